This is an optimization exercise on Yosys and OpenROAD, whose aim is small area, a short achievable clock period and few clock cycles per item, not a production implementation.
At most, simulation tests tie the RTL to the original design; equivalence was not proved.
Order is by start time. A run may have started before the one above it ended, and the first run may already hold edits.
The series may have gaps, and a smaller design here may also do less where the tests do not look.
Only the layout flow was run in runs 2, 4 to 6, 9, 17 and 19; the RTL was not checked for function there.

$ cat flow/run.sh
#!/bin/bash
# synth_recipe.tcl (not shown) runs the flow's synth.tcl, then flattens the netlist and writes it again
# the make line also repeats each setting of config.mk as NAME=value (left out here)
make -C /OpenROAD-flow-scripts/flow DESIGN_CONFIG=/design/flow/config.mk WORK_HOME=/design/flow/orfs CLKGATE_MAP_FILE= SYNTH_SCRIPT=/design/flow/synth_recipe.tcl finish
$ cat flow/config.mk
export PLATFORM = sky130hd
export DESIGN_NAME = MGT_01_mul_unit
export DESIGN_NICKNAME = MGT_01_mul_unit
export VERILOG_FILES = /design/flow/design.v
export SDC_FILE = /design/flow/constraint.sdc
export NUM_CORES = 4
export LEC_CHECK = 0
export CAP_MARGIN = 20
export CORE_MARGIN = 2
export CORE_UTILIZATION = 40
export PLACE_DENSITY = 0.6
export SLEW_MARGIN = 20
$ cat flow/constraint.sdc
create_clock -name core_clock -period 10.0 [get_ports {clk_i}]
set_input_delay 2.0000 -clock core_clock [delete_from_list [all_inputs] [get_ports {clk_i}]]
set_output_delay 2.0000 -clock core_clock [all_outputs]
set_load 0.01 [all_outputs]
$ cat flow/design.v
module MGT_01_booth_radix16
(  
  input  logic signed [31:0]             multiplier_i, multiplicand_i, 
  input  logic                           clk_i, clk_en_i,                
  input  logic                           rst_n_i,                        
  output logic signed [63:0]             result_o,
  output logic                           valid_o                             
); 
  localparam XLEN = 32;
  localparam TOTAL_BITS = XLEN + 4;
  typedef enum logic [1:0] {IDLE, MULTIPLY, VALID} fsm_state_e;
  fsm_state_e crt_state, nxt_state;
  logic [2:0] counter;
  logic rst_n_dly;
      always_ff @(posedge clk_i)
        begin
          rst_n_dly <= rst_n_i;
        end
      always_ff @(posedge clk_i)
        begin : STATE_REGISTER
          if (!rst_n_i)
            crt_state <= IDLE;
          else if (clk_en_i)
            crt_state <= nxt_state;
        end : STATE_REGISTER
      always_comb 
        begin
          case (crt_state)
            IDLE:     nxt_state = (~rst_n_dly) ? IDLE : MULTIPLY;
            MULTIPLY: nxt_state = (&counter) ? VALID : MULTIPLY;
            VALID:    nxt_state = IDLE;
            default:  nxt_state = IDLE;
          endcase
        end
  typedef struct packed {
    logic signed [TOTAL_BITS - 1:0] _P;       
    logic signed [XLEN - 1:0]       _A;       
      logic                         _L;       
  } reg_pair_s;
  reg_pair_s reg_pair_in, reg_pair_out;
  logic signed [TOTAL_BITS - 1:0] partial_product;
  logic signed [TOTAL_BITS - 1:0] reg_b_in, reg_b_out;    
      always_ff @(posedge clk_i)
        begin 
          if (!rst_n_i)
            reg_pair_out <= 0;
          else if (clk_en_i)   
            begin
              if (crt_state == IDLE)
                reg_pair_out <= {36'b0, multiplier_i, 1'b0};
              else if (crt_state == MULTIPLY)
                reg_pair_out <= reg_pair_in;
            end
        end
  assign reg_b_in = TOTAL_BITS'(multiplicand_i);
      always_ff @(posedge clk_i)
        begin
          if (!rst_n_i)
            reg_b_out <= 0;
          else if ((crt_state == IDLE) & clk_en_i)     
            reg_b_out <= reg_b_in;
        end
      always_comb 
        begin : BOOTH_RULES
          partial_product = reg_pair_out._P;
          if (crt_state == MULTIPLY)
            begin
              case ({reg_pair_out._A[3:0], reg_pair_out._L})     
                5'b00000,
                5'b11111:    partial_product = reg_pair_out._P;    
                5'b00001,
                5'b00010:    partial_product = reg_pair_out._P + reg_b_out;    
                5'b00011,
                5'b00100:    partial_product = reg_pair_out._P + (reg_b_out << 1);     
                5'b00101,
                5'b00110:    partial_product = reg_pair_out._P + ((reg_b_out << 1) + reg_b_out);     
                5'b00111,
                5'b01000:    partial_product = reg_pair_out._P + (reg_b_out << 2);     
                5'b01001,
                5'b01010:    partial_product = reg_pair_out._P + ((reg_b_out << 2) + reg_b_out);     
                5'b01011,
                5'b01100:    partial_product = reg_pair_out._P + ((reg_b_out << 2) + (reg_b_out << 1));    
                5'b01101,
                5'b01110:    partial_product = reg_pair_out._P + ((reg_b_out << 2) + (reg_b_out << 1) + reg_b_out);    
                5'b01111:    partial_product = reg_pair_out._P + (reg_b_out << 3);     
                5'b10000:    partial_product = reg_pair_out._P - (reg_b_out << 3);     
                5'b10001,
                5'b10010:    partial_product = reg_pair_out._P - ((reg_b_out << 2) + (reg_b_out << 1) + reg_b_out);     
                5'b10011,
                5'b10100:    partial_product = reg_pair_out._P - ((reg_b_out << 2) + (reg_b_out << 1));     
                5'b10101,
                5'b10110:    partial_product = reg_pair_out._P - ((reg_b_out << 2) + reg_b_out);    
                5'b10111,
                5'b11000:    partial_product = reg_pair_out._P - (reg_b_out << 2);     
                5'b11001,
                5'b11010:    partial_product = reg_pair_out._P - ((reg_b_out << 1) + reg_b_out);     
                5'b11011,
                5'b11100:    partial_product = reg_pair_out._P - (reg_b_out << 1);     
                5'b11101,
                5'b11110:    partial_product = reg_pair_out._P - reg_b_out;    
                default:     partial_product = reg_pair_out._P;
              endcase
              reg_pair_in = $signed({partial_product, reg_pair_out._A, reg_pair_out._L}) >>> 4;
            end
          else 
            begin 
              reg_pair_in = 0;
            end
        end : BOOTH_RULES
      always_ff @(posedge clk_i)
        begin : COUNTER
          if (!rst_n_i)
            counter <= 0;
          else if (clk_en_i & (crt_state == MULTIPLY))
            counter <= counter + 1;
        end : COUNTER
  assign result_o = {reg_pair_out._P[XLEN - 1:0], reg_pair_out._A};
  assign valid_o = (crt_state == VALID);
endmodule
module MGT_01_mul_unit
(  
  input  logic signed [31:0]       multiplier_i, multiplicand_i, 
  input  logic                     clk_i, clk_en_i,                
  input  logic                     rst_n_i,                        
  input  logic [1:0]               operation_i,
  output logic signed [31:0]       result_o,                      
  output logic                     valid_o
);
  localparam XLEN = 32;
  localparam logic [1:0] MUL_    = 2'b00;
  localparam logic [1:0] MULH_   = 2'b01;
  localparam logic [1:0] MULHSU_ = 2'b10;
  localparam logic [1:0] MULHU_  = 2'b11;
  logic signed [(XLEN * 2) - 1:0] result_mul;
  MGT_01_booth_radix16 mantissa_multiplier (
  .multiplier_i   ( multiplier_i     ),
  .multiplicand_i ( multiplicand_i   ),
  .clk_i          ( clk_i            ),
  .clk_en_i       ( clk_en_i         ),
  .rst_n_i        ( rst_n_i          ),
  .result_o       ( result_mul       ),  
  .valid_o        ( valid_o          )
  );
  logic [XLEN - 1:0] corr_a, corr_b;
  assign corr_a = multiplicand_i[XLEN - 1] ? multiplier_i : '0;
  assign corr_b = multiplier_i[XLEN - 1] ? multiplicand_i : '0;
    always_comb 
      begin : OUTPUT_LOGIC
        case (operation_i)
          MUL_:     result_o = result_mul[XLEN - 1:0];  
          MULH_:    result_o = result_mul[63:XLEN];
          MULHU_:   result_o = result_mul[63:XLEN] + corr_a + corr_b;
          MULHSU_:  result_o = result_mul[63:XLEN] + corr_a;
          default:  result_o = result_mul[XLEN - 1:0];
        endcase
      end : OUTPUT_LOGIC
endmodule
==> results.txt, run 1 <==
syn avg cell area=7.15 um^2; initial core utilization=40.6%; DP HPWL=81.7 mm; Die H=266 um; Syn Inst Count=3828; main flop type after synthesis=dfxtp_1; Sink Count=103; top-area cell type share of the netlist area=14.9%; Avg Vias per Cell=6.19; H-tree depth=3; Final nets=4254; Critical Path Most Common Cell=a21oi_2; 1st-iter DRT viols=2640; total gr overflow=0; hold_sp=mantissa_multiplier.counter[2]; Clock transition at path regs=80 ps; Vias=29292; post-route cell area=29900 um^2; Critical R2R Launch=mantissa_multiplier.reg_b_out[0]; Yosys warnings=2; worst skew pair latency=390 ps; CTS root buffer=clkbuf_16; Max Clk Rate=104 MHz; Hold Crit Class=flip-flop to flip-flop; Max stage delay on crit path=490 ps; share of cells above drive strength 1=6.12%; largest area contributor in the netlist=ha_1; Seq/Total Area, Yosys=7.53%; Yosys cell types=105; pin count of the biggest net entering global routing=76; Total Wirelength=102 mm; CP Launch Type=primary input; Slew @ Worst Pin=1240 ps; CP Capture Type=output pin; Max Cap Viol=0; row count=95; Worst Path Arrival=7630 ps; Worst Hold Endpoint=mantissa_multiplier.counter[2]; hold path depth=2; ANT nets after route=0; Pre-Repair DR Iteration Count=8; Worst Path Required=8000 ps; CTS buffer count=9; count of pins over their slew limit=0; CORE AREA=67500 um^2; GPL Wtd Cong=0.942; Worst Skew=21.4 ps; kind of critical path=primary input to output pin; R2R Setup Slk=630 ps; final setup fails=0; critical path fanouts, max=14; DP Area=29500 um^2; GRT Util Overall=27.9%; hold_buf cts=0; number of global-route vias before repair=27795; minimum clock period=9630 ps; Ports=102; Area contributors post-synth=ha_1, xnor2_1, dfxtp_1; CP max-delay cell=clkdlybuf4s50_1; I/O Buffers=101; status=no timing/DRC/antenna violations; #FFs+latches synth=103; area of the mapped netlist=27400 um^2; final critical-path share of the clock period=96.3%; Longest Clk Path Bufs=2; Post-synth EDFFs=0; asr flop ratio synth=0%; WL/cell=21.5 um; initial antenna violation count=0; Slew headroom=16.8%; Final Hold Fails=0; die area=70600 um^2; first-pass GRT wire length=157 mm; DRC Markers=0; Reg2Reg Depth=35; die width=266 um; synthesis-to-layout area growth=9.27%; CTS tree=yes; Crit Reg-Reg Endpoint=mantissa_multiplier.reg_pair_out[62]
worst max path at each step:
stage / from / endpoint / slack (ps)
2_1_floorplan: multiplicand_i[31] / result_o[29] / 1570
3_3_place_gp: multiplicand_i[31] / result_o[30] / 30
3_5_place_dp: multiplicand_i[31] / result_o[30] / -70
4_1_cts: multiplicand_i[31] / result_o[31] / 80
5_1_grt: mantissa_multiplier.reg_b_out[1] / mantissa_multiplier.reg_pair_out[62] / -9
6_report: multiplicand_i[31] / result_o[29] / 370
per-layer routing:
metal | up-vias | global-route usage, % | routed length [um]
li1 | 14250 | - | -
met1 | 13810 | 37.8 | 45800
met2 | 1076 | 47.2 | 46200
met3 | 156 | 1.99 | 6720
met4 | 0 | 8.32 | 3180
met5 | - | 0 | 0
synth_stat cells, types with 29 or more instances:
cell type	instances
dfxtp_1	103
xor2_1	111
o211a_1	33
nand2_1	402
nor2b_1	56
and2_1	93
ha_1	326
mux4_2	29
xnor2_1	292
a21oi_1	324
and3_1	38
clkbuf_1	167
o211ai_1	36
a22oi_1	30
nor3_1	94
o21a_1	58
nor2_1	266
o21bai_1	33
a21o_1	117
inv_1	137
o21ai_0	225
o22ai_1	51
o221ai_1	43
a21boi_0	62
a31oi_1	39
a221oi_1	35
nand2b_1	55
mux2i_1	45
a211oi_1	43
nand4_1	34
nand3_1	86
timing repair:
action,CTS,global route
resized for setup,5,24
setup buffers,0,0
setup endpoints to repair,2,9
pin swaps,1,7
layout by cell type (no fill, tap or decap), types with 45 or more instances in the layout:
cell type,Yosys,layout
nand2b_1,55,55
and2_1,93,93
o21ai_0,225,220
dfxtp_1,103,101
o22ai_1,51,51
nor3_1,94,90
xnor2_1,292,291
ha_1,326,326
a21boi_0,62,60
mux2i_1,45,45
a21o_1,117,117
nor2b_1,56,55
xor2_1,111,110
inv_1,137,137
clkdlybuf4s50_1,0,96
a21oi_1,324,314
nand2_1,402,402
nand3_1,86,86
o21a_1,58,57
buf_4,0,92
nor2_1,266,263
area by class of cell:
| type | count | area, um^2 |
|---|---|---|
| Sequential cell | 103 | 2060 |
| Antenna cell | 1 | 2.50 |
| Tap cell | 873 | 1090 |
| Clock inverter | 6 | 47.5 |
| Clock buffer | 10 | 229 |
| Inverter | 141 | 529 |
| Multi-Input combinational cell | 3403 | 24300 |
| Fill cell | 6979 | 37600 |
| Timing Repair Buffer | 192 | 1690 |
registers in the layout, summed over array words and instances, names as in the netlist:
name and count:
mantissa_multiplier.reg_pair_out 65, mantissa_multiplier.crt_state 2, mantissa_multiplier.reg_b_out 32, mantissa_multiplier.counter 3, mantissa_multiplier.rst_n_dly 1
through the flow:
step | util, % | worst slack [ps] | hold WS (ps) | TNS, ps | instances
2_1_floorplan | - | 1570 | 447 | 0 | 3828
3_3_place_gp | 43.7 | 33.3 | 457 | 0 | 4712
3_5_place_dp | 43.7 | -74.9 | 472 | -74.9 | 4712
4_1_cts | 44.2 | 83.7 | 483 | 0 | 4728
5_1_grt | 44.3 | -8.83 | 521 | -8.83 | 4728
6_report | 44.3 | 371 | 479 | 0 | 4729
cells by family (layout without fill, tap and decap cells):
family | after synthesis | in the layout | synth area share [%]
other | 0 | 1 | 0
AND/OR/NAND/NOR | 1265 | 1265 | 22.8
adder cells (fa/ha/maj) | 335 | 335 | 15.6
XOR/XNOR | 405 | 405 | 13.0
flip-flops | 103 | 103 | 7.53
multiplexers | 75 | 75 | 4.07
buffers and inverters | 322 | 349 | 4.42
AO/OA/AOI/OAI | 1323 | 1323 | 32.6
critical path, delay by kind of cell:
family	cells	cell delay, ps
AOI/OAI and AO/OA	12	2190
xor gates and xnor gates	2	320
adders and majority gates	3	920
buffers and inverters	4	1230
muxes	1	470
and+or+nand+nor	3	470
Testbench counts, summed over its fixed seeds: cycles 32,000, items 3,200.
Power of run 1 is not shown: the default activity estimate is doubtful for this run.
==> run 2: changes to the inputs <==
==> flow/design.v (replaced) <==
module MGT_01_booth_row
(
  input  logic [2:0]  digit_i,
  input  logic [33:0] y_i,
  output logic [33:0] pp_o,
  output logic        neg_o
);
  logic one, two;
  assign one   = digit_i[1] ^ digit_i[0];
  assign two   = (digit_i[2] & ~digit_i[1] & ~digit_i[0]) | (~digit_i[2] & digit_i[1] & digit_i[0]);
  assign neg_o = digit_i[2];
  genvar j;
  generate
    for (j = 0; j < 34; j++) begin : g_bit
      MGT_01_booth_bit u_bit (.one_i(one), .two_i(two), .neg_i(neg_o),
                              .y_i(y_i[j]), .ym1_i((j == 0) ? 1'b0 : y_i[(j == 0) ? 0 : j - 1]),
                              .pp_o(pp_o[j]));
    end
  endgenerate
endmodule
module MGT_01_booth_bit
(
  input  logic one_i, two_i, neg_i, y_i, ym1_i,
  output logic pp_o
);
  assign pp_o = ((one_i & y_i) | (two_i & ym1_i)) ^ neg_i;
endmodule
module MGT_01_fa
(
  input  logic a_i, b_i, c_i,
  output logic s_o, c_o
);
  assign s_o = a_i ^ b_i ^ c_i;
  assign c_o = (a_i & b_i) | (a_i & c_i) | (b_i & c_i);
endmodule
module MGT_01_ha
(
  input  logic a_i, b_i,
  output logic s_o, c_o
);
  assign s_o = a_i ^ b_i;
  assign c_o = a_i & b_i;
endmodule
module MGT_01_mul_unit
(  
  input  logic signed [31:0]       multiplier_i, multiplicand_i,
  input  logic                     clk_i, clk_en_i,                
  input  logic                     rst_n_i,                        
  input  logic [1:0]               operation_i,
  output logic signed [31:0]       result_o,
  output logic                     valid_o
);
  localparam int K = 2;
  logic [31:0]     b_q;       
  logic            bs_q;      
  logic            mul_q;     
  logic            corr_q;    
  logic [16:0]      d_q;       
  logic [2:0]      cnt_q;
  logic            valid_q;
  logic [32:0]     s_q, c_q;  
  logic            cl_q;      
  logic [31:0]     res_q;
  logic [2:0]      sel;
  assign sel = cnt_q;
  always_ff @(posedge clk_i) begin
    b_q    <= multiplicand_i;
    bs_q   <= (operation_i == 2'b01) & multiplicand_i[31];
    mul_q  <= (operation_i == 2'b00);
    corr_q <= operation_i[1] & operation_i[0] & multiplier_i[31];
    if (clk_en_i)
    case (sel[0:0])
      0: d_q <= {multiplier_i[15:0], 1'b0};
      1: d_q <= {multiplier_i[31:16], multiplier_i[15]};
      default: d_q <= '0;
    endcase
  end
  logic [33:0] y;
  assign y = {bs_q, bs_q, b_q};
  logic [7:0]       neg;
  logic [7:0][33:0] pp;
  genvar gi;
  generate
    for (gi = 0; gi < 8; gi++) begin : g_row
      MGT_01_booth_row u_row (.digit_i(d_q[2*gi+2:2*gi]), .y_i(y), .pp_o(pp[gi]), .neg_o(neg[gi]));
    end
  endgenerate
  logic t0_s, t0_c;
  MGT_01_ha u_ha0 (.a_i(c_q[12]), .b_i(s_q[12]), .s_o(t0_s), .c_o(t0_c));
  logic t1_s, t1_c;
  MGT_01_ha u_ha1 (.a_i(c_q[13]), .b_i(s_q[13]), .s_o(t1_s), .c_o(t1_c));
  logic t2_s, t2_c;
  MGT_01_fa u_fa2 (.a_i(c_q[14]), .b_i(s_q[14]), .c_i(neg[7]), .s_o(t2_s), .c_o(t2_c));
  logic t3_s, t3_c;
  MGT_01_ha u_ha3 (.a_i(pp[0][14]), .b_i(pp[1][12]), .s_o(t3_s), .c_o(t3_c));
  logic t4_s, t4_c;
  MGT_01_fa u_fa4 (.a_i(c_q[15]), .b_i(s_q[15]), .c_i(pp[0][15]), .s_o(t4_s), .c_o(t4_c));
  logic t5_s, t5_c;
  MGT_01_ha u_ha5 (.a_i(pp[1][13]), .b_i(pp[2][11]), .s_o(t5_s), .c_o(t5_c));
  logic t6_s, t6_c;
  MGT_01_fa u_fa6 (.a_i(c_q[16]), .b_i(s_q[16]), .c_i(pp[0][16]), .s_o(t6_s), .c_o(t6_c));
  logic t7_s, t7_c;
  MGT_01_ha u_ha7 (.a_i(pp[1][14]), .b_i(pp[2][12]), .s_o(t7_s), .c_o(t7_c));
  logic t8_s, t8_c;
  MGT_01_fa u_fa8 (.a_i(c_q[17]), .b_i(s_q[17]), .c_i(pp[0][17]), .s_o(t8_s), .c_o(t8_c));
  logic t9_s, t9_c;
  MGT_01_ha u_ha9 (.a_i(pp[1][15]), .b_i(pp[2][13]), .s_o(t9_s), .c_o(t9_c));
  logic t10_s, t10_c;
  MGT_01_fa u_fa10 (.a_i(c_q[18]), .b_i(s_q[18]), .c_i(pp[0][18]), .s_o(t10_s), .c_o(t10_c));
  logic t11_s, t11_c;
  MGT_01_ha u_ha11 (.a_i(pp[1][16]), .b_i(pp[2][14]), .s_o(t11_s), .c_o(t11_c));
  logic t12_s, t12_c;
  MGT_01_fa u_fa12 (.a_i(c_q[19]), .b_i(s_q[19]), .c_i(pp[0][19]), .s_o(t12_s), .c_o(t12_c));
  logic t13_s, t13_c;
  MGT_01_ha u_ha13 (.a_i(pp[1][17]), .b_i(pp[2][15]), .s_o(t13_s), .c_o(t13_c));
  logic t14_s, t14_c;
  MGT_01_fa u_fa14 (.a_i(c_q[20]), .b_i(s_q[20]), .c_i(pp[0][20]), .s_o(t14_s), .c_o(t14_c));
  logic t15_s, t15_c;
  MGT_01_ha u_ha15 (.a_i(pp[1][18]), .b_i(pp[2][16]), .s_o(t15_s), .c_o(t15_c));
  logic t16_s, t16_c;
  MGT_01_fa u_fa16 (.a_i(c_q[21]), .b_i(s_q[21]), .c_i(pp[0][21]), .s_o(t16_s), .c_o(t16_c));
  logic t17_s, t17_c;
  MGT_01_ha u_ha17 (.a_i(pp[1][19]), .b_i(pp[2][17]), .s_o(t17_s), .c_o(t17_c));
  logic t18_s, t18_c;
  MGT_01_fa u_fa18 (.a_i(c_q[22]), .b_i(s_q[22]), .c_i(pp[0][22]), .s_o(t18_s), .c_o(t18_c));
  logic t19_s, t19_c;
  MGT_01_ha u_ha19 (.a_i(pp[1][20]), .b_i(pp[2][18]), .s_o(t19_s), .c_o(t19_c));
  logic t20_s, t20_c;
  MGT_01_fa u_fa20 (.a_i(c_q[23]), .b_i(s_q[23]), .c_i(pp[0][23]), .s_o(t20_s), .c_o(t20_c));
  logic t21_s, t21_c;
  MGT_01_ha u_ha21 (.a_i(pp[1][21]), .b_i(pp[2][19]), .s_o(t21_s), .c_o(t21_c));
  logic t22_s, t22_c;
  MGT_01_fa u_fa22 (.a_i(c_q[24]), .b_i(s_q[24]), .c_i(pp[0][24]), .s_o(t22_s), .c_o(t22_c));
  logic t23_s, t23_c;
  MGT_01_ha u_ha23 (.a_i(pp[1][22]), .b_i(pp[2][20]), .s_o(t23_s), .c_o(t23_c));
  logic t24_s, t24_c;
  MGT_01_fa u_fa24 (.a_i(c_q[25]), .b_i(s_q[25]), .c_i(pp[0][25]), .s_o(t24_s), .c_o(t24_c));
  logic t25_s, t25_c;
  MGT_01_ha u_ha25 (.a_i(pp[1][23]), .b_i(pp[2][21]), .s_o(t25_s), .c_o(t25_c));
  logic t26_s, t26_c;
  MGT_01_fa u_fa26 (.a_i(c_q[26]), .b_i(s_q[26]), .c_i(pp[0][26]), .s_o(t26_s), .c_o(t26_c));
  logic t27_s, t27_c;
  MGT_01_ha u_ha27 (.a_i(pp[1][24]), .b_i(pp[2][22]), .s_o(t27_s), .c_o(t27_c));
  logic t28_s, t28_c;
  MGT_01_fa u_fa28 (.a_i(c_q[27]), .b_i(s_q[27]), .c_i(pp[0][27]), .s_o(t28_s), .c_o(t28_c));
  logic t29_s, t29_c;
  MGT_01_ha u_ha29 (.a_i(pp[1][25]), .b_i(pp[2][23]), .s_o(t29_s), .c_o(t29_c));
  logic t30_s, t30_c;
  MGT_01_fa u_fa30 (.a_i(c_q[28]), .b_i(s_q[28]), .c_i(pp[0][28]), .s_o(t30_s), .c_o(t30_c));
  logic t31_s, t31_c;
  MGT_01_ha u_ha31 (.a_i(pp[1][26]), .b_i(pp[2][24]), .s_o(t31_s), .c_o(t31_c));
  logic t32_s, t32_c;
  MGT_01_fa u_fa32 (.a_i(c_q[29]), .b_i(s_q[29]), .c_i(pp[0][29]), .s_o(t32_s), .c_o(t32_c));
  logic t33_s, t33_c;
  MGT_01_ha u_ha33 (.a_i(pp[1][27]), .b_i(pp[2][25]), .s_o(t33_s), .c_o(t33_c));
  logic t34_s, t34_c;
  MGT_01_fa u_fa34 (.a_i(c_q[30]), .b_i(s_q[30]), .c_i(pp[0][30]), .s_o(t34_s), .c_o(t34_c));
  logic t35_s, t35_c;
  MGT_01_ha u_ha35 (.a_i(pp[1][28]), .b_i(pp[2][26]), .s_o(t35_s), .c_o(t35_c));
  logic t36_s, t36_c;
  MGT_01_fa u_fa36 (.a_i(c_q[31]), .b_i(s_q[31]), .c_i(pp[0][31]), .s_o(t36_s), .c_o(t36_c));
  logic t37_s, t37_c;
  MGT_01_ha u_ha37 (.a_i(pp[1][29]), .b_i(pp[2][27]), .s_o(t37_s), .c_o(t37_c));
  logic t38_s, t38_c;
  MGT_01_fa u_fa38 (.a_i(c_q[32]), .b_i(s_q[32]), .c_i(pp[0][32]), .s_o(t38_s), .c_o(t38_c));
  logic t39_s, t39_c;
  MGT_01_ha u_ha39 (.a_i(pp[1][30]), .b_i(pp[2][28]), .s_o(t39_s), .c_o(t39_c));
  logic t40_s, t40_c;
  MGT_01_ha u_ha40 (.a_i(pp[1][31]), .b_i(pp[2][29]), .s_o(t40_s), .c_o(t40_c));
  logic t41_s, t41_c;
  MGT_01_ha u_ha41 (.a_i(c_q[6]), .b_i(s_q[6]), .s_o(t41_s), .c_o(t41_c));
  logic t42_s, t42_c;
  MGT_01_ha u_ha42 (.a_i(c_q[7]), .b_i(s_q[7]), .s_o(t42_s), .c_o(t42_c));
  logic t43_s, t43_c;
  MGT_01_fa u_fa43 (.a_i(c_q[8]), .b_i(s_q[8]), .c_i(neg[4]), .s_o(t43_s), .c_o(t43_c));
  logic t44_s, t44_c;
  MGT_01_ha u_ha44 (.a_i(pp[0][8]), .b_i(pp[1][6]), .s_o(t44_s), .c_o(t44_c));
  logic t45_s, t45_c;
  MGT_01_fa u_fa45 (.a_i(c_q[9]), .b_i(s_q[9]), .c_i(pp[0][9]), .s_o(t45_s), .c_o(t45_c));
  logic t46_s, t46_c;
  MGT_01_ha u_ha46 (.a_i(pp[1][7]), .b_i(pp[2][5]), .s_o(t46_s), .c_o(t46_c));
  logic t47_s, t47_c;
  MGT_01_fa u_fa47 (.a_i(c_q[10]), .b_i(s_q[10]), .c_i(neg[5]), .s_o(t47_s), .c_o(t47_c));
  logic t48_s, t48_c;
  MGT_01_fa u_fa48 (.a_i(pp[0][10]), .b_i(pp[1][8]), .c_i(pp[2][6]), .s_o(t48_s), .c_o(t48_c));
  logic t49_s, t49_c;
  MGT_01_ha u_ha49 (.a_i(pp[3][4]), .b_i(pp[4][2]), .s_o(t49_s), .c_o(t49_c));
  logic t50_s, t50_c;
  MGT_01_fa u_fa50 (.a_i(c_q[11]), .b_i(s_q[11]), .c_i(pp[0][11]), .s_o(t50_s), .c_o(t50_c));
  logic t51_s, t51_c;
  MGT_01_fa u_fa51 (.a_i(pp[1][9]), .b_i(pp[2][7]), .c_i(pp[3][5]), .s_o(t51_s), .c_o(t51_c));
  logic t52_s, t52_c;
  MGT_01_ha u_ha52 (.a_i(pp[4][3]), .b_i(pp[5][1]), .s_o(t52_s), .c_o(t52_c));
  logic t53_s, t53_c;
  MGT_01_fa u_fa53 (.a_i(t0_s), .b_i(neg[6]), .c_i(pp[0][12]), .s_o(t53_s), .c_o(t53_c));
  logic t54_s, t54_c;
  MGT_01_fa u_fa54 (.a_i(pp[1][10]), .b_i(pp[2][8]), .c_i(pp[3][6]), .s_o(t54_s), .c_o(t54_c));
  logic t55_s, t55_c;
  MGT_01_fa u_fa55 (.a_i(pp[4][4]), .b_i(pp[5][2]), .c_i(pp[6][0]), .s_o(t55_s), .c_o(t55_c));
  logic t56_s, t56_c;
  MGT_01_fa u_fa56 (.a_i(t0_c), .b_i(t1_s), .c_i(pp[0][13]), .s_o(t56_s), .c_o(t56_c));
  logic t57_s, t57_c;
  MGT_01_fa u_fa57 (.a_i(pp[1][11]), .b_i(pp[2][9]), .c_i(pp[3][7]), .s_o(t57_s), .c_o(t57_c));
  logic t58_s, t58_c;
  MGT_01_fa u_fa58 (.a_i(pp[4][5]), .b_i(pp[5][3]), .c_i(pp[6][1]), .s_o(t58_s), .c_o(t58_c));
  logic t59_s, t59_c;
  MGT_01_fa u_fa59 (.a_i(t1_c), .b_i(pp[2][10]), .c_i(pp[3][8]), .s_o(t59_s), .c_o(t59_c));
  logic t60_s, t60_c;
  MGT_01_fa u_fa60 (.a_i(pp[4][6]), .b_i(pp[5][4]), .c_i(pp[6][2]), .s_o(t60_s), .c_o(t60_c));
  logic t61_s, t61_c;
  MGT_01_fa u_fa61 (.a_i(pp[7][0]), .b_i(t2_s), .c_i(t3_s), .s_o(t61_s), .c_o(t61_c));
  logic t62_s, t62_c;
  MGT_01_fa u_fa62 (.a_i(t2_c), .b_i(pp[3][9]), .c_i(pp[4][7]), .s_o(t62_s), .c_o(t62_c));
  logic t63_s, t63_c;
  MGT_01_fa u_fa63 (.a_i(pp[5][5]), .b_i(pp[6][3]), .c_i(pp[7][1]), .s_o(t63_s), .c_o(t63_c));
  logic t64_s, t64_c;
  MGT_01_fa u_fa64 (.a_i(t3_c), .b_i(t5_s), .c_i(t4_s), .s_o(t64_s), .c_o(t64_c));
  logic t65_s, t65_c;
  MGT_01_fa u_fa65 (.a_i(pp[3][10]), .b_i(pp[4][8]), .c_i(pp[5][6]), .s_o(t65_s), .c_o(t65_c));
  logic t66_s, t66_c;
  MGT_01_fa u_fa66 (.a_i(pp[6][4]), .b_i(pp[7][2]), .c_i(t5_c), .s_o(t66_s), .c_o(t66_c));
  logic t67_s, t67_c;
  MGT_01_fa u_fa67 (.a_i(t7_s), .b_i(t4_c), .c_i(t6_s), .s_o(t67_s), .c_o(t67_c));
  logic t68_s, t68_c;
  MGT_01_fa u_fa68 (.a_i(pp[3][11]), .b_i(pp[4][9]), .c_i(pp[5][7]), .s_o(t68_s), .c_o(t68_c));
  logic t69_s, t69_c;
  MGT_01_fa u_fa69 (.a_i(pp[6][5]), .b_i(pp[7][3]), .c_i(t7_c), .s_o(t69_s), .c_o(t69_c));
  logic t70_s, t70_c;
  MGT_01_fa u_fa70 (.a_i(t9_s), .b_i(t6_c), .c_i(t8_s), .s_o(t70_s), .c_o(t70_c));
  logic t71_s, t71_c;
  MGT_01_fa u_fa71 (.a_i(pp[3][12]), .b_i(pp[4][10]), .c_i(pp[5][8]), .s_o(t71_s), .c_o(t71_c));
  logic t72_s, t72_c;
  MGT_01_fa u_fa72 (.a_i(pp[6][6]), .b_i(pp[7][4]), .c_i(t9_c), .s_o(t72_s), .c_o(t72_c));
  logic t73_s, t73_c;
  MGT_01_fa u_fa73 (.a_i(t11_s), .b_i(t8_c), .c_i(t10_s), .s_o(t73_s), .c_o(t73_c));
  logic t74_s, t74_c;
  MGT_01_fa u_fa74 (.a_i(pp[3][13]), .b_i(pp[4][11]), .c_i(pp[5][9]), .s_o(t74_s), .c_o(t74_c));
  logic t75_s, t75_c;
  MGT_01_fa u_fa75 (.a_i(pp[6][7]), .b_i(pp[7][5]), .c_i(t11_c), .s_o(t75_s), .c_o(t75_c));
  logic t76_s, t76_c;
  MGT_01_fa u_fa76 (.a_i(t13_s), .b_i(t10_c), .c_i(t12_s), .s_o(t76_s), .c_o(t76_c));
  logic t77_s, t77_c;
  MGT_01_fa u_fa77 (.a_i(pp[3][14]), .b_i(pp[4][12]), .c_i(pp[5][10]), .s_o(t77_s), .c_o(t77_c));
  logic t78_s, t78_c;
  MGT_01_fa u_fa78 (.a_i(pp[6][8]), .b_i(pp[7][6]), .c_i(t13_c), .s_o(t78_s), .c_o(t78_c));
  logic t79_s, t79_c;
  MGT_01_fa u_fa79 (.a_i(t15_s), .b_i(t12_c), .c_i(t14_s), .s_o(t79_s), .c_o(t79_c));
  logic t80_s, t80_c;
  MGT_01_fa u_fa80 (.a_i(pp[3][15]), .b_i(pp[4][13]), .c_i(pp[5][11]), .s_o(t80_s), .c_o(t80_c));
  logic t81_s, t81_c;
  MGT_01_fa u_fa81 (.a_i(pp[6][9]), .b_i(pp[7][7]), .c_i(t15_c), .s_o(t81_s), .c_o(t81_c));
  logic t82_s, t82_c;
  MGT_01_fa u_fa82 (.a_i(t17_s), .b_i(t14_c), .c_i(t16_s), .s_o(t82_s), .c_o(t82_c));
  logic t83_s, t83_c;
  MGT_01_fa u_fa83 (.a_i(pp[3][16]), .b_i(pp[4][14]), .c_i(pp[5][12]), .s_o(t83_s), .c_o(t83_c));
  logic t84_s, t84_c;
  MGT_01_fa u_fa84 (.a_i(pp[6][10]), .b_i(pp[7][8]), .c_i(t17_c), .s_o(t84_s), .c_o(t84_c));
  logic t85_s, t85_c;
  MGT_01_fa u_fa85 (.a_i(t19_s), .b_i(t16_c), .c_i(t18_s), .s_o(t85_s), .c_o(t85_c));
  logic t86_s, t86_c;
  MGT_01_fa u_fa86 (.a_i(pp[3][17]), .b_i(pp[4][15]), .c_i(pp[5][13]), .s_o(t86_s), .c_o(t86_c));
  logic t87_s, t87_c;
  MGT_01_fa u_fa87 (.a_i(pp[6][11]), .b_i(pp[7][9]), .c_i(t19_c), .s_o(t87_s), .c_o(t87_c));
  logic t88_s, t88_c;
  MGT_01_fa u_fa88 (.a_i(t21_s), .b_i(t18_c), .c_i(t20_s), .s_o(t88_s), .c_o(t88_c));
  logic t89_s, t89_c;
  MGT_01_fa u_fa89 (.a_i(pp[3][18]), .b_i(pp[4][16]), .c_i(pp[5][14]), .s_o(t89_s), .c_o(t89_c));
  logic t90_s, t90_c;
  MGT_01_fa u_fa90 (.a_i(pp[6][12]), .b_i(pp[7][10]), .c_i(t21_c), .s_o(t90_s), .c_o(t90_c));
  logic t91_s, t91_c;
  MGT_01_fa u_fa91 (.a_i(t23_s), .b_i(t20_c), .c_i(t22_s), .s_o(t91_s), .c_o(t91_c));
  logic t92_s, t92_c;
  MGT_01_fa u_fa92 (.a_i(pp[3][19]), .b_i(pp[4][17]), .c_i(pp[5][15]), .s_o(t92_s), .c_o(t92_c));
  logic t93_s, t93_c;
  MGT_01_fa u_fa93 (.a_i(pp[6][13]), .b_i(pp[7][11]), .c_i(t23_c), .s_o(t93_s), .c_o(t93_c));
  logic t94_s, t94_c;
  MGT_01_fa u_fa94 (.a_i(t25_s), .b_i(t22_c), .c_i(t24_s), .s_o(t94_s), .c_o(t94_c));
  logic t95_s, t95_c;
  MGT_01_fa u_fa95 (.a_i(pp[3][20]), .b_i(pp[4][18]), .c_i(pp[5][16]), .s_o(t95_s), .c_o(t95_c));
  logic t96_s, t96_c;
  MGT_01_fa u_fa96 (.a_i(pp[6][14]), .b_i(pp[7][12]), .c_i(t25_c), .s_o(t96_s), .c_o(t96_c));
  logic t97_s, t97_c;
  MGT_01_fa u_fa97 (.a_i(t27_s), .b_i(t24_c), .c_i(t26_s), .s_o(t97_s), .c_o(t97_c));
  logic t98_s, t98_c;
  MGT_01_fa u_fa98 (.a_i(pp[3][21]), .b_i(pp[4][19]), .c_i(pp[5][17]), .s_o(t98_s), .c_o(t98_c));
  logic t99_s, t99_c;
  MGT_01_fa u_fa99 (.a_i(pp[6][15]), .b_i(pp[7][13]), .c_i(t27_c), .s_o(t99_s), .c_o(t99_c));
  logic t100_s, t100_c;
  MGT_01_fa u_fa100 (.a_i(t29_s), .b_i(t26_c), .c_i(t28_s), .s_o(t100_s), .c_o(t100_c));
  logic t101_s, t101_c;
  MGT_01_fa u_fa101 (.a_i(pp[3][22]), .b_i(pp[4][20]), .c_i(pp[5][18]), .s_o(t101_s), .c_o(t101_c));
  logic t102_s, t102_c;
  MGT_01_fa u_fa102 (.a_i(pp[6][16]), .b_i(pp[7][14]), .c_i(t29_c), .s_o(t102_s), .c_o(t102_c));
  logic t103_s, t103_c;
  MGT_01_fa u_fa103 (.a_i(t31_s), .b_i(t28_c), .c_i(t30_s), .s_o(t103_s), .c_o(t103_c));
  logic t104_s, t104_c;
  MGT_01_fa u_fa104 (.a_i(pp[3][23]), .b_i(pp[4][21]), .c_i(pp[5][19]), .s_o(t104_s), .c_o(t104_c));
  logic t105_s, t105_c;
  MGT_01_fa u_fa105 (.a_i(pp[6][17]), .b_i(pp[7][15]), .c_i(t31_c), .s_o(t105_s), .c_o(t105_c));
  logic t106_s, t106_c;
  MGT_01_fa u_fa106 (.a_i(t33_s), .b_i(t30_c), .c_i(t32_s), .s_o(t106_s), .c_o(t106_c));
  logic t107_s, t107_c;
  MGT_01_fa u_fa107 (.a_i(pp[3][24]), .b_i(pp[4][22]), .c_i(pp[5][20]), .s_o(t107_s), .c_o(t107_c));
  logic t108_s, t108_c;
  MGT_01_fa u_fa108 (.a_i(pp[6][18]), .b_i(pp[7][16]), .c_i(t33_c), .s_o(t108_s), .c_o(t108_c));
  logic t109_s, t109_c;
  MGT_01_fa u_fa109 (.a_i(t35_s), .b_i(t32_c), .c_i(t34_s), .s_o(t109_s), .c_o(t109_c));
  logic t110_s, t110_c;
  MGT_01_fa u_fa110 (.a_i(pp[3][25]), .b_i(pp[4][23]), .c_i(pp[5][21]), .s_o(t110_s), .c_o(t110_c));
  logic t111_s, t111_c;
  MGT_01_fa u_fa111 (.a_i(pp[6][19]), .b_i(pp[7][17]), .c_i(t35_c), .s_o(t111_s), .c_o(t111_c));
  logic t112_s, t112_c;
  MGT_01_fa u_fa112 (.a_i(t37_s), .b_i(t34_c), .c_i(t36_s), .s_o(t112_s), .c_o(t112_c));
  logic t113_s, t113_c;
  MGT_01_fa u_fa113 (.a_i(pp[3][26]), .b_i(pp[4][24]), .c_i(pp[5][22]), .s_o(t113_s), .c_o(t113_c));
  logic t114_s, t114_c;
  MGT_01_fa u_fa114 (.a_i(pp[6][20]), .b_i(pp[7][18]), .c_i(t37_c), .s_o(t114_s), .c_o(t114_c));
  logic t115_s, t115_c;
  MGT_01_fa u_fa115 (.a_i(t39_s), .b_i(t36_c), .c_i(t38_s), .s_o(t115_s), .c_o(t115_c));
  logic t116_s, t116_c;
  MGT_01_fa u_fa116 (.a_i(pp[3][27]), .b_i(pp[4][25]), .c_i(pp[5][23]), .s_o(t116_s), .c_o(t116_c));
  logic t117_s, t117_c;
  MGT_01_fa u_fa117 (.a_i(pp[6][21]), .b_i(pp[7][19]), .c_i(~pp[0][33]), .s_o(t117_s), .c_o(t117_c));
  logic t118_s, t118_c;
  MGT_01_fa u_fa118 (.a_i(t39_c), .b_i(t40_s), .c_i(t38_c), .s_o(t118_s), .c_o(t118_c));
  logic t119_s, t119_c;
  MGT_01_fa u_fa119 (.a_i(pp[1][32]), .b_i(pp[2][30]), .c_i(pp[3][28]), .s_o(t119_s), .c_o(t119_c));
  logic t120_s, t120_c;
  MGT_01_fa u_fa120 (.a_i(pp[4][26]), .b_i(pp[5][24]), .c_i(pp[6][22]), .s_o(t120_s), .c_o(t120_c));
  logic t121_s, t121_c;
  MGT_01_ha u_ha121 (.a_i(pp[7][20]), .b_i(t40_c), .s_o(t121_s), .c_o(t121_c));
  logic t122_s, t122_c;
  MGT_01_fa u_fa122 (.a_i(pp[2][31]), .b_i(pp[3][29]), .c_i(pp[4][27]), .s_o(t122_s), .c_o(t122_c));
  logic t123_s, t123_c;
  MGT_01_fa u_fa123 (.a_i(pp[5][25]), .b_i(pp[6][23]), .c_i(pp[7][21]), .s_o(t123_s), .c_o(t123_c));
  logic t124_s, t124_c;
  MGT_01_fa u_fa124 (.a_i(pp[2][32]), .b_i(pp[3][30]), .c_i(pp[4][28]), .s_o(t124_s), .c_o(t124_c));
  logic t125_s, t125_c;
  MGT_01_ha u_ha125 (.a_i(pp[3][31]), .b_i(pp[4][29]), .s_o(t125_s), .c_o(t125_c));
  logic t126_s, t126_c;
  MGT_01_ha u_ha126 (.a_i(c_q[2]), .b_i(s_q[2]), .s_o(t126_s), .c_o(t126_c));
  logic t127_s, t127_c;
  MGT_01_ha u_ha127 (.a_i(c_q[3]), .b_i(s_q[3]), .s_o(t127_s), .c_o(t127_c));
  logic t128_s, t128_c;
  MGT_01_fa u_fa128 (.a_i(c_q[4]), .b_i(s_q[4]), .c_i(neg[2]), .s_o(t128_s), .c_o(t128_c));
  logic t129_s, t129_c;
  MGT_01_ha u_ha129 (.a_i(pp[0][4]), .b_i(pp[1][2]), .s_o(t129_s), .c_o(t129_c));
  logic t130_s, t130_c;
  MGT_01_fa u_fa130 (.a_i(c_q[5]), .b_i(s_q[5]), .c_i(pp[0][5]), .s_o(t130_s), .c_o(t130_c));
  logic t131_s, t131_c;
  MGT_01_ha u_ha131 (.a_i(pp[1][3]), .b_i(pp[2][1]), .s_o(t131_s), .c_o(t131_c));
  logic t132_s, t132_c;
  MGT_01_fa u_fa132 (.a_i(t41_s), .b_i(neg[3]), .c_i(pp[0][6]), .s_o(t132_s), .c_o(t132_c));
  logic t133_s, t133_c;
  MGT_01_fa u_fa133 (.a_i(pp[1][4]), .b_i(pp[2][2]), .c_i(pp[3][0]), .s_o(t133_s), .c_o(t133_c));
  logic t134_s, t134_c;
  MGT_01_fa u_fa134 (.a_i(t41_c), .b_i(t42_s), .c_i(pp[0][7]), .s_o(t134_s), .c_o(t134_c));
  logic t135_s, t135_c;
  MGT_01_fa u_fa135 (.a_i(pp[1][5]), .b_i(pp[2][3]), .c_i(pp[3][1]), .s_o(t135_s), .c_o(t135_c));
  logic t136_s, t136_c;
  MGT_01_fa u_fa136 (.a_i(t42_c), .b_i(pp[2][4]), .c_i(pp[3][2]), .s_o(t136_s), .c_o(t136_c));
  logic t137_s, t137_c;
  MGT_01_fa u_fa137 (.a_i(pp[4][0]), .b_i(t43_s), .c_i(t44_s), .s_o(t137_s), .c_o(t137_c));
  logic t138_s, t138_c;
  MGT_01_fa u_fa138 (.a_i(t43_c), .b_i(pp[3][3]), .c_i(pp[4][1]), .s_o(t138_s), .c_o(t138_c));
  logic t139_s, t139_c;
  MGT_01_fa u_fa139 (.a_i(t44_c), .b_i(t46_s), .c_i(t45_s), .s_o(t139_s), .c_o(t139_c));
  logic t140_s, t140_c;
  MGT_01_fa u_fa140 (.a_i(pp[5][0]), .b_i(t47_s), .c_i(t46_c), .s_o(t140_s), .c_o(t140_c));
  logic t141_s, t141_c;
  MGT_01_fa u_fa141 (.a_i(t49_s), .b_i(t45_c), .c_i(t48_s), .s_o(t141_s), .c_o(t141_c));
  logic t142_s, t142_c;
  MGT_01_fa u_fa142 (.a_i(t47_c), .b_i(t49_c), .c_i(t52_s), .s_o(t142_s), .c_o(t142_c));
  logic t143_s, t143_c;
  MGT_01_fa u_fa143 (.a_i(t48_c), .b_i(t50_s), .c_i(t51_s), .s_o(t143_s), .c_o(t143_c));
  logic t144_s, t144_c;
  MGT_01_fa u_fa144 (.a_i(t52_c), .b_i(t50_c), .c_i(t51_c), .s_o(t144_s), .c_o(t144_c));
  logic t145_s, t145_c;
  MGT_01_fa u_fa145 (.a_i(t53_s), .b_i(t54_s), .c_i(t55_s), .s_o(t145_s), .c_o(t145_c));
  logic t146_s, t146_c;
  MGT_01_fa u_fa146 (.a_i(t53_c), .b_i(t54_c), .c_i(t55_c), .s_o(t146_s), .c_o(t146_c));
  logic t147_s, t147_c;
  MGT_01_fa u_fa147 (.a_i(t56_s), .b_i(t57_s), .c_i(t58_s), .s_o(t147_s), .c_o(t147_c));
  logic t148_s, t148_c;
  MGT_01_fa u_fa148 (.a_i(t56_c), .b_i(t57_c), .c_i(t58_c), .s_o(t148_s), .c_o(t148_c));
  logic t149_s, t149_c;
  MGT_01_fa u_fa149 (.a_i(t59_s), .b_i(t60_s), .c_i(t61_s), .s_o(t149_s), .c_o(t149_c));
  logic t150_s, t150_c;
  MGT_01_fa u_fa150 (.a_i(t59_c), .b_i(t60_c), .c_i(t62_s), .s_o(t150_s), .c_o(t150_c));
  logic t151_s, t151_c;
  MGT_01_fa u_fa151 (.a_i(t63_s), .b_i(t61_c), .c_i(t64_s), .s_o(t151_s), .c_o(t151_c));
  logic t152_s, t152_c;
  MGT_01_fa u_fa152 (.a_i(t62_c), .b_i(t63_c), .c_i(t65_s), .s_o(t152_s), .c_o(t152_c));
  logic t153_s, t153_c;
  MGT_01_fa u_fa153 (.a_i(t66_s), .b_i(t64_c), .c_i(t67_s), .s_o(t153_s), .c_o(t153_c));
  logic t154_s, t154_c;
  MGT_01_fa u_fa154 (.a_i(t65_c), .b_i(t68_s), .c_i(t66_c), .s_o(t154_s), .c_o(t154_c));
  logic t155_s, t155_c;
  MGT_01_fa u_fa155 (.a_i(t69_s), .b_i(t67_c), .c_i(t70_s), .s_o(t155_s), .c_o(t155_c));
  logic t156_s, t156_c;
  MGT_01_fa u_fa156 (.a_i(t68_c), .b_i(t71_s), .c_i(t69_c), .s_o(t156_s), .c_o(t156_c));
  logic t157_s, t157_c;
  MGT_01_fa u_fa157 (.a_i(t72_s), .b_i(t70_c), .c_i(t73_s), .s_o(t157_s), .c_o(t157_c));
  logic t158_s, t158_c;
  MGT_01_fa u_fa158 (.a_i(t71_c), .b_i(t74_s), .c_i(t72_c), .s_o(t158_s), .c_o(t158_c));
  logic t159_s, t159_c;
  MGT_01_fa u_fa159 (.a_i(t75_s), .b_i(t73_c), .c_i(t76_s), .s_o(t159_s), .c_o(t159_c));
  logic t160_s, t160_c;
  MGT_01_fa u_fa160 (.a_i(t74_c), .b_i(t77_s), .c_i(t75_c), .s_o(t160_s), .c_o(t160_c));
  logic t161_s, t161_c;
  MGT_01_fa u_fa161 (.a_i(t78_s), .b_i(t76_c), .c_i(t79_s), .s_o(t161_s), .c_o(t161_c));
  logic t162_s, t162_c;
  MGT_01_fa u_fa162 (.a_i(t77_c), .b_i(t80_s), .c_i(t78_c), .s_o(t162_s), .c_o(t162_c));
  logic t163_s, t163_c;
  MGT_01_fa u_fa163 (.a_i(t81_s), .b_i(t79_c), .c_i(t82_s), .s_o(t163_s), .c_o(t163_c));
  logic t164_s, t164_c;
  MGT_01_fa u_fa164 (.a_i(t80_c), .b_i(t83_s), .c_i(t81_c), .s_o(t164_s), .c_o(t164_c));
  logic t165_s, t165_c;
  MGT_01_fa u_fa165 (.a_i(t84_s), .b_i(t82_c), .c_i(t85_s), .s_o(t165_s), .c_o(t165_c));
  logic t166_s, t166_c;
  MGT_01_fa u_fa166 (.a_i(t83_c), .b_i(t86_s), .c_i(t84_c), .s_o(t166_s), .c_o(t166_c));
  logic t167_s, t167_c;
  MGT_01_fa u_fa167 (.a_i(t87_s), .b_i(t85_c), .c_i(t88_s), .s_o(t167_s), .c_o(t167_c));
  logic t168_s, t168_c;
  MGT_01_fa u_fa168 (.a_i(t86_c), .b_i(t89_s), .c_i(t87_c), .s_o(t168_s), .c_o(t168_c));
  logic t169_s, t169_c;
  MGT_01_fa u_fa169 (.a_i(t90_s), .b_i(t88_c), .c_i(t91_s), .s_o(t169_s), .c_o(t169_c));
  logic t170_s, t170_c;
  MGT_01_fa u_fa170 (.a_i(t89_c), .b_i(t92_s), .c_i(t90_c), .s_o(t170_s), .c_o(t170_c));
  logic t171_s, t171_c;
  MGT_01_fa u_fa171 (.a_i(t93_s), .b_i(t91_c), .c_i(t94_s), .s_o(t171_s), .c_o(t171_c));
  logic t172_s, t172_c;
  MGT_01_fa u_fa172 (.a_i(t92_c), .b_i(t95_s), .c_i(t93_c), .s_o(t172_s), .c_o(t172_c));
  logic t173_s, t173_c;
  MGT_01_fa u_fa173 (.a_i(t96_s), .b_i(t94_c), .c_i(t97_s), .s_o(t173_s), .c_o(t173_c));
  logic t174_s, t174_c;
  MGT_01_fa u_fa174 (.a_i(t95_c), .b_i(t98_s), .c_i(t96_c), .s_o(t174_s), .c_o(t174_c));
  logic t175_s, t175_c;
  MGT_01_fa u_fa175 (.a_i(t99_s), .b_i(t97_c), .c_i(t100_s), .s_o(t175_s), .c_o(t175_c));
  logic t176_s, t176_c;
  MGT_01_fa u_fa176 (.a_i(t98_c), .b_i(t101_s), .c_i(t99_c), .s_o(t176_s), .c_o(t176_c));
  logic t177_s, t177_c;
  MGT_01_fa u_fa177 (.a_i(t102_s), .b_i(t100_c), .c_i(t103_s), .s_o(t177_s), .c_o(t177_c));
  logic t178_s, t178_c;
  MGT_01_fa u_fa178 (.a_i(t101_c), .b_i(t104_s), .c_i(t102_c), .s_o(t178_s), .c_o(t178_c));
  logic t179_s, t179_c;
  MGT_01_fa u_fa179 (.a_i(t105_s), .b_i(t103_c), .c_i(t106_s), .s_o(t179_s), .c_o(t179_c));
  logic t180_s, t180_c;
  MGT_01_fa u_fa180 (.a_i(t104_c), .b_i(t107_s), .c_i(t105_c), .s_o(t180_s), .c_o(t180_c));
  logic t181_s, t181_c;
  MGT_01_fa u_fa181 (.a_i(t108_s), .b_i(t106_c), .c_i(t109_s), .s_o(t181_s), .c_o(t181_c));
  logic t182_s, t182_c;
  MGT_01_fa u_fa182 (.a_i(t107_c), .b_i(t110_s), .c_i(t108_c), .s_o(t182_s), .c_o(t182_c));
  logic t183_s, t183_c;
  MGT_01_fa u_fa183 (.a_i(t111_s), .b_i(t109_c), .c_i(t112_s), .s_o(t183_s), .c_o(t183_c));
  logic t184_s, t184_c;
  MGT_01_fa u_fa184 (.a_i(t110_c), .b_i(t113_s), .c_i(t111_c), .s_o(t184_s), .c_o(t184_c));
  logic t185_s, t185_c;
  MGT_01_fa u_fa185 (.a_i(t114_s), .b_i(t112_c), .c_i(t115_s), .s_o(t185_s), .c_o(t185_c));
  logic t186_s, t186_c;
  MGT_01_fa u_fa186 (.a_i(t113_c), .b_i(t116_s), .c_i(t117_s), .s_o(t186_s), .c_o(t186_c));
  logic t187_s, t187_c;
  MGT_01_fa u_fa187 (.a_i(t114_c), .b_i(t115_c), .c_i(t118_s), .s_o(t187_s), .c_o(t187_c));
  logic t188_s, t188_c;
  MGT_01_fa u_fa188 (.a_i(t116_c), .b_i(t117_c), .c_i(t119_s), .s_o(t188_s), .c_o(t188_c));
  logic t189_s, t189_c;
  MGT_01_fa u_fa189 (.a_i(t120_s), .b_i(t121_s), .c_i(t118_c), .s_o(t189_s), .c_o(t189_c));
  logic t190_s, t190_c;
  MGT_01_fa u_fa190 (.a_i(~pp[1][33]), .b_i(t119_c), .c_i(t120_c), .s_o(t190_s), .c_o(t190_c));
  logic t191_s, t191_c;
  MGT_01_fa u_fa191 (.a_i(t122_s), .b_i(t123_s), .c_i(t121_c), .s_o(t191_s), .c_o(t191_c));
  logic t192_s, t192_c;
  MGT_01_fa u_fa192 (.a_i(pp[5][26]), .b_i(pp[6][24]), .c_i(pp[7][22]), .s_o(t192_s), .c_o(t192_c));
  logic t193_s, t193_c;
  MGT_01_fa u_fa193 (.a_i(t122_c), .b_i(t123_c), .c_i(t124_s), .s_o(t193_s), .c_o(t193_c));
  logic t194_s, t194_c;
  MGT_01_fa u_fa194 (.a_i(pp[5][27]), .b_i(pp[6][25]), .c_i(pp[7][23]), .s_o(t194_s), .c_o(t194_c));
  logic t195_s, t195_c;
  MGT_01_fa u_fa195 (.a_i(~pp[2][33]), .b_i(t125_s), .c_i(t124_c), .s_o(t195_s), .c_o(t195_c));
  logic t196_s, t196_c;
  MGT_01_fa u_fa196 (.a_i(pp[3][32]), .b_i(pp[4][30]), .c_i(pp[5][28]), .s_o(t196_s), .c_o(t196_c));
  logic t197_s, t197_c;
  MGT_01_fa u_fa197 (.a_i(pp[6][26]), .b_i(pp[7][24]), .c_i(t125_c), .s_o(t197_s), .c_o(t197_c));
  logic t198_s, t198_c;
  MGT_01_fa u_fa198 (.a_i(pp[4][31]), .b_i(pp[5][29]), .c_i(pp[6][27]), .s_o(t198_s), .c_o(t198_c));
  logic t199_s, t199_c;
  MGT_01_ha u_ha199 (.a_i(pp[7][25]), .b_i(~pp[3][33]), .s_o(t199_s), .c_o(t199_c));
  logic t200_s, t200_c;
  MGT_01_fa u_fa200 (.a_i(pp[4][32]), .b_i(pp[5][30]), .c_i(pp[6][28]), .s_o(t200_s), .c_o(t200_c));
  logic t201_s, t201_c;
  MGT_01_ha u_ha201 (.a_i(pp[5][31]), .b_i(pp[6][29]), .s_o(t201_s), .c_o(t201_c));
  logic t202_s, t202_c;
  MGT_01_ha u_ha202 (.a_i(c_q[0]), .b_i(s_q[0]), .s_o(t202_s), .c_o(t202_c));
  logic t203_s, t203_c;
  MGT_01_ha u_ha203 (.a_i(c_q[1]), .b_i(s_q[1]), .s_o(t203_s), .c_o(t203_c));
  logic t204_s, t204_c;
  MGT_01_fa u_fa204 (.a_i(t126_s), .b_i(neg[1]), .c_i(pp[0][2]), .s_o(t204_s), .c_o(t204_c));
  logic t205_s, t205_c;
  MGT_01_fa u_fa205 (.a_i(t126_c), .b_i(t127_s), .c_i(pp[0][3]), .s_o(t205_s), .c_o(t205_c));
  logic t206_s, t206_c;
  MGT_01_fa u_fa206 (.a_i(t127_c), .b_i(pp[2][0]), .c_i(t128_s), .s_o(t206_s), .c_o(t206_c));
  logic t207_s, t207_c;
  MGT_01_fa u_fa207 (.a_i(t128_c), .b_i(t129_c), .c_i(t131_s), .s_o(t207_s), .c_o(t207_c));
  logic t208_s, t208_c;
  MGT_01_fa u_fa208 (.a_i(t131_c), .b_i(t130_c), .c_i(t132_s), .s_o(t208_s), .c_o(t208_c));
  logic t209_s, t209_c;
  MGT_01_fa u_fa209 (.a_i(t132_c), .b_i(t133_c), .c_i(t134_s), .s_o(t209_s), .c_o(t209_c));
  logic t210_s, t210_c;
  MGT_01_fa u_fa210 (.a_i(t134_c), .b_i(t135_c), .c_i(t136_s), .s_o(t210_s), .c_o(t210_c));
  logic t211_s, t211_c;
  MGT_01_fa u_fa211 (.a_i(t136_c), .b_i(t138_s), .c_i(t137_c), .s_o(t211_s), .c_o(t211_c));
  logic t212_s, t212_c;
  MGT_01_fa u_fa212 (.a_i(t138_c), .b_i(t140_s), .c_i(t139_c), .s_o(t212_s), .c_o(t212_c));
  logic t213_s, t213_c;
  MGT_01_fa u_fa213 (.a_i(t140_c), .b_i(t142_s), .c_i(t141_c), .s_o(t213_s), .c_o(t213_c));
  logic t214_s, t214_c;
  MGT_01_fa u_fa214 (.a_i(t142_c), .b_i(t143_c), .c_i(t144_s), .s_o(t214_s), .c_o(t214_c));
  logic t215_s, t215_c;
  MGT_01_fa u_fa215 (.a_i(t144_c), .b_i(t145_c), .c_i(t146_s), .s_o(t215_s), .c_o(t215_c));
  logic t216_s, t216_c;
  MGT_01_fa u_fa216 (.a_i(t146_c), .b_i(t147_c), .c_i(t148_s), .s_o(t216_s), .c_o(t216_c));
  logic t217_s, t217_c;
  MGT_01_fa u_fa217 (.a_i(t148_c), .b_i(t150_s), .c_i(t149_c), .s_o(t217_s), .c_o(t217_c));
  logic t218_s, t218_c;
  MGT_01_fa u_fa218 (.a_i(t150_c), .b_i(t152_s), .c_i(t151_c), .s_o(t218_s), .c_o(t218_c));
  logic t219_s, t219_c;
  MGT_01_fa u_fa219 (.a_i(t152_c), .b_i(t154_s), .c_i(t153_c), .s_o(t219_s), .c_o(t219_c));
  logic t220_s, t220_c;
  MGT_01_fa u_fa220 (.a_i(t154_c), .b_i(t156_s), .c_i(t155_c), .s_o(t220_s), .c_o(t220_c));
  logic t221_s, t221_c;
  MGT_01_fa u_fa221 (.a_i(t156_c), .b_i(t158_s), .c_i(t157_c), .s_o(t221_s), .c_o(t221_c));
  logic t222_s, t222_c;
  MGT_01_fa u_fa222 (.a_i(t158_c), .b_i(t160_s), .c_i(t159_c), .s_o(t222_s), .c_o(t222_c));
  logic t223_s, t223_c;
  MGT_01_fa u_fa223 (.a_i(t160_c), .b_i(t162_s), .c_i(t161_c), .s_o(t223_s), .c_o(t223_c));
  logic t224_s, t224_c;
  MGT_01_fa u_fa224 (.a_i(t162_c), .b_i(t164_s), .c_i(t163_c), .s_o(t224_s), .c_o(t224_c));
  logic t225_s, t225_c;
  MGT_01_fa u_fa225 (.a_i(t164_c), .b_i(t166_s), .c_i(t165_c), .s_o(t225_s), .c_o(t225_c));
  logic t226_s, t226_c;
  MGT_01_fa u_fa226 (.a_i(t166_c), .b_i(t168_s), .c_i(t167_c), .s_o(t226_s), .c_o(t226_c));
  logic t227_s, t227_c;
  MGT_01_fa u_fa227 (.a_i(t168_c), .b_i(t170_s), .c_i(t169_c), .s_o(t227_s), .c_o(t227_c));
  logic t228_s, t228_c;
  MGT_01_fa u_fa228 (.a_i(t170_c), .b_i(t172_s), .c_i(t171_c), .s_o(t228_s), .c_o(t228_c));
  logic t229_s, t229_c;
  MGT_01_fa u_fa229 (.a_i(t172_c), .b_i(t174_s), .c_i(t173_c), .s_o(t229_s), .c_o(t229_c));
  logic t230_s, t230_c;
  MGT_01_fa u_fa230 (.a_i(t174_c), .b_i(t176_s), .c_i(t175_c), .s_o(t230_s), .c_o(t230_c));
  logic t231_s, t231_c;
  MGT_01_fa u_fa231 (.a_i(t176_c), .b_i(t178_s), .c_i(t177_c), .s_o(t231_s), .c_o(t231_c));
  logic t232_s, t232_c;
  MGT_01_fa u_fa232 (.a_i(t178_c), .b_i(t180_s), .c_i(t179_c), .s_o(t232_s), .c_o(t232_c));
  logic t233_s, t233_c;
  MGT_01_fa u_fa233 (.a_i(t180_c), .b_i(t182_s), .c_i(t181_c), .s_o(t233_s), .c_o(t233_c));
  logic t234_s, t234_c;
  MGT_01_fa u_fa234 (.a_i(t182_c), .b_i(t184_s), .c_i(t183_c), .s_o(t234_s), .c_o(t234_c));
  logic t235_s, t235_c;
  MGT_01_fa u_fa235 (.a_i(t186_s), .b_i(t184_c), .c_i(t185_c), .s_o(t235_s), .c_o(t235_c));
  logic t236_s, t236_c;
  MGT_01_fa u_fa236 (.a_i(t186_c), .b_i(t188_s), .c_i(t187_c), .s_o(t236_s), .c_o(t236_c));
  logic t237_s, t237_c;
  MGT_01_fa u_fa237 (.a_i(t188_c), .b_i(t190_s), .c_i(t191_s), .s_o(t237_s), .c_o(t237_c));
  logic t238_s, t238_c;
  MGT_01_fa u_fa238 (.a_i(t192_s), .b_i(t190_c), .c_i(t191_c), .s_o(t238_s), .c_o(t238_c));
  logic t239_s, t239_c;
  MGT_01_fa u_fa239 (.a_i(t192_c), .b_i(t194_s), .c_i(t193_c), .s_o(t239_s), .c_o(t239_c));
  logic t240_s, t240_c;
  MGT_01_fa u_fa240 (.a_i(t194_c), .b_i(t196_s), .c_i(t197_s), .s_o(t240_s), .c_o(t240_c));
  logic t241_s, t241_c;
  MGT_01_fa u_fa241 (.a_i(t199_s), .b_i(t196_c), .c_i(t198_s), .s_o(t241_s), .c_o(t241_c));
  logic t242_s, t242_c;
  MGT_01_fa u_fa242 (.a_i(pp[7][26]), .b_i(t199_c), .c_i(t198_c), .s_o(t242_s), .c_o(t242_c));
  logic t243_s, t243_c;
  MGT_01_fa u_fa243 (.a_i(pp[7][27]), .b_i(~pp[4][33]), .c_i(t201_s), .s_o(t243_s), .c_o(t243_c));
  logic t244_s, t244_c;
  MGT_01_fa u_fa244 (.a_i(pp[5][32]), .b_i(pp[6][30]), .c_i(pp[7][28]), .s_o(t244_s), .c_o(t244_c));
  logic t245_s, t245_c;
  MGT_01_ha u_ha245 (.a_i(pp[6][31]), .b_i(pp[7][29]), .s_o(t245_s), .c_o(t245_c));
  logic t246_s, t246_c;
  MGT_01_ha u_ha246 (.a_i(t202_s), .b_i(neg[0]), .s_o(t246_s), .c_o(t246_c));
  logic t247_s, t247_c;
  MGT_01_fa u_fa247 (.a_i(t202_c), .b_i(t203_s), .c_i(pp[0][1]), .s_o(t247_s), .c_o(t247_c));
  logic t248_s, t248_c;
  MGT_01_fa u_fa248 (.a_i(t203_c), .b_i(pp[1][0]), .c_i(t204_s), .s_o(t248_s), .c_o(t248_c));
  logic t249_s, t249_c;
  MGT_01_fa u_fa249 (.a_i(pp[1][1]), .b_i(t204_c), .c_i(t205_s), .s_o(t249_s), .c_o(t249_c));
  logic t250_s, t250_c;
  MGT_01_fa u_fa250 (.a_i(t129_s), .b_i(t205_c), .c_i(t206_s), .s_o(t250_s), .c_o(t250_c));
  logic t251_s, t251_c;
  MGT_01_fa u_fa251 (.a_i(t206_c), .b_i(t130_s), .c_i(t207_s), .s_o(t251_s), .c_o(t251_c));
  logic t252_s, t252_c;
  MGT_01_fa u_fa252 (.a_i(t133_s), .b_i(t207_c), .c_i(t208_s), .s_o(t252_s), .c_o(t252_c));
  logic t253_s, t253_c;
  MGT_01_fa u_fa253 (.a_i(t135_s), .b_i(t208_c), .c_i(t209_s), .s_o(t253_s), .c_o(t253_c));
  logic t254_s, t254_c;
  MGT_01_fa u_fa254 (.a_i(t137_s), .b_i(t209_c), .c_i(t210_s), .s_o(t254_s), .c_o(t254_c));
  logic t255_s, t255_c;
  MGT_01_fa u_fa255 (.a_i(t210_c), .b_i(t139_s), .c_i(t211_s), .s_o(t255_s), .c_o(t255_c));
  logic t256_s, t256_c;
  MGT_01_fa u_fa256 (.a_i(t141_s), .b_i(t211_c), .c_i(t212_s), .s_o(t256_s), .c_o(t256_c));
  logic t257_s, t257_c;
  MGT_01_fa u_fa257 (.a_i(t143_s), .b_i(t212_c), .c_i(t213_s), .s_o(t257_s), .c_o(t257_c));
  logic t258_s, t258_c;
  MGT_01_fa u_fa258 (.a_i(t145_s), .b_i(t213_c), .c_i(t214_s), .s_o(t258_s), .c_o(t258_c));
  logic t259_s, t259_c;
  MGT_01_fa u_fa259 (.a_i(t147_s), .b_i(t214_c), .c_i(t215_s), .s_o(t259_s), .c_o(t259_c));
  logic t260_s, t260_c;
  MGT_01_fa u_fa260 (.a_i(t215_c), .b_i(t149_s), .c_i(t216_s), .s_o(t260_s), .c_o(t260_c));
  logic t261_s, t261_c;
  MGT_01_fa u_fa261 (.a_i(t216_c), .b_i(t151_s), .c_i(t217_s), .s_o(t261_s), .c_o(t261_c));
  logic t262_s, t262_c;
  MGT_01_fa u_fa262 (.a_i(t153_s), .b_i(t217_c), .c_i(t218_s), .s_o(t262_s), .c_o(t262_c));
  logic t263_s, t263_c;
  MGT_01_fa u_fa263 (.a_i(t155_s), .b_i(t218_c), .c_i(t219_s), .s_o(t263_s), .c_o(t263_c));
  logic t264_s, t264_c;
  MGT_01_fa u_fa264 (.a_i(t157_s), .b_i(t219_c), .c_i(t220_s), .s_o(t264_s), .c_o(t264_c));
  logic t265_s, t265_c;
  MGT_01_fa u_fa265 (.a_i(t159_s), .b_i(t220_c), .c_i(t221_s), .s_o(t265_s), .c_o(t265_c));
  logic t266_s, t266_c;
  MGT_01_fa u_fa266 (.a_i(t161_s), .b_i(t221_c), .c_i(t222_s), .s_o(t266_s), .c_o(t266_c));
  logic t267_s, t267_c;
  MGT_01_fa u_fa267 (.a_i(t163_s), .b_i(t222_c), .c_i(t223_s), .s_o(t267_s), .c_o(t267_c));
  logic t268_s, t268_c;
  MGT_01_fa u_fa268 (.a_i(t165_s), .b_i(t223_c), .c_i(t224_s), .s_o(t268_s), .c_o(t268_c));
  logic t269_s, t269_c;
  MGT_01_fa u_fa269 (.a_i(t167_s), .b_i(t224_c), .c_i(t225_s), .s_o(t269_s), .c_o(t269_c));
  logic t270_s, t270_c;
  MGT_01_fa u_fa270 (.a_i(t169_s), .b_i(t225_c), .c_i(t226_s), .s_o(t270_s), .c_o(t270_c));
  logic t271_s, t271_c;
  MGT_01_fa u_fa271 (.a_i(t171_s), .b_i(t226_c), .c_i(t227_s), .s_o(t271_s), .c_o(t271_c));
  logic t272_s, t272_c;
  MGT_01_fa u_fa272 (.a_i(t173_s), .b_i(t227_c), .c_i(t228_s), .s_o(t272_s), .c_o(t272_c));
  logic t273_s, t273_c;
  MGT_01_fa u_fa273 (.a_i(t175_s), .b_i(t228_c), .c_i(t229_s), .s_o(t273_s), .c_o(t273_c));
  logic t274_s, t274_c;
  MGT_01_fa u_fa274 (.a_i(t177_s), .b_i(t229_c), .c_i(t230_s), .s_o(t274_s), .c_o(t274_c));
  logic t275_s, t275_c;
  MGT_01_fa u_fa275 (.a_i(t179_s), .b_i(t230_c), .c_i(t231_s), .s_o(t275_s), .c_o(t275_c));
  logic t276_s, t276_c;
  MGT_01_fa u_fa276 (.a_i(t181_s), .b_i(t231_c), .c_i(t232_s), .s_o(t276_s), .c_o(t276_c));
  logic t277_s, t277_c;
  MGT_01_fa u_fa277 (.a_i(t183_s), .b_i(t232_c), .c_i(t233_s), .s_o(t277_s), .c_o(t277_c));
  logic t278_s, t278_c;
  MGT_01_fa u_fa278 (.a_i(t185_s), .b_i(t233_c), .c_i(t234_s), .s_o(t278_s), .c_o(t278_c));
  logic t279_s, t279_c;
  MGT_01_fa u_fa279 (.a_i(t187_s), .b_i(t234_c), .c_i(t235_s), .s_o(t279_s), .c_o(t279_c));
  logic t280_s, t280_c;
  MGT_01_fa u_fa280 (.a_i(t189_s), .b_i(t235_c), .c_i(t236_s), .s_o(t280_s), .c_o(t280_c));
  logic t281_s, t281_c;
  MGT_01_fa u_fa281 (.a_i(t189_c), .b_i(t237_s), .c_i(t236_c), .s_o(t281_s), .c_o(t281_c));
  logic t282_s, t282_c;
  MGT_01_fa u_fa282 (.a_i(t193_s), .b_i(t237_c), .c_i(t238_s), .s_o(t282_s), .c_o(t282_c));
  logic t283_s, t283_c;
  MGT_01_fa u_fa283 (.a_i(t195_s), .b_i(t238_c), .c_i(t239_s), .s_o(t283_s), .c_o(t283_c));
  logic t284_s, t284_c;
  MGT_01_fa u_fa284 (.a_i(t195_c), .b_i(t240_s), .c_i(t239_c), .s_o(t284_s), .c_o(t284_c));
  logic t285_s, t285_c;
  MGT_01_fa u_fa285 (.a_i(t197_c), .b_i(t241_s), .c_i(t240_c), .s_o(t285_s), .c_o(t285_c));
  logic t286_s, t286_c;
  MGT_01_fa u_fa286 (.a_i(t200_s), .b_i(t241_c), .c_i(t242_s), .s_o(t286_s), .c_o(t286_c));
  logic t287_s, t287_c;
  MGT_01_fa u_fa287 (.a_i(t200_c), .b_i(t242_c), .c_i(t243_s), .s_o(t287_s), .c_o(t287_c));
  logic t288_s, t288_c;
  MGT_01_fa u_fa288 (.a_i(t201_c), .b_i(t244_s), .c_i(t243_c), .s_o(t288_s), .c_o(t288_c));
  logic t289_s, t289_c;
  MGT_01_fa u_fa289 (.a_i(~pp[5][33]), .b_i(t245_s), .c_i(t244_c), .s_o(t289_s), .c_o(t289_c));
  logic t290_s, t290_c;
  MGT_01_fa u_fa290 (.a_i(pp[6][32]), .b_i(pp[7][30]), .c_i(t245_c), .s_o(t290_s), .c_o(t290_c));
  logic t291_s, t291_c;
  MGT_01_ha u_ha291 (.a_i(pp[7][31]), .b_i(~pp[6][33]), .s_o(t291_s), .c_o(t291_c));
  logic [48:0] row_a, row_b;
  assign row_a = {1'b0, ~pp[7][33], pp[7][32], t291_s, t290_s, t289_s, t288_s, t287_s, t286_s, t285_s, t284_s, t283_s, t282_s, t281_s, t280_s, t279_s, t278_s, t277_s, t276_s, t275_s, t274_s, t273_s, t272_s, t271_s, t270_s, t269_s, t268_s, t267_s, t266_s, t265_s, t264_s, t263_s, t262_s, t261_s, t260_s, t259_s, t258_s, t257_s, t256_s, t255_s, t254_s, t253_s, t252_s, t251_s, t250_s, t249_s, t248_s, t247_s, pp[0][0]};
  assign row_b = {1'b0, 1'b0, t291_c, t290_c, t289_c, t288_c, t287_c, t286_c, t285_c, t284_c, t283_c, t282_c, t281_c, t280_c, t279_c, t278_c, t277_c, t276_c, t275_c, t274_c, t273_c, t272_c, t271_c, t270_c, t269_c, t268_c, t267_c, t266_c, t265_c, t264_c, t263_c, t262_c, t261_c, t260_c, t259_c, t258_c, t257_c, t256_c, t255_c, t254_c, t253_c, t252_c, t251_c, t250_c, t249_c, t248_c, t247_c, t246_c, t246_s};
  logic [16:0] low;
  assign low = {1'b0, row_a[15:0]} + {1'b0, row_b[15:0]} + {16'b0, cl_q};
  logic [31:0] hi;
  assign hi = s_q[31:0] + c_q[31:0] + 32'h55555556 + (corr_q ? b_q : 32'b0) + {31'b0, cl_q};
  logic compute;
  assign compute = (cnt_q != 0) & (cnt_q <= K);
  always_ff @(posedge clk_i) begin
    if (!rst_n_i) begin
      cnt_q   <= '0;
      valid_q <= 1'b0;
    end else if (clk_en_i) begin
      if (valid_q) begin
        cnt_q   <= '0;
        valid_q <= 1'b0;
      end else begin
        cnt_q   <= cnt_q + 1'b1;
        valid_q <= (cnt_q == K) ? mul_q : (cnt_q == K + 1);
      end
    end
  end
  always_ff @(posedge clk_i) begin
    if (clk_en_i) begin
      if (cnt_q == 0) begin
        s_q  <= '0;
        c_q  <= '0;
        cl_q <= 1'b0;
      end else if (compute) begin
        s_q  <= row_a[48:16];
        c_q  <= row_b[48:16];
        cl_q <= low[16];
      end
      if (compute)
        res_q <= {low[15:0], res_q[31:16]};
      else if (cnt_q == K + 1 && !mul_q)
        res_q <= hi;
    end
  end
  assign result_o = res_q;
  assign valid_o  = valid_q;
endmodule
--- a/flow/config.mk
+++ b/flow/config.mk
@@ -8,5 +8,7 @@
 export CAP_MARGIN = 20
 export CORE_MARGIN = 2
-export CORE_UTILIZATION = 40
-export PLACE_DENSITY = 0.6
+export CORE_UTILIZATION = 55
+export PLACE_DENSITY = 0.65
 export SLEW_MARGIN = 20
+export SYNTH_HIERARCHICAL = 1
+export SYNTH_MINIMUM_KEEP_SIZE = 0
==> results.txt, run 2 <==
count of pins over their slew limit=0 (unchanged); Sink Count=152 (+48%); post-route insts no fill=2439 (-48%); Ports=102 (unchanged); Final nets=2390 (-44%); synthesis-to-layout area growth=13.2%; syn avg cell area=11.9 um^2 (+66%); Worst Path Required=10330 ps (+2330 ps); GPL Wtd Cong=0.881 (-6.5%); die area=39700 um^2 (-44%); first-pass GRT wire length=96.1 mm (-39%); Hold Crit Class=flip-flop to flip-flop; Setup Buffers After CTS=0 (unchanged); commonest cells in the netlist=fa_1, xnor2_1, a22oi_2; Seq/Total Area, Yosys=19.9% (+12 points); main flop type after synthesis=edfxtp_1; cts repair resizes=0 (-5); number of global-route vias before repair=15794 (-43%); Top Layer Used=met4; n_diodes=0 (-1); initial antenna violation count=1 (+1); final critical-path share of the clock period=57.1% (-39 points); Util after Layout=63.2% (+19 points); M1 WL=25.4 mm (-45%); biggest registers after layout=b_q: 32 flops, res_q: 32 flops, s_q: 32 flops; row count=71 (-25%); DP HPWL=44.5 mm (-46%); mux share of post-synthesis cell area=1.15% (-2.9 points); CP max-delay cell=buf_4; H-tree depth=4 (+1); Post-Synth Adder-Cell Area=34.4% (+19 points); largest area contributor in the netlist=fa_1; top-area cell type share of the netlist area=27.2% (+12 points); CTS buffer count=17 (+8); WL/cell=25.7 um (+19%); Worst Path Arrival=6040 ps (-1590 ps); simple-gate portion of the synthesized area=6.41% (-16 points); Die H=199 um (-25%); RSZ-0062 raised after global routing=no; GRT Util Overall=33.4% (+5.6 points); CTS tree=yes; Max Cap Viol=0 (unchanged); critical path fanouts, max=40 (+26); asr flop ratio synth=0% (unchanged); Total Wirelength=62.6 mm (-39%); initial core utilization=55.8% (+15 points); CP Capture Type=flip-flop; setup TNS=0 ps (unchanged); 1st-iter DRT viols=1116 (-58%); Final Hold Fails=0 (unchanged); Critical Path Most Common Cell=fa_1; #FFs+latches synth=152 (+48%); met3 routed WL=4.46 mm (-34%); minimum clock period=5710 ps (-3920 ps); hold_buf cts=0 (unchanged); met2 routed WL=29.6 mm (-36%); ANT nets after route=0 (unchanged); status=no timing/DRC/antenna violations; Max Clk Rate=175 MHz (+69%); Avg Vias per Cell=6.11 (-1.4%); Max stage delay on crit path=620 ps (+130 ps); Slew headroom=23.8% (+7.0 points); Post-Place Cells=2407 (-49%); DRC Markers=0 (unchanged); most frequent cells in the layout=xnor2_1, fa_1, a22oi_2, inv_1, ha_1; Post-synth EDFFs=113 (+113); area of the mapped netlist=21000 um^2 (-23%); die width=199 um (-25%); CORE AREA=37600 um^2 (-44%); worst skew pair latency=500 ps (+110 ps); Clock transition at path regs=70 ps (about the same); Pre-Repair DR Iteration Count=5 (-3); Vias=14900 (-49%); Buf/Inv on CP=2 (-2); fraction of synthesized cell area in xor and xnor cells=13.2% (+0.15 points); Area contributors post-synth=fa_1, a22oi_2, edfxtp_1; Slew @ Worst Pin=1140 ps (-101 ps); Longest Clk Path Bufs=2 (unchanged); Fill cells=3118 (-55%); CP Launch Type=flip-flop; share of cells above drive strength 1=21.2% (+15 points); fraction of the mapped netlist area in compound gates=21.6% (-11 points); I/O Buffers=101 (unchanged); Reg area=4170 um^2 (+100%); CTS root buffer=clkbuf_16; area occupied by multi-input gates=16400 um^2 (-33%); final setup fails=0 (unchanged); Yosys cell types=60 (-43%); CP Cell Sequence=buf_4, nand2b_1, o22ai_4, buf_4, a22oi_2, xnor2_1, fa_1, fa_1, fa_1, fa_1, ha_1, nand3_1, a211oi_1, nor2_1, a2111o_1, o221ai_1; largest family of logic cells by synthesized area=adder cells; kind of critical path=flip-flop to flip-flop; Worst path top cell family by delay=adder cells; Syn Inst Count=1764 (-54%); total gr overflow=0 (unchanged); pin count of the biggest net entering global routing=65 (-14%); Yosys warnings=7 (+5); Worst Skew=12.6 ps (-8.78 ps)
-- run 2: cell types whose count changed in the layout (fill, tap and decap cells not counted), sizes merged, moves of 95 or more --
cell,previous run,this run
edfxtp,0,113
o21ai,237,29
ha,326,121
a21o,117,22
nor2,267,34
nand2,402,69
a22oi,30,272
fa,9,285
a21oi,327,50
-- run 2: layout make-up --
| type | count | area share, % |
|---|---|---|
| multi-input cells | 1447 | 69.0 |
| clock inverters | 13 | 0.490 |
| repair buffers | 164 | 6.25 |
| flip-flops and latches | 152 | 17.6 |
| clock buffers | 19 | 1.91 |
| well taps | 511 | 2.69 |
| inverters | 133 | 2.10 |
-- run 2: cells by family (layout without fill, tap and decap cells) --
| group | after synthesis | in the layout |
|---|---|---|
| multiplexers | 22 | 22 |
| XOR/XNOR | 315 | 315 |
| AND/OR/NAND/NOR | 259 | 259 |
| adder cells (fa/ha/maj) | 406 | 406 |
| AO/OA/AOI/OAI | 434 | 434 |
| other | 9 | 11 |
| buffers and inverters | 167 | 329 |
| flip-flops | 152 | 152 |
-- run 2: Yosys stat by module (local to each module, per instance) --
module            copies in the design  cell area, um^2  cells inside  flip-flops and latches
MGT_01_fa                          251             20.0             1                       0
MGT_01_mul_unit                      1             9300           880                     152
MGT_01_booth_row                     8             42.5             6                       0
MGT_01_booth_bit                   272             21.3             2                       0
MGT_01_ha                           41             12.5             1                       0
-- run 2: routing by layer --
| layer | vias to the layer above | GRT usage [%] |
|---|---|---|
| met4 | 0 | 17.8 |
| met3 | 147 | 6.57 |
| met2 | 680 | 54.0 |
| met5 | - | 0 |
| li1 | 6526 | - |
| met1 | 7547 | 42.6 |
-- run 2: worst paths after layout --
kind / start / end / slack (ps) / cells after the start
min reg2reg: res_q[17] / res_q[1] / 540 / 2
max reg2reg: d_q[4] / res_q[31] / 4290 / 16
max: d_q[4] / res_q[31] / 4290 / 16
min: res_q[17] / res_q[1] / 540 / 2
-- run 2: tightest hold or removal path, delay by kind of cell, from the launching register on --
family / cells / cell delay (ps)
flip-flops: 1 / 340
AND/OR/NAND/NOR: 2 / 100
-- run 2: through the flow --
step | hold slack (ps) | worst slack (ps) | area (um^2)
after global placement | 528 | 4440 | 23200
after detailed placement | 527 | 4340 | 23200
after global routing | 556 | 3980 | 23700
after floorplan | 582 | 2630 | 21000
final | 543 | 4290 | 23700
after CTS | 544 | 4290 | 23700
Power of run 2 is left out: the tool's default activity adds up to more than one toggle a clock period on the data nets, which glitch-free logic cannot reach.
==> run 3: changes to the inputs <==
==> flow/design.v (replaced) <==
module MGT_01_booth_row
(
  input  logic [2:0]  digit_i,
  input  logic [33:0] y_i,
  output logic [33:0] pp_o,
  output logic        neg_o
);
  logic one, two;
  assign one   = digit_i[1] ^ digit_i[0];
  assign two   = (digit_i[2] & ~digit_i[1] & ~digit_i[0]) | (~digit_i[2] & digit_i[1] & digit_i[0]);
  assign neg_o = digit_i[2];
  genvar j;
  generate
    for (j = 0; j < 34; j++) begin : g_bit
      MGT_01_booth_bit u_bit (.one_i(one), .two_i(two), .neg_i(neg_o),
                              .y_i(y_i[j]), .ym1_i((j == 0) ? 1'b0 : y_i[(j == 0) ? 0 : j - 1]),
                              .pp_o(pp_o[j]));
    end
  endgenerate
endmodule
module MGT_01_booth_bit
(
  input  logic one_i, two_i, neg_i, y_i, ym1_i,
  output logic pp_o
);
  assign pp_o = ((one_i & y_i) | (two_i & ym1_i)) ^ neg_i;
endmodule
module MGT_01_fa
(
  input  logic a_i, b_i, c_i,
  output logic s_o, c_o
);
  assign s_o = a_i ^ b_i ^ c_i;
  assign c_o = (a_i & b_i) | (a_i & c_i) | (b_i & c_i);
endmodule
module MGT_01_ha
(
  input  logic a_i, b_i,
  output logic s_o, c_o
);
  assign s_o = a_i ^ b_i;
  assign c_o = a_i & b_i;
endmodule
module MGT_01_mul_unit
(  
  input  logic signed [31:0]       multiplier_i, multiplicand_i,
  input  logic                     clk_i, clk_en_i,                
  input  logic                     rst_n_i,                        
  input  logic [1:0]               operation_i,
  output logic signed [31:0]       result_o,
  output logic                     valid_o
);
  localparam int K = 4;
  logic [31:0]     b_q;       
  logic            bs_q;      
  logic            mul_q;     
  logic            corr_q;    
  logic [8:0]      d_q;       
  logic [2:0]      cnt_q;
  logic            valid_q;
  logic [32:0]     s_q, c_q;  
  logic            cl_q;      
  logic [31:0]     res_q;
  logic [2:0]      sel;
  assign sel = cnt_q;
  always_ff @(posedge clk_i) begin
    b_q    <= multiplicand_i;
    bs_q   <= (operation_i == 2'b01) & multiplicand_i[31];
    mul_q  <= (operation_i == 2'b00);
    corr_q <= operation_i[1] & operation_i[0] & multiplier_i[31];
    if (clk_en_i)
    case (sel[1:0])
      0: d_q <= {multiplier_i[7:0], 1'b0};
      1: d_q <= {multiplier_i[15:8], multiplier_i[7]};
      2: d_q <= {multiplier_i[23:16], multiplier_i[15]};
      3: d_q <= {multiplier_i[31:24], multiplier_i[23]};
      default: d_q <= '0;
    endcase
  end
  logic [33:0] y;
  assign y = {bs_q, bs_q, b_q};
  logic [3:0]       neg;
  logic [3:0][33:0] pp;
  genvar gi;
  generate
    for (gi = 0; gi < 4; gi++) begin : g_row
      MGT_01_booth_row u_row (.digit_i(d_q[2*gi+2:2*gi]), .y_i(y), .pp_o(pp[gi]), .neg_o(neg[gi]));
    end
  endgenerate
  logic t0_s, t0_c;
  MGT_01_ha u_ha0 (.a_i(c_q[6]), .b_i(s_q[6]), .s_o(t0_s), .c_o(t0_c));
  logic t1_s, t1_c;
  MGT_01_ha u_ha1 (.a_i(c_q[7]), .b_i(s_q[7]), .s_o(t1_s), .c_o(t1_c));
  logic t2_s, t2_c;
  MGT_01_ha u_ha2 (.a_i(c_q[8]), .b_i(s_q[8]), .s_o(t2_s), .c_o(t2_c));
  logic t3_s, t3_c;
  MGT_01_ha u_ha3 (.a_i(c_q[9]), .b_i(s_q[9]), .s_o(t3_s), .c_o(t3_c));
  logic t4_s, t4_c;
  MGT_01_ha u_ha4 (.a_i(c_q[10]), .b_i(s_q[10]), .s_o(t4_s), .c_o(t4_c));
  logic t5_s, t5_c;
  MGT_01_ha u_ha5 (.a_i(c_q[11]), .b_i(s_q[11]), .s_o(t5_s), .c_o(t5_c));
  logic t6_s, t6_c;
  MGT_01_ha u_ha6 (.a_i(c_q[12]), .b_i(s_q[12]), .s_o(t6_s), .c_o(t6_c));
  logic t7_s, t7_c;
  MGT_01_ha u_ha7 (.a_i(c_q[13]), .b_i(s_q[13]), .s_o(t7_s), .c_o(t7_c));
  logic t8_s, t8_c;
  MGT_01_ha u_ha8 (.a_i(c_q[14]), .b_i(s_q[14]), .s_o(t8_s), .c_o(t8_c));
  logic t9_s, t9_c;
  MGT_01_ha u_ha9 (.a_i(c_q[15]), .b_i(s_q[15]), .s_o(t9_s), .c_o(t9_c));
  logic t10_s, t10_c;
  MGT_01_ha u_ha10 (.a_i(c_q[16]), .b_i(s_q[16]), .s_o(t10_s), .c_o(t10_c));
  logic t11_s, t11_c;
  MGT_01_ha u_ha11 (.a_i(c_q[17]), .b_i(s_q[17]), .s_o(t11_s), .c_o(t11_c));
  logic t12_s, t12_c;
  MGT_01_ha u_ha12 (.a_i(c_q[18]), .b_i(s_q[18]), .s_o(t12_s), .c_o(t12_c));
  logic t13_s, t13_c;
  MGT_01_ha u_ha13 (.a_i(c_q[19]), .b_i(s_q[19]), .s_o(t13_s), .c_o(t13_c));
  logic t14_s, t14_c;
  MGT_01_ha u_ha14 (.a_i(c_q[20]), .b_i(s_q[20]), .s_o(t14_s), .c_o(t14_c));
  logic t15_s, t15_c;
  MGT_01_ha u_ha15 (.a_i(c_q[21]), .b_i(s_q[21]), .s_o(t15_s), .c_o(t15_c));
  logic t16_s, t16_c;
  MGT_01_ha u_ha16 (.a_i(c_q[22]), .b_i(s_q[22]), .s_o(t16_s), .c_o(t16_c));
  logic t17_s, t17_c;
  MGT_01_ha u_ha17 (.a_i(c_q[23]), .b_i(s_q[23]), .s_o(t17_s), .c_o(t17_c));
  logic t18_s, t18_c;
  MGT_01_ha u_ha18 (.a_i(c_q[24]), .b_i(s_q[24]), .s_o(t18_s), .c_o(t18_c));
  logic t19_s, t19_c;
  MGT_01_ha u_ha19 (.a_i(c_q[25]), .b_i(s_q[25]), .s_o(t19_s), .c_o(t19_c));
  logic t20_s, t20_c;
  MGT_01_ha u_ha20 (.a_i(c_q[26]), .b_i(s_q[26]), .s_o(t20_s), .c_o(t20_c));
  logic t21_s, t21_c;
  MGT_01_ha u_ha21 (.a_i(c_q[27]), .b_i(s_q[27]), .s_o(t21_s), .c_o(t21_c));
  logic t22_s, t22_c;
  MGT_01_ha u_ha22 (.a_i(c_q[28]), .b_i(s_q[28]), .s_o(t22_s), .c_o(t22_c));
  logic t23_s, t23_c;
  MGT_01_ha u_ha23 (.a_i(c_q[29]), .b_i(s_q[29]), .s_o(t23_s), .c_o(t23_c));
  logic t24_s, t24_c;
  MGT_01_ha u_ha24 (.a_i(c_q[30]), .b_i(s_q[30]), .s_o(t24_s), .c_o(t24_c));
  logic t25_s, t25_c;
  MGT_01_ha u_ha25 (.a_i(c_q[31]), .b_i(s_q[31]), .s_o(t25_s), .c_o(t25_c));
  logic t26_s, t26_c;
  MGT_01_ha u_ha26 (.a_i(c_q[32]), .b_i(s_q[32]), .s_o(t26_s), .c_o(t26_c));
  logic t27_s, t27_c;
  MGT_01_ha u_ha27 (.a_i(c_q[2]), .b_i(s_q[2]), .s_o(t27_s), .c_o(t27_c));
  logic t28_s, t28_c;
  MGT_01_ha u_ha28 (.a_i(c_q[3]), .b_i(s_q[3]), .s_o(t28_s), .c_o(t28_c));
  logic t29_s, t29_c;
  MGT_01_fa u_fa29 (.a_i(c_q[4]), .b_i(s_q[4]), .c_i(neg[2]), .s_o(t29_s), .c_o(t29_c));
  logic t30_s, t30_c;
  MGT_01_ha u_ha30 (.a_i(pp[0][4]), .b_i(pp[1][2]), .s_o(t30_s), .c_o(t30_c));
  logic t31_s, t31_c;
  MGT_01_fa u_fa31 (.a_i(c_q[5]), .b_i(s_q[5]), .c_i(pp[0][5]), .s_o(t31_s), .c_o(t31_c));
  logic t32_s, t32_c;
  MGT_01_ha u_ha32 (.a_i(pp[1][3]), .b_i(pp[2][1]), .s_o(t32_s), .c_o(t32_c));
  logic t33_s, t33_c;
  MGT_01_fa u_fa33 (.a_i(t0_s), .b_i(neg[3]), .c_i(pp[0][6]), .s_o(t33_s), .c_o(t33_c));
  logic t34_s, t34_c;
  MGT_01_fa u_fa34 (.a_i(pp[1][4]), .b_i(pp[2][2]), .c_i(pp[3][0]), .s_o(t34_s), .c_o(t34_c));
  logic t35_s, t35_c;
  MGT_01_fa u_fa35 (.a_i(t0_c), .b_i(t1_s), .c_i(pp[0][7]), .s_o(t35_s), .c_o(t35_c));
  logic t36_s, t36_c;
  MGT_01_fa u_fa36 (.a_i(pp[1][5]), .b_i(pp[2][3]), .c_i(pp[3][1]), .s_o(t36_s), .c_o(t36_c));
  logic t37_s, t37_c;
  MGT_01_fa u_fa37 (.a_i(t1_c), .b_i(t2_s), .c_i(pp[0][8]), .s_o(t37_s), .c_o(t37_c));
  logic t38_s, t38_c;
  MGT_01_fa u_fa38 (.a_i(pp[1][6]), .b_i(pp[2][4]), .c_i(pp[3][2]), .s_o(t38_s), .c_o(t38_c));
  logic t39_s, t39_c;
  MGT_01_fa u_fa39 (.a_i(t2_c), .b_i(t3_s), .c_i(pp[0][9]), .s_o(t39_s), .c_o(t39_c));
  logic t40_s, t40_c;
  MGT_01_fa u_fa40 (.a_i(pp[1][7]), .b_i(pp[2][5]), .c_i(pp[3][3]), .s_o(t40_s), .c_o(t40_c));
  logic t41_s, t41_c;
  MGT_01_fa u_fa41 (.a_i(t3_c), .b_i(t4_s), .c_i(pp[0][10]), .s_o(t41_s), .c_o(t41_c));
  logic t42_s, t42_c;
  MGT_01_fa u_fa42 (.a_i(pp[1][8]), .b_i(pp[2][6]), .c_i(pp[3][4]), .s_o(t42_s), .c_o(t42_c));
  logic t43_s, t43_c;
  MGT_01_fa u_fa43 (.a_i(t4_c), .b_i(t5_s), .c_i(pp[0][11]), .s_o(t43_s), .c_o(t43_c));
  logic t44_s, t44_c;
  MGT_01_fa u_fa44 (.a_i(pp[1][9]), .b_i(pp[2][7]), .c_i(pp[3][5]), .s_o(t44_s), .c_o(t44_c));
  logic t45_s, t45_c;
  MGT_01_fa u_fa45 (.a_i(t5_c), .b_i(t6_s), .c_i(pp[0][12]), .s_o(t45_s), .c_o(t45_c));
  logic t46_s, t46_c;
  MGT_01_fa u_fa46 (.a_i(pp[1][10]), .b_i(pp[2][8]), .c_i(pp[3][6]), .s_o(t46_s), .c_o(t46_c));
  logic t47_s, t47_c;
  MGT_01_fa u_fa47 (.a_i(t6_c), .b_i(t7_s), .c_i(pp[0][13]), .s_o(t47_s), .c_o(t47_c));
  logic t48_s, t48_c;
  MGT_01_fa u_fa48 (.a_i(pp[1][11]), .b_i(pp[2][9]), .c_i(pp[3][7]), .s_o(t48_s), .c_o(t48_c));
  logic t49_s, t49_c;
  MGT_01_fa u_fa49 (.a_i(t7_c), .b_i(t8_s), .c_i(pp[0][14]), .s_o(t49_s), .c_o(t49_c));
  logic t50_s, t50_c;
  MGT_01_fa u_fa50 (.a_i(pp[1][12]), .b_i(pp[2][10]), .c_i(pp[3][8]), .s_o(t50_s), .c_o(t50_c));
  logic t51_s, t51_c;
  MGT_01_fa u_fa51 (.a_i(t8_c), .b_i(t9_s), .c_i(pp[0][15]), .s_o(t51_s), .c_o(t51_c));
  logic t52_s, t52_c;
  MGT_01_fa u_fa52 (.a_i(pp[1][13]), .b_i(pp[2][11]), .c_i(pp[3][9]), .s_o(t52_s), .c_o(t52_c));
  logic t53_s, t53_c;
  MGT_01_fa u_fa53 (.a_i(t9_c), .b_i(t10_s), .c_i(pp[0][16]), .s_o(t53_s), .c_o(t53_c));
  logic t54_s, t54_c;
  MGT_01_fa u_fa54 (.a_i(pp[1][14]), .b_i(pp[2][12]), .c_i(pp[3][10]), .s_o(t54_s), .c_o(t54_c));
  logic t55_s, t55_c;
  MGT_01_fa u_fa55 (.a_i(t10_c), .b_i(t11_s), .c_i(pp[0][17]), .s_o(t55_s), .c_o(t55_c));
  logic t56_s, t56_c;
  MGT_01_fa u_fa56 (.a_i(pp[1][15]), .b_i(pp[2][13]), .c_i(pp[3][11]), .s_o(t56_s), .c_o(t56_c));
  logic t57_s, t57_c;
  MGT_01_fa u_fa57 (.a_i(t11_c), .b_i(t12_s), .c_i(pp[0][18]), .s_o(t57_s), .c_o(t57_c));
  logic t58_s, t58_c;
  MGT_01_fa u_fa58 (.a_i(pp[1][16]), .b_i(pp[2][14]), .c_i(pp[3][12]), .s_o(t58_s), .c_o(t58_c));
  logic t59_s, t59_c;
  MGT_01_fa u_fa59 (.a_i(t12_c), .b_i(t13_s), .c_i(pp[0][19]), .s_o(t59_s), .c_o(t59_c));
  logic t60_s, t60_c;
  MGT_01_fa u_fa60 (.a_i(pp[1][17]), .b_i(pp[2][15]), .c_i(pp[3][13]), .s_o(t60_s), .c_o(t60_c));
  logic t61_s, t61_c;
  MGT_01_fa u_fa61 (.a_i(t13_c), .b_i(t14_s), .c_i(pp[0][20]), .s_o(t61_s), .c_o(t61_c));
  logic t62_s, t62_c;
  MGT_01_fa u_fa62 (.a_i(pp[1][18]), .b_i(pp[2][16]), .c_i(pp[3][14]), .s_o(t62_s), .c_o(t62_c));
  logic t63_s, t63_c;
  MGT_01_fa u_fa63 (.a_i(t14_c), .b_i(t15_s), .c_i(pp[0][21]), .s_o(t63_s), .c_o(t63_c));
  logic t64_s, t64_c;
  MGT_01_fa u_fa64 (.a_i(pp[1][19]), .b_i(pp[2][17]), .c_i(pp[3][15]), .s_o(t64_s), .c_o(t64_c));
  logic t65_s, t65_c;
  MGT_01_fa u_fa65 (.a_i(t15_c), .b_i(t16_s), .c_i(pp[0][22]), .s_o(t65_s), .c_o(t65_c));
  logic t66_s, t66_c;
  MGT_01_fa u_fa66 (.a_i(pp[1][20]), .b_i(pp[2][18]), .c_i(pp[3][16]), .s_o(t66_s), .c_o(t66_c));
  logic t67_s, t67_c;
  MGT_01_fa u_fa67 (.a_i(t16_c), .b_i(t17_s), .c_i(pp[0][23]), .s_o(t67_s), .c_o(t67_c));
  logic t68_s, t68_c;
  MGT_01_fa u_fa68 (.a_i(pp[1][21]), .b_i(pp[2][19]), .c_i(pp[3][17]), .s_o(t68_s), .c_o(t68_c));
  logic t69_s, t69_c;
  MGT_01_fa u_fa69 (.a_i(t17_c), .b_i(t18_s), .c_i(pp[0][24]), .s_o(t69_s), .c_o(t69_c));
  logic t70_s, t70_c;
  MGT_01_fa u_fa70 (.a_i(pp[1][22]), .b_i(pp[2][20]), .c_i(pp[3][18]), .s_o(t70_s), .c_o(t70_c));
  logic t71_s, t71_c;
  MGT_01_fa u_fa71 (.a_i(t18_c), .b_i(t19_s), .c_i(pp[0][25]), .s_o(t71_s), .c_o(t71_c));
  logic t72_s, t72_c;
  MGT_01_fa u_fa72 (.a_i(pp[1][23]), .b_i(pp[2][21]), .c_i(pp[3][19]), .s_o(t72_s), .c_o(t72_c));
  logic t73_s, t73_c;
  MGT_01_fa u_fa73 (.a_i(t19_c), .b_i(t20_s), .c_i(pp[0][26]), .s_o(t73_s), .c_o(t73_c));
  logic t74_s, t74_c;
  MGT_01_fa u_fa74 (.a_i(pp[1][24]), .b_i(pp[2][22]), .c_i(pp[3][20]), .s_o(t74_s), .c_o(t74_c));
  logic t75_s, t75_c;
  MGT_01_fa u_fa75 (.a_i(t20_c), .b_i(t21_s), .c_i(pp[0][27]), .s_o(t75_s), .c_o(t75_c));
  logic t76_s, t76_c;
  MGT_01_fa u_fa76 (.a_i(pp[1][25]), .b_i(pp[2][23]), .c_i(pp[3][21]), .s_o(t76_s), .c_o(t76_c));
  logic t77_s, t77_c;
  MGT_01_fa u_fa77 (.a_i(t21_c), .b_i(t22_s), .c_i(pp[0][28]), .s_o(t77_s), .c_o(t77_c));
  logic t78_s, t78_c;
  MGT_01_fa u_fa78 (.a_i(pp[1][26]), .b_i(pp[2][24]), .c_i(pp[3][22]), .s_o(t78_s), .c_o(t78_c));
  logic t79_s, t79_c;
  MGT_01_fa u_fa79 (.a_i(t22_c), .b_i(t23_s), .c_i(pp[0][29]), .s_o(t79_s), .c_o(t79_c));
  logic t80_s, t80_c;
  MGT_01_fa u_fa80 (.a_i(pp[1][27]), .b_i(pp[2][25]), .c_i(pp[3][23]), .s_o(t80_s), .c_o(t80_c));
  logic t81_s, t81_c;
  MGT_01_fa u_fa81 (.a_i(t23_c), .b_i(t24_s), .c_i(pp[0][30]), .s_o(t81_s), .c_o(t81_c));
  logic t82_s, t82_c;
  MGT_01_fa u_fa82 (.a_i(pp[1][28]), .b_i(pp[2][26]), .c_i(pp[3][24]), .s_o(t82_s), .c_o(t82_c));
  logic t83_s, t83_c;
  MGT_01_fa u_fa83 (.a_i(t24_c), .b_i(t25_s), .c_i(pp[0][31]), .s_o(t83_s), .c_o(t83_c));
  logic t84_s, t84_c;
  MGT_01_fa u_fa84 (.a_i(pp[1][29]), .b_i(pp[2][27]), .c_i(pp[3][25]), .s_o(t84_s), .c_o(t84_c));
  logic t85_s, t85_c;
  MGT_01_fa u_fa85 (.a_i(t25_c), .b_i(t26_s), .c_i(pp[0][32]), .s_o(t85_s), .c_o(t85_c));
  logic t86_s, t86_c;
  MGT_01_fa u_fa86 (.a_i(pp[1][30]), .b_i(pp[2][28]), .c_i(pp[3][26]), .s_o(t86_s), .c_o(t86_c));
  logic t87_s, t87_c;
  MGT_01_fa u_fa87 (.a_i(t26_c), .b_i(pp[1][31]), .c_i(pp[2][29]), .s_o(t87_s), .c_o(t87_c));
  logic t88_s, t88_c;
  MGT_01_ha u_ha88 (.a_i(pp[3][27]), .b_i(~pp[0][33]), .s_o(t88_s), .c_o(t88_c));
  logic t89_s, t89_c;
  MGT_01_ha u_ha89 (.a_i(pp[1][32]), .b_i(pp[2][30]), .s_o(t89_s), .c_o(t89_c));
  logic t90_s, t90_c;
  MGT_01_ha u_ha90 (.a_i(c_q[0]), .b_i(s_q[0]), .s_o(t90_s), .c_o(t90_c));
  logic t91_s, t91_c;
  MGT_01_ha u_ha91 (.a_i(c_q[1]), .b_i(s_q[1]), .s_o(t91_s), .c_o(t91_c));
  logic t92_s, t92_c;
  MGT_01_fa u_fa92 (.a_i(t27_s), .b_i(neg[1]), .c_i(pp[0][2]), .s_o(t92_s), .c_o(t92_c));
  logic t93_s, t93_c;
  MGT_01_fa u_fa93 (.a_i(t27_c), .b_i(t28_s), .c_i(pp[0][3]), .s_o(t93_s), .c_o(t93_c));
  logic t94_s, t94_c;
  MGT_01_fa u_fa94 (.a_i(t28_c), .b_i(pp[2][0]), .c_i(t29_s), .s_o(t94_s), .c_o(t94_c));
  logic t95_s, t95_c;
  MGT_01_fa u_fa95 (.a_i(t29_c), .b_i(t30_c), .c_i(t32_s), .s_o(t95_s), .c_o(t95_c));
  logic t96_s, t96_c;
  MGT_01_fa u_fa96 (.a_i(t32_c), .b_i(t31_c), .c_i(t33_s), .s_o(t96_s), .c_o(t96_c));
  logic t97_s, t97_c;
  MGT_01_fa u_fa97 (.a_i(t33_c), .b_i(t34_c), .c_i(t35_s), .s_o(t97_s), .c_o(t97_c));
  logic t98_s, t98_c;
  MGT_01_fa u_fa98 (.a_i(t35_c), .b_i(t36_c), .c_i(t37_s), .s_o(t98_s), .c_o(t98_c));
  logic t99_s, t99_c;
  MGT_01_fa u_fa99 (.a_i(t37_c), .b_i(t38_c), .c_i(t39_s), .s_o(t99_s), .c_o(t99_c));
  logic t100_s, t100_c;
  MGT_01_fa u_fa100 (.a_i(t39_c), .b_i(t40_c), .c_i(t41_s), .s_o(t100_s), .c_o(t100_c));
  logic t101_s, t101_c;
  MGT_01_fa u_fa101 (.a_i(t41_c), .b_i(t42_c), .c_i(t43_s), .s_o(t101_s), .c_o(t101_c));
  logic t102_s, t102_c;
  MGT_01_fa u_fa102 (.a_i(t43_c), .b_i(t44_c), .c_i(t45_s), .s_o(t102_s), .c_o(t102_c));
  logic t103_s, t103_c;
  MGT_01_fa u_fa103 (.a_i(t45_c), .b_i(t46_c), .c_i(t47_s), .s_o(t103_s), .c_o(t103_c));
  logic t104_s, t104_c;
  MGT_01_fa u_fa104 (.a_i(t47_c), .b_i(t48_c), .c_i(t49_s), .s_o(t104_s), .c_o(t104_c));
  logic t105_s, t105_c;
  MGT_01_fa u_fa105 (.a_i(t49_c), .b_i(t50_c), .c_i(t51_s), .s_o(t105_s), .c_o(t105_c));
  logic t106_s, t106_c;
  MGT_01_fa u_fa106 (.a_i(t51_c), .b_i(t52_c), .c_i(t53_s), .s_o(t106_s), .c_o(t106_c));
  logic t107_s, t107_c;
  MGT_01_fa u_fa107 (.a_i(t53_c), .b_i(t54_c), .c_i(t55_s), .s_o(t107_s), .c_o(t107_c));
  logic t108_s, t108_c;
  MGT_01_fa u_fa108 (.a_i(t55_c), .b_i(t56_c), .c_i(t57_s), .s_o(t108_s), .c_o(t108_c));
  logic t109_s, t109_c;
  MGT_01_fa u_fa109 (.a_i(t57_c), .b_i(t58_c), .c_i(t59_s), .s_o(t109_s), .c_o(t109_c));
  logic t110_s, t110_c;
  MGT_01_fa u_fa110 (.a_i(t59_c), .b_i(t60_c), .c_i(t61_s), .s_o(t110_s), .c_o(t110_c));
  logic t111_s, t111_c;
  MGT_01_fa u_fa111 (.a_i(t61_c), .b_i(t62_c), .c_i(t63_s), .s_o(t111_s), .c_o(t111_c));
  logic t112_s, t112_c;
  MGT_01_fa u_fa112 (.a_i(t63_c), .b_i(t64_c), .c_i(t65_s), .s_o(t112_s), .c_o(t112_c));
  logic t113_s, t113_c;
  MGT_01_fa u_fa113 (.a_i(t65_c), .b_i(t66_c), .c_i(t67_s), .s_o(t113_s), .c_o(t113_c));
  logic t114_s, t114_c;
  MGT_01_fa u_fa114 (.a_i(t67_c), .b_i(t68_c), .c_i(t69_s), .s_o(t114_s), .c_o(t114_c));
  logic t115_s, t115_c;
  MGT_01_fa u_fa115 (.a_i(t69_c), .b_i(t70_c), .c_i(t71_s), .s_o(t115_s), .c_o(t115_c));
  logic t116_s, t116_c;
  MGT_01_fa u_fa116 (.a_i(t71_c), .b_i(t72_c), .c_i(t73_s), .s_o(t116_s), .c_o(t116_c));
  logic t117_s, t117_c;
  MGT_01_fa u_fa117 (.a_i(t73_c), .b_i(t74_c), .c_i(t75_s), .s_o(t117_s), .c_o(t117_c));
  logic t118_s, t118_c;
  MGT_01_fa u_fa118 (.a_i(t75_c), .b_i(t76_c), .c_i(t77_s), .s_o(t118_s), .c_o(t118_c));
  logic t119_s, t119_c;
  MGT_01_fa u_fa119 (.a_i(t77_c), .b_i(t78_c), .c_i(t79_s), .s_o(t119_s), .c_o(t119_c));
  logic t120_s, t120_c;
  MGT_01_fa u_fa120 (.a_i(t79_c), .b_i(t80_c), .c_i(t81_s), .s_o(t120_s), .c_o(t120_c));
  logic t121_s, t121_c;
  MGT_01_fa u_fa121 (.a_i(t81_c), .b_i(t82_c), .c_i(t83_s), .s_o(t121_s), .c_o(t121_c));
  logic t122_s, t122_c;
  MGT_01_fa u_fa122 (.a_i(t83_c), .b_i(t84_c), .c_i(t85_s), .s_o(t122_s), .c_o(t122_c));
  logic t123_s, t123_c;
  MGT_01_fa u_fa123 (.a_i(t88_s), .b_i(t85_c), .c_i(t86_c), .s_o(t123_s), .c_o(t123_c));
  logic t124_s, t124_c;
  MGT_01_fa u_fa124 (.a_i(pp[3][28]), .b_i(t88_c), .c_i(t89_s), .s_o(t124_s), .c_o(t124_c));
  logic t125_s, t125_c;
  MGT_01_fa u_fa125 (.a_i(pp[2][31]), .b_i(pp[3][29]), .c_i(~pp[1][33]), .s_o(t125_s), .c_o(t125_c));
  logic t126_s, t126_c;
  MGT_01_ha u_ha126 (.a_i(t90_s), .b_i(neg[0]), .s_o(t126_s), .c_o(t126_c));
  logic t127_s, t127_c;
  MGT_01_fa u_fa127 (.a_i(t90_c), .b_i(t91_s), .c_i(pp[0][1]), .s_o(t127_s), .c_o(t127_c));
  logic t128_s, t128_c;
  MGT_01_fa u_fa128 (.a_i(t91_c), .b_i(pp[1][0]), .c_i(t92_s), .s_o(t128_s), .c_o(t128_c));
  logic t129_s, t129_c;
  MGT_01_fa u_fa129 (.a_i(pp[1][1]), .b_i(t92_c), .c_i(t93_s), .s_o(t129_s), .c_o(t129_c));
  logic t130_s, t130_c;
  MGT_01_fa u_fa130 (.a_i(t30_s), .b_i(t93_c), .c_i(t94_s), .s_o(t130_s), .c_o(t130_c));
  logic t131_s, t131_c;
  MGT_01_fa u_fa131 (.a_i(t94_c), .b_i(t31_s), .c_i(t95_s), .s_o(t131_s), .c_o(t131_c));
  logic t132_s, t132_c;
  MGT_01_fa u_fa132 (.a_i(t34_s), .b_i(t95_c), .c_i(t96_s), .s_o(t132_s), .c_o(t132_c));
  logic t133_s, t133_c;
  MGT_01_fa u_fa133 (.a_i(t36_s), .b_i(t96_c), .c_i(t97_s), .s_o(t133_s), .c_o(t133_c));
  logic t134_s, t134_c;
  MGT_01_fa u_fa134 (.a_i(t38_s), .b_i(t97_c), .c_i(t98_s), .s_o(t134_s), .c_o(t134_c));
  logic t135_s, t135_c;
  MGT_01_fa u_fa135 (.a_i(t40_s), .b_i(t98_c), .c_i(t99_s), .s_o(t135_s), .c_o(t135_c));
  logic t136_s, t136_c;
  MGT_01_fa u_fa136 (.a_i(t42_s), .b_i(t99_c), .c_i(t100_s), .s_o(t136_s), .c_o(t136_c));
  logic t137_s, t137_c;
  MGT_01_fa u_fa137 (.a_i(t44_s), .b_i(t100_c), .c_i(t101_s), .s_o(t137_s), .c_o(t137_c));
  logic t138_s, t138_c;
  MGT_01_fa u_fa138 (.a_i(t46_s), .b_i(t101_c), .c_i(t102_s), .s_o(t138_s), .c_o(t138_c));
  logic t139_s, t139_c;
  MGT_01_fa u_fa139 (.a_i(t48_s), .b_i(t102_c), .c_i(t103_s), .s_o(t139_s), .c_o(t139_c));
  logic t140_s, t140_c;
  MGT_01_fa u_fa140 (.a_i(t50_s), .b_i(t103_c), .c_i(t104_s), .s_o(t140_s), .c_o(t140_c));
  logic t141_s, t141_c;
  MGT_01_fa u_fa141 (.a_i(t52_s), .b_i(t104_c), .c_i(t105_s), .s_o(t141_s), .c_o(t141_c));
  logic t142_s, t142_c;
  MGT_01_fa u_fa142 (.a_i(t54_s), .b_i(t105_c), .c_i(t106_s), .s_o(t142_s), .c_o(t142_c));
  logic t143_s, t143_c;
  MGT_01_fa u_fa143 (.a_i(t56_s), .b_i(t106_c), .c_i(t107_s), .s_o(t143_s), .c_o(t143_c));
  logic t144_s, t144_c;
  MGT_01_fa u_fa144 (.a_i(t58_s), .b_i(t107_c), .c_i(t108_s), .s_o(t144_s), .c_o(t144_c));
  logic t145_s, t145_c;
  MGT_01_fa u_fa145 (.a_i(t60_s), .b_i(t108_c), .c_i(t109_s), .s_o(t145_s), .c_o(t145_c));
  logic t146_s, t146_c;
  MGT_01_fa u_fa146 (.a_i(t62_s), .b_i(t109_c), .c_i(t110_s), .s_o(t146_s), .c_o(t146_c));
  logic t147_s, t147_c;
  MGT_01_fa u_fa147 (.a_i(t64_s), .b_i(t110_c), .c_i(t111_s), .s_o(t147_s), .c_o(t147_c));
  logic t148_s, t148_c;
  MGT_01_fa u_fa148 (.a_i(t66_s), .b_i(t111_c), .c_i(t112_s), .s_o(t148_s), .c_o(t148_c));
  logic t149_s, t149_c;
  MGT_01_fa u_fa149 (.a_i(t68_s), .b_i(t112_c), .c_i(t113_s), .s_o(t149_s), .c_o(t149_c));
  logic t150_s, t150_c;
  MGT_01_fa u_fa150 (.a_i(t70_s), .b_i(t113_c), .c_i(t114_s), .s_o(t150_s), .c_o(t150_c));
  logic t151_s, t151_c;
  MGT_01_fa u_fa151 (.a_i(t72_s), .b_i(t114_c), .c_i(t115_s), .s_o(t151_s), .c_o(t151_c));
  logic t152_s, t152_c;
  MGT_01_fa u_fa152 (.a_i(t74_s), .b_i(t115_c), .c_i(t116_s), .s_o(t152_s), .c_o(t152_c));
  logic t153_s, t153_c;
  MGT_01_fa u_fa153 (.a_i(t76_s), .b_i(t116_c), .c_i(t117_s), .s_o(t153_s), .c_o(t153_c));
  logic t154_s, t154_c;
  MGT_01_fa u_fa154 (.a_i(t78_s), .b_i(t117_c), .c_i(t118_s), .s_o(t154_s), .c_o(t154_c));
  logic t155_s, t155_c;
  MGT_01_fa u_fa155 (.a_i(t80_s), .b_i(t118_c), .c_i(t119_s), .s_o(t155_s), .c_o(t155_c));
  logic t156_s, t156_c;
  MGT_01_fa u_fa156 (.a_i(t82_s), .b_i(t119_c), .c_i(t120_s), .s_o(t156_s), .c_o(t156_c));
  logic t157_s, t157_c;
  MGT_01_fa u_fa157 (.a_i(t84_s), .b_i(t120_c), .c_i(t121_s), .s_o(t157_s), .c_o(t157_c));
  logic t158_s, t158_c;
  MGT_01_fa u_fa158 (.a_i(t86_s), .b_i(t121_c), .c_i(t122_s), .s_o(t158_s), .c_o(t158_c));
  logic t159_s, t159_c;
  MGT_01_fa u_fa159 (.a_i(t87_s), .b_i(t122_c), .c_i(t123_s), .s_o(t159_s), .c_o(t159_c));
  logic t160_s, t160_c;
  MGT_01_fa u_fa160 (.a_i(t87_c), .b_i(t123_c), .c_i(t124_s), .s_o(t160_s), .c_o(t160_c));
  logic t161_s, t161_c;
  MGT_01_fa u_fa161 (.a_i(t89_c), .b_i(t125_s), .c_i(t124_c), .s_o(t161_s), .c_o(t161_c));
  logic t162_s, t162_c;
  MGT_01_fa u_fa162 (.a_i(pp[2][32]), .b_i(pp[3][30]), .c_i(t125_c), .s_o(t162_s), .c_o(t162_c));
  logic t163_s, t163_c;
  MGT_01_ha u_ha163 (.a_i(pp[3][31]), .b_i(~pp[2][33]), .s_o(t163_s), .c_o(t163_c));
  logic [40:0] row_a, row_b;
  assign row_a = {1'b0, ~pp[3][33], pp[3][32], t163_s, t162_s, t161_s, t160_s, t159_s, t158_s, t157_s, t156_s, t155_s, t154_s, t153_s, t152_s, t151_s, t150_s, t149_s, t148_s, t147_s, t146_s, t145_s, t144_s, t143_s, t142_s, t141_s, t140_s, t139_s, t138_s, t137_s, t136_s, t135_s, t134_s, t133_s, t132_s, t131_s, t130_s, t129_s, t128_s, t127_s, pp[0][0]};
  assign row_b = {1'b0, 1'b0, t163_c, t162_c, t161_c, t160_c, t159_c, t158_c, t157_c, t156_c, t155_c, t154_c, t153_c, t152_c, t151_c, t150_c, t149_c, t148_c, t147_c, t146_c, t145_c, t144_c, t143_c, t142_c, t141_c, t140_c, t139_c, t138_c, t137_c, t136_c, t135_c, t134_c, t133_c, t132_c, t131_c, t130_c, t129_c, t128_c, t127_c, t126_c, t126_s};
  logic [8:0] low;
  assign low = {1'b0, row_a[7:0]} + {1'b0, row_b[7:0]} + {8'b0, cl_q};
  logic [31:0] hi;
  assign hi = s_q[31:0] + c_q[31:0] + 32'h55555556 + (corr_q ? b_q : 32'b0) + {31'b0, cl_q};
  logic compute;
  assign compute = (cnt_q != 0) & (cnt_q <= K);
  always_ff @(posedge clk_i) begin
    if (!rst_n_i) begin
      cnt_q   <= '0;
      valid_q <= 1'b0;
    end else if (clk_en_i) begin
      if (valid_q) begin
        cnt_q   <= '0;
        valid_q <= 1'b0;
      end else begin
        cnt_q   <= cnt_q + 1'b1;
        valid_q <= (cnt_q == K) ? mul_q : (cnt_q == K + 1);
      end
    end
  end
  always_ff @(posedge clk_i) begin
    if (clk_en_i) begin
      if (cnt_q == 0) begin
        s_q  <= '0;
        c_q  <= '0;
        cl_q <= 1'b0;
      end else if (compute) begin
        s_q  <= row_a[40:8];
        c_q  <= row_b[40:8];
        cl_q <= low[8];
      end
      if (compute)
        res_q <= {low[7:0], res_q[31:8]};
      else if (cnt_q == K + 1 && !mul_q)
        res_q <= hi;
    end
  end
  assign result_o = res_q;
  assign valid_o  = valid_q;
endmodule
==> results.txt, run 3 <==
setup TNS=0 ps (unchanged); most frequent cells in the layout=fa_1, xnor2_1, a22oi_2, inv_1, ha_1; CP Capture Type=flip-flop; worst skew pair latency=440 ps (-60 ps); Slew headroom=33.6% (+9.8 points); DRC Markers=0 (unchanged); WL/cell=21.7 um (-16%); Max Cap Viol=0 (unchanged); Post-synth EDFFs=105 (-7.1%); Hold Crit Class=flip-flop to flip-flop; cts repair resizes=0 (unchanged); Sink Count=144 (-5.3%); CTS tree=yes; first-pass GRT wire length=60.1 mm (-37%); Max Clk Rate=202 MHz (+16%); syn avg cell area=11.4 um^2 (-4.4%); Seq/Total Area, Yosys=26.5% (+6.6 points); synthesis-to-layout area growth=14.5%; die area=28400 um^2 (-29%); minimum clock period=4940 ps (-772 ps); met2 Use GR=49.3% (-4.7 points); Avg Vias per Cell=5.83 (-4.6%); Util after Layout=63.7% (+0.54 points); pin count of the biggest net entering global routing=66 (+1.5%); ANT nets after route=0 (unchanged); mux share of post-synthesis cell area=0.429% (-0.72 points); count of pins over their slew limit=0 (unchanged); Final Hold Fails=0 (unchanged); met1 global-route usage=35.7% (-6.9 points); 1st-iter DRT viols=764 (-32%); n_diodes=0 (unchanged); die width=168 um (-15%); simple-gate portion of the synthesized area=8.84% (+2.4 points); DP HPWL=29.1 mm (-35%); Worst Path Required=10160 ps (-170 ps); met3 Use GR=4.14% (-2.4 points); Buf/Inv on CP=2 (unchanged); share of cells above drive strength 1=14.4% (-6.7 points); Area contributors post-synth=fa_1, edfxtp_1, a22oi_2; hold_buf cts=0 (unchanged); commonest cells in the netlist=fa_1, xnor2_1, a22oi_2; Vias=10278 (-31%); Ports=102 (unchanged); initial antenna violation count=0 (-1); Max stage delay on crit path=640 ps (+20 ps); area of the mapped netlist=14900 um^2 (-29%); grt peak-use layer=met2; Longest Clk Path Bufs=2 (unchanged); row count=60 (-15%); critical path fanouts, max=40 (unchanged); CTS buffer count=17 (unchanged); Yosys warnings=7 (unchanged); largest family of logic cells by synthesized area=adder cells; CTS root buffer=clkbuf_16; Yosys cell types=63 (+5.0%); Setup Buffers After CTS=0 (unchanged); final setup fails=0 (unchanged); total gr overflow=0 (unchanged); #FFs+latches synth=144 (-5.3%); CP Cell Sequence=buf_4, nand2_1, o22ai_4, buf_4, a22oi_2, xnor2_1, ha_1, fa_1, fa_1, ha_1, o21ai_0, o21bai_1, xnor2_1, mux2i_1; status=no timing/DRC/antenna violations; kind of critical path=flip-flop to flip-flop; Die H=168 um (-15%); Hold Slack=560 ps (+17.5 ps); H-tree depth=4 (unchanged); Slew @ Worst Pin=987 ps (-154 ps); Worst Path Arrival=5100 ps (-940 ps); Syn Inst Count=1308 (-26%); Final nets=1751 (-27%); Pre-Repair DR Iteration Count=6 (+1); number of global-route vias before repair=10822 (-31%); Total Wirelength=38.2 mm (-39%); fraction of synthesized cell area in xor and xnor cells=9.84% (-3.3 points); main flop type after synthesis=edfxtp_1; CP Launch Type=flip-flop; CORE AREA=26700 um^2 (-29%); final critical-path share of the clock period=49.4% (-7.7 points); most common cell after layout, fill and taps aside=fa_1; Worst path top cell family by delay=adder cells; Post-Synth Adder-Cell Area=31.1% (-3.3 points); I/O Buffers=101 (unchanged); biggest registers after layout=b_q: 32 flops, res_q: 32 flops, s_q: 32 flops; Worst Skew=18.8 ps (+6.18 ps); Clock transition at path regs=70 ps (about the same); initial core utilization=55.6% (-0.18 points); RSZ-0062 raised after global routing=no; GPL Wtd Cong=0.902 (+2.4%); top-area cell type share of the netlist area=21.7% (-5.5 points); asr flop ratio synth=0% (unchanged); largest area contributor in the netlist=fa_1; most frequent cell after synthesis=fa_1; GRT Util Overall=27.9% (-5.6 points); CP max-delay cell=o22ai_4; fraction of the mapped netlist area in compound gates=18.8% (-2.9 points)
## run 3: cells by family (layout without fill, tap and decap cells)
group                    after synthesis  after routing
XOR/XNOR                             167            167
other                                  5              7
flip-flops                           144            144
multiplexers                           6              6
adder cells (fa/ha/maj)              273            273
AND/OR/NAND/NOR                      254            254
buffers and inverters                166            278
AO/OA/AOI/OAI                        293            293
## run 3: worst paths after layout
kind                                 from         to  slack, ps  cells past startpoint
worst max-delay path               d_q[4]  res_q[31]       5060                     14
worst max register to register     d_q[4]  res_q[31]       5060                     14
worst min register to register  res_q[14]   res_q[6]        560                      2
worst min-delay path            res_q[14]   res_q[6]        560                      2
## run 3: per-module statistics from Yosys (local to each module, per instance)
module / area (um^2) / flops+latches
MGT_01_booth_bit: 21.3 / 0
MGT_01_mul_unit: 8800 / 144
MGT_01_fa: 20.0 / 0
MGT_01_booth_row: 42.5 / 0
MGT_01_ha: 12.5 / 0
## run 3: cell type report
type / count / area (um^2)
clock buffer: 22 / 518
sequential: 144 / 3930
tap: 341 / 427
inverter: 128 / 480
clock inverter: 10 / 134
fill: 2153 / 9700
multi-input combinational: 1000 / 10400
timing repair buffer: 118 / 1140
## run 3: through the flow
| stage | instances | setup WS [ps] | cell area [um^2] |
|---|---|---|---|
| after global placement | 1731 | 5190 | 16400 |
| after floorplan | 1310 | 3530 | 14900 |
| after global routing | 1763 | 4780 | 17000 |
| after CTS | 1763 | 5110 | 17000 |
| final | 1763 | 5060 | 17000 |
| after detailed placement | 1731 | 5140 | 16400 |
## run 3: worst reg2reg max path, stage by stage (launching register included)
cell and delay, ps:
edfxtp_1 320, buf_4 570, nand2_1 310, o22ai_4 640
buf_4 410, a22oi_2 110, xnor2_1 160, ha_1 310
fa_1 500, fa_1 420, ha_1 320, o21ai_0 240
o21bai_1 120, xnor2_1 150, mux2i_1 80
## run 3: metal layers
metal	wire, um	vias up
met1	16200	5129
met3	1690	51
li1	-	4773
met5	0	-
met2	19400	325
met4	936	0
Testbench counts for the RTL of run 3, summed over its fixed seeds: cycles 21,607, items 3,200.
Power of run 3 is not shown: the default activity estimate is doubtful for this run.
==> run 4: changes to the inputs <==
==> flow/design.v (replaced) <==
module MGT_01_booth_row
(
  input  logic        one_i, two_i, neg_i,
  input  logic [33:0] y_i,
  output logic [33:0] pp_o
);
  genvar j;
  generate
    for (j = 0; j < 34; j++) begin : g_bit
      if (j == 0) begin : g_lsb
        MGT_01_booth_bit u_bit (.one_i(one_i), .two_i(two_i), .neg_i(neg_i),
                                .y_i(y_i[0]), .ym1_i(1'b0), .pp_o(pp_o[0]));
      end else if (j == 33) begin : g_msb
        MGT_01_booth_bit u_bit (.one_i(one_i), .two_i(two_i), .neg_i(~neg_i),
                                .y_i(y_i[33]), .ym1_i(y_i[32]), .pp_o(pp_o[33]));
      end else begin : g_mid
        MGT_01_booth_bit u_bit (.one_i(one_i), .two_i(two_i), .neg_i(neg_i),
                                .y_i(y_i[j]), .ym1_i(y_i[j-1]), .pp_o(pp_o[j]));
      end
    end
  endgenerate
endmodule
module MGT_01_booth_bit
(
  input  logic one_i, two_i, neg_i, y_i, ym1_i,
  output logic pp_o
);
  assign pp_o = ((one_i & y_i) | (two_i & ym1_i)) ^ neg_i;
endmodule
module MGT_01_fa
(
  input  logic a_i, b_i, c_i,
  output logic s_o, c_o
);
  assign s_o = a_i ^ b_i ^ c_i;
  assign c_o = (a_i & b_i) | (a_i & c_i) | (b_i & c_i);
endmodule
module MGT_01_ha
(
  input  logic a_i, b_i,
  output logic s_o, c_o
);
  assign s_o = a_i ^ b_i;
  assign c_o = a_i & b_i;
endmodule
module MGT_01_mul_unit
(  
  input  logic signed [31:0]       multiplier_i, multiplicand_i,
  input  logic                     clk_i, clk_en_i,                
  input  logic                     rst_n_i,                        
  input  logic [1:0]               operation_i,
  output logic signed [31:0]       result_o,
  output logic                     valid_o
);
  localparam int K = 4;
  logic [31:0]     b_q;       
  logic            bs_q;      
  logic            mul_q;     
  logic            corr_q;    
  logic [2:0]      cnt_q;
  logic            valid_q;
  logic [3:0]       one_q, two_q, neg_q;    
  logic [33:0]     s_q, c_q;  
  logic [7:0]      ls_q, lc_q;   
  logic            cl_q;      
  logic [31:0]     res_q;
  always_ff @(posedge clk_i) begin
    b_q    <= multiplicand_i;
    bs_q   <= (operation_i == 2'b01) & multiplicand_i[31];
    mul_q  <= (operation_i == 2'b00);
    corr_q <= operation_i[1] & operation_i[0] & multiplier_i[31];
  end
  logic [8:0] chunk;
  always_comb
    case (cnt_q[1:0])
      2'd0: chunk = {multiplier_i[7:0], 1'b0};
      2'd1: chunk = {multiplier_i[15:8], multiplier_i[7]};
      2'd2: chunk = {multiplier_i[23:16], multiplier_i[15]};
      2'd3: chunk = {multiplier_i[31:24], multiplier_i[23]};
      default: chunk = '0;
    endcase
  always_ff @(posedge clk_i)
    if (clk_en_i)
      for (int r = 0; r < 4; r++) begin
        neg_q[r] <= chunk[2*r+2];
        one_q[r] <= chunk[2*r+1] ^ chunk[2*r];
        two_q[r] <= chunk[2*r+2] ? ~(chunk[2*r+1] | chunk[2*r]) : (chunk[2*r+1] & chunk[2*r]);
      end
  logic [33:0] y;
  assign y = {bs_q, bs_q, b_q};
  logic [3:0]       neg;
  logic [3:0][33:0] pp;
  assign neg = neg_q;
  genvar gi;
  generate
    for (gi = 0; gi < 4; gi++) begin : g_row
      MGT_01_booth_row u_row (.one_i(one_q[gi]), .two_i(two_q[gi]), .neg_i(neg_q[gi]), .y_i(y), .pp_o(pp[gi]));
    end
  endgenerate
  logic t0_s, t0_c;
  MGT_01_ha u_ha0 (.a_i(c_q[6]), .b_i(s_q[6]), .s_o(t0_s), .c_o(t0_c));
  logic t1_s, t1_c;
  MGT_01_ha u_ha1 (.a_i(c_q[7]), .b_i(s_q[7]), .s_o(t1_s), .c_o(t1_c));
  logic t2_s, t2_c;
  MGT_01_ha u_ha2 (.a_i(c_q[8]), .b_i(s_q[8]), .s_o(t2_s), .c_o(t2_c));
  logic t3_s, t3_c;
  MGT_01_ha u_ha3 (.a_i(c_q[9]), .b_i(s_q[9]), .s_o(t3_s), .c_o(t3_c));
  logic t4_s, t4_c;
  MGT_01_ha u_ha4 (.a_i(c_q[10]), .b_i(s_q[10]), .s_o(t4_s), .c_o(t4_c));
  logic t5_s, t5_c;
  MGT_01_ha u_ha5 (.a_i(c_q[11]), .b_i(s_q[11]), .s_o(t5_s), .c_o(t5_c));
  logic t6_s, t6_c;
  MGT_01_ha u_ha6 (.a_i(c_q[12]), .b_i(s_q[12]), .s_o(t6_s), .c_o(t6_c));
  logic t7_s, t7_c;
  MGT_01_ha u_ha7 (.a_i(c_q[13]), .b_i(s_q[13]), .s_o(t7_s), .c_o(t7_c));
  logic t8_s, t8_c;
  MGT_01_ha u_ha8 (.a_i(c_q[14]), .b_i(s_q[14]), .s_o(t8_s), .c_o(t8_c));
  logic t9_s, t9_c;
  MGT_01_ha u_ha9 (.a_i(c_q[15]), .b_i(s_q[15]), .s_o(t9_s), .c_o(t9_c));
  logic t10_s, t10_c;
  MGT_01_ha u_ha10 (.a_i(c_q[16]), .b_i(s_q[16]), .s_o(t10_s), .c_o(t10_c));
  logic t11_s, t11_c;
  MGT_01_ha u_ha11 (.a_i(c_q[17]), .b_i(s_q[17]), .s_o(t11_s), .c_o(t11_c));
  logic t12_s, t12_c;
  MGT_01_ha u_ha12 (.a_i(c_q[18]), .b_i(s_q[18]), .s_o(t12_s), .c_o(t12_c));
  logic t13_s, t13_c;
  MGT_01_ha u_ha13 (.a_i(c_q[19]), .b_i(s_q[19]), .s_o(t13_s), .c_o(t13_c));
  logic t14_s, t14_c;
  MGT_01_ha u_ha14 (.a_i(c_q[20]), .b_i(s_q[20]), .s_o(t14_s), .c_o(t14_c));
  logic t15_s, t15_c;
  MGT_01_ha u_ha15 (.a_i(c_q[21]), .b_i(s_q[21]), .s_o(t15_s), .c_o(t15_c));
  logic t16_s, t16_c;
  MGT_01_ha u_ha16 (.a_i(c_q[22]), .b_i(s_q[22]), .s_o(t16_s), .c_o(t16_c));
  logic t17_s, t17_c;
  MGT_01_ha u_ha17 (.a_i(c_q[23]), .b_i(s_q[23]), .s_o(t17_s), .c_o(t17_c));
  logic t18_s, t18_c;
  MGT_01_ha u_ha18 (.a_i(c_q[24]), .b_i(s_q[24]), .s_o(t18_s), .c_o(t18_c));
  logic t19_s, t19_c;
  MGT_01_ha u_ha19 (.a_i(c_q[25]), .b_i(s_q[25]), .s_o(t19_s), .c_o(t19_c));
  logic t20_s, t20_c;
  MGT_01_ha u_ha20 (.a_i(c_q[26]), .b_i(s_q[26]), .s_o(t20_s), .c_o(t20_c));
  logic t21_s, t21_c;
  MGT_01_ha u_ha21 (.a_i(c_q[27]), .b_i(s_q[27]), .s_o(t21_s), .c_o(t21_c));
  logic t22_s, t22_c;
  MGT_01_ha u_ha22 (.a_i(c_q[28]), .b_i(s_q[28]), .s_o(t22_s), .c_o(t22_c));
  logic t23_s, t23_c;
  MGT_01_ha u_ha23 (.a_i(c_q[29]), .b_i(s_q[29]), .s_o(t23_s), .c_o(t23_c));
  logic t24_s, t24_c;
  MGT_01_ha u_ha24 (.a_i(c_q[30]), .b_i(s_q[30]), .s_o(t24_s), .c_o(t24_c));
  logic t25_s, t25_c;
  MGT_01_ha u_ha25 (.a_i(c_q[31]), .b_i(s_q[31]), .s_o(t25_s), .c_o(t25_c));
  logic t26_s, t26_c;
  MGT_01_ha u_ha26 (.a_i(c_q[32]), .b_i(s_q[32]), .s_o(t26_s), .c_o(t26_c));
  logic t27_s, t27_c;
  MGT_01_ha u_ha27 (.a_i(c_q[33]), .b_i(s_q[33]), .s_o(t27_s), .c_o(t27_c));
  logic t28_s, t28_c;
  MGT_01_ha u_ha28 (.a_i(c_q[2]), .b_i(s_q[2]), .s_o(t28_s), .c_o(t28_c));
  logic t29_s, t29_c;
  MGT_01_ha u_ha29 (.a_i(c_q[3]), .b_i(s_q[3]), .s_o(t29_s), .c_o(t29_c));
  logic t30_s, t30_c;
  MGT_01_fa u_fa30 (.a_i(c_q[4]), .b_i(s_q[4]), .c_i(neg[2]), .s_o(t30_s), .c_o(t30_c));
  logic t31_s, t31_c;
  MGT_01_ha u_ha31 (.a_i(pp[0][4]), .b_i(pp[1][2]), .s_o(t31_s), .c_o(t31_c));
  logic t32_s, t32_c;
  MGT_01_fa u_fa32 (.a_i(c_q[5]), .b_i(s_q[5]), .c_i(pp[0][5]), .s_o(t32_s), .c_o(t32_c));
  logic t33_s, t33_c;
  MGT_01_ha u_ha33 (.a_i(pp[1][3]), .b_i(pp[2][1]), .s_o(t33_s), .c_o(t33_c));
  logic t34_s, t34_c;
  MGT_01_fa u_fa34 (.a_i(t0_s), .b_i(neg[3]), .c_i(pp[0][6]), .s_o(t34_s), .c_o(t34_c));
  logic t35_s, t35_c;
  MGT_01_fa u_fa35 (.a_i(pp[1][4]), .b_i(pp[2][2]), .c_i(pp[3][0]), .s_o(t35_s), .c_o(t35_c));
  logic t36_s, t36_c;
  MGT_01_fa u_fa36 (.a_i(t0_c), .b_i(t1_s), .c_i(pp[0][7]), .s_o(t36_s), .c_o(t36_c));
  logic t37_s, t37_c;
  MGT_01_fa u_fa37 (.a_i(pp[1][5]), .b_i(pp[2][3]), .c_i(pp[3][1]), .s_o(t37_s), .c_o(t37_c));
  logic t38_s, t38_c;
  MGT_01_fa u_fa38 (.a_i(t1_c), .b_i(t2_s), .c_i(pp[0][8]), .s_o(t38_s), .c_o(t38_c));
  logic t39_s, t39_c;
  MGT_01_fa u_fa39 (.a_i(pp[1][6]), .b_i(pp[2][4]), .c_i(pp[3][2]), .s_o(t39_s), .c_o(t39_c));
  logic t40_s, t40_c;
  MGT_01_fa u_fa40 (.a_i(t2_c), .b_i(t3_s), .c_i(pp[0][9]), .s_o(t40_s), .c_o(t40_c));
  logic t41_s, t41_c;
  MGT_01_fa u_fa41 (.a_i(pp[1][7]), .b_i(pp[2][5]), .c_i(pp[3][3]), .s_o(t41_s), .c_o(t41_c));
  logic t42_s, t42_c;
  MGT_01_fa u_fa42 (.a_i(t3_c), .b_i(t4_s), .c_i(pp[0][10]), .s_o(t42_s), .c_o(t42_c));
  logic t43_s, t43_c;
  MGT_01_fa u_fa43 (.a_i(pp[1][8]), .b_i(pp[2][6]), .c_i(pp[3][4]), .s_o(t43_s), .c_o(t43_c));
  logic t44_s, t44_c;
  MGT_01_fa u_fa44 (.a_i(t4_c), .b_i(t5_s), .c_i(pp[0][11]), .s_o(t44_s), .c_o(t44_c));
  logic t45_s, t45_c;
  MGT_01_fa u_fa45 (.a_i(pp[1][9]), .b_i(pp[2][7]), .c_i(pp[3][5]), .s_o(t45_s), .c_o(t45_c));
  logic t46_s, t46_c;
  MGT_01_fa u_fa46 (.a_i(t5_c), .b_i(t6_s), .c_i(pp[0][12]), .s_o(t46_s), .c_o(t46_c));
  logic t47_s, t47_c;
  MGT_01_fa u_fa47 (.a_i(pp[1][10]), .b_i(pp[2][8]), .c_i(pp[3][6]), .s_o(t47_s), .c_o(t47_c));
  logic t48_s, t48_c;
  MGT_01_fa u_fa48 (.a_i(t6_c), .b_i(t7_s), .c_i(pp[0][13]), .s_o(t48_s), .c_o(t48_c));
  logic t49_s, t49_c;
  MGT_01_fa u_fa49 (.a_i(pp[1][11]), .b_i(pp[2][9]), .c_i(pp[3][7]), .s_o(t49_s), .c_o(t49_c));
  logic t50_s, t50_c;
  MGT_01_fa u_fa50 (.a_i(t7_c), .b_i(t8_s), .c_i(pp[0][14]), .s_o(t50_s), .c_o(t50_c));
  logic t51_s, t51_c;
  MGT_01_fa u_fa51 (.a_i(pp[1][12]), .b_i(pp[2][10]), .c_i(pp[3][8]), .s_o(t51_s), .c_o(t51_c));
  logic t52_s, t52_c;
  MGT_01_fa u_fa52 (.a_i(t8_c), .b_i(t9_s), .c_i(pp[0][15]), .s_o(t52_s), .c_o(t52_c));
  logic t53_s, t53_c;
  MGT_01_fa u_fa53 (.a_i(pp[1][13]), .b_i(pp[2][11]), .c_i(pp[3][9]), .s_o(t53_s), .c_o(t53_c));
  logic t54_s, t54_c;
  MGT_01_fa u_fa54 (.a_i(t9_c), .b_i(t10_s), .c_i(pp[0][16]), .s_o(t54_s), .c_o(t54_c));
  logic t55_s, t55_c;
  MGT_01_fa u_fa55 (.a_i(pp[1][14]), .b_i(pp[2][12]), .c_i(pp[3][10]), .s_o(t55_s), .c_o(t55_c));
  logic t56_s, t56_c;
  MGT_01_fa u_fa56 (.a_i(t10_c), .b_i(t11_s), .c_i(pp[0][17]), .s_o(t56_s), .c_o(t56_c));
  logic t57_s, t57_c;
  MGT_01_fa u_fa57 (.a_i(pp[1][15]), .b_i(pp[2][13]), .c_i(pp[3][11]), .s_o(t57_s), .c_o(t57_c));
  logic t58_s, t58_c;
  MGT_01_fa u_fa58 (.a_i(t11_c), .b_i(t12_s), .c_i(pp[0][18]), .s_o(t58_s), .c_o(t58_c));
  logic t59_s, t59_c;
  MGT_01_fa u_fa59 (.a_i(pp[1][16]), .b_i(pp[2][14]), .c_i(pp[3][12]), .s_o(t59_s), .c_o(t59_c));
  logic t60_s, t60_c;
  MGT_01_fa u_fa60 (.a_i(t12_c), .b_i(t13_s), .c_i(pp[0][19]), .s_o(t60_s), .c_o(t60_c));
  logic t61_s, t61_c;
  MGT_01_fa u_fa61 (.a_i(pp[1][17]), .b_i(pp[2][15]), .c_i(pp[3][13]), .s_o(t61_s), .c_o(t61_c));
  logic t62_s, t62_c;
  MGT_01_fa u_fa62 (.a_i(t13_c), .b_i(t14_s), .c_i(pp[0][20]), .s_o(t62_s), .c_o(t62_c));
  logic t63_s, t63_c;
  MGT_01_fa u_fa63 (.a_i(pp[1][18]), .b_i(pp[2][16]), .c_i(pp[3][14]), .s_o(t63_s), .c_o(t63_c));
  logic t64_s, t64_c;
  MGT_01_fa u_fa64 (.a_i(t14_c), .b_i(t15_s), .c_i(pp[0][21]), .s_o(t64_s), .c_o(t64_c));
  logic t65_s, t65_c;
  MGT_01_fa u_fa65 (.a_i(pp[1][19]), .b_i(pp[2][17]), .c_i(pp[3][15]), .s_o(t65_s), .c_o(t65_c));
  logic t66_s, t66_c;
  MGT_01_fa u_fa66 (.a_i(t15_c), .b_i(t16_s), .c_i(pp[0][22]), .s_o(t66_s), .c_o(t66_c));
  logic t67_s, t67_c;
  MGT_01_fa u_fa67 (.a_i(pp[1][20]), .b_i(pp[2][18]), .c_i(pp[3][16]), .s_o(t67_s), .c_o(t67_c));
  logic t68_s, t68_c;
  MGT_01_fa u_fa68 (.a_i(t16_c), .b_i(t17_s), .c_i(pp[0][23]), .s_o(t68_s), .c_o(t68_c));
  logic t69_s, t69_c;
  MGT_01_fa u_fa69 (.a_i(pp[1][21]), .b_i(pp[2][19]), .c_i(pp[3][17]), .s_o(t69_s), .c_o(t69_c));
  logic t70_s, t70_c;
  MGT_01_fa u_fa70 (.a_i(t17_c), .b_i(t18_s), .c_i(pp[0][24]), .s_o(t70_s), .c_o(t70_c));
  logic t71_s, t71_c;
  MGT_01_fa u_fa71 (.a_i(pp[1][22]), .b_i(pp[2][20]), .c_i(pp[3][18]), .s_o(t71_s), .c_o(t71_c));
  logic t72_s, t72_c;
  MGT_01_fa u_fa72 (.a_i(t18_c), .b_i(t19_s), .c_i(pp[0][25]), .s_o(t72_s), .c_o(t72_c));
  logic t73_s, t73_c;
  MGT_01_fa u_fa73 (.a_i(pp[1][23]), .b_i(pp[2][21]), .c_i(pp[3][19]), .s_o(t73_s), .c_o(t73_c));
  logic t74_s, t74_c;
  MGT_01_fa u_fa74 (.a_i(t19_c), .b_i(t20_s), .c_i(pp[0][26]), .s_o(t74_s), .c_o(t74_c));
  logic t75_s, t75_c;
  MGT_01_fa u_fa75 (.a_i(pp[1][24]), .b_i(pp[2][22]), .c_i(pp[3][20]), .s_o(t75_s), .c_o(t75_c));
  logic t76_s, t76_c;
  MGT_01_fa u_fa76 (.a_i(t20_c), .b_i(t21_s), .c_i(pp[0][27]), .s_o(t76_s), .c_o(t76_c));
  logic t77_s, t77_c;
  MGT_01_fa u_fa77 (.a_i(pp[1][25]), .b_i(pp[2][23]), .c_i(pp[3][21]), .s_o(t77_s), .c_o(t77_c));
  logic t78_s, t78_c;
  MGT_01_fa u_fa78 (.a_i(t21_c), .b_i(t22_s), .c_i(pp[0][28]), .s_o(t78_s), .c_o(t78_c));
  logic t79_s, t79_c;
  MGT_01_fa u_fa79 (.a_i(pp[1][26]), .b_i(pp[2][24]), .c_i(pp[3][22]), .s_o(t79_s), .c_o(t79_c));
  logic t80_s, t80_c;
  MGT_01_fa u_fa80 (.a_i(t22_c), .b_i(t23_s), .c_i(pp[0][29]), .s_o(t80_s), .c_o(t80_c));
  logic t81_s, t81_c;
  MGT_01_fa u_fa81 (.a_i(pp[1][27]), .b_i(pp[2][25]), .c_i(pp[3][23]), .s_o(t81_s), .c_o(t81_c));
  logic t82_s, t82_c;
  MGT_01_fa u_fa82 (.a_i(t23_c), .b_i(t24_s), .c_i(pp[0][30]), .s_o(t82_s), .c_o(t82_c));
  logic t83_s, t83_c;
  MGT_01_fa u_fa83 (.a_i(pp[1][28]), .b_i(pp[2][26]), .c_i(pp[3][24]), .s_o(t83_s), .c_o(t83_c));
  logic t84_s, t84_c;
  MGT_01_fa u_fa84 (.a_i(t24_c), .b_i(t25_s), .c_i(pp[0][31]), .s_o(t84_s), .c_o(t84_c));
  logic t85_s, t85_c;
  MGT_01_fa u_fa85 (.a_i(pp[1][29]), .b_i(pp[2][27]), .c_i(pp[3][25]), .s_o(t85_s), .c_o(t85_c));
  logic t86_s, t86_c;
  MGT_01_fa u_fa86 (.a_i(t25_c), .b_i(t26_s), .c_i(pp[0][32]), .s_o(t86_s), .c_o(t86_c));
  logic t87_s, t87_c;
  MGT_01_fa u_fa87 (.a_i(pp[1][30]), .b_i(pp[2][28]), .c_i(pp[3][26]), .s_o(t87_s), .c_o(t87_c));
  logic t88_s, t88_c;
  MGT_01_fa u_fa88 (.a_i(t26_c), .b_i(t27_s), .c_i(pp[0][33]), .s_o(t88_s), .c_o(t88_c));
  logic t89_s, t89_c;
  MGT_01_fa u_fa89 (.a_i(pp[1][31]), .b_i(pp[2][29]), .c_i(pp[3][27]), .s_o(t89_s), .c_o(t89_c));
  logic t90_s, t90_c;
  assign t90_s = ~(t27_c ^ pp[1][32]);
  assign t90_c = t27_c | pp[1][32];
  logic t91_s, t91_c;
  MGT_01_ha u_ha91 (.a_i(pp[2][30]), .b_i(pp[3][28]), .s_o(t91_s), .c_o(t91_c));
  logic t92_s, t92_c;
  MGT_01_ha u_ha92 (.a_i(pp[1][33]), .b_i(pp[2][31]), .s_o(t92_s), .c_o(t92_c));
  logic t93_s, t93_c;
  MGT_01_ha u_ha93 (.a_i(c_q[0]), .b_i(s_q[0]), .s_o(t93_s), .c_o(t93_c));
  logic t94_s, t94_c;
  MGT_01_ha u_ha94 (.a_i(c_q[1]), .b_i(s_q[1]), .s_o(t94_s), .c_o(t94_c));
  logic t95_s, t95_c;
  MGT_01_fa u_fa95 (.a_i(t28_s), .b_i(neg[1]), .c_i(pp[0][2]), .s_o(t95_s), .c_o(t95_c));
  logic t96_s, t96_c;
  MGT_01_fa u_fa96 (.a_i(t28_c), .b_i(t29_s), .c_i(pp[0][3]), .s_o(t96_s), .c_o(t96_c));
  logic t97_s, t97_c;
  MGT_01_fa u_fa97 (.a_i(t29_c), .b_i(pp[2][0]), .c_i(t30_s), .s_o(t97_s), .c_o(t97_c));
  logic t98_s, t98_c;
  MGT_01_fa u_fa98 (.a_i(t30_c), .b_i(t31_c), .c_i(t33_s), .s_o(t98_s), .c_o(t98_c));
  logic t99_s, t99_c;
  MGT_01_fa u_fa99 (.a_i(t33_c), .b_i(t32_c), .c_i(t34_s), .s_o(t99_s), .c_o(t99_c));
  logic t100_s, t100_c;
  MGT_01_fa u_fa100 (.a_i(t34_c), .b_i(t35_c), .c_i(t36_s), .s_o(t100_s), .c_o(t100_c));
  logic t101_s, t101_c;
  MGT_01_fa u_fa101 (.a_i(t36_c), .b_i(t37_c), .c_i(t38_s), .s_o(t101_s), .c_o(t101_c));
  logic t102_s, t102_c;
  MGT_01_fa u_fa102 (.a_i(t38_c), .b_i(t39_c), .c_i(t40_s), .s_o(t102_s), .c_o(t102_c));
  logic t103_s, t103_c;
  MGT_01_fa u_fa103 (.a_i(t40_c), .b_i(t41_c), .c_i(t42_s), .s_o(t103_s), .c_o(t103_c));
  logic t104_s, t104_c;
  MGT_01_fa u_fa104 (.a_i(t42_c), .b_i(t43_c), .c_i(t44_s), .s_o(t104_s), .c_o(t104_c));
  logic t105_s, t105_c;
  MGT_01_fa u_fa105 (.a_i(t44_c), .b_i(t45_c), .c_i(t46_s), .s_o(t105_s), .c_o(t105_c));
  logic t106_s, t106_c;
  MGT_01_fa u_fa106 (.a_i(t46_c), .b_i(t47_c), .c_i(t48_s), .s_o(t106_s), .c_o(t106_c));
  logic t107_s, t107_c;
  MGT_01_fa u_fa107 (.a_i(t48_c), .b_i(t49_c), .c_i(t50_s), .s_o(t107_s), .c_o(t107_c));
  logic t108_s, t108_c;
  MGT_01_fa u_fa108 (.a_i(t50_c), .b_i(t51_c), .c_i(t52_s), .s_o(t108_s), .c_o(t108_c));
  logic t109_s, t109_c;
  MGT_01_fa u_fa109 (.a_i(t52_c), .b_i(t53_c), .c_i(t54_s), .s_o(t109_s), .c_o(t109_c));
  logic t110_s, t110_c;
  MGT_01_fa u_fa110 (.a_i(t54_c), .b_i(t55_c), .c_i(t56_s), .s_o(t110_s), .c_o(t110_c));
  logic t111_s, t111_c;
  MGT_01_fa u_fa111 (.a_i(t56_c), .b_i(t57_c), .c_i(t58_s), .s_o(t111_s), .c_o(t111_c));
  logic t112_s, t112_c;
  MGT_01_fa u_fa112 (.a_i(t58_c), .b_i(t59_c), .c_i(t60_s), .s_o(t112_s), .c_o(t112_c));
  logic t113_s, t113_c;
  MGT_01_fa u_fa113 (.a_i(t60_c), .b_i(t61_c), .c_i(t62_s), .s_o(t113_s), .c_o(t113_c));
  logic t114_s, t114_c;
  MGT_01_fa u_fa114 (.a_i(t62_c), .b_i(t63_c), .c_i(t64_s), .s_o(t114_s), .c_o(t114_c));
  logic t115_s, t115_c;
  MGT_01_fa u_fa115 (.a_i(t64_c), .b_i(t65_c), .c_i(t66_s), .s_o(t115_s), .c_o(t115_c));
  logic t116_s, t116_c;
  MGT_01_fa u_fa116 (.a_i(t66_c), .b_i(t67_c), .c_i(t68_s), .s_o(t116_s), .c_o(t116_c));
  logic t117_s, t117_c;
  MGT_01_fa u_fa117 (.a_i(t68_c), .b_i(t69_c), .c_i(t70_s), .s_o(t117_s), .c_o(t117_c));
  logic t118_s, t118_c;
  MGT_01_fa u_fa118 (.a_i(t70_c), .b_i(t71_c), .c_i(t72_s), .s_o(t118_s), .c_o(t118_c));
  logic t119_s, t119_c;
  MGT_01_fa u_fa119 (.a_i(t72_c), .b_i(t73_c), .c_i(t74_s), .s_o(t119_s), .c_o(t119_c));
  logic t120_s, t120_c;
  MGT_01_fa u_fa120 (.a_i(t74_c), .b_i(t75_c), .c_i(t76_s), .s_o(t120_s), .c_o(t120_c));
  logic t121_s, t121_c;
  MGT_01_fa u_fa121 (.a_i(t76_c), .b_i(t77_c), .c_i(t78_s), .s_o(t121_s), .c_o(t121_c));
  logic t122_s, t122_c;
  MGT_01_fa u_fa122 (.a_i(t78_c), .b_i(t79_c), .c_i(t80_s), .s_o(t122_s), .c_o(t122_c));
  logic t123_s, t123_c;
  MGT_01_fa u_fa123 (.a_i(t80_c), .b_i(t81_c), .c_i(t82_s), .s_o(t123_s), .c_o(t123_c));
  logic t124_s, t124_c;
  MGT_01_fa u_fa124 (.a_i(t82_c), .b_i(t83_c), .c_i(t84_s), .s_o(t124_s), .c_o(t124_c));
  logic t125_s, t125_c;
  MGT_01_fa u_fa125 (.a_i(t84_c), .b_i(t85_c), .c_i(t86_s), .s_o(t125_s), .c_o(t125_c));
  logic t126_s, t126_c;
  MGT_01_fa u_fa126 (.a_i(t86_c), .b_i(t87_c), .c_i(t88_s), .s_o(t126_s), .c_o(t126_c));
  logic t127_s, t127_c;
  MGT_01_fa u_fa127 (.a_i(t91_s), .b_i(t88_c), .c_i(t89_c), .s_o(t127_s), .c_o(t127_c));
  logic t128_s, t128_c;
  MGT_01_fa u_fa128 (.a_i(pp[3][29]), .b_i(t91_c), .c_i(t92_s), .s_o(t128_s), .c_o(t128_c));
  logic t129_s, t129_c;
  assign t129_s = ~(pp[2][32] ^ pp[3][30]);
  assign t129_c = pp[2][32] | pp[3][30];
  logic t130_s, t130_c;
  MGT_01_ha u_ha130 (.a_i(t93_s), .b_i(neg[0]), .s_o(t130_s), .c_o(t130_c));
  logic t131_s, t131_c;
  MGT_01_fa u_fa131 (.a_i(t93_c), .b_i(t94_s), .c_i(pp[0][1]), .s_o(t131_s), .c_o(t131_c));
  logic t132_s, t132_c;
  MGT_01_fa u_fa132 (.a_i(t94_c), .b_i(pp[1][0]), .c_i(t95_s), .s_o(t132_s), .c_o(t132_c));
  logic t133_s, t133_c;
  MGT_01_fa u_fa133 (.a_i(pp[1][1]), .b_i(t95_c), .c_i(t96_s), .s_o(t133_s), .c_o(t133_c));
  logic t134_s, t134_c;
  MGT_01_fa u_fa134 (.a_i(t31_s), .b_i(t96_c), .c_i(t97_s), .s_o(t134_s), .c_o(t134_c));
  logic t135_s, t135_c;
  MGT_01_fa u_fa135 (.a_i(t97_c), .b_i(t32_s), .c_i(t98_s), .s_o(t135_s), .c_o(t135_c));
  logic t136_s, t136_c;
  MGT_01_fa u_fa136 (.a_i(t35_s), .b_i(t98_c), .c_i(t99_s), .s_o(t136_s), .c_o(t136_c));
  logic t137_s, t137_c;
  MGT_01_fa u_fa137 (.a_i(t37_s), .b_i(t99_c), .c_i(t100_s), .s_o(t137_s), .c_o(t137_c));
  logic t138_s, t138_c;
  MGT_01_fa u_fa138 (.a_i(t39_s), .b_i(t100_c), .c_i(t101_s), .s_o(t138_s), .c_o(t138_c));
  logic t139_s, t139_c;
  MGT_01_fa u_fa139 (.a_i(t41_s), .b_i(t101_c), .c_i(t102_s), .s_o(t139_s), .c_o(t139_c));
  logic t140_s, t140_c;
  MGT_01_fa u_fa140 (.a_i(t43_s), .b_i(t102_c), .c_i(t103_s), .s_o(t140_s), .c_o(t140_c));
  logic t141_s, t141_c;
  MGT_01_fa u_fa141 (.a_i(t45_s), .b_i(t103_c), .c_i(t104_s), .s_o(t141_s), .c_o(t141_c));
  logic t142_s, t142_c;
  MGT_01_fa u_fa142 (.a_i(t47_s), .b_i(t104_c), .c_i(t105_s), .s_o(t142_s), .c_o(t142_c));
  logic t143_s, t143_c;
  MGT_01_fa u_fa143 (.a_i(t49_s), .b_i(t105_c), .c_i(t106_s), .s_o(t143_s), .c_o(t143_c));
  logic t144_s, t144_c;
  MGT_01_fa u_fa144 (.a_i(t51_s), .b_i(t106_c), .c_i(t107_s), .s_o(t144_s), .c_o(t144_c));
  logic t145_s, t145_c;
  MGT_01_fa u_fa145 (.a_i(t53_s), .b_i(t107_c), .c_i(t108_s), .s_o(t145_s), .c_o(t145_c));
  logic t146_s, t146_c;
  MGT_01_fa u_fa146 (.a_i(t55_s), .b_i(t108_c), .c_i(t109_s), .s_o(t146_s), .c_o(t146_c));
  logic t147_s, t147_c;
  MGT_01_fa u_fa147 (.a_i(t57_s), .b_i(t109_c), .c_i(t110_s), .s_o(t147_s), .c_o(t147_c));
  logic t148_s, t148_c;
  MGT_01_fa u_fa148 (.a_i(t59_s), .b_i(t110_c), .c_i(t111_s), .s_o(t148_s), .c_o(t148_c));
  logic t149_s, t149_c;
  MGT_01_fa u_fa149 (.a_i(t61_s), .b_i(t111_c), .c_i(t112_s), .s_o(t149_s), .c_o(t149_c));
  logic t150_s, t150_c;
  MGT_01_fa u_fa150 (.a_i(t63_s), .b_i(t112_c), .c_i(t113_s), .s_o(t150_s), .c_o(t150_c));
  logic t151_s, t151_c;
  MGT_01_fa u_fa151 (.a_i(t65_s), .b_i(t113_c), .c_i(t114_s), .s_o(t151_s), .c_o(t151_c));
  logic t152_s, t152_c;
  MGT_01_fa u_fa152 (.a_i(t67_s), .b_i(t114_c), .c_i(t115_s), .s_o(t152_s), .c_o(t152_c));
  logic t153_s, t153_c;
  MGT_01_fa u_fa153 (.a_i(t69_s), .b_i(t115_c), .c_i(t116_s), .s_o(t153_s), .c_o(t153_c));
  logic t154_s, t154_c;
  MGT_01_fa u_fa154 (.a_i(t71_s), .b_i(t116_c), .c_i(t117_s), .s_o(t154_s), .c_o(t154_c));
  logic t155_s, t155_c;
  MGT_01_fa u_fa155 (.a_i(t73_s), .b_i(t117_c), .c_i(t118_s), .s_o(t155_s), .c_o(t155_c));
  logic t156_s, t156_c;
  MGT_01_fa u_fa156 (.a_i(t75_s), .b_i(t118_c), .c_i(t119_s), .s_o(t156_s), .c_o(t156_c));
  logic t157_s, t157_c;
  MGT_01_fa u_fa157 (.a_i(t77_s), .b_i(t119_c), .c_i(t120_s), .s_o(t157_s), .c_o(t157_c));
  logic t158_s, t158_c;
  MGT_01_fa u_fa158 (.a_i(t79_s), .b_i(t120_c), .c_i(t121_s), .s_o(t158_s), .c_o(t158_c));
  logic t159_s, t159_c;
  MGT_01_fa u_fa159 (.a_i(t81_s), .b_i(t121_c), .c_i(t122_s), .s_o(t159_s), .c_o(t159_c));
  logic t160_s, t160_c;
  MGT_01_fa u_fa160 (.a_i(t83_s), .b_i(t122_c), .c_i(t123_s), .s_o(t160_s), .c_o(t160_c));
  logic t161_s, t161_c;
  MGT_01_fa u_fa161 (.a_i(t85_s), .b_i(t123_c), .c_i(t124_s), .s_o(t161_s), .c_o(t161_c));
  logic t162_s, t162_c;
  MGT_01_fa u_fa162 (.a_i(t87_s), .b_i(t124_c), .c_i(t125_s), .s_o(t162_s), .c_o(t162_c));
  logic t163_s, t163_c;
  MGT_01_fa u_fa163 (.a_i(t89_s), .b_i(t125_c), .c_i(t126_s), .s_o(t163_s), .c_o(t163_c));
  logic t164_s, t164_c;
  MGT_01_fa u_fa164 (.a_i(t90_s), .b_i(t126_c), .c_i(t127_s), .s_o(t164_s), .c_o(t164_c));
  logic t165_s, t165_c;
  MGT_01_fa u_fa165 (.a_i(t90_c), .b_i(t127_c), .c_i(t128_s), .s_o(t165_s), .c_o(t165_c));
  logic t166_s, t166_c;
  MGT_01_fa u_fa166 (.a_i(t92_c), .b_i(t129_s), .c_i(t128_c), .s_o(t166_s), .c_o(t166_c));
  logic t167_s, t167_c;
  MGT_01_fa u_fa167 (.a_i(pp[2][33]), .b_i(pp[3][31]), .c_i(t129_c), .s_o(t167_s), .c_o(t167_c));
  logic t168_s, t168_c;
  assign t168_s = ~pp[3][32];
  assign t168_c = pp[3][32];
  logic [41:0] row_a, row_b;
  assign row_a = {1'b0, 1'b1, pp[3][33], t168_s, t167_s, t166_s, t165_s, t164_s, t163_s, t162_s, t161_s, t160_s, t159_s, t158_s, t157_s, t156_s, t155_s, t154_s, t153_s, t152_s, t151_s, t150_s, t149_s, t148_s, t147_s, t146_s, t145_s, t144_s, t143_s, t142_s, t141_s, t140_s, t139_s, t138_s, t137_s, t136_s, t135_s, t134_s, t133_s, t132_s, t131_s, pp[0][0]};
  assign row_b = {1'b0, 1'b0, t168_c, t167_c, t166_c, t165_c, t164_c, t163_c, t162_c, t161_c, t160_c, t159_c, t158_c, t157_c, t156_c, t155_c, t154_c, t153_c, t152_c, t151_c, t150_c, t149_c, t148_c, t147_c, t146_c, t145_c, t144_c, t143_c, t142_c, t141_c, t140_c, t139_c, t138_c, t137_c, t136_c, t135_c, t134_c, t133_c, t132_c, t131_c, t130_c, t130_s};
  logic [8:0] low;
  assign low = {1'b0, ls_q} + {1'b0, lc_q} + {8'b0, cl_q};
  logic [31:0] hs, hc, hi;
  always_comb
    for (int j = 0; j < 32; j++) begin
      hs[j] = s_q[j] ^ c_q[j] ^ (corr_q & b_q[j]);
      hc[j] = (s_q[j] & c_q[j]) | (s_q[j] & corr_q & b_q[j]) | (c_q[j] & corr_q & b_q[j]);
    end
  assign hi = hs + {hc[30:0], 1'b0} + {31'b0, low[8]};
  logic compute, last;
  assign compute = (cnt_q != 0) & (cnt_q <= K);
  assign last    = (cnt_q == K + 1);
  always_ff @(posedge clk_i) begin
    if (!rst_n_i) begin
      cnt_q   <= '0;
      valid_q <= 1'b0;
    end else if (clk_en_i) begin
      if (valid_q) begin
        cnt_q   <= '0;
        valid_q <= 1'b0;
      end else begin
        cnt_q   <= cnt_q + 1'b1;
        valid_q <= last;
      end
    end
  end
  always_ff @(posedge clk_i) begin
    if (clk_en_i) begin
      if (cnt_q == 0) begin
        s_q  <= 34'(1) << 33;
        c_q  <= '0;
      end else if (compute) begin
        s_q  <= row_a[41:8];
        c_q  <= row_b[41:8];
        ls_q <= row_a[7:0];
        lc_q <= row_b[7:0];
      end
      if (compute | last)
        cl_q <= (cnt_q == 1) ? 1'b0 : low[8];
      if (compute | (last & mul_q))
        res_q <= {low[7:0], res_q[31:8]};
      else if (last)
        res_q <= hi;
    end
  end
  assign result_o = res_q;
  assign valid_o  = valid_q;
endmodule
==> results.txt, run 4 <==
status=no timing/DRC/antenna violations; RSZ-0062 raised after global routing=no; Setup Buffers After CTS=0 (unchanged); Yosys warnings=7 (unchanged); die width=170 um (+1.1%); DRC Markers=0 (unchanged); final worst slack=5380 ps (+321 ps); Slew headroom=30.7% (-2.9 points); pin count of the biggest net entering global routing=67 (+1.5%); Worst Path Required=10150 ps (about the same); worst skew pair latency=440 ps (about the same); CTS root buffer=clkbuf_16; n_diodes=0 (unchanged); Avg Vias per Cell=6.03 (+3.4%); hold_buf cts=0 (unchanged); asr flop ratio synth=0% (unchanged); minimum clock period=4620 ps (-321 ps); #FFs+latches synth=166 (+15%); most common cell after layout, fill and taps aside=xnor2_1; Syn Inst Count=1293 (-1.1%); Pre-Repair DR Iteration Count=7 (+1); CP Launch Type=flip-flop; Max stage delay on crit path=390 ps (-250 ps); Top reg by flops=s_q; CP Capture Type=flip-flop; kind of critical path=flip-flop to flip-flop; GPL Wtd Cong=0.852 (-5.5%); GRT Util Overall=27.9% (about the same); initial core utilization=56.3% (+0.63 points); most frequent cell after synthesis=xnor2_1; WL/cell=22.1 um (+1.9%); final setup fails=0 (unchanged); Seq/Total Area, Yosys=30.2% (+3.8 points); main flop type after synthesis=edfxtp_1; row count=60 (unchanged); Worst path top cell family by delay=compound AO/OA/AOI/OAI gates; largest area contributor in the netlist=edfxtp_1; Longest Clk Path Bufs=2 (unchanged); Clock transition at path regs=80 ps (about the same); Yosys cell types=63 (unchanged); critical path fanouts, max=3 (-93%); initial antenna violation count=0 (unchanged); Vias=10567 (+2.8%); CTS tree=yes; Final Hold Fails=0 (unchanged); Sink Count=166 (+15%); Total Wirelength=38.7 mm (+1.4%); setup TNS=0 ps (unchanged); Die H=170 um (+1.1%); CP max-delay cell=fa_1; CTS buffer count=17 (unchanged); most frequent cells in the layout=xnor2_1, a22oi_2, fa_1, edfxtp_1, ha_1; I/O Buffers=101 (unchanged); synthesis-to-layout area growth=13.6%; top-area cell type share of the netlist area=25.1% (+3.4 points); final critical-path share of the clock period=46.2% (-3.2 points); max FFs per register=34; commonest cells in the netlist=xnor2_1, a22oi_2, fa_1; cts repair resizes=0 (unchanged); Ports=102 (unchanged); Place WS=5440 ps (+299 ps); ANT nets after route=0 (unchanged); H-tree depth=4 (unchanged); DP HPWL=28.7 mm (-1.2%); Worst Skew=19.1 ps (+0.260 ps); count of pins over their slew limit=0 (unchanged); area of the mapped netlist=15200 um^2 (+2.3%); Final nets=1722 (-1.7%); share of cells above drive strength 1=14.9% (+0.53 points); number of global-route vias before repair=10745 (-0.71%); first-pass GRT wire length=61.1 mm (+1.5%); Slew @ Worst Pin=1040 ps (+51.5 ps); Max Clk Rate=216 MHz (+7.0%); Buf/Inv on CP=3 (+1); 1st-iter DRT viols=826 (+8.1%); die area=29000 um^2 (+2.2%); total gr overflow=0 (unchanged); syn avg cell area=11.8 um^2 (+3.5%); CP Cell Sequence=inv_1, fa_1, inv_1, fa_1, a21o_1, a21oi_1, o21bai_1, a21oi_1, nor2b_1, o21ai_0, nand2_1, ha_1, inv_1, fa_1, and2b_1, o211ai_1, a21oi_1, nor2_1, o21bai_1, a211oi_1, xor2_1, o21ai_0; CORE AREA=27000 um^2 (+1.1%); Post-synth EDFFs=127 (+21%); Area contributors post-synth=edfxtp_1, fa_1, a22oi_2; Max Cap Viol=0 (unchanged); Hold Crit Class=flip-flop to flip-flop; Worst Path Arrival=4770 ps (-330 ps)
## run 4: changes by cell type in the layout (fill, tap and decap cells not counted), sizes merged, moves of 7 or more
cell    change
a21oi       +7
and2       -17
edfxtp     +22
fa         -29
ha         +10
inv        -89
nand2      +18
nor2       +19
o21bai     +33
xnor2      +32
## run 4: logic make-up (layout without fill, tap and decap cells)
group / count (synthesis) / count (layout) / share of synthesized area (%)
mux: 12 / 12 / 0.856
fa+ha+maj: 254 / 254 / 27.4
other cells: 5 / 6 / 0.123
compound gates: 321 / 321 / 19.6
simple gates: 264 / 264 / 8.48
buf+inv: 72 / 190 / 1.88
xor+xnor: 199 / 199 / 11.5
flops: 166 / 166 / 30.2
## run 4: final cells by class
class,instances,area (um^2)
multi-input combinational,1056,10400
fill,2205,9760
clock inverter,13,165
tap,341,427
sequential,166,4590
inverter,39,146
clock buffer,19,433
timing repair buffer,119,1150
## run 4: worst reg2reg max path, stage by stage, from the launching register on
cell,delay [ps]
edfxtp_1,370
inv_1,80
fa_1,160
inv_1,60
fa_1,390
a21o_1,190
a21oi_1,220
o21bai_1,90
a21oi_1,230
nor2b_1,70
o21ai_0,250
nand2_1,110
ha_1,240
inv_1,70
fa_1,190
and2b_1,200
o211ai_1,240
a21oi_1,180
nor2_1,270
o21bai_1,200
a211oi_1,280
xor2_1,160
o21ai_0,80
## run 4: per-stage QoR
step	instance area, um^2	instances	hold WS [ps]	util [%]
2_1_floorplan	15200	1294	589	-
3_3_place_gp	16700	1720	539	61.6
3_5_place_dp	16700	1720	535	61.6
4_1_cts	17300	1752	552	63.8
5_1_grt	17300	1753	599	63.9
6_report	17300	1753	551	63.9
## run 4: metal layers
metal	up-vias	track usage, %	wire (um)
li1	4857	-	-
met1	5326	39.3	17700
met2	331	45.4	18400
met3	53	3.74	1970
met4	0	7.73	718
met5	-	0	0
## run 4: Yosys stat by module (local to each module, per instance)
module            cells  flops+latches  times used
MGT_01_booth_bit      2              0         136
MGT_01_booth_row      2              0           4
MGT_01_fa             1              0         129
MGT_01_ha             1              0          37
MGT_01_mul_unit     847            166           1
## run 4: path summary, 6_finish.rpt
kind                            startpoint        end  slack, ps  depth (start not counted)
worst max register to register     lc_q[0]  res_q[18]       5380                         22
worst min register to register   res_q[19]  res_q[11]        550                          2
worst max-delay path               lc_q[0]  res_q[18]       5380                         22
worst min-delay path             res_q[19]  res_q[11]        550                          2
Power of run 4 is not shown: the default activity estimate is doubtful for this run.
==> run 5: changes to the inputs <==
--- a/flow/design.v
+++ b/flow/design.v
@@ -63,4 +63,5 @@
   logic [33:0]     s_q, c_q;  
   logic [7:0]      ls_q, lc_q;   
+  logic            first_q;   
   logic            cl_q;      
   logic [31:0]     res_q;
@@ -98,70 +99,73 @@
     end
   endgenerate
+  logic [33:0] s_in, c_in;
+  assign s_in = first_q ? (34'(1) << 33) : s_q;
+  assign c_in = first_q ? '0 : c_q;
   logic t0_s, t0_c;
-  MGT_01_ha u_ha0 (.a_i(c_q[6]), .b_i(s_q[6]), .s_o(t0_s), .c_o(t0_c));
+  MGT_01_ha u_ha0 (.a_i(c_in[6]), .b_i(s_in[6]), .s_o(t0_s), .c_o(t0_c));
   logic t1_s, t1_c;
-  MGT_01_ha u_ha1 (.a_i(c_q[7]), .b_i(s_q[7]), .s_o(t1_s), .c_o(t1_c));
+  MGT_01_ha u_ha1 (.a_i(c_in[7]), .b_i(s_in[7]), .s_o(t1_s), .c_o(t1_c));
   logic t2_s, t2_c;
-  MGT_01_ha u_ha2 (.a_i(c_q[8]), .b_i(s_q[8]), .s_o(t2_s), .c_o(t2_c));
+  MGT_01_ha u_ha2 (.a_i(c_in[8]), .b_i(s_in[8]), .s_o(t2_s), .c_o(t2_c));
   logic t3_s, t3_c;
-  MGT_01_ha u_ha3 (.a_i(c_q[9]), .b_i(s_q[9]), .s_o(t3_s), .c_o(t3_c));
+  MGT_01_ha u_ha3 (.a_i(c_in[9]), .b_i(s_in[9]), .s_o(t3_s), .c_o(t3_c));
   logic t4_s, t4_c;
-  MGT_01_ha u_ha4 (.a_i(c_q[10]), .b_i(s_q[10]), .s_o(t4_s), .c_o(t4_c));
+  MGT_01_ha u_ha4 (.a_i(c_in[10]), .b_i(s_in[10]), .s_o(t4_s), .c_o(t4_c));
   logic t5_s, t5_c;
-  MGT_01_ha u_ha5 (.a_i(c_q[11]), .b_i(s_q[11]), .s_o(t5_s), .c_o(t5_c));
+  MGT_01_ha u_ha5 (.a_i(c_in[11]), .b_i(s_in[11]), .s_o(t5_s), .c_o(t5_c));
   logic t6_s, t6_c;
-  MGT_01_ha u_ha6 (.a_i(c_q[12]), .b_i(s_q[12]), .s_o(t6_s), .c_o(t6_c));
+  MGT_01_ha u_ha6 (.a_i(c_in[12]), .b_i(s_in[12]), .s_o(t6_s), .c_o(t6_c));
   logic t7_s, t7_c;
-  MGT_01_ha u_ha7 (.a_i(c_q[13]), .b_i(s_q[13]), .s_o(t7_s), .c_o(t7_c));
+  MGT_01_ha u_ha7 (.a_i(c_in[13]), .b_i(s_in[13]), .s_o(t7_s), .c_o(t7_c));
   logic t8_s, t8_c;
-  MGT_01_ha u_ha8 (.a_i(c_q[14]), .b_i(s_q[14]), .s_o(t8_s), .c_o(t8_c));
+  MGT_01_ha u_ha8 (.a_i(c_in[14]), .b_i(s_in[14]), .s_o(t8_s), .c_o(t8_c));
   logic t9_s, t9_c;
-  MGT_01_ha u_ha9 (.a_i(c_q[15]), .b_i(s_q[15]), .s_o(t9_s), .c_o(t9_c));
+  MGT_01_ha u_ha9 (.a_i(c_in[15]), .b_i(s_in[15]), .s_o(t9_s), .c_o(t9_c));
   logic t10_s, t10_c;
-  MGT_01_ha u_ha10 (.a_i(c_q[16]), .b_i(s_q[16]), .s_o(t10_s), .c_o(t10_c));
+  MGT_01_ha u_ha10 (.a_i(c_in[16]), .b_i(s_in[16]), .s_o(t10_s), .c_o(t10_c));
   logic t11_s, t11_c;
-  MGT_01_ha u_ha11 (.a_i(c_q[17]), .b_i(s_q[17]), .s_o(t11_s), .c_o(t11_c));
+  MGT_01_ha u_ha11 (.a_i(c_in[17]), .b_i(s_in[17]), .s_o(t11_s), .c_o(t11_c));
   logic t12_s, t12_c;
-  MGT_01_ha u_ha12 (.a_i(c_q[18]), .b_i(s_q[18]), .s_o(t12_s), .c_o(t12_c));
+  MGT_01_ha u_ha12 (.a_i(c_in[18]), .b_i(s_in[18]), .s_o(t12_s), .c_o(t12_c));
   logic t13_s, t13_c;
-  MGT_01_ha u_ha13 (.a_i(c_q[19]), .b_i(s_q[19]), .s_o(t13_s), .c_o(t13_c));
+  MGT_01_ha u_ha13 (.a_i(c_in[19]), .b_i(s_in[19]), .s_o(t13_s), .c_o(t13_c));
   logic t14_s, t14_c;
-  MGT_01_ha u_ha14 (.a_i(c_q[20]), .b_i(s_q[20]), .s_o(t14_s), .c_o(t14_c));
+  MGT_01_ha u_ha14 (.a_i(c_in[20]), .b_i(s_in[20]), .s_o(t14_s), .c_o(t14_c));
   logic t15_s, t15_c;
-  MGT_01_ha u_ha15 (.a_i(c_q[21]), .b_i(s_q[21]), .s_o(t15_s), .c_o(t15_c));
+  MGT_01_ha u_ha15 (.a_i(c_in[21]), .b_i(s_in[21]), .s_o(t15_s), .c_o(t15_c));
   logic t16_s, t16_c;
-  MGT_01_ha u_ha16 (.a_i(c_q[22]), .b_i(s_q[22]), .s_o(t16_s), .c_o(t16_c));
+  MGT_01_ha u_ha16 (.a_i(c_in[22]), .b_i(s_in[22]), .s_o(t16_s), .c_o(t16_c));
   logic t17_s, t17_c;
-  MGT_01_ha u_ha17 (.a_i(c_q[23]), .b_i(s_q[23]), .s_o(t17_s), .c_o(t17_c));
+  MGT_01_ha u_ha17 (.a_i(c_in[23]), .b_i(s_in[23]), .s_o(t17_s), .c_o(t17_c));
   logic t18_s, t18_c;
-  MGT_01_ha u_ha18 (.a_i(c_q[24]), .b_i(s_q[24]), .s_o(t18_s), .c_o(t18_c));
+  MGT_01_ha u_ha18 (.a_i(c_in[24]), .b_i(s_in[24]), .s_o(t18_s), .c_o(t18_c));
   logic t19_s, t19_c;
-  MGT_01_ha u_ha19 (.a_i(c_q[25]), .b_i(s_q[25]), .s_o(t19_s), .c_o(t19_c));
+  MGT_01_ha u_ha19 (.a_i(c_in[25]), .b_i(s_in[25]), .s_o(t19_s), .c_o(t19_c));
   logic t20_s, t20_c;
-  MGT_01_ha u_ha20 (.a_i(c_q[26]), .b_i(s_q[26]), .s_o(t20_s), .c_o(t20_c));
+  MGT_01_ha u_ha20 (.a_i(c_in[26]), .b_i(s_in[26]), .s_o(t20_s), .c_o(t20_c));
   logic t21_s, t21_c;
-  MGT_01_ha u_ha21 (.a_i(c_q[27]), .b_i(s_q[27]), .s_o(t21_s), .c_o(t21_c));
+  MGT_01_ha u_ha21 (.a_i(c_in[27]), .b_i(s_in[27]), .s_o(t21_s), .c_o(t21_c));
   logic t22_s, t22_c;
-  MGT_01_ha u_ha22 (.a_i(c_q[28]), .b_i(s_q[28]), .s_o(t22_s), .c_o(t22_c));
+  MGT_01_ha u_ha22 (.a_i(c_in[28]), .b_i(s_in[28]), .s_o(t22_s), .c_o(t22_c));
   logic t23_s, t23_c;
-  MGT_01_ha u_ha23 (.a_i(c_q[29]), .b_i(s_q[29]), .s_o(t23_s), .c_o(t23_c));
+  MGT_01_ha u_ha23 (.a_i(c_in[29]), .b_i(s_in[29]), .s_o(t23_s), .c_o(t23_c));
   logic t24_s, t24_c;
-  MGT_01_ha u_ha24 (.a_i(c_q[30]), .b_i(s_q[30]), .s_o(t24_s), .c_o(t24_c));
+  MGT_01_ha u_ha24 (.a_i(c_in[30]), .b_i(s_in[30]), .s_o(t24_s), .c_o(t24_c));
   logic t25_s, t25_c;
-  MGT_01_ha u_ha25 (.a_i(c_q[31]), .b_i(s_q[31]), .s_o(t25_s), .c_o(t25_c));
+  MGT_01_ha u_ha25 (.a_i(c_in[31]), .b_i(s_in[31]), .s_o(t25_s), .c_o(t25_c));
   logic t26_s, t26_c;
-  MGT_01_ha u_ha26 (.a_i(c_q[32]), .b_i(s_q[32]), .s_o(t26_s), .c_o(t26_c));
+  MGT_01_ha u_ha26 (.a_i(c_in[32]), .b_i(s_in[32]), .s_o(t26_s), .c_o(t26_c));
   logic t27_s, t27_c;
-  MGT_01_ha u_ha27 (.a_i(c_q[33]), .b_i(s_q[33]), .s_o(t27_s), .c_o(t27_c));
+  MGT_01_ha u_ha27 (.a_i(c_in[33]), .b_i(s_in[33]), .s_o(t27_s), .c_o(t27_c));
   logic t28_s, t28_c;
-  MGT_01_ha u_ha28 (.a_i(c_q[2]), .b_i(s_q[2]), .s_o(t28_s), .c_o(t28_c));
+  MGT_01_ha u_ha28 (.a_i(c_in[2]), .b_i(s_in[2]), .s_o(t28_s), .c_o(t28_c));
   logic t29_s, t29_c;
-  MGT_01_ha u_ha29 (.a_i(c_q[3]), .b_i(s_q[3]), .s_o(t29_s), .c_o(t29_c));
+  MGT_01_ha u_ha29 (.a_i(c_in[3]), .b_i(s_in[3]), .s_o(t29_s), .c_o(t29_c));
   logic t30_s, t30_c;
-  MGT_01_fa u_fa30 (.a_i(c_q[4]), .b_i(s_q[4]), .c_i(neg[2]), .s_o(t30_s), .c_o(t30_c));
+  MGT_01_fa u_fa30 (.a_i(c_in[4]), .b_i(s_in[4]), .c_i(neg[2]), .s_o(t30_s), .c_o(t30_c));
   logic t31_s, t31_c;
   MGT_01_ha u_ha31 (.a_i(pp[0][4]), .b_i(pp[1][2]), .s_o(t31_s), .c_o(t31_c));
   logic t32_s, t32_c;
-  MGT_01_fa u_fa32 (.a_i(c_q[5]), .b_i(s_q[5]), .c_i(pp[0][5]), .s_o(t32_s), .c_o(t32_c));
+  MGT_01_fa u_fa32 (.a_i(c_in[5]), .b_i(s_in[5]), .c_i(pp[0][5]), .s_o(t32_s), .c_o(t32_c));
   logic t33_s, t33_c;
   MGT_01_ha u_ha33 (.a_i(pp[1][3]), .b_i(pp[2][1]), .s_o(t33_s), .c_o(t33_c));
@@ -286,7 +290,7 @@
   MGT_01_ha u_ha92 (.a_i(pp[1][33]), .b_i(pp[2][31]), .s_o(t92_s), .c_o(t92_c));
   logic t93_s, t93_c;
-  MGT_01_ha u_ha93 (.a_i(c_q[0]), .b_i(s_q[0]), .s_o(t93_s), .c_o(t93_c));
+  MGT_01_ha u_ha93 (.a_i(c_in[0]), .b_i(s_in[0]), .s_o(t93_s), .c_o(t93_c));
   logic t94_s, t94_c;
-  MGT_01_ha u_ha94 (.a_i(c_q[1]), .b_i(s_q[1]), .s_o(t94_s), .c_o(t94_c));
+  MGT_01_ha u_ha94 (.a_i(c_in[1]), .b_i(s_in[1]), .s_o(t94_s), .c_o(t94_c));
   logic t95_s, t95_c;
   MGT_01_fa u_fa95 (.a_i(t28_s), .b_i(neg[1]), .c_i(pp[0][2]), .s_o(t95_s), .c_o(t95_c));
@@ -442,7 +446,5 @@
   assign row_a = {1'b0, 1'b1, pp[3][33], t168_s, t167_s, t166_s, t165_s, t164_s, t163_s, t162_s, t161_s, t160_s, t159_s, t158_s, t157_s, t156_s, t155_s, t154_s, t153_s, t152_s, t151_s, t150_s, t149_s, t148_s, t147_s, t146_s, t145_s, t144_s, t143_s, t142_s, t141_s, t140_s, t139_s, t138_s, t137_s, t136_s, t135_s, t134_s, t133_s, t132_s, t131_s, pp[0][0]};
   assign row_b = {1'b0, 1'b0, t168_c, t167_c, t166_c, t165_c, t164_c, t163_c, t162_c, t161_c, t160_c, t159_c, t158_c, t157_c, t156_c, t155_c, t154_c, t153_c, t152_c, t151_c, t150_c, t149_c, t148_c, t147_c, t146_c, t145_c, t144_c, t143_c, t142_c, t141_c, t140_c, t139_c, t138_c, t137_c, t136_c, t135_c, t134_c, t133_c, t132_c, t131_c, t130_c, t130_s};
-  logic [8:0] low;
-  assign low = {1'b0, ls_q} + {1'b0, lc_q} + {8'b0, cl_q};
-  logic [31:0] hs, hc, hi;
+  logic [31:0] hs, hc;
   always_comb
     for (int j = 0; j < 32; j++) begin
@@ -450,5 +452,363 @@
       hc[j] = (s_q[j] & c_q[j]) | (s_q[j] & corr_q & b_q[j]) | (c_q[j] & corr_q & b_q[j]);
     end
-  assign hi = hs + {hc[30:0], 1'b0} + {31'b0, low[8]};
+  logic [39:0] fa_a, fa_b;
+  assign fa_a = {hs, ls_q};
+  assign fa_b = {hc[30:0], 1'b0, lc_q};
+  logic [39:0] fa_g0, fa_p0, fa_s;
+  logic [40:0] fa_c;
+  assign fa_g0 = fa_a & fa_b;
+  assign fa_p0 = fa_a ^ fa_b;
+  logic fa_G1_1, fa_P1_1;
+  assign fa_G1_1 = fa_g0[0] | (fa_p0[0] & cl_q);
+  assign fa_P1_1 = fa_p0[0] & 1'b0;
+  logic fa_G1_3, fa_P1_3;
+  assign fa_G1_3 = fa_g0[2] | (fa_p0[2] & fa_g0[1]);
+  assign fa_P1_3 = fa_p0[2] & fa_p0[1];
+  logic fa_G1_5, fa_P1_5;
+  assign fa_G1_5 = fa_g0[4] | (fa_p0[4] & fa_g0[3]);
+  assign fa_P1_5 = fa_p0[4] & fa_p0[3];
+  logic fa_G1_7, fa_P1_7;
+  assign fa_G1_7 = fa_g0[6] | (fa_p0[6] & fa_g0[5]);
+  assign fa_P1_7 = fa_p0[6] & fa_p0[5];
+  logic fa_G1_9, fa_P1_9;
+  assign fa_G1_9 = fa_g0[8] | (fa_p0[8] & fa_g0[7]);
+  assign fa_P1_9 = fa_p0[8] & fa_p0[7];
+  logic fa_G1_11, fa_P1_11;
+  assign fa_G1_11 = fa_g0[10] | (fa_p0[10] & fa_g0[9]);
+  assign fa_P1_11 = fa_p0[10] & fa_p0[9];
+  logic fa_G1_13, fa_P1_13;
+  assign fa_G1_13 = fa_g0[12] | (fa_p0[12] & fa_g0[11]);
+  assign fa_P1_13 = fa_p0[12] & fa_p0[11];
+  logic fa_G1_15, fa_P1_15;
+  assign fa_G1_15 = fa_g0[14] | (fa_p0[14] & fa_g0[13]);
+  assign fa_P1_15 = fa_p0[14] & fa_p0[13];
+  logic fa_G1_17, fa_P1_17;
+  assign fa_G1_17 = fa_g0[16] | (fa_p0[16] & fa_g0[15]);
+  assign fa_P1_17 = fa_p0[16] & fa_p0[15];
+  logic fa_G1_19, fa_P1_19;
+  assign fa_G1_19 = fa_g0[18] | (fa_p0[18] & fa_g0[17]);
+  assign fa_P1_19 = fa_p0[18] & fa_p0[17];
+  logic fa_G1_21, fa_P1_21;
+  assign fa_G1_21 = fa_g0[20] | (fa_p0[20] & fa_g0[19]);
+  assign fa_P1_21 = fa_p0[20] & fa_p0[19];
+  logic fa_G1_23, fa_P1_23;
+  assign fa_G1_23 = fa_g0[22] | (fa_p0[22] & fa_g0[21]);
+  assign fa_P1_23 = fa_p0[22] & fa_p0[21];
+  logic fa_G1_25, fa_P1_25;
+  assign fa_G1_25 = fa_g0[24] | (fa_p0[24] & fa_g0[23]);
+  assign fa_P1_25 = fa_p0[24] & fa_p0[23];
+  logic fa_G1_27, fa_P1_27;
+  assign fa_G1_27 = fa_g0[26] | (fa_p0[26] & fa_g0[25]);
+  assign fa_P1_27 = fa_p0[26] & fa_p0[25];
+  logic fa_G1_29, fa_P1_29;
+  assign fa_G1_29 = fa_g0[28] | (fa_p0[28] & fa_g0[27]);
+  assign fa_P1_29 = fa_p0[28] & fa_p0[27];
+  logic fa_G1_31, fa_P1_31;
+  assign fa_G1_31 = fa_g0[30] | (fa_p0[30] & fa_g0[29]);
+  assign fa_P1_31 = fa_p0[30] & fa_p0[29];
+  logic fa_G1_33, fa_P1_33;
+  assign fa_G1_33 = fa_g0[32] | (fa_p0[32] & fa_g0[31]);
+  assign fa_P1_33 = fa_p0[32] & fa_p0[31];
+  logic fa_G1_35, fa_P1_35;
+  assign fa_G1_35 = fa_g0[34] | (fa_p0[34] & fa_g0[33]);
+  assign fa_P1_35 = fa_p0[34] & fa_p0[33];
+  logic fa_G1_37, fa_P1_37;
+  assign fa_G1_37 = fa_g0[36] | (fa_p0[36] & fa_g0[35]);
+  assign fa_P1_37 = fa_p0[36] & fa_p0[35];
+  logic fa_G1_39, fa_P1_39;
+  assign fa_G1_39 = fa_g0[38] | (fa_p0[38] & fa_g0[37]);
+  assign fa_P1_39 = fa_p0[38] & fa_p0[37];
+  logic fa_G2_2, fa_P2_2;
+  assign fa_G2_2 = fa_g0[1] | (fa_p0[1] & fa_G1_1);
+  assign fa_P2_2 = fa_p0[1] & fa_P1_1;
+  logic fa_G2_3, fa_P2_3;
+  assign fa_G2_3 = fa_G1_3 | (fa_P1_3 & fa_G1_1);
+  assign fa_P2_3 = fa_P1_3 & fa_P1_1;
+  logic fa_G2_6, fa_P2_6;
+  assign fa_G2_6 = fa_g0[5] | (fa_p0[5] & fa_G1_5);
+  assign fa_P2_6 = fa_p0[5] & fa_P1_5;
+  logic fa_G2_7, fa_P2_7;
+  assign fa_G2_7 = fa_G1_7 | (fa_P1_7 & fa_G1_5);
+  assign fa_P2_7 = fa_P1_7 & fa_P1_5;
+  logic fa_G2_10, fa_P2_10;
+  assign fa_G2_10 = fa_g0[9] | (fa_p0[9] & fa_G1_9);
+  assign fa_P2_10 = fa_p0[9] & fa_P1_9;
+  logic fa_G2_11, fa_P2_11;
+  assign fa_G2_11 = fa_G1_11 | (fa_P1_11 & fa_G1_9);
+  assign fa_P2_11 = fa_P1_11 & fa_P1_9;
+  logic fa_G2_14, fa_P2_14;
+  assign fa_G2_14 = fa_g0[13] | (fa_p0[13] & fa_G1_13);
+  assign fa_P2_14 = fa_p0[13] & fa_P1_13;
+  logic fa_G2_15, fa_P2_15;
+  assign fa_G2_15 = fa_G1_15 | (fa_P1_15 & fa_G1_13);
+  assign fa_P2_15 = fa_P1_15 & fa_P1_13;
+  logic fa_G2_18, fa_P2_18;
+  assign fa_G2_18 = fa_g0[17] | (fa_p0[17] & fa_G1_17);
+  assign fa_P2_18 = fa_p0[17] & fa_P1_17;
+  logic fa_G2_19, fa_P2_19;
+  assign fa_G2_19 = fa_G1_19 | (fa_P1_19 & fa_G1_17);
+  assign fa_P2_19 = fa_P1_19 & fa_P1_17;
+  logic fa_G2_22, fa_P2_22;
+  assign fa_G2_22 = fa_g0[21] | (fa_p0[21] & fa_G1_21);
+  assign fa_P2_22 = fa_p0[21] & fa_P1_21;
+  logic fa_G2_23, fa_P2_23;
+  assign fa_G2_23 = fa_G1_23 | (fa_P1_23 & fa_G1_21);
+  assign fa_P2_23 = fa_P1_23 & fa_P1_21;
+  logic fa_G2_26, fa_P2_26;
+  assign fa_G2_26 = fa_g0[25] | (fa_p0[25] & fa_G1_25);
+  assign fa_P2_26 = fa_p0[25] & fa_P1_25;
+  logic fa_G2_27, fa_P2_27;
+  assign fa_G2_27 = fa_G1_27 | (fa_P1_27 & fa_G1_25);
+  assign fa_P2_27 = fa_P1_27 & fa_P1_25;
+  logic fa_G2_30, fa_P2_30;
+  assign fa_G2_30 = fa_g0[29] | (fa_p0[29] & fa_G1_29);
+  assign fa_P2_30 = fa_p0[29] & fa_P1_29;
+  logic fa_G2_31, fa_P2_31;
+  assign fa_G2_31 = fa_G1_31 | (fa_P1_31 & fa_G1_29);
+  assign fa_P2_31 = fa_P1_31 & fa_P1_29;
+  logic fa_G2_34, fa_P2_34;
+  assign fa_G2_34 = fa_g0[33] | (fa_p0[33] & fa_G1_33);
+  assign fa_P2_34 = fa_p0[33] & fa_P1_33;
+  logic fa_G2_35, fa_P2_35;
+  assign fa_G2_35 = fa_G1_35 | (fa_P1_35 & fa_G1_33);
+  assign fa_P2_35 = fa_P1_35 & fa_P1_33;
+  logic fa_G2_38, fa_P2_38;
+  assign fa_G2_38 = fa_g0[37] | (fa_p0[37] & fa_G1_37);
+  assign fa_P2_38 = fa_p0[37] & fa_P1_37;
+  logic fa_G2_39, fa_P2_39;
+  assign fa_G2_39 = fa_G1_39 | (fa_P1_39 & fa_G1_37);
+  assign fa_P2_39 = fa_P1_39 & fa_P1_37;
+  logic fa_G3_4, fa_P3_4;
+  assign fa_G3_4 = fa_g0[3] | (fa_p0[3] & fa_G2_3);
+  assign fa_P3_4 = fa_p0[3] & fa_P2_3;
+  logic fa_G3_5, fa_P3_5;
+  assign fa_G3_5 = fa_G1_5 | (fa_P1_5 & fa_G2_3);
+  assign fa_P3_5 = fa_P1_5 & fa_P2_3;
+  logic fa_G3_6, fa_P3_6;
+  assign fa_G3_6 = fa_G2_6 | (fa_P2_6 & fa_G2_3);
+  assign fa_P3_6 = fa_P2_6 & fa_P2_3;
+  logic fa_G3_7, fa_P3_7;
+  assign fa_G3_7 = fa_G2_7 | (fa_P2_7 & fa_G2_3);
+  assign fa_P3_7 = fa_P2_7 & fa_P2_3;
+  logic fa_G3_12, fa_P3_12;
+  assign fa_G3_12 = fa_g0[11] | (fa_p0[11] & fa_G2_11);
+  assign fa_P3_12 = fa_p0[11] & fa_P2_11;
+  logic fa_G3_13, fa_P3_13;
+  assign fa_G3_13 = fa_G1_13 | (fa_P1_13 & fa_G2_11);
+  assign fa_P3_13 = fa_P1_13 & fa_P2_11;
+  logic fa_G3_14, fa_P3_14;
+  assign fa_G3_14 = fa_G2_14 | (fa_P2_14 & fa_G2_11);
+  assign fa_P3_14 = fa_P2_14 & fa_P2_11;
+  logic fa_G3_15, fa_P3_15;
+  assign fa_G3_15 = fa_G2_15 | (fa_P2_15 & fa_G2_11);
+  assign fa_P3_15 = fa_P2_15 & fa_P2_11;
+  logic fa_G3_20, fa_P3_20;
+  assign fa_G3_20 = fa_g0[19] | (fa_p0[19] & fa_G2_19);
+  assign fa_P3_20 = fa_p0[19] & fa_P2_19;
+  logic fa_G3_21, fa_P3_21;
+  assign fa_G3_21 = fa_G1_21 | (fa_P1_21 & fa_G2_19);
+  assign fa_P3_21 = fa_P1_21 & fa_P2_19;
+  logic fa_G3_22, fa_P3_22;
+  assign fa_G3_22 = fa_G2_22 | (fa_P2_22 & fa_G2_19);
+  assign fa_P3_22 = fa_P2_22 & fa_P2_19;
+  logic fa_G3_23, fa_P3_23;
+  assign fa_G3_23 = fa_G2_23 | (fa_P2_23 & fa_G2_19);
+  assign fa_P3_23 = fa_P2_23 & fa_P2_19;
+  logic fa_G3_28, fa_P3_28;
+  assign fa_G3_28 = fa_g0[27] | (fa_p0[27] & fa_G2_27);
+  assign fa_P3_28 = fa_p0[27] & fa_P2_27;
+  logic fa_G3_29, fa_P3_29;
+  assign fa_G3_29 = fa_G1_29 | (fa_P1_29 & fa_G2_27);
+  assign fa_P3_29 = fa_P1_29 & fa_P2_27;
+  logic fa_G3_30, fa_P3_30;
+  assign fa_G3_30 = fa_G2_30 | (fa_P2_30 & fa_G2_27);
+  assign fa_P3_30 = fa_P2_30 & fa_P2_27;
+  logic fa_G3_31, fa_P3_31;
+  assign fa_G3_31 = fa_G2_31 | (fa_P2_31 & fa_G2_27);
+  assign fa_P3_31 = fa_P2_31 & fa_P2_27;
+  logic fa_G3_36, fa_P3_36;
+  assign fa_G3_36 = fa_g0[35] | (fa_p0[35] & fa_G2_35);
+  assign fa_P3_36 = fa_p0[35] & fa_P2_35;
+  logic fa_G3_37, fa_P3_37;
+  assign fa_G3_37 = fa_G1_37 | (fa_P1_37 & fa_G2_35);
+  assign fa_P3_37 = fa_P1_37 & fa_P2_35;
+  logic fa_G3_38, fa_P3_38;
+  assign fa_G3_38 = fa_G2_38 | (fa_P2_38 & fa_G2_35);
+  assign fa_P3_38 = fa_P2_38 & fa_P2_35;
+  logic fa_G3_39, fa_P3_39;
+  assign fa_G3_39 = fa_G2_39 | (fa_P2_39 & fa_G2_35);
+  assign fa_P3_39 = fa_P2_39 & fa_P2_35;
+  logic fa_G4_8, fa_P4_8;
+  assign fa_G4_8 = fa_g0[7] | (fa_p0[7] & fa_G3_7);
+  assign fa_P4_8 = fa_p0[7] & fa_P3_7;
+  logic fa_G4_9, fa_P4_9;
+  assign fa_G4_9 = fa_G1_9 | (fa_P1_9 & fa_G3_7);
+  assign fa_P4_9 = fa_P1_9 & fa_P3_7;
+  logic fa_G4_10, fa_P4_10;
+  assign fa_G4_10 = fa_G2_10 | (fa_P2_10 & fa_G3_7);
+  assign fa_P4_10 = fa_P2_10 & fa_P3_7;
+  logic fa_G4_11, fa_P4_11;
+  assign fa_G4_11 = fa_G2_11 | (fa_P2_11 & fa_G3_7);
+  assign fa_P4_11 = fa_P2_11 & fa_P3_7;
+  logic fa_G4_12, fa_P4_12;
+  assign fa_G4_12 = fa_G3_12 | (fa_P3_12 & fa_G3_7);
+  assign fa_P4_12 = fa_P3_12 & fa_P3_7;
+  logic fa_G4_13, fa_P4_13;
+  assign fa_G4_13 = fa_G3_13 | (fa_P3_13 & fa_G3_7);
+  assign fa_P4_13 = fa_P3_13 & fa_P3_7;
+  logic fa_G4_14, fa_P4_14;
+  assign fa_G4_14 = fa_G3_14 | (fa_P3_14 & fa_G3_7);
+  assign fa_P4_14 = fa_P3_14 & fa_P3_7;
+  logic fa_G4_15, fa_P4_15;
+  assign fa_G4_15 = fa_G3_15 | (fa_P3_15 & fa_G3_7);
+  assign fa_P4_15 = fa_P3_15 & fa_P3_7;
+  logic fa_G4_24, fa_P4_24;
+  assign fa_G4_24 = fa_g0[23] | (fa_p0[23] & fa_G3_23);
+  assign fa_P4_24 = fa_p0[23] & fa_P3_23;
+  logic fa_G4_25, fa_P4_25;
+  assign fa_G4_25 = fa_G1_25 | (fa_P1_25 & fa_G3_23);
+  assign fa_P4_25 = fa_P1_25 & fa_P3_23;
+  logic fa_G4_26, fa_P4_26;
+  assign fa_G4_26 = fa_G2_26 | (fa_P2_26 & fa_G3_23);
+  assign fa_P4_26 = fa_P2_26 & fa_P3_23;
+  logic fa_G4_27, fa_P4_27;
+  assign fa_G4_27 = fa_G2_27 | (fa_P2_27 & fa_G3_23);
+  assign fa_P4_27 = fa_P2_27 & fa_P3_23;
+  logic fa_G4_28, fa_P4_28;
+  assign fa_G4_28 = fa_G3_28 | (fa_P3_28 & fa_G3_23);
+  assign fa_P4_28 = fa_P3_28 & fa_P3_23;
+  logic fa_G4_29, fa_P4_29;
+  assign fa_G4_29 = fa_G3_29 | (fa_P3_29 & fa_G3_23);
+  assign fa_P4_29 = fa_P3_29 & fa_P3_23;
+  logic fa_G4_30, fa_P4_30;
+  assign fa_G4_30 = fa_G3_30 | (fa_P3_30 & fa_G3_23);
+  assign fa_P4_30 = fa_P3_30 & fa_P3_23;
+  logic fa_G4_31, fa_P4_31;
+  assign fa_G4_31 = fa_G3_31 | (fa_P3_31 & fa_G3_23);
+  assign fa_P4_31 = fa_P3_31 & fa_P3_23;
+  logic fa_G4_40, fa_P4_40;
+  assign fa_G4_40 = fa_g0[39] | (fa_p0[39] & fa_G3_39);
+  assign fa_P4_40 = fa_p0[39] & fa_P3_39;
+  logic fa_G5_16, fa_P5_16;
+  assign fa_G5_16 = fa_g0[15] | (fa_p0[15] & fa_G4_15);
+  assign fa_P5_16 = fa_p0[15] & fa_P4_15;
+  logic fa_G5_17, fa_P5_17;
+  assign fa_G5_17 = fa_G1_17 | (fa_P1_17 & fa_G4_15);
+  assign fa_P5_17 = fa_P1_17 & fa_P4_15;
+  logic fa_G5_18, fa_P5_18;
+  assign fa_G5_18 = fa_G2_18 | (fa_P2_18 & fa_G4_15);
+  assign fa_P5_18 = fa_P2_18 & fa_P4_15;
+  logic fa_G5_19, fa_P5_19;
+  assign fa_G5_19 = fa_G2_19 | (fa_P2_19 & fa_G4_15);
+  assign fa_P5_19 = fa_P2_19 & fa_P4_15;
+  logic fa_G5_20, fa_P5_20;
+  assign fa_G5_20 = fa_G3_20 | (fa_P3_20 & fa_G4_15);
+  assign fa_P5_20 = fa_P3_20 & fa_P4_15;
+  logic fa_G5_21, fa_P5_21;
+  assign fa_G5_21 = fa_G3_21 | (fa_P3_21 & fa_G4_15);
+  assign fa_P5_21 = fa_P3_21 & fa_P4_15;
+  logic fa_G5_22, fa_P5_22;
+  assign fa_G5_22 = fa_G3_22 | (fa_P3_22 & fa_G4_15);
+  assign fa_P5_22 = fa_P3_22 & fa_P4_15;
+  logic fa_G5_23, fa_P5_23;
+  assign fa_G5_23 = fa_G3_23 | (fa_P3_23 & fa_G4_15);
+  assign fa_P5_23 = fa_P3_23 & fa_P4_15;
+  logic fa_G5_24, fa_P5_24;
+  assign fa_G5_24 = fa_G4_24 | (fa_P4_24 & fa_G4_15);
+  assign fa_P5_24 = fa_P4_24 & fa_P4_15;
+  logic fa_G5_25, fa_P5_25;
+  assign fa_G5_25 = fa_G4_25 | (fa_P4_25 & fa_G4_15);
+  assign fa_P5_25 = fa_P4_25 & fa_P4_15;
+  logic fa_G5_26, fa_P5_26;
+  assign fa_G5_26 = fa_G4_26 | (fa_P4_26 & fa_G4_15);
+  assign fa_P5_26 = fa_P4_26 & fa_P4_15;
+  logic fa_G5_27, fa_P5_27;
+  assign fa_G5_27 = fa_G4_27 | (fa_P4_27 & fa_G4_15);
+  assign fa_P5_27 = fa_P4_27 & fa_P4_15;
+  logic fa_G5_28, fa_P5_28;
+  assign fa_G5_28 = fa_G4_28 | (fa_P4_28 & fa_G4_15);
+  assign fa_P5_28 = fa_P4_28 & fa_P4_15;
+  logic fa_G5_29, fa_P5_29;
+  assign fa_G5_29 = fa_G4_29 | (fa_P4_29 & fa_G4_15);
+  assign fa_P5_29 = fa_P4_29 & fa_P4_15;
+  logic fa_G5_30, fa_P5_30;
+  assign fa_G5_30 = fa_G4_30 | (fa_P4_30 & fa_G4_15);
+  assign fa_P5_30 = fa_P4_30 & fa_P4_15;
+  logic fa_G5_31, fa_P5_31;
+  assign fa_G5_31 = fa_G4_31 | (fa_P4_31 & fa_G4_15);
+  assign fa_P5_31 = fa_P4_31 & fa_P4_15;
+  logic fa_G6_32, fa_P6_32;
+  assign fa_G6_32 = fa_g0[31] | (fa_p0[31] & fa_G5_31);
+  assign fa_P6_32 = fa_p0[31] & fa_P5_31;
+  logic fa_G6_33, fa_P6_33;
+  assign fa_G6_33 = fa_G1_33 | (fa_P1_33 & fa_G5_31);
+  assign fa_P6_33 = fa_P1_33 & fa_P5_31;
+  logic fa_G6_34, fa_P6_34;
+  assign fa_G6_34 = fa_G2_34 | (fa_P2_34 & fa_G5_31);
+  assign fa_P6_34 = fa_P2_34 & fa_P5_31;
+  logic fa_G6_35, fa_P6_35;
+  assign fa_G6_35 = fa_G2_35 | (fa_P2_35 & fa_G5_31);
+  assign fa_P6_35 = fa_P2_35 & fa_P5_31;
+  logic fa_G6_36, fa_P6_36;
+  assign fa_G6_36 = fa_G3_36 | (fa_P3_36 & fa_G5_31);
+  assign fa_P6_36 = fa_P3_36 & fa_P5_31;
+  logic fa_G6_37, fa_P6_37;
+  assign fa_G6_37 = fa_G3_37 | (fa_P3_37 & fa_G5_31);
+  assign fa_P6_37 = fa_P3_37 & fa_P5_31;
+  logic fa_G6_38, fa_P6_38;
+  assign fa_G6_38 = fa_G3_38 | (fa_P3_38 & fa_G5_31);
+  assign fa_P6_38 = fa_P3_38 & fa_P5_31;
+  logic fa_G6_39, fa_P6_39;
+  assign fa_G6_39 = fa_G3_39 | (fa_P3_39 & fa_G5_31);
+  assign fa_P6_39 = fa_P3_39 & fa_P5_31;
+  logic fa_G6_40, fa_P6_40;
+  assign fa_G6_40 = fa_G4_40 | (fa_P4_40 & fa_G5_31);
+  assign fa_P6_40 = fa_P4_40 & fa_P5_31;
+  assign fa_c[0] = cl_q;
+  assign fa_c[1] = fa_G1_1;
+  assign fa_c[2] = fa_G2_2;
+  assign fa_c[3] = fa_G2_3;
+  assign fa_c[4] = fa_G3_4;
+  assign fa_c[5] = fa_G3_5;
+  assign fa_c[6] = fa_G3_6;
+  assign fa_c[7] = fa_G3_7;
+  assign fa_c[8] = fa_G4_8;
+  assign fa_c[9] = fa_G4_9;
+  assign fa_c[10] = fa_G4_10;
+  assign fa_c[11] = fa_G4_11;
+  assign fa_c[12] = fa_G4_12;
+  assign fa_c[13] = fa_G4_13;
+  assign fa_c[14] = fa_G4_14;
+  assign fa_c[15] = fa_G4_15;
+  assign fa_c[16] = fa_G5_16;
+  assign fa_c[17] = fa_G5_17;
+  assign fa_c[18] = fa_G5_18;
+  assign fa_c[19] = fa_G5_19;
+  assign fa_c[20] = fa_G5_20;
+  assign fa_c[21] = fa_G5_21;
+  assign fa_c[22] = fa_G5_22;
+  assign fa_c[23] = fa_G5_23;
+  assign fa_c[24] = fa_G5_24;
+  assign fa_c[25] = fa_G5_25;
+  assign fa_c[26] = fa_G5_26;
+  assign fa_c[27] = fa_G5_27;
+  assign fa_c[28] = fa_G5_28;
+  assign fa_c[29] = fa_G5_29;
+  assign fa_c[30] = fa_G5_30;
+  assign fa_c[31] = fa_G5_31;
+  assign fa_c[32] = fa_G6_32;
+  assign fa_c[33] = fa_G6_33;
+  assign fa_c[34] = fa_G6_34;
+  assign fa_c[35] = fa_G6_35;
+  assign fa_c[36] = fa_G6_36;
+  assign fa_c[37] = fa_G6_37;
+  assign fa_c[38] = fa_G6_38;
+  assign fa_c[39] = fa_G6_39;
+  assign fa_c[40] = fa_G6_40;
+  assign fa_s = fa_p0 ^ fa_c[39:0];
+  logic [8:0] low;
+  assign low = {fa_c[8], fa_s[7:0]};
+  logic [31:0] hi;
+  assign hi = fa_s[39:8];
   logic compute, last;
   assign compute = (cnt_q != 0) & (cnt_q <= K);
@@ -470,8 +830,6 @@
   always_ff @(posedge clk_i) begin
     if (clk_en_i) begin
-      if (cnt_q == 0) begin
-        s_q  <= 34'(1) << 33;
-        c_q  <= '0;
-      end else if (compute) begin
+      first_q <= (cnt_q == 0);
+      if (compute) begin
         s_q  <= row_a[41:8];
         c_q  <= row_b[41:8];
==> results.txt, run 5 <==
Clock transition at path regs=70 ps (about the same); Worst Path Arrival=4200 ps (-570 ps); hold_buf cts=0 (unchanged); largest family of logic cells by synthesized area=adder cells; Syn Inst Count=1235 (-4.5%); Avg Vias per Cell=5.86 (-2.8%); RSZ-0062 raised after global routing=no; Vias=10002 (-5.3%); die width=168 um (-1.1%); Post-Synth Adder-Cell Area=28.3% (+0.84 points); R2R Setup Slk=5990 ps (+600 ps); Slew @ Worst Pin=951 ps (-87.4 ps); DRC Markers=0 (unchanged); Yosys warnings=7 (unchanged); first-pass GRT wire length=59.8 mm (-2.0%); most frequent cells in the layout=xnor2_1, a22oi_2, fa_1, edfxtp_1, ha_1; pin count of the biggest net entering global routing=81 (+21%); simple-gate portion of the synthesized area=8.58% (+0.10 points); Final Hold Fails=0 (unchanged); kind of critical path=flip-flop to flip-flop; CTS root buffer=clkbuf_16; 1st-iter DRT viols=748 (-9.4%); CTS tree=yes; Ports=102 (unchanged); Max Cap Viol=0 (unchanged); critical path fanouts, max=23 (+20); CTS buffer count=17 (unchanged); GRT Util Overall=27.8% (-0.11 points); top-area cell type share of the netlist area=25.4% (+0.35 points); Total Wirelength=37.5 mm (-3.2%); H-tree depth=4 (unchanged); minimum clock period=4010 ps (-605 ps); worst skew pair latency=440 ps (about the same); die area=28400 um^2 (-2.1%); I/O Buffers=101 (unchanged); Critical R2R Launch=corr_q; Reg2Reg Depth=12 (-45%); first element of the critical path=corr_q; GPL Wtd Cong=0.854 (+0.18%); n_diodes=0 (unchanged); Die H=168 um (-1.1%); Post-synth EDFFs=126 (-0.79%); largest area contributor in the netlist=edfxtp_1; CP Launch Type=flip-flop; ANT nets after route=0 (unchanged); count of pins over their slew limit=0 (unchanged); asr flop ratio synth=0% (unchanged); most common cell after layout, fill and taps aside=xnor2_1; main flop type after synthesis=edfxtp_1; syn avg cell area=12.0 um^2 (+2.5%); most frequent cell after synthesis=xnor2_1; setup TNS=0 ps (unchanged); WL/cell=22.0 um (-0.63%); final critical-path share of the clock period=40.1% (-6.0 points); commonest cells in the netlist=xnor2_1, a22oi_2, fa_1; number of global-route vias before repair=10475 (-2.5%); share of cells above drive strength 1=15.3% (+0.36 points); Util after Layout=63.5% (-0.40 points); #FFs+latches synth=165 (-0.60%); fraction of synthesized cell area in xor and xnor cells=11.3% (-0.16 points); Seq/Total Area, Yosys=30.7% (+0.46 points); row count=60 (unchanged); Setup crit end=res_q[30]; status=no timing/DRC/antenna violations; Hold Crit Class=flip-flop to flip-flop; Pre-Repair DR Iteration Count=5 (-2); cts repair resizes=0 (unchanged); initial antenna violation count=1 (+1); Place WS=5900 ps (+453 ps); Crit Reg-Reg Endpoint=res_q[30]; total gr overflow=0 (unchanged); final setup fails=0 (unchanged); CORE AREA=26700 um^2 (-1.1%); Sink Count=165 (-0.60%); DP HPWL=27.5 mm (-4.3%); Worst Skew=16.4 ps (-2.67 ps); Longest Clk Path Bufs=2 (unchanged); final worst slack=5990 ps (+605 ps); CP Capture Type=flip-flop; mux share of post-synthesis cell area=1.01% (+0.15 points); post-route cell area=17000 um^2 (-1.7%); synthesis-to-layout area growth=14.1%; Area contributors post-synth=edfxtp_1, fa_1, a22oi_2; fraction of the mapped netlist area in compound gates=18.4% (-1.2 points); Setup Buffers After CTS=0 (unchanged); Max Clk Rate=249 MHz (+15%); initial core utilization=55.7% (-0.59 points); Worst Path Required=10190 ps (+40 ps); Slew headroom=36.4% (+5.7 points); Yosys cell types=62 (-1.6%); Final nets=1677 (-2.6%); area of the mapped netlist=14900 um^2 (-2.1%); DP Area=16400 um^2 (-1.7%)
==> run 5: cell count changes after synthesis, sizes merged, moves of 3 or more <==
cell    before  now
clkbuf      26   19
nand4       10    5
fa         132  135
xor2        17   10
nand2       92   78
buf          7    3
inv         39   45
nor2        52   48
o211a        3    0
a21oi       39   22
o21ai       45   33
o21bai      37   29
and3         2    7
==> run 5: kinds of logic (layout without fill, tap and decap cells) <==
logic type	count (synthesis)	count (layout)
compound gates	285	285
xor+xnor	192	192
fa+ha+maj	255	255
buf+inv	67	197
flops	165	165
mux	14	14
other cells	5	6
simple gates	252	252
==> run 5: metrics by stage <==
step / std cells / hold WS [ps]
6_report: 1707 / 514
4_1_cts: 1705 / 517
2_1_floorplan: 1236 / 513
3_3_place_gp: 1673 / 496
3_5_place_dp: 1673 / 505
5_1_grt: 1707 / 575
==> run 5: per-module statistics from Yosys, one instance, submodules excluded <==
module / cells / times used
MGT_01_mul_unit: 789 / 1
MGT_01_booth_bit: 2 / 136
MGT_01_fa: 1 / 129
MGT_01_ha: 1 / 37
MGT_01_booth_row: 2 / 4
==> run 5: routing by layer <==
layer  vias up  GRT usage, %  wire length (um)
li1       4691             -                 -
met3        40          5.49              2000
met4         0          6.26               512
met1      5030          39.1             17400
met5         -             0                 0
met2       241          44.9             17600
==> run 5: layout make-up <==
type | instances | area, um^2
multi-input cells | 1004 | 10100
fillers | 2166 | 9750
flip-flops and latches | 165 | 4560
repair buffers | 120 | 1170
well taps | 341 | 427
clock buffers | 17 | 425
inverters | 45 | 169
clock inverters | 15 | 138
==> run 5: worst max-delay path: stages (launching register included) <==
cell and delay (ps):
dfxtp_1 560, buf_4 380, nand2_1 150, xnor2_1 230, ha_1 380, a21oi_1 430
a32o_1 240, a31oi_1 60, a21bo_2 270, o31a_1 370, a21o_1 200, a211o_1 290
a32o_1 210
==> run 5: worst min-delay path by stage <==
stage	startpoint	to	slack, ps	depth (start not counted)
2_1_floorplan	cnt_q[2]	valid_q	510	2
3_3_place_gp	valid_q	valid_q	500	2
3_5_place_dp	valid_q	valid_q	500	2
4_1_cts	valid_q	valid_q	520	2
5_1_grt	valid_q	valid_q	580	2
6_report	valid_q	valid_q	510	2
Power of run 5 is not shown: the default activity estimate is doubtful for this run.
==> run 6: changes to the inputs <==
==> flow/flow/run.sh (new file) <==
#!/bin/bash
# Layout flow: the standard flow, logged to standard.log
bash standard.sh > standard.log 2>&1
==> flow/standard.sh (new file) <==
#!/bin/bash
# synth_recipe.tcl (not shown) runs the flow's synth.tcl, then flattens the netlist and writes it again
# the make line also repeats each setting of config.mk as NAME=value (left out here)
make -C /OpenROAD-flow-scripts/flow DESIGN_CONFIG=/design/flow/config.mk WORK_HOME=/design/flow/orfs CLKGATE_MAP_FILE= SYNTH_SCRIPT=/design/flow/synth_recipe.tcl "${@:-finish}"
removed: flow/run.sh
==> results.txt, run 6 <==
count of pins over their slew limit=0 (unchanged); final setup fails=0 (unchanged); minimum clock period=4010 ps (unchanged); status=no timing/DRC/antenna violations; final critical-path share of the clock period=40.1% (unchanged); Final Hold Fails=0 (unchanged); CP Launch Type=flip-flop; n_diodes=0 (unchanged); critical path fanouts, max=23 (unchanged); hold_sp=valid_q; most frequent cell after synthesis=xnor2_1; Clock transition at path regs=70 ps (about the same); Area contributors post-synth=edfxtp_1, fa_1, a22oi_2; kind of critical path=flip-flop to flip-flop; I/O Buffers=101 (unchanged); Slew @ Worst Pin=951 ps (unchanged); CORE AREA=26700 um^2 (unchanged); Hold Crit Class=flip-flop to flip-flop; H-tree depth=4 (unchanged); hold_buf cts=0 (unchanged); total gr overflow=0 (unchanged); Worst Path Arrival=4200 ps (about the same); DP HPWL=27.5 mm (unchanged); worst skew pair latency=440 ps (about the same); Longest Clk Path Bufs=2 (unchanged); Fill cells=2166 (unchanged); Die H=168 um (unchanged); CP Capture Type=flip-flop; top-area cell type share of the netlist area=25.4% (unchanged); Total Wirelength=37.5 mm (unchanged); setup TNS=0 ps (unchanged); Worst Skew=16.4 ps (unchanged); Worst Path Required=10190 ps (about the same); most common cell after layout, fill and taps aside=xnor2_1; share of cells above drive strength 1=15.3% (unchanged); 1st-iter DRT viols=748 (unchanged); Max Cap Viol=0 (unchanged); area occupied by multi-input gates=10100 um^2 (unchanged); met3 routed WL=2.00 mm (unchanged); Avg Vias per Cell=5.86 (unchanged); Final nets=1677 (unchanged); DRC Markers=0 (unchanged); Reg area=4560 um^2 (unchanged); row count=60 (unchanged); M1 WL=17.4 mm (unchanged); first element of the critical path=corr_q; pin count of the biggest net entering global routing=81 (unchanged); synthesis-to-layout area growth=14.1% (unchanged); Sink Count=165 (unchanged); syn avg cell area=12.0 um^2 (unchanged); Critical R2R Launch=corr_q; WL/cell=22.0 um (unchanged); Ports=102 (unchanged); die width=168 um (unchanged); Yosys warnings=7 (unchanged); #FFs+latches synth=165 (unchanged); RSZ-0062 raised after global routing=no; asr flop ratio synth=0% (unchanged); largest area contributor in the netlist=edfxtp_1; Yosys cell types=62 (unchanged); commonest cells in the netlist=xnor2_1, a22oi_2, fa_1; Hold Slack=514 ps (unchanged); Pre-Repair DR Iteration Count=5 (unchanged); Post-synth EDFFs=126 (unchanged); CTS tree=yes; Seq/Total Area, Yosys=30.7% (unchanged); cts repair resizes=0 (unchanged); main flop type after synthesis=edfxtp_1; ANT nets after route=0 (unchanged); GPL Wtd Cong=0.854 (unchanged); CTS root buffer=clkbuf_16; Slew headroom=36.4% (unchanged); met2 routed WL=17.6 mm (unchanged); area of the mapped netlist=14900 um^2 (unchanged); number of global-route vias before repair=10475 (unchanged); initial antenna violation count=1 (unchanged); first-pass GRT wire length=59.8 mm (unchanged); most frequent cells in the layout=xnor2_1, a22oi_2, fa_1, edfxtp_1, ha_1; GRT Util Overall=27.8% (unchanged); Setup Buffers After CTS=0 (unchanged); die area=28400 um^2 (unchanged); Syn Inst Count=1235 (unchanged); Top Layer Used=met4; Max Clk Rate=249 MHz (unchanged); initial core utilization=55.7% (unchanged); CTS buffer count=17 (unchanged); Vias=10002 (unchanged)
==> run 6: routing by layer <==
metal / vias up / GRT usage (%)
met4: 0 / 6.26
met3: 40 / 5.49
met5: - / 0
met2: 241 / 44.9
li1: 4691 / -
met1: 5030 / 39.1
==> run 6: final cells by class <==
type                       instances  area share [%]
timing repair buffer             120            6.92
inverter                          45           0.995
multi-input combinational       1004            59.4
sequential                       165            26.9
clock buffer                      17            2.51
tap                              341            2.51
clock inverter                    15           0.811
==> run 6: metrics by stage <==
stage	setup WS [ps]	cells	utilization [%]	cell area [um^2]
2_1_floorplan	5690	1236	-	14900
3_3_place_gp	5930	1673	61.3	16400
3_5_place_dp	5900	1673	61.3	16400
4_1_cts	5980	1705	63.4	16900
5_1_grt	5720	1707	63.5	17000
6_report	5990	1707	63.5	17000
==> run 6: path summary, 6_finish.rpt <==
path          endpoint  slack [ps]  cells after the start
max          res_q[30]        5990                     12
min            valid_q         510                      2
max reg2reg  res_q[30]        5990                     12
min reg2reg    valid_q         510                      2
==> run 6: logic make-up (layout without fill, tap and decap cells) <==
group	Yosys count	in the layout	share of synthesized area, %
other	5	6	0.126
muxes	14	14	1.01
DFF	165	165	30.7
and+or+nand+nor	252	252	8.58
buffers and inverters	67	197	1.70
adders and majority gates	255	255	28.3
AOI/OAI and AO/OA	285	285	18.4
xor gates and xnor gates	192	192	11.3
==> run 6: modules after synthesis, one instance, submodules excluded <==
| module | copies in the design | flops+latches | area (um^2) |
|---|---|---|---|
| MGT_01_mul_unit | 1 | 165 | 8910 |
| MGT_01_booth_bit | 136 | 0 | 21.3 |
| MGT_01_fa | 129 | 0 | 20.0 |
| MGT_01_ha | 37 | 0 | 12.5 |
| MGT_01_booth_row | 4 | 0 | 7.51 |
==> run 6: critical path: stages, from the launching register on <==
cell and delay (ps):
dfxtp_1 560, buf_4 380, nand2_1 150, xnor2_1 230, ha_1 380, a21oi_1 430, a32o_1 240, a31oi_1 60
a21bo_2 270, o31a_1 370, a21o_1 200, a211o_1 290, a32o_1 210
Power of run 6 is not shown: the default activity estimate is doubtful for this run.
==> run 7: changes to the inputs <==
--- a/flow/design.v
+++ b/flow/design.v
@@ -57,5 +57,4 @@
   logic            bs_q;      
   logic            mul_q;     
-  logic            corr_q;    
   logic [2:0]      cnt_q;
   logic            valid_q;
@@ -64,4 +63,5 @@
   logic [7:0]      ls_q, lc_q;   
   logic            first_q;   
+  logic            corrl_q;   
   logic            cl_q;      
   logic [31:0]     res_q;
@@ -70,5 +70,4 @@
     bs_q   <= (operation_i == 2'b01) & multiplicand_i[31];
     mul_q  <= (operation_i == 2'b00);
-    corr_q <= operation_i[1] & operation_i[0] & multiplier_i[31];
   end
   logic [8:0] chunk;
@@ -102,4 +101,6 @@
   assign s_in = first_q ? (34'(1) << 33) : s_q;
   assign c_in = first_q ? '0 : c_q;
+  logic [31:0] corr_row;
+  assign corr_row = corrl_q ? b_q : 32'b0;
   logic t0_s, t0_c;
   MGT_01_ha u_ha0 (.a_i(c_in[6]), .b_i(s_in[6]), .s_o(t0_s), .c_o(t0_c));
@@ -107,55 +108,55 @@
   MGT_01_ha u_ha1 (.a_i(c_in[7]), .b_i(s_in[7]), .s_o(t1_s), .c_o(t1_c));
   logic t2_s, t2_c;
-  MGT_01_ha u_ha2 (.a_i(c_in[8]), .b_i(s_in[8]), .s_o(t2_s), .c_o(t2_c));
+  MGT_01_fa u_fa2 (.a_i(c_in[8]), .b_i(s_in[8]), .c_i(corr_row[0]), .s_o(t2_s), .c_o(t2_c));
   logic t3_s, t3_c;
-  MGT_01_ha u_ha3 (.a_i(c_in[9]), .b_i(s_in[9]), .s_o(t3_s), .c_o(t3_c));
+  MGT_01_fa u_fa3 (.a_i(c_in[9]), .b_i(s_in[9]), .c_i(corr_row[1]), .s_o(t3_s), .c_o(t3_c));
   logic t4_s, t4_c;
-  MGT_01_ha u_ha4 (.a_i(c_in[10]), .b_i(s_in[10]), .s_o(t4_s), .c_o(t4_c));
+  MGT_01_fa u_fa4 (.a_i(c_in[10]), .b_i(s_in[10]), .c_i(corr_row[2]), .s_o(t4_s), .c_o(t4_c));
   logic t5_s, t5_c;
-  MGT_01_ha u_ha5 (.a_i(c_in[11]), .b_i(s_in[11]), .s_o(t5_s), .c_o(t5_c));
+  MGT_01_fa u_fa5 (.a_i(c_in[11]), .b_i(s_in[11]), .c_i(corr_row[3]), .s_o(t5_s), .c_o(t5_c));
   logic t6_s, t6_c;
-  MGT_01_ha u_ha6 (.a_i(c_in[12]), .b_i(s_in[12]), .s_o(t6_s), .c_o(t6_c));
+  MGT_01_fa u_fa6 (.a_i(c_in[12]), .b_i(s_in[12]), .c_i(corr_row[4]), .s_o(t6_s), .c_o(t6_c));
   logic t7_s, t7_c;
-  MGT_01_ha u_ha7 (.a_i(c_in[13]), .b_i(s_in[13]), .s_o(t7_s), .c_o(t7_c));
+  MGT_01_fa u_fa7 (.a_i(c_in[13]), .b_i(s_in[13]), .c_i(corr_row[5]), .s_o(t7_s), .c_o(t7_c));
   logic t8_s, t8_c;
-  MGT_01_ha u_ha8 (.a_i(c_in[14]), .b_i(s_in[14]), .s_o(t8_s), .c_o(t8_c));
+  MGT_01_fa u_fa8 (.a_i(c_in[14]), .b_i(s_in[14]), .c_i(corr_row[6]), .s_o(t8_s), .c_o(t8_c));
   logic t9_s, t9_c;
-  MGT_01_ha u_ha9 (.a_i(c_in[15]), .b_i(s_in[15]), .s_o(t9_s), .c_o(t9_c));
+  MGT_01_fa u_fa9 (.a_i(c_in[15]), .b_i(s_in[15]), .c_i(corr_row[7]), .s_o(t9_s), .c_o(t9_c));
   logic t10_s, t10_c;
-  MGT_01_ha u_ha10 (.a_i(c_in[16]), .b_i(s_in[16]), .s_o(t10_s), .c_o(t10_c));
+  MGT_01_fa u_fa10 (.a_i(c_in[16]), .b_i(s_in[16]), .c_i(corr_row[8]), .s_o(t10_s), .c_o(t10_c));
   logic t11_s, t11_c;
-  MGT_01_ha u_ha11 (.a_i(c_in[17]), .b_i(s_in[17]), .s_o(t11_s), .c_o(t11_c));
+  MGT_01_fa u_fa11 (.a_i(c_in[17]), .b_i(s_in[17]), .c_i(corr_row[9]), .s_o(t11_s), .c_o(t11_c));
   logic t12_s, t12_c;
-  MGT_01_ha u_ha12 (.a_i(c_in[18]), .b_i(s_in[18]), .s_o(t12_s), .c_o(t12_c));
+  MGT_01_fa u_fa12 (.a_i(c_in[18]), .b_i(s_in[18]), .c_i(corr_row[10]), .s_o(t12_s), .c_o(t12_c));
   logic t13_s, t13_c;
-  MGT_01_ha u_ha13 (.a_i(c_in[19]), .b_i(s_in[19]), .s_o(t13_s), .c_o(t13_c));
+  MGT_01_fa u_fa13 (.a_i(c_in[19]), .b_i(s_in[19]), .c_i(corr_row[11]), .s_o(t13_s), .c_o(t13_c));
   logic t14_s, t14_c;
-  MGT_01_ha u_ha14 (.a_i(c_in[20]), .b_i(s_in[20]), .s_o(t14_s), .c_o(t14_c));
+  MGT_01_fa u_fa14 (.a_i(c_in[20]), .b_i(s_in[20]), .c_i(corr_row[12]), .s_o(t14_s), .c_o(t14_c));
   logic t15_s, t15_c;
-  MGT_01_ha u_ha15 (.a_i(c_in[21]), .b_i(s_in[21]), .s_o(t15_s), .c_o(t15_c));
+  MGT_01_fa u_fa15 (.a_i(c_in[21]), .b_i(s_in[21]), .c_i(corr_row[13]), .s_o(t15_s), .c_o(t15_c));
   logic t16_s, t16_c;
-  MGT_01_ha u_ha16 (.a_i(c_in[22]), .b_i(s_in[22]), .s_o(t16_s), .c_o(t16_c));
+  MGT_01_fa u_fa16 (.a_i(c_in[22]), .b_i(s_in[22]), .c_i(corr_row[14]), .s_o(t16_s), .c_o(t16_c));
   logic t17_s, t17_c;
-  MGT_01_ha u_ha17 (.a_i(c_in[23]), .b_i(s_in[23]), .s_o(t17_s), .c_o(t17_c));
+  MGT_01_fa u_fa17 (.a_i(c_in[23]), .b_i(s_in[23]), .c_i(corr_row[15]), .s_o(t17_s), .c_o(t17_c));
   logic t18_s, t18_c;
-  MGT_01_ha u_ha18 (.a_i(c_in[24]), .b_i(s_in[24]), .s_o(t18_s), .c_o(t18_c));
+  MGT_01_fa u_fa18 (.a_i(c_in[24]), .b_i(s_in[24]), .c_i(corr_row[16]), .s_o(t18_s), .c_o(t18_c));
   logic t19_s, t19_c;
-  MGT_01_ha u_ha19 (.a_i(c_in[25]), .b_i(s_in[25]), .s_o(t19_s), .c_o(t19_c));
+  MGT_01_fa u_fa19 (.a_i(c_in[25]), .b_i(s_in[25]), .c_i(corr_row[17]), .s_o(t19_s), .c_o(t19_c));
   logic t20_s, t20_c;
-  MGT_01_ha u_ha20 (.a_i(c_in[26]), .b_i(s_in[26]), .s_o(t20_s), .c_o(t20_c));
+  MGT_01_fa u_fa20 (.a_i(c_in[26]), .b_i(s_in[26]), .c_i(corr_row[18]), .s_o(t20_s), .c_o(t20_c));
   logic t21_s, t21_c;
-  MGT_01_ha u_ha21 (.a_i(c_in[27]), .b_i(s_in[27]), .s_o(t21_s), .c_o(t21_c));
+  MGT_01_fa u_fa21 (.a_i(c_in[27]), .b_i(s_in[27]), .c_i(corr_row[19]), .s_o(t21_s), .c_o(t21_c));
   logic t22_s, t22_c;
-  MGT_01_ha u_ha22 (.a_i(c_in[28]), .b_i(s_in[28]), .s_o(t22_s), .c_o(t22_c));
+  MGT_01_fa u_fa22 (.a_i(c_in[28]), .b_i(s_in[28]), .c_i(corr_row[20]), .s_o(t22_s), .c_o(t22_c));
   logic t23_s, t23_c;
-  MGT_01_ha u_ha23 (.a_i(c_in[29]), .b_i(s_in[29]), .s_o(t23_s), .c_o(t23_c));
+  MGT_01_fa u_fa23 (.a_i(c_in[29]), .b_i(s_in[29]), .c_i(corr_row[21]), .s_o(t23_s), .c_o(t23_c));
   logic t24_s, t24_c;
-  MGT_01_ha u_ha24 (.a_i(c_in[30]), .b_i(s_in[30]), .s_o(t24_s), .c_o(t24_c));
+  MGT_01_fa u_fa24 (.a_i(c_in[30]), .b_i(s_in[30]), .c_i(corr_row[22]), .s_o(t24_s), .c_o(t24_c));
   logic t25_s, t25_c;
-  MGT_01_ha u_ha25 (.a_i(c_in[31]), .b_i(s_in[31]), .s_o(t25_s), .c_o(t25_c));
+  MGT_01_fa u_fa25 (.a_i(c_in[31]), .b_i(s_in[31]), .c_i(corr_row[23]), .s_o(t25_s), .c_o(t25_c));
   logic t26_s, t26_c;
-  MGT_01_ha u_ha26 (.a_i(c_in[32]), .b_i(s_in[32]), .s_o(t26_s), .c_o(t26_c));
+  MGT_01_fa u_fa26 (.a_i(c_in[32]), .b_i(s_in[32]), .c_i(corr_row[24]), .s_o(t26_s), .c_o(t26_c));
   logic t27_s, t27_c;
-  MGT_01_ha u_ha27 (.a_i(c_in[33]), .b_i(s_in[33]), .s_o(t27_s), .c_o(t27_c));
+  MGT_01_fa u_fa27 (.a_i(c_in[33]), .b_i(s_in[33]), .c_i(corr_row[25]), .s_o(t27_s), .c_o(t27_c));
   logic t28_s, t28_c;
   MGT_01_ha u_ha28 (.a_i(c_in[2]), .b_i(s_in[2]), .s_o(t28_s), .c_o(t28_c));
@@ -283,176 +284,178 @@
   MGT_01_fa u_fa89 (.a_i(pp[1][31]), .b_i(pp[2][29]), .c_i(pp[3][27]), .s_o(t89_s), .c_o(t89_c));
   logic t90_s, t90_c;
-  assign t90_s = ~(t27_c ^ pp[1][32]);
-  assign t90_c = t27_c | pp[1][32];
+  assign t90_s = ~(corr_row[26] ^ t27_c);
+  assign t90_c = corr_row[26] | t27_c;
   logic t91_s, t91_c;
-  MGT_01_ha u_ha91 (.a_i(pp[2][30]), .b_i(pp[3][28]), .s_o(t91_s), .c_o(t91_c));
+  MGT_01_fa u_fa91 (.a_i(pp[1][32]), .b_i(pp[2][30]), .c_i(pp[3][28]), .s_o(t91_s), .c_o(t91_c));
   logic t92_s, t92_c;
-  MGT_01_ha u_ha92 (.a_i(pp[1][33]), .b_i(pp[2][31]), .s_o(t92_s), .c_o(t92_c));
+  MGT_01_fa u_fa92 (.a_i(corr_row[27]), .b_i(pp[1][33]), .c_i(pp[2][31]), .s_o(t92_s), .c_o(t92_c));
   logic t93_s, t93_c;
-  MGT_01_ha u_ha93 (.a_i(c_in[0]), .b_i(s_in[0]), .s_o(t93_s), .c_o(t93_c));
+  assign t93_s = ~corr_row[28];
+  assign t93_c = corr_row[28];
   logic t94_s, t94_c;
-  MGT_01_ha u_ha94 (.a_i(c_in[1]), .b_i(s_in[1]), .s_o(t94_s), .c_o(t94_c));
+  MGT_01_ha u_ha94 (.a_i(c_in[0]), .b_i(s_in[0]), .s_o(t94_s), .c_o(t94_c));
   logic t95_s, t95_c;
-  MGT_01_fa u_fa95 (.a_i(t28_s), .b_i(neg[1]), .c_i(pp[0][2]), .s_o(t95_s), .c_o(t95_c));
+  MGT_01_ha u_ha95 (.a_i(c_in[1]), .b_i(s_in[1]), .s_o(t95_s), .c_o(t95_c));
   logic t96_s, t96_c;
-  MGT_01_fa u_fa96 (.a_i(t28_c), .b_i(t29_s), .c_i(pp[0][3]), .s_o(t96_s), .c_o(t96_c));
+  MGT_01_fa u_fa96 (.a_i(t28_s), .b_i(neg[1]), .c_i(pp[0][2]), .s_o(t96_s), .c_o(t96_c));
   logic t97_s, t97_c;
-  MGT_01_fa u_fa97 (.a_i(t29_c), .b_i(pp[2][0]), .c_i(t30_s), .s_o(t97_s), .c_o(t97_c));
+  MGT_01_fa u_fa97 (.a_i(t28_c), .b_i(t29_s), .c_i(pp[0][3]), .s_o(t97_s), .c_o(t97_c));
   logic t98_s, t98_c;
-  MGT_01_fa u_fa98 (.a_i(t30_c), .b_i(t31_c), .c_i(t33_s), .s_o(t98_s), .c_o(t98_c));
+  MGT_01_fa u_fa98 (.a_i(t29_c), .b_i(pp[2][0]), .c_i(t30_s), .s_o(t98_s), .c_o(t98_c));
   logic t99_s, t99_c;
-  MGT_01_fa u_fa99 (.a_i(t33_c), .b_i(t32_c), .c_i(t34_s), .s_o(t99_s), .c_o(t99_c));
+  MGT_01_fa u_fa99 (.a_i(t30_c), .b_i(t31_c), .c_i(t33_s), .s_o(t99_s), .c_o(t99_c));
   logic t100_s, t100_c;
-  MGT_01_fa u_fa100 (.a_i(t34_c), .b_i(t35_c), .c_i(t36_s), .s_o(t100_s), .c_o(t100_c));
+  MGT_01_fa u_fa100 (.a_i(t33_c), .b_i(t32_c), .c_i(t34_s), .s_o(t100_s), .c_o(t100_c));
   logic t101_s, t101_c;
-  MGT_01_fa u_fa101 (.a_i(t36_c), .b_i(t37_c), .c_i(t38_s), .s_o(t101_s), .c_o(t101_c));
+  MGT_01_fa u_fa101 (.a_i(t34_c), .b_i(t35_c), .c_i(t36_s), .s_o(t101_s), .c_o(t101_c));
   logic t102_s, t102_c;
-  MGT_01_fa u_fa102 (.a_i(t38_c), .b_i(t39_c), .c_i(t40_s), .s_o(t102_s), .c_o(t102_c));
+  MGT_01_fa u_fa102 (.a_i(t36_c), .b_i(t37_c), .c_i(t38_s), .s_o(t102_s), .c_o(t102_c));
   logic t103_s, t103_c;
-  MGT_01_fa u_fa103 (.a_i(t40_c), .b_i(t41_c), .c_i(t42_s), .s_o(t103_s), .c_o(t103_c));
+  MGT_01_fa u_fa103 (.a_i(t38_c), .b_i(t39_c), .c_i(t40_s), .s_o(t103_s), .c_o(t103_c));
   logic t104_s, t104_c;
-  MGT_01_fa u_fa104 (.a_i(t42_c), .b_i(t43_c), .c_i(t44_s), .s_o(t104_s), .c_o(t104_c));
+  MGT_01_fa u_fa104 (.a_i(t40_c), .b_i(t41_c), .c_i(t42_s), .s_o(t104_s), .c_o(t104_c));
   logic t105_s, t105_c;
-  MGT_01_fa u_fa105 (.a_i(t44_c), .b_i(t45_c), .c_i(t46_s), .s_o(t105_s), .c_o(t105_c));
+  MGT_01_fa u_fa105 (.a_i(t42_c), .b_i(t43_c), .c_i(t44_s), .s_o(t105_s), .c_o(t105_c));
   logic t106_s, t106_c;
-  MGT_01_fa u_fa106 (.a_i(t46_c), .b_i(t47_c), .c_i(t48_s), .s_o(t106_s), .c_o(t106_c));
+  MGT_01_fa u_fa106 (.a_i(t44_c), .b_i(t45_c), .c_i(t46_s), .s_o(t106_s), .c_o(t106_c));
   logic t107_s, t107_c;
-  MGT_01_fa u_fa107 (.a_i(t48_c), .b_i(t49_c), .c_i(t50_s), .s_o(t107_s), .c_o(t107_c));
+  MGT_01_fa u_fa107 (.a_i(t46_c), .b_i(t47_c), .c_i(t48_s), .s_o(t107_s), .c_o(t107_c));
   logic t108_s, t108_c;
-  MGT_01_fa u_fa108 (.a_i(t50_c), .b_i(t51_c), .c_i(t52_s), .s_o(t108_s), .c_o(t108_c));
+  MGT_01_fa u_fa108 (.a_i(t48_c), .b_i(t49_c), .c_i(t50_s), .s_o(t108_s), .c_o(t108_c));
   logic t109_s, t109_c;
-  MGT_01_fa u_fa109 (.a_i(t52_c), .b_i(t53_c), .c_i(t54_s), .s_o(t109_s), .c_o(t109_c));
+  MGT_01_fa u_fa109 (.a_i(t50_c), .b_i(t51_c), .c_i(t52_s), .s_o(t109_s), .c_o(t109_c));
   logic t110_s, t110_c;
-  MGT_01_fa u_fa110 (.a_i(t54_c), .b_i(t55_c), .c_i(t56_s), .s_o(t110_s), .c_o(t110_c));
+  MGT_01_fa u_fa110 (.a_i(t52_c), .b_i(t53_c), .c_i(t54_s), .s_o(t110_s), .c_o(t110_c));
   logic t111_s, t111_c;
-  MGT_01_fa u_fa111 (.a_i(t56_c), .b_i(t57_c), .c_i(t58_s), .s_o(t111_s), .c_o(t111_c));
+  MGT_01_fa u_fa111 (.a_i(t54_c), .b_i(t55_c), .c_i(t56_s), .s_o(t111_s), .c_o(t111_c));
   logic t112_s, t112_c;
-  MGT_01_fa u_fa112 (.a_i(t58_c), .b_i(t59_c), .c_i(t60_s), .s_o(t112_s), .c_o(t112_c));
+  MGT_01_fa u_fa112 (.a_i(t56_c), .b_i(t57_c), .c_i(t58_s), .s_o(t112_s), .c_o(t112_c));
   logic t113_s, t113_c;
-  MGT_01_fa u_fa113 (.a_i(t60_c), .b_i(t61_c), .c_i(t62_s), .s_o(t113_s), .c_o(t113_c));
+  MGT_01_fa u_fa113 (.a_i(t58_c), .b_i(t59_c), .c_i(t60_s), .s_o(t113_s), .c_o(t113_c));
   logic t114_s, t114_c;
-  MGT_01_fa u_fa114 (.a_i(t62_c), .b_i(t63_c), .c_i(t64_s), .s_o(t114_s), .c_o(t114_c));
+  MGT_01_fa u_fa114 (.a_i(t60_c), .b_i(t61_c), .c_i(t62_s), .s_o(t114_s), .c_o(t114_c));
   logic t115_s, t115_c;
-  MGT_01_fa u_fa115 (.a_i(t64_c), .b_i(t65_c), .c_i(t66_s), .s_o(t115_s), .c_o(t115_c));
+  MGT_01_fa u_fa115 (.a_i(t62_c), .b_i(t63_c), .c_i(t64_s), .s_o(t115_s), .c_o(t115_c));
   logic t116_s, t116_c;
-  MGT_01_fa u_fa116 (.a_i(t66_c), .b_i(t67_c), .c_i(t68_s), .s_o(t116_s), .c_o(t116_c));
+  MGT_01_fa u_fa116 (.a_i(t64_c), .b_i(t65_c), .c_i(t66_s), .s_o(t116_s), .c_o(t116_c));
   logic t117_s, t117_c;
-  MGT_01_fa u_fa117 (.a_i(t68_c), .b_i(t69_c), .c_i(t70_s), .s_o(t117_s), .c_o(t117_c));
+  MGT_01_fa u_fa117 (.a_i(t66_c), .b_i(t67_c), .c_i(t68_s), .s_o(t117_s), .c_o(t117_c));
   logic t118_s, t118_c;
-  MGT_01_fa u_fa118 (.a_i(t70_c), .b_i(t71_c), .c_i(t72_s), .s_o(t118_s), .c_o(t118_c));
+  MGT_01_fa u_fa118 (.a_i(t68_c), .b_i(t69_c), .c_i(t70_s), .s_o(t118_s), .c_o(t118_c));
   logic t119_s, t119_c;
-  MGT_01_fa u_fa119 (.a_i(t72_c), .b_i(t73_c), .c_i(t74_s), .s_o(t119_s), .c_o(t119_c));
+  MGT_01_fa u_fa119 (.a_i(t70_c), .b_i(t71_c), .c_i(t72_s), .s_o(t119_s), .c_o(t119_c));
   logic t120_s, t120_c;
-  MGT_01_fa u_fa120 (.a_i(t74_c), .b_i(t75_c), .c_i(t76_s), .s_o(t120_s), .c_o(t120_c));
+  MGT_01_fa u_fa120 (.a_i(t72_c), .b_i(t73_c), .c_i(t74_s), .s_o(t120_s), .c_o(t120_c));
   logic t121_s, t121_c;
-  MGT_01_fa u_fa121 (.a_i(t76_c), .b_i(t77_c), .c_i(t78_s), .s_o(t121_s), .c_o(t121_c));
+  MGT_01_fa u_fa121 (.a_i(t74_c), .b_i(t75_c), .c_i(t76_s), .s_o(t121_s), .c_o(t121_c));
   logic t122_s, t122_c;
-  MGT_01_fa u_fa122 (.a_i(t78_c), .b_i(t79_c), .c_i(t80_s), .s_o(t122_s), .c_o(t122_c));
+  MGT_01_fa u_fa122 (.a_i(t76_c), .b_i(t77_c), .c_i(t78_s), .s_o(t122_s), .c_o(t122_c));
   logic t123_s, t123_c;
-  MGT_01_fa u_fa123 (.a_i(t80_c), .b_i(t81_c), .c_i(t82_s), .s_o(t123_s), .c_o(t123_c));
+  MGT_01_fa u_fa123 (.a_i(t78_c), .b_i(t79_c), .c_i(t80_s), .s_o(t123_s), .c_o(t123_c));
   logic t124_s, t124_c;
-  MGT_01_fa u_fa124 (.a_i(t82_c), .b_i(t83_c), .c_i(t84_s), .s_o(t124_s), .c_o(t124_c));
+  MGT_01_fa u_fa124 (.a_i(t80_c), .b_i(t81_c), .c_i(t82_s), .s_o(t124_s), .c_o(t124_c));
   logic t125_s, t125_c;
-  MGT_01_fa u_fa125 (.a_i(t84_c), .b_i(t85_c), .c_i(t86_s), .s_o(t125_s), .c_o(t125_c));
+  MGT_01_fa u_fa125 (.a_i(t82_c), .b_i(t83_c), .c_i(t84_s), .s_o(t125_s), .c_o(t125_c));
   logic t126_s, t126_c;
-  MGT_01_fa u_fa126 (.a_i(t86_c), .b_i(t87_c), .c_i(t88_s), .s_o(t126_s), .c_o(t126_c));
+  MGT_01_fa u_fa126 (.a_i(t84_c), .b_i(t85_c), .c_i(t86_s), .s_o(t126_s), .c_o(t126_c));
   logic t127_s, t127_c;
-  MGT_01_fa u_fa127 (.a_i(t91_s), .b_i(t88_c), .c_i(t89_c), .s_o(t127_s), .c_o(t127_c));
+  MGT_01_fa u_fa127 (.a_i(t86_c), .b_i(t87_c), .c_i(t88_s), .s_o(t127_s), .c_o(t127_c));
   logic t128_s, t128_c;
-  MGT_01_fa u_fa128 (.a_i(pp[3][29]), .b_i(t91_c), .c_i(t92_s), .s_o(t128_s), .c_o(t128_c));
+  MGT_01_fa u_fa128 (.a_i(t90_s), .b_i(t88_c), .c_i(t89_c), .s_o(t128_s), .c_o(t128_c));
   logic t129_s, t129_c;
-  assign t129_s = ~(pp[2][32] ^ pp[3][30]);
-  assign t129_c = pp[2][32] | pp[3][30];
+  MGT_01_fa u_fa129 (.a_i(pp[3][29]), .b_i(t90_c), .c_i(t91_c), .s_o(t129_s), .c_o(t129_c));
   logic t130_s, t130_c;
-  MGT_01_ha u_ha130 (.a_i(t93_s), .b_i(neg[0]), .s_o(t130_s), .c_o(t130_c));
+  MGT_01_fa u_fa130 (.a_i(t93_s), .b_i(pp[2][32]), .c_i(pp[3][30]), .s_o(t130_s), .c_o(t130_c));
   logic t131_s, t131_c;
-  MGT_01_fa u_fa131 (.a_i(t93_c), .b_i(t94_s), .c_i(pp[0][1]), .s_o(t131_s), .c_o(t131_c));
+  MGT_01_fa u_fa131 (.a_i(corr_row[29]), .b_i(t93_c), .c_i(pp[2][33]), .s_o(t131_s), .c_o(t131_c));
   logic t132_s, t132_c;
-  MGT_01_fa u_fa132 (.a_i(t94_c), .b_i(pp[1][0]), .c_i(t95_s), .s_o(t132_s), .c_o(t132_c));
+  assign t132_s = ~corr_row[30];
+  assign t132_c = corr_row[30];
   logic t133_s, t133_c;
-  MGT_01_fa u_fa133 (.a_i(pp[1][1]), .b_i(t95_c), .c_i(t96_s), .s_o(t133_s), .c_o(t133_c));
+  MGT_01_ha u_ha133 (.a_i(t94_s), .b_i(neg[0]), .s_o(t133_s), .c_o(t133_c));
   logic t134_s, t134_c;
-  MGT_01_fa u_fa134 (.a_i(t31_s), .b_i(t96_c), .c_i(t97_s), .s_o(t134_s), .c_o(t134_c));
+  MGT_01_fa u_fa134 (.a_i(t94_c), .b_i(t95_s), .c_i(pp[0][1]), .s_o(t134_s), .c_o(t134_c));
   logic t135_s, t135_c;
-  MGT_01_fa u_fa135 (.a_i(t97_c), .b_i(t32_s), .c_i(t98_s), .s_o(t135_s), .c_o(t135_c));
+  MGT_01_fa u_fa135 (.a_i(t95_c), .b_i(pp[1][0]), .c_i(t96_s), .s_o(t135_s), .c_o(t135_c));
   logic t136_s, t136_c;
-  MGT_01_fa u_fa136 (.a_i(t35_s), .b_i(t98_c), .c_i(t99_s), .s_o(t136_s), .c_o(t136_c));
+  MGT_01_fa u_fa136 (.a_i(pp[1][1]), .b_i(t96_c), .c_i(t97_s), .s_o(t136_s), .c_o(t136_c));
   logic t137_s, t137_c;
-  MGT_01_fa u_fa137 (.a_i(t37_s), .b_i(t99_c), .c_i(t100_s), .s_o(t137_s), .c_o(t137_c));
+  MGT_01_fa u_fa137 (.a_i(t31_s), .b_i(t97_c), .c_i(t98_s), .s_o(t137_s), .c_o(t137_c));
   logic t138_s, t138_c;
-  MGT_01_fa u_fa138 (.a_i(t39_s), .b_i(t100_c), .c_i(t101_s), .s_o(t138_s), .c_o(t138_c));
+  MGT_01_fa u_fa138 (.a_i(t98_c), .b_i(t32_s), .c_i(t99_s), .s_o(t138_s), .c_o(t138_c));
   logic t139_s, t139_c;
-  MGT_01_fa u_fa139 (.a_i(t41_s), .b_i(t101_c), .c_i(t102_s), .s_o(t139_s), .c_o(t139_c));
+  MGT_01_fa u_fa139 (.a_i(t35_s), .b_i(t99_c), .c_i(t100_s), .s_o(t139_s), .c_o(t139_c));
   logic t140_s, t140_c;
-  MGT_01_fa u_fa140 (.a_i(t43_s), .b_i(t102_c), .c_i(t103_s), .s_o(t140_s), .c_o(t140_c));
+  MGT_01_fa u_fa140 (.a_i(t37_s), .b_i(t100_c), .c_i(t101_s), .s_o(t140_s), .c_o(t140_c));
   logic t141_s, t141_c;
-  MGT_01_fa u_fa141 (.a_i(t45_s), .b_i(t103_c), .c_i(t104_s), .s_o(t141_s), .c_o(t141_c));
+  MGT_01_fa u_fa141 (.a_i(t39_s), .b_i(t101_c), .c_i(t102_s), .s_o(t141_s), .c_o(t141_c));
   logic t142_s, t142_c;
-  MGT_01_fa u_fa142 (.a_i(t47_s), .b_i(t104_c), .c_i(t105_s), .s_o(t142_s), .c_o(t142_c));
+  MGT_01_fa u_fa142 (.a_i(t41_s), .b_i(t102_c), .c_i(t103_s), .s_o(t142_s), .c_o(t142_c));
   logic t143_s, t143_c;
-  MGT_01_fa u_fa143 (.a_i(t49_s), .b_i(t105_c), .c_i(t106_s), .s_o(t143_s), .c_o(t143_c));
+  MGT_01_fa u_fa143 (.a_i(t43_s), .b_i(t103_c), .c_i(t104_s), .s_o(t143_s), .c_o(t143_c));
   logic t144_s, t144_c;
-  MGT_01_fa u_fa144 (.a_i(t51_s), .b_i(t106_c), .c_i(t107_s), .s_o(t144_s), .c_o(t144_c));
+  MGT_01_fa u_fa144 (.a_i(t45_s), .b_i(t104_c), .c_i(t105_s), .s_o(t144_s), .c_o(t144_c));
   logic t145_s, t145_c;
-  MGT_01_fa u_fa145 (.a_i(t53_s), .b_i(t107_c), .c_i(t108_s), .s_o(t145_s), .c_o(t145_c));
+  MGT_01_fa u_fa145 (.a_i(t47_s), .b_i(t105_c), .c_i(t106_s), .s_o(t145_s), .c_o(t145_c));
   logic t146_s, t146_c;
-  MGT_01_fa u_fa146 (.a_i(t55_s), .b_i(t108_c), .c_i(t109_s), .s_o(t146_s), .c_o(t146_c));
+  MGT_01_fa u_fa146 (.a_i(t49_s), .b_i(t106_c), .c_i(t107_s), .s_o(t146_s), .c_o(t146_c));
   logic t147_s, t147_c;
-  MGT_01_fa u_fa147 (.a_i(t57_s), .b_i(t109_c), .c_i(t110_s), .s_o(t147_s), .c_o(t147_c));
+  MGT_01_fa u_fa147 (.a_i(t51_s), .b_i(t107_c), .c_i(t108_s), .s_o(t147_s), .c_o(t147_c));
   logic t148_s, t148_c;
-  MGT_01_fa u_fa148 (.a_i(t59_s), .b_i(t110_c), .c_i(t111_s), .s_o(t148_s), .c_o(t148_c));
+  MGT_01_fa u_fa148 (.a_i(t53_s), .b_i(t108_c), .c_i(t109_s), .s_o(t148_s), .c_o(t148_c));
   logic t149_s, t149_c;
-  MGT_01_fa u_fa149 (.a_i(t61_s), .b_i(t111_c), .c_i(t112_s), .s_o(t149_s), .c_o(t149_c));
+  MGT_01_fa u_fa149 (.a_i(t55_s), .b_i(t109_c), .c_i(t110_s), .s_o(t149_s), .c_o(t149_c));
   logic t150_s, t150_c;
-  MGT_01_fa u_fa150 (.a_i(t63_s), .b_i(t112_c), .c_i(t113_s), .s_o(t150_s), .c_o(t150_c));
+  MGT_01_fa u_fa150 (.a_i(t57_s), .b_i(t110_c), .c_i(t111_s), .s_o(t150_s), .c_o(t150_c));
   logic t151_s, t151_c;
-  MGT_01_fa u_fa151 (.a_i(t65_s), .b_i(t113_c), .c_i(t114_s), .s_o(t151_s), .c_o(t151_c));
+  MGT_01_fa u_fa151 (.a_i(t59_s), .b_i(t111_c), .c_i(t112_s), .s_o(t151_s), .c_o(t151_c));
   logic t152_s, t152_c;
-  MGT_01_fa u_fa152 (.a_i(t67_s), .b_i(t114_c), .c_i(t115_s), .s_o(t152_s), .c_o(t152_c));
+  MGT_01_fa u_fa152 (.a_i(t61_s), .b_i(t112_c), .c_i(t113_s), .s_o(t152_s), .c_o(t152_c));
   logic t153_s, t153_c;
-  MGT_01_fa u_fa153 (.a_i(t69_s), .b_i(t115_c), .c_i(t116_s), .s_o(t153_s), .c_o(t153_c));
+  MGT_01_fa u_fa153 (.a_i(t63_s), .b_i(t113_c), .c_i(t114_s), .s_o(t153_s), .c_o(t153_c));
   logic t154_s, t154_c;
-  MGT_01_fa u_fa154 (.a_i(t71_s), .b_i(t116_c), .c_i(t117_s), .s_o(t154_s), .c_o(t154_c));
+  MGT_01_fa u_fa154 (.a_i(t65_s), .b_i(t114_c), .c_i(t115_s), .s_o(t154_s), .c_o(t154_c));
   logic t155_s, t155_c;
-  MGT_01_fa u_fa155 (.a_i(t73_s), .b_i(t117_c), .c_i(t118_s), .s_o(t155_s), .c_o(t155_c));
+  MGT_01_fa u_fa155 (.a_i(t67_s), .b_i(t115_c), .c_i(t116_s), .s_o(t155_s), .c_o(t155_c));
   logic t156_s, t156_c;
-  MGT_01_fa u_fa156 (.a_i(t75_s), .b_i(t118_c), .c_i(t119_s), .s_o(t156_s), .c_o(t156_c));
+  MGT_01_fa u_fa156 (.a_i(t69_s), .b_i(t116_c), .c_i(t117_s), .s_o(t156_s), .c_o(t156_c));
   logic t157_s, t157_c;
-  MGT_01_fa u_fa157 (.a_i(t77_s), .b_i(t119_c), .c_i(t120_s), .s_o(t157_s), .c_o(t157_c));
+  MGT_01_fa u_fa157 (.a_i(t71_s), .b_i(t117_c), .c_i(t118_s), .s_o(t157_s), .c_o(t157_c));
   logic t158_s, t158_c;
-  MGT_01_fa u_fa158 (.a_i(t79_s), .b_i(t120_c), .c_i(t121_s), .s_o(t158_s), .c_o(t158_c));
+  MGT_01_fa u_fa158 (.a_i(t73_s), .b_i(t118_c), .c_i(t119_s), .s_o(t158_s), .c_o(t158_c));
   logic t159_s, t159_c;
-  MGT_01_fa u_fa159 (.a_i(t81_s), .b_i(t121_c), .c_i(t122_s), .s_o(t159_s), .c_o(t159_c));
+  MGT_01_fa u_fa159 (.a_i(t75_s), .b_i(t119_c), .c_i(t120_s), .s_o(t159_s), .c_o(t159_c));
   logic t160_s, t160_c;
-  MGT_01_fa u_fa160 (.a_i(t83_s), .b_i(t122_c), .c_i(t123_s), .s_o(t160_s), .c_o(t160_c));
+  MGT_01_fa u_fa160 (.a_i(t77_s), .b_i(t120_c), .c_i(t121_s), .s_o(t160_s), .c_o(t160_c));
   logic t161_s, t161_c;
-  MGT_01_fa u_fa161 (.a_i(t85_s), .b_i(t123_c), .c_i(t124_s), .s_o(t161_s), .c_o(t161_c));
+  MGT_01_fa u_fa161 (.a_i(t79_s), .b_i(t121_c), .c_i(t122_s), .s_o(t161_s), .c_o(t161_c));
   logic t162_s, t162_c;
-  MGT_01_fa u_fa162 (.a_i(t87_s), .b_i(t124_c), .c_i(t125_s), .s_o(t162_s), .c_o(t162_c));
+  MGT_01_fa u_fa162 (.a_i(t81_s), .b_i(t122_c), .c_i(t123_s), .s_o(t162_s), .c_o(t162_c));
   logic t163_s, t163_c;
-  MGT_01_fa u_fa163 (.a_i(t89_s), .b_i(t125_c), .c_i(t126_s), .s_o(t163_s), .c_o(t163_c));
+  MGT_01_fa u_fa163 (.a_i(t83_s), .b_i(t123_c), .c_i(t124_s), .s_o(t163_s), .c_o(t163_c));
   logic t164_s, t164_c;
-  MGT_01_fa u_fa164 (.a_i(t90_s), .b_i(t126_c), .c_i(t127_s), .s_o(t164_s), .c_o(t164_c));
+  MGT_01_fa u_fa164 (.a_i(t85_s), .b_i(t124_c), .c_i(t125_s), .s_o(t164_s), .c_o(t164_c));
   logic t165_s, t165_c;
-  MGT_01_fa u_fa165 (.a_i(t90_c), .b_i(t127_c), .c_i(t128_s), .s_o(t165_s), .c_o(t165_c));
+  MGT_01_fa u_fa165 (.a_i(t87_s), .b_i(t125_c), .c_i(t126_s), .s_o(t165_s), .c_o(t165_c));
   logic t166_s, t166_c;
-  MGT_01_fa u_fa166 (.a_i(t92_c), .b_i(t129_s), .c_i(t128_c), .s_o(t166_s), .c_o(t166_c));
+  MGT_01_fa u_fa166 (.a_i(t89_s), .b_i(t126_c), .c_i(t127_s), .s_o(t166_s), .c_o(t166_c));
   logic t167_s, t167_c;
-  MGT_01_fa u_fa167 (.a_i(pp[2][33]), .b_i(pp[3][31]), .c_i(t129_c), .s_o(t167_s), .c_o(t167_c));
+  MGT_01_fa u_fa167 (.a_i(t91_s), .b_i(t127_c), .c_i(t128_s), .s_o(t167_s), .c_o(t167_c));
   logic t168_s, t168_c;
-  assign t168_s = ~pp[3][32];
-  assign t168_c = pp[3][32];
+  MGT_01_fa u_fa168 (.a_i(t92_s), .b_i(t128_c), .c_i(t129_s), .s_o(t168_s), .c_o(t168_c));
+  logic t169_s, t169_c;
+  MGT_01_fa u_fa169 (.a_i(t92_c), .b_i(t130_s), .c_i(t129_c), .s_o(t169_s), .c_o(t169_c));
+  logic t170_s, t170_c;
+  MGT_01_fa u_fa170 (.a_i(pp[3][31]), .b_i(t130_c), .c_i(t131_s), .s_o(t170_s), .c_o(t170_c));
+  logic t171_s, t171_c;
+  MGT_01_fa u_fa171 (.a_i(t132_s), .b_i(pp[3][32]), .c_i(t131_c), .s_o(t171_s), .c_o(t171_c));
+  logic t172_s, t172_c;
+  MGT_01_fa u_fa172 (.a_i(corr_row[31]), .b_i(t132_c), .c_i(pp[3][33]), .s_o(t172_s), .c_o(t172_c));
   logic [41:0] row_a, row_b;
-  assign row_a = {1'b0, 1'b1, pp[3][33], t168_s, t167_s, t166_s, t165_s, t164_s, t163_s, t162_s, t161_s, t160_s, t159_s, t158_s, t157_s, t156_s, t155_s, t154_s, t153_s, t152_s, t151_s, t150_s, t149_s, t148_s, t147_s, t146_s, t145_s, t144_s, t143_s, t142_s, t141_s, t140_s, t139_s, t138_s, t137_s, t136_s, t135_s, t134_s, t133_s, t132_s, t131_s, pp[0][0]};
-  assign row_b = {1'b0, 1'b0, t168_c, t167_c, t166_c, t165_c, t164_c, t163_c, t162_c, t161_c, t160_c, t159_c, t158_c, t157_c, t156_c, t155_c, t154_c, t153_c, t152_c, t151_c, t150_c, t149_c, t148_c, t147_c, t146_c, t145_c, t144_c, t143_c, t142_c, t141_c, t140_c, t139_c, t138_c, t137_c, t136_c, t135_c, t134_c, t133_c, t132_c, t131_c, t130_c, t130_s};
-  logic [31:0] hs, hc;
-  always_comb
-    for (int j = 0; j < 32; j++) begin
-      hs[j] = s_q[j] ^ c_q[j] ^ (corr_q & b_q[j]);
-      hc[j] = (s_q[j] & c_q[j]) | (s_q[j] & corr_q & b_q[j]) | (c_q[j] & corr_q & b_q[j]);
-    end
+  assign row_a = {1'b0, 1'b1, t172_s, t171_s, t170_s, t169_s, t168_s, t167_s, t166_s, t165_s, t164_s, t163_s, t162_s, t161_s, t160_s, t159_s, t158_s, t157_s, t156_s, t155_s, t154_s, t153_s, t152_s, t151_s, t150_s, t149_s, t148_s, t147_s, t146_s, t145_s, t144_s, t143_s, t142_s, t141_s, t140_s, t139_s, t138_s, t137_s, t136_s, t135_s, t134_s, pp[0][0]};
+  assign row_b = {1'b0, t172_c, t171_c, t170_c, t169_c, t168_c, t167_c, t166_c, t165_c, t164_c, t163_c, t162_c, t161_c, t160_c, t159_c, t158_c, t157_c, t156_c, t155_c, t154_c, t153_c, t152_c, t151_c, t150_c, t149_c, t148_c, t147_c, t146_c, t145_c, t144_c, t143_c, t142_c, t141_c, t140_c, t139_c, t138_c, t137_c, t136_c, t135_c, t134_c, t133_c, t133_s};
   logic [39:0] fa_a, fa_b;
-  assign fa_a = {hs, ls_q};
-  assign fa_b = {hc[30:0], 1'b0, lc_q};
+  assign fa_a = {s_q[31:0], ls_q};
+  assign fa_b = {c_q[31:0], lc_q};
   logic [39:0] fa_g0, fa_p0, fa_s;
   logic [40:0] fa_c;
@@ -831,4 +834,5 @@
     if (clk_en_i) begin
       first_q <= (cnt_q == 0);
+      corrl_q <= (cnt_q == K - 1) & operation_i[1] & operation_i[0] & multiplier_i[31];
       if (compute) begin
         s_q  <= row_a[41:8];
==> flow/run.sh (new file) <==
#!/bin/bash
# synth_recipe.tcl (not shown) runs the flow's synth.tcl, then flattens the netlist and writes it again
# the make line also repeats each setting of config.mk as NAME=value (left out here)
make -C /OpenROAD-flow-scripts/flow DESIGN_CONFIG=/design/flow/config.mk WORK_HOME=/design/flow/orfs CLKGATE_MAP_FILE= SYNTH_SCRIPT=/design/flow/synth_recipe.tcl finish
removed: flow/flow/run.sh
removed: flow/standard.sh
==> results.txt, run 7 <==
Max Clk Rate=254 MHz (+2.1%); Vias=9209 (-7.9%); Yosys warnings=7 (unchanged); Clock transition at path regs=70 ps (about the same); count of pins over their slew limit=0 (unchanged); initial antenna violation count=0 (-1); worst skew pair latency=440 ps (about the same); Max Cap Viol=0 (unchanged); CP Cell Sequence=buf_4, nor2b_1, fa_1, fa_1, fa_1, fa_1; CTS buffer count=17 (unchanged); CP Capture Type=flip-flop; final critical-path share of the clock period=39.3% (-0.83 points); main flop type after synthesis=edfxtp_1; Slew headroom=21.4% (-15 points); Yosys cell types=57 (-8.1%); CTS root buffer=clkbuf_16; status=no timing/DRC/antenna violations; I/O Buffers=101 (unchanged); setup TNS=0 ps (unchanged); DP HPWL=27.8 mm (+1.3%); critical path fanouts, max=37 (+61%); cts repair resizes=0 (unchanged); Top reg by flops=c_q; #FFs+latches synth=166 (+0.61%); Final nets=1518 (-9.5%); ANT nets after route=0 (unchanged); final setup fails=0 (unchanged); Reg area=4600 um^2 (+0.88%); most frequent cells in the layout=fa_1, xnor2_1, a22oi_2, edfxtp_1, clkdlybuf4s50_1; Worst path top cell family by delay=adder cells; hold_buf cts=0 (unchanged); DRC Markers=0 (unchanged); Pre-Repair DR Iteration Count=5 (unchanged); synthesis-to-layout area growth=15.1%; initial core utilization=56.1% (+0.39 points); syn avg cell area=12.9 um^2 (+6.7%); CP Launch Type=flip-flop; row count=58 (-3.3%); number of global-route vias before repair=9726 (-7.2%); Total Wirelength=36.9 mm (-1.5%); H-tree depth=4 (unchanged); share of cells above drive strength 1=17.1% (+1.8 points); commonest cells in the netlist=fa_1, xnor2_1, a22oi_2; kind of critical path=flip-flop to flip-flop; first-pass GRT wire length=57.1 mm (-4.5%); Final Hold Fails=0 (unchanged); GRT Util Overall=28.8% (+1.0 points); Area contributors post-synth=edfxtp_1, fa_1, a22oi_2; Syn Inst Count=1101 (-11%); Setup Buffers After CTS=0 (unchanged); Critical Path Most Common Cell=fa_1; asr flop ratio synth=0% (unchanged); die area=27000 um^2 (-4.7%); Fill cells=1954 (-9.8%); Hold Crit Class=flip-flop to flip-flop; CP max-delay cell=edfxtp_1; area of the mapped netlist=14200 um^2 (-4.8%); most common cell after layout, fill and taps aside=fa_1; RSZ-0062 raised after global routing=no; Slew @ Worst Pin=1180 ps (+227 ps); minimum clock period=3930 ps (-83.1 ps); Post-synth EDFFs=128 (+1.6%); Max stage delay on crit path=1030 ps (+470 ps); CORE AREA=25300 um^2 (-5.5%); Longest Clk Path Bufs=2 (unchanged); CTS tree=yes; die width=164 um (-2.4%); Seq/Total Area, Yosys=32.5% (+1.8 points); total gr overflow=0 (unchanged); largest area contributor in the netlist=edfxtp_1; Buf/Inv on CP=1 (unchanged); WL/cell=23.6 um (+7.5%); max FFs per register=33; Worst Path Arrival=4110 ps (-90 ps); top-area cell type share of the netlist area=27.1% (+1.7 points); area occupied by multi-input gates=9340 um^2 (-7.3%); 1st-iter DRT viols=687 (-8.2%); Die H=164 um (-2.4%); Worst Skew=15.6 ps (-0.791 ps); Worst Path Required=10170 ps (-20 ps); Avg Vias per Cell=5.89 (+0.49%); GPL Wtd Cong=0.906 (+6.1%); Sink Count=166 (+0.61%); Ports=102 (unchanged); most frequent cell after synthesis=fa_1; pin count of the biggest net entering global routing=82 (+1.2%)
==> run 7: stage by stage <==
step	hold WS (ps)	instances	setup WS, ps	utilization [%]	area, um^2
floorplan	491	1101	5670	-	14200
global placement	512	1526	5900	61.9	15600
detailed placement	526	1528	5880	62.0	15700
CTS	540	1560	6050	64.2	16200
global route	560	1563	5870	64.5	16300
finish	545	1564	6070	64.5	16300
==> run 7: cells by family after synthesis <==
| logic type | synth area share (%) |
|---|---|
| xor gates and xnor gates | 10.1 |
| muxes | 1.06 |
| and+or+nand+nor | 8.35 |
| adders and majority gates | 29.1 |
| AOI/OAI and AO/OA | 17.1 |
| other | 0.133 |
| DFF | 32.5 |
| buffers and inverters | 1.62 |
==> run 7: layout make-up <==
cell class                      count  area share [%]
Tap cell                          330            2.53
Clock buffer                       17            2.61
Clock inverter                     15           0.883
Antenna cell                        1          0.0154
Inverter                           40           0.921
Timing Repair Buffer              121            7.51
Sequential cell                   166            28.3
Multi-Input combinational cell    874            57.3
==> run 7: metal layers <==
layer	global-route usage (%)	routed length, um	share of wire (%)
met3	4.80	1830	5.0
met5	0	0	0
met2	49.2	18500	50
met4	7.75	777	2.1
met1	38.2	15800	43
==> run 7: per-module statistics from Yosys, one instance, submodules excluded <==
module	cell area, um^2	flops+latches
MGT_01_mul_unit	7900	166
MGT_01_booth_row	7.51	0
MGT_01_ha	12.5	0
MGT_01_booth_bit	21.3	0
MGT_01_fa	20.0	0
==> run 7: path summary, 6_finish.rpt <==
kind	startpoint	to	slack (ps)	cells past startpoint
max	first_q	s_q[0]	6070	6
min	valid_q	valid_q	550	2
max reg2reg	first_q	s_q[0]	6070	6
min reg2reg	valid_q	valid_q	550	2
==> run 7: worst register-to-register path, delay by kind of cell (launching register included) <==
kind / cells / cell delay, ps
buf+inv: 1 / 510
simple gates: 1 / 150
flops: 1 / 1030
fa+ha+maj: 4 / 1980
Testbench counts for the RTL of run 7, summed over its fixed seeds: cycles 22,400, items 3,200.
Power of run 7 is not shown: the default activity estimate is doubtful for this run.
==> run 8: changes to the inputs <==
==> flow/flow/run.sh (new file) <==
#!/bin/bash
# Layout flow: the standard ORFS flow (standard.sh), with
#  - buf_2 cells as the port buffers (buffer_ports' default pick is a slow
#    delay cell), every input and output port still gets its own buffer
#  - timing repair aiming at a setup margin below the clock period
# Each tool's output goes to standard.log.
export BUFFER_PORTS_ARGS="-buffer_cell sky130_fd_sc_hd__buf_2"
export SETUP_SLACK_MARGIN=${MARGIN:-7}
bash standard.sh > standard.log 2>&1
==> flow/standard.sh (new file) <==
#!/bin/bash
# synth_recipe.tcl (not shown) runs the flow's synth.tcl, then flattens the netlist and writes it again
# the make line also repeats each setting of config.mk as NAME=value (left out here)
make -C /OpenROAD-flow-scripts/flow DESIGN_CONFIG=/design/flow/config.mk WORK_HOME=/design/flow/orfs CLKGATE_MAP_FILE= SYNTH_SCRIPT=/design/flow/synth_recipe.tcl "${@:-finish}"
removed: flow/run.sh
==> results.txt, run 8 <==
Critical R2R Launch=first_q; Crit Reg-Reg Endpoint=s_q[25]; initial core utilization=56.1% (unchanged); met1 global-route usage=40.0% (+1.8 points); grt peak-use layer=met2; first-pass GRT wire length=59.4 mm (+3.9%); DP HPWL=26.6 mm (-4.7%); main flop type after synthesis=edfxtp_1; Syn Inst Count=1101 (unchanged); hold path depth=2 (unchanged); Worst Skew=13.9 ps (-1.77 ps); Total Wirelength=39.2 mm (+6.3%); Max Cap Viol=0 (unchanged); Reg area=4630 um^2 (+0.54%); Vias=9715 (+5.5%); kind of critical path=flip-flop to flip-flop; most common cell after layout, fill and taps aside=xnor2_1; Area contributors post-synth=edfxtp_1, fa_1, a22oi_2; RSZ-0062 raised after global routing=yes; syn avg cell area=12.9 um^2 (unchanged); CP Launch Type=flip-flop; Avg Vias per Cell=5.97 (+1.5%); Setup crit end=s_q[25]; CTS tree=yes; most frequent cells in the layout=xnor2_1, a22oi_2, edfxtp_1, buf_2, fa_1; Buf/Inv on CP=3 (+2); CP Capture Type=flip-flop; Critical Path Most Common Cell=fa_2; area occupied by multi-input gates=10100 um^2 (+7.9%); n_diodes=0 (-1); Max Clk Rate=315 MHz (+24%); pin count of the biggest net entering global routing=58 (-29%); max FFs per register=33 (unchanged); Seq/Total Area, Yosys=32.5% (unchanged); row count=58 (unchanged); top-area cell type share of the netlist area=27.1% (unchanged); Yosys cell types=57 (unchanged); Longest Clk Path Bufs=2 (unchanged); setup TNS=0 ps (unchanged); CP Cell Sequence=buf_6, buf_16, buf_6, fa_1, fa_2, fa_2, fa_2; die width=164 um (unchanged); Die H=164 um (unchanged); initial antenna violation count=0 (unchanged); asr flop ratio synth=0% (unchanged); Top reg by flops=c_q; ANT nets after route=0 (unchanged); met3 Use GR=4.80% (unchanged); Worst path top cell family by delay=adder cells; Slew @ Worst Pin=756 ps (-423 ps); CTS root buffer=clkbuf_16; critical path fanouts, max=8 (-78%); H-tree depth=4 (unchanged); Max stage delay on crit path=560 ps (-470 ps); hold_buf cts=0 (unchanged); CTS buffer count=17 (unchanged); WL/cell=24.1 um (+2.2%); largest area contributor in the netlist=edfxtp_1; Ports=102 (unchanged); status=no timing/DRC/antenna violations; CP max-delay cell=fa_1; Sink Count=166 (unchanged); Pre-Repair DR Iteration Count=5 (unchanged); CP Depth=7 (+1); Worst Path Required=10170 ps (about the same); Post-synth EDFFs=128 (unchanged); CORE AREA=25300 um^2 (unchanged); I/O Buffers=101 (unchanged); Worst Path Arrival=3340 ps (-770 ps); synthesis-to-layout area growth=21.1%; commonest cells in the netlist=fa_1, xnor2_1, a22oi_2; count of pins over their slew limit=0 (unchanged); share of cells above drive strength 1=42.1% (+25 points); Reg2Reg Depth=7 (+1); Yosys warnings=7 (unchanged); Slew headroom=49.6% (+28 points); final setup fails=0 (unchanged); area of the mapped netlist=14200 um^2 (unchanged); number of global-route vias before repair=10255 (+5.4%); GRT Util Overall=29.9% (+1.2 points); 1st-iter DRT viols=728 (+6.0%); met2 Use GR=50.8% (+1.6 points); Final Hold Fails=0 (unchanged); Hold Crit Class=flip-flop to flip-flop; first element of the critical path=first_q; Fill cells=1853 (-5.2%); most frequent cell after synthesis=fa_1; worst skew pair latency=430 ps (about the same); DRC Markers=0 (unchanged); final critical-path share of the clock period=31.7% (-7.6 points); Final nets=1581 (+4.2%); Clock transition at path regs=70 ps (about the same); die area=27000 um^2 (unchanged); minimum clock period=3170 ps (-759 ps); #FFs+latches synth=166 (unchanged); total gr overflow=0 (unchanged); R2R Setup Slk=6830 ps (+760 ps); GPL Wtd Cong=0.867 (-4.3%)
## run 8: changes by cell type in the layout (fill, tap and decap cells not counted), moves of 20 or more
| cell | before | now |
|---|---|---|
| dfxtp_2 | 0 | 20 |
| fa_1 | 167 | 96 |
| buf_4 | 15 | 66 |
| nor2b_2 | 1 | 27 |
| buf_2 | 0 | 98 |
| fa_2 | 0 | 71 |
| clkdlybuf4s50_1 | 101 | 0 |
| nor2b_1 | 68 | 24 |
| dfxtp_1 | 38 | 18 |
## run 8: cell type report
type | count | share of cell area [%]
multi-input combinational | 878 | 58.8
sequential | 166 | 27.0
timing repair buffer | 180 | 7.46
clock buffer | 17 | 2.48
tap | 330 | 2.41
clock inverter | 15 | 0.978
inverter | 40 | 0.876
## run 8: timing repair
action / CTS / global route
cloned: 7 / 1
buffers inserted: 38 / 21
pin swaps: 24 / 35
setup endpoints to repair: 218 / 172
resized for setup: 138 / 48
## run 8: how the worst min path moves through the flow
stage / startpoint / end
6_report: valid_q / valid_q
3_3_place_gp: valid_q / valid_q
2_1_floorplan: cnt_q[2] / valid_q
5_1_grt: valid_q / valid_q
3_5_place_dp: valid_q / valid_q
4_1_cts: valid_q / valid_q
## run 8: tightest hold or removal path, stage by stage (launching register included)
cell and delay (ps):
dfxtp_1 340, nand2b_1 70, a21boi_0 80
## run 8: kinds of logic (layout without fill, tap and decap cells)
logic type	Yosys count	after routing	share of synthesized area, %
muxes	14	14	1.06
and+or+nand+nor	219	223	8.35
AOI/OAI and AO/OA	244	244	17.1
other	5	5	0.133
DFF	166	166	32.5
adders and majority gates	229	229	29.1
xor gates and xnor gates	163	163	10.1
buffers and inverters	61	252	1.62
## run 8: Yosys stat by module, one instance, submodules excluded
module,copies in the design,flip-flops and latches
MGT_01_fa,161,0
MGT_01_booth_row,4,0
MGT_01_mul_unit,1,166
MGT_01_ha,9,0
MGT_01_booth_bit,136,0
## run 8: through the flow
step | cell area (um^2) | hold WS [ps] | utilization [%] | std cells | worst slack [ps]
6_report | 17100 | 539 | 67.9 | 1626 | 6830
5_1_grt | 17100 | 554 | 67.9 | 1626 | 6790
4_1_cts | 16800 | 536 | 66.4 | 1604 | 6870
3_5_place_dp | 15200 | 524 | 60.3 | 1527 | 6140
3_3_place_gp | 15200 | 504 | 60.3 | 1527 | 6190
2_1_floorplan | 14300 | 491 | - | 1101 | 6750
## run 8: metal layers
metal | vias up | part of all wire, %
met5 | - | 0
met1 | 5017 | 42
met4 | 0 | 2.6
li1 | 4294 | -
met2 | 328 | 50
met3 | 76 | 5.3
Power of run 8 is not shown: the default activity estimate is doubtful for this run.
==> run 9: changes to the inputs <==
--- a/flow/design.v
+++ b/flow/design.v
@@ -62,5 +62,4 @@
   logic [33:0]     s_q, c_q;  
   logic [7:0]      ls_q, lc_q;   
-  logic            first_q;   
   logic            corrl_q;   
   logic            cl_q;      
@@ -98,75 +97,72 @@
     end
   endgenerate
-  logic [33:0] s_in, c_in;
-  assign s_in = first_q ? (34'(1) << 33) : s_q;
-  assign c_in = first_q ? '0 : c_q;
   logic [31:0] corr_row;
   assign corr_row = corrl_q ? b_q : 32'b0;
   logic t0_s, t0_c;
-  MGT_01_ha u_ha0 (.a_i(c_in[6]), .b_i(s_in[6]), .s_o(t0_s), .c_o(t0_c));
+  MGT_01_ha u_ha0 (.a_i(c_q[6]), .b_i(s_q[6]), .s_o(t0_s), .c_o(t0_c));
   logic t1_s, t1_c;
-  MGT_01_ha u_ha1 (.a_i(c_in[7]), .b_i(s_in[7]), .s_o(t1_s), .c_o(t1_c));
+  MGT_01_ha u_ha1 (.a_i(c_q[7]), .b_i(s_q[7]), .s_o(t1_s), .c_o(t1_c));
   logic t2_s, t2_c;
-  MGT_01_fa u_fa2 (.a_i(c_in[8]), .b_i(s_in[8]), .c_i(corr_row[0]), .s_o(t2_s), .c_o(t2_c));
+  MGT_01_fa u_fa2 (.a_i(c_q[8]), .b_i(s_q[8]), .c_i(corr_row[0]), .s_o(t2_s), .c_o(t2_c));
   logic t3_s, t3_c;
-  MGT_01_fa u_fa3 (.a_i(c_in[9]), .b_i(s_in[9]), .c_i(corr_row[1]), .s_o(t3_s), .c_o(t3_c));
+  MGT_01_fa u_fa3 (.a_i(c_q[9]), .b_i(s_q[9]), .c_i(corr_row[1]), .s_o(t3_s), .c_o(t3_c));
   logic t4_s, t4_c;
-  MGT_01_fa u_fa4 (.a_i(c_in[10]), .b_i(s_in[10]), .c_i(corr_row[2]), .s_o(t4_s), .c_o(t4_c));
+  MGT_01_fa u_fa4 (.a_i(c_q[10]), .b_i(s_q[10]), .c_i(corr_row[2]), .s_o(t4_s), .c_o(t4_c));
   logic t5_s, t5_c;
-  MGT_01_fa u_fa5 (.a_i(c_in[11]), .b_i(s_in[11]), .c_i(corr_row[3]), .s_o(t5_s), .c_o(t5_c));
+  MGT_01_fa u_fa5 (.a_i(c_q[11]), .b_i(s_q[11]), .c_i(corr_row[3]), .s_o(t5_s), .c_o(t5_c));
   logic t6_s, t6_c;
-  MGT_01_fa u_fa6 (.a_i(c_in[12]), .b_i(s_in[12]), .c_i(corr_row[4]), .s_o(t6_s), .c_o(t6_c));
+  MGT_01_fa u_fa6 (.a_i(c_q[12]), .b_i(s_q[12]), .c_i(corr_row[4]), .s_o(t6_s), .c_o(t6_c));
   logic t7_s, t7_c;
-  MGT_01_fa u_fa7 (.a_i(c_in[13]), .b_i(s_in[13]), .c_i(corr_row[5]), .s_o(t7_s), .c_o(t7_c));
+  MGT_01_fa u_fa7 (.a_i(c_q[13]), .b_i(s_q[13]), .c_i(corr_row[5]), .s_o(t7_s), .c_o(t7_c));
   logic t8_s, t8_c;
-  MGT_01_fa u_fa8 (.a_i(c_in[14]), .b_i(s_in[14]), .c_i(corr_row[6]), .s_o(t8_s), .c_o(t8_c));
+  MGT_01_fa u_fa8 (.a_i(c_q[14]), .b_i(s_q[14]), .c_i(corr_row[6]), .s_o(t8_s), .c_o(t8_c));
   logic t9_s, t9_c;
-  MGT_01_fa u_fa9 (.a_i(c_in[15]), .b_i(s_in[15]), .c_i(corr_row[7]), .s_o(t9_s), .c_o(t9_c));
+  MGT_01_fa u_fa9 (.a_i(c_q[15]), .b_i(s_q[15]), .c_i(corr_row[7]), .s_o(t9_s), .c_o(t9_c));
   logic t10_s, t10_c;
-  MGT_01_fa u_fa10 (.a_i(c_in[16]), .b_i(s_in[16]), .c_i(corr_row[8]), .s_o(t10_s), .c_o(t10_c));
+  MGT_01_fa u_fa10 (.a_i(c_q[16]), .b_i(s_q[16]), .c_i(corr_row[8]), .s_o(t10_s), .c_o(t10_c));
   logic t11_s, t11_c;
-  MGT_01_fa u_fa11 (.a_i(c_in[17]), .b_i(s_in[17]), .c_i(corr_row[9]), .s_o(t11_s), .c_o(t11_c));
+  MGT_01_fa u_fa11 (.a_i(c_q[17]), .b_i(s_q[17]), .c_i(corr_row[9]), .s_o(t11_s), .c_o(t11_c));
   logic t12_s, t12_c;
-  MGT_01_fa u_fa12 (.a_i(c_in[18]), .b_i(s_in[18]), .c_i(corr_row[10]), .s_o(t12_s), .c_o(t12_c));
+  MGT_01_fa u_fa12 (.a_i(c_q[18]), .b_i(s_q[18]), .c_i(corr_row[10]), .s_o(t12_s), .c_o(t12_c));
   logic t13_s, t13_c;
-  MGT_01_fa u_fa13 (.a_i(c_in[19]), .b_i(s_in[19]), .c_i(corr_row[11]), .s_o(t13_s), .c_o(t13_c));
+  MGT_01_fa u_fa13 (.a_i(c_q[19]), .b_i(s_q[19]), .c_i(corr_row[11]), .s_o(t13_s), .c_o(t13_c));
   logic t14_s, t14_c;
-  MGT_01_fa u_fa14 (.a_i(c_in[20]), .b_i(s_in[20]), .c_i(corr_row[12]), .s_o(t14_s), .c_o(t14_c));
+  MGT_01_fa u_fa14 (.a_i(c_q[20]), .b_i(s_q[20]), .c_i(corr_row[12]), .s_o(t14_s), .c_o(t14_c));
   logic t15_s, t15_c;
-  MGT_01_fa u_fa15 (.a_i(c_in[21]), .b_i(s_in[21]), .c_i(corr_row[13]), .s_o(t15_s), .c_o(t15_c));
+  MGT_01_fa u_fa15 (.a_i(c_q[21]), .b_i(s_q[21]), .c_i(corr_row[13]), .s_o(t15_s), .c_o(t15_c));
   logic t16_s, t16_c;
-  MGT_01_fa u_fa16 (.a_i(c_in[22]), .b_i(s_in[22]), .c_i(corr_row[14]), .s_o(t16_s), .c_o(t16_c));
+  MGT_01_fa u_fa16 (.a_i(c_q[22]), .b_i(s_q[22]), .c_i(corr_row[14]), .s_o(t16_s), .c_o(t16_c));
   logic t17_s, t17_c;
-  MGT_01_fa u_fa17 (.a_i(c_in[23]), .b_i(s_in[23]), .c_i(corr_row[15]), .s_o(t17_s), .c_o(t17_c));
+  MGT_01_fa u_fa17 (.a_i(c_q[23]), .b_i(s_q[23]), .c_i(corr_row[15]), .s_o(t17_s), .c_o(t17_c));
   logic t18_s, t18_c;
-  MGT_01_fa u_fa18 (.a_i(c_in[24]), .b_i(s_in[24]), .c_i(corr_row[16]), .s_o(t18_s), .c_o(t18_c));
+  MGT_01_fa u_fa18 (.a_i(c_q[24]), .b_i(s_q[24]), .c_i(corr_row[16]), .s_o(t18_s), .c_o(t18_c));
   logic t19_s, t19_c;
-  MGT_01_fa u_fa19 (.a_i(c_in[25]), .b_i(s_in[25]), .c_i(corr_row[17]), .s_o(t19_s), .c_o(t19_c));
+  MGT_01_fa u_fa19 (.a_i(c_q[25]), .b_i(s_q[25]), .c_i(corr_row[17]), .s_o(t19_s), .c_o(t19_c));
   logic t20_s, t20_c;
-  MGT_01_fa u_fa20 (.a_i(c_in[26]), .b_i(s_in[26]), .c_i(corr_row[18]), .s_o(t20_s), .c_o(t20_c));
+  MGT_01_fa u_fa20 (.a_i(c_q[26]), .b_i(s_q[26]), .c_i(corr_row[18]), .s_o(t20_s), .c_o(t20_c));
   logic t21_s, t21_c;
-  MGT_01_fa u_fa21 (.a_i(c_in[27]), .b_i(s_in[27]), .c_i(corr_row[19]), .s_o(t21_s), .c_o(t21_c));
+  MGT_01_fa u_fa21 (.a_i(c_q[27]), .b_i(s_q[27]), .c_i(corr_row[19]), .s_o(t21_s), .c_o(t21_c));
   logic t22_s, t22_c;
-  MGT_01_fa u_fa22 (.a_i(c_in[28]), .b_i(s_in[28]), .c_i(corr_row[20]), .s_o(t22_s), .c_o(t22_c));
+  MGT_01_fa u_fa22 (.a_i(c_q[28]), .b_i(s_q[28]), .c_i(corr_row[20]), .s_o(t22_s), .c_o(t22_c));
   logic t23_s, t23_c;
-  MGT_01_fa u_fa23 (.a_i(c_in[29]), .b_i(s_in[29]), .c_i(corr_row[21]), .s_o(t23_s), .c_o(t23_c));
+  MGT_01_fa u_fa23 (.a_i(c_q[29]), .b_i(s_q[29]), .c_i(corr_row[21]), .s_o(t23_s), .c_o(t23_c));
   logic t24_s, t24_c;
-  MGT_01_fa u_fa24 (.a_i(c_in[30]), .b_i(s_in[30]), .c_i(corr_row[22]), .s_o(t24_s), .c_o(t24_c));
+  MGT_01_fa u_fa24 (.a_i(c_q[30]), .b_i(s_q[30]), .c_i(corr_row[22]), .s_o(t24_s), .c_o(t24_c));
   logic t25_s, t25_c;
-  MGT_01_fa u_fa25 (.a_i(c_in[31]), .b_i(s_in[31]), .c_i(corr_row[23]), .s_o(t25_s), .c_o(t25_c));
+  MGT_01_fa u_fa25 (.a_i(c_q[31]), .b_i(s_q[31]), .c_i(corr_row[23]), .s_o(t25_s), .c_o(t25_c));
   logic t26_s, t26_c;
-  MGT_01_fa u_fa26 (.a_i(c_in[32]), .b_i(s_in[32]), .c_i(corr_row[24]), .s_o(t26_s), .c_o(t26_c));
+  MGT_01_fa u_fa26 (.a_i(c_q[32]), .b_i(s_q[32]), .c_i(corr_row[24]), .s_o(t26_s), .c_o(t26_c));
   logic t27_s, t27_c;
-  MGT_01_fa u_fa27 (.a_i(c_in[33]), .b_i(s_in[33]), .c_i(corr_row[25]), .s_o(t27_s), .c_o(t27_c));
+  MGT_01_fa u_fa27 (.a_i(c_q[33]), .b_i(s_q[33]), .c_i(corr_row[25]), .s_o(t27_s), .c_o(t27_c));
   logic t28_s, t28_c;
-  MGT_01_ha u_ha28 (.a_i(c_in[2]), .b_i(s_in[2]), .s_o(t28_s), .c_o(t28_c));
+  MGT_01_ha u_ha28 (.a_i(c_q[2]), .b_i(s_q[2]), .s_o(t28_s), .c_o(t28_c));
   logic t29_s, t29_c;
-  MGT_01_ha u_ha29 (.a_i(c_in[3]), .b_i(s_in[3]), .s_o(t29_s), .c_o(t29_c));
+  MGT_01_ha u_ha29 (.a_i(c_q[3]), .b_i(s_q[3]), .s_o(t29_s), .c_o(t29_c));
   logic t30_s, t30_c;
-  MGT_01_fa u_fa30 (.a_i(c_in[4]), .b_i(s_in[4]), .c_i(neg[2]), .s_o(t30_s), .c_o(t30_c));
+  MGT_01_fa u_fa30 (.a_i(c_q[4]), .b_i(s_q[4]), .c_i(neg[2]), .s_o(t30_s), .c_o(t30_c));
   logic t31_s, t31_c;
   MGT_01_ha u_ha31 (.a_i(pp[0][4]), .b_i(pp[1][2]), .s_o(t31_s), .c_o(t31_c));
   logic t32_s, t32_c;
-  MGT_01_fa u_fa32 (.a_i(c_in[5]), .b_i(s_in[5]), .c_i(pp[0][5]), .s_o(t32_s), .c_o(t32_c));
+  MGT_01_fa u_fa32 (.a_i(c_q[5]), .b_i(s_q[5]), .c_i(pp[0][5]), .s_o(t32_s), .c_o(t32_c));
   logic t33_s, t33_c;
   MGT_01_ha u_ha33 (.a_i(pp[1][3]), .b_i(pp[2][1]), .s_o(t33_s), .c_o(t33_c));
@@ -180,112 +176,112 @@
   MGT_01_fa u_fa37 (.a_i(pp[1][5]), .b_i(pp[2][3]), .c_i(pp[3][1]), .s_o(t37_s), .c_o(t37_c));
   logic t38_s, t38_c;
-  MGT_01_fa u_fa38 (.a_i(t1_c), .b_i(t2_s), .c_i(pp[0][8]), .s_o(t38_s), .c_o(t38_c));
+  MGT_01_fa u_fa38 (.a_i(t1_c), .b_i(pp[0][8]), .c_i(pp[1][6]), .s_o(t38_s), .c_o(t38_c));
   logic t39_s, t39_c;
-  MGT_01_fa u_fa39 (.a_i(pp[1][6]), .b_i(pp[2][4]), .c_i(pp[3][2]), .s_o(t39_s), .c_o(t39_c));
+  MGT_01_fa u_fa39 (.a_i(pp[2][4]), .b_i(pp[3][2]), .c_i(t2_s), .s_o(t39_s), .c_o(t39_c));
   logic t40_s, t40_c;
-  MGT_01_fa u_fa40 (.a_i(t2_c), .b_i(t3_s), .c_i(pp[0][9]), .s_o(t40_s), .c_o(t40_c));
+  MGT_01_fa u_fa40 (.a_i(pp[0][9]), .b_i(pp[1][7]), .c_i(pp[2][5]), .s_o(t40_s), .c_o(t40_c));
   logic t41_s, t41_c;
-  MGT_01_fa u_fa41 (.a_i(pp[1][7]), .b_i(pp[2][5]), .c_i(pp[3][3]), .s_o(t41_s), .c_o(t41_c));
+  MGT_01_fa u_fa41 (.a_i(pp[3][3]), .b_i(t2_c), .c_i(t3_s), .s_o(t41_s), .c_o(t41_c));
   logic t42_s, t42_c;
-  MGT_01_fa u_fa42 (.a_i(t3_c), .b_i(t4_s), .c_i(pp[0][10]), .s_o(t42_s), .c_o(t42_c));
+  MGT_01_fa u_fa42 (.a_i(pp[0][10]), .b_i(pp[1][8]), .c_i(pp[2][6]), .s_o(t42_s), .c_o(t42_c));
   logic t43_s, t43_c;
-  MGT_01_fa u_fa43 (.a_i(pp[1][8]), .b_i(pp[2][6]), .c_i(pp[3][4]), .s_o(t43_s), .c_o(t43_c));
+  MGT_01_fa u_fa43 (.a_i(pp[3][4]), .b_i(t3_c), .c_i(t4_s), .s_o(t43_s), .c_o(t43_c));
   logic t44_s, t44_c;
-  MGT_01_fa u_fa44 (.a_i(t4_c), .b_i(t5_s), .c_i(pp[0][11]), .s_o(t44_s), .c_o(t44_c));
+  MGT_01_fa u_fa44 (.a_i(pp[0][11]), .b_i(pp[1][9]), .c_i(pp[2][7]), .s_o(t44_s), .c_o(t44_c));
   logic t45_s, t45_c;
-  MGT_01_fa u_fa45 (.a_i(pp[1][9]), .b_i(pp[2][7]), .c_i(pp[3][5]), .s_o(t45_s), .c_o(t45_c));
+  MGT_01_fa u_fa45 (.a_i(pp[3][5]), .b_i(t4_c), .c_i(t5_s), .s_o(t45_s), .c_o(t45_c));
   logic t46_s, t46_c;
-  MGT_01_fa u_fa46 (.a_i(t5_c), .b_i(t6_s), .c_i(pp[0][12]), .s_o(t46_s), .c_o(t46_c));
+  MGT_01_fa u_fa46 (.a_i(pp[0][12]), .b_i(pp[1][10]), .c_i(pp[2][8]), .s_o(t46_s), .c_o(t46_c));
   logic t47_s, t47_c;
-  MGT_01_fa u_fa47 (.a_i(pp[1][10]), .b_i(pp[2][8]), .c_i(pp[3][6]), .s_o(t47_s), .c_o(t47_c));
+  MGT_01_fa u_fa47 (.a_i(pp[3][6]), .b_i(t5_c), .c_i(t6_s), .s_o(t47_s), .c_o(t47_c));
   logic t48_s, t48_c;
-  MGT_01_fa u_fa48 (.a_i(t6_c), .b_i(t7_s), .c_i(pp[0][13]), .s_o(t48_s), .c_o(t48_c));
+  MGT_01_fa u_fa48 (.a_i(pp[0][13]), .b_i(pp[1][11]), .c_i(pp[2][9]), .s_o(t48_s), .c_o(t48_c));
   logic t49_s, t49_c;
-  MGT_01_fa u_fa49 (.a_i(pp[1][11]), .b_i(pp[2][9]), .c_i(pp[3][7]), .s_o(t49_s), .c_o(t49_c));
+  MGT_01_fa u_fa49 (.a_i(pp[3][7]), .b_i(t6_c), .c_i(t7_s), .s_o(t49_s), .c_o(t49_c));
   logic t50_s, t50_c;
-  MGT_01_fa u_fa50 (.a_i(t7_c), .b_i(t8_s), .c_i(pp[0][14]), .s_o(t50_s), .c_o(t50_c));
+  MGT_01_fa u_fa50 (.a_i(pp[0][14]), .b_i(pp[1][12]), .c_i(pp[2][10]), .s_o(t50_s), .c_o(t50_c));
   logic t51_s, t51_c;
-  MGT_01_fa u_fa51 (.a_i(pp[1][12]), .b_i(pp[2][10]), .c_i(pp[3][8]), .s_o(t51_s), .c_o(t51_c));
+  MGT_01_fa u_fa51 (.a_i(pp[3][8]), .b_i(t7_c), .c_i(t8_s), .s_o(t51_s), .c_o(t51_c));
   logic t52_s, t52_c;
-  MGT_01_fa u_fa52 (.a_i(t8_c), .b_i(t9_s), .c_i(pp[0][15]), .s_o(t52_s), .c_o(t52_c));
+  MGT_01_fa u_fa52 (.a_i(pp[0][15]), .b_i(pp[1][13]), .c_i(pp[2][11]), .s_o(t52_s), .c_o(t52_c));
   logic t53_s, t53_c;
-  MGT_01_fa u_fa53 (.a_i(pp[1][13]), .b_i(pp[2][11]), .c_i(pp[3][9]), .s_o(t53_s), .c_o(t53_c));
+  MGT_01_fa u_fa53 (.a_i(pp[3][9]), .b_i(t8_c), .c_i(t9_s), .s_o(t53_s), .c_o(t53_c));
   logic t54_s, t54_c;
-  MGT_01_fa u_fa54 (.a_i(t9_c), .b_i(t10_s), .c_i(pp[0][16]), .s_o(t54_s), .c_o(t54_c));
+  MGT_01_fa u_fa54 (.a_i(pp[0][16]), .b_i(pp[1][14]), .c_i(pp[2][12]), .s_o(t54_s), .c_o(t54_c));
   logic t55_s, t55_c;
-  MGT_01_fa u_fa55 (.a_i(pp[1][14]), .b_i(pp[2][12]), .c_i(pp[3][10]), .s_o(t55_s), .c_o(t55_c));
+  MGT_01_fa u_fa55 (.a_i(pp[3][10]), .b_i(t9_c), .c_i(t10_s), .s_o(t55_s), .c_o(t55_c));
   logic t56_s, t56_c;
-  MGT_01_fa u_fa56 (.a_i(t10_c), .b_i(t11_s), .c_i(pp[0][17]), .s_o(t56_s), .c_o(t56_c));
+  MGT_01_fa u_fa56 (.a_i(pp[0][17]), .b_i(pp[1][15]), .c_i(pp[2][13]), .s_o(t56_s), .c_o(t56_c));
   logic t57_s, t57_c;
-  MGT_01_fa u_fa57 (.a_i(pp[1][15]), .b_i(pp[2][13]), .c_i(pp[3][11]), .s_o(t57_s), .c_o(t57_c));
+  MGT_01_fa u_fa57 (.a_i(pp[3][11]), .b_i(t10_c), .c_i(t11_s), .s_o(t57_s), .c_o(t57_c));
   logic t58_s, t58_c;
-  MGT_01_fa u_fa58 (.a_i(t11_c), .b_i(t12_s), .c_i(pp[0][18]), .s_o(t58_s), .c_o(t58_c));
+  MGT_01_fa u_fa58 (.a_i(pp[0][18]), .b_i(pp[1][16]), .c_i(pp[2][14]), .s_o(t58_s), .c_o(t58_c));
   logic t59_s, t59_c;
-  MGT_01_fa u_fa59 (.a_i(pp[1][16]), .b_i(pp[2][14]), .c_i(pp[3][12]), .s_o(t59_s), .c_o(t59_c));
+  MGT_01_fa u_fa59 (.a_i(pp[3][12]), .b_i(t11_c), .c_i(t12_s), .s_o(t59_s), .c_o(t59_c));
   logic t60_s, t60_c;
-  MGT_01_fa u_fa60 (.a_i(t12_c), .b_i(t13_s), .c_i(pp[0][19]), .s_o(t60_s), .c_o(t60_c));
+  MGT_01_fa u_fa60 (.a_i(pp[0][19]), .b_i(pp[1][17]), .c_i(pp[2][15]), .s_o(t60_s), .c_o(t60_c));
   logic t61_s, t61_c;
-  MGT_01_fa u_fa61 (.a_i(pp[1][17]), .b_i(pp[2][15]), .c_i(pp[3][13]), .s_o(t61_s), .c_o(t61_c));
+  MGT_01_fa u_fa61 (.a_i(pp[3][13]), .b_i(t12_c), .c_i(t13_s), .s_o(t61_s), .c_o(t61_c));
   logic t62_s, t62_c;
-  MGT_01_fa u_fa62 (.a_i(t13_c), .b_i(t14_s), .c_i(pp[0][20]), .s_o(t62_s), .c_o(t62_c));
+  MGT_01_fa u_fa62 (.a_i(pp[0][20]), .b_i(pp[1][18]), .c_i(pp[2][16]), .s_o(t62_s), .c_o(t62_c));
   logic t63_s, t63_c;
-  MGT_01_fa u_fa63 (.a_i(pp[1][18]), .b_i(pp[2][16]), .c_i(pp[3][14]), .s_o(t63_s), .c_o(t63_c));
+  MGT_01_fa u_fa63 (.a_i(pp[3][14]), .b_i(t13_c), .c_i(t14_s), .s_o(t63_s), .c_o(t63_c));
   logic t64_s, t64_c;
-  MGT_01_fa u_fa64 (.a_i(t14_c), .b_i(t15_s), .c_i(pp[0][21]), .s_o(t64_s), .c_o(t64_c));
+  MGT_01_fa u_fa64 (.a_i(pp[0][21]), .b_i(pp[1][19]), .c_i(pp[2][17]), .s_o(t64_s), .c_o(t64_c));
   logic t65_s, t65_c;
-  MGT_01_fa u_fa65 (.a_i(pp[1][19]), .b_i(pp[2][17]), .c_i(pp[3][15]), .s_o(t65_s), .c_o(t65_c));
+  MGT_01_fa u_fa65 (.a_i(pp[3][15]), .b_i(t14_c), .c_i(t15_s), .s_o(t65_s), .c_o(t65_c));
   logic t66_s, t66_c;
-  MGT_01_fa u_fa66 (.a_i(t15_c), .b_i(t16_s), .c_i(pp[0][22]), .s_o(t66_s), .c_o(t66_c));
+  MGT_01_fa u_fa66 (.a_i(pp[0][22]), .b_i(pp[1][20]), .c_i(pp[2][18]), .s_o(t66_s), .c_o(t66_c));
   logic t67_s, t67_c;
-  MGT_01_fa u_fa67 (.a_i(pp[1][20]), .b_i(pp[2][18]), .c_i(pp[3][16]), .s_o(t67_s), .c_o(t67_c));
+  MGT_01_fa u_fa67 (.a_i(pp[3][16]), .b_i(t15_c), .c_i(t16_s), .s_o(t67_s), .c_o(t67_c));
   logic t68_s, t68_c;
-  MGT_01_fa u_fa68 (.a_i(t16_c), .b_i(t17_s), .c_i(pp[0][23]), .s_o(t68_s), .c_o(t68_c));
+  MGT_01_fa u_fa68 (.a_i(pp[0][23]), .b_i(pp[1][21]), .c_i(pp[2][19]), .s_o(t68_s), .c_o(t68_c));
   logic t69_s, t69_c;
-  MGT_01_fa u_fa69 (.a_i(pp[1][21]), .b_i(pp[2][19]), .c_i(pp[3][17]), .s_o(t69_s), .c_o(t69_c));
+  MGT_01_fa u_fa69 (.a_i(pp[3][17]), .b_i(t16_c), .c_i(t17_s), .s_o(t69_s), .c_o(t69_c));
   logic t70_s, t70_c;
-  MGT_01_fa u_fa70 (.a_i(t17_c), .b_i(t18_s), .c_i(pp[0][24]), .s_o(t70_s), .c_o(t70_c));
+  MGT_01_fa u_fa70 (.a_i(pp[0][24]), .b_i(pp[1][22]), .c_i(pp[2][20]), .s_o(t70_s), .c_o(t70_c));
   logic t71_s, t71_c;
-  MGT_01_fa u_fa71 (.a_i(pp[1][22]), .b_i(pp[2][20]), .c_i(pp[3][18]), .s_o(t71_s), .c_o(t71_c));
+  MGT_01_fa u_fa71 (.a_i(pp[3][18]), .b_i(t17_c), .c_i(t18_s), .s_o(t71_s), .c_o(t71_c));
   logic t72_s, t72_c;
-  MGT_01_fa u_fa72 (.a_i(t18_c), .b_i(t19_s), .c_i(pp[0][25]), .s_o(t72_s), .c_o(t72_c));
+  MGT_01_fa u_fa72 (.a_i(pp[0][25]), .b_i(pp[1][23]), .c_i(pp[2][21]), .s_o(t72_s), .c_o(t72_c));
   logic t73_s, t73_c;
-  MGT_01_fa u_fa73 (.a_i(pp[1][23]), .b_i(pp[2][21]), .c_i(pp[3][19]), .s_o(t73_s), .c_o(t73_c));
+  MGT_01_fa u_fa73 (.a_i(pp[3][19]), .b_i(t18_c), .c_i(t19_s), .s_o(t73_s), .c_o(t73_c));
   logic t74_s, t74_c;
-  MGT_01_fa u_fa74 (.a_i(t19_c), .b_i(t20_s), .c_i(pp[0][26]), .s_o(t74_s), .c_o(t74_c));
+  MGT_01_fa u_fa74 (.a_i(pp[0][26]), .b_i(pp[1][24]), .c_i(pp[2][22]), .s_o(t74_s), .c_o(t74_c));
   logic t75_s, t75_c;
-  MGT_01_fa u_fa75 (.a_i(pp[1][24]), .b_i(pp[2][22]), .c_i(pp[3][20]), .s_o(t75_s), .c_o(t75_c));
+  MGT_01_fa u_fa75 (.a_i(pp[3][20]), .b_i(t19_c), .c_i(t20_s), .s_o(t75_s), .c_o(t75_c));
   logic t76_s, t76_c;
-  MGT_01_fa u_fa76 (.a_i(t20_c), .b_i(t21_s), .c_i(pp[0][27]), .s_o(t76_s), .c_o(t76_c));
+  MGT_01_fa u_fa76 (.a_i(pp[0][27]), .b_i(pp[1][25]), .c_i(pp[2][23]), .s_o(t76_s), .c_o(t76_c));
   logic t77_s, t77_c;
-  MGT_01_fa u_fa77 (.a_i(pp[1][25]), .b_i(pp[2][23]), .c_i(pp[3][21]), .s_o(t77_s), .c_o(t77_c));
+  MGT_01_fa u_fa77 (.a_i(pp[3][21]), .b_i(t20_c), .c_i(t21_s), .s_o(t77_s), .c_o(t77_c));
   logic t78_s, t78_c;
-  MGT_01_fa u_fa78 (.a_i(t21_c), .b_i(t22_s), .c_i(pp[0][28]), .s_o(t78_s), .c_o(t78_c));
+  MGT_01_fa u_fa78 (.a_i(pp[0][28]), .b_i(pp[1][26]), .c_i(pp[2][24]), .s_o(t78_s), .c_o(t78_c));
   logic t79_s, t79_c;
-  MGT_01_fa u_fa79 (.a_i(pp[1][26]), .b_i(pp[2][24]), .c_i(pp[3][22]), .s_o(t79_s), .c_o(t79_c));
+  MGT_01_fa u_fa79 (.a_i(pp[3][22]), .b_i(t21_c), .c_i(t22_s), .s_o(t79_s), .c_o(t79_c));
   logic t80_s, t80_c;
-  MGT_01_fa u_fa80 (.a_i(t22_c), .b_i(t23_s), .c_i(pp[0][29]), .s_o(t80_s), .c_o(t80_c));
+  MGT_01_fa u_fa80 (.a_i(pp[0][29]), .b_i(pp[1][27]), .c_i(pp[2][25]), .s_o(t80_s), .c_o(t80_c));
   logic t81_s, t81_c;
-  MGT_01_fa u_fa81 (.a_i(pp[1][27]), .b_i(pp[2][25]), .c_i(pp[3][23]), .s_o(t81_s), .c_o(t81_c));
+  MGT_01_fa u_fa81 (.a_i(pp[3][23]), .b_i(t22_c), .c_i(t23_s), .s_o(t81_s), .c_o(t81_c));
   logic t82_s, t82_c;
-  MGT_01_fa u_fa82 (.a_i(t23_c), .b_i(t24_s), .c_i(pp[0][30]), .s_o(t82_s), .c_o(t82_c));
+  MGT_01_fa u_fa82 (.a_i(pp[0][30]), .b_i(pp[1][28]), .c_i(pp[2][26]), .s_o(t82_s), .c_o(t82_c));
   logic t83_s, t83_c;
-  MGT_01_fa u_fa83 (.a_i(pp[1][28]), .b_i(pp[2][26]), .c_i(pp[3][24]), .s_o(t83_s), .c_o(t83_c));
+  MGT_01_fa u_fa83 (.a_i(pp[3][24]), .b_i(t23_c), .c_i(t24_s), .s_o(t83_s), .c_o(t83_c));
   logic t84_s, t84_c;
-  MGT_01_fa u_fa84 (.a_i(t24_c), .b_i(t25_s), .c_i(pp[0][31]), .s_o(t84_s), .c_o(t84_c));
+  MGT_01_fa u_fa84 (.a_i(pp[0][31]), .b_i(pp[1][29]), .c_i(pp[2][27]), .s_o(t84_s), .c_o(t84_c));
   logic t85_s, t85_c;
-  MGT_01_fa u_fa85 (.a_i(pp[1][29]), .b_i(pp[2][27]), .c_i(pp[3][25]), .s_o(t85_s), .c_o(t85_c));
+  MGT_01_fa u_fa85 (.a_i(pp[3][25]), .b_i(t24_c), .c_i(t25_s), .s_o(t85_s), .c_o(t85_c));
   logic t86_s, t86_c;
-  MGT_01_fa u_fa86 (.a_i(t25_c), .b_i(t26_s), .c_i(pp[0][32]), .s_o(t86_s), .c_o(t86_c));
+  MGT_01_fa u_fa86 (.a_i(pp[0][32]), .b_i(pp[1][30]), .c_i(pp[2][28]), .s_o(t86_s), .c_o(t86_c));
   logic t87_s, t87_c;
-  MGT_01_fa u_fa87 (.a_i(pp[1][30]), .b_i(pp[2][28]), .c_i(pp[3][26]), .s_o(t87_s), .c_o(t87_c));
+  MGT_01_fa u_fa87 (.a_i(pp[3][26]), .b_i(t25_c), .c_i(t26_s), .s_o(t87_s), .c_o(t87_c));
   logic t88_s, t88_c;
-  MGT_01_fa u_fa88 (.a_i(t26_c), .b_i(t27_s), .c_i(pp[0][33]), .s_o(t88_s), .c_o(t88_c));
+  MGT_01_fa u_fa88 (.a_i(pp[0][33]), .b_i(pp[1][31]), .c_i(pp[2][29]), .s_o(t88_s), .c_o(t88_c));
   logic t89_s, t89_c;
-  MGT_01_fa u_fa89 (.a_i(pp[1][31]), .b_i(pp[2][29]), .c_i(pp[3][27]), .s_o(t89_s), .c_o(t89_c));
+  MGT_01_fa u_fa89 (.a_i(pp[3][27]), .b_i(t26_c), .c_i(t27_s), .s_o(t89_s), .c_o(t89_c));
   logic t90_s, t90_c;
-  assign t90_s = ~(corr_row[26] ^ t27_c);
-  assign t90_c = corr_row[26] | t27_c;
+  assign t90_s = ~(corr_row[26] ^ pp[1][32]);
+  assign t90_c = corr_row[26] | pp[1][32];
   logic t91_s, t91_c;
-  MGT_01_fa u_fa91 (.a_i(pp[1][32]), .b_i(pp[2][30]), .c_i(pp[3][28]), .s_o(t91_s), .c_o(t91_c));
+  MGT_01_fa u_fa91 (.a_i(pp[2][30]), .b_i(pp[3][28]), .c_i(t27_c), .s_o(t91_s), .c_o(t91_c));
   logic t92_s, t92_c;
   MGT_01_fa u_fa92 (.a_i(corr_row[27]), .b_i(pp[1][33]), .c_i(pp[2][31]), .s_o(t92_s), .c_o(t92_c));
@@ -294,7 +290,7 @@
   assign t93_c = corr_row[28];
   logic t94_s, t94_c;
-  MGT_01_ha u_ha94 (.a_i(c_in[0]), .b_i(s_in[0]), .s_o(t94_s), .c_o(t94_c));
+  MGT_01_ha u_ha94 (.a_i(c_q[0]), .b_i(s_q[0]), .s_o(t94_s), .c_o(t94_c));
   logic t95_s, t95_c;
-  MGT_01_ha u_ha95 (.a_i(c_in[1]), .b_i(s_in[1]), .s_o(t95_s), .c_o(t95_c));
+  MGT_01_ha u_ha95 (.a_i(c_q[1]), .b_i(s_q[1]), .s_o(t95_s), .c_o(t95_c));
   logic t96_s, t96_c;
   MGT_01_fa u_fa96 (.a_i(t28_s), .b_i(neg[1]), .c_i(pp[0][2]), .s_o(t96_s), .c_o(t96_c));
@@ -312,55 +308,55 @@
   MGT_01_fa u_fa102 (.a_i(t36_c), .b_i(t37_c), .c_i(t38_s), .s_o(t102_s), .c_o(t102_c));
   logic t103_s, t103_c;
-  MGT_01_fa u_fa103 (.a_i(t38_c), .b_i(t39_c), .c_i(t40_s), .s_o(t103_s), .c_o(t103_c));
+  MGT_01_fa u_fa103 (.a_i(t38_c), .b_i(t40_s), .c_i(t39_c), .s_o(t103_s), .c_o(t103_c));
   logic t104_s, t104_c;
-  MGT_01_fa u_fa104 (.a_i(t40_c), .b_i(t41_c), .c_i(t42_s), .s_o(t104_s), .c_o(t104_c));
+  MGT_01_fa u_fa104 (.a_i(t40_c), .b_i(t42_s), .c_i(t41_c), .s_o(t104_s), .c_o(t104_c));
   logic t105_s, t105_c;
-  MGT_01_fa u_fa105 (.a_i(t42_c), .b_i(t43_c), .c_i(t44_s), .s_o(t105_s), .c_o(t105_c));
+  MGT_01_fa u_fa105 (.a_i(t42_c), .b_i(t44_s), .c_i(t43_c), .s_o(t105_s), .c_o(t105_c));
   logic t106_s, t106_c;
-  MGT_01_fa u_fa106 (.a_i(t44_c), .b_i(t45_c), .c_i(t46_s), .s_o(t106_s), .c_o(t106_c));
+  MGT_01_fa u_fa106 (.a_i(t44_c), .b_i(t46_s), .c_i(t45_c), .s_o(t106_s), .c_o(t106_c));
   logic t107_s, t107_c;
-  MGT_01_fa u_fa107 (.a_i(t46_c), .b_i(t47_c), .c_i(t48_s), .s_o(t107_s), .c_o(t107_c));
+  MGT_01_fa u_fa107 (.a_i(t46_c), .b_i(t48_s), .c_i(t47_c), .s_o(t107_s), .c_o(t107_c));
   logic t108_s, t108_c;
-  MGT_01_fa u_fa108 (.a_i(t48_c), .b_i(t49_c), .c_i(t50_s), .s_o(t108_s), .c_o(t108_c));
+  MGT_01_fa u_fa108 (.a_i(t48_c), .b_i(t50_s), .c_i(t49_c), .s_o(t108_s), .c_o(t108_c));
   logic t109_s, t109_c;
-  MGT_01_fa u_fa109 (.a_i(t50_c), .b_i(t51_c), .c_i(t52_s), .s_o(t109_s), .c_o(t109_c));
+  MGT_01_fa u_fa109 (.a_i(t50_c), .b_i(t52_s), .c_i(t51_c), .s_o(t109_s), .c_o(t109_c));
   logic t110_s, t110_c;
-  MGT_01_fa u_fa110 (.a_i(t52_c), .b_i(t53_c), .c_i(t54_s), .s_o(t110_s), .c_o(t110_c));
+  MGT_01_fa u_fa110 (.a_i(t52_c), .b_i(t54_s), .c_i(t53_c), .s_o(t110_s), .c_o(t110_c));
   logic t111_s, t111_c;
-  MGT_01_fa u_fa111 (.a_i(t54_c), .b_i(t55_c), .c_i(t56_s), .s_o(t111_s), .c_o(t111_c));
+  MGT_01_fa u_fa111 (.a_i(t54_c), .b_i(t56_s), .c_i(t55_c), .s_o(t111_s), .c_o(t111_c));
   logic t112_s, t112_c;
-  MGT_01_fa u_fa112 (.a_i(t56_c), .b_i(t57_c), .c_i(t58_s), .s_o(t112_s), .c_o(t112_c));
+  MGT_01_fa u_fa112 (.a_i(t56_c), .b_i(t58_s), .c_i(t57_c), .s_o(t112_s), .c_o(t112_c));
   logic t113_s, t113_c;
-  MGT_01_fa u_fa113 (.a_i(t58_c), .b_i(t59_c), .c_i(t60_s), .s_o(t113_s), .c_o(t113_c));
+  MGT_01_fa u_fa113 (.a_i(t58_c), .b_i(t60_s), .c_i(t59_c), .s_o(t113_s), .c_o(t113_c));
   logic t114_s, t114_c;
-  MGT_01_fa u_fa114 (.a_i(t60_c), .b_i(t61_c), .c_i(t62_s), .s_o(t114_s), .c_o(t114_c));
+  MGT_01_fa u_fa114 (.a_i(t60_c), .b_i(t62_s), .c_i(t61_c), .s_o(t114_s), .c_o(t114_c));
   logic t115_s, t115_c;
-  MGT_01_fa u_fa115 (.a_i(t62_c), .b_i(t63_c), .c_i(t64_s), .s_o(t115_s), .c_o(t115_c));
+  MGT_01_fa u_fa115 (.a_i(t62_c), .b_i(t64_s), .c_i(t63_c), .s_o(t115_s), .c_o(t115_c));
   logic t116_s, t116_c;
-  MGT_01_fa u_fa116 (.a_i(t64_c), .b_i(t65_c), .c_i(t66_s), .s_o(t116_s), .c_o(t116_c));
+  MGT_01_fa u_fa116 (.a_i(t64_c), .b_i(t66_s), .c_i(t65_c), .s_o(t116_s), .c_o(t116_c));
   logic t117_s, t117_c;
-  MGT_01_fa u_fa117 (.a_i(t66_c), .b_i(t67_c), .c_i(t68_s), .s_o(t117_s), .c_o(t117_c));
+  MGT_01_fa u_fa117 (.a_i(t66_c), .b_i(t68_s), .c_i(t67_c), .s_o(t117_s), .c_o(t117_c));
   logic t118_s, t118_c;
-  MGT_01_fa u_fa118 (.a_i(t68_c), .b_i(t69_c), .c_i(t70_s), .s_o(t118_s), .c_o(t118_c));
+  MGT_01_fa u_fa118 (.a_i(t68_c), .b_i(t70_s), .c_i(t69_c), .s_o(t118_s), .c_o(t118_c));
   logic t119_s, t119_c;
-  MGT_01_fa u_fa119 (.a_i(t70_c), .b_i(t71_c), .c_i(t72_s), .s_o(t119_s), .c_o(t119_c));
+  MGT_01_fa u_fa119 (.a_i(t70_c), .b_i(t72_s), .c_i(t71_c), .s_o(t119_s), .c_o(t119_c));
   logic t120_s, t120_c;
-  MGT_01_fa u_fa120 (.a_i(t72_c), .b_i(t73_c), .c_i(t74_s), .s_o(t120_s), .c_o(t120_c));
+  MGT_01_fa u_fa120 (.a_i(t72_c), .b_i(t74_s), .c_i(t73_c), .s_o(t120_s), .c_o(t120_c));
   logic t121_s, t121_c;
-  MGT_01_fa u_fa121 (.a_i(t74_c), .b_i(t75_c), .c_i(t76_s), .s_o(t121_s), .c_o(t121_c));
+  MGT_01_fa u_fa121 (.a_i(t74_c), .b_i(t76_s), .c_i(t75_c), .s_o(t121_s), .c_o(t121_c));
   logic t122_s, t122_c;
-  MGT_01_fa u_fa122 (.a_i(t76_c), .b_i(t77_c), .c_i(t78_s), .s_o(t122_s), .c_o(t122_c));
+  MGT_01_fa u_fa122 (.a_i(t76_c), .b_i(t78_s), .c_i(t77_c), .s_o(t122_s), .c_o(t122_c));
   logic t123_s, t123_c;
-  MGT_01_fa u_fa123 (.a_i(t78_c), .b_i(t79_c), .c_i(t80_s), .s_o(t123_s), .c_o(t123_c));
+  MGT_01_fa u_fa123 (.a_i(t78_c), .b_i(t80_s), .c_i(t79_c), .s_o(t123_s), .c_o(t123_c));
   logic t124_s, t124_c;
-  MGT_01_fa u_fa124 (.a_i(t80_c), .b_i(t81_c), .c_i(t82_s), .s_o(t124_s), .c_o(t124_c));
+  MGT_01_fa u_fa124 (.a_i(t80_c), .b_i(t82_s), .c_i(t81_c), .s_o(t124_s), .c_o(t124_c));
   logic t125_s, t125_c;
-  MGT_01_fa u_fa125 (.a_i(t82_c), .b_i(t83_c), .c_i(t84_s), .s_o(t125_s), .c_o(t125_c));
+  MGT_01_fa u_fa125 (.a_i(t82_c), .b_i(t84_s), .c_i(t83_c), .s_o(t125_s), .c_o(t125_c));
   logic t126_s, t126_c;
-  MGT_01_fa u_fa126 (.a_i(t84_c), .b_i(t85_c), .c_i(t86_s), .s_o(t126_s), .c_o(t126_c));
+  MGT_01_fa u_fa126 (.a_i(t84_c), .b_i(t86_s), .c_i(t85_c), .s_o(t126_s), .c_o(t126_c));
   logic t127_s, t127_c;
-  MGT_01_fa u_fa127 (.a_i(t86_c), .b_i(t87_c), .c_i(t88_s), .s_o(t127_s), .c_o(t127_c));
+  MGT_01_fa u_fa127 (.a_i(t86_c), .b_i(t88_s), .c_i(t87_c), .s_o(t127_s), .c_o(t127_c));
   logic t128_s, t128_c;
-  MGT_01_fa u_fa128 (.a_i(t90_s), .b_i(t88_c), .c_i(t89_c), .s_o(t128_s), .c_o(t128_c));
+  MGT_01_fa u_fa128 (.a_i(t88_c), .b_i(t90_s), .c_i(t89_c), .s_o(t128_s), .c_o(t128_c));
   logic t129_s, t129_c;
   MGT_01_fa u_fa129 (.a_i(pp[3][29]), .b_i(t90_c), .c_i(t91_c), .s_o(t129_s), .c_o(t129_c));
@@ -833,7 +829,9 @@
   always_ff @(posedge clk_i) begin
     if (clk_en_i) begin
-      first_q <= (cnt_q == 0);
       corrl_q <= (cnt_q == K - 1) & operation_i[1] & operation_i[0] & multiplier_i[31];
-      if (compute) begin
+      if (cnt_q == 0) begin
+        s_q  <= 34'(1) << 33;
+        c_q  <= '0;
+      end else if (compute) begin
         s_q  <= row_a[41:8];
         c_q  <= row_b[41:8];
==> results.txt, run 9 <==
initial antenna violation count=3 (+3); number of global-route vias before repair=9928 (-3.2%); main flop type after synthesis=edfxtp_1; Seq/Total Area, Yosys=32.6% (+0.039 points); Post-synth EDFFs=129 (+0.78%); row count=58 (unchanged); Yosys cell types=58 (+1.8%); GPL Wtd Cong=0.843 (-2.8%); Syn Inst Count=1105 (+0.36%); Post-Synth Adder-Cell Area=29.0% (-0.066 points); RSZ-0062 raised after global routing=yes; kind of critical path=flip-flop to flip-flop; most frequent cells in the layout=xnor2_1, a22oi_2, edfxtp_1, fa_2, buf_2; Critical R2R Launch=c_q[0]; CP Capture Type=flip-flop; #FFs+latches synth=167 (+0.60%); Vias=9585 (-1.3%); area occupied by multi-input gates=10300 um^2 (+1.9%); setup TNS=0 ps (unchanged); CP Launch Type=flip-flop; Slew headroom=43.2% (-6.4 points); commonest cells in the netlist=fa_1, xnor2_1, a22oi_2; critical path fanouts, max=4 (-4); Max Clk Rate=313 MHz (-0.74%); total gr overflow=0 (unchanged); final setup fails=0 (unchanged); final critical-path share of the clock period=32.0% (+0.24 points); Top reg by flops=s_q; area of the mapped netlist=14200 um^2 (+0.53%); share of cells above drive strength 1=44.5% (+2.4 points); Hold Crit Class=flip-flop to flip-flop; Longest Clk Path Bufs=2 (unchanged); I/O Buffers=101 (unchanged); Slew @ Worst Pin=851 ps (+95.5 ps); count of pins over their slew limit=0 (unchanged); syn avg cell area=12.9 um^2 (+0.17%); worst skew pair latency=430 ps (about the same); Sink Count=167 (+0.60%); Total Wirelength=38.3 mm (-2.4%); status=no timing/DRC/antenna violations; Pre-Repair DR Iteration Count=5 (unchanged); simple-gate portion of the synthesized area=8.49% (+0.14 points); CTS tree=yes; DRC Markers=0 (unchanged); biggest registers after layout=s_q: 34 flops, c_q: 33 flops; fraction of synthesized cell area in xor and xnor cells=9.97% (-0.11 points); max FFs per register=34 (+3.0%); DP HPWL=26.4 mm (-0.73%); minimum clock period=3200 ps (+23.7 ps); CTS buffer count=17 (unchanged); most frequent cell after synthesis=fa_1; Final Hold Fails=0 (unchanged); die area=27200 um^2 (+0.52%); R2R Setup Slk=6800 ps (-20 ps); Final nets=1593 (+0.76%); largest family of logic cells by synthesized area=adder cells; WL/cell=23.4 um (-3.1%); Fill cells=1877 (+1.3%); Worst Skew=17.7 ps (+3.84 ps); Worst Path Arrival=3370 ps (+30 ps); Clock transition at path regs=70 ps (about the same); CTS root buffer=clkbuf_16; first-pass GRT wire length=58.5 mm (-1.5%); pin count of the biggest net entering global routing=68 (+17%); mux share of post-synthesis cell area=0.993% (-0.067 points); CORE AREA=25300 um^2 (+0.29%); Avg Vias per Cell=5.85 (-2.1%); top-area cell type share of the netlist area=27.2% (+0.068 points); hold_sp=valid_q; die width=165 um (+0.26%); Ports=102 (unchanged); most common cell after layout, fill and taps aside=xnor2_1; GRT Util Overall=29.1% (-0.82 points); Yosys warnings=7 (unchanged); ANT nets after route=0 (unchanged); H-tree depth=4 (unchanged); asr flop ratio synth=0% (unchanged); Area contributors post-synth=edfxtp_1, fa_1, a22oi_2; synthesis-to-layout area growth=22.3%; 1st-iter DRT viols=862 (+18%); largest area contributor in the netlist=edfxtp_1; Worst Path Required=10180 ps (about the same); first element of the critical path=c_q[0]; Max Cap Viol=0 (unchanged); Reg area=4660 um^2 (+0.76%); fraction of the mapped netlist area in compound gates=17.2% (+0.11 points); Die H=165 um (+0.26%); initial core utilization=56.2% (+0.14 points)
==> run 9: cell count changes in the layout (fill, tap and decap cells not counted), sizes merged, moves of 3 or more <==
cell	delta
clkbuf	+3
nand2	+4
inv	-5
and2	-3
nor2b	+3
buf	+10
==> run 9: metrics by stage <==
stage	util, %	instance area (um^2)	instances	hold WS, ps	worst slack [ps]
2_1_floorplan	-	14500	1105	495	6420
3_3_place_gp	60.9	15400	1531	489	6270
3_5_place_dp	60.9	15400	1531	500	6230
4_1_cts	66.7	16900	1615	513	6860
5_1_grt	68.7	17400	1637	561	6760
6_report	68.7	17400	1638	508	6800
==> run 9: per-module statistics from Yosys, one instance, submodules excluded <==
module | cells | area, um^2
MGT_01_mul_unit | 655 | 7970
MGT_01_booth_bit | 2 | 21.3
MGT_01_fa | 1 | 20.0
MGT_01_ha | 1 | 12.5
MGT_01_booth_row | 2 | 7.51
==> run 9: what timing repair did <==
item	4_1_cts	5_1_grt
gates cloned	3	1
hold buffers	0	0
buffers inserted	49	21
setup endpoints to repair	211	89
pin swaps	29	34
resized for setup	110	77
==> run 9: final timing paths <==
| check | end | cells past startpoint |
|---|---|---|
| worst max-delay path | res_q[23] | 11 |
| worst min-delay path | valid_q | 2 |
| worst max register to register | res_q[23] | 11 |
| worst min register to register | valid_q | 2 |
==> run 9: cell families after synthesis <==
family,count (synthesis)
adders and majority gates,230
and+or+nand+nor,224
AOI/OAI and AO/OA,245
other,5
DFF,167
buffers and inverters,59
muxes,13
xor gates and xnor gates,162
==> run 9: area by class of cell <==
cell class                 count  area share (%)
multi-input combinational    880            59.0
tap                          330            2.37
antenna                        1          0.0144
sequential                   167            26.8
clock buffer                  19            2.49
inverter                      37           0.798
timing repair buffer         191            8.00
clock inverter                13           0.546
==> run 9: per-layer routing <==
metal,vias up,GRT usage (%),part of all wire [%]
met5,-,0,0.071
met4,4,7.19,1.9
met3,61,5.17,5.2
met2,330,49.0,50
met1,4872,39.4,43
li1,4318,-,-
==> run 9: worst max-delay path, stage by stage (launching register included) <==
cell and delay (ps):
edfxtp_1 450, ha_4 320, nand4_1 130, buf_4 180, a211oi_4 310, o2111ai_4 170
a21oi_4 280, o211ai_4 140, and2b_1 210, inv_2 60, fa_2 400, mux2_4 290
Power of run 9 is not shown: the default activity estimate is doubtful for this run.
==> run 10: changes to the inputs <==
==> flow/design.v: back to that of run 7 <==
==> flow/flow/run.sh (replaced) <==
#!/bin/bash
# Layout flow: the standard ORFS flow (standard.sh), with
#  - buf_2 cells as the port buffers (buffer_ports' default pick is a slow
#    delay cell); every input and output port still gets its own buffer
#  - the Booth rows' a22oi_2 gates from synthesis sized down to a22oi_1
#    (same function and pins); timing repair sizes up what it needs
#  - timing repair aiming at a setup margin below the clock period
# Each tool's output goes to synth.log and standard.log.
set -e
export BUFFER_PORTS_ARGS="-buffer_cell sky130_fd_sc_hd__buf_2"
export SETUP_SLACK_MARGIN=${MARGIN:-7}
RES=orfs/results/sky130hd/MGT_01_mul_unit/base
bash standard.sh $PWD/$RES/1_2_yosys.v > synth.log 2>&1
sed -i 's/sky130_fd_sc_hd__a22oi_2 /sky130_fd_sc_hd__a22oi_1 /' $RES/1_2_yosys.v
bash standard.sh > standard.log 2>&1
==> results.txt, run 10 <==
status=no timing/DRC/antenna violations; Worst Skew=11.6 ps (-6.10 ps); critical path fanouts, max=8 (+4); final setup fails=0 (unchanged); Max Clk Rate=312 MHz (-0.39%); CTS root buffer=clkbuf_16; ANT nets after route=0 (unchanged); CORE AREA=24200 um^2 (-4.5%); CTS buffer count=17 (unchanged); die width=161 um (-2.6%); setup TNS=0 ps (unchanged); die area=25800 um^2 (-5.2%); Max Cap Viol=0 (unchanged); count of pins over their slew limit=0 (unchanged); initial core utilization=55.7% (-0.45 points); H-tree depth=4 (unchanged); area occupied by multi-input gates=9540 um^2 (-7.1%); most common cell after layout, fill and taps aside=xnor2_1; post-route cell area=16600 um^2 (-4.3%); initial antenna violation count=0 (-3); CP Capture Type=flip-flop; Final nets=1587 (-0.38%); Pre-Repair DR Iteration Count=8 (+3); Syn Inst Count=1101 (-0.36%); Top reg by flops=c_q; number of global-route vias before repair=10137 (+2.1%); GRT Util Overall=29.6% (+0.52 points); first-pass GRT wire length=57.6 mm (-1.5%); Avg Vias per Cell=6.04 (+3.3%); DRC Markers=0 (unchanged); Worst path top cell family by delay=adder cells; Slew headroom=52.1% (+8.8 points); Util after Layout=68.9% (+0.14 points); Fill cells=1732 (-7.7%); Max stage delay on crit path=550 ps (+100 ps); Die H=161 um (-2.6%); most frequent cells in the layout=xnor2_1, a22oi_1, edfxtp_1, fa_1, buf_2; DP HPWL=25.6 mm (-3.0%); total gr overflow=0 (unchanged); DP Area=14500 um^2 (-6.2%); met2 routed WL=19.1 mm (-0.13%); Vias=9826 (+2.5%); CP Launch Type=flip-flop; worst skew pair latency=440 ps (about the same); M1 WL=15.5 mm (-5.2%); Ports=102 (unchanged); Final Hold Fails=0 (unchanged); Clock transition at path regs=70 ps (about the same); 1st-iter DRT viols=857 (-0.58%); I/O Buffers=101 (unchanged); Reg area=4610 um^2 (-1.2%); Longest Clk Path Bufs=2 (unchanged); RSZ-0062 raised after global routing=yes; kind of critical path=flip-flop to flip-flop; share of cells above drive strength 1=30.8% (-14 points); WL/cell=23.4 um (-0.11%); row count=57 (-1.7%); Worst Path Required=10180 ps (about the same); CTS tree=yes; Place WS=6170 ps (-65.2 ps); pin count of the biggest net entering global routing=58 (-15%); area of the mapped netlist=13500 um^2 (-5.3%); final critical-path share of the clock period=32.1% (+0.12 points); Hold Crit Class=flip-flop to flip-flop; CP Cell Sequence=buf_6, buf_12, buf_16, nor2b_4, fa_2, fa_2, fa_2, fa_2; syn avg cell area=12.2 um^2 (-5.0%); n_diodes=0 (-1); hold_buf cts=0 (unchanged); final worst slack=6790 ps (-12.4 ps); Slew @ Worst Pin=719 ps (-133 ps); Yosys warnings=7 (unchanged); synthesis-to-layout area growth=23.5%; GPL Wtd Cong=0.858 (+1.8%); Critical Path Most Common Cell=fa_2; Worst Path Arrival=3380 ps (about the same); Top Layer Used=met4; Total Wirelength=38.0 mm (-0.84%); Buf/Inv on CP=3 (+1); CP max-delay cell=fa_2; met3 routed WL=2.43 mm (+21%); minimum clock period=3210 ps (+12.4 ps); max FFs per register=33 (-2.9%); Sink Count=166 (-0.60%)
-- run 10: what timing repair did --
action | in CTS | in global routing
pin swaps | 44 | 60
buffers inserted | 30 | 34
setup endpoints to repair | 214 | 194
gates cloned | 6 | 4
resized for setup | 157 | 69
-- run 10: area by class of cell --
class	count	share of cell area, %
repair buffers	186	8.30
clock buffers	17	2.56
flip-flops and latches	166	27.7
clock inverters	15	0.842
multi-input cells	878	57.3
inverters	40	0.902
well taps	324	2.43
-- run 10: final timing paths --
path	start	to	slack (ps)	cells after the start
setup / recovery	first_q	s_q[17]	6790	8
hold / removal	valid_q	valid_q	510	2
setup reg to reg	first_q	s_q[17]	6790	8
hold reg to reg	valid_q	valid_q	510	2
-- run 10: worst reg2reg max path: cells and delay by family (launching register included) --
kind / cells / cell delay [ps]
fa+ha+maj: 4 / 1900
flops: 1 / 430
buf+inv: 3 / 480
simple gates: 1 / 140
-- run 10: layer usage --
metal / vias up / global-route usage [%]
li1: 4312 / -
met1: 5047 / 40.3
met2: 393 / 50.1
met3: 74 / 4.21
met4: 0 / 8.68
met5: - / 0
-- run 10: through the flow --
stage | cells | hold slack [ps]
after floorplan | 1101 | 491
after global placement | 1519 | 513
after detailed placement | 1520 | 523
after CTS | 1588 | 534
after global routing | 1626 | 542
final | 1626 | 515
Testbench counts for the RTL of run 10, summed over its fixed seeds: cycles 22,400, items 3,200.
Power of run 10 is not shown: the default activity estimate is doubtful for this run.
==> run 11: changes to the inputs <==
--- a/flow/config.mk
+++ b/flow/config.mk
@@ -9,4 +9,5 @@
 export CORE_MARGIN = 2
 export CORE_UTILIZATION = 55
+export CTS_BUF_LIST = sky130_fd_sc_hd__clkbuf_4 sky130_fd_sc_hd__clkbuf_8
 export PLACE_DENSITY = 0.65
 export SLEW_MARGIN = 20
==> results.txt, run 11 <==
status=no timing/DRC/antenna violations; Die H=161 um (unchanged); count of pins over their slew limit=0 (unchanged); I/O Buffers=101 (unchanged); first element of the critical path=first_q; grt peak-use layer=met2; Longest Clk Path Bufs=2 (unchanged); pin count of the biggest net entering global routing=58 (unchanged); 1st-iter DRT viols=787 (-8.2%); Critical R2R Launch=first_q; met2 Use GR=50.5% (+0.43 points); syn avg cell area=12.2 um^2 (unchanged); RSZ-0062 raised after global routing=yes; initial antenna violation count=0 (unchanged); Post-Place Cells=1520 (unchanged); met1 global-route usage=40.4% (+0.11 points); Vias=9763 (-0.64%); max FFs per register=33 (unchanged); Slew headroom=51.5% (-0.58 points); n_diodes=0 (unchanged); final setup fails=0 (unchanged); GPL Wtd Cong=0.858 (unchanged); Clock transition at path regs=100 ps (+30 ps); final critical-path share of the clock period=32.9% (+0.84 points); Worst Path Arrival=3510 ps (+130 ps); die area=25800 um^2 (unchanged); Max Clk Rate=304 MHz (-2.5%); Yosys warnings=7 (unchanged); hold_buf cts=0 (unchanged); CORE AREA=24200 um^2 (unchanged); Top reg by flops=c_q; Sink Count=166 (unchanged); minimum clock period=3290 ps (+84.0 ps); GRT Util Overall=29.9% (+0.21 points); Worst Path Required=10220 ps (+40 ps); row count=57 (unchanged); CP Launch Type=flip-flop; total gr overflow=0 (unchanged); Total Wirelength=38.2 mm (+0.56%); Avg Vias per Cell=5.99 (-0.82%); met3 Use GR=3.85% (-0.36 points); Hold Crit Class=flip-flop to flip-flop; Worst Skew=15.3 ps (+3.70 ps); Syn Inst Count=1101 (unchanged); initial core utilization=55.7% (unchanged); DRC Markers=0 (unchanged); Fill cells=1740 (+0.46%); Reg2Reg Depth=9 (+1); kind of critical path=flip-flop to flip-flop; Setup crit end=s_q[23]; CTS buffer count=17 (unchanged); Final nets=1590 (+0.19%); Ports=102 (unchanged); Crit Reg-Reg Endpoint=s_q[23]; critical path fanouts, max=8 (unchanged); post-route insts no fill=1629 (+0.18%); ANT nets after route=0 (unchanged); Final Hold Fails=0 (unchanged); synthesis-to-layout area growth=22.8%; H-tree depth=4 (unchanged); CTS tree=yes; setup TNS=0 ps (unchanged); most common cell after layout, fill and taps aside=xnor2_1; Slew @ Worst Pin=727 ps (+8.72 ps); share of cells above drive strength 1=31.4% (+0.62 points); most frequent cells in the layout=xnor2_1, a22oi_1, edfxtp_1, buf_2, fa_1; CP Capture Type=flip-flop; worst skew pair latency=480 ps (+40 ps); DP HPWL=25.6 mm (unchanged); WL/cell=23.4 um (+0.38%); first-pass GRT wire length=57.8 mm (+0.23%); Util after Layout=68.5% (-0.40 points); die width=161 um (unchanged); number of global-route vias before repair=10104 (-0.33%); Max Cap Viol=0 (unchanged); area of the mapped netlist=13500 um^2 (unchanged); R2R Setup Slk=6710 ps (-80 ps); Pre-Repair DR Iteration Count=6 (-2); CTS root buffer=clkbuf_8
[run 11: changes by cell type in the layout (fill, tap and decap cells not counted), moves of 2 or more]
cell / delta
ha_1: -2
clkbuf_16: -19
fa_1: -8
mux2i_1: +2
nor2b_2: -4
mux2i_2: -2
buf_16: +4
fa_2: +8
clkbuf_8: +17
buf_4: +3
a21oi_2: -2
nor2b_4: +5
buf_6: -3
[run 11: worst max-delay path, stage by stage (launching register included)]
cell,delay [ps]
edfxtp_1,440
buf_6,160
buf_8,130
buf_12,120
buf_16,150
nor2b_4,110
fa_1,460
fa_2,480
fa_2,540
fa_2,420
[run 11: area by class of cell]
cell class / count / area, um^2 / area share [%]
clock buffer: 17 / 234 / 1.41
inverter: 40 / 150 / 0.907
multi-input combinational: 878 / 9590 / 57.9
timing repair buffer: 189 / 1430 / 8.65
tap: 324 / 405 / 2.45
sequential: 166 / 4610 / 27.8
clock inverter: 15 / 140 / 0.847
[run 11: worst min path at each step]
stage | startpoint | slack (ps) | cells after the start | to
final | cnt_q[2] | 570 | 2 | valid_q
after global routing | cnt_q[2] | 600 | 2 | valid_q
after CTS | cnt_q[2] | 530 | 2 | valid_q
after detailed placement | valid_q | 520 | 2 | valid_q
after global placement | cnt_q[2] | 510 | 2 | valid_q
after floorplan | cnt_q[2] | 490 | 2 | valid_q
[run 11: layer usage]
layer	routed length, um	part of all wire, %	up-vias
li1	-	-	4316
met3	2570	6.7	78
met5	0	0	-
met1	15500	41	4945
met2	19100	50	424
met4	1000	2.6	0
[run 11: through the flow]
step	cell area [um^2]	setup slack, ps	hold WS, ps
4_1_cts	16100	6740	534
6_report	16600	6710	568
2_1_floorplan	13500	6790	491
3_5_place_dp	14500	6170	523
5_1_grt	16600	6660	603
3_3_place_gp	14500	6190	513
[run 11: repair_timing]
action,CTS,global route
resized for setup,196,46
setup endpoints to repair,220,187
pin swaps,46,56
buffers inserted,36,28
hold endpoints to repair,0,0
cloned,11,2
Power of run 11 is not shown: the default activity estimate is doubtful for this run.
## Run 12: large edit since run 11, in outline
flow/design.v: 853 -> 974 lines; modules unchanged: 4
  MGT_01_mul_unit: edited, 808 -> 929 lines, shown in part
==> module MGT_01_mul_unit, changes in run 12, first 56 of 766 lines <==
@@ -8,5 +8,5 @@
   output logic                     valid_o
 );
-  localparam int K = 4;
+  localparam int K = 3;
   logic [31:0]     b_q;       
   logic            bs_q;      
@@ -14,9 +14,8 @@
   logic [2:0]      cnt_q;
   logic            valid_q;
-  logic [3:0]       one_q, two_q, neg_q;    
-  logic [33:0]     s_q, c_q;  
-  logic [7:0]      ls_q, lc_q;   
   logic            first_q;   
-  logic            corrl_q;   
+  logic [5:0]       one_q, two_q, neg_q;    
+  logic [33:0]     s_q, c_q;  
+  logic [11:0]     ls_q, lc_q;   
   logic            cl_q;      
   logic [31:0]     res_q;
@@ -26,16 +25,17 @@
     mul_q  <= (operation_i == 2'b00);
   end
-  logic [8:0] chunk;
+  logic [35:0] x;
+  assign x = {{4{(operation_i[0] ^ operation_i[1]) & multiplier_i[31]}}, multiplier_i};
+  logic [12:0] chunk;
   always_comb
     case (cnt_q[1:0])
-      2'd0: chunk = {multiplier_i[7:0], 1'b0};
-      2'd1: chunk = {multiplier_i[15:8], multiplier_i[7]};
-      2'd2: chunk = {multiplier_i[23:16], multiplier_i[15]};
-      2'd3: chunk = {multiplier_i[31:24], multiplier_i[23]};
-      default: chunk = '0;
+      2'd0: chunk = {x[11:0], 1'b0};
+      2'd1: chunk = {x[23:12], x[11]};
+      2'd2: chunk = {x[35:24], x[23]};
+      default: chunk = {x[11:0], 1'b0};
     endcase
   always_ff @(posedge clk_i)
     if (clk_en_i)
-      for (int r = 0; r < 4; r++) begin
+      for (int r = 0; r < 6; r++) begin
         neg_q[r] <= chunk[2*r+2];
         one_q[r] <= chunk[2*r+1] ^ chunk[2*r];
@@ -44,10 +44,8 @@
   logic [33:0] y;
   assign y = {bs_q, bs_q, b_q};
-  logic [3:0]       neg;
-  logic [3:0][33:0] pp;
-  assign neg = neg_q;
+  logic [5:0][33:0] pp;
   genvar gi;
   generate
-    for (gi = 0; gi < 4; gi++) begin : g_row
+    for (gi = 0; gi < 6; gi++) begin : g_row
--- a/flow/config.mk
+++ b/flow/config.mk
@@ -9,5 +9,4 @@
 export CORE_MARGIN = 2
 export CORE_UTILIZATION = 55
-export CTS_BUF_LIST = sky130_fd_sc_hd__clkbuf_4 sky130_fd_sc_hd__clkbuf_8
 export PLACE_DENSITY = 0.65
 export SLEW_MARGIN = 20
==> results.txt, run 12 <==
I/O Buffers=101 (unchanged); CP Cell Sequence=buf_12, a22oi_1, xnor2_1, fa_1, fa_2, fa_1, fa_2; hold_sp=valid_q; CORE AREA=28500 um^2 (+18%); hold_buf cts=0 (unchanged); Worst Hold Endpoint=valid_q; Sink Count=178 (+7.2%); minimum clock period=3220 ps (-72.1 ps); worst skew pair latency=450 ps (-30 ps); CP Depth=7 (-2); setup TNS=0 ps (unchanged); most common cell after layout, fill and taps aside=xnor2_1; DP HPWL=30.6 mm (+20%); die width=173 um (+8.0%); Max stage delay on crit path=550 ps (about the same); H-tree depth=4 (unchanged); GRT Util Overall=29.6% (-0.28 points); most frequent cells in the layout=xnor2_1, a22oi_1, edfxtp_1, fa_1, buf_2; CP Capture Type=flip-flop; Reg2Reg Depth=7 (-2); Longest Clk Path Bufs=2 (unchanged); row count=62 (+8.8%); count of pins over their slew limit=0 (unchanged); ANT nets after route=0 (unchanged); Pre-Repair DR Iteration Count=5 (-1); Hold Slack=604 ps (+36.1 ps); Total Wirelength=43.7 mm (+15%); Critical R2R Launch=one_q[0]; final critical-path share of the clock period=32.2% (-0.72 points); RSZ-0062 raised after global routing=yes; initial antenna violation count=2 (+2); Worst Path Required=10180 ps (-40 ps); GPL Wtd Cong=0.833 (-2.9%); kind of critical path=flip-flop to flip-flop; CTS tree=yes; CP max-delay cell=fa_1; Slew @ Worst Pin=882 ps (+155 ps); pin count of the biggest net entering global routing=67 (+16%); WL/cell=24.2 um (+3.2%); critical path fanouts, max=34 (+26); Fill cells=2188 (+26%); 1st-iter DRT viols=1075 (+37%); initial core utilization=55.4% (-0.31 points); R2R Setup Slk=6780 ps (+70 ps); number of global-route vias before repair=11375 (+13%); Clock transition at path regs=70 ps (-30 ps); Ports=102 (unchanged); Yosys warnings=7 (unchanged); syn avg cell area=12.3 um^2 (+0.88%); Max Cap Viol=0 (unchanged); Crit Reg-Reg Endpoint=s_q[14]; share of cells above drive strength 1=30.0% (-1.4 points); Hold Crit Class=flip-flop to flip-flop; Final nets=1775 (+12%); CTS buffer count=17 (unchanged); total gr overflow=0 (unchanged); first element of the critical path=one_q[0]; status=no timing/DRC/antenna violations; Avg Vias per Cell=6.14 (+2.5%); Slew headroom=40.9% (-11 points); Syn Inst Count=1278 (+16%); synthesis-to-layout area growth=20.0%; Worst path top cell family by delay=adder cells; hold path depth=2 (unchanged); Worst Skew=14.2 ps (-1.11 ps); CP Launch Type=flip-flop; Vias=11103 (+14%); DRC Markers=0 (unchanged); area of the mapped netlist=15800 um^2 (+17%); first-pass GRT wire length=67.4 mm (+17%); final setup fails=0 (unchanged); Buf/Inv on CP=1 (-3); die area=30100 um^2 (+17%); Max Clk Rate=311 MHz (+2.2%); Final Hold Fails=0 (unchanged); CTS root buffer=clkbuf_16; n_diodes=0 (unchanged); Worst Path Arrival=3400 ps (-110 ps); Die H=173 um (+8.0%)
==> run 12: routing by layer <==
metal / track usage (%) / vias to the layer above / share of wire [%] / routed length [um]
li1: - / 4890 / - / -
met1: 41.8 / 5572 / 43 / 18600
met2: 45.4 / 557 / 46 / 20000
met3: 7.19 / 82 / 8.8 / 3870
met4: 9.39 / 2 / 2.7 / 1190
met5: 0 / - / 0.030 / 13
==> run 12: worst register-to-register path, cell delays in order (launching register included) <==
cell and delay [ps]:
edfxtp_1 410, buf_12 200, a22oi_1 300, xnor2_1 170, fa_1 470, fa_2 390, fa_1 550, fa_2 450
==> run 12: how the worst max path moves through the flow <==
stage	to
6_report	s_q[14]
4_1_cts	s_q[8]
5_1_grt	s_q[20]
2_1_floorplan	cl_q
3_5_place_dp	cl_q
3_3_place_gp	cl_q
==> run 12: repair_timing <==
| action | 4_1_cts | 5_1_grt |
|---|---|---|
| buffers inserted | 1 | 3 |
| pin swaps | 14 | 34 |
| cloned | 1 | 2 |
| resized for setup | 101 | 104 |
| setup endpoints to repair | 183 | 99 |
==> run 12: final cells by class <==
type | instances | area [um^2] | area share (%)
multi-input cells | 1036 | 11600 | 61.5
flip-flops and latches | 178 | 5000 | 26.4
inverters | 48 | 200 | 1.06
clock inverters | 14 | 165 | 0.872
clock buffers | 18 | 429 | 2.27
well taps | 384 | 480 | 2.54
repair buffers | 130 | 1020 | 5.38
==> run 12: per-stage QoR <==
step | utilization, % | setup slack [ps] | instance area, um^2 | std cells
after CTS | 64.2 | 6830 | 18300 | 1803
final | 66.5 | 6780 | 18900 | 1808
after floorplan | - | 4960 | 16200 | 1279
after detailed placement | 60.7 | 5620 | 17300 | 1769
after global routing | 66.5 | 6730 | 18900 | 1808
after global placement | 60.7 | 5640 | 17300 | 1769
Testbench counts for the RTL of run 12, summed over its fixed seeds: cycles 19,200, items 3,200.
Power of run 12 is not shown: the default activity estimate is doubtful for this run.
==> run 13: changes to the inputs <==
--- a/flow/flow/run.sh
+++ b/flow/flow/run.sh
@@ -9,5 +9,5 @@
 set -e
 export BUFFER_PORTS_ARGS="-buffer_cell sky130_fd_sc_hd__buf_2"
-export SETUP_SLACK_MARGIN=${MARGIN:-7}
+export SETUP_SLACK_MARGIN=${MARGIN:-8}
 RES=orfs/results/sky130hd/MGT_01_mul_unit/base
 bash standard.sh $PWD/$RES/1_2_yosys.v > synth.log 2>&1
==> results.txt, run 13 <==
Hold Crit Class=flip-flop to flip-flop; area of the mapped netlist=15800 um^2 (unchanged); n_diodes=0 (unchanged); Worst Path Required=10190 ps (about the same); Max Cap Viol=0 (unchanged); Ports=102 (unchanged); CTS buffer count=17 (unchanged); Reg2Reg Depth=7 (unchanged); initial core utilization=55.4% (unchanged); CTS tree=yes; share of cells above drive strength 1=43.3% (+13 points); critical path fanouts, max=34 (unchanged); Critical R2R Launch=one_q[0]; Clock transition at path regs=80 ps (about the same); GRT Util Overall=32.5% (+2.9 points); R2R Setup Slk=6740 ps (-40 ps); Vias=11855 (+6.8%); Sink Count=178 (unchanged); CP Launch Type=flip-flop; synthesis-to-layout area growth=35.1%; CP Capture Type=flip-flop; final worst slack=6740 ps (-41.0 ps); most frequent cells in the layout=xnor2_1, a22oi_1, edfxtp_1, fa_2, buf_2; Final Hold Fails=0 (unchanged); final critical-path share of the clock period=32.6% (+0.41 points); Slew @ Worst Pin=884 ps (+2.21 ps); die area=30100 um^2 (unchanged); Final nets=1893 (+6.6%); Pre-Repair DR Iteration Count=6 (+1); Die H=173 um (unchanged); worst skew pair latency=460 ps (about the same); pin count of the biggest net entering global routing=41 (-39%); Worst Path Arrival=3450 ps (+50 ps); Util after Layout=74.9% (+8.4 points); CORE AREA=28500 um^2 (unchanged); first-pass GRT wire length=73.1 mm (+8.5%); WL/cell=25.3 um (+4.5%); status=no timing/DRC/antenna violations; Longest Clk Path Bufs=2 (unchanged); DP HPWL=31.1 mm (+1.6%); initial antenna violation count=0 (-2); post-route insts no fill=1926 (+6.5%); DRC Markers=0 (unchanged); setup TNS=0 ps (unchanged); Max Clk Rate=307 MHz (-1.3%); RSZ-0062 raised after global routing=yes; 1st-iter DRT viols=1178 (+9.6%); ANT nets after route=0 (unchanged); Slew headroom=41.0% (+0.20 points); Post-Place Cells=1768 (-0.057%); minimum clock period=3260 ps (+41.0 ps); Syn Inst Count=1278 (unchanged); Place WS=5120 ps (-499 ps); most common cell after layout, fill and taps aside=xnor2_1; CTS root buffer=clkbuf_16; Avg Vias per Cell=6.16 (+0.23%); Worst Hold Endpoint=cnt_q[1]; H-tree depth=4 (unchanged); GPL Wtd Cong=0.857 (+2.9%); final setup fails=0 (unchanged); kind of critical path=flip-flop to flip-flop; hold path depth=3 (+1); Total Wirelength=48.7 mm (+11%); hold_sp=cnt_q[1]; hold_buf cts=0 (unchanged); die width=173 um (unchanged); number of global-route vias before repair=12208 (+7.3%); syn avg cell area=12.3 um^2 (unchanged); count of pins over their slew limit=0 (unchanged); Yosys warnings=7 (unchanged); Crit Reg-Reg Endpoint=s_q[10]; row count=62 (unchanged); I/O Buffers=101 (unchanged); Worst Skew=21.3 ps (+7.14 ps); total gr overflow=0 (unchanged)
## run 13: cell types whose count changed in the layout (fill, tap and decap cells not counted), sizes merged
cell and change:
clkinvlp +2, bufbuf -1, clkinv -2, buf +117, bufinv +1, o21a +1
## run 13: layout make-up
cell class / instances / area (um^2)
clock buffer: 17 / 425
clock inverter: 15 / 194
fill: 1851 / 7150
inverter: 48 / 203
multi-input combinational: 1037 / 12400
sequential: 178 / 5000
tap: 384 / 480
timing repair buffer: 247 / 2640
## run 13: critical path: stages, from the launching register on
cell      delay, ps
edfxtp_1        420
buf_12          190
a22oi_2         240
xnor2_1         190
fa_2            520
fa_2            380
fa_1            560
fa_2            450
## run 13: stage by stage
stage	cell area (um^2)	hold WS [ps]
after CTS	20500	705
after global placement	17700	588
after floorplan	16600	593
final	21300	695
after global routing	21300	729
after detailed placement	17700	599
## run 13: worst max-delay path by stage
stage,start,endpoint,slack [ps],depth (start not counted)
2_1_floorplan,clk_en_i,cl_q,4980,3
3_3_place_gp,clk_en_i,cl_q,5200,4
3_5_place_dp,clk_en_i,cl_q,5120,4
4_1_cts,one_q[0],s_q[21],6790,7
5_1_grt,one_q[0],s_q[12],6680,7
6_report,one_q[0],s_q[10],6740,7
## run 13: layer usage
metal / wire (um) / vias to the layer above / GRT usage [%]
met1: 20000 / 5997 / 44.9
met4: 1480 / 0 / 10.2
met5: 0 / - / 0
li1: - / 5139 / -
met2: 22900 / 625 / 51.5
met3: 4350 / 94 / 7.32
## run 13: timing repair
action	4_1_cts	5_1_grt
setup buffers	79	27
cloned	17	3
setup endpoints to repair	310	295
gates resized for setup	274	117
pin swaps	62	40
Power of run 13 is not shown: the default activity estimate is doubtful for this run.
==> run 14: changes to the inputs <==
--- a/flow/flow/run.sh
+++ b/flow/flow/run.sh
@@ -9,5 +9,5 @@
 set -e
 export BUFFER_PORTS_ARGS="-buffer_cell sky130_fd_sc_hd__buf_2"
-export SETUP_SLACK_MARGIN=${MARGIN:-8}
+export SETUP_SLACK_MARGIN=${MARGIN:-6}
 RES=orfs/results/sky130hd/MGT_01_mul_unit/base
 bash standard.sh $PWD/$RES/1_2_yosys.v > synth.log 2>&1
==> results.txt, run 14 <==
n_diodes=0 (unchanged); most frequent cells in the layout=xnor2_1, a22oi_1, fa_1, edfxtp_1, buf_2; Worst path top cell family by delay=buffers and inverters; DP Area=16900 um^2 (-4.5%); ANT nets after route=0 (unchanged); hold_buf cts=0 (unchanged); Pre-Repair DR Iteration Count=6 (unchanged); Final nets=1768 (-6.6%); 1st-iter DRT viols=1149 (-2.5%); R2R Setup Slk=6250 ps (-490 ps); Max Cap Viol=0 (unchanged); Worst Path Arrival=3980 ps (+530 ps); share of cells above drive strength 1=12.4% (-31 points); Critical R2R Launch=one_q[4]; DP HPWL=30.2 mm (-2.8%); GPL Wtd Cong=0.884 (+3.2%); GRT Util Overall=30.7% (-1.8 points); Syn Inst Count=1278 (unchanged); first element of the critical path=clk_en_i; RSZ-0062 raised after global routing=no; Sink Count=178 (unchanged); Ports=102 (unchanged); pin count of the biggest net entering global routing=67 (+63%); Avg Vias per Cell=6.24 (+1.3%); final critical-path share of the clock period=38.0% (+5.4 points); initial antenna violation count=0 (unchanged); area of the mapped netlist=15800 um^2 (unchanged); post-route insts no fill=1801 (-6.5%); synthesis-to-layout area growth=10.9%; total gr overflow=0 (unchanged); post-route cell area=17500 um^2 (-18%); CORE AREA=28500 um^2 (unchanged); number of global-route vias before repair=11818 (-3.2%); Total Wirelength=44.2 mm (-9.2%); CP max-delay cell=buf_6; CTS root buffer=clkbuf_16; CP Depth=5 (-2); Longest Clk Path Bufs=2 (unchanged); minimum clock period=3800 ps (+539 ps); Place WS=5540 ps (+415 ps); count of pins over their slew limit=0 (unchanged); kind of critical path=primary input to flip-flop; first-pass GRT wire length=69.3 mm (-5.2%); Yosys warnings=7 (unchanged); Worst Skew=13.4 ps (-7.95 ps); setup TNS=0 ps (unchanged); H-tree depth=4 (unchanged); Die H=173 um (unchanged); Max Clk Rate=263 MHz (-14%); syn avg cell area=12.3 um^2 (unchanged); critical path fanouts, max=54 (+59%); worst skew pair latency=450 ps (about the same); row count=62 (unchanged); Setup Buffers After CTS=0 (-100%); die area=30100 um^2 (unchanged); CP Capture Type=flip-flop; final setup fails=0 (unchanged); Slew @ Worst Pin=857 ps (-27.5 ps); Slew headroom=42.9% (+1.8 points); Crit Reg-Reg Endpoint=s_q[21]; most common cell after layout, fill and taps aside=xnor2_1; Post-Place Cells=1769 (+0.057%); status=no timing/DRC/antenna violations; Hold Crit Class=flip-flop to flip-flop; DRC Markers=0 (unchanged); Vias=11231 (-5.3%); final worst slack=6200 ps (-539 ps); CTS buffer count=17 (unchanged); Setup crit end=cl_q; Final Hold Fails=0 (unchanged); I/O Buffers=101 (unchanged); CP Launch Type=primary input; initial core utilization=55.4% (unchanged); die width=173 um (unchanged); CP Cell Sequence=buf_2, nor3b_4, buf_4, buf_6, or2_2; Worst Path Required=10180 ps (about the same); cts repair resizes=0 (-100%); Clock transition at path regs=80 ps (about the same); Max stage delay on crit path=500 ps (-60 ps); Reg2Reg Depth=7 (unchanged); Buf/Inv on CP=3 (+2); WL/cell=24.5 um (-2.9%); CTS tree=yes
run 14: metal layers:
| metal | vias to the layer above | GRT usage [%] | wire length, um |
|---|---|---|---|
| met2 | 495 | 49.1 | 21300 |
| met1 | 5801 | 42.1 | 18300 |
| met4 | 0 | 12.8 | 1740 |
| li1 | 4863 | - | - |
| met3 | 72 | 4.96 | 2900 |
| met5 | - | 0 | 0 |
run 14: tightest hold or removal path: stages, from the launching register on:
cell and delay, ps:
dfxtp_1 330, mux2i_1 130, and2_1 130
run 14: through the flow:
stage                     hold WS (ps)  utilization, %
after floorplan                    611               -
after global placement             608            59.3
after detailed placement           606            59.3
after CTS                          625            61.4
after global routing               678            61.4
final                              623            61.4
run 14: worst min-delay path by stage:
stage                        from      end  slack, ps  depth (start not counted)
after detailed placement  valid_q  valid_q        610                          2
final                     valid_q  valid_q        620                          2
after global placement    valid_q  valid_q        610                          2
after floorplan           valid_q  valid_q        610                          2
after CTS                 valid_q  valid_q        630                          2
after global routing      valid_q  valid_q        680                          2
run 14: layout make-up:
cell class / count / area (um^2)
fillers: 2416 / 11000
multi-input cells: 1036 / 10600
flip-flops and latches: 178 / 4960
repair buffers: 123 / 674
well taps: 384 / 480
clock buffers: 18 / 439
inverters: 48 / 180
clock inverters: 14 / 164
Power of run 14 is not shown: the default activity estimate is doubtful for this run.
==> run 15: changes to the inputs <==
--- a/flow/flow/run.sh
+++ b/flow/flow/run.sh
@@ -9,5 +9,5 @@
 set -e
 export BUFFER_PORTS_ARGS="-buffer_cell sky130_fd_sc_hd__buf_2"
-export SETUP_SLACK_MARGIN=${MARGIN:-6}
+export SETUP_SLACK_MARGIN=${MARGIN:-6.5}
 RES=orfs/results/sky130hd/MGT_01_mul_unit/base
 bash standard.sh $PWD/$RES/1_2_yosys.v > synth.log 2>&1
==> results.txt, run 15 <==
CTS buffer count=17 (unchanged); minimum clock period=3380 ps (-422 ps); Final Hold Fails=0 (unchanged); Avg Vias per Cell=6.06 (-2.8%); pin count of the biggest net entering global routing=67 (unchanged); Sink Count=178 (unchanged); number of global-route vias before repair=11155 (-5.6%); Pre-Repair DR Iteration Count=5 (-1); GRT Util Overall=29.0% (-1.7 points); Final nets=1769 (+0.057%); DRC Markers=0 (unchanged); CP Capture Type=flip-flop; worst skew pair latency=440 ps (about the same); DP HPWL=30.2 mm (about the same); Util after Layout=62.3% (+0.88 points); Critical R2R Launch=one_q[2]; Critical Path Most Common Cell=fa_2; Worst Path Arrival=3550 ps (-430 ps); status=no timing/DRC/antenna violations; Total Wirelength=41.7 mm (-5.8%); GPL Wtd Cong=0.847 (-4.2%); Max Cap Viol=0 (unchanged); most frequent cells in the layout=a22oi_1, xnor2_1, edfxtp_1, fa_1, buf_2; CP max-delay cell=fa_2; Worst Path Required=10170 ps (about the same); Slew headroom=50.2% (+7.3 points); Yosys warnings=7 (unchanged); Max stage delay on crit path=540 ps (+40 ps); WL/cell=23.1 um (-5.8%); Hold Crit Class=flip-flop to flip-flop; Setup Buffers After CTS=0 (unchanged); total gr overflow=0 (unchanged); RSZ-0062 raised after global routing=no; row count=62 (unchanged); M1 WL=18.3 mm (+0.12%); die width=173 um (unchanged); H-tree depth=4 (unchanged); synthesis-to-layout area growth=12.4%; final setup fails=0 (unchanged); I/O Buffers=101 (unchanged); CTS root buffer=clkbuf_16; CORE AREA=28500 um^2 (unchanged); Slew @ Worst Pin=747 ps (-110 ps); 1st-iter DRT viols=1075 (-6.4%); final critical-path share of the clock period=33.8% (-4.2 points); syn avg cell area=12.3 um^2 (unchanged); Buf/Inv on CP=1 (-2); Syn Inst Count=1278 (unchanged); Ports=102 (unchanged); first-pass GRT wire length=66.4 mm (-4.2%); Longest Clk Path Bufs=2 (unchanged); share of cells above drive strength 1=18.0% (+5.6 points); hold_sp=valid_q; Vias=10928 (-2.7%); most common cell after layout, fill and taps aside=a22oi_1; final worst slack=6620 ps (+422 ps); CP Cell Sequence=buf_4, a22oi_1, xnor2_1, fa_2, fa_2, fa_2, fa_1; initial core utilization=55.4% (unchanged); met2 routed WL=19.2 mm (-9.8%); Worst Skew=12.1 ps (-1.25 ps); Place WS=5710 ps (+173 ps); kind of critical path=flip-flop to flip-flop; Top Layer Used=met4; CTS tree=yes; critical path fanouts, max=34 (-37%); die area=30100 um^2 (unchanged); count of pins over their slew limit=0 (unchanged); area of the mapped netlist=15800 um^2 (unchanged); Fill cells=2317 (-4.1%); CP Launch Type=flip-flop; hold path depth=2 (unchanged); setup TNS=0 ps (unchanged); initial antenna violation count=2 (+2); Worst path top cell family by delay=adder cells; Die H=173 um (unchanged); CP Depth=7 (+2); Clock transition at path regs=70 ps (about the same); ANT nets after route=0 (unchanged); Reg2Reg Depth=7 (unchanged); Max Clk Rate=296 MHz (+12%); first element of the critical path=one_q[2]; met3 routed WL=3.57 mm (+23%); n_diodes=0 (unchanged)
==> run 15: cell type report <==
| type | instances | area, um^2 | share of cell area (%) |
|---|---|---|---|
| sequential | 178 | 4960 | 28.0 |
| tap | 384 | 480 | 2.71 |
| multi-input combinational | 1036 | 10800 | 61.1 |
| clock inverter | 15 | 158 | 0.888 |
| timing repair buffer | 124 | 696 | 3.92 |
| inverter | 48 | 180 | 1.02 |
| clock buffer | 17 | 425 | 2.40 |
==> run 15: worst paths after layout <==
path	to	slack (ps)
setup / recovery	s_q[22]	6620
hold reg to reg	valid_q	620
hold / removal	valid_q	620
setup reg to reg	s_q[22]	6620
==> run 15: worst reg2reg max path, stage by stage (launching register included) <==
cell      delay [ps]
edfxtp_1         330
buf_4            390
a22oi_1          240
xnor2_1          310
fa_2             500
fa_2             360
fa_2             540
fa_1             450
==> run 15: routing by layer <==
| metal | vias to the layer above | track usage (%) |
|---|---|---|
| met5 | - | 0 |
| met4 | 0 | 6.43 |
| met3 | 38 | 5.96 |
| met2 | 510 | 45.4 |
| met1 | 5512 | 42.1 |
| li1 | 4868 | - |
==> run 15: through the flow <==
| step | instances | hold WS (ps) | area (um^2) |
|---|---|---|---|
| finish | 1802 | 623 | 17700 |
| global route | 1802 | 686 | 17700 |
| CTS | 1802 | 626 | 17700 |
| detailed placement | 1770 | 615 | 17100 |
| global placement | 1770 | 610 | 17100 |
| floorplan | 1279 | 611 | 16100 |
==> run 15: what timing repair did <==
item / 4_1_cts / 5_1_grt
pin swaps: 0 / 0
setup endpoints to repair: 61 / 8
cloned: 0 / 0
hold buffers: 0 / 0
gates resized for setup: 3 / 2
Power of run 15 is not shown: the default activity estimate is doubtful for this run.
==> run 16: changes to the inputs <==
--- a/flow/flow/run.sh
+++ b/flow/flow/run.sh
@@ -1,5 +1,5 @@
 #!/bin/bash
 # Layout flow: the standard ORFS flow (standard.sh), with
-#  - buf_2 cells as the port buffers (buffer_ports' default pick is a slow
+#  - buf_1 cells as the port buffers (buffer_ports' default pick is a slow
 #    delay cell); every input and output port still gets its own buffer
 #  - the Booth rows' a22oi_2 gates from synthesis sized down to a22oi_1
@@ -8,5 +8,5 @@
 # Each tool's output goes to synth.log and standard.log.
 set -e
-export BUFFER_PORTS_ARGS="-buffer_cell sky130_fd_sc_hd__buf_2"
+export BUFFER_PORTS_ARGS="-buffer_cell sky130_fd_sc_hd__buf_1"
 export SETUP_SLACK_MARGIN=${MARGIN:-6.5}
 RES=orfs/results/sky130hd/MGT_01_mul_unit/base
--- a/flow/config.mk
+++ b/flow/config.mk
@@ -9,4 +9,6 @@
 export CORE_MARGIN = 2
 export CORE_UTILIZATION = 55
+export CTS_CLUSTER_DIAMETER = 100
+export CTS_CLUSTER_SIZE = 40
 export PLACE_DENSITY = 0.65
 export SLEW_MARGIN = 20
==> results.txt, run 16 <==
Max Cap Viol=0 (unchanged); CP Launch Type=flip-flop; RSZ-0062 raised after global routing=no; Hold Crit Class=flip-flop to flip-flop; final setup fails=0 (unchanged); most common cell after layout, fill and taps aside=a22oi_1; critical path fanouts, max=34 (unchanged); 1st-iter DRT viols=1139 (+6.0%); Worst Skew=15.8 ps (+3.71 ps); CP Capture Type=flip-flop; ANT nets after route=0 (unchanged); first-pass GRT wire length=66.7 mm (+0.55%); final critical-path share of the clock period=33.9% (+0.14 points); WL/cell=23.3 um (+0.72%); die area=30100 um^2 (unchanged); Ports=102 (unchanged); Total Wirelength=42.0 mm (+0.84%); GPL Wtd Cong=0.860 (+1.5%); n_diodes=0 (unchanged); area of the mapped netlist=15800 um^2 (unchanged); I/O Buffers=101 (unchanged); Final Hold Fails=0 (unchanged); row count=62 (unchanged); Clock transition at path regs=70 ps (about the same); Pre-Repair DR Iteration Count=7 (+2); die width=173 um (unchanged); DP HPWL=30.3 mm (about the same); CORE AREA=28500 um^2 (unchanged); GRT Util Overall=29.2% (+0.17 points); Max stage delay on crit path=540 ps (about the same); minimum clock period=3390 ps (+13.9 ps); Fill cells=2302 (-0.65%); syn avg cell area=12.3 um^2 (unchanged); pin count of the biggest net entering global routing=75 (+12%); Syn Inst Count=1278 (unchanged); initial antenna violation count=0 (-2); status=no timing/DRC/antenna violations; count of pins over their slew limit=0 (unchanged); kind of critical path=flip-flop to flip-flop; CP max-delay cell=fa_1; hold_buf cts=0 (unchanged); initial core utilization=55.4% (unchanged); CTS tree=yes; Max Clk Rate=295 MHz (-0.41%); Longest Clk Path Bufs=2 (unchanged); Avg Vias per Cell=6.06 (about the same); CTS root buffer=clkbuf_16; Sink Count=178 (unchanged); Util after Layout=62.1% (-0.25 points); most frequent cells in the layout=a22oi_1, xnor2_1, edfxtp_1, fa_1, buf_1; Yosys warnings=7 (unchanged); Worst Path Required=10190 ps (+20 ps); share of cells above drive strength 1=11.1% (-6.9 points); setup TNS=0 ps (unchanged); post-route cell area=17700 um^2 (-0.41%); DRC Markers=0 (unchanged); Slew headroom=50.4% (+0.23 points); Vias=10932 (+0.037%); CTS buffer count=17 (unchanged); CP Cell Sequence=buf_4, a22oi_1, xnor2_1, fa_1, fa_2, fa_1, fa_2; Slew @ Worst Pin=743 ps (-3.51 ps); total gr overflow=0 (unchanged); worst skew pair latency=450 ps (about the same); number of global-route vias before repair=11283 (+1.1%); Die H=173 um (unchanged); synthesis-to-layout area growth=12.0%; Final nets=1771 (+0.11%); H-tree depth=4 (unchanged); Worst Path Arrival=3580 ps (+30 ps); DP Area=17000 um^2 (-0.74%)
run 16: area by class of cell:
class | instances | area, um^2 | share of cell area, %
clock buffer | 17 | 425 | 2.41
clock inverter | 15 | 190 | 1.08
inverter | 48 | 180 | 1.02
multi-input combinational | 1036 | 10800 | 61.3
sequential | 178 | 4970 | 28.1
tap | 384 | 480 | 2.72
timing repair buffer | 126 | 589 | 3.33
run 16: what timing repair did:
item / CTS / global route
setup buffers: 2 / 0
setup endpoints to repair: 81 / 16
gates resized for setup: 1 / 7
run 16: final timing paths:
| path | depth (start not counted) | slack (ps) | to | start |
|---|---|---|---|---|
| setup / recovery | 7 | 6610 | s_q[15] | one_q[0] |
| hold reg to reg | 2 | 620 | valid_q | valid_q |
| setup reg to reg | 7 | 6610 | s_q[15] | one_q[0] |
| hold / removal | 2 | 620 | valid_q | valid_q |
run 16: worst max-delay path: cells and delay by family (launching register included):
family | cells | cell delay [ps]
adders and majority gates | 4 | 1860
buffers and inverters | 1 | 390
DFF | 1 | 320
AOI/OAI and AO/OA | 1 | 180
xor gates and xnor gates | 1 | 340
run 16: stage by stage:
stage / hold slack [ps] / std cells / setup slack [ps]
after floorplan: 611 / 1279 / 4960
after global placement: 596 / 1770 / 5570
after detailed placement: 610 / 1770 / 5520
after CTS: 623 / 1804 / 6590
after global routing: 662 / 1804 / 6510
final: 620 / 1804 / 6610
run 16: routing by layer:
layer	share of wire (%)	up-vias	GRT usage [%]
li1	-	4883	-
met1	44	5485	42.5
met2	46	514	45.9
met3	7.8	50	4.98
met4	1.6	0	7.20
met5	0	-	0
Power of run 16 is not shown: the default activity estimate is doubtful for this run.
==> run 17: too many edits to list; what changed since run 16 <==
flow/design.v: 974 -> 902 lines; modules unchanged: 4
  MGT_01_mul_unit: edited, 929 -> 857 lines, shown in part
==> module MGT_01_mul_unit, changes in run 17, first 28 of 688 lines <==
@@ -55,481 +55,409 @@
   assign c_in = first_q ? '0 : c_q;
   logic t0_s, t0_c;
-  MGT_01_ha u_ha0 (.a_i(neg_q[3]), .b_i(c_in[6]), .s_o(t0_s), .c_o(t0_c));
+  MGT_01_fa u_fa0 (.a_i(neg_q[0]), .b_i(c_in[0]), .c_i(s_in[0]), .s_o(t0_s), .c_o(t0_c));
   logic t1_s, t1_c;
-  MGT_01_ha u_ha1 (.a_i(c_in[7]), .b_i(s_in[7]), .s_o(t1_s), .c_o(t1_c));
+  MGT_01_fa u_fa1 (.a_i(c_in[1]), .b_i(s_in[1]), .c_i(pp[0][1]), .s_o(t1_s), .c_o(t1_c));
   logic t2_s, t2_c;
-  MGT_01_fa u_fa2 (.a_i(neg_q[4]), .b_i(c_in[8]), .c_i(s_in[8]), .s_o(t2_s), .c_o(t2_c));
+  MGT_01_fa u_fa2 (.a_i(neg_q[1]), .b_i(c_in[2]), .c_i(s_in[2]), .s_o(t2_s), .c_o(t2_c));
   logic t3_s, t3_c;
-  MGT_01_ha u_ha3 (.a_i(pp[0][8]), .b_i(pp[1][6]), .s_o(t3_s), .c_o(t3_c));
+  MGT_01_fa u_fa3 (.a_i(pp[0][2]), .b_i(pp[1][0]), .c_i(t2_s), .s_o(t3_s), .c_o(t3_c));
   logic t4_s, t4_c;
-  MGT_01_fa u_fa4 (.a_i(c_in[9]), .b_i(s_in[9]), .c_i(pp[0][9]), .s_o(t4_s), .c_o(t4_c));
+  MGT_01_fa u_fa4 (.a_i(c_in[3]), .b_i(s_in[3]), .c_i(pp[0][3]), .s_o(t4_s), .c_o(t4_c));
   logic t5_s, t5_c;
-  MGT_01_ha u_ha5 (.a_i(pp[1][7]), .b_i(pp[2][5]), .s_o(t5_s), .c_o(t5_c));
+  MGT_01_fa u_fa5 (.a_i(pp[1][1]), .b_i(t2_c), .c_i(t4_s), .s_o(t5_s), .c_o(t5_c));
   logic t6_s, t6_c;
-  MGT_01_fa u_fa6 (.a_i(neg_q[5]), .b_i(c_in[10]), .c_i(s_in[10]), .s_o(t6_s), .c_o(t6_c));
+  MGT_01_fa u_fa6 (.a_i(neg_q[2]), .b_i(c_in[4]), .c_i(s_in[4]), .s_o(t6_s), .c_o(t6_c));
   logic t7_s, t7_c;
-  MGT_01_fa u_fa7 (.a_i(pp[0][10]), .b_i(pp[1][8]), .c_i(pp[2][6]), .s_o(t7_s), .c_o(t7_c));
+  MGT_01_fa u_fa7 (.a_i(pp[0][4]), .b_i(pp[1][2]), .c_i(pp[2][0]), .s_o(t7_s), .c_o(t7_c));
   logic t8_s, t8_c;
-  MGT_01_ha u_ha8 (.a_i(pp[3][4]), .b_i(pp[4][2]), .s_o(t8_s), .c_o(t8_c));
--- a/flow/config.mk
+++ b/flow/config.mk
@@ -9,6 +9,4 @@
 export CORE_MARGIN = 2
 export CORE_UTILIZATION = 55
-export CTS_CLUSTER_DIAMETER = 100
-export CTS_CLUSTER_SIZE = 40
 export PLACE_DENSITY = 0.65
 export SLEW_MARGIN = 20
==> results.txt, run 17 <==
kind of critical path=flip-flop to flip-flop; Hold Crit Class=flip-flop to flip-flop; pin count of the biggest net entering global routing=69 (-8.0%); H-tree depth=4 (unchanged); Final Hold Fails=0 (unchanged); CP Launch Type=flip-flop; DRC Markers=0 (unchanged); share of cells above drive strength 1=10.9% (-0.18 points); Avg Vias per Cell=6.11 (+0.81%); syn avg cell area=12.2 um^2 (-0.92%); ANT nets after route=0 (unchanged); Max Clk Rate=292 MHz (-0.91%); count of pins over their slew limit=0 (unchanged); final setup fails=0 (unchanged); Longest Clk Path Bufs=2 (unchanged); critical path fanouts, max=35 (+2.9%); Ports=102 (unchanged); worst skew pair latency=440 ps (about the same); Worst Path Arrival=3580 ps (about the same); status=no timing/DRC/antenna violations; final critical-path share of the clock period=34.2% (+0.31 points); 1st-iter DRT viols=1269 (+11%); CP Capture Type=flip-flop; CTS tree=yes; initial antenna violation count=1 (+1); n_diodes=0 (unchanged); Die H=171 um (-1.3%); GRT Util Overall=29.7% (+0.47 points); total gr overflow=0 (unchanged); Slew headroom=33.5% (-17 points); most frequent cells in the layout=xnor2_1, a22oi_1, edfxtp_1, fa_1, buf_1; die width=171 um (-1.3%); GPL Wtd Cong=0.881 (+2.5%); Total Wirelength=41.4 mm (-1.3%); minimum clock period=3420 ps (+31.3 ps); Pre-Repair DR Iteration Count=6 (-1); setup TNS=0 ps (unchanged); first-pass GRT wire length=63.8 mm (-4.4%); Final nets=1716 (-3.1%); area of the mapped netlist=15400 um^2 (-2.7%); Clock transition at path regs=70 ps (about the same); Worst Skew=9.17 ps (-6.66 ps); number of global-route vias before repair=10478 (-7.1%); synthesis-to-layout area growth=12.1% (about the same); Vias=10850 (-0.75%); initial core utilization=55.6% (+0.14 points); Max Cap Viol=0 (unchanged); row count=61 (-1.6%); Yosys warnings=7 (unchanged); most common cell after layout, fill and taps aside=xnor2_1; CORE AREA=27600 um^2 (-3.0%); Worst Path Required=10160 ps (-30 ps); CTS root buffer=clkbuf_16; die area=29300 um^2 (-2.6%); CTS buffer count=17 (unchanged); Sink Count=177 (-0.56%); Syn Inst Count=1255 (-1.8%); RSZ-0062 raised after global routing=no; biggest registers after layout=b_q: 32 flops, res_q: 32 flops, s_q: 32 flops; I/O Buffers=101 (unchanged); Slew @ Worst Pin=993 ps (+249 ps); WL/cell=23.3 um (+0.21%); DP HPWL=29.3 mm (-3.1%)
run 17: cell count changes in the layout (fill, tap and decap cells not counted), sizes merged, moves of 5 or more:
| cell | change |
|---|---|
| ha | -31 |
| inv | +14 |
| xor2 | -8 |
| nor2 | -7 |
| o21ai | -7 |
| a211o | +5 |
| nand2 | +5 |
run 17: worst paths after layout:
kind                 start      end  slack [ps]  cells past startpoint
setup / recovery  neg_q[0]  c_q[23]        6580                      7
hold / removal     valid_q  valid_q         620                      2
setup reg to reg  neg_q[0]  c_q[23]        6580                      7
hold reg to reg    valid_q  valid_q         620                      2
run 17: per-layer routing:
metal | GRT usage (%) | vias up | wire length (um)
met5 | 0 | - | 0
met4 | 5.56 | 0 | 586
met3 | 5.67 | 44 | 3930
met2 | 45.4 | 576 | 18800
met1 | 44.6 | 5449 | 18100
li1 | - | 4781 | -
run 17: worst max-delay path, cell delays in order, from the launching register on:
cell and delay (ps):
edfxtp_1 320, buf_4 580, inv_1 120, xnor2_1 180
fa_1 450, fa_1 460, fa_1 520, fa_1 470
run 17: area by class of cell:
type,instances,area (um^2)
inverters,63,236
fillers,2267,10400
well taps,378,473
flip-flops and latches,177,4930
clock inverters,15,175
multi-input cells,1001,10400
repair buffers,125,567
clock buffers,17,425
run 17: per-stage QoR:
stage / instance area, um^2 / setup WS, ps / utilization, % / hold WS (ps) / std cells
final: 17200 / 6580 / 62.3 / 621 / 1776
after global routing: 17200 / 6510 / 62.3 / 693 / 1776
after CTS: 17200 / 6580 / 62.3 / 618 / 1776
after detailed placement: 16600 / 5190 / 60.0 / 605 / 1742
after global placement: 16600 / 5250 / 60.0 / 600 / 1742
after floorplan: 15600 / 4990 / - / 611 / 1257
run 17: repair_timing:
item,CTS,global route
pin swaps,0,0
buffers inserted,1,0
hold buffers,0,0
cloned,1,0
resized for setup,1,1
endpoints found under the setup margin,68,6
Power of run 17 is not shown: the default activity estimate is doubtful for this run.
==> run 18: changes to the inputs <==
--- a/flow/design.v
+++ b/flow/design.v
@@ -12,6 +12,6 @@
                                 .y_i(y_i[0]), .ym1_i(1'b0), .pp_o(pp_o[0]));
       end else if (j == 33) begin : g_msb
-        MGT_01_booth_bit u_bit (.one_i(one_i), .two_i(two_i), .neg_i(~neg_i),
-                                .y_i(y_i[33]), .ym1_i(y_i[32]), .pp_o(pp_o[33]));
+        MGT_01_booth_bit_n u_bit (.one_i(one_i), .two_i(two_i), .neg_i(neg_i),
+                                  .y_i(y_i[33]), .ym1_i(y_i[32]), .pp_o(pp_o[33]));
       end else begin : g_mid
         MGT_01_booth_bit u_bit (.one_i(one_i), .two_i(two_i), .neg_i(neg_i),
@@ -28,4 +28,11 @@
   assign pp_o = ((one_i & y_i) | (two_i & ym1_i)) ^ neg_i;
 endmodule
+module MGT_01_booth_bit_n
+(
+  input  logic one_i, two_i, neg_i, y_i, ym1_i,
+  output logic pp_o
+);
+  assign pp_o = ~(((one_i & y_i) | (two_i & ym1_i)) ^ neg_i);
+endmodule
 module MGT_01_fa
 (
--- a/flow/flow/run.sh
+++ b/flow/flow/run.sh
@@ -9,5 +9,5 @@
 set -e
 export BUFFER_PORTS_ARGS="-buffer_cell sky130_fd_sc_hd__buf_1"
-export SETUP_SLACK_MARGIN=${MARGIN:-6.5}
+export SETUP_SLACK_MARGIN=${MARGIN:-7}
 RES=orfs/results/sky130hd/MGT_01_mul_unit/base
 bash standard.sh $PWD/$RES/1_2_yosys.v > synth.log 2>&1
==> results.txt, run 18 <==
CTS tree=yes; DP HPWL=29.5 mm (+0.78%); R2R Setup Slk=6760 ps (+190 ps); kind of critical path=flip-flop to flip-flop; ANT nets after route=0 (unchanged); Crit Reg-Reg Endpoint=c_q[14]; DRC Markers=0 (unchanged); Hold Crit Class=flip-flop to flip-flop; share of cells above drive strength 1=24.0% (+13 points); Slew @ Worst Pin=702 ps (-291 ps); Setup crit end=c_q[14]; Fill cells=2140 (-5.6%); number of global-route vias before repair=11001 (+5.0%); Slew headroom=53.2% (+20 points); Sink Count=177 (unchanged); Total Wirelength=43.3 mm (+4.4%); biggest registers after layout=b_q: 32 flops, res_q: 32 flops, s_q: 32 flops; Critical Path Most Common Cell=fa_2; Max stage delay on crit path=560 ps (-20 ps); initial antenna violation count=0 (-1); row count=61 (unchanged); Syn Inst Count=1249 (-0.48%); Final Hold Fails=0 (unchanged); Clock transition at path regs=80 ps (about the same); setup TNS=0 ps (unchanged); Pre-Repair DR Iteration Count=6 (unchanged); CP Capture Type=flip-flop; CP Cell Sequence=buf_12, a22oi_1, xnor2_1, fa_2, fa_2, fa_1, fa_2; Worst Path Required=10190 ps (+30 ps); WL/cell=24.2 um (+3.8%); area of the mapped netlist=15300 um^2 (-0.15%); Vias=10924 (+0.68%); H-tree depth=4 (unchanged); syn avg cell area=12.3 um^2 (+0.33%); critical path fanouts, max=34 (-2.9%); CORE AREA=27600 um^2 (unchanged); Worst Path Arrival=3430 ps (-150 ps); CTS buffer count=17 (unchanged); Die H=171 um (about the same); area occupied by multi-input gates=11100 um^2 (+6.7%); Worst Skew=13.6 ps (+4.44 ps); status=no timing/DRC/antenna violations; hold_buf cts=0 (unchanged); met3 Use GR=8.47% (+2.8 points); Critical R2R Launch=one_q[3]; Max Clk Rate=309 MHz (+5.8%); most frequent cells in the layout=xnor2_1, a22oi_1, edfxtp_1, fa_2, buf_1; CTS root buffer=clkbuf_16; first-pass GRT wire length=66.7 mm (+4.5%); total gr overflow=0 (unchanged); Ports=102 (unchanged); synthesis-to-layout area growth=19.3%; Avg Vias per Cell=6.12 (+0.12%); GPL Wtd Cong=0.876 (-0.59%); CP max-delay cell=fa_1; CP Depth=7 (unchanged); Final nets=1726 (+0.58%); Yosys warnings=7 (unchanged); Reg area=4970 um^2 (+0.66%); final critical-path share of the clock period=32.4% (-1.9 points); CP Launch Type=flip-flop; minimum clock period=3240 ps (-186 ps); RSZ-0062 raised after global routing=yes; grt peak-use layer=met2; Buf/Inv on CP=1 (-1); die area=29200 um^2 (-0.15%); Worst path top cell family by delay=adder cells; Reg2Reg Depth=7 (unchanged); most common cell after layout, fill and taps aside=xnor2_1; 1st-iter DRT viols=1156 (-8.9%); met2 Use GR=47.8% (+2.5 points); worst skew pair latency=450 ps (about the same); first element of the critical path=one_q[3]; n_diodes=0 (unchanged); met1 global-route usage=43.7% (-0.92 points); Max Cap Viol=0 (unchanged); GRT Util Overall=30.9% (+1.2 points); count of pins over their slew limit=0 (unchanged); Longest Clk Path Bufs=2 (unchanged); pin count of the biggest net entering global routing=66 (-4.3%); I/O Buffers=101 (unchanged); initial core utilization=55.5% (-0.082 points); die width=171 um (about the same); final setup fails=0 (unchanged)
run 18: through the flow:
step	area, um^2	instances	hold slack (ps)	util [%]	worst slack, ps
2_1_floorplan	15700	1251	611	-	4990
6_report	18300	1786	645	66.2	6760
4_1_cts	17900	1779	632	64.7	6820
3_5_place_dp	16700	1735	618	60.4	5600
5_1_grt	18300	1786	672	66.2	6700
3_3_place_gp	16700	1735	598	60.4	5640
run 18: cell type report:
type                    count  share of cell area [%]
multi-input cells        1000                    60.6
repair buffers            142                    5.12
flip-flops and latches    177                    27.2
well taps                 378                    2.59
clock buffers              17                    2.33
inverters                  57                    1.27
clock inverters            15                   0.923
run 18: worst min-delay path by stage:
stage	startpoint	endpoint	slack, ps	cells after the start
after floorplan	valid_q	valid_q	610	2
after global placement	valid_q	valid_q	600	2
after detailed placement	valid_q	valid_q	620	2
after CTS	valid_q	valid_q	630	2
after global routing	valid_q	valid_q	670	2
final	valid_q	valid_q	640	2
run 18: per-layer routing:
layer	wire length, um	vias to the layer above
li1	-	4804
met3	4170	62
met1	18400	5533
met5	0	-
met2	19900	525
met4	798	0
run 18: worst register-to-register path, stage by stage (launching register included):
cell      delay [ps]
edfxtp_1         420
buf_12           190
a22oi_1          330
xnor2_1          200
fa_2             480
fa_2             350
fa_1             560
fa_2             450
run 18: what timing repair did:
| action | in CTS | in global routing |
|---|---|---|
| gates cloned | 1 | 1 |
| setup buffers | 11 | 6 |
| resized for setup | 127 | 72 |
| setup endpoints to repair | 162 | 121 |
| pin swaps | 32 | 32 |
Testbench counts for the RTL of run 18, summed over its fixed seeds: cycles 19,200, items 3,200.
Power of run 18 is not shown: the default activity estimate is doubtful for this run.
==> run 19: too many edits to list; what changed since run 18 <==
flow/design.v: 909 -> 933 lines; modules unchanged: 5
  MGT_01_fax: new, 10 lines
  MGT_01_xor2: new, 7 lines
  MGT_01_mux2: new, 7 lines
  MGT_01_mul_unit: edited, 857 -> 857 lines, shown in part
==> module MGT_01_fax as of run 19 <==
module MGT_01_fax
(
  input  logic a_i, b_i, c_i,
  output logic s_o, c_o
);
  logic p;
  MGT_01_xor2 u_p (.a_i(a_i), .b_i(b_i), .y_o(p));
  MGT_01_xor2 u_s (.a_i(p), .b_i(c_i), .y_o(s_o));
  MGT_01_mux2 u_c (.s_i(p), .d1_i(c_i), .d0_i(a_i), .y_o(c_o));
endmodule
==> module MGT_01_xor2 as of run 19 <==
module MGT_01_xor2
(
  input  logic a_i, b_i,
  output logic y_o
);
  assign y_o = a_i ^ b_i;
endmodule
==> module MGT_01_mux2 as of run 19 <==
module MGT_01_mux2
(
  input  logic s_i, d1_i, d0_i,
  output logic y_o
);
  assign y_o = s_i ? d1_i : d0_i;
endmodule
==> module MGT_01_mul_unit, changes in run 19, first 29 of 547 lines <==
@@ -65,5 +65,5 @@
   MGT_01_fa u_fa4 (.a_i(c_in[3]), .b_i(s_in[3]), .c_i(pp[0][3]), .s_o(t4_s), .c_o(t4_c));
   logic t5_s, t5_c;
-  MGT_01_fa u_fa5 (.a_i(pp[1][1]), .b_i(t2_c), .c_i(t4_s), .s_o(t5_s), .c_o(t5_c));
+  MGT_01_fa u_fa5 (.a_i(pp[1][1]), .b_i(t4_s), .c_i(t2_c), .s_o(t5_s), .c_o(t5_c));
   logic t6_s, t6_c;
   MGT_01_fa u_fa6 (.a_i(neg_q[2]), .b_i(c_in[4]), .c_i(s_in[4]), .s_o(t6_s), .c_o(t6_c));
@@ -75,7 +75,7 @@
   MGT_01_fa u_fa9 (.a_i(c_in[5]), .b_i(s_in[5]), .c_i(pp[0][5]), .s_o(t9_s), .c_o(t9_c));
   logic t10_s, t10_c;
-  MGT_01_fa u_fa10 (.a_i(pp[1][3]), .b_i(pp[2][1]), .c_i(t6_c), .s_o(t10_s), .c_o(t10_c));
+  MGT_01_fa u_fa10 (.a_i(pp[1][3]), .b_i(pp[2][1]), .c_i(t9_s), .s_o(t10_s), .c_o(t10_c));
   logic t11_s, t11_c;
-  MGT_01_fa u_fa11 (.a_i(t7_c), .b_i(t9_s), .c_i(t10_s), .s_o(t11_s), .c_o(t11_c));
+  MGT_01_fa u_fa11 (.a_i(t6_c), .b_i(t10_s), .c_i(t7_c), .s_o(t11_s), .c_o(t11_c));
   logic t12_s, t12_c;
   MGT_01_fa u_fa12 (.a_i(neg_q[3]), .b_i(c_in[6]), .c_i(s_in[6]), .s_o(t12_s), .c_o(t12_c));
@@ -91,315 +91,315 @@
   MGT_01_fa u_fa17 (.a_i(pp[1][5]), .b_i(pp[2][3]), .c_i(pp[3][1]), .s_o(t17_s), .c_o(t17_c));
   logic t18_s, t18_c;
-  MGT_01_fa u_fa18 (.a_i(t12_c), .b_i(t13_c), .c_i(t16_s), .s_o(t18_s), .c_o(t18_c));
+  MGT_01_fa u_fa18 (.a_i(t16_s), .b_i(t12_c), .c_i(t17_s), .s_o(t18_s), .c_o(t18_c));
   logic t19_s, t19_c;
-  MGT_01_fa u_fa19 (.a_i(t17_s), .b_i(t14_c), .c_i(t18_s), .s_o(t19_s), .c_o(t19_c));
+  MGT_01_fa u_fa19 (.a_i(t13_c), .b_i(t14_c), .c_i(t18_s), .s_o(t19_s), .c_o(t19_c));
   logic t20_s, t20_c;
   MGT_01_fa u_fa20 (.a_i(neg_q[4]), .b_i(c_in[8]), .c_i(s_in[8]), .s_o(t20_s), .c_o(t20_c));
   logic t21_s, t21_c;
-  MGT_01_fa u_fa21 (.a_i(pp[0][8]), .b_i(pp[1][6]), .c_i(pp[2][4]), .s_o(t21_s), .c_o(t21_c));
==> flow/flow/run.sh (replaced) <==
#!/bin/bash
# Layout flow: the standard ORFS flow (standard.sh), with
#  - buf_1 cells as the port buffers (buffer_ports' default pick is a slow
#    delay cell); every input and output port still gets its own buffer
#  - the a22oi_2 and mux2_4 gates from synthesis sized down to a22oi_1 and
#    mux2_1
#    (same function and pins); timing repair sizes up what it needs
#  - timing repair aiming at a setup margin below the clock period
# Each tool's output goes to synth.log and standard.log.
set -e
export BUFFER_PORTS_ARGS="-buffer_cell sky130_fd_sc_hd__buf_1"
export SETUP_SLACK_MARGIN=${MARGIN:-7}
RES=orfs/results/sky130hd/MGT_01_mul_unit/base
bash standard.sh $PWD/$RES/1_2_yosys.v > synth.log 2>&1
sed -i 's/sky130_fd_sc_hd__a22oi_2 /sky130_fd_sc_hd__a22oi_1 /; s/sky130_fd_sc_hd__mux2_4 /sky130_fd_sc_hd__mux2_1 /' $RES/1_2_yosys.v
bash standard.sh > standard.log 2>&1
==> results.txt, run 19 <==
Yosys warnings=7 (unchanged); count of pins over their slew limit=0 (unchanged); syn avg cell area=10.7 um^2 (-13%); Worst Skew=11.8 ps (-1.76 ps); Worst Path Required=10210 ps (+20 ps); minimum clock period=3190 ps (-52.1 ps); Max stage delay on crit path=390 ps (-170 ps); DRC Markers=0 (unchanged); WL/cell=23.3 um (-3.7%); final critical-path share of the clock period=31.9% (-0.52 points); DP HPWL=32.0 mm (+8.2%); Worst Hold Endpoint=valid_q; met2 routed WL=24.6 mm (+24%); status=no timing/DRC/antenna violations; CTS buffer count=17 (unchanged); H-tree depth=4 (unchanged); n_diodes=0 (unchanged); hold_sp=valid_q; I/O Buffers=101 (unchanged); Top Layer Used=met4; initial core utilization=55.9% (+0.45 points); Final Hold Fails=0 (unchanged); GRT Util Overall=32.0% (+1.2 points); hold path depth=2 (unchanged); CP max-delay cell=edfxtp_1; hold_buf cts=0 (unchanged); Avg Vias per Cell=6.07 (-0.74%); number of global-route vias before repair=13257 (+21%); Vias=13320 (+22%); Reg2Reg Depth=10 (+3); CORE AREA=29700 um^2 (+7.6%); CP Cell Sequence=buf_4, buf_16, nor2b_1, xor2_1, xor2_1, xor2_1, xor2_1, xor2_1, xor2_1, mux2_4; R2R Setup Slk=6810 ps (+50 ps); Syn Inst Count=1551 (+24%); worst skew pair latency=460 ps (about the same); Clock transition at path regs=80 ps (about the same); die area=31600 um^2 (+8.2%); first-pass GRT wire length=75.4 mm (+13%); row count=63 (+3.3%); met3 routed WL=3.53 mm (-15%); die width=178 um (+4.0%); Die H=178 um (+4.0%); Total Wirelength=51.2 mm (+18%); ANT nets after route=0 (unchanged); share of cells above drive strength 1=27.5% (+3.5 points); CTS tree=yes; kind of critical path=flip-flop to flip-flop; Hold Crit Class=flip-flop to flip-flop; Slew headroom=55.1% (+1.9 points); Critical R2R Launch=first_q; CP Capture Type=flip-flop; Critical Path Most Common Cell=xor2_1; biggest registers after layout=b_q: 32 flops, res_q: 32 flops, s_q: 32 flops; Ports=102 (unchanged); Fill cells=2192 (+2.4%); Max Clk Rate=314 MHz (+1.6%); critical path fanouts, max=32 (-5.9%); Max Cap Viol=0 (unchanged); most common cell after layout, fill and taps aside=xor2_1; GPL Wtd Cong=0.902 (+3.0%); final setup fails=0 (unchanged); area of the mapped netlist=16600 um^2 (+8.4%); synthesis-to-layout area growth=26.5%; CTS root buffer=clkbuf_16; 1st-iter DRT viols=1260 (+9.0%); Longest Clk Path Bufs=2 (unchanged); initial antenna violation count=0 (unchanged); Slew @ Worst Pin=672 ps (-30.0 ps); Worst Path Arrival=3400 ps (-30 ps); CP Launch Type=flip-flop; pin count of the biggest net entering global routing=36 (-45%); RSZ-0062 raised after global routing=yes; most frequent cells in the layout=xor2_1, xnor2_1, a22oi_1, edfxtp_1, mux2_1; Final nets=1971 (+14%); Sink Count=176 (-0.56%); Crit Reg-Reg Endpoint=c_q[19]; Pre-Repair DR Iteration Count=6 (unchanged); M1 WL=21.6 mm (+17%); total gr overflow=0 (unchanged); setup TNS=0 ps (unchanged)
-- run 19: worst max path at each step --
stage | startpoint | cells past startpoint | to
after floorplan | clk_en_i | 3 | cl_q
after global placement | clk_en_i | 6 | cl_q
after detailed placement | clk_en_i | 6 | cl_q
after CTS | one_q[1] | 13 | s_q[20]
after global routing | first_q | 10 | c_q[19]
final | first_q | 10 | c_q[19]
-- run 19: metal layers --
layer / vias to the layer above / GRT usage (%)
met3: 103 / 4.41
met4: 0 / 11.6
met2: 571 / 52.2
met5: - / 0
li1: 5975 / -
met1: 6671 / 43.4
-- run 19: worst max-delay path, delay by kind of cell, from the launching register on --
kind	cells	cell delay (ps)
multiplexers	1	330
XOR/XNOR	6	1620
flip-flops	1	390
AND/OR/NAND/NOR	1	210
buffers and inverters	2	370
-- run 19: final cells by class --
type | instances | area [um^2] | area share, %
well taps | 390 | 488 | 2.32
clock inverters | 13 | 146 | 0.696
repair buffers | 230 | 1780 | 8.46
flip-flops and latches | 176 | 4940 | 23.5
clock buffers | 19 | 433 | 2.06
multi-input cells | 1309 | 13000 | 61.9
inverters | 57 | 229 | 1.09
-- run 19: what timing repair did --
| item | in CTS | in global routing |
|---|---|---|
| setup buffers | 69 | 30 |
| pin swaps | 142 | 175 |
| cloned | 4 | 1 |
| setup endpoints to repair | 142 | 93 |
| resized for setup | 156 | 215 |
-- run 19: per-stage QoR --
| step | instance area, um^2 | instances | hold slack, ps | utilization [%] | setup WS [ps] |
|---|---|---|---|---|---|
| 2_1_floorplan | 16900 | 1558 | 611 | - | 5020 |
| 3_3_place_gp | 17900 | 2058 | 622 | 60.2 | 5720 |
| 3_5_place_dp | 17900 | 2058 | 613 | 60.2 | 5710 |
| 4_1_cts | 19800 | 2163 | 628 | 66.5 | 6890 |
| 5_1_grt | 21000 | 2194 | 626 | 70.7 | 6670 |
| 6_report | 21000 | 2194 | 597 | 70.7 | 6810 |
Power of run 19 is not shown: the default activity estimate is doubtful for this run.
==> run 20: changes to the inputs <==
==> flow/design.v: back to that of run 18 <==
==> flow/flow/run.sh (replaced) <==
#!/bin/bash
# Layout flow: the standard ORFS flow (standard.sh), with
#  - buf_1 cells as the port buffers (buffer_ports' default pick is a slow
#    delay cell); every input and output port still gets its own buffer
#  - the Booth rows' a22oi_2 gates from synthesis sized down to a22oi_1
#    (same function and pins); timing repair sizes up what it needs
#  - timing repair aiming at a setup margin below the clock period
# Each tool's output goes to synth.log and standard.log.
set -e
export BUFFER_PORTS_ARGS="-buffer_cell sky130_fd_sc_hd__buf_1"
export SETUP_SLACK_MARGIN=${MARGIN:-6.5}
RES=orfs/results/sky130hd/MGT_01_mul_unit/base
bash standard.sh $PWD/$RES/1_2_yosys.v > synth.log 2>&1
sed -i 's/sky130_fd_sc_hd__a22oi_2 /sky130_fd_sc_hd__a22oi_1 /' $RES/1_2_yosys.v
bash standard.sh > standard.log 2>&1
==> results.txt, run 20 <==
1st-iter DRT viols=1023 (-19%); Final nets=1711 (-13%); share of cells above drive strength 1=10.8% (-17 points); synthesis-to-layout area growth=11.9%; DP HPWL=29.1 mm (-8.8%); Total Wirelength=41.9 mm (-18%); kind of critical path=primary input to flip-flop; Worst Path Required=10160 ps (-50 ps); Longest Clk Path Bufs=2 (unchanged); GPL Wtd Cong=0.844 (-6.5%); WL/cell=23.6 um (+1.4%); Syn Inst Count=1249 (-19%); n_diodes=0 (unchanged); Clock transition at path regs=80 ps (about the same); Yosys warnings=7 (unchanged); Hold Slack=627 ps (+30.5 ps); Worst Skew=14.6 ps (+2.76 ps); initial core utilization=55.5% (-0.45 points); Hold Crit Class=flip-flop to flip-flop; DP Area=16500 um^2 (-7.7%); Sink Count=177 (+0.57%); setup TNS=0 ps (unchanged); Fill cells=2260 (+3.1%); CORE AREA=27600 um^2 (-7.0%); CTS buffer count=17 (unchanged); final critical-path share of the clock period=34.1% (+2.2 points); Pre-Repair DR Iteration Count=6 (unchanged); hold_buf cts=0 (unchanged); worst skew pair latency=450 ps (about the same); Ports=102 (unchanged); Final Hold Fails=0 (unchanged); count of pins over their slew limit=0 (unchanged); area of the mapped netlist=15300 um^2 (-7.8%); row count=61 (-3.2%); biggest registers after layout=b_q: 32 flops, res_q: 32 flops, s_q: 32 flops; Slew @ Worst Pin=889 ps (+217 ps); die area=29200 um^2 (-7.6%); R2R Setup Slk=6600 ps (-210 ps); DRC Markers=0 (unchanged); ANT nets after route=0 (unchanged); post-route cell area=17200 um^2 (-18%); most frequent cells in the layout=a22oi_1, xnor2_1, edfxtp_1, fa_1, buf_1; minimum clock period=3410 ps (+220 ps); CTS tree=yes; Max Clk Rate=294 MHz (-6.5%); first-pass GRT wire length=65.7 mm (-13%); initial antenna violation count=1 (+1); pin count of the biggest net entering global routing=69 (+92%); Vias=10791 (-19%); I/O Buffers=101 (unchanged); CP Capture Type=flip-flop; CTS root buffer=clkbuf_16; CP Launch Type=primary input; RSZ-0062 raised after global routing=no; total gr overflow=0 (unchanged); die width=171 um (-3.9%); status=no timing/DRC/antenna violations; Die H=171 um (-3.9%); Worst Path Arrival=3570 ps (+170 ps); Slew headroom=40.5% (-15 points); number of global-route vias before repair=10874 (-18%); critical path fanouts, max=68 (+110%); Max Cap Viol=0 (unchanged); final setup fails=0 (unchanged); Avg Vias per Cell=6.09 (+0.36%); syn avg cell area=12.3 um^2 (+15%); H-tree depth=4 (unchanged); GRT Util Overall=30.4% (-1.6 points)
[run 20: cell count changes in the layout (fill, tap and decap cells not counted), moves of 21 or more]
| cell | change |
|---|---|
| a22oi_2 | -54 |
| dfxtp_2 | -29 |
| fa_2 | +58 |
| dfxtp_1 | +29 |
| mux2_4 | -31 |
| a22oi_1 | +54 |
| buf_1 | +22 |
| buf_4 | -68 |
| fa_1 | +92 |
| mux2_1 | -112 |
| xor2_1 | -223 |
| xor2_2 | -76 |
| xnor2_2 | -22 |
| xnor2_1 | +21 |
[run 20: routing by layer]
metal	track usage, %	vias up	share of wire, %
met3	7.61	58	8.8
met5	0	-	0
met4	7.00	0	1.7
met1	43.3	5474	43
met2	47.3	484	46
li1	-	4775	-
[run 20: stage by stage]
step           setup WS, ps  util (%)  instances
2_1_floorplan          4990         -       1251
3_3_place_gp           5290      59.8       1736
3_5_place_dp           5220      59.8       1736
4_1_cts                6550      62.1       1771
5_1_grt                6500      62.1       1771
6_report               6590      62.1       1771
[run 20: path summary, 6_finish.rpt]
check / start / endpoint / cells past startpoint
setup / recovery: clk_en_i / cl_q / 5
hold / removal: valid_q / valid_q / 2
setup reg to reg: one_q[2] / c_q[18] / 7
hold reg to reg: valid_q / valid_q / 2
[run 20: cell type report]
| cell class | count | area, um^2 | share of cell area (%) |
|---|---|---|---|
| clock buffer | 17 | 425 | 2.48 |
| clock inverter | 15 | 168 | 0.977 |
| inverter | 57 | 214 | 1.25 |
| multi-input combinational | 1001 | 10400 | 60.4 |
| sequential | 177 | 4930 | 28.8 |
| tap | 378 | 473 | 2.76 |
| timing repair buffer | 126 | 578 | 3.37 |
[run 20: critical path, cell delays in order]
cell and delay (ps):
buf_1 70, buf_4 340, nor3b_4 440, buf_8 440, or2_2 210
[run 20: what timing repair did]
action | 4_1_cts | 5_1_grt
setup endpoints to repair | 69 | 2
buffers inserted | 2 | 0
resized for setup | 1 | 3
gates cloned | 1 | 0
Testbench counts for the RTL of run 20, summed over its fixed seeds: cycles 19,200, items 3,200.
Power of run 20 is not shown: the default activity estimate is doubtful for this run.
==> run 21: changes to the inputs <==
--- a/flow/config.mk
+++ b/flow/config.mk
@@ -9,4 +9,5 @@
 export CORE_MARGIN = 2
 export CORE_UTILIZATION = 55
+export CTS_BUF_LIST = sky130_fd_sc_hd__clkbuf_8
 export PLACE_DENSITY = 0.65
 export SLEW_MARGIN = 20
==> results.txt, run 21 <==
pin count of the biggest net entering global routing=69 (unchanged); Worst path top cell family by delay=buffers and inverters; Syn Inst Count=1249 (unchanged); critical path fanouts, max=68 (unchanged); row count=61 (unchanged); status=no timing/DRC/antenna violations; CTS buffer count=17 (unchanged); most frequent cells in the layout=a22oi_1, xnor2_1, edfxtp_1, fa_1, buf_1; Final nets=1711 (unchanged); Buf/Inv on CP=3 (unchanged); I/O Buffers=101 (unchanged); Die H=171 um (unchanged); DP HPWL=29.1 mm (unchanged); Max Cap Viol=0 (unchanged); met2 routed WL=19.2 mm (-1.2%); 1st-iter DRT viols=1227 (+20%); Worst Path Arrival=3630 ps (+60 ps); CP Launch Type=primary input; Avg Vias per Cell=6.03 (-1.1%); first-pass GRT wire length=65.3 mm (-0.61%); Clock transition at path regs=110 ps (+30 ps); total gr overflow=0 (unchanged); H-tree depth=4 (unchanged); minimum clock period=3410 ps (+5.86 ps); DRC Markers=0 (unchanged); Ports=102 (unchanged); syn avg cell area=12.3 um^2 (unchanged); ANT nets after route=0 (unchanged); biggest registers after layout=b_q: 32 flops, res_q: 32 flops, s_q: 32 flops; WL/cell=23.5 um (-0.69%); CTS tree=yes; met3 routed WL=3.72 mm (+0.30%); M1 WL=18.0 mm (-0.16%); Pre-Repair DR Iteration Count=6 (unchanged); Total Wirelength=41.6 mm (-0.69%); Fill cells=2283 (+1.0%); initial antenna violation count=1 (unchanged); Top Layer Used=met4; CTS root buffer=clkbuf_8; RSZ-0062 raised after global routing=no; die width=171 um (unchanged); CP max-delay cell=clkbuf_8; share of cells above drive strength 1=10.8% (unchanged); CORE AREA=27600 um^2 (unchanged); GPL Wtd Cong=0.844 (unchanged); Longest Clk Path Bufs=2 (unchanged); final critical-path share of the clock period=34.1% (+0.059 points); Vias=10677 (-1.1%); Max Clk Rate=293 MHz (-0.17%); hold_buf cts=0 (unchanged); GRT Util Overall=30.3% (-0.11 points); Sink Count=177 (unchanged); count of pins over their slew limit=0 (unchanged); Worst Path Required=10210 ps (+50 ps); CP Capture Type=flip-flop; setup TNS=0 ps (unchanged); n_diodes=0 (unchanged); worst skew pair latency=500 ps (+50 ps); Worst Skew=25.9 ps (+11.3 ps); initial core utilization=55.5% (unchanged); die area=29200 um^2 (unchanged); Slew headroom=33.0% (-7.4 points); Slew @ Worst Pin=1000 ps (+111 ps); number of global-route vias before repair=10814 (-0.55%); kind of critical path=primary input to flip-flop; Yosys warnings=7 (unchanged); CP Cell Sequence=buf_1, buf_4, nor3b_4, clkbuf_8, or2_2; synthesis-to-layout area growth=10.7%; final setup fails=0 (unchanged); Max stage delay on crit path=500 ps (+60 ps); Util after Layout=61.4% (-0.68 points); Final Hold Fails=0 (unchanged); Hold Crit Class=flip-flop to flip-flop; area of the mapped netlist=15300 um^2 (unchanged)
## run 21: layout make-up
| cell class | count | area, um^2 | area share (%) |
|---|---|---|---|
| inverter | 57 | 214 | 1.26 |
| sequential | 177 | 4930 | 29.1 |
| multi-input combinational | 1001 | 10400 | 61.1 |
| timing repair buffer | 126 | 581 | 3.42 |
| clock buffer | 17 | 234 | 1.38 |
| clock inverter | 15 | 168 | 0.988 |
| tap | 378 | 473 | 2.79 |
## run 21: metrics by stage
stage	area (um^2)	cells	worst slack, ps	hold WS [ps]
after floorplan	15600	1251	4990	611
after global placement	16500	1736	5290	603
after detailed placement	16500	1736	5220	618
after CTS	17000	1771	6610	637
after global routing	17000	1771	6510	669
final	17000	1771	6590	632
## run 21: final timing paths
path	startpoint	to	slack, ps	cells after the start
setup / recovery	clk_en_i	cl_q	6590	5
hold / removal	valid_q	valid_q	630	2
setup reg to reg	one_q[3]	c_q[13]	6650	7
hold reg to reg	valid_q	valid_q	630	2
## run 21: metal layers
layer | vias up | GRT usage, %
li1 | 4764 | -
met1 | 5383 | 43.5
met2 | 479 | 46.9
met3 | 51 | 7.01
met4 | 0 | 7.59
met5 | - | 0
## run 21: what timing repair did
| action | CTS | global route |
|---|---|---|
| setup buffers | 2 | 0 |
| resized for setup | 1 | 3 |
| setup endpoints to repair | 69 | 3 |
| hold endpoints to repair | 0 | 0 |
| gates cloned | 1 | 0 |
## run 21: worst reg2reg max path: cells and delay by family (launching register included)
family | cells | cell delay, ps
flip-flops | 1 | 330
buffers and inverters | 1 | 410
adder cells (fa/ha/maj) | 4 | 1830
XOR/XNOR | 1 | 310
AO/OA/AOI/OAI | 1 | 220
Power of run 21 is not shown: the default activity estimate is doubtful for this run.
==> run 22: changes to the inputs <==
--- a/flow/flow/run.sh
+++ b/flow/flow/run.sh
@@ -9,5 +9,5 @@
 set -e
 export BUFFER_PORTS_ARGS="-buffer_cell sky130_fd_sc_hd__buf_1"
-export SETUP_SLACK_MARGIN=${MARGIN:-6.5}
+export SETUP_SLACK_MARGIN=${MARGIN:-6.75}
 RES=orfs/results/sky130hd/MGT_01_mul_unit/base
 bash standard.sh $PWD/$RES/1_2_yosys.v > synth.log 2>&1
--- a/flow/config.mk
+++ b/flow/config.mk
@@ -9,5 +9,4 @@
 export CORE_MARGIN = 2
 export CORE_UTILIZATION = 55
-export CTS_BUF_LIST = sky130_fd_sc_hd__clkbuf_8
 export PLACE_DENSITY = 0.65
 export SLEW_MARGIN = 20
==> results.txt, run 22 <==
status=no timing/DRC/antenna violations; total gr overflow=0 (unchanged); setup TNS=0 ps (unchanged); worst skew pair latency=440 ps (-60 ps); Hold Slack=660 ps (+28.4 ps); most common cell after layout, fill and taps aside=xnor2_1; row count=61 (unchanged); die area=29200 um^2 (unchanged); Slew headroom=55.3% (+22 points); final critical-path share of the clock period=32.1% (-2.0 points); biggest registers after layout=b_q: 32 flops, res_q: 32 flops, s_q: 32 flops; Hold Crit Class=flip-flop to flip-flop; critical path fanouts, max=34 (-50%); Total Wirelength=41.9 mm (+0.65%); Post-Place Cells=1737 (+0.058%); die width=171 um (unchanged); hold path depth=2 (unchanged); number of global-route vias before repair=10921 (+0.99%); RSZ-0062 raised after global routing=yes; Die H=171 um (unchanged); CTS root buffer=clkbuf_16; Pre-Repair DR Iteration Count=8 (+2); minimum clock period=3210 ps (-204 ps); count of pins over their slew limit=0 (unchanged); CTS tree=yes; I/O Buffers=101 (unchanged); Clock transition at path regs=80 ps (-30 ps); Slew @ Worst Pin=670 ps (-330 ps); Ports=102 (unchanged); Final nets=1714 (+0.18%); WL/cell=23.6 um (+0.48%); H-tree depth=4 (unchanged); Worst Path Arrival=3380 ps (-250 ps); Worst Skew=14.0 ps (-11.9 ps); syn avg cell area=12.3 um^2 (unchanged); share of cells above drive strength 1=18.0% (+7.2 points); Syn Inst Count=1249 (unchanged); GRT Util Overall=30.1% (-0.21 points); Max Clk Rate=312 MHz (+6.3%); initial antenna violation count=1 (unchanged); ANT nets after route=0 (unchanged); n_diodes=0 (unchanged); area of the mapped netlist=15300 um^2 (unchanged); Vias=10863 (+1.7%); CP Capture Type=flip-flop; Avg Vias per Cell=6.12 (+1.6%); 1st-iter DRT viols=981 (-20%); Max Cap Viol=0 (unchanged); Critical R2R Launch=one_q[3]; Yosys warnings=7 (unchanged); DP HPWL=29.7 mm (+2.0%); Worst Path Required=10180 ps (-30 ps); pin count of the biggest net entering global routing=66 (-4.3%); R2R Setup Slk=6790 ps (+140 ps); Crit Reg-Reg Endpoint=c_q[21]; synthesis-to-layout area growth=15.3%; kind of critical path=flip-flop to flip-flop; CTS buffer count=17 (unchanged); CORE AREA=27600 um^2 (unchanged); CP Launch Type=flip-flop; Worst Hold Endpoint=valid_q; Reg2Reg Depth=7 (unchanged); DRC Markers=0 (unchanged); Sink Count=177 (unchanged); most frequent cells in the layout=xnor2_1, a22oi_1, edfxtp_1, fa_1, buf_1; hold_sp=valid_q; final setup fails=0 (unchanged); GPL Wtd Cong=0.840 (-0.46%); first-pass GRT wire length=65.0 mm (-0.50%); Final Hold Fails=0 (unchanged); Longest Clk Path Bufs=2 (unchanged); post-route insts no fill=1774 (+0.17%); initial core utilization=55.5% (unchanged)
-- run 22: per-stage QoR --
step / util, % / worst slack [ps] / cell area (um^2)
after floorplan: - / 4990 / 15700
after global placement: 60.2 / 6230 / 16600
after detailed placement: 60.2 / 6190 / 16600
after CTS: 62.7 / 6750 / 17300
after global routing: 64.0 / 6710 / 17700
final: 64.0 / 6790 / 17700
-- run 22: worst max path at each step --
stage,from,end,cells past startpoint
6_report,one_q[3],c_q[21],7
4_1_cts,neg_q[1],c_q[21],6
3_3_place_gp,clk_en_i,cl_q,5
5_1_grt,neg_q[2],c_q[21],6
2_1_floorplan,clk_en_i,cl_q,3
3_5_place_dp,clk_en_i,cl_q,5
-- run 22: timing repair --
| item | CTS | global route |
|---|---|---|
| pin swaps | 0 | 14 |
| hold buffers | 0 | 0 |
| gates resized for setup | 18 | 100 |
| setup endpoints to repair | 34 | 33 |
| setup buffers | 3 | 2 |
-- run 22: critical path: stages, from the launching register on --
cell,delay (ps)
edfxtp_1,420
buf_12,200
a22oi_1,240
xnor2_1,200
fa_2,490
fa_2,370
fa_2,550
fa_2,440
-- run 22: area by class of cell --
cell class	instances	area [um^2]
Clock buffer	17	425
Clock inverter	15	199
Fill cell	2159	9950
Inverter	57	229
Multi-Input combinational cell	1000	10700
Sequential cell	177	4970
Tap cell	378	473
Timing Repair Buffer	130	714
-- run 22: routing by layer --
metal	share of wire [%]	up-vias	track usage, %
met5	0.029	-	0
met4	2.2	2	7.92
met3	10	81	8.91
met2	46	568	46.5
met1	42	5439	41.7
li1	-	4773	-
Power of run 22 is not shown: the default activity estimate is doubtful for this run.
==> run 23: changes to the inputs <==
--- a/flow/config.mk
+++ b/flow/config.mk
@@ -8,6 +8,6 @@
 export CAP_MARGIN = 20
 export CORE_MARGIN = 2
-export CORE_UTILIZATION = 55
-export PLACE_DENSITY = 0.65
+export CORE_UTILIZATION = 70
+export PLACE_DENSITY = 0.8
 export SLEW_MARGIN = 20
 export SYNTH_HIERARCHICAL = 1
==> results.txt, run 23 <==
die width=152 um (-11%); count of pins over their slew limit=0 (unchanged); initial antenna violation count=1 (unchanged); Pre-Repair DR Iteration Count=7 (-1); Max Clk Rate=305 MHz (-2.3%); pin count of the biggest net entering global routing=81 (+23%); DP HPWL=28.8 mm (-3.0%); minimum clock period=3280 ps (+75.6 ps); CP Capture Type=flip-flop; Slew headroom=36.0% (-19 points); Hold Crit Class=flip-flop to flip-flop; share of cells above drive strength 1=16.8% (-1.1 points); GRT Util Overall=36.0% (+5.9 points); CTS tree=yes; biggest registers after layout=b_q: 32 flops, res_q: 32 flops, s_q: 32 flops; ANT nets after route=0 (unchanged); n_diodes=0 (unchanged); Clock transition at path regs=80 ps (about the same); first-pass GRT wire length=63.9 mm (-1.7%); WL/cell=24.7 um (+4.5%); setup TNS=0 ps (unchanged); Longest Clk Path Bufs=2 (unchanged); Total Wirelength=41.2 mm (-1.7%); CTS buffer count=17 (unchanged); Worst Path Required=10180 ps (about the same); most frequent cells in the layout=xnor2_1, a22oi_1, edfxtp_1, fa_1, buf_1; Sink Count=177 (unchanged); Yosys warnings=7 (unchanged); Final Hold Fails=0 (unchanged); initial core utilization=70.7% (+15 points); Slew @ Worst Pin=959 ps (+289 ps); CP Launch Type=flip-flop; final setup fails=0 (unchanged); CTS root buffer=clkbuf_16; RSZ-0062 raised after global routing=yes; I/O Buffers=101 (unchanged); Vias=11320 (+4.2%); most common cell after layout, fill and taps aside=xnor2_1; hold_buf cts=0 (unchanged); GPL Wtd Cong=0.896 (+6.7%); 1st-iter DRT viols=1359 (+39%); critical path fanouts, max=34 (unchanged); Syn Inst Count=1249 (unchanged); total gr overflow=0 (unchanged); Ports=102 (unchanged); status=no timing/DRC/antenna violations; die area=23100 um^2 (-21%); Avg Vias per Cell=6.78 (+11%); syn avg cell area=12.3 um^2 (unchanged); area of the mapped netlist=15300 um^2 (unchanged); Final nets=1708 (-0.35%); DRC Markers=0 (unchanged); H-tree depth=4 (unchanged); synthesis-to-layout area growth=13.7%; Max Cap Viol=0 (unchanged); worst skew pair latency=450 ps (about the same); row count=54 (-11%); Die H=152 um (-11%); final critical-path share of the clock period=32.8% (+0.76 points); CORE AREA=21700 um^2 (-22%); Worst Path Arrival=3460 ps (+80 ps); kind of critical path=flip-flop to flip-flop; number of global-route vias before repair=11349 (+3.9%); Worst Skew=11.4 ps (-2.62 ps)
[run 23: per-stage QoR]
stage | hold slack [ps] | setup slack, ps | cell area (um^2) | std cells | util (%)
after floorplan | 611 | 4990 | 15700 | 1251 | -
after global placement | 594 | 5670 | 16500 | 1637 | 76.1
after detailed placement | 608 | 5630 | 16500 | 1637 | 76.1
after CTS | 623 | 6750 | 17100 | 1669 | 79.0
after global routing | 657 | 6650 | 17400 | 1669 | 80.4
final | 619 | 6720 | 17400 | 1669 | 80.4
[run 23: critical path: stages, from the launching register on]
cell,delay (ps)
edfxtp_1,420
buf_12,210
a22oi_1,300
xnor2_1,190
fa_1,500
fa_2,400
fa_1,540
fa_2,440
[run 23: final cells by class]
class / instances / area (um^2)
multi-input cells: 1000 / 10600
flip-flops and latches: 177 / 4960
fillers: 1286 / 4260
repair buffers: 124 / 677
clock buffers: 17 / 425
well taps: 280 / 350
inverters: 57 / 229
clock inverters: 14 / 145
[run 23: path summary, 6_finish.rpt]
kind | cells past startpoint | endpoint | startpoint | slack (ps)
worst max register to register | 7 | c_q[14] | one_q[0] | 6720
worst max-delay path | 7 | c_q[14] | one_q[0] | 6720
worst min register to register | 2 | valid_q | valid_q | 620
worst min-delay path | 2 | valid_q | valid_q | 620
[run 23: routing by layer]
| metal | GRT usage [%] | vias to the layer above | share of wire [%] |
|---|---|---|---|
| li1 | - | 4767 | - |
| met1 | 50.9 | 5597 | 38 |
| met2 | 54.2 | 840 | 45 |
| met3 | 11.1 | 116 | 13 |
| met4 | 11.7 | 0 | 2.9 |
| met5 | 0 | - | 0 |
[run 23: repair_timing]
item,4_1_cts,5_1_grt
buffers inserted,1,0
pin swaps,0,16
endpoints found under the setup margin,105,30
gates resized for setup,21,82
Power of run 23 is not shown: the default activity estimate is doubtful for this run.
==> run 24: changes to the inputs <==
--- a/flow/config.mk
+++ b/flow/config.mk
@@ -8,6 +8,7 @@
 export CAP_MARGIN = 20
 export CORE_MARGIN = 2
-export CORE_UTILIZATION = 70
-export PLACE_DENSITY = 0.8
+export CORE_UTILIZATION = 55
+export CTS_BUF_LIST = sky130_fd_sc_hd__clkbuf_8 sky130_fd_sc_hd__clkbuf_16
+export PLACE_DENSITY = 0.65
 export SLEW_MARGIN = 20
 export SYNTH_HIERARCHICAL = 1
==> results.txt, run 24 <==
biggest registers after layout=b_q: 32 flops, res_q: 32 flops, s_q: 32 flops; most common cell after layout, fill and taps aside=xnor2_1; Worst Path Required=10180 ps (about the same); DP HPWL=29.7 mm (+3.1%); Max Cap Viol=0 (unchanged); worst skew pair latency=440 ps (about the same); ANT nets after route=0 (unchanged); setup TNS=0 ps (unchanged); Slew headroom=55.3% (+19 points); first-pass GRT wire length=65.0 mm (+1.8%); Crit Reg-Reg Endpoint=c_q[21]; Max Clk Rate=312 MHz (+2.4%); share of cells above drive strength 1=18.0% (+1.1 points); status=no timing/DRC/antenna violations; Ports=102 (unchanged); Slew @ Worst Pin=670 ps (-289 ps); initial antenna violation count=1 (unchanged); CP Launch Type=flip-flop; H-tree depth=4 (unchanged); CORE AREA=27600 um^2 (+27%); kind of critical path=flip-flop to flip-flop; area occupied by multi-input gates=10700 um^2 (+0.29%); WL/cell=23.6 um (-4.3%); Final nets=1714 (+0.35%); 1st-iter DRT viols=981 (-28%); Die H=171 um (+12%); CTS tree=yes; final critical-path share of the clock period=32.1% (-0.76 points); I/O Buffers=101 (unchanged); Fill cells=2159 (+68%); syn avg cell area=12.3 um^2 (unchanged); count of pins over their slew limit=0 (unchanged); Final Hold Fails=0 (unchanged); Reg2Reg Depth=7 (unchanged); CTS root buffer=clkbuf_16; critical path fanouts, max=34 (unchanged); Longest Clk Path Bufs=2 (unchanged); die width=171 um (+12%); number of global-route vias before repair=10921 (-3.8%); R2R Setup Slk=6790 ps (+80 ps); Hold Crit Class=flip-flop to flip-flop; Worst Skew=14.0 ps (+2.62 ps); RSZ-0062 raised after global routing=yes; hold path depth=2 (unchanged); Critical R2R Launch=one_q[3]; Vias=10863 (-4.0%); hold_buf cts=0 (unchanged); CTS buffer count=17 (unchanged); Worst Hold Endpoint=valid_q; CP Capture Type=flip-flop; Yosys warnings=7 (unchanged); GRT Util Overall=30.1% (-5.9 points); Pre-Repair DR Iteration Count=8 (+1); DRC Markers=0 (unchanged); die area=29200 um^2 (+27%); row count=61 (+13%); Avg Vias per Cell=6.12 (-9.7%); Reg area=4970 um^2 (about the same); area of the mapped netlist=15300 um^2 (unchanged); Sink Count=177 (unchanged); initial core utilization=55.5% (-15 points); final setup fails=0 (unchanged); Hold Slack=660 ps (+41.5 ps); GPL Wtd Cong=0.840 (-6.3%); Worst Path Arrival=3380 ps (-80 ps); most frequent cells in the layout=xnor2_1, a22oi_1, edfxtp_1, fa_1, buf_1; total gr overflow=0 (unchanged); Syn Inst Count=1249 (unchanged); synthesis-to-layout area growth=15.3%; pin count of the biggest net entering global routing=66 (-19%); hold_sp=valid_q; Total Wirelength=41.9 mm (+1.7%); Clock transition at path regs=80 ps (about the same); n_diodes=0 (unchanged); minimum clock period=3210 ps (-75.6 ps)
run 24: area by class of cell:
class	count	share of cell area, %
repair buffers	130	4.04
well taps	378	2.67
flip-flops and latches	177	28.1
multi-input cells	1000	60.4
inverters	57	1.30
clock inverters	15	1.13
clock buffers	17	2.41
run 24: worst max-delay path, cell delays in order, from the launching register on:
cell and delay [ps]:
edfxtp_1 420, buf_12 200, a22oi_1 240, xnor2_1 200, fa_2 490, fa_2 370, fa_2 550, fa_2 440
run 24: stage by stage:
stage	setup WS, ps	cells	util [%]	instance area [um^2]
6_report	6790	1774	64.0	17700
5_1_grt	6710	1774	64.0	17700
4_1_cts	6750	1772	62.7	17300
3_5_place_dp	6190	1737	60.2	16600
3_3_place_gp	6230	1737	60.2	16600
2_1_floorplan	4990	1251	-	15700
run 24: timing repair:
| action | in CTS | in global routing |
|---|---|---|
| setup endpoints to repair | 34 | 33 |
| gates resized for setup | 18 | 100 |
| buffers inserted | 3 | 2 |
| hold endpoints to repair | 0 | 0 |
| pin swaps | 0 | 14 |
run 24: worst max-delay path by stage:
| stage | start | to | slack [ps] | cells past startpoint |
|---|---|---|---|---|
| global placement | clk_en_i | cl_q | 6230 | 5 |
| CTS | neg_q[1] | c_q[21] | 6750 | 6 |
| finish | one_q[3] | c_q[21] | 6790 | 7 |
| detailed placement | clk_en_i | cl_q | 6190 | 5 |
| global route | neg_q[2] | c_q[21] | 6710 | 6 |
| floorplan | clk_en_i | cl_q | 4990 | 3 |
run 24: routing by layer:
layer / track usage, % / part of all wire [%] / vias up
met5: 0 / 0.029 / -
met4: 7.92 / 2.2 / 2
met3: 8.91 / 10 / 81
met2: 46.5 / 46 / 568
met1: 41.7 / 42 / 5439
li1: - / - / 4773
Power of run 24 is not shown: the default activity estimate is doubtful for this run.
==> run 25: changes to the inputs <==
--- a/flow/config.mk
+++ b/flow/config.mk
@@ -6,8 +6,8 @@
 export NUM_CORES = 4
 export LEC_CHECK = 0
+export ABC_CLOCK_PERIOD_IN_PS = 3000
 export CAP_MARGIN = 20
 export CORE_MARGIN = 2
 export CORE_UTILIZATION = 55
-export CTS_BUF_LIST = sky130_fd_sc_hd__clkbuf_8 sky130_fd_sc_hd__clkbuf_16
 export PLACE_DENSITY = 0.65
 export SLEW_MARGIN = 20
==> results.txt, run 25 <==
Max Cap Viol=0 (unchanged); CP Cell Sequence=buf_12, a22oi_1, xnor2_1, fa_2, fa_2, fa_2, fa_2; status=no timing/DRC/antenna violations; Ports=102 (unchanged); CP max-delay cell=fa_2; n_diodes=0 (unchanged); H-tree depth=4 (unchanged); row count=61 (unchanged); post-route insts no fill=1774 (unchanged); DRC Markers=0 (unchanged); Max stage delay on crit path=550 ps (about the same); WL/cell=23.6 um (unchanged); CTS tree=yes; Hold Crit Class=flip-flop to flip-flop; ANT nets after route=0 (unchanged); Hold Slack=660 ps (unchanged); most frequent cells in the layout=xnor2_1, a22oi_1, edfxtp_1, fa_1, buf_1; Sink Count=177 (unchanged); CP Launch Type=flip-flop; Worst Path Arrival=3380 ps (about the same); GRT Util Overall=30.1% (unchanged); setup TNS=0 ps (unchanged); die width=171 um (unchanged); Yosys warnings=7 (unchanged); pin count of the biggest net entering global routing=66 (unchanged); Post-Place Cells=1737 (unchanged); 1st-iter DRT viols=981 (unchanged); initial core utilization=55.5% (unchanged); GPL Wtd Cong=0.840 (unchanged); Slew @ Worst Pin=670 ps (unchanged); Worst Skew=14.0 ps (unchanged); first-pass GRT wire length=65.0 mm (unchanged); Avg Vias per Cell=6.12 (unchanged); Total Wirelength=41.9 mm (unchanged); I/O Buffers=101 (unchanged); count of pins over their slew limit=0 (unchanged); Slew headroom=55.3% (unchanged); Syn Inst Count=1249 (unchanged); syn avg cell area=12.3 um^2 (unchanged); synthesis-to-layout area growth=15.3% (unchanged); total gr overflow=0 (unchanged); Longest Clk Path Bufs=2 (unchanged); Pre-Repair DR Iteration Count=8 (unchanged); share of cells above drive strength 1=18.0% (unchanged); CTS root buffer=clkbuf_16; kind of critical path=flip-flop to flip-flop; Final Hold Fails=0 (unchanged); CP Capture Type=flip-flop; number of global-route vias before repair=10921 (unchanged); Clock transition at path regs=80 ps (about the same); RSZ-0062 raised after global routing=yes; final critical-path share of the clock period=32.1% (unchanged); critical path fanouts, max=34 (unchanged); die area=29200 um^2 (unchanged); CTS buffer count=17 (unchanged); minimum clock period=3210 ps (unchanged); Vias=10863 (unchanged); Max Clk Rate=312 MHz (unchanged); worst skew pair latency=440 ps (about the same); Critical Path Most Common Cell=fa_2; most common cell after layout, fill and taps aside=xnor2_1; Final nets=1714 (unchanged); DP HPWL=29.7 mm (unchanged); initial antenna violation count=1 (unchanged); area of the mapped netlist=15300 um^2 (unchanged); Worst Path Required=10180 ps (about the same); final setup fails=0 (unchanged); Die H=171 um (unchanged); biggest registers after layout=b_q: 32 flops, res_q: 32 flops, s_q: 32 flops; CORE AREA=27600 um^2 (unchanged)
run 25: area by class of cell:
class                           count  area (um^2)
Multi-Input combinational cell   1000        10700
Fill cell                        2159         9950
Sequential cell                   177         4970
Timing Repair Buffer              130          714
Tap cell                          378          473
Clock buffer                       17          425
Inverter                           57          229
Clock inverter                     15          199
run 25: critical path: cells and delay by family (launching register included):
| family | cells | cell delay, ps |
|---|---|---|
| xor+xnor | 1 | 200 |
| buf+inv | 1 | 200 |
| fa+ha+maj | 4 | 1850 |
| compound gates | 1 | 240 |
| flops | 1 | 420 |
run 25: timing repair:
| action | 4_1_cts | 5_1_grt |
|---|---|---|
| cloned | 0 | 0 |
| gates resized for setup | 18 | 100 |
| buffers inserted | 3 | 2 |
| pin swaps | 0 | 14 |
| hold buffers | 0 | 0 |
| setup endpoints to repair | 34 | 33 |
run 25: final timing paths:
path	from	end	slack, ps	depth (start not counted)
setup / recovery	one_q[3]	c_q[21]	6790	7
hold / removal	valid_q	valid_q	660	2
setup reg to reg	one_q[3]	c_q[21]	6790	7
hold reg to reg	valid_q	valid_q	660	2
run 25: per-layer routing:
metal  part of all wire [%]  GRT usage [%]  vias up
met5                  0.029              0        -
met2                     46           46.5      568
li1                       -              -     4773
met3                     10           8.91       81
met4                    2.2           7.92        2
met1                     42           41.7     5439
run 25: through the flow:
stage               cell area, um^2  setup WS [ps]  util, %
finish                        17700           6790     64.0
global route                  17700           6710     64.0
CTS                           17300           6750     62.7
detailed placement            16600           6190     60.2
global placement              16600           6230     60.2
floorplan                     15700           4990        -
Power of run 25 is not shown: the default activity estimate is doubtful for this run.

## what the ideal ports hide
No port has a modelled driver above. Below, the same layouts with a new extraction and two added sets of constraints.
Step 1 assumes that a clkbuf_16 drives the clock port and a buf_2 every other input.
Step 2 adds t to the input delays and takes it off the output delays; t is the mean of the earliest and latest rising clock arrival at the registers after step 1. Input paths then give back, and output paths get back, about the clock's delay inside the block.
Slacks: ideal ports / drivers / drivers and shift; pairs: ideal ports / drivers.
| run | shift t [ns] | slack for setup (ns) | clock arrival spread, ns | worst register clock-pin slew, ns |
|---|---|---|---|---|
| run 1 | 0.428 | 0.371 / 0.347 / 0.347 | 0.024 / 0.023 | 0.09 / 0.09 |
| run 2 | 0.552 | 4.287 / 4.287 / 4.287 | 0.013 / 0.013 | 0.07 / 0.07 |
| run 3 | 0.478 | 5.059 / 5.059 / 5.059 | 0.019 / 0.019 | 0.08 / 0.08 |
| run 4 | 0.480 | 5.381 / 5.381 / 5.381 | 0.019 / 0.020 | 0.08 / 0.08 |
| run 5 | 0.478 | 5.985 / 5.985 / 5.985 | 0.017 / 0.017 | 0.08 / 0.08 |
| run 6 | 0.478 | 5.985 / 5.985 / 5.985 | 0.017 / 0.017 | 0.08 / 0.08 |
| run 7 | 0.480 | 6.068 / 6.068 / 6.042 | 0.016 / 0.017 | 0.08 / 0.08 |
| run 8 | 0.473 | 6.827 / 6.827 / 6.574 | 0.014 / 0.014 | 0.07 / 0.07 |
| run 9 | 0.472 | 6.804 / 6.804 / 6.619 | 0.018 / 0.018 | 0.07 / 0.07 |
| run 10 | 0.481 | 6.791 / 6.791 / 6.533 | 0.012 / 0.013 | 0.07 / 0.07 |
| run 11 | 0.518 | 6.707 / 6.707 / 6.553 | 0.015 / 0.015 | 0.10 / 0.10 |
| run 12 | 0.495 | 6.779 / 6.779 / 6.395 | 0.014 / 0.014 | 0.08 / 0.08 |
| run 13 | 0.498 | 6.739 / 6.739 / 6.397 | 0.021 / 0.021 | 0.08 / 0.08 |
| run 14 | 0.499 | 6.200 / 6.232 / 5.733 | 0.013 / 0.014 | 0.08 / 0.08 |
| run 15 | 0.490 | 6.622 / 6.622 / 6.178 | 0.015 / 0.015 | 0.08 / 0.08 |
| run 16 | 0.495 | 6.608 / 6.608 / 6.250 | 0.017 / 0.018 | 0.08 / 0.08 |
| run 17 | 0.485 | 6.576 / 6.576 / 6.164 | 0.010 / 0.010 | 0.07 / 0.07 |
| run 18 | 0.494 | 6.763 / 6.763 / 6.396 | 0.014 / 0.013 | 0.08 / 0.08 |
| run 19 | 0.502 | 6.815 / 6.815 / 6.393 | 0.012 / 0.012 | 0.08 / 0.08 |
| run 20 | 0.494 | 6.594 / 6.596 / 6.130 | 0.016 / 0.015 | 0.08 / 0.08 |
| run 21 | 0.532 | 6.589 / 6.613 / 6.082 | 0.028 / 0.029 | 0.12 / 0.12 |
| run 22 | 0.482 | 6.792 / 6.792 / 6.403 | 0.015 / 0.014 | 0.08 / 0.08 |
| run 23 | 0.488 | 6.717 / 6.717 / 6.369 | 0.011 / 0.012 | 0.08 / 0.08 |
| run 24 | 0.482 | 6.792 / 6.792 / 6.403 | 0.015 / 0.014 | 0.08 / 0.08 |
| run 25 | 0.482 | 6.792 / 6.792 / 6.403 | 0.015 / 0.014 | 0.08 / 0.08 |
After both steps setup and hold are still met in every run listed. For run 21, which loses most, drivers alone change the setup slack by +0.024 ns; drivers and shift together by -0.507 ns.
